From an optimization exercise on the open Yosys and OpenROAD flow, aimed at small area; shortcuts taken in it are not production practice. RTL that was checked went through simulation tests only; none was proved equivalent to the original. Runs are listed by start time; runs that overlapped did not see each other's results, and the first one shown may already differ from the original design. The series may have gaps, and a smaller design here may also do less where the tests do not look. Function not checked in runs 1 to 4, 13, 17, 21 and 29: the RTL went through the layout flow alone. The clock cells of runs 8 to 34 come from the design's own scripts or RTL, not from TritonCTS. The flow treats the clock pin as an ideal source. Dropping or thinning the clock tree relies on that and would not hold on a real chip.

$ cat design.v
`default_nettype none
module MagComp
  #(parameter WIDTH = 30)
  (output logic AltB, AeqB, AgtB,
   input logic [WIDTH-1:0] A,
   input logic [WIDTH-1:0] B);
  assign AltB= (A<B);
  assign AgtB= (A>B);
  assign AeqB= (A==B);
endmodule
module Adder
  #(parameter WIDTH = 30)
  (output logic [WIDTH:0] S,
   input logic add,
   input logic [WIDTH-1:0] A,
   input logic [WIDTH-1:0] B);
  assign S = add ? A+B : A-B;
endmodule
module Multiplier
  #(parameter WIDTH = 30)
  (output logic [(WIDTH*2)-1:0] S,
   input logic [WIDTH-1:0] A,
   input logic [WIDTH-1:0] B);
  assign S = A*B;
endmodule
module Mux2to1
  #(parameter WIDTH = 30)
  (output logic [WIDTH-1:0]Y,
   input logic S,
   input logic [WIDTH-1:0]I0,
   input logic [WIDTH-1:0]I1);
  assign Y=S?I1:I0;
endmodule
module Register
  #(parameter WIDTH = 3)
  (input logic [WIDTH-1:0] D,
   input logic en, clear,
   input logic clock,
   output logic [WIDTH-1:0] Q);
  always_ff @(posedge clock)
    if (clear)
      Q <= 0;
    else if (en)
      Q <= D;
    else
      Q <= Q;
endmodule
module Counter
  #(parameter WIDTH = 4)
  (input logic clock,
   input logic clear,
   input logic en,
   output logic [WIDTH-1:0] Q);
  always_ff @(posedge clock) begin
    if (clear) begin
      Q <= 0;
    end
    else if (en) begin
      Q <= Q + 1'b1;
    end
    else begin
      Q <= Q;
    end
  end
endmodule
module Synchronizer
  (input logic async,
   input logic clock,
   output logic sync);
  logic tmp1, tmp2;
  assign tmp2 = tmp1;
  always_ff @(posedge clock)
    tmp1 <= async;
  always_ff @(posedge clock)
    sync <= tmp2;
endmodule
module ShiftRegister_8_128 
  (input logic [7:0] data_in,
   input logic en,
   input logic clock, rst,
   output logic [127:0] Q);
  always_ff @(posedge clock) begin
    if (rst) begin
      Q <= 128'b0;
    end
    else if (en) begin
      Q <= {Q[119:0],data_in};
    end
    else begin
      Q <= Q;
    end
  end
endmodule
module ShiftRegister_6_96
  (input logic [5:0] data_in,
   input logic en,
   input logic clock, rst,
   output logic [95:0] Q);
  always_ff @(posedge clock) begin
    if (rst) begin
      Q <= 96'b0;
    end
    else if (en) begin
      Q <= {Q[89:0],data_in};
    end
    else begin
      Q <= Q;
    end
  end
endmodule
module ShiftRegister_48_96
  (input logic [47:0] data_in,
   input logic en,
   input logic clock, rst,
   output logic [95:0] Q);
  always_ff @(posedge clock) begin
    if (rst) begin
      Q <= 96'b0;
    end
    else if (en) begin
      Q <= {Q[47:0],data_in};
    end
    else begin
      Q <= Q;
    end
  end
endmodule
module edge_detector (
    input logic signal,
    input logic clk,
    output logic pulse
);
    logic tmp1;
    always_ff @(posedge clk) begin
        tmp1<=signal;
    end
    assign pulse = (~tmp1)& signal;
endmodule
module ShiftRegister_12_96
  (input logic [11:0] data_in,
   input logic en,
   input logic clock, rst,
   output logic [95:0] Q);
  always_ff @(posedge clock) begin
    if (rst) begin
      Q <= 96'b0;
    end
    else if (en) begin
      Q <= {Q[83:0],data_in};
    end
    else begin
      Q <= Q;
    end
  end
endmodule
module ShiftRegister_20_160
  (input logic [19:0] data_in,
   input logic en,
   input logic clock, rst,
   output logic [159:0] Q);
  always_ff @(posedge clock) begin
    if (rst) begin
      Q <= 160'b0;
    end
    else if (en) begin
      Q <= {Q[149:0],data_in};
    end
    else begin
      Q <= Q;
    end
  end
endmodule
module ShiftRegister_96_96
  (input logic [95:0] data_in,
   input logic en,
   input logic clock, rst,
   output logic [95:0] Q);
  always_ff @(posedge clock) begin
    if (rst) begin
      Q <= 96'b0;
    end
    else if (en) begin
      Q <= data_in;
    end
    else begin
      Q <= Q;
    end
  end
endmodule
module ShiftRegister_160_160
  (input logic [159:0] data_in,
   input logic en,
   input logic clock, rst,
   output logic [159:0] Q);
  always_ff @(posedge clock) begin
    if (rst) begin
      Q <= 160'b0;
    end
    else if (en) begin
      Q <= data_in;
    end
    else begin
      Q <= Q;
    end
  end
endmodule
module ShiftRegister_80_160
  (input logic [79:0] data_in,
   input logic en,
   input logic clock, rst,
   output logic [159:0] Q);
  always_ff @(posedge clock) begin
    if (rst) begin
      Q <= 160'b0;
    end
    else if (en) begin
      Q <= {Q[79:0],data_in};
    end
    else begin
      Q <= Q;
    end
  end
endmodule
module ShiftRegister_40_160
  (input logic [39:0] data_in,
   input logic en,
   input logic clock, rst,
   output logic [159:0] Q);
  always_ff @(posedge clock) begin
    if (rst) begin
      Q <= 160'b0;
    end
    else if (en) begin
      Q <= {Q[119:0],data_in};
    end
    else begin
      Q <= Q;
    end
  end
endmodule
`default_nettype none
module Add_Path(input logic [63:0] mat_A, mat_B,
                input logic clk, rst, add_en,
                input logic sign,
                output logic [159:0] mat_out,
                output logic finish);
    logic shift_en;
    logic [39:0] shift_in;
    logic [4:0] add1_out, add2_out, add3_out, add4_out;
    logic [3:0] add1_in1, add1_in2, add2_in1, add2_in2;
    logic [3:0] add3_in1, add3_in2, add4_in1, add4_in2;
    Adder #(4) add1 (.S(add1_out), .add(~sign), .A(add1_in1), .B(add1_in2));
    Adder #(4) add2 (.S(add2_out), .add(~sign), .A(add2_in1), .B(add2_in2));
    Adder #(4) add3 (.S(add3_out), .add(~sign), .A(add3_in1), .B(add3_in2));
    Adder #(4) add4 (.S(add4_out), .add(~sign), .A(add4_in1), .B(add4_in2));
    assign shift_in[39:30] = {5'b0, add1_out};
    assign shift_in[29:20] = {5'b0, add2_out};
    assign shift_in[19:10] = {5'b0, add3_out};
    assign shift_in[9:0] = {5'b0, add4_out};
    ShiftRegister_40_160 shift1 (.data_in(shift_in), .en(shift_en), .clock(clk), .rst(rst), .Q(mat_out));
    add_fsm fsm (.mat_A(mat_A), .mat_B(mat_B), .clk(clk), .rst(rst), .add_en(add_en),
                 .add1_in1(add1_in1), .add1_in2(add1_in2), .add2_in1(add2_in1), .add2_in2(add2_in2),
                 .add3_in1(add3_in1), .add3_in2(add3_in2), .add4_in1(add4_in1), .add4_in2(add4_in2),
                 .shift_en(shift_en), .finish(finish));
endmodule
module add_fsm (input logic [63:0] mat_A, mat_B,
                input logic clk, rst, add_en,
                output logic [3:0] add1_in1, add1_in2, add2_in1, add2_in2,
                output logic [3:0] add3_in1, add3_in2, add4_in1, add4_in2,
                output logic shift_en, finish);
    logic [3:0] mat_A_1, mat_A_2, mat_A_3, mat_A_4;
    logic [3:0] mat_A_5, mat_A_6, mat_A_7, mat_A_8;
    logic [3:0] mat_A_9, mat_A_10, mat_A_11, mat_A_12;
    logic [3:0] mat_A_13, mat_A_14, mat_A_15, mat_A_16;
    logic [3:0] mat_B_1, mat_B_2, mat_B_3, mat_B_4;
    logic [3:0] mat_B_5, mat_B_6, mat_B_7, mat_B_8;
    logic [3:0] mat_B_9, mat_B_10, mat_B_11, mat_B_12;
    logic [3:0] mat_B_13, mat_B_14, mat_B_15, mat_B_16;
    assign mat_A_1 = mat_A[63:60];
    assign mat_A_2 = mat_A[59:56];
    assign mat_A_3 = mat_A[55:52];
    assign mat_A_4 = mat_A[51:48];
    assign mat_A_5 = mat_A[47:44];
    assign mat_A_6 = mat_A[43:40];
    assign mat_A_7 = mat_A[39:36];
    assign mat_A_8 = mat_A[35:32];
    assign mat_A_9 = mat_A[31:28];
    assign mat_A_10 = mat_A[27:24];
    assign mat_A_11 = mat_A[23:20];
    assign mat_A_12 = mat_A[19:16];
    assign mat_A_13 = mat_A[15:12];
    assign mat_A_14 = mat_A[11:8];
    assign mat_A_15 = mat_A[7:4];
    assign mat_A_16 = mat_A[3:0];
    assign mat_B_1 = mat_B[63:60];
    assign mat_B_2 = mat_B[59:56];
    assign mat_B_3 = mat_B[55:52];
    assign mat_B_4 = mat_B[51:48];
    assign mat_B_5 = mat_B[47:44];
    assign mat_B_6 = mat_B[43:40];
    assign mat_B_7 = mat_B[39:36];
    assign mat_B_8 = mat_B[35:32];
    assign mat_B_9 = mat_B[31:28];
    assign mat_B_10 = mat_B[27:24];
    assign mat_B_11 = mat_B[23:20];
    assign mat_B_12 = mat_B[19:16];
    assign mat_B_13 = mat_B[15:12];
    assign mat_B_14 = mat_B[11:8];
    assign mat_B_15 = mat_B[7:4];
    assign mat_B_16 = mat_B[3:0];
    enum logic [3:0] {S,A1,A2,A3,A4,E} cur_state, n_state;
    always_comb begin
        case(cur_state)
            S: begin
                add1_in1 = 4'b0;
                add1_in2 = 4'b0;
                add2_in1 = 4'b0;
                add2_in2 = 4'b0;
                add3_in1 = 4'b0;
                add3_in2 = 4'b0;
                add4_in1 = 4'b0;
                add4_in2 = 4'b0;
                shift_en = 1'b0;
                finish = 1'b0;
                if(add_en) begin
                    n_state = A1;
                end
                else begin
                    n_state = S;
                end
            end
            A1: begin
                add1_in1 = mat_A_1;
                add1_in2 = mat_B_1;
                add2_in1 = mat_A_2;
                add2_in2 = mat_B_2;
                add3_in1 = mat_A_3;
                add3_in2 = mat_B_3;
                add4_in1 = mat_A_4;
                add4_in2 = mat_B_4;
                shift_en = 1'b1;
                finish = 1'b0;
                n_state = A2;
            end
            A2: begin
                add1_in1 = mat_A_5;
                add1_in2 = mat_B_5;
                add2_in1 = mat_A_6;
                add2_in2 = mat_B_6;
                add3_in1 = mat_A_7;
                add3_in2 = mat_B_7;
                add4_in1 = mat_A_8;
                add4_in2 = mat_B_8;
                shift_en = 1'b1;
                finish = 1'b0;
                n_state = A3;
            end
            A3: begin
                add1_in1 = mat_A_9;
                add1_in2 = mat_B_9;
                add2_in1 = mat_A_10;
                add2_in2 = mat_B_10;
                add3_in1 = mat_A_11;
                add3_in2 = mat_B_11;
                add4_in1 = mat_A_12;
                add4_in2 = mat_B_12;
                shift_en = 1'b1;
                finish = 1'b0;
                n_state = A4;
            end
            A4: begin
                add1_in1 = mat_A_13;
                add1_in2 = mat_B_13;
                add2_in1 = mat_A_14;
                add2_in2 = mat_B_14;
                add3_in1 = mat_A_15;
                add3_in2 = mat_B_15;
                add4_in1 = mat_A_16;
                add4_in2 = mat_B_16;
                shift_en = 1'b1;
                finish = 1'b0;
                n_state = E;
            end
            E: begin
                add1_in1 = 4'b0;
                add1_in2 = 4'b0;
                add2_in1 = 4'b0;
                add2_in2 = 4'b0;
                add3_in1 = 4'b0;
                add3_in2 = 4'b0;
                add4_in1 = 4'b0;
                add4_in2 = 4'b0;
                shift_en = 1'b0;
                finish = 1'b1;
                n_state = E;
            end
            default: begin
                add1_in1 = 4'b0;
                add1_in2 = 4'b0;
                add2_in1 = 4'b0;
                add2_in2 = 4'b0;
                add3_in1 = 4'b0;
                add3_in2 = 4'b0;
                add4_in1 = 4'b0;
                add4_in2 = 4'b0;
                shift_en = 1'b0;
                finish = 1'b0;
                n_state = S;
            end
        endcase
    end
    always_ff @(posedge clk) begin
        if(rst)
            cur_state <= S;
        else
            cur_state <= n_state;
    end
endmodule
`default_nettype none
module Multiply_Path(input logic [63:0] mat_A, mat_B,
                     input logic clk, rst, mult_en,
                     output logic [159:0] mat_out,
                     output logic finish);
    logic [3:0] mult1_in1, mult1_in2;
    logic [7:0] mult1_out;
    logic [3:0] mult2_in1, mult2_in2;
    logic [7:0] mult2_out;
    logic [3:0] mult3_in1, mult3_in2;
    logic [7:0] mult3_out;
    logic [3:0] mult4_in1, mult4_in2;
    logic [7:0] mult4_out;
    logic [3:0] mult5_in1, mult5_in2;
    logic [7:0] mult5_out;
    logic [3:0] mult6_in1, mult6_in2;
    logic [7:0] mult6_out;
    logic [3:0] mult7_in1, mult7_in2;
    logic [7:0] mult7_out;
    logic [3:0] mult8_in1, mult8_in2;
    logic [7:0] mult8_out;
    logic [7:0] add_in1, add_in2, add_in3, add_in4;
    logic [9:0] add_out;
    logic [7:0] add_in5, add_in6, add_in7, add_in8;
    logic [9:0] add_out2;
    logic layer_1_en, layer_2_en;
    Multiplier #(4) mult1(.S(mult1_out),
                          .A(mult1_in1),
                          .B(mult1_in2));
    Multiplier #(4) mult2(.S(mult2_out),
                          .A(mult2_in1),
                          .B(mult2_in2));
    Multiplier #(4) mult3(.S(mult3_out),
                          .A(mult3_in1),
                          .B(mult3_in2));
    Multiplier #(4) mult4(.S(mult4_out),
                          .A(mult4_in1),
                          .B(mult4_in2));
    Multiplier #(4) mult5(.S(mult5_out),
                          .A(mult5_in1),
                          .B(mult5_in2));
    Multiplier #(4) mult6(.S(mult6_out),
                          .A(mult6_in1),
                          .B(mult6_in2));
    Multiplier #(4) mult7(.S(mult7_out),
                          .A(mult7_in1),
                          .B(mult7_in2));
    Multiplier #(4) mult8(.S(mult8_out),
                          .A(mult8_in1),
                          .B(mult8_in2));
    Register #(32) layer_1_reg(.D({mult1_out, mult2_out, mult3_out, mult4_out}),
                               .en(layer_1_en),
                               .clock(clk),
                               .clear(rst),
                               .Q({add_in1, add_in2, add_in3, add_in4}));
    Register #(32) layer_1_2_reg(.D({mult5_out, mult6_out, mult7_out, mult8_out}),
                                 .en(layer_1_en),
                                 .clock(clk),
                                 .clear(rst),
                                 .Q({add_in5, add_in6, add_in7, add_in8}));
    assign add_out = add_in1 + add_in2 + add_in3 + add_in4;
    assign add_out2 = add_in5 + add_in6 + add_in7 + add_in8;
    ShiftRegister_20_160 shift_register(.data_in({add_out, add_out2}),
                                      .en(layer_2_en),
                                      .clock(clk),
                                      .rst(rst),
                                      .Q(mat_out));
    mult_fsm fsm(.mat_A(mat_A),
                 .mat_B(mat_B),
                 .clk(clk),
                 .rst(rst),
                 .mult_en(mult_en),
                 .mult1_in1(mult1_in1),
                 .mult1_in2(mult1_in2),
                 .mult2_in1(mult2_in1),
                 .mult2_in2(mult2_in2),
                 .mult3_in1(mult3_in1),
                 .mult3_in2(mult3_in2),
                 .mult4_in1(mult4_in1),
                 .mult4_in2(mult4_in2),
                 .mult5_in1(mult5_in1),
                 .mult5_in2(mult5_in2),
                 .mult6_in1(mult6_in1),
                 .mult6_in2(mult6_in2),
                 .mult7_in1(mult7_in1),
                 .mult7_in2(mult7_in2),
                 .mult8_in1(mult8_in1),
                 .mult8_in2(mult8_in2),
                 .layer_1_en(layer_1_en),
                 .layer_2_en(layer_2_en),
                 .finish(finish));
endmodule
module mult_fsm(input logic [63:0] mat_A, mat_B,
                input logic clk, rst, mult_en,
                output logic [3:0] mult1_in1, mult1_in2,
                output logic [3:0] mult2_in1, mult2_in2,
                output logic [3:0] mult3_in1, mult3_in2,
                output logic [3:0] mult4_in1, mult4_in2,
                output logic [3:0] mult5_in1, mult5_in2,
                output logic [3:0] mult6_in1, mult6_in2,
                output logic [3:0] mult7_in1, mult7_in2,
                output logic [3:0] mult8_in1, mult8_in2,
                output logic layer_1_en, layer_2_en, finish);
    logic [3:0] mat_A_1, mat_A_2, mat_A_3, mat_A_4;
    logic [3:0] mat_A_5, mat_A_6, mat_A_7, mat_A_8;
    logic [3:0] mat_A_9, mat_A_10, mat_A_11, mat_A_12;
    logic [3:0] mat_A_13, mat_A_14, mat_A_15, mat_A_16;
    logic [3:0] mat_B_1, mat_B_2, mat_B_3, mat_B_4;
    logic [3:0] mat_B_5, mat_B_6, mat_B_7, mat_B_8;
    logic [3:0] mat_B_9, mat_B_10, mat_B_11, mat_B_12;
    logic [3:0] mat_B_13, mat_B_14, mat_B_15, mat_B_16;
    assign mat_A_1 = mat_A[63:60];
    assign mat_A_2 = mat_A[59:56];
    assign mat_A_3 = mat_A[55:52];
    assign mat_A_4 = mat_A[51:48];
    assign mat_A_5 = mat_A[47:44];
    assign mat_A_6 = mat_A[43:40];
    assign mat_A_7 = mat_A[39:36];
    assign mat_A_8 = mat_A[35:32];
    assign mat_A_9 = mat_A[31:28];
    assign mat_A_10 = mat_A[27:24];
    assign mat_A_11 = mat_A[23:20];
    assign mat_A_12 = mat_A[19:16];
    assign mat_A_13 = mat_A[15:12];
    assign mat_A_14 = mat_A[11:8];
    assign mat_A_15 = mat_A[7:4];
    assign mat_A_16 = mat_A[3:0];
    assign mat_B_1 = mat_B[63:60];
    assign mat_B_2 = mat_B[59:56];
    assign mat_B_3 = mat_B[55:52];
    assign mat_B_4 = mat_B[51:48];
    assign mat_B_5 = mat_B[47:44];
    assign mat_B_6 = mat_B[43:40];
    assign mat_B_7 = mat_B[39:36];
    assign mat_B_8 = mat_B[35:32];
    assign mat_B_9 = mat_B[31:28];
    assign mat_B_10 = mat_B[27:24];
    assign mat_B_11 = mat_B[23:20];
    assign mat_B_12 = mat_B[19:16];
    assign mat_B_13 = mat_B[15:12];
    assign mat_B_14 = mat_B[11:8];
    assign mat_B_15 = mat_B[7:4];
    assign mat_B_16 = mat_B[3:0];
    enum logic [4:0] {S,M1,M2A1,M3A2,M4A3,M5A4,M6A5,M7A6,M8A7,A8,E} cur_state, n_state;
    always_comb begin
        case(cur_state)
            S: begin
                mult1_in1 = 4'b0;
                mult1_in2 = 4'b0;
                mult2_in1 = 4'b0;
                mult2_in2 = 4'b0;
                mult3_in1 = 4'b0;
                mult3_in2 = 4'b0;
                mult4_in1 = 4'b0;
                mult4_in2 = 4'b0;
                mult5_in1 = 4'b0;
                mult5_in2 = 4'b0;
                mult6_in1 = 4'b0;
                mult6_in2 = 4'b0;
                mult7_in1 = 4'b0;
                mult7_in2 = 4'b0;
                mult8_in1 = 4'b0;
                mult8_in2 = 4'b0;
                layer_1_en = 1'b0;
                layer_2_en = 1'b0;
                finish = 1'b0;
                if(mult_en)
                    n_state = M1;
                else
                    n_state = S;
            end
            M1: begin
                mult1_in1 = mat_A_1;
                mult1_in2 = mat_B_1;
                mult2_in1 = mat_A_2;
                mult2_in2 = mat_B_5;
                mult3_in1 = mat_A_3;
                mult3_in2 = mat_B_9;
                mult4_in1 = mat_A_4;
                mult4_in2 = mat_B_13;
                mult5_in1 = mat_A_1;
                mult5_in2 = mat_B_2;
                mult6_in1 = mat_A_2;
                mult6_in2 = mat_B_6;
                mult7_in1 = mat_A_3;
                mult7_in2 = mat_B_10;
                mult8_in1 = mat_A_4;
                mult8_in2 = mat_B_14;
                layer_1_en = 1'b1;
                layer_2_en = 1'b0;
                finish = 1'b0;
                n_state = M2A1;
            end
            M2A1: begin
                mult1_in1 = mat_A_1;
                mult1_in2 = mat_B_3;
                mult2_in1 = mat_A_2;
                mult2_in2 = mat_B_7;
                mult3_in1 = mat_A_3;
                mult3_in2 = mat_B_11;
                mult4_in1 = mat_A_4;
                mult4_in2 = mat_B_15;
                mult5_in1 = mat_A_1;
                mult5_in2 = mat_B_4;
                mult6_in1 = mat_A_2;
                mult6_in2 = mat_B_8;
                mult7_in1 = mat_A_3;
                mult7_in2 = mat_B_12;
                mult8_in1 = mat_A_4;
                mult8_in2 = mat_B_16;
                layer_1_en = 1'b1;
                layer_2_en = 1'b1;
                finish = 1'b0;
                n_state = M3A2;
            end
            M3A2: begin
                mult1_in1 = mat_A_5;
                mult1_in2 = mat_B_1;
                mult2_in1 = mat_A_6;
                mult2_in2 = mat_B_5;
                mult3_in1 = mat_A_7;
                mult3_in2 = mat_B_9;
                mult4_in1 = mat_A_8;
                mult4_in2 = mat_B_13;
                mult5_in1 = mat_A_5;
                mult5_in2 = mat_B_2;
                mult6_in1 = mat_A_6;
                mult6_in2 = mat_B_6;
                mult7_in1 = mat_A_7;
                mult7_in2 = mat_B_10;
                mult8_in1 = mat_A_8;
                mult8_in2 = mat_B_14;
                layer_1_en = 1'b1;
                layer_2_en = 1'b1;
                finish = 1'b0;
                n_state = M4A3;
            end
            M4A3: begin
                mult1_in1 = mat_A_5;
                mult1_in2 = mat_B_3;
                mult2_in1 = mat_A_6;
                mult2_in2 = mat_B_7;
                mult3_in1 = mat_A_7;
                mult3_in2 = mat_B_11;
                mult4_in1 = mat_A_8;
                mult4_in2 = mat_B_15;
                mult5_in1 = mat_A_5;
                mult5_in2 = mat_B_4;
                mult6_in1 = mat_A_6;
                mult6_in2 = mat_B_8;
                mult7_in1 = mat_A_7;
                mult7_in2 = mat_B_12;
                mult8_in1 = mat_A_8;
                mult8_in2 = mat_B_16;
                layer_1_en = 1'b1;
                layer_2_en = 1'b1;
                finish = 1'b0;
                n_state = M5A4;
            end
            M5A4: begin
                mult1_in1 = mat_A_9;
                mult1_in2 = mat_B_1;
                mult2_in1 = mat_A_10;
                mult2_in2 = mat_B_5;
                mult3_in1 = mat_A_11;
                mult3_in2 = mat_B_9;
                mult4_in1 = mat_A_12;
                mult4_in2 = mat_B_13;
                mult5_in1 = mat_A_9;
                mult5_in2 = mat_B_2;
                mult6_in1 = mat_A_10;
                mult6_in2 = mat_B_6;
                mult7_in1 = mat_A_11;
                mult7_in2 = mat_B_10;
                mult8_in1 = mat_A_12;
                mult8_in2 = mat_B_14;
                layer_1_en = 1'b1;
                layer_2_en = 1'b1;
                finish = 1'b0;
                n_state = M6A5;
            end
            M6A5: begin
                mult1_in1 = mat_A_9;
                mult1_in2 = mat_B_3;
                mult2_in1 = mat_A_10;
                mult2_in2 = mat_B_7;
                mult3_in1 = mat_A_11;
                mult3_in2 = mat_B_11;
                mult4_in1 = mat_A_12;
                mult4_in2 = mat_B_15;
                mult5_in1 = mat_A_9;
                mult5_in2 = mat_B_4;
                mult6_in1 = mat_A_10;
                mult6_in2 = mat_B_8;
                mult7_in1 = mat_A_11;
                mult7_in2 = mat_B_12;
                mult8_in1 = mat_A_12;
                mult8_in2 = mat_B_16;
                layer_1_en = 1'b1;
                layer_2_en = 1'b1;
                finish = 1'b0;
                n_state = M7A6;
            end
            M7A6: begin
                mult1_in1 = mat_A_13;
                mult1_in2 = mat_B_1;
                mult2_in1 = mat_A_14;
                mult2_in2 = mat_B_5;
                mult3_in1 = mat_A_15;
                mult3_in2 = mat_B_9;
                mult4_in1 = mat_A_16;
                mult4_in2 = mat_B_13;
                mult5_in1 = mat_A_13;
                mult5_in2 = mat_B_2;
                mult6_in1 = mat_A_14;
                mult6_in2 = mat_B_6;
                mult7_in1 = mat_A_15;
                mult7_in2 = mat_B_10;
                mult8_in1 = mat_A_16;
                mult8_in2 = mat_B_14;
                layer_1_en = 1'b1;
                layer_2_en = 1'b1;
                finish = 1'b0;
                n_state = M8A7;
            end
            M8A7: begin
                mult1_in1 = mat_A_13;
                mult1_in2 = mat_B_3;
                mult2_in1 = mat_A_14;
                mult2_in2 = mat_B_7;
                mult3_in1 = mat_A_15;
                mult3_in2 = mat_B_11;
                mult4_in1 = mat_A_16;
                mult4_in2 = mat_B_15;
                mult5_in1 = mat_A_13;
                mult5_in2 = mat_B_4;
                mult6_in1 = mat_A_14;
                mult6_in2 = mat_B_8;
                mult7_in1 = mat_A_15;
                mult7_in2 = mat_B_12;
                mult8_in1 = mat_A_16;
                mult8_in2 = mat_B_16;
                layer_1_en = 1'b1;
                layer_2_en = 1'b1;
                finish = 1'b0;
                n_state = A8;
            end
            A8: begin
                mult1_in1 = 4'b0;
                mult1_in2 = 4'b0;
                mult2_in1 = 4'b0;
                mult2_in2 = 4'b0;
                mult3_in1 = 4'b0;
                mult3_in2 = 4'b0;
                mult4_in1 = 4'b0;
                mult4_in2 = 4'b0;
                mult5_in1 = 4'b0;
                mult5_in2 = 4'b0;
                mult6_in1 = 4'b0;
                mult6_in2 = 4'b0;
                mult7_in1 = 4'b0;
                mult7_in2 = 4'b0;
                mult8_in1 = 4'b0;
                mult8_in2 = 4'b0;
                layer_1_en = 1'b0;
                layer_2_en = 1'b1;
                finish = 1'b0;
                n_state = E;
            end
            E: begin
                mult1_in1 = 4'b0;
                mult1_in2 = 4'b0;
                mult2_in1 = 4'b0;
                mult2_in2 = 4'b0;
                mult3_in1 = 4'b0;
                mult3_in2 = 4'b0;
                mult4_in1 = 4'b0;
                mult4_in2 = 4'b0;
                mult5_in1 = 4'b0;
                mult5_in2 = 4'b0;
                mult6_in1 = 4'b0;
                mult6_in2 = 4'b0;
                mult7_in1 = 4'b0;
                mult7_in2 = 4'b0;
                mult8_in1 = 4'b0;
                mult8_in2 = 4'b0;
                layer_1_en = 1'b0;
                layer_2_en = 1'b0;
                finish = 1'b1;
                n_state = E;
            end
            default: begin
                mult1_in1 = 4'b0;
                mult1_in2 = 4'b0;
                mult2_in1 = 4'b0;
                mult2_in2 = 4'b0;
                mult3_in1 = 4'b0;
                mult3_in2 = 4'b0;
                mult4_in1 = 4'b0;
                mult4_in2 = 4'b0;
                mult5_in1 = 4'b0;
                mult5_in2 = 4'b0;
                mult6_in1 = 4'b0;
                mult6_in2 = 4'b0;
                mult7_in1 = 4'b0;
                mult7_in2 = 4'b0;
                mult8_in1 = 4'b0;
                mult8_in2 = 4'b0;
                layer_1_en = 1'b0;
                layer_2_en = 1'b0;
                finish = 1'b0;
                n_state = S;
            end
        endcase
    end
    always_ff @(posedge clk) begin
        if(rst)
            cur_state <= S;
        else
            cur_state <= n_state;
    end
endmodule
`default_nettype none
module Matrix_Calculator 
    (input logic [7:0] data_in,
     input logic enter, sw,
     input logic [1:0] operation,
     input logic clk, rst,
     output logic [4:0] data_out,
     output logic finish, error,
     output logic [3:0] index);
    logic input_en;
    logic[127:0] input_matrix;
    logic[1:0] input_op;
    logic[159:0] add_output, mul_output;
    logic[159:0] selected_output;
    logic[63:0] input_matrix_A, input_matrix_B;
    logic add_en, mul_en;
    logic add_finish, mul_finish;
    logic switch_pulse, enter_pulse;
    assign input_matrix_A = input_matrix[127:64];
    assign input_matrix_B = input_matrix[63:0];
    ShiftRegister_8_128 shift_register(.data_in(data_in),
                                      .en(enter_pulse && input_en),
                                      .clock(clk),
                                      .rst(rst),
                                      .Q(input_matrix));
    Register #(2) op_reg(.D(operation),
                         .en(enter_pulse && input_en),
                         .clock(clk),
                         .clear(rst),
                         .Q(input_op));
    Mux2to1 #(160) output_mux(.Y(selected_output),
                             .I1(add_output),
                             .I0(mul_output),
                             .S(input_op[1]));
    matrix_calc_fsm fsm(.clk(clk),
                        .rst(rst),
                        .enter(enter_pulse),
                        .add_finish(add_finish),
                        .mul_finish(mul_finish),
                        .finish(finish),
                        .input_op(input_op),
                        .input_en(input_en),
                        .error(error),
                        .mul_en(mul_en),
                        .add_en(add_en));
    Add_Path add_logic(.mat_A(input_matrix_A),
                       .mat_B(input_matrix_B),
                       .clk(clk),
                       .rst(rst),
                       .add_en(add_en),
                       .sign(input_op[0]),
                       .mat_out(add_output),
                       .finish(add_finish));
    Multiply_Path mul_logic(.mat_A(input_matrix_A),
                            .mat_B(input_matrix_B),
                            .clk(clk),
                            .rst(rst),
                            .mult_en(mul_en),
                            .mat_out(mul_output),
                            .finish(mul_finish));
    edge_detector sw_de(.clk(clk),
                        .signal(sw),
                        .pulse(switch_pulse));
    edge_detector ed_de(.clk(clk),
                        .signal(enter),
                        .pulse(enter_pulse));
    logic [4:0] index_count;
    Counter #(5) index_counter(.clock(clk),
                               .clear(rst),
                               .en(finish && switch_pulse),
                               .Q(index_count));
    assign index = index_count[4:1];
    always_comb begin
        case(index_count)
            5'b0000_0: data_out = selected_output[159:155];
            5'b0000_1: data_out = selected_output[154:150];
            5'b0001_0: data_out = selected_output[149:145];
            5'b0001_1: data_out = selected_output[144:140];
            5'b0010_0: data_out = selected_output[139:135];
            5'b0010_1: data_out = selected_output[134:130];
            5'b0011_0: data_out = selected_output[129:125];
            5'b0011_1: data_out = selected_output[124:120];
            5'b0100_0: data_out = selected_output[119:115];
            5'b0100_1: data_out = selected_output[114:110];
            5'b0101_0: data_out = selected_output[109:105];
            5'b0101_1: data_out = selected_output[104:100];
            5'b0110_0: data_out = selected_output[99:95];
            5'b0110_1: data_out = selected_output[94:90];
            5'b0111_0: data_out = selected_output[89:85];
            5'b0111_1: data_out = selected_output[84:80];
            5'b1000_0: data_out = selected_output[79:75];
            5'b1000_1: data_out = selected_output[74:70];
            5'b1001_0: data_out = selected_output[69:65];
            5'b1001_1: data_out = selected_output[64:60];
            5'b1010_0: data_out = selected_output[59:55];
            5'b1010_1: data_out = selected_output[54:50];
            5'b1011_0: data_out = selected_output[49:45];
            5'b1011_1: data_out = selected_output[44:40];
            5'b1100_0: data_out = selected_output[39:35];
            5'b1100_1: data_out = selected_output[34:30];
            5'b1101_0: data_out = selected_output[29:25];
            5'b1101_1: data_out = selected_output[24:20];
            5'b1110_0: data_out = selected_output[19:15];
            5'b1110_1: data_out = selected_output[14:10];
            5'b1111_0: data_out = selected_output[9:5];
            5'b1111_1: data_out = selected_output[4:0];
            default: data_out = 5'b0;
        endcase
    end
endmodule
module matrix_calc_fsm (input logic clk, rst,
                        input logic enter,
                        input logic [1:0] input_op,
                        input logic add_finish, mul_finish,
                        output logic finish,
                        output logic input_en, error,
                        output logic mul_en, add_en);
    enum logic [4:0] {S,S1,S2,S3,S4,S5,S6,S7,S8,
                      S9,S10,S11,S12,S13,S14,S15,S16,
                      M,A,E,F} cur_state, n_state;
    always_comb begin
        case(cur_state)
            S: begin
                input_en = 1'b1;
                error = 1'b0;
                mul_en = 1'b0;
                add_en = 1'b0;
                finish = 1'b0;
                if(enter) begin
                    n_state = S1;
                end
                else begin
                    n_state = S;
                end
            end
            S1: begin
                input_en = 1'b1;
                error = 1'b0;
                mul_en = 1'b0;
                add_en = 1'b0;
                finish = 1'b0;
                if(enter) begin
                    n_state = S2;
                end
                else begin
                    n_state = S1;
                end
            end
            S2: begin
                input_en = 1'b1;
                error = 1'b0;
                mul_en = 1'b0;
                add_en = 1'b0;
                finish = 1'b0;
                if(enter) begin
                    n_state = S3;
                end
                else begin
                    n_state = S2;
                end
            end
            S3: begin
                input_en = 1'b1;
                error = 1'b0;
                mul_en = 1'b0;
                add_en = 1'b0;
                finish = 1'b0;
                if(enter) begin
                    n_state = S4;
                end
                else begin
                    n_state = S3;
                end
            end
            S4: begin
                input_en = 1'b1;
                error = 1'b0;
                mul_en = 1'b0;
                add_en = 1'b0;
                finish = 1'b0;
                if(enter) begin
                    n_state = S5;
                end
                else begin
                    n_state = S4;
                end
            end
            S5: begin
                input_en = 1'b1;
                error = 1'b0;
                mul_en = 1'b0;
                add_en = 1'b0;
                finish = 1'b0;
                if(enter) begin
                    n_state = S6;
                end
                else begin
                    n_state = S5;
                end
            end
            S6: begin
                input_en = 1'b1;
                error = 1'b0;
                mul_en = 1'b0;
                add_en = 1'b0;
                finish = 1'b0;
                if(enter) begin
                    n_state = S7;
                end
                else begin
                    n_state = S6;
                end
            end
            S7: begin
                input_en = 1'b1;
                error = 1'b0;
                mul_en = 1'b0;
                add_en = 1'b0;
                finish = 1'b0;
                if(enter) begin
                    n_state = S8;
                end
                else begin
                    n_state = S7;
                end
            end
            S8: begin
                input_en = 1'b1;
                error = 1'b0;
                mul_en = 1'b0;
                add_en = 1'b0;
                finish = 1'b0;
                if(enter) begin
                    n_state = S9;
                end
                else begin
                    n_state = S8;
                end
            end
            S9: begin
                input_en = 1'b1;
                error = 1'b0;
                mul_en = 1'b0;
                add_en = 1'b0;
                finish = 1'b0;
                if(enter) begin
                    n_state = S10;
                end
                else begin
                    n_state = S9;
                end
            end
            S10: begin
                input_en = 1'b1;
                error = 1'b0;
                mul_en = 1'b0;
                add_en = 1'b0;
                finish = 1'b0;
                if(enter) begin
                    n_state = S11;
                end
                else begin
                    n_state = S10;
                end
            end
            S11: begin
                input_en = 1'b1;
                error = 1'b0;
                mul_en = 1'b0;
                add_en = 1'b0;
                finish = 1'b0;
                if(enter) begin
                    n_state = S12;
                end
                else begin
                    n_state = S11;
                end
            end
            S12: begin
                input_en = 1'b1;
                error = 1'b0;
                mul_en = 1'b0;
                add_en = 1'b0;
                finish = 1'b0;
                if(enter) begin
                    n_state = S13;
                end
                else begin
                    n_state = S12;
                end
            end
            S13: begin
                input_en = 1'b1;
                error = 1'b0;
                mul_en = 1'b0;
                add_en = 1'b0;
                finish = 1'b0;
                if(enter) begin
                    n_state = S14;
                end
                else begin
                    n_state = S13;
                end
            end
            S14: begin
                input_en = 1'b1;
                error = 1'b0;
                mul_en = 1'b0;
                add_en = 1'b0;
                finish = 1'b0;
                if(enter) begin
                    n_state = S15;
                end
                else begin
                    n_state = S14;
                end
            end
            S15: begin
                input_en = 1'b1;
                error = 1'b0;
                mul_en = 1'b0;
                add_en = 1'b0;
                finish = 1'b0;
                if(enter) begin
                    n_state = S16;
                end
                else begin
                    n_state = S15;
                end
            end
            S16: begin
                input_en = 1'b0;
                mul_en = 1'b0;
                add_en = 1'b0;
                finish = 1'b0;
                if (input_op == 2'b00) begin
                    n_state = M;
                    error = 1'b0;
                    mul_en = 1'b1;
                end
                else if (input_op[1] == 1'b1) begin
                    n_state = A;
                    error = 1'b0;
                    add_en = 1'b1;
                end
                else begin
                    n_state = F;
                    error = 1'b1;
                end
            end
            F: begin
                input_en = 1'b0;
                error = 1'b1;
                mul_en = 1'b0;
                add_en = 1'b0;
                finish = 1'b0;
                n_state = F;
            end
            M: begin
                input_en = 1'b0;
                mul_en = 1'b0;
                add_en = 1'b0;
                error = 1'b0;
                if (mul_finish) begin
                    n_state = E;
                    finish = 1'b1;
                end
                else begin
                    n_state = M;
                    finish = 1'b0;
                end
            end
            A: begin
                input_en = 1'b0;
                mul_en = 1'b0;
                add_en = 1'b0;
                error = 1'b0;
                if (add_finish) begin
                    n_state = E;
                    finish = 1'b1;
                end
                else begin
                    n_state = A;
                    finish = 1'b0;
                end
            end
            E: begin
                input_en = 1'b0;
                mul_en = 1'b0;
                add_en = 1'b0;
                error = 1'b0;
                finish = 1'b1;
                n_state = E;
            end
            default: begin
                input_en = 1'b0;
                mul_en = 1'b0;
                add_en = 1'b0;
                error = 1'b0;
                finish = 1'b0;
                n_state = S;
            end
        endcase
    end
    always_ff @(posedge clk) begin
        if(rst)
            cur_state <= S;
        else
            cur_state <= n_state;
    end
endmodule
$ cat run.sh
#!/bin/bash
# synth_recipe.tcl (not shown) runs the flow's synth.tcl, then flattens the netlist and writes it again
# the make line also repeats each setting of config.mk as NAME=value (left out here)
make -C /OpenROAD-flow-scripts/flow DESIGN_CONFIG=/design/flow/config.mk WORK_HOME=/design/flow/orfs CLKGATE_MAP_FILE= SYNTH_SCRIPT=/design/flow/synth_recipe.tcl finish
$ cat config.mk
export PLATFORM = sky130hd
export DESIGN_NAME = Matrix_Calculator
export DESIGN_NICKNAME = Matrix_Calculator
export VERILOG_FILES = /design/flow/design.v
export SDC_FILE = /design/flow/constraint.sdc
export NUM_CORES = 4
export LEC_CHECK = 0
export CAP_MARGIN = 20
export CORE_MARGIN = 2
export CORE_UTILIZATION = 45
export PLACE_DENSITY = 0.6
export SLEW_MARGIN = 20
$ cat constraint.sdc
create_clock -name core_clock -period 10.0 [get_ports {clk}]
set_input_delay 2.0000 -clock core_clock [delete_from_list [all_inputs] [get_ports {clk}]]
set_output_delay 2.0000 -clock core_clock [all_outputs]
set_load 0.01 [all_outputs]
==> results of run 1 <==
critical path, delay by kind of cell, from the launching register on:
| family | cells | cell delay (ns) |
|---|---|---|
| adder cells (fa/ha/maj) | 2 | 1.30 |
| AND/OR/NAND/NOR | 3 | 0.47 |
| buffers and inverters | 1 | 0.53 |
| AO/OA/AOI/OAI | 3 | 0.81 |
| flip-flops | 1 | 0.42 |
cell usage after synthesis, types with 5 or more instances:
master and number:
nor2b_1 16, a21oi_1 476, nand2b_1 11, a22oi_1 73, a211oi_1 28, a2bb2oi_1 17
a31oi_1 9, o22ai_1 11, mux2i_1 50, or2_2 32, o221ai_1 8, nand3b_1 5
mux2_2 14, nor3_1 21, inv_1 123, a22o_1 36, dfxtp_1 453, a221o_1 5
a221oi_1 33, fa_1 56, nand3_1 14, o21ai_0 44, nor2_1 171, nand2_1 867
a222oi_1 7, buf_1 7, buf_2 27, o21a_1 6, ha_1 154, buf_4 5
xor2_1 36, xnor2_1 42, clkbuf_1 176, a221oi_2 13, a21o_1 27
how the worst max path moves through the flow:
stage / slack [ns] / endpoint
detailed placement: 4.49 / data_out[2]
global placement: 4.54 / data_out[1]
global route: 3.63 / data_out[1]
CTS: 3.87 / data_out[2]
finish: 3.88 / data_out[1]
floorplan: 5.44 / data_out[2]
cell families (layout without fill, tap and decap cells):
group / count (synthesis) / count (layout) / share of synthesized area [%]
compound gates: 829 / 829 / 20.97
buf+inv: 339 / 275 / 5.385
simple gates: 1174 / 1174 / 19.20
flops: 453 / 453 / 36.64
xor+xnor: 79 / 79 / 2.826
fa+ha+maj: 210 / 210 / 12.32
mux: 64 / 64 / 2.659
per-layer routing:
| metal | vias to the layer above | GRT usage (%) |
|---|---|---|
| li1 | 10509 | - |
| met1 | 10061 | 31.71 |
| met2 | 559 | 40.49 |
| met4 | 0 | 9.110 |
| met5 | - | 0 |
| met3 | 126 | 2.575 |
sequential cells by signal (all words and copies together) (netlist names):
name	cells
shift_register.Q	128
sw_de.tmp1	1
mul_logic.layer_1_reg.Q	32
index_counter.Q	5
add_logic.fsm.cur_state	3
mul_logic.layer_1_2_reg.Q	32
op_reg.Q	2
ed_de.tmp1	1
add_logic.shift1.Q	80
mul_logic.shift_register.Q	160
fsm.cur_state	5
mul_logic.fsm.cur_state	4
stage by stage:
step,area (um2),setup slack (ns),hold slack [ns],instances
2_1_floorplan,24750,5.438,0.4319,3148
3_3_place_gp,25360,4.536,0.4419,3687
3_5_place_dp,25360,4.487,0.4465,3687
4_1_cts,27160,3.866,0.4548,3780
5_1_grt,27160,3.634,0.4670,3780
6_report,27160,3.876,0.4513,3780
area by class of cell:
| type | instances | share of cell area (%) |
|---|---|---|
| timing repair buffer | 59 | 1.930 |
| sequential | 453 | 33.40 |
| inverter | 123 | 1.700 |
| tap | 696 | 3.206 |
| clock buffer | 69 | 5.353 |
| multi-input combinational | 2356 | 53.14 |
| clock inverter | 24 | 1.262 |
==> out/results.txt, run 1 <==
RSZ-0062 raised after global routing: false
CP Class: reg2out
sequential cell area: 9072 um2
Period minus WS final: 6.124 ns
Clock transition at path regs: 0.06 ns
Most common cell on crit path: ha_1
Period Utilization, post-route: 61.24%
Post-synth EDFFs: 0
Hold Buf Count CTS: 0
Clock Sinks: 453
area of the multi-input gates: 14430 um2
Area growth syn-to-layout: 9.748%
DR top layer: met4
Syn Nets: 3372
crit path max fanout: 19
detailed-route wire length: 69170 um
post-CTS setup buffer count: 0
slew margin rel.: 27.16%
root buffer cell: clkbuf_16
Ant. Diodes: 0
First DRT Iteration DRCs: 1740
register bit total from synthesis: 453
drt via density: 5.623
Starting Density: 45.72%
reg2reg start: mul_logic.fsm.cur_state[3]
Die Y-Extent: 238.5 um
Clock Tree Buf Depth: 3
sequence of cells on the critical path: ha_1 -> and3_1 -> ha_1 -> nor3_1 -> nand3_1 -> a211oi_1 -> a222oi_1 -> o221ai_1 -> clkdlybuf4s50_1
Final Util: 50.17%
I/O pins: 25
R2R cell count: 16
Crit path arrival time: 4.12 ns
share of cells above drive strength 1: 6.485%
setup slack, reg-to-reg: 4.87 ns
worst hold path type: reg2reg
via count: 21255
Hold Crit Endpoint: mul_logic.layer_1_reg.Q[6]
total negative setup slack: 0 ns
final-layout fill cell count: 5213
largest net degree at the start of global routing: 230
M1 wire length: 30610 um
slowest stage delay, CP: 0.84 ns
commonest cells after routing, fill and taps aside: 865 x nand2_1, 476 x a21oi_1, 452 x dfxtp_1
fin nets: 3268
status: finished clean
first-pass GRT wire length: 109200 um
cell count after synthesis: 3148
routed wl met2: 32820 um
max_cap viols: 0
routed len/inst: 18.30 um
Synth Cell Area: 24750 um2
Die Width: 238.5 um
CTS tree: built
FP Rows: 85
initial antenna violation count: 0
slowest CP cell: ha_1
CP required: 8.00 ns
Async S/R FF share, synth: 0%
Clock Latency Late Sink: 0.59 ns
gr ovfl total: 0
WL met3: 3193 um
Layout Skew: 0.02147 ns
Yosys Warn Count: 11
DRC: 0
worst hold stages: 2
PostCTS Resize Cnt: 0
Slew Limit Fails: 0
GPL Wtd Cong: 0.8971
Worst-Margin Slew: 1.093 ns
Final ANT Viol Nets: 0
Synth Flop Type: dfxtp_1
H-tree Lvls: 2
Final Setup Violations: 0
Total GRT Usage: 24.01%
Worst setup SP type: register
Synth area leaders: dfxtp_1 37%, nand2_1 13%, a21oi_1 9.6%
fmax: 0.1633 GHz
CP Capture Type: output port
Die ar.: 56890 um2
Final Hold Fails: 0
post-synth top area share: 36.64%
core area: 54130 um2
Port Buf Inserts: 24
Worst Setup SP: index_counter.Q[1]
hold path start: mul_logic.layer_1_reg.Q[6]
TritonCTS Buffers: 51
worst r2r dst: mul_logic.layer_1_reg.Q[23]
sequential-to-total area share from yosys stat: 36.64%
Pre-Repair DR Iteration Count: 5
vias in the first global route: 19924
Yosys top cell by area: dfxtp_1
Netlist cell types: 70
commonest non-fill, non-tap cell in the layout: nand2_1
mean post-synth cell area: 7.861 um2
DPL Wire Length: 48240 um
Power of run 1 is not shown: the default activity estimate is doubtful for this run.
==> inputs of run 2 (changes only) <==
==> design.v (replaced) <==
`default_nettype none
`default_nettype none
`default_nettype none
`default_nettype none
module Matrix_Calculator
    (input logic [7:0] data_in,
     input logic enter, sw,
     input logic [1:0] operation,
     input logic clk, rst,
     output logic [4:0] data_out,
     output logic finish, error,
     output logic [3:0] index);
    logic enter_d, sw_d;
    logic enter_pulse, switch_pulse;
    logic [4:0] count;        
    logic [1:0] op;
    logic [127:0] mat;
    logic [4:0] n;            
    logic accept;
    always_ff @(posedge clk) begin
        enter_d <= enter;
        sw_d <= sw;
    end
    assign enter_pulse = enter & ~enter_d;
    assign switch_pulse = sw & ~sw_d;
    assign accept = enter_pulse & ~count[4];
    always_ff @(posedge clk) begin
        if (rst)
            count <= 5'd0;
        else if (accept)
            count <= count + 5'd1;
    end
    always_ff @(posedge clk) begin
        if (accept) begin
            op <= operation;
            mat <= {mat[119:0], data_in};
        end
    end
    assign error = count[4] & ~op[1] & op[0];
    assign finish = count[4] & ~(~op[1] & op[0]);
    always_ff @(posedge clk) begin
        if (rst)
            n <= 5'd0;
        else if (finish & switch_pulse)
            n <= n + 5'd1;
    end
    assign index = n[4:1];
    logic [3:0] a [0:3][0:3];
    logic [3:0] b [0:3][0:3];
    always_comb begin
        for (int r = 0; r < 4; r++)
            for (int c = 0; c < 4; c++) begin
                a[r][c] = mat[127 - 4*(4*r+c) -: 4];
                b[r][c] = mat[63 - 4*(4*r+c) -: 4];
            end
    end
    logic [1:0] ri, cj;
    assign ri = n[4:3];
    assign cj = n[2:1];
    logic [3:0] arow [0:3];
    logic [3:0] bcol [0:3];
    always_comb begin
        for (int k = 0; k < 4; k++) begin
            arow[k] = a[ri][k];
            bcol[k] = b[k][cj];
        end
    end
    logic [9:0] prod;
    assign prod = arow[0]*bcol[0] + arow[1]*bcol[1] + arow[2]*bcol[2] + arow[3]*bcol[3];
    logic [4:0] sum;
    assign sum = op[0] ? {1'b0, arow[cj]} - {1'b0, bcol[ri]}
                       : {1'b0, arow[cj]} + {1'b0, bcol[ri]};
    always_comb begin
        if (op[1])
            data_out = n[0] ? sum : 5'd0;
        else
            data_out = n[0] ? prod[4:0] : prod[9:5];
    end
endmodule
==> run 2 against run 1 <==
  * Critical path type unchanged
  * Non-clock buffer count shrank 27
  * Global-route usage is 6.0 points lower
  * Hold slack got worse by 0.014 ns
==> out/results.txt, run 2 <==
status: finished clean (unchanged)
drt via density: 5.267 (was 5.623)
routed len/inst: 18.90 um (was 18.30 um)
Period minus WS final: 9.295 ns (was 6.124 ns)
CP Capture Type: output port (unchanged)
reg2reg start: count[4] (was mul_logic.fsm.cur_state[3])
Starting Density: 45.86% (was 45.72%)
Layout Skew: 0.01191 ns (was 0.02147 ns)
Yosys top cell by area: edfxtp_1 (was dfxtp_1)
Final Hold Fails: 0 (unchanged)
via count: 4177 (was 21255)
slew margin rel.: 36.09% (was 27.16%)
Worst Setup SP: n[1] (was index_counter.Q[1])
total negative setup slack: 0 ns (unchanged)
vias in the first global route: 4384 (was 19924)
Crit path arrival time: 7.29 ns (was 4.12 ns)
Reg with most FFs: mat (was mul_logic.shift_register.Q)
DRC: 0 (unchanged)
Clock Tree Buf Depth: 2 (was 3)
Commonest cells post-synth: 130 x edfxtp_1, 74 x inv_1, 49 x fa_1 (was 867 x nand2_1, 476 x a21oi_1, 453 x dfxtp_1)
Worst setup endpoint: data_out[3] (was data_out[1])
R2R cell count: 3 (was 16)
Area growth syn-to-layout: 13.58% (was 9.748%)
setup slack, reg-to-reg: 7.59 ns (was 4.87 ns)
post-CTS setup buffer count: 0 (unchanged)
Worst-Margin Slew: 0.9587 ns (was 1.093 ns)
Die Y-Extent: 136.3 um (was 238.5 um)
CP Class: reg2out (unchanged)
Pre-Repair DR Iteration Count: 5 (unchanged)
Post-synth EDFFs: 130 (was 0)
commonest non-fill, non-tap cell in the layout: edfxtp_1 (was nand2_1)
largest net degree at the start of global routing: 78 (was 230)
Syn Nets: 629 (was 3372)
pre-CTS setup slack: 1.103 ns (was 4.487 ns)
Synth area leaders: edfxtp_1 50%, fa_1 12%, mux4_2 9.7% (was dfxtp_1 37%, nand2_1 13%, a21oi_1 9.6%)
first-pass GRT wire length: 24390 um (was 109200 um)
fin nets: 662 (was 3268)
cell count after synthesis: 523 (was 3148)
post-synth top area share: 49.56% (was 36.64%)
max_cap viols: 0 (unchanged)
detailed-route wire length: 14990 um (was 69170 um)
Synth Flop Type: edfxtp_1 (was dfxtp_1)
leading registers by flop count: mat (128), count (5), n (5) (was mul_logic.shift_register.Q (160), shift_register.Q (128), add_logic.shift1.Q (80))
RSZ-0062 raised after global routing: false (unchanged)
Slew Limit Fails: 0 (unchanged)
TritonCTS Buffers: 17 (was 51)
register bit total from synthesis: 142 (was 453)
crit path max fanout: 11 (was 19)
commonest cells after routing, fill and taps aside: 130 x edfxtp_1, 74 x inv_1, 49 x fa_1 (was 865 x nand2_1, 476 x a21oi_1, 452 x dfxtp_1)
FP Rows: 48 (was 85)
Die Width: 136.3 um (was 238.5 um)
core area: 17180 um2 (was 54130 um2)
Period Utilization, post-route: 92.95% (was 61.24%)
H-tree Lvls: 4 (was 2)
top-count cell post-synth: edfxtp_1 (was nand2_1)
hold_ws: 0.4372 ns (was 0.4513 ns)
Total GRT Usage: 18.06% (was 24.01%)
DPL Wire Length: 11180 um (was 48240 um)
Die ar.: 18580 um2 (was 56890 um2)
number of flip-flops in the largest register: 128 (was 160)
Final Setup Violations: 0 (unchanged)
CTS tree: built (unchanged)
First DRT Iteration DRCs: 258 (was 1740)
CP required: 8.00 ns (about the same)
Worst setup SP type: register (unchanged)
final setup margin: 0.7053 ns (was 3.876 ns)
Port Buf Inserts: 24 (unchanged)
share of cells above drive strength 1: 13.91% (was 6.485%)
I/O pins: 25 (unchanged)
Clock Sinks: 142 (was 453)
Hold Buf Count CTS: 0 (unchanged)
root buffer cell: clkbuf_16 (unchanged)
Final ANT Viol Nets: 0 (unchanged)
gr ovfl total: 0 (unchanged)
fmax: 0.1076 GHz (was 0.1633 GHz)
Synth Cell Area: 7876 um2 (was 24750 um2)
worst r2r dst: mat[60] (was mul_logic.layer_1_reg.Q[23])
PostCTS Resize Cnt: 0 (unchanged)
Clock transition at path regs: 0.07 ns (was 0.06 ns)
worst hold path type: reg2reg (unchanged)
Async S/R FF share, synth: 0% (unchanged)
initial antenna violation count: 0 (unchanged)
Clock Latency Late Sink: 0.43 ns (was 0.59 ns)
Netlist cell types: 40 (was 70)
Ant. Diodes: 0 (unchanged)
Yosys Warn Count: 5 (was 11)
GPL Wtd Cong: 0.8016 (was 0.8971)
mean post-synth cell area: 15.06 um2 (was 7.861 um2)
sequential-to-total area share from yosys stat: 52.61% (was 36.64%)
## run 2: cell types whose count changed in the layout (fill, tap and decap cells not counted), sizes merged, moves of 37 or more
cell / before / now
ha: 154 / 43
a22oi: 73 / 0
a221oi: 46 / 0
and2: 3 / 44
edfxtp: 0 / 130
nand2: 867 / 30
mux4: 0 / 37
a21oi: 476 / 10
nor2: 171 / 15
inv: 125 / 83
mux2i: 50 / 9
clkbuf: 69 / 17
o21ai: 45 / 3
dfxtp: 453 / 12
## run 2: per-layer routing
metal / global-route usage (%) / vias up / part of all wire [%]
met4: 5.035 / 0 / 1.2
met2: 29.03 / 133 / 49
met3: 3.840 / 17 / 6.0
li1: - / 1911 / -
met5: 0 / - / 0
met1: 25.09 / 2116 / 43
## run 2: kinds of logic (layout without fill, tap and decap cells)
family | count (synthesis) | in the layout | share of synthesized area (%)
flops | 142 | 142 | 52.61
simple gates | 103 | 103 | 6.799
buf+inv | 94 | 139 | 4.972
fa+ha+maj | 92 | 92 | 19.29
mux | 49 | 49 | 12.30
compound gates | 27 | 27 | 2.256
xor+xnor | 16 | 16 | 1.779
## run 2: worst min path at each step
stage                         from       end  slack [ns]  cells after the start
after CTS                   mat[4]   mat[12]        0.44                      0
after floorplan            mat[10]   mat[18]        0.42                      0
after global placement     mat[20]   mat[28]        0.42                      0
after detailed placement    mat[4]   mat[12]        0.43                      0
after global routing       mat[50]   mat[58]        0.45                      0
final                     mat[115]  mat[123]        0.44                      0
## run 2: stage by stage
step	std cells	util, %	instance area, um2
detailed placement	762	48.69	8363
finish	793	52.08	8946
CTS	793	52.08	8946
global placement	762	48.69	8363
floorplan	523	-	7881
global route	793	52.08	8946
## run 2: final cells by class
class,instances,area [um2]
Tap cell,225,281.5
Inverter,76,285.3
Fill cell,1469,8230
Multi-Input combinational cell,287,3352
Sequential cell,142,4144
Clock buffer,17,425.4
Timing Repair Buffer,32,300.3
Clock inverter,14,157.7
## run 2: worst max-delay path, stage by stage, from the launching register on
cell,delay (ns)
dfxtp_1,0.72
buf_4,0.34
mux4_2,0.59
and2_1,0.20
fa_1,0.50
inv_1,0.05
fa_1,0.50
fa_1,0.51
inv_1,0.05
fa_1,0.47
inv_1,0.05
fa_1,0.52
inv_1,0.04
ha_1,0.32
fa_1,0.46
a21o_1,0.17
a21oi_1,0.23
o21bai_1,0.10
a21oi_1,0.20
mux2i_1,0.24
mux2i_1,0.10
clkdlybuf4s50_1,0.50
Power of run 2 is not shown: the default activity estimate is doubtful for this run.
==> inputs of run 3 (changes only) <==
==> design.v (replaced) <==
`default_nettype none
`default_nettype none
`default_nettype none
`default_nettype none
module Matrix_Calculator
    (input logic [7:0] data_in,
     input logic enter, sw,
     input logic [1:0] operation,
     input logic clk, rst,
     output logic [4:0] data_out,
     output logic finish, error,
     output logic [3:0] index);
    logic enter_d, sw_d;
    logic enter_pulse, switch_pulse;
    logic [4:0] count;        
    logic accept, second;     
    logic [3:0] low_nib;
    logic [1:0] op;
    logic [4:0] n;            
    logic rot_a, rot_b;
    always_ff @(posedge clk) begin
        enter_d <= enter;
        sw_d <= sw;
        low_nib <= data_in[3:0];
    end
    assign enter_pulse = enter & ~enter_d;
    assign switch_pulse = sw & ~sw_d;
    assign accept = enter_pulse & ~count[4] & ~rst;
    always_ff @(posedge clk) begin
        second <= accept;
        if (accept)
            op <= operation;
    end
    always_ff @(posedge clk) begin
        if (rst)
            count <= 5'd0;
        else if (second)
            count <= count + 5'd1;
    end
    assign error = ~op[1] & op[0] & (count[4] | (second & (&count[3:0])));
    assign finish = count[4] & ~(~op[1] & op[0]);
    always_ff @(posedge clk) begin
        if (rst)
            n <= 5'd0;
        else if (finish & switch_pulse)
            n <= n + 5'd1;
    end
    assign index = n[4:1];
    assign rot_b = finish & switch_pulse & n[0];
    assign rot_a = rot_b & n[1] & n[2];
    logic [7:0] pa [0:3];     
    logic [7:0] qa [0:3];     
    logic en_pa, en_qa;
    assign en_pa = (accept & ~count[3] & ~count[0]) | rot_a;
    assign en_qa = (accept & ~count[3] & count[0]) | rot_a;
    always_ff @(posedge clk) begin
        if (en_pa) begin
            pa[0] <= count[4] ? pa[3] : data_in;
            pa[1] <= pa[0];
            pa[2] <= pa[1];
            pa[3] <= pa[2];
        end
        if (en_qa) begin
            qa[0] <= count[4] ? qa[3] : data_in;
            qa[1] <= qa[0];
            qa[2] <= qa[1];
            qa[3] <= qa[2];
        end
    end
    logic [3:0] rb [0:3][0:3];
    logic [3:0] nib_in;
    assign nib_in = second ? low_nib : data_in[7:4];
    genvar gk;
    generate
        for (gk = 0; gk < 4; gk++) begin : brow
            logic en;
            assign en = ((accept | second) & count[3] & (count[2:1] == gk)) | rot_b;
            always_ff @(posedge clk) begin
                if (en) begin
                    rb[gk][0] <= count[4] ? rb[gk][3] : nib_in;
                    rb[gk][1] <= rb[gk][0];
                    rb[gk][2] <= rb[gk][1];
                    rb[gk][3] <= rb[gk][2];
                end
            end
        end
    endgenerate
    logic [3:0] ak [0:3];
    logic [3:0] bk [0:3];
    assign ak[0] = pa[3][7:4];
    assign ak[1] = pa[3][3:0];
    assign ak[2] = qa[3][7:4];
    assign ak[3] = qa[3][3:0];
    assign bk[0] = rb[0][3];
    assign bk[1] = rb[1][3];
    assign bk[2] = rb[2][3];
    assign bk[3] = rb[3][3];
    logic [9:0] prod;
    logic pp1;
    logic pp2;
    logic pp3;
    logic pp4;
    logic pp5;
    logic pp6;
    logic pp7;
    logic pp8;
    logic pp9;
    logic pp10;
    logic pp11;
    logic pp12;
    logic pp13;
    logic pp14;
    logic pp15;
    logic pp16;
    logic pp17;
    logic pp18;
    logic pp19;
    logic pp20;
    logic pp21;
    logic pp22;
    logic pp23;
    logic pp24;
    logic pp25;
    logic pp26;
    logic pp27;
    logic pp28;
    logic pp29;
    logic pp30;
    logic pp31;
    logic pp32;
    logic pp33;
    logic pp34;
    logic pp35;
    logic pp36;
    logic pp37;
    logic pp38;
    logic pp39;
    logic pp40;
    logic pp41;
    logic pp42;
    logic pp43;
    logic pp44;
    logic pp45;
    logic pp46;
    logic pp47;
    logic pp48;
    logic pp49;
    logic pp50;
    logic pp51;
    logic pp52;
    logic pp53;
    logic pp54;
    logic pp55;
    logic pp56;
    logic pp57;
    logic pp58;
    logic pp59;
    logic pp60;
    logic pp61;
    logic pp62;
    logic pp63;
    logic pp64;
    logic s65;
    logic c66;
    logic s67;
    logic c68;
    logic s69;
    logic c70;
    logic s71;
    logic c72;
    logic s73;
    logic c74;
    logic s75;
    logic c76;
    logic s77;
    logic c78;
    logic s79;
    logic c80;
    logic s81;
    logic c82;
    logic s83;
    logic c84;
    logic s85;
    logic c86;
    logic s87;
    logic c88;
    logic s89;
    logic c90;
    logic s91;
    logic c92;
    logic s93;
    logic c94;
    logic s95;
    logic c96;
    logic s97;
    logic c98;
    logic s99;
    logic c100;
    logic s101;
    logic c102;
    logic s103;
    logic c104;
    logic s105;
    logic c106;
    logic s107;
    logic c108;
    logic s109;
    logic c110;
    logic s111;
    logic c112;
    logic s113;
    logic c114;
    logic s115;
    logic c116;
    logic s117;
    logic c118;
    logic s119;
    logic c120;
    logic s121;
    logic c122;
    logic s123;
    logic c124;
    logic s125;
    logic c126;
    logic s127;
    logic c128;
    logic s129;
    logic c130;
    logic s131;
    logic c132;
    logic s133;
    logic c134;
    logic s135;
    logic c136;
    logic s137;
    logic c138;
    logic s139;
    logic c140;
    logic s141;
    logic c142;
    logic s143;
    logic c144;
    logic s145;
    logic c146;
    logic s147;
    logic c148;
    logic s149;
    logic c150;
    logic s151;
    logic c152;
    logic s153;
    logic c154;
    logic s155;
    logic c156;
    logic s157;
    logic c158;
    logic s159;
    logic c160;
    logic s161;
    logic c162;
    logic s163;
    logic c164;
    logic s165;
    logic c166;
    logic s167;
    logic c168;
    logic s169;
    logic c170;
    logic s171;
    logic c172;
    logic s173;
    logic c174;
    logic s175;
    logic c176;
    logic s177;
    logic c178;
    logic s179;
    logic c180;
    logic s181;
    logic c182;
    logic s183;
    logic c184;
    assign pp1 = ~(ak[0][0] & bk[0][0]);
    assign pp2 = ~(ak[0][0] & bk[0][1]);
    assign pp3 = ~(ak[0][0] & bk[0][2]);
    assign pp4 = ~(ak[0][0] & bk[0][3]);
    assign pp5 = ~(ak[0][1] & bk[0][0]);
    assign pp6 = ~(ak[0][1] & bk[0][1]);
    assign pp7 = ~(ak[0][1] & bk[0][2]);
    assign pp8 = ~(ak[0][1] & bk[0][3]);
    assign pp9 = ~(ak[0][2] & bk[0][0]);
    assign pp10 = ~(ak[0][2] & bk[0][1]);
    assign pp11 = ~(ak[0][2] & bk[0][2]);
    assign pp12 = ~(ak[0][2] & bk[0][3]);
    assign pp13 = ~(ak[0][3] & bk[0][0]);
    assign pp14 = ~(ak[0][3] & bk[0][1]);
    assign pp15 = ~(ak[0][3] & bk[0][2]);
    assign pp16 = ~(ak[0][3] & bk[0][3]);
    assign pp17 = ~(ak[1][0] & bk[1][0]);
    assign pp18 = ~(ak[1][0] & bk[1][1]);
    assign pp19 = ~(ak[1][0] & bk[1][2]);
    assign pp20 = ~(ak[1][0] & bk[1][3]);
    assign pp21 = ~(ak[1][1] & bk[1][0]);
    assign pp22 = ~(ak[1][1] & bk[1][1]);
    assign pp23 = ~(ak[1][1] & bk[1][2]);
    assign pp24 = ~(ak[1][1] & bk[1][3]);
    assign pp25 = ~(ak[1][2] & bk[1][0]);
    assign pp26 = ~(ak[1][2] & bk[1][1]);
    assign pp27 = ~(ak[1][2] & bk[1][2]);
    assign pp28 = ~(ak[1][2] & bk[1][3]);
    assign pp29 = ~(ak[1][3] & bk[1][0]);
    assign pp30 = ~(ak[1][3] & bk[1][1]);
    assign pp31 = ~(ak[1][3] & bk[1][2]);
    assign pp32 = ~(ak[1][3] & bk[1][3]);
    assign pp33 = ~(ak[2][0] & bk[2][0]);
    assign pp34 = ~(ak[2][0] & bk[2][1]);
    assign pp35 = ~(ak[2][0] & bk[2][2]);
    assign pp36 = ~(ak[2][0] & bk[2][3]);
    assign pp37 = ~(ak[2][1] & bk[2][0]);
    assign pp38 = ~(ak[2][1] & bk[2][1]);
    assign pp39 = ~(ak[2][1] & bk[2][2]);
    assign pp40 = ~(ak[2][1] & bk[2][3]);
    assign pp41 = ~(ak[2][2] & bk[2][0]);
    assign pp42 = ~(ak[2][2] & bk[2][1]);
    assign pp43 = ~(ak[2][2] & bk[2][2]);
    assign pp44 = ~(ak[2][2] & bk[2][3]);
    assign pp45 = ~(ak[2][3] & bk[2][0]);
    assign pp46 = ~(ak[2][3] & bk[2][1]);
    assign pp47 = ~(ak[2][3] & bk[2][2]);
    assign pp48 = ~(ak[2][3] & bk[2][3]);
    assign pp49 = ~(ak[3][0] & bk[3][0]);
    assign pp50 = ~(ak[3][0] & bk[3][1]);
    assign pp51 = ~(ak[3][0] & bk[3][2]);
    assign pp52 = ~(ak[3][0] & bk[3][3]);
    assign pp53 = ~(ak[3][1] & bk[3][0]);
    assign pp54 = ~(ak[3][1] & bk[3][1]);
    assign pp55 = ~(ak[3][1] & bk[3][2]);
    assign pp56 = ~(ak[3][1] & bk[3][3]);
    assign pp57 = ~(ak[3][2] & bk[3][0]);
    assign pp58 = ~(ak[3][2] & bk[3][1]);
    assign pp59 = ~(ak[3][2] & bk[3][2]);
    assign pp60 = ~(ak[3][2] & bk[3][3]);
    assign pp61 = ~(ak[3][3] & bk[3][0]);
    assign pp62 = ~(ak[3][3] & bk[3][1]);
    assign pp63 = ~(ak[3][3] & bk[3][2]);
    assign pp64 = ~(ak[3][3] & bk[3][3]);
    FullAdder fa66 (.a(pp1), .b(pp17), .c(pp33), .s(s65), .co(c66));
    InvHalfAdder ha68 (.a(pp49), .b(s65), .s(s67), .co(c68));
    FullAdder fa70 (.a(pp2), .b(pp5), .c(pp18), .s(s69), .co(c70));
    FullAdder fa72 (.a(pp21), .b(pp34), .c(pp37), .s(s71), .co(c72));
    FullAdder fa74 (.a(pp50), .b(pp53), .c(c66), .s(s73), .co(c74));
    FullAdder fa76 (.a(s69), .b(s71), .c(c68), .s(s75), .co(c76));
    InvHalfAdder ha78 (.a(s73), .b(s75), .s(s77), .co(c78));
    FullAdder fa80 (.a(pp3), .b(pp6), .c(pp9), .s(s79), .co(c80));
    FullAdder fa82 (.a(pp19), .b(pp22), .c(pp25), .s(s81), .co(c82));
    FullAdder fa84 (.a(pp35), .b(pp38), .c(pp41), .s(s83), .co(c84));
    FullAdder fa86 (.a(pp51), .b(pp54), .c(pp57), .s(s85), .co(c86));
    FullAdder fa88 (.a(c70), .b(c72), .c(s79), .s(s87), .co(c88));
    FullAdder fa90 (.a(s81), .b(s83), .c(s85), .s(s89), .co(c90));
    FullAdder fa92 (.a(c74), .b(s87), .c(s89), .s(s91), .co(c92));
    FullAdder fa94 (.a(c76), .b(c78), .c(s91), .s(s93), .co(c94));
    FullAdder fa96 (.a(pp4), .b(pp7), .c(pp10), .s(s95), .co(c96));
    FullAdder fa98 (.a(pp13), .b(pp20), .c(pp23), .s(s97), .co(c98));
    FullAdder fa100 (.a(pp26), .b(pp29), .c(pp36), .s(s99), .co(c100));
    FullAdder fa102 (.a(pp39), .b(pp42), .c(pp45), .s(s101), .co(c102));
    FullAdder fa104 (.a(pp52), .b(pp55), .c(pp58), .s(s103), .co(c104));
    FullAdder fa106 (.a(pp61), .b(c80), .c(c82), .s(s105), .co(c106));
    FullAdder fa108 (.a(c84), .b(c86), .c(s95), .s(s107), .co(c108));
    FullAdder fa110 (.a(s97), .b(s99), .c(s101), .s(s109), .co(c110));
    FullAdder fa112 (.a(s103), .b(c88), .c(c90), .s(s111), .co(c112));
    FullAdder fa114 (.a(s105), .b(s107), .c(s109), .s(s113), .co(c114));
    FullAdder fa116 (.a(c92), .b(s111), .c(s113), .s(s115), .co(c116));
    InvHalfAdder ha118 (.a(c94), .b(s115), .s(s117), .co(c118));
    FullAdder fa120 (.a(pp8), .b(pp11), .c(pp14), .s(s119), .co(c120));
    FullAdder fa122 (.a(pp24), .b(pp27), .c(pp30), .s(s121), .co(c122));
    FullAdder fa124 (.a(pp40), .b(pp43), .c(pp46), .s(s123), .co(c124));
    FullAdder fa126 (.a(pp56), .b(pp59), .c(pp62), .s(s125), .co(c126));
    FullAdder fa128 (.a(c96), .b(c98), .c(c100), .s(s127), .co(c128));
    FullAdder fa130 (.a(c102), .b(c104), .c(s119), .s(s129), .co(c130));
    FullAdder fa132 (.a(s121), .b(s123), .c(s125), .s(s131), .co(c132));
    FullAdder fa134 (.a(c106), .b(c108), .c(c110), .s(s133), .co(c134));
    FullAdder fa136 (.a(s127), .b(s129), .c(s131), .s(s135), .co(c136));
    FullAdder fa138 (.a(c112), .b(c114), .c(s133), .s(s137), .co(c138));
    FullAdder fa140 (.a(s135), .b(c116), .c(s137), .s(s139), .co(c140));
    InvHalfAdder ha142 (.a(c118), .b(s139), .s(s141), .co(c142));
    FullAdder fa144 (.a(pp12), .b(pp15), .c(pp28), .s(s143), .co(c144));
    FullAdder fa146 (.a(pp31), .b(pp44), .c(pp47), .s(s145), .co(c146));
    FullAdder fa148 (.a(pp60), .b(pp63), .c(c120), .s(s147), .co(c148));
    FullAdder fa150 (.a(c122), .b(c124), .c(c126), .s(s149), .co(c150));
    FullAdder fa152 (.a(s143), .b(s145), .c(c128), .s(s151), .co(c152));
    FullAdder fa154 (.a(c130), .b(c132), .c(s147), .s(s153), .co(c154));
    FullAdder fa156 (.a(s149), .b(c134), .c(c136), .s(s155), .co(c156));
    FullAdder fa158 (.a(s151), .b(s153), .c(c138), .s(s157), .co(c158));
    FullAdder fa160 (.a(s155), .b(c140), .c(s157), .s(s159), .co(c160));
    InvHalfAdder ha162 (.a(c142), .b(s159), .s(s161), .co(c162));
    FullAdder fa164 (.a(pp16), .b(pp32), .c(pp48), .s(s163), .co(c164));
    FullAdder fa166 (.a(pp64), .b(c144), .c(c146), .s(s165), .co(c166));
    FullAdder fa168 (.a(s163), .b(c148), .c(c150), .s(s167), .co(c168));
    FullAdder fa170 (.a(s165), .b(c152), .c(c154), .s(s169), .co(c170));
    FullAdder fa172 (.a(s167), .b(c156), .c(s169), .s(s171), .co(c172));
    FullAdder fa174 (.a(c158), .b(s171), .c(c160), .s(s173), .co(c174));
    InvHalfAdder ha176 (.a(c162), .b(s173), .s(s175), .co(c176));
    FullAdder fa178 (.a(c164), .b(c166), .c(c168), .s(s177), .co(c178));
    FullAdder fa180 (.a(c170), .b(s177), .c(c172), .s(s179), .co(c180));
    FullAdder fa182 (.a(s179), .b(c174), .c(c176), .s(s181), .co(c182));
    FullAdder fa184 (.a(c178), .b(c180), .c(c182), .s(s183), .co(c184));
    assign prod = {~c184, ~s183, ~s181, ~s175, ~s161, ~s141, ~s117, ~s93, ~s77, ~s67};
    logic [3:0] aij, bij;
    assign aij = ak[n[2:1]];
    assign bij = bk[n[4:3]];
    logic [4:0] sum;
    assign sum = op[0] ? {1'b0, aij} - {1'b0, bij} : {1'b0, aij} + {1'b0, bij};
    always_comb begin
        if (op[1])
            data_out = n[0] ? sum : 5'd0;
        else
            data_out = n[0] ? prod[4:0] : prod[9:5];
    end
endmodule
module FullAdder (input logic a, b, c, output logic s, co);
    assign s = a ^ b ^ c;
    assign co = (a & b) | (a & c) | (b & c);
endmodule
module InvHalfAdder (input logic a, b, output logic s, co);
    Xnor2 x (.a(a), .b(b), .y(s));
    assign co = a | b;
endmodule
module Xnor2 (input logic a, b, output logic y);
    assign y = ~(a ^ b);
endmodule
--- a/config.mk
+++ b/config.mk
@@ -9,4 +9,7 @@
 export CORE_MARGIN = 2
 export CORE_UTILIZATION = 45
+export CTS_BUF_LIST = sky130_fd_sc_hd__clkbuf_4 sky130_fd_sc_hd__clkbuf_8
 export PLACE_DENSITY = 0.6
 export SLEW_MARGIN = 20
+export SYNTH_HIERARCHICAL = 1
+export SYNTH_MINIMUM_KEEP_SIZE = 0
==> run 3 against run 2 <==
  * Via count down 12%
  * Utilization down 0.82 points
  * First-iteration DRC count up 18%
  * Non-clock buffer count down 2
  * Area after synthesis down 13%
  * Sequential share of layout area up 8.8 points
  * Count of clock-buffer cells in the layout up 2
  * Highest routed layer unchanged
  * Critical path depth down 6
  * Worst setup slack better by 0.88 ns
  * Fmax up 11%
==> out/results.txt, run 3 <==
Reg with most FFs: rb (was mat)
Crit path arrival time: 6.41 ns (was 7.29 ns)
fin nets: 575 (was 662)
slew margin rel.: 40.31% (was 36.09%)
Final Cell Area: 7706 um2 (was 8946 um2)
Final Hold Fails: 0 (unchanged)
status: finished clean (unchanged)
Die Width: 127.5 um (was 136.3 um)
post-synth top area share: 56.89% (was 49.56%)
Synth Cell Area: 6862 um2 (was 7876 um2)
Worst-Margin Slew: 0.8829 ns (was 0.9587 ns)
fmax: 0.1189 GHz (was 0.1076 GHz)
CP Class: reg2out (unchanged)
cell count after synthesis: 468 (was 523)
Period Utilization, post-route: 84.11% (was 92.95%)
CTS tree: built (unchanged)
Final ANT Viol Nets: 0 (unchanged)
detailed-route wire length: 14020 um (was 14990 um)
DPL Wire Length: 10110 um (was 11180 um)
share of cells above drive strength 1: 9.728% (was 13.91%)
FP Rows: 45 (was 48)
Clock Latency Late Sink: 0.45 ns (was 0.43 ns)
sequence of cells on the critical path: nand2_1 -> fa_1 -> fa_1 -> fa_1 -> fa_1 -> fa_1 -> fa_1 -> fa_1 -> or2_1 -> fa_1 -> fa_1 -> nor3_1 -> nor2_1 -> o21ai_1 -> clkdlybuf4s50_1 (was buf_4 -> mux4_2 -> and2_1 -> fa_1 -> inv_1 -> fa_1 -> fa_1 -> inv_1 -> fa_1 -> inv_1 -> fa_1 -> inv_1 -> ha_1 -> fa_1 -> a21o_1 -> a21oi_1 -> o21bai_1 -> a21oi_1 -> mux2i_1 -> mux2i_1 -> clkdlybuf4s50_1)
Post-synth EDFFs: 130 (unchanged)
sequential-to-total area share from yosys stat: 61.85% (was 52.61%)
gr ovfl total: 0 (unchanged)
Synth Flop Type: edfxtp_1 (unchanged)
Slew Limit Fails: 0 (unchanged)
Async S/R FF share, synth: 0% (unchanged)
Clock Tree Buf Depth: 2 (unchanged)
commonest cells after routing, fill and taps aside: 130 x edfxtp_1, 115 x nand2_1, 55 x fa_1 (was 130 x edfxtp_1, 74 x inv_1, 49 x fa_1)
Netlist cell types: 40 (unchanged)
leading registers by flop count: rb (64), pa (32), qa (32) (was mat (128), count (5), n (5))
CP required: 8.00 ns (about the same)
PostCTS Resize Cnt: 0 (unchanged)
GPL Wtd Cong: 0.9050 (was 0.8016)
Most common cell on crit path: fa_1 (unchanged)
slowest stage delay, CP: 0.59 ns (was 0.72 ns)
via count: 3668 (was 4177)
mean post-synth cell area: 14.66 um2 (was 15.06 um2)
drt via density: 5.225 (was 5.267)
Yosys Warn Count: 12 (was 5)
Clock transition at path regs: 0.09 ns (was 0.07 ns)
R2R cell count: 5 (was 3)
Placed Cells: 670 (was 762)
total negative setup slack: 0 ns (unchanged)
hold_ws: 0.4181 ns (was 0.4372 ns)
root buffer cell: clkbuf_8 (was clkbuf_16)
final-layout fill cell count: 1269 (was 1469)
Commonest cells post-synth: 130 x edfxtp_1, 115 x nand2_1, 55 x fa_1 (was 130 x edfxtp_1, 74 x inv_1, 49 x fa_1)
first-pass GRT wire length: 22110 um (was 24390 um)
CP Capture Type: output port (unchanged)
Period minus WS final: 8.411 ns (was 9.295 ns)
initial antenna violation count: 0 (unchanged)
Hold Buf Count CTS: 0 (unchanged)
register bit total from synthesis: 147 (was 142)
worst hold stages: 0 (unchanged)
First DRT Iteration DRCs: 304 (was 258)
TritonCTS Buffers: 17 (unchanged)
core area: 15030 um2 (was 17180 um2)
Area growth syn-to-layout: 12.31% (was 13.58%)
placed inst area: 7306 um2 (was 8363 um2)
vias in the first global route: 3776 (was 4384)
Syn Nets: 542 (was 629)
RSZ-0062 raised after global routing: false (unchanged)
slowest CP cell: edfxtp_1 (was dfxtp_1)
routed len/inst: 19.97 um (was 18.90 um)
largest net degree at the start of global routing: 40 (was 78)
Non-Filler Instances: 702 (was 793)
Starting Density: 45.64% (was 45.86%)
crit path max fanout: 6 (was 11)
post-CTS setup buffer count: 0 (unchanged)
Yosys top cell by area: edfxtp_1 (unchanged)
Ant. Diodes: 0 (unchanged)
worst hold path type: reg2reg (unchanged)
Final Setup Violations: 0 (unchanged)
H-tree Lvls: 4 (unchanged)
Total GRT Usage: 18.97% (was 18.06%)
commonest non-fill, non-tap cell in the layout: edfxtp_1 (unchanged)
number of flip-flops in the largest register: 64 (was 128)
Worst setup SP type: register (unchanged)
max_cap viols: 0 (unchanged)
DRC: 0 (unchanged)
Synth area leaders: edfxtp_1 57%, fa_1 16%, nand2_1 6.3% (was edfxtp_1 50%, fa_1 12%, mux4_2 9.7%)
Die Y-Extent: 127.5 um (was 136.3 um)
top-count cell post-synth: edfxtp_1 (unchanged)
Layout Skew: 0.01200 ns (was 0.01191 ns)
Die ar.: 16250 um2 (was 18580 um2)
Clock Sinks: 147 (was 142)
Pre-Repair DR Iteration Count: 5 (unchanged)
Port Buf Inserts: 24 (unchanged)
I/O pins: 25 (unchanged)
[run 3: cell count changes in the layout (fill, tap and decap cells not counted), moves of 5 or more]
cell,delta
a21oi_1,+8
and2_1,-43
clkbuf_16,-17
clkbuf_8,+19
dfxtp_1,+5
fa_1,+6
ha_1,-38
inv_1,-55
mux4_2,-27
nand2_1,+85
or2_1,+6
[run 3: cell type report]
cell class / count / area (um2) / area share [%]
clock buffers: 19 / 261.5 / 3.393
multi-input cells: 285 / 2466 / 32.00
repair buffers: 30 / 285.3 / 3.702
inverters: 20 / 75.07 / 0.9742
clock inverters: 13 / 138.9 / 1.802
flip-flops and latches: 147 / 4244 / 55.07
well taps: 188 / 235.2 / 3.052
[run 3: critical path: cells and delay by family (launching register included)]
kind / cells / cell delay (ns)
simple gates: 4 / 0.66
fa+ha+maj: 9 / 4.07
flops: 1 / 0.59
compound gates: 1 / 0.08
buf+inv: 1 / 0.54
[run 3: stage by stage]
stage          utilization, %  worst slack (ns)
2_1_floorplan               -             2.970
3_3_place_gp            48.60             2.139
3_5_place_dp            48.60             2.049
4_1_cts                 51.26             1.536
5_1_grt                 51.26             1.351
6_report                51.26             1.589
[run 3: cell families after synthesis]
| group | Yosys count | share of synthesized area (%) |
|---|---|---|
| AOI/OAI and AO/OA | 39 | 3.392 |
| xor gates and xnor gates | 21 | 2.680 |
| adders and majority gates | 60 | 16.96 |
| buffers and inverters | 36 | 2.316 |
| DFF | 147 | 61.85 |
| muxes | 14 | 3.556 |
| and+or+nand+nor | 151 | 9.245 |
[run 3: worst paths after layout]
path / startpoint / to / slack (ns)
hold / removal: rb[12][1] / rb[13][1] / 0.42
setup / recovery: rb[7][3] / data_out[3] / 1.59
hold reg to reg: rb[12][1] / rb[13][1] / 0.42
setup reg to reg: count[4] / rb[12][1] / 7.32
[run 3: per-layer routing]
| metal | wire, um | GRT usage, % |
|---|---|---|
| met2 | 6522 | 27.71 |
| met3 | 677 | 4.271 |
| met1 | 6650 | 28.40 |
| met4 | 170 | 6.464 |
| met5 | 0 | 0 |
[run 3: modules after synthesis, one instance, submodules excluded]
module | flops+latches | area, um2 | cells | copies in the design
FullAdder | 0 | 20.02 | 1 | 54
Matrix_Calculator | 147 | 5690 | 402 | 1
InvHalfAdder | 0 | 6.256 | 1 | 6
Xnor2 | 0 | 8.758 | 1 | 6
Power of run 3 is not shown: the default activity estimate is doubtful for this run.
==> inputs of run 4 (changes only) <==
--- a/config.mk
+++ b/config.mk
@@ -9,5 +9,4 @@
 export CORE_MARGIN = 2
 export CORE_UTILIZATION = 45
-export CTS_BUF_LIST = sky130_fd_sc_hd__clkbuf_4 sky130_fd_sc_hd__clkbuf_8
 export PLACE_DENSITY = 0.6
 export SLEW_MARGIN = 20
==> run 4 against run 3 <==
  * Register-to-register slack about the same
  * Largest cell class unchanged
  * Count of clock-buffer cells in the layout unchanged
  * Cell area up 2.5%
  * Non-clock buffer count unchanged
  * Critical path depth unchanged
==> out/results.txt, run 4 <==
slew margin rel.: 41.35% (was 40.31%)
drt via density: 5.303 (was 5.225)
Synth area leaders: edfxtp_1 57%, fa_1 16%, nand2_1 6.3% (unchanged)
DRC: 0 (unchanged)
commonest cells after routing, fill and taps aside: 130 x edfxtp_1, 115 x nand2_1, 55 x fa_1 (unchanged)
mean post-synth cell area: 14.66 um2 (unchanged)
Total GRT Usage: 18.89% (was 18.97%)
H-tree Lvls: 4 (unchanged)
Netlist cell types: 40 (unchanged)
crit path max fanout: 6 (unchanged)
first-pass GRT wire length: 22150 um (was 22110 um)
I/O pins: 25 (unchanged)
vias in the first global route: 3784 (was 3776)
placed inst area: 7306 um2 (unchanged)
detailed-route wire length: 14090 um (was 14020 um)
Layout Skew: 0.01012 ns (was 0.01200 ns)
total negative setup slack: 0 ns (unchanged)
Final Cell Area: 7898 um2 (was 7706 um2)
max_cap viols: 0 (unchanged)
Clock Tree Buf Depth: 2 (unchanged)
Pre-Repair DR Iteration Count: 5 (unchanged)
TritonCTS Buffers: 17 (unchanged)
gr ovfl total: 0 (unchanged)
Post-synth EDFFs: 130 (unchanged)
Final Setup Violations: 0 (unchanged)
status: finished clean (unchanged)
Reg with most FFs: rb (unchanged)
worst hold path type: reg2reg (unchanged)
root buffer cell: clkbuf_16 (was clkbuf_8)
Final ANT Viol Nets: 0 (unchanged)
core area: 15030 um2 (unchanged)
FP Rows: 45 (unchanged)
Die Y-Extent: 127.5 um (unchanged)
GPL Wtd Cong: 0.9050 (unchanged)
PostCTS Resize Cnt: 0 (unchanged)
Synth Flop Type: edfxtp_1 (unchanged)
largest net degree at the start of global routing: 40 (unchanged)
Hold Buf Count CTS: 0 (unchanged)
Syn Nets: 542 (unchanged)
fmax: 0.1197 GHz (was 0.1189 GHz)
share of cells above drive strength 1: 9.728% (unchanged)
Worst Setup SP: rb[3][3] (was rb[7][3])
number of flip-flops in the largest register: 64 (unchanged)
routed len/inst: 20.07 um (was 19.97 um)
CP Class: reg2out (unchanged)
fin nets: 575 (unchanged)
leading registers by flop count: rb (64), pa (32), qa (32) (unchanged)
initial antenna violation count: 0 (unchanged)
final-layout fill cell count: 1239 (was 1269)
Area growth syn-to-layout: 15.10% (was 12.31%)
First DRT Iteration DRCs: 345 (was 304)
Crit path arrival time: 6.36 ns (was 6.41 ns)
cell count after synthesis: 468 (unchanged)
Async S/R FF share, synth: 0% (unchanged)
CP Capture Type: output port (unchanged)
RSZ-0062 raised after global routing: false (unchanged)
Period minus WS final: 8.357 ns (was 8.411 ns)
post-synth top area share: 56.89% (unchanged)
Yosys top cell by area: edfxtp_1 (unchanged)
Period Utilization, post-route: 83.57% (was 84.11%)
Worst-Margin Slew: 0.8675 ns (was 0.8829 ns)
post-CTS setup buffer count: 0 (unchanged)
Starting Density: 45.64% (unchanged)
Die Width: 127.5 um (unchanged)
reg2reg start: count[4] (unchanged)
register bit total from synthesis: 147 (unchanged)
Commonest cells post-synth: 130 x edfxtp_1, 115 x nand2_1, 55 x fa_1 (unchanged)
Port Buf Inserts: 24 (unchanged)
Slew Limit Fails: 0 (unchanged)
Synth Cell Area: 6862 um2 (unchanged)
Worst setup SP type: register (unchanged)
Yosys Warn Count: 12 (unchanged)
sequential-to-total area share from yosys stat: 61.85% (unchanged)
Clock transition at path regs: 0.06 ns (was 0.09 ns)
hold path start: rb[5][1] (was rb[12][1])
Clock Latency Late Sink: 0.43 ns (was 0.45 ns)
Final Hold Fails: 0 (unchanged)
Ant. Diodes: 0 (unchanged)
via count: 3723 (was 3668)
commonest non-fill, non-tap cell in the layout: edfxtp_1 (unchanged)
DPL Wire Length: 10110 um (unchanged)
CTS tree: built (unchanged)
Die ar.: 16250 um2 (unchanged)
Clock Sinks: 147 (unchanged)
top-count cell post-synth: edfxtp_1 (unchanged)
CP required: 8.00 ns (about the same)
run 4: cell types whose count changed in the layout (fill, tap and decap cells not counted):
| cell | before | now |
|---|---|---|
| clkbuf_16 | 0 | 17 |
| clkbuf_8 | 19 | 2 |
run 4: cells by family (layout without fill, tap and decap cells):
group	after synthesis	in the layout	share of synthesized area, %
adders and majority gates	60	60	16.96
AOI/OAI and AO/OA	39	39	3.392
muxes	14	14	3.556
DFF	147	147	61.85
buffers and inverters	36	82	2.316
and+or+nand+nor	151	151	9.245
xor gates and xnor gates	21	21	2.680
run 4: stage by stage:
step           std cells  worst slack (ns)  hold slack, ns  utilization (%)
2_1_floorplan        468             2.970          0.4003                -
3_3_place_gp         670             2.139          0.4010            48.60
3_5_place_dp         670             2.049          0.4045            48.60
4_1_cts              702             1.587          0.4190            52.53
5_1_grt              702             1.412          0.4191            52.53
6_report             702             1.643          0.4198            52.53
run 4: worst paths after layout:
check / endpoint / slack [ns] / depth (start not counted)
setup / recovery: data_out[3] / 1.64 / 15
hold / removal: rb[6][1] / 0.42 / 0
setup reg to reg: rb[15][1] / 7.32 / 5
hold reg to reg: rb[6][1] / 0.42 / 0
run 4: final cells by class:
type,count,area (um2),area share (%)
flip-flops and latches,147,4244,53.74
multi-input cells,285,2466,31.23
clock buffers,19,452.9,5.735
repair buffers,30,285.3,3.612
well taps,188,235.2,2.978
clock inverters,13,138.9,1.759
inverters,20,75.07,0.9506
run 4: layer usage:
metal	GRT usage, %	part of all wire (%)	up-vias
met2	27.56	47	110
met3	3.894	4.8	18
met1	28.55	47	1908
met5	0	0	-
met4	6.464	1.3	0
li1	-	-	1687
run 4: worst max-delay path, cell delays in order, from the launching register on:
cell             delay (ns)
edfxtp_1               0.54
nand2_1                0.14
fa_1                   0.61
fa_1                   0.45
fa_1                   0.44
fa_1                   0.48
fa_1                   0.40
fa_1                   0.41
fa_1                   0.47
or2_1                  0.26
fa_1                   0.38
fa_1                   0.44
nor3_1                 0.19
nor2_1                 0.08
o21ai_1                0.08
clkdlybuf4s50_1        0.54
run 4: Yosys stat by module, one instance, submodules excluded:
module	flip-flops and latches	cells inside	area, um2
FullAdder	0	1	20.02
InvHalfAdder	0	1	6.256
Matrix_Calculator	147	402	5690
Xnor2	0	1	8.758
Power of run 4 is not shown: the default activity estimate is doubtful for this run.
==> inputs of run 5 (changes only) <==
--- a/design.v
+++ b/design.v
@@ -13,10 +13,10 @@
     logic enter_d, sw_d;
     logic enter_pulse, switch_pulse;
-    logic [4:0] count;        
+    logic [4:0] c;
+    logic done;
     logic accept, second;     
     logic [3:0] low_nib;
     logic [1:0] op;
-    logic [4:0] n;            
-    logic rot_a, rot_b;
+    logic invalid, step, rot_a, rot_b;
     always_ff @(posedge clk) begin
         enter_d <= enter;
@@ -26,5 +26,5 @@
     assign enter_pulse = enter & ~enter_d;
     assign switch_pulse = sw & ~sw_d;
-    assign accept = enter_pulse & ~count[4] & ~rst;
+    assign accept = enter_pulse & ~done & ~rst;
     always_ff @(posedge clk) begin
         second <= accept;
@@ -32,29 +32,32 @@
             op <= operation;
     end
+    assign invalid = ~op[1] & op[0];
+    assign finish = done & ~invalid;
+    assign error = invalid & (done | (second & (&c[3:0])));
+    assign step = finish & switch_pulse;
     always_ff @(posedge clk) begin
-        if (rst)
-            count <= 5'd0;
-        else if (second)
-            count <= count + 5'd1;
-    end
-    assign error = ~op[1] & op[0] & (count[4] | (second & (&count[3:0])));
-    assign finish = count[4] & ~(~op[1] & op[0]);
-    always_ff @(posedge clk) begin
-        if (rst)
-            n <= 5'd0;
-        else if (finish & switch_pulse)
-            n <= n + 5'd1;
+        if (rst) begin
+            c <= 5'd0;
+            done <= 1'b0;
+        end else begin
+            if ((second & ~done) | step)
+                c[3:0] <= c[3:0] + 4'd1;
+            if (step & (&c[3:0]))
+                c[4] <= ~c[4];
+            if (second & (&c[3:0]))
+                done <= 1'b1;
+        end
     end
-    assign index = n[4:1];
-    assign rot_b = finish & switch_pulse & n[0];
-    assign rot_a = rot_b & n[1] & n[2];
+    assign index = done ? c[4:1] : 4'd0;
+    assign rot_b = step & c[0];
+    assign rot_a = rot_b & c[1] & c[2];
     logic [7:0] pa [0:3];     
     logic [7:0] qa [0:3];     
     logic en_pa, en_qa;
-    assign en_pa = (accept & ~count[3] & ~count[0]) | rot_a;
-    assign en_qa = (accept & ~count[3] & count[0]) | rot_a;
+    assign en_pa = (accept & ~c[3] & ~c[0]) | rot_a;
+    assign en_qa = (accept & ~c[3] & c[0]) | rot_a;
     always_ff @(posedge clk) begin
         if (en_pa) begin
-            pa[0] <= count[4] ? pa[3] : data_in;
+            pa[0] <= done ? pa[3] : data_in;
             pa[1] <= pa[0];
             pa[2] <= pa[1];
@@ -62,5 +65,5 @@
         end
         if (en_qa) begin
-            qa[0] <= count[4] ? qa[3] : data_in;
+            qa[0] <= done ? qa[3] : data_in;
             qa[1] <= qa[0];
             qa[2] <= qa[1];
@@ -75,8 +78,8 @@
         for (gk = 0; gk < 4; gk++) begin : brow
             logic en;
-            assign en = ((accept | second) & count[3] & (count[2:1] == gk)) | rot_b;
+            assign en = ((accept | second) & c[3] & (c[2:1] == gk)) | rot_b;
             always_ff @(posedge clk) begin
                 if (en) begin
-                    rb[gk][0] <= count[4] ? rb[gk][3] : nib_in;
+                    rb[gk][0] <= done ? rb[gk][3] : nib_in;
                     rb[gk][1] <= rb[gk][0];
                     rb[gk][2] <= rb[gk][1];
@@ -407,13 +410,13 @@
     assign prod = {~c184, ~s183, ~s181, ~s175, ~s161, ~s141, ~s117, ~s93, ~s77, ~s67};
     logic [3:0] aij, bij;
-    assign aij = ak[n[2:1]];
-    assign bij = bk[n[4:3]];
+    assign aij = ak[c[2:1]];
+    assign bij = bk[c[4:3]];
     logic [4:0] sum;
     assign sum = op[0] ? {1'b0, aij} - {1'b0, bij} : {1'b0, aij} + {1'b0, bij};
     always_comb begin
         if (op[1])
-            data_out = n[0] ? sum : 5'd0;
+            data_out = c[0] ? sum : 5'd0;
         else
-            data_out = n[0] ? prod[4:0] : prod[9:5];
+            data_out = c[0] ? prod[4:0] : prod[9:5];
     end
 endmodule
==> run 5 against run 4 <==
  * Still clean
  * Via count decreased by 0.86%
  * Count of clock-buffer cells in the layout increased by 3
  * First-iteration DRC count decreased by 9.0%
  * Worst setup slack improved by 0.052 ns
  * Global-route usage increased by 0.15 points
  * Routed wire length decreased by 0.89%
  * Hold slack got worse by 0.0074 ns
  * Critical path depth unchanged
  * Critical path type unchanged
  * Critical endpoint unchanged
==> out/results.txt, run 5 <==
cell count after synthesis: 458 (was 468)
Reg with most FFs: rb (unchanged)
max_cap viols: 0 (unchanged)
M1 wire length: 6034 um (was 6611 um)
Clock Sinks: 143 (was 147)
Period Utilization, post-route: 83.05% (was 83.57%)
Final Setup Violations: 0 (unchanged)
Synth area leaders: edfxtp_1 58%, fa_1 16%, nand2_1 6.0% (was edfxtp_1 57%, fa_1 16%, nand2_1 6.3%)
core area: 14590 um2 (was 15030 um2)
drt via density: 5.357 (was 5.303)
post-CTS setup buffer count: 0 (unchanged)
hold path start: pa[0][7] (was rb[5][1])
TritonCTS Buffers: 17 (unchanged)
DR top layer: met4 (unchanged)
Yosys top cell by area: edfxtp_1 (unchanged)
Final Hold Fails: 0 (unchanged)
RSZ-0062 raised after global routing: false (unchanged)
final-layout fill cell count: 1169 (was 1239)
Total GRT Usage: 19.04% (was 18.89%)
gr ovfl total: 0 (unchanged)
detailed-route wire length: 13970 um (was 14090 um)
CP required: 8.00 ns (about the same)
R2R cell count: 7 (was 5)
Clock transition at path regs: 0.06 ns (about the same)
number of flip-flops in the largest register: 64 (unchanged)
slew margin rel.: 35.55% (was 41.35%)
Slew Limit Fails: 0 (unchanged)
Netlist cell types: 38 (was 40)
worst r2r dst: rb[8][1] (was rb[15][1])
Worst setup SP type: register (unchanged)
CTS tree: built (unchanged)
Commonest cells post-synth: 130 x edfxtp_1, 108 x nand2_1, 55 x fa_1 (was 130 x edfxtp_1, 115 x nand2_1, 55 x fa_1)
register bit total from synthesis: 143 (was 147)
fin nets: 567 (was 575)
Period minus WS final: 8.305 ns (was 8.357 ns)
routed wl met2: 6539 um (was 6622 um)
initial antenna violation count: 0 (unchanged)
largest net degree at the start of global routing: 55 (was 40)
commonest cells after routing, fill and taps aside: 130 x edfxtp_1, 108 x nand2_1, 55 x fa_1 (was 130 x edfxtp_1, 115 x nand2_1, 55 x fa_1)
WL met3: 937 um (was 670 um)
share of cells above drive strength 1: 8.119% (was 9.728%)
fmax: 0.1204 GHz (was 0.1197 GHz)
CP Class: reg2out (unchanged)
Clock Tree Buf Depth: 2 (unchanged)
Hold Buf Count CTS: 0 (unchanged)
Layout Skew: 0.01543 ns (was 0.01012 ns)
commonest non-fill, non-tap cell in the layout: edfxtp_1 (unchanged)
Worst-Margin Slew: 0.9609 ns (was 0.8675 ns)
Post-synth EDFFs: 130 (unchanged)
CP Capture Type: output port (unchanged)
sequential-to-total area share from yosys stat: 61.69% (was 61.85%)
Die Y-Extent: 126.5 um (was 127.5 um)
Crit path arrival time: 6.30 ns (was 6.36 ns)
Clock Latency Late Sink: 0.43 ns (about the same)
Die Width: 126.5 um (was 127.5 um)
leading registers by flop count: rb (64), pa (32), qa (32) (unchanged)
routed len/inst: 20.27 um (was 20.07 um)
crit path max fanout: 6 (unchanged)
setup slack, reg-to-reg: 7.42 ns (was 7.32 ns)
First DRT Iteration DRCs: 314 (was 345)
Synth Flop Type: edfxtp_1 (unchanged)
final setup margin: 1.695 ns (was 1.643 ns)
PostCTS Resize Cnt: 0 (unchanged)
Starting Density: 46.27% (was 45.64%)
first-pass GRT wire length: 22090 um (was 22150 um)
Yosys Warn Count: 12 (unchanged)
worst hold stages: 0 (unchanged)
via count: 3691 (was 3723)
Pre-Repair DR Iteration Count: 4 (was 5)
status: finished clean (unchanged)
Area growth syn-to-layout: 14.90% (was 15.10%)
Async S/R FF share, synth: 0% (unchanged)
root buffer cell: clkbuf_16 (unchanged)
total negative setup slack: 0 ns (unchanged)
vias in the first global route: 3931 (was 3784)
Hold Crit Endpoint: pa[1][7] (was rb[6][1])
reg2reg start: done (was count[4])
DRC: 0 (unchanged)
mean post-synth cell area: 14.74 um2 (was 14.66 um2)
GPL Wtd Cong: 0.8653 (was 0.9050)
pre-CTS setup slack: 2.144 ns (was 2.049 ns)
FP Rows: 44 (was 45)
DPL Wire Length: 9610 um (was 10110 um)
I/O pins: 25 (unchanged)
H-tree Lvls: 4 (unchanged)
Syn Nets: 531 (was 542)
worst hold path type: reg2reg (unchanged)
post-synth top area share: 57.83% (was 56.89%)
Final ANT Viol Nets: 0 (unchanged)
Die ar.: 16000 um2 (was 16250 um2)
top-count cell post-synth: edfxtp_1 (unchanged)
Ant. Diodes: 0 (unchanged)
Synth Cell Area: 6750 um2 (was 6862 um2)
Port Buf Inserts: 24 (unchanged)
==> run 5: layout make-up <==
cell class              count  area, um2  area share, %
well taps                 184      230.2          2.968
multi-input cells         282       2465          31.78
clock buffers              22      444.2          5.727
repair buffers             30      285.3          3.678
inverters                  20      75.07         0.9679
flip-flops and latches    143       4164          53.69
clock inverters             8      92.59          1.194
==> run 5: cell families after synthesis <==
family | share of synthesized area, %
AO/OA/AOI/OAI | 3.596
AND/OR/NAND/NOR | 10.03
multiplexers | 3.466
buffers and inverters | 1.965
XOR/XNOR | 2.206
flip-flops | 61.69
adder cells (fa/ha/maj) | 17.05
==> run 5: through the flow <==
step	hold slack [ns]	cell area, um2	util, %	instances
floorplan	0.4003	6750	-	458
global placement	0.4004	7219	49.49	659
global route	0.4192	7756	53.16	689
detailed placement	0.4045	7219	49.49	659
finish	0.4124	7756	53.16	689
CTS	0.4143	7756	53.16	689
==> run 5: critical path, cell delays in order, from the launching register on <==
cell and delay (ns):
edfxtp_1 0.50, nand2_1 0.15, fa_1 0.53, fa_1 0.57
fa_1 0.43, fa_1 0.40, fa_1 0.44, fa_1 0.42
fa_1 0.48, or2_1 0.26, fa_1 0.38, fa_1 0.46
nor3_1 0.18, nor2_1 0.07, o21ai_0 0.06, clkdlybuf4s50_1 0.55
==> run 5: worst max path at each step <==
stage / startpoint / to / slack, ns
2_1_floorplan: rb[3][0] / data_out[3] / 2.97
3_3_place_gp: pa[3][4] / data_out[3] / 2.15
3_5_place_dp: pa[3][5] / data_out[3] / 2.14
4_1_cts: pa[3][7] / data_out[3] / 1.68
5_1_grt: pa[3][0] / data_out[3] / 1.49
6_report: pa[3][7] / data_out[3] / 1.70
==> run 5: per-layer routing <==
metal	vias to the layer above	global-route usage [%]
li1	1657	-
met1	1863	24.98
met2	138	29.16
met3	33	5.694
met4	0	9.438
met5	-	0
==> run 5: modules after synthesis (local to each module, per instance) <==
module             cell area, um2  cells  flops+latches  copies in the design
Matrix_Calculator            5579    392            143                     1
FullAdder                   20.02      1              0                    54
InvHalfAdder                6.256      1              0                     6
Xnor2                       8.758      1              0                     6
Power of run 5 is not shown: the default activity estimate is doubtful for this run.
==> inputs of run 6 (changes only) <==
==> flow/run.sh (new file) <==
#!/bin/bash
# The standard layout, with smaller port buffers and a clock tree without
# dummy loads. Each tool's full output goes to the ORFS logs under orfs/logs;
# make's own output goes to make.log here.
set -euo pipefail
cd "$(dirname "$0")/.."
bash standard.sh \
  "BUFFER_PORTS_ARGS=-buffer_cell sky130_fd_sc_hd__buf_1" \
  "CTS_ARGS=-sink_clustering_enable -repair_clock_nets -dont_use_dummy_load -buf_list sky130_fd_sc_hd__clkbuf_8 -sink_clustering_size 20 -sink_clustering_max_diameter 80" \
  finish > make.log 2>&1
==> standard.sh (new file) <==
#!/bin/bash
# synth_recipe.tcl (not shown) runs the flow's synth.tcl, then flattens the netlist and writes it again
# the make line also repeats each setting of config.mk as NAME=value (left out here)
make -C /OpenROAD-flow-scripts/flow DESIGN_CONFIG=/design/flow/config.mk WORK_HOME=/design/flow/orfs CLKGATE_MAP_FILE= SYNTH_SCRIPT=/design/flow/synth_recipe.tcl "${@:-finish}"
--- a/config.mk
+++ b/config.mk
@@ -8,6 +8,6 @@
 export CAP_MARGIN = 20
 export CORE_MARGIN = 2
-export CORE_UTILIZATION = 45
-export PLACE_DENSITY = 0.6
+export CORE_UTILIZATION = 70
+export PLACE_DENSITY = 0.8
 export SLEW_MARGIN = 20
 export SYNTH_HIERARCHICAL = 1
removed: run.sh
==> run 6 against run 5 <==
  * Die area decreased by 35%
  * Sequential share of layout area increased by 3.9 points
  * Still clean
  * Flip-flop and latch count unchanged
  * Utilization increased by 25 points
  * Fmax increased by 4.2%
  * Routed wire length decreased by 4.6%
  * Global-route usage increased by 10 points
  * Critical path depth unchanged
  * Clock skew increased by 0.0069 ns
  * Worst setup slack improved by 0.34 ns
==> out/results.txt, run 6 <==
slew margin rel.: 40.39% (was 35.55%)
CP Class: reg2out (unchanged)
Reg with most FFs: rb (unchanged)
GR peak layer: met2 (unchanged)
Synth Flop Type: edfxtp_1 (unchanged)
Crit path arrival time: 5.97 ns (was 6.30 ns)
post-CTS setup buffer count: 0 (unchanged)
gr ovfl total: 0 (unchanged)
Worst-Margin Slew: 0.8889 ns (was 0.9609 ns)
Pre-Repair DR Iteration Count: 14 (was 4)
GPL Wtd Cong: 0.9191 (was 0.8653)
cell count after synthesis: 458 (unchanged)
CP required: 8.00 ns (about the same)
Starting Density: 72.71% (was 46.27%)
vias in the first global route: 3965 (was 3931)
Hold Buf Count CTS: 0 (unchanged)
CTS tree: built (unchanged)
register bit total from synthesis: 143 (unchanged)
mean post-synth cell area: 14.74 um2 (unchanged)
Ant. Diodes: 0 (unchanged)
Die ar.: 10440 um2 (was 16000 um2)
crit path max fanout: 6 (unchanged)
post-synth top area share: 57.83% (unchanged)
worst r2r dst: rb[10][2] (was rb[8][1])
status: finished clean (unchanged)
Slew Limit Fails: 0 (unchanged)
I/O pins: 25 (unchanged)
Clock transition at path regs: 0.09 ns (was 0.06 ns)
sequential-to-total area share from yosys stat: 61.69% (unchanged)
met3 GRT Util: 8.960% (was 5.694%)
Die Y-Extent: 102.2 um (was 126.5 um)
initial antenna violation count: 0 (unchanged)
max_cap viols: 0 (unchanged)
routed len/inst: 21.45 um (was 20.27 um)
commonest cells after routing, fill and taps aside: 130 x edfxtp_1, 108 x nand2_1, 55 x fa_1 (unchanged)
RSZ-0062 raised after global routing: false (unchanged)
PostCTS Resize Cnt: 0 (unchanged)
total negative setup slack: 0 ns (unchanged)
Final ANT Viol Nets: 0 (unchanged)
Layout Skew: 0.02229 ns (was 0.01543 ns)
Die Width: 102.2 um (was 126.5 um)
fin nets: 567 (unchanged)
Worst Setup SP: qa[3][2] (was pa[3][7])
Yosys Warn Count: 12 (unchanged)
Clock Sinks: 143 (unchanged)
number of flip-flops in the largest register: 64 (unchanged)
Post-synth EDFFs: 130 (unchanged)
Clock Latency Late Sink: 0.44 ns (was 0.43 ns)
DPL Wire Length: 9301 um (was 9610 um)
H-tree Lvls: 4 (unchanged)
first-pass GRT wire length: 21090 um (was 22090 um)
root buffer cell: clkbuf_8 (was clkbuf_16)
share of cells above drive strength 1: 7.317% (was 8.119%)
TritonCTS Buffers: 17 (unchanged)
FP Rows: 35 (was 44)
met2 global-route usage: 44.99% (was 29.16%)
Synth area leaders: edfxtp_1 58%, fa_1 16%, nand2_1 6.0% (unchanged)
Netlist cell types: 38 (unchanged)
Commonest cells post-synth: 130 x edfxtp_1, 108 x nand2_1, 55 x fa_1 (unchanged)
fmax: 0.1255 GHz (was 0.1204 GHz)
detailed-route wire length: 13320 um (was 13970 um)
leading registers by flop count: rb (64), pa (32), qa (32) (unchanged)
First DRT Iteration DRCs: 426 (was 314)
Worst setup endpoint: data_out[3] (unchanged)
Total GRT Usage: 29.00% (was 19.04%)
met1 usage: 39.27% (was 24.98%)
Final Hold Fails: 0 (unchanged)
Area growth syn-to-layout: 7.173% (was 14.90%)
reg2reg start: done (unchanged)
Period minus WS final: 7.967 ns (was 8.305 ns)
Period Utilization, post-route: 79.67% (was 83.05%)
commonest non-fill, non-tap cell in the layout: edfxtp_1 (unchanged)
Synth Cell Area: 6750 um2 (unchanged)
core area: 9284 um2 (was 14590 um2)
Port Buf Inserts: 24 (unchanged)
largest net degree at the start of global routing: 55 (unchanged)
worst hold path type: reg2reg (unchanged)
top-count cell post-synth: edfxtp_1 (unchanged)
DRC: 0 (unchanged)
drt via density: 6.118 (was 5.357)
R2R cell count: 7 (unchanged)
Final Setup Violations: 0 (unchanged)
Yosys top cell by area: edfxtp_1 (unchanged)
Syn Nets: 531 (unchanged)
via count: 3799 (was 3691)
CP Capture Type: output port (unchanged)
Worst setup SP type: register (unchanged)
setup slack, reg-to-reg: 7.43 ns (was 7.42 ns)
Async S/R FF share, synth: 0% (unchanged)
Clock Tree Buf Depth: 2 (unchanged)
run 6: cell counts after synthesis:
Identical to the previous run, type by type.
run 6: per-layer routing:
layer / vias to the layer above / share of wire (%)
li1: 1649 / -
met3: 52 / 9.3
met1: 1869 / 39
met4: 0 / 3.5
met2: 229 / 48
met5: - / 0
run 6: logic make-up (layout without fill, tap and decap cells):
group	after synthesis	after routing	share of synthesized area, %
AO/OA/AOI/OAI	39	39	3.596
adder cells (fa/ha/maj)	59	59	17.05
buffers and inverters	33	67	1.965
multiplexers	13	13	3.466
XOR/XNOR	17	17	2.206
flip-flops	143	143	61.69
AND/OR/NAND/NOR	154	154	10.03
run 6: through the flow:
| step | instances | area, um2 | util (%) | hold slack (ns) | setup WS [ns] |
|---|---|---|---|---|---|
| 2_1_floorplan | 458 | 6750 | - | 0.4003 | 2.967 |
| 3_3_place_gp | 604 | 7000 | 75.40 | 0.4005 | 2.631 |
| 3_5_place_dp | 604 | 7000 | 75.40 | 0.4045 | 2.509 |
| 4_1_cts | 621 | 7234 | 77.92 | 0.4139 | 2.037 |
| 5_1_grt | 621 | 7234 | 77.92 | 0.4217 | 1.785 |
| 6_report | 621 | 7234 | 77.92 | 0.4155 | 2.033 |
run 6: how the worst min path moves through the flow:
stage / start / endpoint / slack [ns] / cells past startpoint
2_1_floorplan: pa[0][0] / pa[1][0] / 0.40 / 0
3_3_place_gp: pa[1][6] / pa[2][6] / 0.40 / 0
3_5_place_dp: pa[0][0] / pa[1][0] / 0.40 / 0
4_1_cts: pa[1][4] / pa[2][4] / 0.41 / 0
5_1_grt: pa[2][3] / pa[3][3] / 0.42 / 0
6_report: pa[1][2] / pa[2][2] / 0.42 / 0
run 6: cell type report:
| cell class | instances | area (um2) |
|---|---|---|
| clock buffer | 17 | 234.0 |
| timing repair buffer | 30 | 135.1 |
| inverter | 20 | 75.07 |
| sequential | 143 | 4164 |
| multi-input combinational | 282 | 2465 |
| fill | 547 | 2049 |
| tap | 129 | 161.4 |
run 6: critical path: stages (launching register included):
cell	delay, ns
edfxtp_1	0.58
nand2_1	0.15
fa_1	0.54
fa_1	0.43
fa_1	0.42
fa_1	0.46
fa_1	0.42
fa_1	0.43
fa_1	0.47
or2_1	0.25
fa_1	0.40
fa_1	0.45
nor3_1	0.21
nor2_1	0.07
o21ai_0	0.07
buf_1	0.16
run 6: modules after synthesis (local to each module, per instance):
module | flops+latches | area [um2] | times used
Matrix_Calculator | 143 | 5579 | 1
FullAdder | 0 | 20.02 | 54
Xnor2 | 0 | 8.758 | 6
InvHalfAdder | 0 | 6.256 | 6
Power of run 6 is not shown: the default activity estimate is doubtful for this run.
==> inputs of run 7 (changes only) <==
--- a/config.mk
+++ b/config.mk
@@ -8,6 +8,6 @@
 export CAP_MARGIN = 20
 export CORE_MARGIN = 2
-export CORE_UTILIZATION = 70
-export PLACE_DENSITY = 0.8
+export CORE_UTILIZATION = 45
+export PLACE_DENSITY = 0.6
 export SLEW_MARGIN = 20
 export SYNTH_HIERARCHICAL = 1
==> run 7 against run 6 <==
  * Die area is 53% higher
  * Sequential share of layout area is 0.54 points lower
  * Register-to-register slack worse by 0.03 ns
  * Area after synthesis stayed put
  * Fmax is 0.12% lower
  * Synthesized cell count stayed put
  * Non-clock buffer count stayed put
  * Critical path depth stayed put
  * Critical endpoint unchanged
==> out/results.txt, run 7 <==
commonest cells after routing, fill and taps aside: 130 x edfxtp_1, 108 x nand2_1, 55 x fa_1 (unchanged)
Period minus WS final: 7.976 ns (was 7.967 ns)
number of flip-flops in the largest register: 64 (unchanged)
DRC: 0 (unchanged)
final setup margin: 2.024 ns (was 2.033 ns)
sequential-to-total area share from yosys stat: 61.69% (unchanged)
I/O pins: 25 (unchanged)
CP Class: reg2out (unchanged)
Slew Limit Fails: 0 (unchanged)
Die ar.: 16000 um2 (was 10440 um2)
Synth Cell Area: 6750 um2 (unchanged)
Period Utilization, post-route: 79.76% (was 79.67%)
Adder-Cell Fraction of Synth Area: 17.05% (unchanged)
post-synth top area share: 57.83% (unchanged)
Synth Area in Compound Gates: 3.596% (unchanged)
via count: 3616 (was 3799)
Layout Skew: 0.04586 ns (was 0.02229 ns)
initial antenna violation count: 0 (unchanged)
worst hold path type: reg2reg (unchanged)
post-CTS setup buffer count: 0 (unchanged)
Final Hold Fails: 0 (unchanged)
Post-synth EDFFs: 130 (unchanged)
top-count cell post-synth: edfxtp_1 (unchanged)
H-tree Lvls: 4 (unchanged)
commonest non-fill, non-tap cell in the layout: edfxtp_1 (unchanged)
Reg with most FFs: rb (unchanged)
pre-CTS setup slack: 2.496 ns (was 2.509 ns)
placed inst area: 7069 um2 (was 7000 um2)
Die Y-Extent: 126.5 um (was 102.2 um)
drt via density: 5.349 (was 6.118)
share of cells above drive strength 1: 7.317% (unchanged)
RSZ-0062 raised after global routing: false (unchanged)
root buffer cell: clkbuf_8 (unchanged)
Clock Tree Buf Depth: 2 (unchanged)
Final ANT Viol Nets: 0 (unchanged)
Synth Flop Type: edfxtp_1 (unchanged)
Worst-Margin Slew: 0.8831 ns (was 0.8889 ns)
core area: 14590 um2 (was 9284 um2)
FP Rows: 44 (was 35)
Starting Density: 46.27% (was 72.71%)
Ant. Diodes: 0 (unchanged)
Clock Sinks: 143 (unchanged)
Commonest cells post-synth: 130 x edfxtp_1, 108 x nand2_1, 55 x fa_1 (unchanged)
fmax: 0.1254 GHz (was 0.1255 GHz)
DPL Wire Length: 9449 um (was 9301 um)
Synth area leaders: edfxtp_1 58%, fa_1 16%, nand2_1 6.0% (unchanged)
Yosys top cell by area: edfxtp_1 (unchanged)
Placed Cells: 659 (was 604)
leading registers by flop count: rb (64), pa (32), qa (32) (unchanged)
TritonCTS Buffers: 17 (unchanged)
Clock transition at path regs: 0.08 ns (was 0.09 ns)
post-synthesis simple-gate area fraction: 10.03% (unchanged)
status: finished clean (unchanged)
Worst setup SP type: register (unchanged)
detailed-route wire length: 13540 um (was 13320 um)
register bit total from synthesis: 143 (unchanged)
Die Width: 126.5 um (was 102.2 um)
Port Buf Inserts: 24 (unchanged)
Crit path arrival time: 5.98 ns (was 5.97 ns)
Yosys Warn Count: 12 (unchanged)
Final Setup Violations: 0 (unchanged)
Clock Latency Late Sink: 0.46 ns (was 0.44 ns)
CP required: 8.00 ns (about the same)
First DRT Iteration DRCs: 311 (was 426)
gr ovfl total: 0 (unchanged)
CP Capture Type: output port (unchanged)
largest family of logic cells by synthesized area: adder cells (unchanged)
Final Cell Area: 7303 um2 (was 7234 um2)
Async S/R FF share, synth: 0% (unchanged)
Syn Nets: 531 (unchanged)
max_cap viols: 0 (unchanged)
fin nets: 567 (unchanged)
mean post-synth cell area: 14.74 um2 (unchanged)
routed len/inst: 20.02 um (was 21.45 um)
mux cell area share after synthesis: 3.466% (unchanged)
crit path max fanout: 6 (unchanged)
GPL Wtd Cong: 0.8619 (was 0.9191)
vias in the first global route: 3840 (was 3965)
XOR/XNOR share of the synthesized area: 2.206% (unchanged)
Netlist cell types: 38 (unchanged)
first-pass GRT wire length: 21380 um (was 21090 um)
PostCTS Resize Cnt: 0 (unchanged)
largest net degree at the start of global routing: 55 (unchanged)
Hold Buf Count CTS: 0 (unchanged)
total negative setup slack: 0 ns (unchanged)
Total GRT Usage: 18.28% (was 29.00%)
cell count after synthesis: 458 (unchanged)
slew margin rel.: 40.77% (was 40.39%)
Non-Filler Instances: 676 (was 621)
Area growth syn-to-layout: 8.193% (was 7.173%)
CTS tree: built (unchanged)
Pre-Repair DR Iteration Count: 7 (was 14)
-- run 7: cell counts after synthesis --
No cell type changed its count.
-- run 7: Yosys stat by module, one instance, submodules excluded --
module,cells,area [um2]
Matrix_Calculator,392,5579
InvHalfAdder,1,6.256
FullAdder,1,20.02
Xnor2,1,8.758
-- run 7: worst max-delay path, stage by stage (launching register included) --
cell,delay (ns)
edfxtp_1,0.50
nand2_1,0.12
fa_1,0.62
fa_1,0.46
fa_1,0.43
fa_1,0.48
fa_1,0.41
fa_1,0.42
fa_1,0.48
or2_1,0.26
fa_1,0.38
fa_1,0.45
nor3_1,0.18
nor2_1,0.07
o21ai_0,0.08
buf_1,0.17
-- run 7: final timing paths --
path,from,end,slack (ns),depth (start not counted)
worst max-delay path,pa[3][4],data_out[3],2.02,15
worst min-delay path,rb[14][2],rb[15][2],0.40,0
worst max register to register,done,rb[8][0],7.40,7
worst min register to register,rb[14][2],rb[15][2],0.40,0
-- run 7: area by class of cell --
type                       count  area (um2)
timing repair buffer          30       135.1
inverter                      20       75.07
tap                          184       230.2
fill                        1228        7286
clock buffer                  17       234.0
sequential                   143        4164
multi-input combinational    282        2465
-- run 7: metrics by stage --
stage / utilization (%) / hold slack, ns
2_1_floorplan: - / 0.4003
3_3_place_gp: 48.46 / 0.4002
3_5_place_dp: 48.46 / 0.4045
4_1_cts: 50.06 / 0.3984
5_1_grt: 50.06 / 0.4082
6_report: 50.06 / 0.3976
-- run 7: cells by family after synthesis --
| logic type | after synthesis |
|---|---|
| XOR/XNOR | 17 |
| buffers and inverters | 33 |
| AND/OR/NAND/NOR | 154 |
| flip-flops | 143 |
| multiplexers | 13 |
| adder cells (fa/ha/maj) | 59 |
| AO/OA/AOI/OAI | 39 |
-- run 7: routing by layer --
| metal | track usage, % | up-vias | routed length, um |
|---|---|---|---|
| li1 | - | 1643 | - |
| met2 | 27.02 | 86 | 6452 |
| met4 | 9.114 | 0 | 317 |
| met1 | 25.55 | 1868 | 6203 |
| met5 | 0 | - | 0 |
| met3 | 4.429 | 19 | 562 |
Power of run 7 is not shown: the default activity estimate is doubtful for this run.
==> inputs of run 8 (changes only) <==
==> flow/run.sh (replaced) <==
#!/bin/bash
# The standard layout with two changes: port buffers are buf_1, and the clock
# tree is built by manual_cts.tcl (a balanced two-level tree of clkbuf
# cells) instead of TritonCTS. Each tool's full output goes to the ORFS logs
# under orfs/logs; make's own output goes to make.log here.
set -euo pipefail
cd "$(dirname "$0")/.."

bash standard.sh \
  "BUFFER_PORTS_ARGS=-buffer_cell sky130_fd_sc_hd__buf_1" \
  "PRE_CTS_TCL=$PWD/flow/manual_cts.tcl" \
  finish > make.log 2>&1
==> flow/manual_cts.tcl (new file) <==
# Used as PRE_CTS_TCL in place of TritonCTS: a two-level clock tree. The
# clock port drives NTOP buffers; each drives an equal share of NLEAF leaf
# buffers; each leaf buffer drives an equal share of the flip-flops. Groups
# come from recursive bisection of the placed locations, cutting the longer
# side of each group's bounding box.
set NTOP 2
set NLEAF 10
set TOPBUF sky130_fd_sc_hd__clkbuf_4
set LEAFBUF sky130_fd_sc_hd__clkbuf_8

proc mcts_split {items n} {
  if {$n <= 1} { return [list $items] }
  set xs {}; set ys {}
  foreach s $items { lappend xs [lindex $s 1]; lappend ys [lindex $s 2] }
  set xs [lsort -real $xs]; set ys [lsort -real $ys]
  set w [expr {[lindex $xs end] - [lindex $xs 0]}]
  set h [expr {[lindex $ys end] - [lindex $ys 0]}]
  set sorted [lsort -real -index [expr {$w >= $h ? 1 : 2}] $items]
  set n1 [expr {$n / 2}]
  set cut [expr {int(round([llength $sorted] * double($n1) / $n))}]
  return [concat [mcts_split [lrange $sorted 0 [expr {$cut - 1}]] $n1] \
                 [mcts_split [lrange $sorted $cut end] [expr {$n - $n1}]]]
}

proc mcts_buffer {block master name innet items} {
  set sx 0; set sy 0
  foreach s $items { set sx [expr {$sx + [lindex $s 1]}]; set sy [expr {$sy + [lindex $s 2]}] }
  set m [llength $items]
  set cx [expr {$sx / $m}]; set cy [expr {$sy / $m}]
  set net [odb::dbNet_create $block "${name}_net"]
  $net setSigType CLOCK
  set inst [odb::dbInst_create $block $master $name]
  $inst setLocation [expr {int($cx)}] [expr {int($cy)}]
  $inst setPlacementStatus PLACED
  [$inst findITerm A] connect $innet
  [$inst findITerm X] connect $net
  foreach s $items {
    set it [lindex $s 0]
    $it disconnect
    $it connect $net
  }
  puts "manual_cts: $name ([$master getName]) drives $m pins"
  return [list [$inst findITerm A] $cx $cy]
}

proc manual_cts {ntop nleaf topbuf leafbuf} {
  set block [ord::get_db_block]
  set clk [$block findNet clk]
  set tm [[ord::get_db] findMaster $topbuf]
  set lm [[ord::get_db] findMaster $leafbuf]
  set sinks {}
  foreach it [$clk getITerms] {
    set b [[$it getInst] getBBox]
    lappend sinks [list $it [expr {([$b xMin] + [$b xMax]) / 2.0}] [expr {([$b yMin] + [$b yMax]) / 2.0}]]
  }
  set leaves {}
  set k 0
  foreach group [mcts_split $sinks $nleaf] {
    lappend leaves [mcts_buffer $block $lm "clkbuf_leaf$k" $clk $group]
    incr k
  }
  set t 0
  foreach group [mcts_split $leaves $ntop] {
    mcts_buffer $block $tm "clkbuf_top$t" $clk $group
    incr t
  }
}

manual_cts $NTOP $NLEAF $TOPBUF $LEAFBUF
rename clock_tree_synthesis __tritoncts_unused
proc clock_tree_synthesis {args} {
  set_propagated_clock [all_clocks]
}
==> run 8 against run 7 <==
  * Via count decreased by 0.39%
  * Synthesized cell count is the same
  * Utilization decreased by 0.56 points
  * Fmax increased by 0.73%
  * Cell area down 1.1%
  * Hold slack got worse by 0.025 ns
  * Critical path depth unchanged
  * Global-route usage decreased by 1.2 points
  * Clock skew rose by 0.0042 ns
  * First-iteration DRC count is 24% lower
  * Routed wire length shrank 1.5%
  * Flip-flop and latch count unchanged
  * Critical path type unchanged
  * Critical endpoint unchanged
==> out/results.txt, run 8 <==
status: finished clean (unchanged)
via count: 3602 (was 3616)
Ant. Diodes: 0 (unchanged)
Die Y-Extent: 126.5 um (unchanged)
top-count cell post-synth: edfxtp_1 (unchanged)
First DRT Iteration DRCs: 235 (was 311)
slew margin rel.: 39.84% (was 40.77%)
leading registers by flop count: rb (64), pa (32), qa (32) (unchanged)
Final Cell Area: 7222 um2 (was 7303 um2)
fmax: 0.1263 GHz (was 0.1254 GHz)
Worst setup SP type: register (unchanged)
Period minus WS final: 7.919 ns (was 7.976 ns)
PostCTS Resize Cnt: 0 (unchanged)
first-pass GRT wire length: 21380 um (about the same)
Netlist cell types: 38 (unchanged)
Yosys top cell by area: edfxtp_1 (unchanged)
DPL Wire Length: 9449 um (unchanged)
Reg with most FFs: rb (unchanged)
Pre-Repair DR Iteration Count: 4 (was 7)
Area growth syn-to-layout: 6.988% (was 8.193%)
Worst-Margin Slew: 0.8970 ns (was 0.8831 ns)
Post-synth EDFFs: 130 (unchanged)
detailed-route wire length: 13340 um (was 13540 um)
Layout Skew: 0.05008 ns (was 0.04586 ns)
Synth area leaders: edfxtp_1 58%, fa_1 16%, nand2_1 6.0% (unchanged)
gr ovfl total: 0 (unchanged)
fin nets: 562 (was 567)
register bit total from synthesis: 143 (unchanged)
commonest cells after routing, fill and taps aside: 130 x edfxtp_1, 108 x nand2_1, 55 x fa_1 (unchanged)
Final Setup Violations: 0 (unchanged)
vias in the first global route: 3823 (was 3840)
crit path max fanout: 6 (unchanged)
Final ANT Viol Nets: 0 (unchanged)
CP Capture Type: output port (unchanged)
number of flip-flops in the largest register: 64 (unchanged)
mean post-synth cell area: 14.74 um2 (unchanged)
Crit path arrival time: 5.92 ns (was 5.98 ns)
cell count after synthesis: 458 (unchanged)
Period Utilization, post-route: 79.19% (was 79.76%)
RSZ-0062 raised after global routing: false (unchanged)
share of cells above drive strength 1: 6.366% (was 7.317%)
Hold Buf Count CTS: 0 (unchanged)
drt via density: 5.368 (was 5.349)
Total GRT Usage: 17.10% (was 18.28%)
Final Util: 49.50% (was 50.06%)
final-layout fill cell count: 1243 (was 1228)
GPL Wtd Cong: 0.8619 (unchanged)
Synth Cell Area: 6750 um2 (unchanged)
placed inst area: 7069 um2 (unchanged)
sequential cell area: 4164 um2 (unchanged)
FP Rows: 44 (unchanged)
Yosys Warn Count: 12 (unchanged)
Final Hold Fails: 0 (unchanged)
sequential-to-total area share from yosys stat: 61.69% (unchanged)
Clock transition at path regs: 0.12 ns (was 0.08 ns)
Synth Flop Type: edfxtp_1 (unchanged)
CP required: 8.00 ns (about the same)
setup slack, reg-to-reg: 7.47 ns (was 7.40 ns)
max_cap viols: 0 (unchanged)
Die ar.: 16000 um2 (unchanged)
I/O pins: 25 (unchanged)
Commonest cells post-synth: 130 x edfxtp_1, 108 x nand2_1, 55 x fa_1 (unchanged)
Slew Limit Fails: 0 (unchanged)
post-CTS setup buffer count: 0 (unchanged)
Clock Latency Late Sink: 0.41 ns (was 0.46 ns)
post-synth top area share: 57.83% (unchanged)
Syn Nets: 531 (unchanged)
largest net degree at the start of global routing: 55 (unchanged)
Port Buf Inserts: 24 (unchanged)
core area: 14590 um2 (unchanged)
Async S/R FF share, synth: 0% (unchanged)
area of the multi-input gates: 2465 um2 (unchanged)
Starting Density: 46.27% (unchanged)
DRC: 0 (unchanged)
routed len/inst: 19.88 um (was 20.02 um)
total negative setup slack: 0 ns (unchanged)
worst hold path type: reg2reg (unchanged)
CP Class: reg2out (unchanged)
Die Width: 126.5 um (unchanged)
commonest non-fill, non-tap cell in the layout: edfxtp_1 (unchanged)
initial antenna violation count: 0 (unchanged)
run 8: final timing paths:
check,startpoint,endpoint,depth (start not counted)
worst max-delay path,rb[3][2],data_out[3],15
worst min-delay path,pa[2][2],pa[3][2],0
worst max register to register,done,rb[9][1],7
worst min register to register,pa[2][2],pa[3][2],0
run 8: cell type report:
type	instances	share of cell area (%)
plain buffers	12	2.114
well taps	184	3.188
repair buffers	30	1.871
flip-flops and latches	143	57.66
inverters	20	1.040
multi-input cells	282	34.13
run 8: routing by layer:
layer	up-vias	wire (um)	share of wire (%)	global-route usage [%]
met5	-	0	0	0
met4	0	478	3.6	5.559
met3	25	719	5.4	1.982
met2	97	6154	46	26.52
met1	1843	5984	45	25.56
li1	1637	-	-	-
run 8: worst max-delay path, cell delays in order, from the launching register on:
cell and delay, ns:
edfxtp_1 0.52, nand2_1 0.12, fa_1 0.60, fa_1 0.46
fa_1 0.43, fa_1 0.48, fa_1 0.41, fa_1 0.42
fa_1 0.48, or2_1 0.26, fa_1 0.39, fa_1 0.45
nor3_1 0.18, nor2_1 0.07, o21ai_0 0.08, buf_1 0.17
run 8: cell families (layout without fill, tap and decap cells):
| family | after synthesis | after routing | synth area share [%] |
|---|---|---|---|
| adders and majority gates | 59 | 59 | 17.05 |
| and+or+nand+nor | 154 | 154 | 10.03 |
| muxes | 13 | 13 | 3.466 |
| DFF | 143 | 143 | 61.69 |
| buffers and inverters | 33 | 62 | 1.965 |
| AOI/OAI and AO/OA | 39 | 39 | 3.596 |
| xor gates and xnor gates | 17 | 17 | 2.206 |
run 8: modules after synthesis (local to each module, per instance):
| module | copies in the design | cells inside | cell area [um2] |
|---|---|---|---|
| InvHalfAdder | 6 | 1 | 6.256 |
| FullAdder | 54 | 1 | 20.02 |
| Xnor2 | 6 | 1 | 8.758 |
| Matrix_Calculator | 1 | 392 | 5579 |
run 8: per-stage QoR:
| stage | setup slack, ns | hold WS, ns | instances |
|---|---|---|---|
| 2_1_floorplan | 2.967 | 0.4003 | 458 |
| 3_3_place_gp | 2.559 | 0.4002 | 659 |
| 3_5_place_dp | 2.496 | 0.4045 | 659 |
| 4_1_cts | 2.071 | 0.3822 | 671 |
| 5_1_grt | 1.870 | 0.4034 | 671 |
| 6_report | 2.081 | 0.3729 | 671 |
Power of run 8 is not shown: the default activity estimate is doubtful for this run.
==> inputs of run 9 (changes only) <==
--- a/flow/manual_cts.tcl
+++ b/flow/manual_cts.tcl
@@ -5,5 +5,5 @@
 # side of each group's bounding box.
 set NTOP 2
-set NLEAF 10
+set NLEAF 11
 set TOPBUF sky130_fd_sc_hd__clkbuf_4
 set LEAFBUF sky130_fd_sc_hd__clkbuf_8
==> run 9 against run 8 <==
  * Hold slack improved by 0.045 ns
  * Critical endpoint unchanged
  * Via count down 0.53%
  * Sequential share of layout area shrank 0.13 points
  * Flip-flop and latch count is the same
  * Cell area grew 0.23%
  * Utilization increased by 0.11 points
  * Worst setup slack better by 0.0023 ns
  * Critical path type unchanged
  * Global-route usage barely moved
  * Still clean
  * Final cell count increased by 0.30%
  * Fmax barely moved
  * Clock skew decreased by 0.029 ns
  * Area after synthesis stayed put
  * Highest routed layer unchanged
==> out/results.txt, run 9 <==
status: finished clean (unchanged)
Worst-Margin Slew: 0.8858 ns (was 0.8970 ns)
Hold Buf Count CTS: 0 (unchanged)
area of the multi-input gates: 2465 um2 (unchanged)
Worst setup SP type: register (unchanged)
WL met3: 666 um (was 719 um)
leading registers by flop count: rb (64), pa (32), qa (32) (unchanged)
post-synth top area share: 57.83% (unchanged)
Final Hold Fails: 0 (unchanged)
post-CTS setup buffer count: 0 (unchanged)
sequential-to-total area share from yosys stat: 61.69% (unchanged)
Starting Density: 46.27% (unchanged)
I/O pins: 25 (unchanged)
vias in the first global route: 3822 (was 3823)
PostCTS Resize Cnt: 0 (unchanged)
drt via density: 5.324 (was 5.368)
Slew Limit Fails: 0 (unchanged)
Total GRT Usage: 17.11% (was 17.10%)
worst hold path type: reg2reg (unchanged)
final-layout fill cell count: 1242 (was 1243)
CP Class: reg2out (unchanged)
commonest cells after routing, fill and taps aside: 130 x edfxtp_1, 108 x nand2_1, 55 x fa_1 (unchanged)
DR top layer: met4 (unchanged)
via count: 3583 (was 3602)
Synth Cell Area: 6750 um2 (unchanged)
Area growth syn-to-layout: 7.229% (was 6.988%)
Yosys top cell by area: edfxtp_1 (unchanged)
total negative setup slack: 0 ns (unchanged)
initial antenna violation count: 1 (was 0)
Period Utilization, post-route: 79.16% (was 79.19%)
detailed-route wire length: 13410 um (was 13340 um)
CP Capture Type: output port (unchanged)
FP Rows: 44 (unchanged)
routed wl met2: 6176 um (was 6154 um)
Syn Nets: 531 (unchanged)
sequential cell area: 4164 um2 (unchanged)
Async S/R FF share, synth: 0% (unchanged)
Die ar.: 16000 um2 (unchanged)
largest net degree at the start of global routing: 55 (unchanged)
max_cap viols: 0 (unchanged)
Commonest cells post-synth: 130 x edfxtp_1, 108 x nand2_1, 55 x fa_1 (unchanged)
hold path start: rb[12][1] (was pa[2][2])
Final ANT Viol Nets: 0 (unchanged)
Clock transition at path regs: 0.10 ns (was 0.12 ns)
fmax: 0.1263 GHz (about the same)
slew margin rel.: 40.59% (was 39.84%)
CP required: 8.00 ns (about the same)
core area: 14590 um2 (unchanged)
Netlist cell types: 38 (unchanged)
Worst Setup SP: pa[3][5] (was rb[3][2])
routed len/inst: 19.93 um (was 19.88 um)
GPL Wtd Cong: 0.8619 (unchanged)
Period minus WS final: 7.916 ns (was 7.919 ns)
commonest non-fill, non-tap cell in the layout: edfxtp_1 (unchanged)
Synth Flop Type: edfxtp_1 (unchanged)
DPL Wire Length: 9449 um (unchanged)
Layout Skew: 0.02085 ns (was 0.05008 ns)
top-count cell post-synth: edfxtp_1 (unchanged)
register bit total from synthesis: 143 (unchanged)
reg2reg start: done (unchanged)
Yosys Warn Count: 12 (unchanged)
Die Y-Extent: 126.5 um (unchanged)
First DRT Iteration DRCs: 257 (was 235)
M1 wire length: 6088 um (was 5984 um)
Pre-Repair DR Iteration Count: 5 (was 4)
Post-synth EDFFs: 130 (unchanged)
cell count after synthesis: 458 (unchanged)
share of cells above drive strength 1: 6.557% (was 6.366%)
Synth area leaders: edfxtp_1 58%, fa_1 16%, nand2_1 6.0% (unchanged)
Crit path arrival time: 5.92 ns (about the same)
RSZ-0062 raised after global routing: false (unchanged)
fin nets: 563 (was 562)
Final Setup Violations: 0 (unchanged)
first-pass GRT wire length: 21320 um (was 21380 um)
gr ovfl total: 0 (unchanged)
Clock Latency Late Sink: 0.40 ns (was 0.41 ns)
Die Width: 126.5 um (unchanged)
DRC: 0 (unchanged)
Port Buf Inserts: 24 (unchanged)
mean post-synth cell area: 14.74 um2 (unchanged)
crit path max fanout: 6 (unchanged)
number of flip-flops in the largest register: 64 (unchanged)
Reg with most FFs: rb (unchanged)
run 9: cell counts after synthesis:
No cell type changed its count.
run 9: cells by family (layout without fill, tap and decap cells):
kind of cell	count (synthesis)	count (layout)	synth area share, %
flops	143	143	61.69
other cells	0	1	0
mux	13	13	3.466
simple gates	154	154	10.03
buf+inv	33	63	1.965
fa+ha+maj	59	59	17.05
xor+xnor	17	17	2.206
compound gates	39	39	3.596
run 9: worst paths after layout:
check,endpoint,slack [ns],depth (start not counted)
worst max register to register,rb[9][3],7.44,7
worst max-delay path,data_out[3],2.08,15
worst min register to register,rb[13][1],0.42,0
worst min-delay path,rb[13][1],0.42,0
run 9: cell type report:
cell class,instances,share of cell area [%]
inverters,20,1.037
repair buffers,30,1.867
multi-input cells,282,34.05
flip-flops and latches,143,57.53
plain buffers,13,2.299
well taps,184,3.181
diodes,1,0.03457
run 9: metal layers:
| metal | track usage [%] | vias to the layer above |
|---|---|---|
| li1 | - | 1639 |
| met4 | 5.882 | 0 |
| met1 | 25.61 | 1813 |
| met2 | 26.61 | 101 |
| met3 | 1.645 | 30 |
| met5 | 0 | - |
run 9: Yosys stat by module (local to each module, per instance):
module	flops+latches	cell area [um2]	cells
Matrix_Calculator	143	5579	392
InvHalfAdder	0	6.256	1
Xnor2	0	8.758	1
FullAdder	0	20.02	1
run 9: metrics by stage:
step	area, um2	hold WS [ns]	setup WS, ns	utilization, %	std cells
finish	7238	0.4176	2.084	49.61	673
global route	7238	0.4277	1.901	49.61	673
CTS	7236	0.4207	2.069	49.60	672
detailed placement	7069	0.4045	2.496	48.46	659
global placement	7069	0.4002	2.559	48.46	659
floorplan	6750	0.4003	2.967	-	458
run 9: worst max-delay path: stages, from the launching register on:
cell      delay [ns]
edfxtp_1        0.54
nand2_1         0.13
fa_1            0.60
fa_1            0.46
fa_1            0.43
fa_1            0.48
fa_1            0.41
fa_1            0.42
fa_1            0.48
or2_1           0.26
fa_1            0.39
fa_1            0.45
nor3_1          0.18
nor2_1          0.07
o21ai_0         0.08
buf_1           0.17
Power of run 9 is not shown: the default activity estimate is doubtful for this run.
==> inputs of run 10 (changes only) <==
--- a/design.v
+++ b/design.v
@@ -413,5 +413,9 @@
     assign bij = bk[c[4:3]];
     logic [4:0] sum;
-    assign sum = op[0] ? {1'b0, aij} - {1'b0, bij} : {1'b0, aij} + {1'b0, bij};
+    logic [3:0] bx;
+    logic [4:0] s4;
+    assign bx = bij ^ {4{op[0]}};
+    assign s4 = {1'b0, aij} + {1'b0, bx} + {4'd0, op[0]};
+    assign sum = {s4[4] ^ op[0], s4[3:0]};
     always_comb begin
         if (op[1])
==> run 10 against run 9 <==
  * Via count fell by 1.6%
  * First-iteration DRC count rose by 31%
  * Flip-flop and latch count did not move
  * Critical path type unchanged
  * Sequential share of layout area rose by 0.15 points
  * Fmax fell by 0.36%
  * Cell area fell by 0.26%
  * Utilization fell by 0.13 points
  * Clock skew fell by 0.0043 ns
  * Routed wire length fell by 2.5%
  * Hold slack got worse by 0.0021 ns
  * Critical path depth fell by 1
==> out/results.txt, run 10 <==
Yosys Warn Count: 12 (unchanged)
total negative setup slack: 0 ns (unchanged)
share of cells above drive strength 1: 7.083% (was 6.557%)
routed wl met2: 6220 um (was 6176 um)
Total GRT Usage: 16.49% (was 17.11%)
Worst Setup SP: pa[3][0] (was pa[3][5])
status: finished clean (unchanged)
Die Width: 126.3 um (was 126.5 um)
Die ar.: 15960 um2 (was 16000 um2)
Clock transition at path regs: 0.09 ns (was 0.10 ns)
final-layout fill cell count: 1258 (was 1242)
first-pass GRT wire length: 20500 um (was 21320 um)
cell count after synthesis: 451 (was 458)
M1 wire length: 6016 um (was 6088 um)
Reg with most FFs: rb (unchanged)
Synth Flop Type: edfxtp_1 (unchanged)
Synth Cell Area: 6734 um2 (was 6750 um2)
Port Buf Inserts: 24 (unchanged)
sequential-to-total area share from yosys stat: 61.84% (was 61.69%)
DR top layer: met4 (unchanged)
Final Setup Violations: 0 (unchanged)
PostCTS Resize Cnt: 0 (unchanged)
slew margin rel.: 35.70% (was 40.59%)
DPL Wire Length: 9277 um (was 9449 um)
CP required: 8.00 ns (about the same)
post-synth top area share: 57.97% (was 57.83%)
Netlist cell types: 39 (was 38)
max_cap viols: 0 (unchanged)
post-CTS setup buffer count: 0 (unchanged)
Layout Skew: 0.01657 ns (was 0.02085 ns)
routed len/inst: 19.70 um (was 19.93 um)
Die Y-Extent: 126.3 um (was 126.5 um)
vias in the first global route: 3639 (was 3822)
Final Hold Fails: 0 (unchanged)
hold path start: rb[10][2] (was rb[12][1])
Post-synth EDFFs: 130 (unchanged)
reg2reg start: done (unchanged)
commonest non-fill, non-tap cell in the layout: edfxtp_1 (unchanged)
slowest CP cell: fa_1 (unchanged)
Period minus WS final: 7.945 ns (was 7.916 ns)
register bit total from synthesis: 143 (unchanged)
GPL Wtd Cong: 0.8275 (was 0.8619)
Pre-Repair DR Iteration Count: 5 (unchanged)
fin nets: 555 (was 563)
First DRT Iteration DRCs: 337 (was 257)
Synth area leaders: edfxtp_1 58%, fa_1 16%, nand2_1 5.6% (was edfxtp_1 58%, fa_1 16%, nand2_1 6.0%)
Worst-Margin Slew: 0.9588 ns (was 0.8858 ns)
post-synthesis simple-gate area fraction: 9.569% (was 10.03%)
Area growth syn-to-layout: 7.209% (was 7.229%)
mean post-synth cell area: 14.93 um2 (was 14.74 um2)
sequence of cells on the critical path: nand2_1 -> fa_1 -> fa_1 -> fa_1 -> fa_1 -> fa_1 -> fa_1 -> fa_1 -> or2_1 -> fa_1 -> fa_1 -> nor3_1 -> a311o_1 -> buf_1 (was nand2_1 -> fa_1 -> fa_1 -> fa_1 -> fa_1 -> fa_1 -> fa_1 -> fa_1 -> or2_1 -> fa_1 -> fa_1 -> nor3_1 -> nor2_1 -> o21ai_0 -> buf_1)
largest family of logic cells by synthesized area: adder cells (unchanged)
Starting Density: 46.16% (was 46.27%)
Adder-Cell Fraction of Synth Area: 17.09% (was 17.05%)
Most common cell on crit path: fa_1 (unchanged)
leading registers by flop count: rb (64), pa (32), qa (32) (unchanged)
via count: 3526 (was 3583)
FP Rows: 44 (unchanged)
Period Utilization, post-route: 79.45% (was 79.16%)
RSZ-0062 raised after global routing: false (unchanged)
drt via density: 5.310 (was 5.324)
worst hold path type: reg2reg (unchanged)
Commonest cells post-synth: 130 x edfxtp_1, 101 x nand2_1, 55 x fa_1 (was 130 x edfxtp_1, 108 x nand2_1, 55 x fa_1)
Ant. Diodes: 0 (was 1)
Yosys top cell by area: edfxtp_1 (unchanged)
number of flip-flops in the largest register: 64 (unchanged)
Synth Area in Compound Gates: 3.716% (was 3.596%)
Slew Limit Fails: 0 (unchanged)
I/O pins: 25 (unchanged)
Syn Nets: 524 (was 531)
CP Capture Type: output port (unchanged)
Hold Buf Count CTS: 0 (unchanged)
fmax: 0.1259 GHz (was 0.1263 GHz)
slowest stage delay, CP: 0.57 ns (was 0.60 ns)
largest net degree at the start of global routing: 55 (unchanged)
Final ANT Viol Nets: 0 (unchanged)
Worst setup SP type: register (unchanged)
DRC: 0 (unchanged)
WL met3: 627 um (was 666 um)
gr ovfl total: 0 (unchanged)
core area: 14590 um2 (unchanged)
commonest cells after routing, fill and taps aside: 130 x edfxtp_1, 101 x nand2_1, 55 x fa_1 (was 130 x edfxtp_1, 108 x nand2_1, 55 x fa_1)
Async S/R FF share, synth: 0% (unchanged)
Crit path arrival time: 5.94 ns (was 5.92 ns)
initial antenna violation count: 0 (was 1)
mux cell area share after synthesis: 3.549% (was 3.466%)
crit path max fanout: 6 (unchanged)
Clock Latency Late Sink: 0.38 ns (was 0.40 ns)
XOR/XNOR share of the synthesized area: 2.211% (was 2.206%)
detailed-route wire length: 13080 um (was 13410 um)
CP Class: reg2out (unchanged)
top-count cell post-synth: edfxtp_1 (unchanged)
-- run 10: metrics by stage --
| step | utilization [%] | worst slack, ns | instance area (um2) | hold slack, ns | cells |
|---|---|---|---|---|---|
| 4_1_cts | 49.49 | 2.040 | 7219 | 0.4208 | 664 |
| 5_1_grt | 49.49 | 1.845 | 7219 | 0.4273 | 664 |
| 3_5_place_dp | 48.34 | 2.472 | 7053 | 0.4045 | 651 |
| 3_3_place_gp | 48.34 | 2.513 | 7053 | 0.4005 | 651 |
| 2_1_floorplan | - | 2.860 | 6734 | 0.4003 | 451 |
| 6_report | 49.49 | 2.055 | 7219 | 0.4156 | 664 |
-- run 10: cells by family (layout without fill, tap and decap cells) --
logic type / count (synthesis) / count (layout)
simple gates: 147 / 147
flops: 143 / 143
fa+ha+maj: 59 / 59
compound gates: 39 / 39
buf+inv: 34 / 63
xor+xnor: 17 / 17
mux: 12 / 12
-- run 10: per-layer routing --
metal	up-vias	track usage, %
met4	0	2.392
met2	92	27.20
met1	1798	24.51
met5	-	0
met3	18	2.024
li1	1618	-
-- run 10: final cells by class --
cell class,count,area (um2),share of cell area (%)
Sequential cell,143,4164,57.68
Buffer,13,166.4,2.305
Timing Repair Buffer,31,142.6,1.976
Inverter,19,71.32,0.9879
Tap cell,184,230.2,3.189
Multi-Input combinational cell,274,2445,33.86
-- run 10: final timing paths --
path	slack [ns]	end	cells past startpoint
worst max-delay path	2.06	data_out[3]	14
worst min-delay path	0.42	rb[11][2]	0
worst max register to register	7.40	rb[7][2]	7
worst min register to register	0.42	rb[11][2]	0
-- run 10: Yosys stat by module (local to each module, per instance) --
module	cells inside	times used	cell area, um2
FullAdder	1	54	20.02
InvHalfAdder	1	6	6.256
Matrix_Calculator	385	1	5563
Xnor2	1	6	8.758
-- run 10: worst max-delay path, delay by kind of cell (launching register included) --
kind | cells | cell delay, ns
fa+ha+maj | 9 | 4.11
simple gates | 3 | 0.45
buf+inv | 1 | 0.13
flops | 1 | 0.56
compound gates | 1 | 0.33
Power of run 10 is not shown: the default activity estimate is doubtful for this run.
==> inputs of run 11 (changes only) <==
--- a/config.mk
+++ b/config.mk
@@ -6,9 +6,9 @@
 export NUM_CORES = 4
 export LEC_CHECK = 0
-export CAP_MARGIN = 20
+export CAP_MARGIN = 0
 export CORE_MARGIN = 2
 export CORE_UTILIZATION = 45
 export PLACE_DENSITY = 0.6
-export SLEW_MARGIN = 20
+export SLEW_MARGIN = 0
 export SYNTH_HIERARCHICAL = 1
 export SYNTH_MINIMUM_KEEP_SIZE = 0
==> run 11 against run 10 <==
  * Area after synthesis unchanged
  * Flip-flop and latch count stayed put
  * Die area did not move
  * Critical endpoint unchanged
  * Largest cell class unchanged
  * Still clean on timing, DRC and antenna
  * Register-to-register slack about the same
  * Global-route usage did not move
==> out/results.txt, run 11 <==
status: finished clean (unchanged)
first-pass GRT wire length: 20500 um (unchanged)
vias in the first global route: 3639 (unchanged)
Period minus WS final: 7.945 ns (unchanged)
largest net degree at the start of global routing: 55 (unchanged)
drt via density: 5.310 (unchanged)
post-CTS setup buffer count: 0 (unchanged)
fmax: 0.1259 GHz (unchanged)
Yosys top cell by area: edfxtp_1 (unchanged)
Syn Nets: 524 (unchanged)
sequential-to-total area share from yosys stat: 61.84% (unchanged)
number of flip-flops in the largest register: 64 (unchanged)
delay-heaviest family, CP: adder cells (unchanged)
Layout Skew: 0.01657 ns (unchanged)
gr ovfl total: 0 (unchanged)
Port Buf Inserts: 24 (unchanged)
max_cap viols: 0 (unchanged)
fin nets: 555 (unchanged)
Final ANT Viol Nets: 0 (unchanged)
RSZ-0062 raised after global routing: false (unchanged)
via count: 3526 (unchanged)
detailed-route wire length: 13080 um (unchanged)
Crit path arrival time: 5.94 ns (about the same)
register bit total from synthesis: 143 (unchanged)
I/O pins: 25 (unchanged)
slew margin rel.: 35.70% (unchanged)
slowest stage delay, CP: 0.57 ns (about the same)
CP Buf/Inv Count: 1 (unchanged)
DPL Wire Length: 9277 um (unchanged)
total negative setup slack: 0 ns (unchanged)
initial antenna violation count: 0 (unchanged)
CP Class: reg2out (unchanged)
core area: 14590 um2 (unchanged)
Synth Flop Type: edfxtp_1 (unchanged)
Ant. Diodes: 0 (unchanged)
Clock transition at path regs: 0.09 ns (about the same)
Commonest cells post-synth: 130 x edfxtp_1, 101 x nand2_1, 55 x fa_1 (unchanged)
GPL Wtd Cong: 0.8275 (unchanged)
Die Width: 126.3 um (unchanged)
cell count after synthesis: 451 (unchanged)
placed inst area: 7053 um2 (unchanged)
First DRT Iteration DRCs: 337 (unchanged)
mean post-synth cell area: 14.93 um2 (unchanged)
Post-synth EDFFs: 130 (unchanged)
Most common cell on crit path: fa_1 (unchanged)
Synth area leaders: edfxtp_1 58%, fa_1 16%, nand2_1 5.6% (unchanged)
Worst setup SP type: register (unchanged)
Period Utilization, post-route: 79.45% (unchanged)
crit path max fanout: 6 (unchanged)
DRC: 0 (unchanged)
Worst-Margin Slew: 0.9588 ns (unchanged)
Final Hold Fails: 0 (unchanged)
Slew Limit Fails: 0 (unchanged)
hold_ws: 0.4156 ns (unchanged)
CP required: 8.00 ns (about the same)
Final Setup Violations: 0 (unchanged)
Final Cell Area: 7219 um2 (unchanged)
slowest CP cell: fa_1 (unchanged)
FP Rows: 44 (unchanged)
leading registers by flop count: rb (64), pa (32), qa (32) (unchanged)
routed len/inst: 19.70 um (unchanged)
Clock Latency Late Sink: 0.38 ns (about the same)
Reg with most FFs: rb (unchanged)
Pre-Repair DR Iteration Count: 5 (unchanged)
CP Capture Type: output port (unchanged)
PostCTS Resize Cnt: 0 (unchanged)
share of cells above drive strength 1: 7.083% (unchanged)
Total GRT Usage: 16.49% (unchanged)
commonest non-fill, non-tap cell in the layout: edfxtp_1 (unchanged)
Starting Density: 46.16% (unchanged)
Die ar.: 15960 um2 (unchanged)
Yosys Warn Count: 12 (unchanged)
Die Y-Extent: 126.3 um (unchanged)
Hold Buf Count CTS: 0 (unchanged)
top-count cell post-synth: edfxtp_1 (unchanged)
Async S/R FF share, synth: 0% (unchanged)
post-synth top area share: 57.97% (unchanged)
worst hold path type: reg2reg (unchanged)
sequence of cells on the critical path: nand2_1 -> fa_1 -> fa_1 -> fa_1 -> fa_1 -> fa_1 -> fa_1 -> fa_1 -> or2_1 -> fa_1 -> fa_1 -> nor3_1 -> a311o_1 -> buf_1 (unchanged)
final-layout fill cell count: 1258 (unchanged)
Area growth syn-to-layout: 7.209% (unchanged)
Synth Cell Area: 6734 um2 (unchanged)
Final Util: 49.49% (unchanged)
Netlist cell types: 39 (unchanged)
commonest cells after routing, fill and taps aside: 130 x edfxtp_1, 101 x nand2_1, 55 x fa_1 (unchanged)
## run 11: cell counts after synthesis
Identical to the previous run, type by type.
## run 11: routing by layer
metal  up-vias  global-route usage, %  wire length (um)
li1       1618                      -                 -
met1      1798                  24.51              6016
met2        92                  27.20              6220
met3        18                  2.024               627
met4         0                  2.392               220
met5         -                      0                 0
## run 11: worst paths after layout
path                  start     endpoint  slack [ns]  cells past startpoint
setup reg to reg       done     rb[7][2]        7.40                      7
hold / removal    rb[10][2]    rb[11][2]        0.42                      0
hold reg to reg   rb[10][2]    rb[11][2]        0.42                      0
setup / recovery   pa[3][0]  data_out[3]        2.06                     14
## run 11: logic make-up after synthesis
family	count (synthesis)	synth area share (%)
buffers and inverters	34	2.025
AO/OA/AOI/OAI	39	3.716
AND/OR/NAND/NOR	147	9.569
multiplexers	12	3.549
XOR/XNOR	17	2.211
adder cells (fa/ha/maj)	59	17.09
flip-flops	143	61.84
## run 11: final cells by class
class,instances,area (um2),share of cell area [%]
Inverter,19,71.32,0.9879
Multi-Input combinational cell,274,2445,33.86
Buffer,13,166.4,2.305
Timing Repair Buffer,31,142.6,1.976
Sequential cell,143,4164,57.68
Tap cell,184,230.2,3.189
## run 11: metrics by stage
step,setup slack [ns],std cells
2_1_floorplan,2.860,451
3_3_place_gp,2.513,651
3_5_place_dp,2.472,651
4_1_cts,2.040,664
5_1_grt,1.845,664
6_report,2.055,664
## run 11: modules after synthesis, one instance, submodules excluded
module,cells,flops+latches,cell area (um2),times used
Xnor2,1,0,8.758,6
Matrix_Calculator,385,143,5563,1
FullAdder,1,0,20.02,54
InvHalfAdder,1,0,6.256,6
Power of run 11 is not shown: the default activity estimate is doubtful for this run.
==> inputs of run 12 (changes only) <==
--- a/flow/manual_cts.tcl
+++ b/flow/manual_cts.tcl
@@ -5,5 +5,5 @@
 # side of each group's bounding box.
 set NTOP 2
-set NLEAF 11
+set NLEAF 8
 set TOPBUF sky130_fd_sc_hd__clkbuf_4
 set LEAFBUF sky130_fd_sc_hd__clkbuf_8
--- a/config.mk
+++ b/config.mk
@@ -6,9 +6,9 @@
 export NUM_CORES = 4
 export LEC_CHECK = 0
-export CAP_MARGIN = 0
+export CAP_MARGIN = 20
 export CORE_MARGIN = 2
 export CORE_UTILIZATION = 45
-export PLACE_DENSITY = 0.6
-export SLEW_MARGIN = 0
+export PLACE_DENSITY = 0.85
+export SLEW_MARGIN = 20
 export SYNTH_HIERARCHICAL = 1
 export SYNTH_MINIMUM_KEEP_SIZE = 0
==> run 12 against run 11 <==
  * Routed wire length grew 3.2%
  * Area after synthesis is the same
  * Die area is the same
  * Worst setup slack lost 0.090 ns
  * Via count grew 4.0%
  * Cell area shrank 0.57%
  * First-iteration DRC count grew 26%
  * Fmax shrank 1.1%
  * Sequential share of layout area grew 0.33 points
  * Flip-flop and latch count is the same
  * Utilization shrank 0.28 points
  * Critical path depth is the same
  * Still clean on timing, DRC and antenna
  * Largest cell class unchanged
  * Critical endpoint unchanged
==> out/results.txt, run 12 <==
commonest non-fill, non-tap cell in the layout: edfxtp_1 (unchanged)
Yosys top cell by area: edfxtp_1 (unchanged)
Die Width: 126.3 um (unchanged)
sequential cell area: 4164 um2 (unchanged)
core area: 14590 um2 (unchanged)
mean post-synth cell area: 14.93 um2 (unchanged)
CP Capture Type: output port (unchanged)
DRC: 0 (unchanged)
commonest cells after routing, fill and taps aside: 130 x edfxtp_1, 101 x nand2_1, 55 x fa_1 (unchanged)
PostCTS Resize Cnt: 0 (unchanged)
first-pass GRT wire length: 20660 um (was 20500 um)
mux cell area share after synthesis: 3.549% (unchanged)
final setup margin: 1.966 ns (was 2.055 ns)
GPL Wtd Cong: 0.9532 (was 0.8275)
leading registers by flop count: rb (64), pa (32), qa (32) (unchanged)
sequential-to-total area share from yosys stat: 61.84% (unchanged)
Synth area leaders: edfxtp_1 58%, fa_1 16%, nand2_1 5.6% (unchanged)
Die ar.: 15960 um2 (unchanged)
I/O pins: 25 (unchanged)
Final ANT Viol Nets: 0 (unchanged)
FP Rows: 44 (unchanged)
slew margin rel.: 44.89% (was 35.70%)
Clock Latency Late Sink: 0.39 ns (was 0.38 ns)
Synth Cell Area: 6734 um2 (unchanged)
largest family of logic cells by synthesized area: adder cells (unchanged)
share of cells above drive strength 1: 6.499% (was 7.083%)
total negative setup slack: 0 ns (unchanged)
DPL Wire Length: 9938 um (was 9277 um)
Area growth syn-to-layout: 6.596% (was 7.209%)
Crit path arrival time: 6.03 ns (was 5.94 ns)
CP required: 8.00 ns (about the same)
Reg with most FFs: rb (unchanged)
Synth Area in Compound Gates: 3.716% (unchanged)
via count: 3667 (was 3526)
Port Buf Inserts: 24 (unchanged)
Slew Limit Fails: 0 (unchanged)
Netlist cell types: 39 (unchanged)
Starting Density: 46.16% (unchanged)
Worst setup SP type: register (unchanged)
max_cap viols: 0 (unchanged)
vias in the first global route: 3746 (was 3639)
Ant. Diodes: 0 (unchanged)
fin nets: 552 (was 555)
Layout Skew: 0.03175 ns (was 0.01657 ns)
gr ovfl total: 0 (unchanged)
final-layout fill cell count: 1222 (was 1258)
area of the multi-input gates: 2445 um2 (unchanged)
pre-CTS setup slack: 2.384 ns (was 2.472 ns)
fmax: 0.1245 GHz (was 0.1259 GHz)
XOR/XNOR share of the synthesized area: 2.211% (unchanged)
top-count cell post-synth: edfxtp_1 (unchanged)
Total GRT Usage: 16.55% (was 16.49%)
Post-synth EDFFs: 130 (unchanged)
post-synth top area share: 57.97% (unchanged)
Period Utilization, post-route: 80.34% (was 79.45%)
RSZ-0062 raised after global routing: false (unchanged)
CP Class: reg2out (unchanged)
Final Hold Fails: 0 (unchanged)
crit path max fanout: 6 (unchanged)
Yosys Warn Count: 12 (unchanged)
number of flip-flops in the largest register: 64 (unchanged)
Final Util: 49.20% (was 49.49%)
drt via density: 5.548 (was 5.310)
post-synthesis simple-gate area fraction: 9.569% (unchanged)
Worst-Margin Slew: 0.8217 ns (was 0.9588 ns)
initial antenna violation count: 0 (unchanged)
cell count after synthesis: 451 (unchanged)
Pre-Repair DR Iteration Count: 5 (unchanged)
Clock transition at path regs: 0.10 ns (was 0.09 ns)
detailed-route wire length: 13500 um (was 13080 um)
Period minus WS final: 8.034 ns (was 7.945 ns)
Final Setup Violations: 0 (unchanged)
status: finished clean (unchanged)
register bit total from synthesis: 143 (unchanged)
Adder-Cell Fraction of Synth Area: 17.09% (unchanged)
post-CTS setup buffer count: 0 (unchanged)
routed len/inst: 20.43 um (was 19.70 um)
Syn Nets: 524 (unchanged)
worst hold path type: reg2reg (unchanged)
First DRT Iteration DRCs: 426 (was 337)
Hold Buf Count CTS: 0 (unchanged)
Synth Flop Type: edfxtp_1 (unchanged)
Commonest cells post-synth: 130 x edfxtp_1, 101 x nand2_1, 55 x fa_1 (unchanged)
Die Y-Extent: 126.3 um (unchanged)
largest net degree at the start of global routing: 55 (unchanged)
Async S/R FF share, synth: 0% (unchanged)
-- run 12: cell type report --
type,count,share of cell area (%)
flip-flops and latches,143,58.01
repair buffers,31,1.987
inverters,19,0.9936
plain buffers,10,1.743
well taps,184,3.207
multi-input cells,274,34.06
-- run 12: layer usage --
layer | track usage [%] | up-vias | share of wire [%]
met4 | 2.909 | 0 | 2.0
li1 | - | 1610 | -
met3 | 2.446 | 30 | 8.9
met5 | 0 | - | 0
met2 | 26.50 | 177 | 46
met1 | 24.82 | 1850 | 43
-- run 12: path summary, 6_finish.rpt --
check,start,to,slack (ns),cells past startpoint
hold / removal,rb[1][2],rb[2][2],0.41,0
setup / recovery,rb[7][2],data_out[3],1.97,14
hold reg to reg,rb[1][2],rb[2][2],0.41,0
setup reg to reg,done,rb[4][3],7.43,7
-- run 12: metrics by stage --
stage | hold slack (ns) | cell area, um2 | instances
floorplan | 0.4003 | 6734 | 451
global placement | 0.4006 | 7053 | 651
detailed placement | 0.4045 | 7053 | 651
CTS | 0.4210 | 7178 | 661
global route | 0.4328 | 7178 | 661
finish | 0.4095 | 7178 | 661
-- run 12: logic make-up (layout without fill, tap and decap cells) --
group / count (synthesis) / after routing
buffers and inverters: 34 / 60
and+or+nand+nor: 147 / 147
muxes: 12 / 12
adders and majority gates: 59 / 59
AOI/OAI and AO/OA: 39 / 39
DFF: 143 / 143
xor gates and xnor gates: 17 / 17
-- run 12: per-module statistics from Yosys, one instance, submodules excluded --
module / copies in the design / cell area, um2 / flops+latches / cells inside
FullAdder: 54 / 20.02 / 0 / 1
InvHalfAdder: 6 / 6.256 / 0 / 1
Matrix_Calculator: 1 / 5563 / 143 / 385
Xnor2: 6 / 8.758 / 0 / 1
-- run 12: critical path, cell delays in order, from the launching register on --
cell and delay, ns:
edfxtp_1 0.57, nand2_1 0.14, fa_1 0.56, fa_1 0.51
fa_1 0.42, fa_1 0.46, fa_1 0.43, fa_1 0.42
fa_1 0.49, or2_1 0.26, fa_1 0.38, fa_1 0.49
nor3_1 0.05, a311o_1 0.33, buf_1 0.13
Power of run 12 is not shown: the default activity estimate is doubtful for this run.
==> inputs of run 13 (changes only) <==
==> design.v (replaced) <==
`default_nettype none
`default_nettype none
`default_nettype none
`default_nettype none
module Matrix_Calculator
    (input logic [7:0] data_in,
     input logic enter, sw,
     input logic [1:0] operation,
     input logic clk, rst,
     output logic [4:0] data_out,
     output logic finish, error,
     output logic [3:0] index);
    logic enter_d, sw_d;
    logic enter_pulse, switch_pulse;
    logic [4:0] c;
    logic done;
    logic accept, second;     
    logic [3:0] low_nib;
    logic [1:0] op;
    logic invalid, mult, step, elem, last;
    logic busy, first, ready;
    logic [1:0] k;
    logic start, rot_a, rot_b;
    always_ff @(posedge clk) begin
        enter_d <= enter;
        sw_d <= sw;
        low_nib <= data_in[3:0];
    end
    assign enter_pulse = enter & ~enter_d;
    assign switch_pulse = sw & ~sw_d;
    assign accept = enter_pulse & ~done & ~rst;
    always_ff @(posedge clk) begin
        second <= accept;
        if (accept)
            op <= operation;
    end
    assign invalid = ~op[1] & op[0];
    assign mult = ~op[1] & ~op[0];
    assign finish = done & ~invalid & (op[1] | ready);
    assign error = invalid & (done | (second & (&c[3:0])));
    assign last = second & (&c[3:0]);
    assign step = finish & switch_pulse;
    assign elem = step & c[0];
    always_ff @(posedge clk) begin
        if (rst) begin
            c <= 5'd0;
            done <= 1'b0;
        end else begin
            if ((second & ~done) | step)
                c[3:0] <= c[3:0] + 4'd1;
            if (step & (&c[3:0]))
                c[4] <= ~c[4];
            if (last)
                done <= 1'b1;
        end
    end
    assign index = done ? c[4:1] : 4'd0;
    logic first_step;
    assign first_step = done & mult & ~first & ~busy;
    assign start = last | first_step | elem;
    always_ff @(posedge clk) begin
        if (rst) begin
            busy <= 1'b0;
            k <= 2'd0;
            first <= 1'b0;
            ready <= 1'b0;
        end else begin
            if (start) begin
                busy <= 1'b1;
                k <= 2'd0;
            end else if (busy) begin
                k <= k + 2'd1;
                if (k == 2'd3)
                    busy <= 1'b0;
            end
            if (first_step)
                first <= 1'b1;
            ready <= first;
        end
    end
    assign rot_b = elem | first_step;
    assign rot_a = elem & c[2] & (c[1] ^ mult);
    logic [7:0] pa [0:3];     
    logic [7:0] qa [0:3];     
    logic en_pa, en_qa;
    assign en_pa = (accept & ~c[3] & ~c[0]) | rot_a;
    assign en_qa = (accept & ~c[3] & c[0]) | rot_a;
    always_ff @(posedge clk) begin
        if (en_pa) begin
            pa[0] <= done ? pa[3] : data_in;
            pa[1] <= pa[0];
            pa[2] <= pa[1];
            pa[3] <= pa[2];
        end
        if (en_qa) begin
            qa[0] <= done ? qa[3] : data_in;
            qa[1] <= qa[0];
            qa[2] <= qa[1];
            qa[3] <= qa[2];
        end
    end
    logic [3:0] rb [0:3][0:3];
    logic [3:0] nib_in;
    assign nib_in = second ? low_nib : data_in[7:4];
    genvar gk;
    generate
        for (gk = 0; gk < 4; gk++) begin : brow
            logic en;
            assign en = ((accept | second) & c[3] & (c[2:1] == gk)) | rot_b;
            always_ff @(posedge clk) begin
                if (en) begin
                    rb[gk][0] <= done ? rb[gk][3] : nib_in;
                    rb[gk][1] <= rb[gk][0];
                    rb[gk][2] <= rb[gk][1];
                    rb[gk][3] <= rb[gk][2];
                end
            end
        end
    endgenerate
    logic [3:0] ak [0:3];
    logic [3:0] bk [0:3];
    assign ak[0] = pa[3][7:4];
    assign ak[1] = pa[3][3:0];
    assign ak[2] = qa[3][7:4];
    assign ak[3] = qa[3][3:0];
    assign bk[0] = rb[0][3];
    assign bk[1] = rb[1][3];
    assign bk[2] = rb[2][3];
    assign bk[3] = rb[3][3];
    logic [1:0] sel_a, sel_b;
    logic [3:0] xa, yb;
    assign sel_a = mult ? k : c[2:1];
    assign sel_b = mult ? k : c[4:3];
    assign xa = ak[sel_a];
    assign yb = bk[sel_b];
    logic [3:0] mx, my;
    assign mx = xa & {4{busy}};
    assign my = yb;
    logic [9:0] acc_n, res_n, mac_n;
    logic pp1;
    logic pp2;
    logic pp3;
    logic pp4;
    logic pp5;
    logic pp6;
    logic pp7;
    logic pp8;
    logic pp9;
    logic pp10;
    logic pp11;
    logic pp12;
    logic pp13;
    logic pp14;
    logic pp15;
    logic pp16;
    logic s17;
    logic c18;
    logic s19;
    logic c20;
    logic s21;
    logic c22;
    logic s23;
    logic c24;
    logic s25;
    logic c26;
    logic s27;
    logic c28;
    logic s29;
    logic c30;
    logic s31;
    logic c32;
    logic s33;
    logic c34;
    logic s35;
    logic c36;
    logic s37;
    logic c38;
    logic s39;
    logic c40;
    logic s41;
    logic c42;
    logic s43;
    logic c44;
    logic s45;
    logic c46;
    logic s47;
    logic c48;
    logic s49;
    logic c50;
    logic s51;
    logic c52;
    logic s53;
    logic c54;
    logic s55;
    logic c56;
    logic s57;
    logic c58;
    logic s59;
    assign pp1 = ~(mx[0] & my[0]);
    assign pp2 = ~(mx[0] & my[1]);
    assign pp3 = ~(mx[0] & my[2]);
    assign pp4 = ~(mx[0] & my[3]);
    assign pp5 = ~(mx[1] & my[0]);
    assign pp6 = ~(mx[1] & my[1]);
    assign pp7 = ~(mx[1] & my[2]);
    assign pp8 = ~(mx[1] & my[3]);
    assign pp9 = ~(mx[2] & my[0]);
    assign pp10 = ~(mx[2] & my[1]);
    assign pp11 = ~(mx[2] & my[2]);
    assign pp12 = ~(mx[2] & my[3]);
    assign pp13 = ~(mx[3] & my[0]);
    assign pp14 = ~(mx[3] & my[1]);
    assign pp15 = ~(mx[3] & my[2]);
    assign pp16 = ~(mx[3] & my[3]);
    InvHalfAdder ha18 (.a(acc_n[0]), .b(pp1), .s(s17), .co(c18));
    FullAdder fa20 (.a(acc_n[1]), .b(pp2), .c(pp5), .s(s19), .co(c20));
    InvHalfAdder ha22 (.a(c18), .b(s19), .s(s21), .co(c22));
    FullAdder fa24 (.a(acc_n[2]), .b(pp3), .c(pp6), .s(s23), .co(c24));
    FullAdder fa26 (.a(pp9), .b(c20), .c(s23), .s(s25), .co(c26));
    InvHalfAdder ha28 (.a(c22), .b(s25), .s(s27), .co(c28));
    FullAdder fa30 (.a(acc_n[3]), .b(pp4), .c(pp7), .s(s29), .co(c30));
    FullAdder fa32 (.a(pp10), .b(pp13), .c(c24), .s(s31), .co(c32));
    FullAdder fa34 (.a(s29), .b(c26), .c(s31), .s(s33), .co(c34));
    InvHalfAdder ha36 (.a(c28), .b(s33), .s(s35), .co(c36));
    FullAdder fa38 (.a(acc_n[4]), .b(pp8), .c(pp11), .s(s37), .co(c38));
    FullAdder fa40 (.a(pp14), .b(c30), .c(s37), .s(s39), .co(c40));
    FullAdder fa42 (.a(c32), .b(s39), .c(c34), .s(s41), .co(c42));
    InvHalfAdder ha44 (.a(c36), .b(s41), .s(s43), .co(c44));
    FullAdder fa46 (.a(acc_n[5]), .b(pp12), .c(pp15), .s(s45), .co(c46));
    FullAdder fa48 (.a(c38), .b(s45), .c(c40), .s(s47), .co(c48));
    FullAdder fa50 (.a(s47), .b(c42), .c(c44), .s(s49), .co(c50));
    FullAdder fa52 (.a(acc_n[6]), .b(pp16), .c(c46), .s(s51), .co(c52));
    FullAdder fa54 (.a(s51), .b(c48), .c(c50), .s(s53), .co(c54));
    FullAdder fa56 (.a(acc_n[7]), .b(c52), .c(c54), .s(s55), .co(c56));
    InvHalfAdder ha58 (.a(acc_n[8]), .b(c56), .s(s57), .co(c58));
    assign s59 = ~(acc_n[9] ^ c58);
    assign mac_n = {s59, s57, s55, s53, s49, s43, s35, s27, s21, s17};
    always_ff @(posedge clk) begin
        acc_n <= start ? 10'h3ff : mac_n;
        if (elem | first_step)
            res_n <= mac_n;
    end
    logic [4:0] sum;
    logic [3:0] bx;
    logic [4:0] s4;
    assign bx = yb ^ {4{op[0]}};
    assign s4 = {1'b0, xa} + {1'b0, bx} + {4'd0, op[0]};
    assign sum = {s4[4] ^ op[0], s4[3:0]};
    always_comb begin
        if (op[1])
            data_out = c[0] ? sum : 5'd0;
        else
            data_out = c[0] ? ~res_n[4:0] : ~res_n[9:5];
    end
endmodule
module FullAdder (input logic a, b, c, output logic s, co);
    assign s = a ^ b ^ c;
    assign co = (a & b) | (a & c) | (b & c);
endmodule
module InvHalfAdder (input logic a, b, output logic s, co);
    Xnor2 x (.a(a), .b(b), .y(s));
    assign co = a | b;
endmodule
module Xnor2 (input logic a, b, output logic y);
    assign y = ~(a ^ b);
endmodule
--- a/flow/manual_cts.tcl
+++ b/flow/manual_cts.tcl
@@ -5,5 +5,5 @@
 # side of each group's bounding box.
 set NTOP 2
-set NLEAF 8
+set NLEAF 12
 set TOPBUF sky130_fd_sc_hd__clkbuf_4
 set LEAFBUF sky130_fd_sc_hd__clkbuf_8
--- a/config.mk
+++ b/config.mk
@@ -9,5 +9,5 @@
 export CORE_MARGIN = 2
 export CORE_UTILIZATION = 45
-export PLACE_DENSITY = 0.85
+export PLACE_DENSITY = 0.6
 export SLEW_MARGIN = 20
 export SYNTH_HIERARCHICAL = 1
==> run 13 against run 12 <==
  * Worst setup slack improved by 1.8 ns
  * Register-to-register slack lost 3.7 ns
  * Largest cell class unchanged
  * Utilization hardly changed
==> out/results.txt, run 13 <==
Port Buf Inserts: 24 (unchanged)
Netlist cell types: 44 (was 39)
Area growth syn-to-layout: 6.924% (was 6.596%)
FP Rows: 44 (unchanged)
slowest stage delay, CP: 0.82 ns (was 0.57 ns)
core area: 14530 um2 (was 14590 um2)
Commonest cells post-synth: 140 x edfxtp_1, 67 x nand2_1, 28 x dfxtp_1 (was 130 x edfxtp_1, 101 x nand2_1, 55 x fa_1)
CP Class: reg2reg (was reg2out)
leading registers by flop count: rb (64), pa (32), qa (32) (unchanged)
Pre-Repair DR Iteration Count: 4 (was 5)
Synth Flop Type: edfxtp_1 (unchanged)
Ant. Diodes: 0 (unchanged)
Hold Crit Endpoint: qa[1][1] (was rb[2][2])
final-layout fill cell count: 1303 (was 1222)
post-CTS setup buffer count: 0 (unchanged)
total negative setup slack: 0 ns (unchanged)
max_cap viols: 0 (unchanged)
Final Util: 49.19% (was 49.20%)
largest net degree at the start of global routing: 44 (was 55)
Final ANT Viol Nets: 0 (unchanged)
Placed Cells: 644 (was 651)
CP required: 10.31 ns (was 8.00 ns)
sequential-to-total area share from yosys stat: 71.26% (was 61.84%)
share of cells above drive strength 1: 9.494% (was 6.499%)
Reg with most FFs: rb (unchanged)
Period Utilization, post-route: 62.47% (was 80.34%)
Period minus WS final: 6.247 ns (was 8.034 ns)
initial antenna violation count: 0 (unchanged)
post-synth top area share: 62.87% (was 57.97%)
Most common cell on crit path: fa_1 (unchanged)
Layout Skew: 0.02418 ns (was 0.03175 ns)
hold path start: qa[0][1] (was rb[1][2])
commonest cells after routing, fill and taps aside: 140 x edfxtp_1, 67 x nand2_1, 28 x dfxtp_1 (was 130 x edfxtp_1, 101 x nand2_1, 55 x fa_1)
Non-Filler Instances: 658 (was 661)
hold_ws: 0.4109 ns (was 0.4095 ns)
register bit total from synthesis: 168 (was 143)
Worst Setup SP: op[1] (was rb[7][2])
worst hold stages: 0 (unchanged)
Die ar.: 15850 um2 (was 15960 um2)
Syn Nets: 483 (was 524)
Yosys top cell by area: edfxtp_1 (unchanged)
Final Setup Violations: 0 (unchanged)
top-count cell post-synth: edfxtp_1 (unchanged)
slowest CP cell: edfxtp_1 (unchanged)
Post-synth EDFFs: 140 (was 130)
Crit path arrival time: 6.56 ns (was 6.03 ns)
Total GRT Usage: 15.04% (was 16.55%)
fmax: 0.1601 GHz (was 0.1245 GHz)
Worst-Margin Slew: 0.9402 ns (was 0.8217 ns)
DPL Wire Length: 8366 um (was 9938 um)
first-pass GRT wire length: 19060 um (was 20660 um)
slew margin rel.: 36.44% (was 44.89%)
Slew Limit Fails: 0 (unchanged)
R2R cell count: 16 (was 7)
Yosys Warn Count: 12 (unchanged)
reg2reg start: op[1] (was done)
crit path max fanout: 21 (was 6)
Async S/R FF share, synth: 0% (unchanged)
number of flip-flops in the largest register: 64 (unchanged)
Worst setup SP type: register (unchanged)
Die Width: 125.9 um (was 126.3 um)
Clock Latency Late Sink: 0.41 ns (was 0.39 ns)
mean post-synth cell area: 14.93 um2 (about the same)
via count: 3345 (was 3667)
Clock transition at path regs: 0.10 ns (about the same)
drt via density: 5.084 (was 5.548)
I/O pins: 25 (unchanged)
Synth area leaders: edfxtp_1 63%, dfxtp_1 8.4%, fa_1 4.8% (was edfxtp_1 58%, fa_1 16%, nand2_1 5.6%)
DRC: 0 (unchanged)
First DRT Iteration DRCs: 210 (was 426)
Hold Buf Count CTS: 0 (unchanged)
worst r2r dst: acc_n[9] (was rb[4][3])
sequence of cells on the critical path: or3b_4 -> and2_1 -> mux4_2 -> and2_1 -> nand2_1 -> fa_1 -> fa_1 -> fa_1 -> fa_1 -> or2_1 -> fa_1 -> fa_1 -> fa_1 -> or2_1 -> xnor2_1 -> or2_2 (was nand2_1 -> fa_1 -> fa_1 -> fa_1 -> fa_1 -> fa_1 -> fa_1 -> fa_1 -> or2_1 -> fa_1 -> fa_1 -> nor3_1 -> a311o_1 -> buf_1)
GPL Wtd Cong: 0.7794 (was 0.9532)
worst hold path type: reg2reg (unchanged)
CP Capture Type: register (was output port)
RSZ-0062 raised after global routing: false (unchanged)
cell count after synthesis: 448 (was 451)
gr ovfl total: 0 (unchanged)
status: finished clean (unchanged)
Die Y-Extent: 125.9 um (was 126.3 um)
detailed-route wire length: 12010 um (was 13500 um)
Starting Density: 46.01% (was 46.16%)
routed len/inst: 18.25 um (was 20.43 um)
setup slack, reg-to-reg: 3.75 ns (was 7.43 ns)
PostCTS Resize Cnt: 0 (unchanged)
commonest non-fill, non-tap cell in the layout: edfxtp_1 (unchanged)
fin nets: 511 (was 552)
vias in the first global route: 3526 (was 3746)
Synth Cell Area: 6686 um2 (was 6734 um2)
Final Hold Fails: 0 (unchanged)
[run 13: layer usage]
metal / GRT usage, % / vias up / share of wire, %
li1: - / 1625 / -
met1: 23.75 / 1653 / 51
met2: 23.37 / 51 / 44
met3: 1.402 / 16 / 2.8
met4: 2.392 / 0 / 1.9
met5: 0 / - / 0
[run 13: final cells by class]
type                            count  area (um2)  area share (%)
Multi-Input combinational cell    241        1764           24.68
Sequential cell                   168        4765           66.64
Timing Repair Buffer               29       127.6           1.785
Inverter                           22       82.58           1.155
Buffer                             14       180.2           2.520
Tap cell                          184       230.2           3.220
[run 13: worst max path at each step]
| stage | to | slack [ns] | cells past startpoint |
|---|---|---|---|
| finish | acc_n[9] | 3.75 | 16 |
| global route | acc_n[9] | 3.45 | 16 |
| CTS | acc_n[9] | 3.74 | 16 |
| detailed placement | acc_n[9] | 3.75 | 16 |
| global placement | acc_n[9] | 3.88 | 16 |
| floorplan | acc_n[9] | 4.22 | 17 |
[run 13: cell families after synthesis]
| logic type | Yosys count | share of synthesized area, % |
|---|---|---|
| xor+xnor | 20 | 2.620 |
| compound gates | 54 | 5.090 |
| mux | 13 | 3.162 |
| simple gates | 133 | 9.712 |
| fa+ha+maj | 21 | 5.726 |
| flops | 168 | 71.26 |
| buf+inv | 39 | 2.433 |
[run 13: critical path, delay by kind of cell, from the launching register on]
family	cells	cell delay [ns]
flops	1	0.82
mux	1	0.60
simple gates	7	1.67
xor+xnor	1	0.15
fa+ha+maj	7	2.92
[run 13: Yosys stat by module, one instance, submodules excluded]
module | flip-flops and latches | area, um2 | copies in the design
Xnor2 | 0 | 8.758 | 6
InvHalfAdder | 0 | 6.256 | 6
Matrix_Calculator | 168 | 6296 | 1
FullAdder | 0 | 20.02 | 15
[run 13: metrics by stage]
stage | setup slack [ns] | area [um2]
floorplan | 4.221 | 6686
global placement | 3.882 | 6969
detailed placement | 3.752 | 6969
CTS | 3.738 | 7149
global route | 3.446 | 7149
finish | 3.753 | 7149
Power of run 13 is not shown: the default activity estimate is doubtful for this run.
==> inputs of run 14 (changes only) <==
--- a/design.v
+++ b/design.v
@@ -15,21 +15,18 @@
     logic [4:0] c;
     logic done;
-    logic accept, second;     
-    logic [3:0] low_nib;
+    logic accept, last;
     logic [1:0] op;
-    logic invalid, mult, step, elem, last;
-    logic busy, first, ready;
+    logic invalid, mult, sub, step, elem;
+    logic busy, first, ready, first_step, start;
     logic [1:0] k;
-    logic start, rot_a, rot_b;
     always_ff @(posedge clk) begin
         enter_d <= enter;
         sw_d <= sw;
-        low_nib <= data_in[3:0];
     end
     assign enter_pulse = enter & ~enter_d;
     assign switch_pulse = sw & ~sw_d;
     assign accept = enter_pulse & ~done & ~rst;
-    always_ff @(posedge clk) begin
-        second <= accept;
+    assign last = accept & (&c[3:0]);
+    always_ff @(posedge clk) begin
         if (accept)
             op <= operation;
@@ -37,7 +34,7 @@
     assign invalid = ~op[1] & op[0];
     assign mult = ~op[1] & ~op[0];
-    assign finish = done & ~invalid & (op[1] | ready);
-    assign error = invalid & (done | (second & (&c[3:0])));
-    assign last = second & (&c[3:0]);
+    assign sub = op[1] & op[0];
+    assign finish = done & ~invalid & ready;
+    assign error = done & invalid;
     assign step = finish & switch_pulse;
     assign elem = step & c[0];
@@ -47,5 +44,5 @@
             done <= 1'b0;
         end else begin
-            if ((second & ~done) | step)
+            if (accept | step)
                 c[3:0] <= c[3:0] + 4'd1;
             if (step & (&c[3:0]))
@@ -56,6 +53,5 @@
     end
     assign index = done ? c[4:1] : 4'd0;
-    logic first_step;
-    assign first_step = done & mult & ~first & ~busy;
+    assign first_step = done & ~invalid & ~first & ~busy;
     assign start = last | first_step | elem;
     always_ff @(posedge clk) begin
@@ -79,6 +75,8 @@
         end
     end
-    assign rot_b = elem | first_step;
-    assign rot_a = elem & c[2] & (c[1] ^ mult);
+    logic [3:0] ce;
+    assign ce = c[4:1] + {3'd0, first};
+    logic rot_a;
+    assign rot_a = elem & c[2] & ~c[1];
     logic [7:0] pa [0:3];     
     logic [7:0] qa [0:3];     
@@ -100,18 +98,20 @@
         end
     end
-    logic [3:0] rb [0:3][0:3];
-    logic [3:0] nib_in;
-    assign nib_in = second ? low_nib : data_in[7:4];
-    genvar gk;
+    logic [3:0] lb [0:3][0:3];
+    logic [3:0] tap;
+    assign tap = lb[0][3];
+    genvar gj;
     generate
-        for (gk = 0; gk < 4; gk++) begin : brow
+        for (gj = 0; gj < 4; gj++) begin : blane
             logic en;
-            assign en = ((accept | second) & c[3] & (c[2:1] == gk)) | rot_b;
+            logic [3:0] nib;
+            assign nib = gj[0] ? data_in[3:0] : data_in[7:4];
+            assign en = (accept & c[3] & (c[0] == gj[1])) | (done & busy);
             always_ff @(posedge clk) begin
                 if (en) begin
-                    rb[gk][0] <= done ? rb[gk][3] : nib_in;
-                    rb[gk][1] <= rb[gk][0];
-                    rb[gk][2] <= rb[gk][1];
-                    rb[gk][3] <= rb[gk][2];
+                    lb[gj][0] <= done ? lb[(gj + 1) % 4][3] : nib;
+                    lb[gj][1] <= lb[gj][0];
+                    lb[gj][2] <= lb[gj][1];
+                    lb[gj][3] <= lb[gj][2];
                 end
             end
@@ -119,22 +119,17 @@
     endgenerate
     logic [3:0] ak [0:3];
-    logic [3:0] bk [0:3];
     assign ak[0] = pa[3][7:4];
     assign ak[1] = pa[3][3:0];
     assign ak[2] = qa[3][7:4];
     assign ak[3] = qa[3][3:0];
-    assign bk[0] = rb[0][3];
-    assign bk[1] = rb[1][3];
-    assign bk[2] = rb[2][3];
-    assign bk[3] = rb[3][3];
-    logic [1:0] sel_a, sel_b;
-    logic [3:0] xa, yb;
-    assign sel_a = mult ? k : c[2:1];
-    assign sel_b = mult ? k : c[4:3];
-    assign xa = ak[sel_a];
-    assign yb = bk[sel_b];
-    logic [3:0] mx, my;
-    assign mx = xa & {4{busy}};
-    assign my = yb;
+    logic [3:0] xa, mx, my;
+    logic [1:0] d;
+    logic add_b, add_a;
+    assign xa = ak[mult ? k : ce[1:0]];
+    assign d = k - ce[3:2];
+    assign add_b = ~mult & (d == 2'd0);
+    assign add_a = ~mult & (d == 2'd1);
+    assign mx = {4{busy}} & (mult ? xa : add_a ? (xa ^ {4{sub}}) : {3'd0, add_b});
+    assign my = (mult | add_b) ? tap : {3'd0, add_a};
     logic [9:0] acc_n, res_n, mac_n;
     logic pp1;
@@ -237,19 +232,13 @@
     assign mac_n = {s59, s57, s55, s53, s49, s43, s35, s27, s21, s17};
     always_ff @(posedge clk) begin
-        acc_n <= start ? 10'h3ff : mac_n;
+        acc_n <= start ? {5'h1f, ~(last ? &operation : sub), 4'hf} : mac_n;
         if (elem | first_step)
             res_n <= mac_n;
     end
-    logic [4:0] sum;
-    logic [3:0] bx;
-    logic [4:0] s4;
-    assign bx = yb ^ {4{op[0]}};
-    assign s4 = {1'b0, xa} + {1'b0, bx} + {4'd0, op[0]};
-    assign sum = {s4[4] ^ op[0], s4[3:0]};
     always_comb begin
-        if (op[1])
-            data_out = c[0] ? sum : 5'd0;
+        if (c[0])
+            data_out = res_n[4:0] ^ {5{~sub}};
         else
-            data_out = c[0] ? ~res_n[4:0] : ~res_n[9:5];
+            data_out = mult ? ~res_n[9:5] : 5'd0;
     end
 endmodule
==> run 14 against run 13 <==
  * Fmax is 1.0% lower
  * Clock skew grew 0.013 ns
  * First-iteration DRC count grew 12%
  * Critical path depth unchanged
  * Utilization is 0.70 points higher
  * Routed wire length fell by 7.2%
  * Area after synthesis shrank 3.1%
  * Die area is 3.0% lower
  * Via count decreased by 0.63%
  * Global-route usage barely moved
  * Hold slack worse by 0.019 ns
  * Highest routed layer unchanged
  * Cell area shrank 2.4%
==> out/results.txt, run 14 <==
status: finished clean (unchanged)
routed len/inst: 17.28 um (was 18.25 um)
R2R cell count: 16 (unchanged)
Die ar.: 15380 um2 (was 15850 um2)
CP Capture Type: register (unchanged)
pre-CTS setup slack: 3.729 ns (was 3.752 ns)
Synth Area in Compound Gates: 4.632% (was 5.090%)
Most common cell on crit path: fa_1 (unchanged)
Synth area leaders: edfxtp_1 65%, dfxtp_1 7.1%, fa_1 4.6% (was edfxtp_1 63%, dfxtp_1 8.4%, fa_1 4.8%)
Layout Skew: 0.03758 ns (was 0.02418 ns)
number of flip-flops in the largest register: 64 (unchanged)
fmax: 0.1584 GHz (was 0.1601 GHz)
Worst setup SP type: register (unchanged)
Synth Cell Area: 6482 um2 (was 6686 um2)
largest family of logic cells by synthesized area: simple AND/OR/NAND/NOR gates (unchanged)
Clock transition at path regs: 0.09 ns (was 0.10 ns)
post-synth top area share: 64.85% (was 62.87%)
CP Class: reg2reg (unchanged)
Final Hold Fails: 0 (unchanged)
total negative setup slack: 0 ns (unchanged)
delay-heaviest family, CP: adder cells (unchanged)
Period minus WS final: 6.312 ns (was 6.247 ns)
Area growth syn-to-layout: 7.663% (was 6.924%)
Ant. Diodes: 0 (unchanged)
First DRT Iteration DRCs: 236 (was 210)
post-CTS setup buffer count: 0 (unchanged)
setup slack, reg-to-reg: 3.69 ns (was 3.75 ns)
via count: 3324 (was 3345)
slew margin rel.: 32.12% (was 36.44%)
Commonest cells post-synth: 140 x edfxtp_1, 72 x nand2_1, 23 x dfxtp_1 (was 140 x edfxtp_1, 67 x nand2_1, 28 x dfxtp_1)
sequential-to-total area share from yosys stat: 71.96% (was 71.26%)
Total GRT Usage: 15.06% (was 15.04%)
reg2reg start: op[0] (was op[1])
PostCTS Resize Cnt: 0 (unchanged)
first-pass GRT wire length: 18080 um (was 19060 um)
DPL Wire Length: 7462 um (was 8366 um)
cell count after synthesis: 439 (was 448)
commonest cells after routing, fill and taps aside: 140 x edfxtp_1, 72 x nand2_1, 24 x buf_1 (was 140 x edfxtp_1, 67 x nand2_1, 28 x dfxtp_1)
Die Width: 124.0 um (was 125.9 um)
detailed-route wire length: 11150 um (was 12010 um)
Hold Buf Count CTS: 0 (unchanged)
post-synthesis simple-gate area fraction: 12.20% (was 9.712%)
worst hold stages: 0 (unchanged)
final setup margin: 3.688 ns (was 3.753 ns)
worst hold path type: reg2reg (unchanged)
worst r2r dst: acc_n[9] (unchanged)
CP required: 10.31 ns (about the same)
Period Utilization, post-route: 63.12% (was 62.47%)
max_cap viols: 0 (unchanged)
Worst-Margin Slew: 1.016 ns (was 0.9402 ns)
CP Buf/Inv Count: 0 (unchanged)
Adder-Cell Fraction of Synth Area: 5.771% (was 5.726%)
sequence of cells on the critical path: nor2_2 -> mux2i_2 -> mux4_2 -> o21a_2 -> nand3_1 -> fa_1 -> fa_1 -> fa_1 -> fa_1 -> or2_1 -> fa_1 -> fa_1 -> fa_1 -> or2_1 -> xnor2_1 -> or2_2 (was or3b_4 -> and2_1 -> mux4_2 -> and2_1 -> nand2_1 -> fa_1 -> fa_1 -> fa_1 -> fa_1 -> or2_1 -> fa_1 -> fa_1 -> fa_1 -> or2_1 -> xnor2_1 -> or2_2)
DRC: 0 (unchanged)
vias in the first global route: 3353 (was 3526)
Slew Limit Fails: 0 (unchanged)
register bit total from synthesis: 163 (was 168)
drt via density: 5.153 (was 5.084)
gr ovfl total: 0 (unchanged)
core area: 13990 um2 (was 14530 um2)
initial antenna violation count: 0 (unchanged)
top-count cell post-synth: edfxtp_1 (unchanged)
Hold Crit Endpoint: qa[2][0] (was qa[1][1])
Crit path arrival time: 6.62 ns (was 6.56 ns)
mux cell area share after synthesis: 1.177% (was 3.162%)
Port Buf Inserts: 24 (unchanged)
I/O pins: 25 (unchanged)
hold path start: qa[1][0] (was qa[0][1])
Reg with most FFs: lb (was rb)
GPL Wtd Cong: 0.8372 (was 0.7794)
Die Y-Extent: 124.0 um (was 125.9 um)
Starting Density: 46.34% (was 46.01%)
leading registers by flop count: lb (64), pa (32), qa (32) (was rb (64), pa (32), qa (32))
Final Util: 49.89% (was 49.19%)
Final Setup Violations: 0 (unchanged)
share of cells above drive strength 1: 9.677% (was 9.494%)
commonest non-fill, non-tap cell in the layout: edfxtp_1 (unchanged)
Synth Flop Type: edfxtp_1 (unchanged)
Syn Nets: 473 (was 483)
Async S/R FF share, synth: 0% (unchanged)
largest net degree at the start of global routing: 51 (was 44)
Pre-Repair DR Iteration Count: 4 (unchanged)
mean post-synth cell area: 14.77 um2 (was 14.93 um2)
Netlist cell types: 50 (was 44)
FP Rows: 43 (was 44)
XOR/XNOR share of the synthesized area: 2.683% (was 2.620%)
Clock Latency Late Sink: 0.42 ns (was 0.41 ns)
slowest CP cell: edfxtp_1 (unchanged)
slowest stage delay, CP: 0.59 ns (was 0.82 ns)
Yosys Warn Count: 11 (was 12)
Post-synth EDFFs: 140 (unchanged)
fin nets: 501 (was 511)
Yosys top cell by area: edfxtp_1 (unchanged)
Final ANT Viol Nets: 0 (unchanged)
crit path max fanout: 11 (was 21)
RSZ-0062 raised after global routing: false (unchanged)
==> run 14: cell types whose count changed after synthesis, moves of 5 or more <==
cell / before / now
and3_1: 1 / 8
nand2_1: 67 / 72
a21oi_1: 20 / 9
nand3_1: 2 / 11
nand2b_1: 1 / 10
mux4_2: 6 / 1
o22ai_1: 0 / 5
inv_1: 21 / 5
nor2b_1: 6 / 1
dfxtp_1: 28 / 23
==> run 14: final cells by class <==
class	count	area (um2)
repair buffers	28	140.1
fillers	1208	7009
plain buffers	14	180.2
inverters	6	22.52
well taps	180	225.2
multi-input cells	254	1747
flip-flops and latches	163	4664
==> run 14: metal layers <==
layer	part of all wire, %	up-vias	global-route usage, %
li1	-	1606	-
met1	48	1637	22.85
met2	45	67	24.18
met3	4.8	14	1.557
met4	1.8	0	2.388
met5	0	-	0
==> run 14: cells by family after synthesis <==
family	Yosys count
AO/OA/AOI/OAI	47
XOR/XNOR	18
multiplexers	6
buffers and inverters	22
flip-flops	163
AND/OR/NAND/NOR	162
adder cells (fa/ha/maj)	21
==> run 14: metrics by stage <==
stage               cells  instance area (um2)  hold WS, ns
floorplan             439                 6482       0.4003
global placement      630                 6771       0.4002
detailed placement    630                 6771       0.4045
CTS                   644                 6952       0.3902
global route          645                 6979       0.4067
finish                645                 6979       0.3920
==> run 14: worst max path at each step <==
stage,startpoint,to,slack (ns),depth (start not counted)
6_report,op[0],acc_n[9],3.69,16
5_1_grt,op[0],acc_n[9],3.36,16
4_1_cts,c[1],acc_n[9],3.70,20
3_5_place_dp,c[1],acc_n[9],3.73,20
3_3_place_gp,c[1],acc_n[9],3.84,20
2_1_floorplan,c[1],acc_n[9],4.00,20
==> run 14: Yosys stat by module, one instance, submodules excluded <==
module / flip-flops and latches / times used / cell area, um2 / cells
Xnor2: 0 / 6 / 8.758 / 1
Matrix_Calculator: 163 / 1 / 6092 / 412
FullAdder: 0 / 15 / 20.02 / 1
InvHalfAdder: 0 / 6 / 6.256 / 1
==> run 14: worst register-to-register path, stage by stage, from the launching register on <==
cell	delay, ns
edfxtp_1	0.59
nor2_2	0.47
mux2i_2	0.50
mux4_2	0.41
o21a_2	0.26
nand3_1	0.11
fa_1	0.44
fa_1	0.40
fa_1	0.41
fa_1	0.47
or2_1	0.25
fa_1	0.38
fa_1	0.42
fa_1	0.41
or2_1	0.25
xnor2_1	0.14
or2_2	0.29
Power of run 14 is not shown: the default activity estimate is doubtful for this run.
==> inputs of run 15 (changes only) <==
--- a/flow/manual_cts.tcl
+++ b/flow/manual_cts.tcl
@@ -5,5 +5,5 @@
 # side of each group's bounding box.
 set NTOP 2
-set NLEAF 12
+set NLEAF 10
 set TOPBUF sky130_fd_sc_hd__clkbuf_4
 set LEAFBUF sky130_fd_sc_hd__clkbuf_8
--- a/config.mk
+++ b/config.mk
@@ -9,5 +9,5 @@
 export CORE_MARGIN = 2
 export CORE_UTILIZATION = 45
-export PLACE_DENSITY = 0.6
+export PLACE_DENSITY = 0.85
 export SLEW_MARGIN = 20
 export SYNTH_HIERARCHICAL = 1
==> run 15 against run 14 <==
  * Cell area is 0.36% lower
  * Critical path depth rose by 4
  * Routed wire length rose by 0.46%
  * Largest cell class unchanged
  * Worst setup slack improved by 0.032 ns
  * Still clean
  * Area after synthesis did not move
  * Critical path type unchanged
  * Clock skew rose by 0.0086 ns
  * Utilization is 0.18 points lower
==> out/results.txt, run 15 <==
Final Setup Violations: 0 (unchanged)
Final ANT Viol Nets: 0 (unchanged)
final-layout fill cell count: 1176 (was 1208)
gr ovfl total: 0 (unchanged)
commonest non-fill, non-tap cell in the layout: edfxtp_1 (unchanged)
Starting Density: 46.34% (unchanged)
Yosys Warn Count: 11 (unchanged)
pre-CTS setup slack: 3.771 ns (was 3.729 ns)
Die ar.: 15380 um2 (unchanged)
Total GRT Usage: 14.98% (was 15.06%)
crit path max fanout: 6 (was 11)
final setup margin: 3.721 ns (was 3.688 ns)
total negative setup slack: 0 ns (unchanged)
Layout Skew: 0.04623 ns (was 0.03758 ns)
fin nets: 499 (was 501)
post-synth top area share: 64.85% (unchanged)
sequential-to-total area share from yosys stat: 71.96% (unchanged)
Worst setup SP type: register (unchanged)
worst r2r dst: acc_n[9] (unchanged)
slowest stage delay, CP: 0.48 ns (was 0.59 ns)
Area growth syn-to-layout: 7.277% (was 7.663%)
Post-synth EDFFs: 140 (unchanged)
Synth area leaders: edfxtp_1 65%, dfxtp_1 7.1%, fa_1 4.6% (unchanged)
reg2reg start: c[1] (was op[0])
area of the multi-input gates: 1747 um2 (unchanged)
cell count after synthesis: 439 (unchanged)
post-CTS setup buffer count: 0 (unchanged)
Crit path arrival time: 6.58 ns (was 6.62 ns)
CP Class: reg2reg (unchanged)
CP required: 10.30 ns (was 10.31 ns)
Pre-Repair DR Iteration Count: 5 (was 4)
Synth Cell Area: 6482 um2 (unchanged)
Async S/R FF share, synth: 0% (unchanged)
drt via density: 5.261 (was 5.153)
CP Buf/Inv Count: 0 (unchanged)
leading registers by flop count: lb (64), pa (32), qa (32) (unchanged)
Non-Filler Instances: 644 (was 645)
delay-heaviest family, CP: adder cells (unchanged)
PostCTS Resize Cnt: 0 (unchanged)
number of flip-flops in the largest register: 64 (unchanged)
Port Buf Inserts: 24 (unchanged)
Hold Buf Count CTS: 0 (unchanged)
Die Y-Extent: 124.0 um (unchanged)
Reg with most FFs: lb (unchanged)
Clock transition at path regs: 0.10 ns (was 0.09 ns)
slowest CP cell: fa_1 (was edfxtp_1)
Placed Cells: 630 (unchanged)
max_cap viols: 0 (unchanged)
mean post-synth cell area: 14.77 um2 (unchanged)
sequential cell area: 4664 um2 (unchanged)
routed len/inst: 17.39 um (was 17.28 um)
Period minus WS final: 6.279 ns (was 6.312 ns)
largest net degree at the start of global routing: 51 (unchanged)
Slew Limit Fails: 0 (unchanged)
DPL Wire Length: 7734 um (was 7462 um)
vias in the first global route: 3393 (was 3353)
Netlist cell types: 50 (unchanged)
First DRT Iteration DRCs: 411 (was 236)
share of cells above drive strength 1: 9.287% (was 9.677%)
detailed-route wire length: 11200 um (was 11150 um)
worst hold stages: 0 (unchanged)
hold path start: lb[2][1] (was qa[1][0])
Most common cell on crit path: fa_1 (unchanged)
Clock Latency Late Sink: 0.41 ns (was 0.42 ns)
core area: 13990 um2 (unchanged)
CP Capture Type: register (unchanged)
initial antenna violation count: 1 (was 0)
DRC: 0 (unchanged)
RSZ-0062 raised after global routing: false (unchanged)
R2R cell count: 20 (was 16)
commonest cells after routing, fill and taps aside: 140 x edfxtp_1, 72 x nand2_1, 24 x buf_1 (unchanged)
I/O pins: 25 (unchanged)
via count: 3388 (was 3324)
Syn Nets: 473 (unchanged)
Die Width: 124.0 um (unchanged)
first-pass GRT wire length: 18010 um (was 18080 um)
worst hold path type: reg2reg (unchanged)
top-count cell post-synth: edfxtp_1 (unchanged)
Worst-Margin Slew: 1.030 ns (was 1.016 ns)
Synth Flop Type: edfxtp_1 (unchanged)
Period Utilization, post-route: 62.79% (was 63.12%)
Hold Crit Endpoint: lb[3][1] (was qa[2][0])
FP Rows: 43 (unchanged)
Commonest cells post-synth: 140 x edfxtp_1, 72 x nand2_1, 23 x dfxtp_1 (unchanged)
Final Hold Fails: 0 (unchanged)
setup slack, reg-to-reg: 3.72 ns (was 3.69 ns)
register bit total from synthesis: 163 (unchanged)
GPL Wtd Cong: 0.8489 (was 0.8372)
sequence of cells on the critical path: ha_1 -> ha_1 -> xor2_1 -> ha_1 -> and4b_1 -> mux2i_1 -> maj3_2 -> o21a_2 -> nand3_1 -> fa_1 -> fa_1 -> fa_1 -> fa_1 -> or2_1 -> fa_1 -> fa_1 -> fa_1 -> or2_1 -> xnor2_1 -> or2_2 (was nor2_2 -> mux2i_2 -> mux4_2 -> o21a_2 -> nand3_1 -> fa_1 -> fa_1 -> fa_1 -> fa_1 -> or2_1 -> fa_1 -> fa_1 -> fa_1 -> or2_1 -> xnor2_1 -> or2_2)
status: finished clean (unchanged)
Yosys top cell by area: edfxtp_1 (unchanged)
fmax: 0.1593 GHz (was 0.1584 GHz)
slew margin rel.: 31.18% (was 32.12%)
hold_ws: 0.3791 ns (was 0.3920 ns)
run 15: per-layer routing:
| layer | share of wire [%] | track usage [%] | up-vias |
|---|---|---|---|
| met5 | 0 | 0 | - |
| met4 | 1.9 | 2.669 | 0 |
| li1 | - | - | 1605 |
| met2 | 46 | 24.28 | 86 |
| met3 | 5.2 | 1.648 | 16 |
| met1 | 47 | 22.39 | 1681 |
run 15: Yosys stat by module (local to each module, per instance):
module             copies in the design  cells inside
Xnor2                                 6             1
InvHalfAdder                          6             1
FullAdder                            15             1
Matrix_Calculator                     1           412
run 15: per-stage QoR:
| stage | utilization, % | instance area (um2) |
|---|---|---|
| floorplan | - | 6482 |
| global placement | 48.41 | 6771 |
| detailed placement | 48.41 | 6771 |
| CTS | 49.50 | 6924 |
| global route | 49.71 | 6954 |
| finish | 49.71 | 6954 |
run 15: layout make-up:
cell class	count	area share, %
tap	180	3.239
timing repair buffer	28	2.015
antenna	1	0.03598
multi-input combinational	254	25.12
buffer	12	2.195
inverter	6	0.3239
sequential	163	67.07
run 15: how the worst max path moves through the flow:
stage	start	end	slack (ns)	depth (start not counted)
global route	c[1]	acc_n[9]	3.44	20
CTS	c[1]	acc_n[9]	3.73	20
finish	c[1]	acc_n[9]	3.72	20
global placement	c[1]	acc_n[9]	3.86	20
floorplan	c[1]	acc_n[9]	4.00	20
detailed placement	c[1]	acc_n[9]	3.77	20
run 15: logic make-up after synthesis:
kind of cell / count (synthesis) / synth area share [%]
compound gates: 47 / 4.632
xor+xnor: 18 / 2.683
fa+ha+maj: 21 / 5.771
buf+inv: 22 / 1.583
flops: 163 / 71.96
mux: 6 / 1.177
simple gates: 162 / 12.20
run 15: worst reg2reg max path, cell delays in order, from the launching register on:
cell	delay, ns
dfxtp_1	0.36
ha_1	0.25
ha_1	0.20
xor2_1	0.14
ha_1	0.34
and4b_1	0.20
mux2i_1	0.24
maj3_2	0.26
o21a_2	0.15
nand3_1	0.10
fa_1	0.48
fa_1	0.40
fa_1	0.42
fa_1	0.48
or2_1	0.26
fa_1	0.38
fa_1	0.40
fa_1	0.41
or2_1	0.26
xnor2_1	0.14
or2_2	0.29
Power of run 15 is not shown: the default activity estimate is doubtful for this run.
==> inputs of run 16 (changes only) <==
--- a/design.v
+++ b/design.v
@@ -130,7 +130,9 @@
     assign add_b = ~mult & (d == 2'd0);
     assign add_a = ~mult & (d == 2'd1);
-    assign mx = {4{busy}} & (mult ? xa : add_a ? (xa ^ {4{sub}}) : {3'd0, add_b});
-    assign my = (mult | add_b) ? tap : {3'd0, add_a};
+    assign mx = {4{busy}} & ((mult | add_a) ? xa : {3'd0, add_b});
+    assign my = (mult | add_b) ? (tap ^ {4{sub}}) : {3'd0, add_a};
     logic [9:0] acc_n, res_n, mac_n;
+    logic sub_init;
+    assign sub_init = last ? &operation : sub;
     logic pp1;
     logic pp2;
@@ -232,5 +234,5 @@
     assign mac_n = {s59, s57, s55, s53, s49, s43, s35, s27, s21, s17};
     always_ff @(posedge clk) begin
-        acc_n <= start ? {5'h1f, ~(last ? &operation : sub), 4'hf} : mac_n;
+        acc_n <= start ? {5'h1f, ~sub_init, 3'h7, ~sub_init} : mac_n;
         if (elem | first_step)
             res_n <= mac_n;
@@ -238,5 +240,5 @@
     always_comb begin
         if (c[0])
-            data_out = res_n[4:0] ^ {5{~sub}};
+            data_out = ~res_n[4:0];
         else
             data_out = mult ? ~res_n[9:5] : 5'd0;
--- a/flow/manual_cts.tcl
+++ b/flow/manual_cts.tcl
@@ -5,5 +5,5 @@
 # side of each group's bounding box.
 set NTOP 2
-set NLEAF 10
+set NLEAF 8
 set TOPBUF sky130_fd_sc_hd__clkbuf_4
 set LEAFBUF sky130_fd_sc_hd__clkbuf_8
==> run 16 against run 15 <==
  * Synthesized cell count is 2.7% lower
  * Cell area is 1.2% lower
  * Hold slack better by 0.0085 ns
  * Area after synthesis is 0.87% lower
  * Worst setup slack worse by 0.20 ns
  * Via count is 3.2% lower
  * Clock skew is 0.0014 ns lower
  * Critical path type unchanged
  * Critical endpoint unchanged
  * Largest cell class unchanged
==> out/results.txt, run 16 <==
leading registers by flop count: lb (64), pa (32), qa (32) (unchanged)
Netlist cell types: 49 (was 50)
fin nets: 487 (was 499)
Die Y-Extent: 123.5 um (was 124.0 um)
Ant. Diodes: 0 (was 1)
largest net degree at the start of global routing: 51 (unchanged)
Hold Buf Count CTS: 0 (unchanged)
DPL Wire Length: 7416 um (was 7734 um)
CP required: 10.29 ns (was 10.30 ns)
CP Capture Type: register (unchanged)
vias in the first global route: 3256 (was 3393)
Reg with most FFs: lb (unchanged)
Period Utilization, post-route: 64.75% (was 62.79%)
core area: 13930 um2 (was 13990 um2)
Starting Density: 46.12% (was 46.34%)
FP Rows: 43 (unchanged)
Period minus WS final: 6.475 ns (was 6.279 ns)
Async S/R FF share, synth: 0% (unchanged)
Synth area leaders: edfxtp_1 65%, dfxtp_1 7.2%, fa_1 4.7% (was edfxtp_1 65%, dfxtp_1 7.1%, fa_1 4.6%)
drt via density: 5.195 (was 5.261)
Die Width: 123.5 um (was 124.0 um)
Commonest cells post-synth: 140 x edfxtp_1, 73 x nand2_1, 23 x dfxtp_1 (was 140 x edfxtp_1, 72 x nand2_1, 23 x dfxtp_1)
status: finished clean (unchanged)
Syn Nets: 461 (was 473)
Worst-Margin Slew: 0.6341 ns (was 1.030 ns)
initial antenna violation count: 0 (was 1)
worst hold path type: reg2reg (unchanged)
Crit path arrival time: 6.77 ns (was 6.58 ns)
GPL Wtd Cong: 0.8657 (was 0.8489)
total negative setup slack: 0 ns (unchanged)
PostCTS Resize Cnt: 0 (unchanged)
Final Setup Violations: 0 (unchanged)
gr ovfl total: 0 (unchanged)
I/O pins: 25 (unchanged)
fmax: 0.1544 GHz (was 0.1593 GHz)
Final Util: 49.32% (was 49.71%)
hold_ws: 0.3877 ns (was 0.3791 ns)
first-pass GRT wire length: 16970 um (was 18010 um)
Die ar.: 15250 um2 (was 15380 um2)
Port Buf Inserts: 24 (unchanged)
Worst setup SP type: register (unchanged)
Yosys top cell by area: edfxtp_1 (unchanged)
Pre-Repair DR Iteration Count: 4 (was 5)
post-synth top area share: 65.42% (was 64.85%)
via count: 3278 (was 3388)
Yosys Warn Count: 11 (unchanged)
Clock transition at path regs: 0.12 ns (was 0.10 ns)
max_cap viols: 0 (unchanged)
mean post-synth cell area: 15.05 um2 (was 14.77 um2)
Synth Cell Area: 6426 um2 (was 6482 um2)
register bit total from synthesis: 163 (unchanged)
CP Class: reg2reg (unchanged)
top-count cell post-synth: edfxtp_1 (unchanged)
slew margin rel.: 57.37% (was 31.18%)
detailed-route wire length: 10750 um (was 11200 um)
post-CTS setup buffer count: 0 (unchanged)
Area growth syn-to-layout: 6.951% (was 7.277%)
Synth Flop Type: edfxtp_1 (unchanged)
Post-synth EDFFs: 140 (unchanged)
commonest non-fill, non-tap cell in the layout: edfxtp_1 (unchanged)
Final Hold Fails: 0 (unchanged)
commonest cells after routing, fill and taps aside: 140 x edfxtp_1, 73 x nand2_1, 24 x buf_1 (was 140 x edfxtp_1, 72 x nand2_1, 24 x buf_1)
Final ANT Viol Nets: 0 (unchanged)
DRC: 0 (unchanged)
routed len/inst: 17.04 um (was 17.39 um)
Slew Limit Fails: 0 (unchanged)
First DRT Iteration DRCs: 334 (was 411)
RSZ-0062 raised after global routing: false (unchanged)
crit path max fanout: 9 (was 6)
Total GRT Usage: 14.25% (was 14.98%)
share of cells above drive strength 1: 7.761% (was 9.287%)
number of flip-flops in the largest register: 64 (unchanged)
Clock Latency Late Sink: 0.40 ns (was 0.41 ns)
Layout Skew: 0.04481 ns (was 0.04623 ns)
sequential-to-total area share from yosys stat: 72.59% (was 71.96%)
cell count after synthesis: 427 (was 439)
-- run 16: cell count changes after synthesis, sizes merged, moves of 5 or more --
cell | before | now
nand3 | 11 | 18
mux2i | 5 | 13
o21ai | 21 | 10
and3 | 8 | 1
or3 | 0 | 5
-- run 16: kinds of logic after synthesis --
| group | after synthesis | share of synthesized area (%) |
|---|---|---|
| AOI/OAI and AO/OA | 31 | 3.213 |
| xor gates and xnor gates | 15 | 2.375 |
| adders and majority gates | 20 | 5.646 |
| buffers and inverters | 23 | 1.635 |
| DFF | 163 | 72.59 |
| muxes | 15 | 2.745 |
| and+or+nand+nor | 160 | 11.80 |
-- run 16: critical path, cell delays in order (launching register included) --
cell     delay [ns]
dfxtp_1        0.43
ha_1           0.20
ha_1           0.17
xor2_1         0.16
ha_1           0.17
xnor3_1        0.25
xnor2_2        0.34
a21oi_1        0.12
nor2b_1        0.44
nand3_1        0.17
fa_1           0.42
fa_1           0.48
fa_1           0.40
fa_1           0.49
or2_1          0.26
fa_1           0.38
fa_1           0.40
fa_1           0.41
or2_1          0.25
xnor2_1        0.14
or2_2          0.27
-- run 16: final timing paths --
kind         startpoint       end  slack [ns]  cells past startpoint
max                c[1]  acc_n[9]        3.52                     20
min            pa[0][7]  pa[1][7]        0.39                      0
max reg2reg        c[1]  acc_n[9]        3.52                     20
min reg2reg    pa[0][7]  pa[1][7]        0.39                      0
-- run 16: cell type report --
type | count | area (um2)
Tap cell | 180 | 225.2
Buffer | 10 | 125.1
Inverter | 8 | 30.03
Timing Repair Buffer | 29 | 147.6
Sequential cell | 163 | 4664
Multi-Input combinational cell | 241 | 1680
Fill cell | 1148 | 7062
-- run 16: Yosys stat by module (local to each module, per instance) --
module / area [um2] / copies in the design / cells
Matrix_Calculator: 6036 / 1 / 400
FullAdder: 20.02 / 15 / 1
Xnor2: 8.758 / 6 / 1
InvHalfAdder: 6.256 / 6 / 1
-- run 16: metal layers --
layer	vias up	track usage [%]	share of wire (%)
met5	-	0	0
met2	101	22.08	45
li1	1560	-	-
met3	20	1.476	5.0
met1	1597	21.77	47
met4	0	3.551	2.5
-- run 16: metrics by stage --
step / setup slack (ns) / std cells / area, um2
after floorplan: 4.137 / 427 / 6426
after global placement: 3.800 / 620 / 6720
after detailed placement: 3.527 / 621 / 6748
after CTS: 3.524 / 631 / 6873
after global routing: 3.018 / 631 / 6873
final: 3.525 / 631 / 6873
Power of run 16 is not shown: the default activity estimate is doubtful for this run.
==> inputs of run 17 (changes only) <==
--- a/design.v
+++ b/design.v
@@ -77,23 +77,15 @@
     logic [3:0] ce;
     assign ce = c[4:1] + {3'd0, first};
-    logic rot_a;
-    assign rot_a = elem & c[2] & ~c[1];
-    logic [7:0] pa [0:3];     
-    logic [7:0] qa [0:3];     
-    logic en_pa, en_qa;
-    assign en_pa = (accept & ~c[3] & ~c[0]) | rot_a;
-    assign en_qa = (accept & ~c[3] & c[0]) | rot_a;
-    always_ff @(posedge clk) begin
-        if (en_pa) begin
-            pa[0] <= done ? pa[3] : data_in;
-            pa[1] <= pa[0];
-            pa[2] <= pa[1];
-            pa[3] <= pa[2];
-        end
-        if (en_qa) begin
-            qa[0] <= done ? qa[3] : data_in;
-            qa[1] <= qa[0];
-            qa[2] <= qa[1];
-            qa[3] <= qa[2];
+    logic row_end, rot_a;
+    assign row_end = busy & (&ce[1:0]) & k[1];
+    assign rot_a = row_end;
+    logic [7:0] sa [0:7];
+    logic en_a;
+    assign en_a = (accept & ~c[3]) | rot_a;
+    always_ff @(posedge clk) begin
+        if (en_a) begin
+            sa[0] <= done ? sa[7] : data_in;
+            for (int s = 1; s < 8; s++)
+                sa[s] <= sa[s - 1];
         end
     end
@@ -119,12 +111,14 @@
     endgenerate
     logic [3:0] ak [0:3];
-    assign ak[0] = pa[3][7:4];
-    assign ak[1] = pa[3][3:0];
-    assign ak[2] = qa[3][7:4];
-    assign ak[3] = qa[3][3:0];
+    assign ak[0] = sa[7][7:4];
+    assign ak[1] = sa[7][3:0];
+    assign ak[2] = sa[6][7:4];
+    assign ak[3] = sa[6][3:0];
     logic [3:0] xa, mx, my;
     logic [1:0] d;
     logic add_b, add_a;
-    assign xa = ak[mult ? k : ce[1:0]];
+    logic [1:0] sel_a;
+    assign sel_a = mult ? k : ce[1:0];
+    assign xa = ak[{sel_a[1] & ~(row_end & k[0]), sel_a[0]}];
     assign d = k - ce[3:2];
     assign add_b = ~mult & (d == 2'd0);
--- a/flow/manual_cts.tcl
+++ b/flow/manual_cts.tcl
@@ -5,5 +5,5 @@
 # side of each group's bounding box.
 set NTOP 2
-set NLEAF 8
+set NLEAF 10
 set TOPBUF sky130_fd_sc_hd__clkbuf_4
 set LEAFBUF sky130_fd_sc_hd__clkbuf_8
==> run 17 against run 16 <==
  * Sequential share of layout area fell by 0.64 points
  * Critical path depth stayed put
  * Cell area increased by 0.95%
  * Via count up 1.2%
  * Area after synthesis is 1.5% higher
  * Final cell count unchanged
  * Worst setup slack better by 0.11 ns
  * Register-to-register slack better by 0.11 ns
  * First-iteration DRC count fell by 14%
  * Die area up 1.4%
  * Highest routed layer unchanged
==> out/results.txt, run 17 <==
CP Buf/Inv Count: 0 (unchanged)
crit path max fanout: 6 (was 9)
Die Width: 124.4 um (was 123.5 um)
detailed-route wire length: 10470 um (was 10750 um)
Layout Skew: 0.04035 ns (was 0.04481 ns)
Port Buf Inserts: 24 (unchanged)
slowest CP cell: fa_1 (unchanged)
CP Class: reg2reg (unchanged)
Synth Cell Area: 6521 um2 (was 6426 um2)
Post-synth EDFFs: 140 (unchanged)
FP Rows: 43 (unchanged)
Final Hold Fails: 0 (unchanged)
Most common cell on crit path: fa_1 (unchanged)
DPL Wire Length: 7109 um (was 7416 um)
GPL Wtd Cong: 0.9071 (was 0.8657)
Total GRT Usage: 13.41% (was 14.25%)
Final Setup Violations: 0 (unchanged)
Non-Filler Instances: 631 (unchanged)
Hold Crit Endpoint: sa[6][2] (was pa[1][7])
commonest non-fill, non-tap cell in the layout: edfxtp_1 (unchanged)
first-pass GRT wire length: 17280 um (was 16970 um)
fmax: 0.1571 GHz (was 0.1544 GHz)
Commonest cells post-synth: 140 x edfxtp_1, 77 x nand2_1, 23 x dfxtp_1 (was 140 x edfxtp_1, 73 x nand2_1, 23 x dfxtp_1)
cell count after synthesis: 427 (unchanged)
core area: 14040 um2 (was 13930 um2)
met2 global-route usage: 22.21% (was 22.08%)
top-count cell post-synth: edfxtp_1 (unchanged)
Period minus WS final: 6.367 ns (was 6.475 ns)
Die Y-Extent: 124.4 um (was 123.5 um)
Hold Buf Count CTS: 0 (unchanged)
worst hold stages: 0 (unchanged)
R2R cell count: 20 (unchanged)
post-CTS setup buffer count: 0 (unchanged)
reg2reg start: c[1] (unchanged)
leading registers by flop count: lb (64), sa (64) (was lb (64), pa (32), qa (32))
Yosys Warn Count: 10 (was 11)
Period Utilization, post-route: 63.67% (was 64.75%)
Synth Flop Type: edfxtp_1 (unchanged)
slowest stage delay, CP: 0.47 ns (was 0.49 ns)
Async S/R FF share, synth: 0% (unchanged)
cell count along the critical path: 20 (unchanged)
via count: 3317 (was 3278)
sequence of cells on the critical path: ha_1 -> ha_1 -> xor2_1 -> ha_1 -> xnor3_2 -> xor2_2 -> and3_1 -> o21ai_2 -> a311o_1 -> fa_1 -> fa_1 -> fa_1 -> fa_1 -> or2_1 -> fa_1 -> fa_1 -> fa_1 -> or2_1 -> xnor2_1 -> or3_1 (was ha_1 -> ha_1 -> xor2_1 -> ha_1 -> xnor3_1 -> xnor2_2 -> a21oi_1 -> nor2b_1 -> nand3_1 -> fa_1 -> fa_1 -> fa_1 -> fa_1 -> or2_1 -> fa_1 -> fa_1 -> fa_1 -> or2_1 -> xnor2_1 -> or2_2)
Die ar.: 15470 um2 (was 15250 um2)
I/O pins: 25 (unchanged)
met3 GRT Util: 1.761% (was 1.476%)
Syn Nets: 461 (unchanged)
Synth area leaders: edfxtp_1 64%, dfxtp_1 7.1%, fa_1 4.6% (was edfxtp_1 65%, dfxtp_1 7.2%, fa_1 4.7%)
Final Util: 49.41% (was 49.32%)
Area growth syn-to-layout: 6.389% (was 6.951%)
Clock Latency Late Sink: 0.40 ns (about the same)
PostCTS Resize Cnt: 0 (unchanged)
register bit total from synthesis: 163 (unchanged)
Netlist cell types: 63 (was 49)
gr ovfl total: 0 (unchanged)
Crit path arrival time: 6.65 ns (was 6.77 ns)
GR peak layer: met2 (unchanged)
First DRT Iteration DRCs: 287 (was 334)
vias in the first global route: 3427 (was 3256)
delay-heaviest family, CP: adder cells (unchanged)
met1 usage: 19.34% (was 21.77%)
worst hold path type: reg2reg (unchanged)
initial antenna violation count: 1 (was 0)
Final ANT Viol Nets: 0 (unchanged)
routed len/inst: 16.60 um (was 17.04 um)
status: finished clean (unchanged)
Slew Limit Fails: 0 (unchanged)
CP Capture Type: register (unchanged)
worst r2r dst: acc_n[9] (unchanged)
share of cells above drive strength 1: 8.667% (was 7.761%)
commonest cells after routing, fill and taps aside: 140 x edfxtp_1, 77 x nand2_1, 24 x buf_1 (was 140 x edfxtp_1, 73 x nand2_1, 24 x buf_1)
Placed Cells: 618 (was 621)
total negative setup slack: 0 ns (unchanged)
largest net degree at the start of global routing: 65 (was 51)
Worst Setup SP: c[1] (unchanged)
sequential-to-total area share from yosys stat: 71.53% (was 72.59%)
Pre-Repair DR Iteration Count: 4 (unchanged)
RSZ-0062 raised after global routing: false (unchanged)
DRC: 0 (unchanged)
CP required: 10.29 ns (about the same)
Clock transition at path regs: 0.10 ns (was 0.12 ns)
post-synth top area share: 64.47% (was 65.42%)
hold path start: sa[5][2] (was pa[0][7])
Yosys top cell by area: edfxtp_1 (unchanged)
Worst-Margin Slew: 0.7876 ns (was 0.6341 ns)
slew margin rel.: 47.50% (was 57.37%)
fin nets: 486 (was 487)
max_cap viols: 0 (unchanged)
setup slack, reg-to-reg: 3.63 ns (was 3.52 ns)
mean post-synth cell area: 15.27 um2 (was 15.05 um2)
Starting Density: 46.44% (was 46.12%)
drt via density: 5.257 (was 5.195)
Worst setup SP type: register (unchanged)
==> run 17: per-layer routing <==
layer	up-vias	part of all wire (%)
li1	1579	-
met1	1622	46
met2	99	46
met3	17	5.4
met4	0	2.0
met5	-	0
==> run 17: kinds of logic (layout without fill, tap and decap cells) <==
| kind of cell | after synthesis | count (layout) | synth area share, % |
|---|---|---|---|
| other cells | 0 | 1 | 0 |
| flops | 163 | 163 | 71.53 |
| mux | 4 | 4 | 0.6523 |
| xor+xnor | 15 | 15 | 2.360 |
| simple gates | 161 | 161 | 12.30 |
| fa+ha+maj | 21 | 21 | 5.718 |
| buf+inv | 22 | 45 | 1.803 |
| compound gates | 41 | 41 | 5.641 |
==> run 17: worst max-delay path by stage <==
stage                           to  slack (ns)
after detailed placement  acc_n[9]        3.68
after global placement    acc_n[9]        3.87
after floorplan           sa[0][0]        2.39
after global routing      acc_n[9]        3.31
after CTS                 acc_n[9]        3.65
final                     acc_n[9]        3.63
==> run 17: final cells by class <==
type / instances / area [um2]
fillers: 1157 / 7104
flip-flops and latches: 163 / 4664
diodes: 1 / 2.502
plain buffers: 12 / 152.6
well taps: 180 / 225.2
multi-input cells: 242 / 1754
repair buffers: 28 / 120.1
inverters: 5 / 18.77
==> run 17: stage by stage <==
step / setup WS, ns / area, um2 / hold WS [ns]
final: 3.633 / 6938 / 0.3824
after global routing: 3.311 / 6938 / 0.3996
after CTS: 3.653 / 6935 / 0.3782
after detailed placement: 3.681 / 6783 / 0.4045
after global placement: 3.868 / 6783 / 0.4023
after floorplan: 2.393 / 6521 / 0.4003
==> run 17: per-module statistics from Yosys, one instance, submodules excluded <==
module,flops+latches,area (um2),cells
InvHalfAdder,0,6.256,1
FullAdder,0,20.02,1
Xnor2,0,8.758,1
Matrix_Calculator,163,6131,400
Power of run 17 is not shown: the default activity estimate is doubtful for this run.
==> inputs of run 18 (changes only) <==
--- a/design.v
+++ b/design.v
@@ -77,15 +77,23 @@
     logic [3:0] ce;
     assign ce = c[4:1] + {3'd0, first};
-    logic row_end, rot_a;
-    assign row_end = busy & (&ce[1:0]) & k[1];
-    assign rot_a = row_end;
-    logic [7:0] sa [0:7];
-    logic en_a;
-    assign en_a = (accept & ~c[3]) | rot_a;
-    always_ff @(posedge clk) begin
-        if (en_a) begin
-            sa[0] <= done ? sa[7] : data_in;
-            for (int s = 1; s < 8; s++)
-                sa[s] <= sa[s - 1];
+    logic rot_a;
+    assign rot_a = elem & c[2] & ~c[1];
+    logic [7:0] pa [0:3];     
+    logic [7:0] qa [0:3];     
+    logic en_pa, en_qa;
+    assign en_pa = (accept & ~c[3] & ~c[0]) | rot_a;
+    assign en_qa = (accept & ~c[3] & c[0]) | rot_a;
+    always_ff @(posedge clk) begin
+        if (en_pa) begin
+            pa[0] <= done ? pa[3] : data_in;
+            pa[1] <= pa[0];
+            pa[2] <= pa[1];
+            pa[3] <= pa[2];
+        end
+        if (en_qa) begin
+            qa[0] <= done ? qa[3] : data_in;
+            qa[1] <= qa[0];
+            qa[2] <= qa[1];
+            qa[3] <= qa[2];
         end
     end
@@ -111,14 +119,12 @@
     endgenerate
     logic [3:0] ak [0:3];
-    assign ak[0] = sa[7][7:4];
-    assign ak[1] = sa[7][3:0];
-    assign ak[2] = sa[6][7:4];
-    assign ak[3] = sa[6][3:0];
+    assign ak[0] = pa[3][7:4];
+    assign ak[1] = pa[3][3:0];
+    assign ak[2] = qa[3][7:4];
+    assign ak[3] = qa[3][3:0];
     logic [3:0] xa, mx, my;
     logic [1:0] d;
     logic add_b, add_a;
-    logic [1:0] sel_a;
-    assign sel_a = mult ? k : ce[1:0];
-    assign xa = ak[{sel_a[1] & ~(row_end & k[0]), sel_a[0]}];
+    assign xa = ak[mult ? k : ce[1:0]];
     assign d = k - ce[3:2];
     assign add_b = ~mult & (d == 2'd0);
==> run 18 against run 17 <==
  * First-iteration DRC count grew 7.3%
  * Critical path depth is the same
  * Die area decreased by 1.4%
  * Sequential share of layout area rose by 0.37 points
  * Highest routed layer unchanged
  * Routed wire length up 3.9%
  * Synthesized cell count stayed put
  * Largest cell class unchanged
  * Cell area is 0.54% lower
  * Clock skew fell by 0.016 ns
  * Area after synthesis shrank 1.5%
==> out/results.txt, run 18 <==
routed len/inst: 17.18 um (was 16.60 um)
Hold Buf Count CTS: 0 (unchanged)
core area: 13930 um2 (was 14040 um2)
slew margin rel.: 57.48% (was 47.50%)
post-synth top area share: 65.42% (was 64.47%)
area of the multi-input gates: 1680 um2 (was 1754 um2)
cell count along the critical path: 20 (unchanged)
Starting Density: 46.12% (was 46.44%)
Period Utilization, post-route: 64.95% (was 63.67%)
Final Hold Fails: 0 (unchanged)
Placed Cells: 621 (was 618)
first-pass GRT wire length: 17180 um (was 17280 um)
DRC: 0 (unchanged)
PostCTS Resize Cnt: 0 (unchanged)
Area growth syn-to-layout: 7.379% (was 6.389%)
delay-heaviest family, CP: adder cells (unchanged)
leading registers by flop count: lb (64), pa (32), qa (32) (was lb (64), sa (64))
Die ar.: 15250 um2 (was 15470 um2)
slowest CP cell: fa_1 (unchanged)
sequence of cells on the critical path: ha_1 -> ha_1 -> xor2_1 -> ha_1 -> xnor3_1 -> xnor2_2 -> a21oi_1 -> nor2b_1 -> nand3_1 -> fa_1 -> fa_1 -> fa_1 -> fa_1 -> or2_1 -> fa_1 -> fa_1 -> fa_1 -> or2_1 -> xnor2_1 -> or2_2 (was ha_1 -> ha_1 -> xor2_1 -> ha_1 -> xnor3_2 -> xor2_2 -> and3_1 -> o21ai_2 -> a311o_1 -> fa_1 -> fa_1 -> fa_1 -> fa_1 -> or2_1 -> fa_1 -> fa_1 -> fa_1 -> or2_1 -> xnor2_1 -> or3_1)
Port Buf Inserts: 24 (unchanged)
final setup margin: 3.505 ns (was 3.633 ns)
vias in the first global route: 3268 (was 3427)
cell count after synthesis: 427 (unchanged)
GPL Wtd Cong: 0.8657 (was 0.9071)
worst r2r dst: acc_n[9] (unchanged)
FP Rows: 43 (unchanged)
sequential cell area: 4664 um2 (unchanged)
CP Class: reg2reg (unchanged)
Async S/R FF share, synth: 0% (unchanged)
largest net degree at the start of global routing: 51 (was 65)
hold_ws: 0.3980 ns (was 0.3824 ns)
Worst-Margin Slew: 0.6324 ns (was 0.7876 ns)
top-count cell post-synth: edfxtp_1 (unchanged)
Synth area leaders: edfxtp_1 65%, dfxtp_1 7.2%, fa_1 4.7% (was edfxtp_1 64%, dfxtp_1 7.1%, fa_1 4.6%)
setup slack, reg-to-reg: 3.50 ns (was 3.63 ns)
Clock Latency Late Sink: 0.41 ns (was 0.40 ns)
Yosys top cell by area: edfxtp_1 (unchanged)
slowest stage delay, CP: 0.48 ns (was 0.47 ns)
Crit path arrival time: 6.79 ns (was 6.65 ns)
Die Width: 123.5 um (was 124.4 um)
commonest cells after routing, fill and taps aside: 140 x edfxtp_1, 73 x nand2_1, 24 x buf_1 (was 140 x edfxtp_1, 77 x nand2_1, 24 x buf_1)
post-CTS setup buffer count: 0 (unchanged)
mean post-synth cell area: 15.05 um2 (was 15.27 um2)
status: finished clean (unchanged)
Final Setup Violations: 0 (unchanged)
Worst setup SP type: register (unchanged)
commonest non-fill, non-tap cell in the layout: edfxtp_1 (unchanged)
final-layout fill cell count: 1144 (was 1157)
Synth Cell Area: 6426 um2 (was 6521 um2)
Post-synth EDFFs: 140 (unchanged)
reg2reg start: c[1] (unchanged)
Total GRT Usage: 14.48% (was 13.41%)
Ant. Diodes: 0 (was 1)
CP Capture Type: register (unchanged)
max_cap viols: 0 (unchanged)
Clock transition at path regs: 0.10 ns (about the same)
sequential-to-total area share from yosys stat: 72.59% (was 71.53%)
Netlist cell types: 49 (was 63)
First DRT Iteration DRCs: 308 (was 287)
fmax: 0.1540 GHz (was 0.1571 GHz)
share of cells above drive strength 1: 8.168% (was 8.667%)
detailed-route wire length: 10880 um (was 10470 um)
I/O pins: 25 (unchanged)
Slew Limit Fails: 0 (unchanged)
Die Y-Extent: 123.5 um (was 124.4 um)
crit path max fanout: 9 (was 6)
initial antenna violation count: 0 (was 1)
worst hold path type: reg2reg (unchanged)
Reg with most FFs: lb
pre-CTS setup slack: 3.527 ns (was 3.681 ns)
Synth Flop Type: edfxtp_1 (unchanged)
Yosys Warn Count: 11 (was 10)
Pre-Repair DR Iteration Count: 5 (was 4)
register bit total from synthesis: 163 (unchanged)
Commonest cells post-synth: 140 x edfxtp_1, 73 x nand2_1, 23 x dfxtp_1 (was 140 x edfxtp_1, 77 x nand2_1, 23 x dfxtp_1)
Most common cell on crit path: fa_1 (unchanged)
CP Buf/Inv Count: 0 (unchanged)
drt via density: 5.243 (was 5.257)
via count: 3319 (was 3317)
CP required: 10.29 ns (about the same)
Worst setup endpoint: acc_n[9] (unchanged)
total negative setup slack: 0 ns (unchanged)
Final ANT Viol Nets: 0 (unchanged)
RSZ-0062 raised after global routing: false (unchanged)
R2R cell count: 20 (unchanged)
Layout Skew: 0.02429 ns (was 0.04035 ns)
Non-Filler Instances: 633 (was 631)
Worst Setup SP: c[1] (unchanged)
Period minus WS final: 6.495 ns (was 6.367 ns)
fin nets: 489 (was 486)
DPL Wire Length: 7416 um (was 7109 um)
gr ovfl total: 0 (unchanged)
number of flip-flops in the largest register: 64
Syn Nets: 461 (unchanged)
==> run 18: cell count changes after synthesis, moves of 4 or more <==
cell       previous run  this run
nand3_1               2        18
mux2i_1               2         9
or2_2                 1         8
nand2_1              77        73
o2111ai_1             0         4
o21ai_0               5         9
o31ai_1               5         1
or3_1                 9         5
==> run 18: kinds of logic (layout without fill, tap and decap cells) <==
family	after synthesis	after routing	synth area share [%]
flip-flops	163	163	72.59
AND/OR/NAND/NOR	160	160	11.80
AO/OA/AOI/OAI	31	31	3.213
buffers and inverters	23	49	1.635
adder cells (fa/ha/maj)	20	20	5.646
XOR/XNOR	15	15	2.375
multiplexers	15	15	2.745
==> run 18: worst min-delay path by stage <==
stage          startpoint   endpoint  cells past startpoint
6_report         lb[1][2]   lb[2][2]                      0
5_1_grt          pa[1][6]   pa[2][6]                      0
4_1_cts          lb[1][2]   lb[2][2]                      0
3_5_place_dp     lb[1][2]   lb[2][2]                      0
3_3_place_gp     pa[2][2]   pa[3][2]                      0
2_1_floorplan    lb[9][0]  lb[10][0]                      0
==> run 18: per-stage QoR <==
step	cell area, um2	utilization (%)
floorplan	6426	-
global placement	6720	48.23
detailed placement	6748	48.42
CTS	6900	49.52
global route	6900	49.52
finish	6900	49.52
==> run 18: worst reg2reg max path: cells and delay by family, from the launching register on <==
| kind | cells | cell delay, ns |
|---|---|---|
| DFF | 1 | 0.43 |
| AOI/OAI and AO/OA | 1 | 0.13 |
| xor gates and xnor gates | 4 | 0.90 |
| and+or+nand+nor | 5 | 1.39 |
| adders and majority gates | 10 | 3.53 |
==> run 18: area by class of cell <==
class,count,area share (%)
tap,180,3.264
multi-input combinational,241,24.35
timing repair buffer,29,2.140
inverter,8,0.4352
sequential,163,67.60
buffer,12,2.212
==> run 18: metal layers <==
metal  track usage [%]  share of wire [%]  wire (um)  vias up
li1                  -                  -          -     1566
met5                 0                  0          0        -
met3             1.568                6.0        656       27
met1             22.05                 46       4979     1615
met4             3.906                2.9        316        0
met2             22.32                 45       4925      111
==> run 18: modules after synthesis (local to each module, per instance) <==
module	flops+latches	cells	times used	cell area (um2)
Matrix_Calculator	163	400	1	6036
FullAdder	0	1	15	20.02
Xnor2	0	1	6	8.758
InvHalfAdder	0	1	6	6.256
Power of run 18 is not shown: the default activity estimate is doubtful for this run.
==> inputs of run 19 (changes only) <==
--- a/flow/manual_cts.tcl
+++ b/flow/manual_cts.tcl
@@ -1,3 +1,4 @@
-# Used as PRE_CTS_TCL in place of TritonCTS: a two-level clock tree. The
+# Used as PRE_CTS_TCL. Sizes cells down where setup slack allows, then
+# builds a two-level clock tree in place of TritonCTS. The
 # clock port drives NTOP buffers; each drives an equal share of NLEAF leaf
 # buffers; each leaf buffer drives an equal share of the flip-flops. Groups
@@ -67,4 +68,7 @@
 }
 
+# the design has ample setup slack: first size cells down where it allows
+estimate_parasitics -placement
+repair_timing -recover_power 100
 manual_cts $NTOP $NLEAF $TOPBUF $LEAFBUF
 rename clock_tree_synthesis __tritoncts_unused
==> run 19 against run 18 <==
  * Still clean
  * Register-to-register slack worse by 0.20 ns
  * Synthesized cell count did not move
  * Hold slack improved by 0.0021 ns
  * Highest routed layer unchanged
==> out/results.txt, run 19 <==
top-count cell post-synth: edfxtp_1 (unchanged)
Clock Latency Late Sink: 0.41 ns (about the same)
routed len/inst: 17.22 um (was 17.18 um)
Die Width: 123.5 um (unchanged)
Port Buf Inserts: 24 (unchanged)
Synth area leaders: edfxtp_1 65%, dfxtp_1 7.2%, fa_1 4.7% (unchanged)
Hold Buf Count CTS: 0 (unchanged)
Async S/R FF share, synth: 0% (unchanged)
CP Capture Type: register (unchanged)
largest net degree at the start of global routing: 51 (unchanged)
cell count after synthesis: 427 (unchanged)
RSZ-0062 raised after global routing: false (unchanged)
Total GRT Usage: 14.51% (was 14.48%)
Clock transition at path regs: 0.10 ns (about the same)
Period minus WS final: 6.700 ns (was 6.495 ns)
Synth Flop Type: edfxtp_1 (unchanged)
Worst setup SP type: register (unchanged)
post-synth top area share: 65.42% (unchanged)
total negative setup slack: 0 ns (unchanged)
First DRT Iteration DRCs: 282 (was 308)
drt via density: 5.215 (was 5.243)
commonest cells after routing, fill and taps aside: 140 x edfxtp_1, 73 x nand2_1, 23 x dfxtp_1, 23 x buf_1, 18 x nand3_1 (was 140 x edfxtp_1, 73 x nand2_1, 24 x buf_1)
Reg with most FFs: lb (unchanged)
DRC: 0 (unchanged)
Post-synth EDFFs: 140 (unchanged)
Slew Limit Fails: 0 (unchanged)
sequential cell area: 4664 um2 (unchanged)
Ant. Diodes: 0 (unchanged)
Syn Nets: 461 (unchanged)
core area: 13930 um2 (unchanged)
initial antenna violation count: 0 (unchanged)
Layout Skew: 0.02560 ns (was 0.02429 ns)
FP Rows: 43 (unchanged)
CP required: 10.29 ns (about the same)
Synth Cell Area: 6426 um2 (unchanged)
final-layout fill cell count: 1147 (was 1144)
Crit path arrival time: 6.99 ns (was 6.79 ns)
Starting Density: 46.12% (unchanged)
Final Setup Violations: 0 (unchanged)
Yosys top cell by area: edfxtp_1 (unchanged)
sequential-to-total area share from yosys stat: 72.59% (unchanged)
max_cap viols: 0 (unchanged)
share of cells above drive strength 1: 8.315% (was 8.168%)
Period Utilization, post-route: 67.00% (was 64.95%)
GPL Wtd Cong: 0.8657 (unchanged)
slew margin rel.: 41.77% (was 57.48%)
leading registers by flop count: lb (64), pa (32), qa (32) (unchanged)
via count: 3322 (was 3319)
Worst-Margin Slew: 0.8565 ns (was 0.6324 ns)
Netlist cell types: 49 (unchanged)
I/O pins: 25 (unchanged)
Yosys Warn Count: 11 (unchanged)
Final Hold Fails: 0 (unchanged)
detailed-route wire length: 10970 um (was 10880 um)
Commonest cells post-synth: 140 x edfxtp_1, 73 x nand2_1, 23 x dfxtp_1 (unchanged)
gr ovfl total: 0 (unchanged)
register bit total from synthesis: 163 (unchanged)
fmax: 0.1493 GHz (was 0.1540 GHz)
post-CTS setup buffer count: 0 (unchanged)
Pre-Repair DR Iteration Count: 5 (unchanged)
PostCTS Resize Cnt: 0 (unchanged)
area of the multi-input gates: 1657 um2 (was 1680 um2)
vias in the first global route: 3269 (was 3268)
fin nets: 493 (was 489)
Final ANT Viol Nets: 0 (unchanged)
first-pass GRT wire length: 17220 um (was 17180 um)
DPL Wire Length: 7416 um (unchanged)
number of flip-flops in the largest register: 64 (unchanged)
Die ar.: 15250 um2 (unchanged)
Die Y-Extent: 123.5 um (unchanged)
CP Class: reg2reg (unchanged)
commonest non-fill, non-tap cell in the layout: edfxtp_1 (unchanged)
status: finished clean (unchanged)
Area growth syn-to-layout: 7.866% (was 7.379%)
mean post-synth cell area: 15.05 um2 (unchanged)
crit path max fanout: 9 (unchanged)
worst hold path type: reg2reg (unchanged)
==> run 19: cell count changes in the layout (fill, tap and decap cells not counted), sizes merged <==
cell / previous run / this run
clkbuf: 12 / 18
buf: 29 / 27
==> run 19: path summary, 6_finish.rpt <==
check / from / endpoint / slack [ns] / cells past startpoint
worst min register to register: lb[1][2] / lb[2][2] / 0.40 / 0
worst max-delay path: c[1] / acc_n[9] / 3.30 / 20
worst max register to register: c[1] / acc_n[9] / 3.30 / 20
worst min-delay path: lb[1][2] / lb[2][2] / 0.40 / 0
==> run 19: critical path: stages, from the launching register on <==
cell and delay [ns]:
dfxtp_1 0.43, ha_1 0.20, ha_1 0.17, xor2_1 0.16
ha_1 0.18, xnor3_1 0.23, xnor2_1 0.53, a21oi_1 0.15
nor2b_1 0.44, nand3_1 0.18, fa_1 0.42, fa_1 0.48
fa_1 0.40, fa_1 0.48, or2_0 0.26, fa_1 0.39
fa_1 0.40, fa_1 0.41, or2_1 0.25, xnor2_1 0.14
or2_2 0.27
==> run 19: Yosys stat by module (local to each module, per instance) <==
module	cell area (um2)	flops+latches	times used
Matrix_Calculator	6036	163	1
FullAdder	20.02	0	15
Xnor2	8.758	0	6
InvHalfAdder	6.256	0	6
==> run 19: final cells by class <==
class | count | share of cell area, %
Timing Repair Buffer | 33 | 2.924
Sequential cell | 163 | 67.29
Tap cell | 180 | 3.249
Inverter | 8 | 0.4332
Buffer | 12 | 2.202
Multi-Input combinational cell | 241 | 23.90
==> run 19: cells by family after synthesis <==
family	share of synthesized area (%)
compound gates	3.213
buf+inv	1.635
simple gates	11.80
mux	2.745
flops	72.59
xor+xnor	2.375
fa+ha+maj	5.646
==> run 19: per-layer routing <==
layer / global-route usage [%] / vias up / wire length (um)
met5: 0 / - / 0
met4: 3.906 / 0 / 278
met3: 1.568 / 26 / 752
met2: 22.32 / 108 / 4989
met1: 22.13 / 1611 / 4946
li1: - / 1577 / -
==> run 19: through the flow <==
| stage | instance area, um2 | utilization [%] | worst slack (ns) | std cells | hold WS [ns] |
|---|---|---|---|---|---|
| after CTS | 6834 | 49.04 | 3.336 | 633 | 0.4095 |
| after global routing | 6932 | 49.74 | 2.748 | 637 | 0.4019 |
| after floorplan | 6426 | - | 4.137 | 427 | 0.4003 |
| after global placement | 6720 | 48.23 | 3.800 | 620 | 0.4001 |
| final | 6932 | 49.74 | 3.300 | 637 | 0.4001 |
| after detailed placement | 6748 | 48.42 | 3.527 | 621 | 0.4045 |
Power of run 19 is not shown: the default activity estimate is doubtful for this run.
==> inputs of run 20 (changes only) <==
--- a/flow/manual_cts.tcl
+++ b/flow/manual_cts.tcl
@@ -1,4 +1,3 @@
-# Used as PRE_CTS_TCL. Sizes cells down where setup slack allows, then
-# builds a two-level clock tree in place of TritonCTS. The
+# Used as PRE_CTS_TCL in place of TritonCTS: a two-level clock tree. The
 # clock port drives NTOP buffers; each drives an equal share of NLEAF leaf
 # buffers; each leaf buffer drives an equal share of the flip-flops. Groups
@@ -6,5 +5,5 @@
 # side of each group's bounding box.
 set NTOP 2
-set NLEAF 10
+set NLEAF 9
 set TOPBUF sky130_fd_sc_hd__clkbuf_4
 set LEAFBUF sky130_fd_sc_hd__clkbuf_8
@@ -68,7 +67,4 @@
 }
 
-# the design has ample setup slack: first size cells down where it allows
-estimate_parasitics -placement
-repair_timing -recover_power 100
 manual_cts $NTOP $NLEAF $TOPBUF $LEAFBUF
 rename clock_tree_synthesis __tritoncts_unused
==> run 20 against run 19 <==
  * Flip-flop and latch count unchanged
  * Global-route usage down 0.18 points
  * Synthesized cell count unchanged
  * Die area unchanged
  * Area after synthesis stayed put
  * Worst setup slack better by 0.20 ns
  * Routed wire length down 1.5%
  * Hold slack improved by 0.021 ns
  * Utilization is 0.32 points lower
  * Sequential share of layout area grew 0.44 points
  * Clock skew shrank 0.0083 ns
  * Fmax increased by 3.0%
  * Critical endpoint unchanged
  * Largest cell class unchanged
==> out/results.txt, run 20 <==
Hold Buf Count CTS: 0 (unchanged)
initial antenna violation count: 0 (unchanged)
leading registers by flop count: lb (64), pa (32), qa (32) (unchanged)
CP required: 10.27 ns (was 10.29 ns)
Synth area leaders: edfxtp_1 65%, dfxtp_1 7.2%, fa_1 4.7% (unchanged)
Port Buf Inserts: 24 (unchanged)
max_cap viols: 0 (unchanged)
detailed-route wire length: 10810 um (was 10970 um)
CP Capture Type: register (unchanged)
cell count after synthesis: 427 (unchanged)
fin nets: 488 (was 493)
gr ovfl total: 0 (unchanged)
DRC: 0 (unchanged)
Hold Crit Endpoint: lb[6][0] (was lb[2][2])
GPL Wtd Cong: 0.8657 (unchanged)
Worst-Margin Slew: 0.6278 ns (was 0.8565 ns)
Netlist cell types: 49 (unchanged)
slew margin rel.: 57.79% (was 41.77%)
number of flip-flops in the largest register: 64 (unchanged)
Total GRT Usage: 14.33% (was 14.51%)
post-synth top area share: 65.42% (unchanged)
Die Width: 123.5 um (unchanged)
Layout Skew: 0.01728 ns (was 0.02560 ns)
FP Rows: 43 (unchanged)
sequence of cells on the critical path: ha_1 -> ha_1 -> xor2_1 -> ha_1 -> xnor3_1 -> xnor2_2 -> a21oi_1 -> nor2b_1 -> nand3_1 -> fa_1 -> fa_1 -> fa_1 -> fa_1 -> or2_1 -> fa_1 -> fa_1 -> fa_1 -> or2_1 -> xnor2_1 -> or2_2 (was ha_1 -> ha_1 -> xor2_1 -> ha_1 -> xnor3_1 -> xnor2_1 -> a21oi_1 -> nor2b_1 -> nand3_1 -> fa_1 -> fa_1 -> fa_1 -> fa_1 -> or2_0 -> fa_1 -> fa_1 -> fa_1 -> or2_1 -> xnor2_1 -> or2_2)
Syn Nets: 461 (unchanged)
Synth Cell Area: 6426 um2 (unchanged)
slowest CP cell: fa_1 (was xnor2_1)
First DRT Iteration DRCs: 335 (was 282)
commonest cells after routing, fill and taps aside: 140 x edfxtp_1, 73 x nand2_1, 24 x buf_1 (was 140 x edfxtp_1, 73 x nand2_1, 23 x dfxtp_1, 23 x buf_1, 18 x nand3_1)
worst hold stages: 0 (unchanged)
Async S/R FF share, synth: 0% (unchanged)
reg2reg start: c[1] (unchanged)
slowest stage delay, CP: 0.48 ns (was 0.53 ns)
Worst setup SP type: register (unchanged)
delay-heaviest family, CP: adder cells (unchanged)
top-count cell post-synth: edfxtp_1 (unchanged)
Post-synth EDFFs: 140 (unchanged)
share of cells above drive strength 1: 7.965% (was 8.315%)
CP Buf/Inv Count: 0 (unchanged)
CP Class: reg2reg (unchanged)
first-pass GRT wire length: 17050 um (was 17220 um)
via count: 3340 (was 3322)
Pre-Repair DR Iteration Count: 5 (unchanged)
worst hold path type: reg2reg (unchanged)
Die ar.: 15250 um2 (unchanged)
Period minus WS final: 6.503 ns (was 6.700 ns)
sequential-to-total area share from yosys stat: 72.59% (unchanged)
total negative setup slack: 0 ns (unchanged)
cell count along the critical path: 20 (unchanged)
RSZ-0062 raised after global routing: false (unchanged)
Clock Latency Late Sink: 0.38 ns (was 0.41 ns)
I/O pins: 25 (unchanged)
Ant. Diodes: 0 (unchanged)
Area growth syn-to-layout: 7.165% (was 7.866%)
Final Setup Violations: 0 (unchanged)
Synth Flop Type: edfxtp_1 (unchanged)
Crit path arrival time: 6.77 ns (was 6.99 ns)
vias in the first global route: 3270 (was 3269)
R2R cell count: 20 (unchanged)
Clock transition at path regs: 0.12 ns (was 0.10 ns)
register bit total from synthesis: 163 (unchanged)
Final Hold Fails: 0 (unchanged)
drt via density: 5.285 (was 5.215)
crit path max fanout: 9 (unchanged)
Yosys Warn Count: 11 (unchanged)
Commonest cells post-synth: 140 x edfxtp_1, 73 x nand2_1, 23 x dfxtp_1 (unchanged)
Final ANT Viol Nets: 0 (unchanged)
Slew Limit Fails: 0 (unchanged)
core area: 13930 um2 (unchanged)
commonest non-fill, non-tap cell in the layout: edfxtp_1 (unchanged)
DPL Wire Length: 7416 um (unchanged)
Die Y-Extent: 123.5 um (unchanged)
Most common cell on crit path: fa_1 (unchanged)
Period Utilization, post-route: 65.03% (was 67.00%)
mean post-synth cell area: 15.05 um2 (unchanged)
worst r2r dst: acc_n[9] (unchanged)
Starting Density: 46.12% (unchanged)
post-CTS setup buffer count: 0 (unchanged)
hold path start: lb[5][0] (was lb[1][2])
Reg with most FFs: lb (unchanged)
setup slack, reg-to-reg: 3.50 ns (was 3.30 ns)
fmax: 0.1538 GHz (was 0.1493 GHz)
status: finished clean (unchanged)
largest net degree at the start of global routing: 51 (unchanged)
routed len/inst: 17.10 um (was 17.22 um)
PostCTS Resize Cnt: 0 (unchanged)
Yosys top cell by area: edfxtp_1 (unchanged)
==> run 20: cell counts after synthesis <==
Identical to the previous run, type by type.
==> run 20: cell families after synthesis <==
| kind of cell | Yosys count | share of synthesized area [%] |
|---|---|---|
| compound gates | 31 | 3.213 |
| buf+inv | 23 | 1.635 |
| simple gates | 160 | 11.80 |
| fa+ha+maj | 20 | 5.646 |
| mux | 15 | 2.745 |
| flops | 163 | 72.59 |
| xor+xnor | 15 | 2.375 |
==> run 20: layout make-up <==
| cell class | count | area (um2) |
|---|---|---|
| timing repair buffer | 29 | 147.6 |
| multi-input combinational | 241 | 1680 |
| fill | 1142 | 7048 |
| tap | 180 | 225.2 |
| buffer | 11 | 138.9 |
| inverter | 8 | 30.03 |
| sequential | 163 | 4664 |
==> run 20: modules after synthesis (local to each module, per instance) <==
| module | copies in the design | flops+latches | cell area (um2) | cells |
|---|---|---|---|---|
| Matrix_Calculator | 1 | 163 | 6036 | 400 |
| FullAdder | 15 | 0 | 20.02 | 1 |
| Xnor2 | 6 | 0 | 8.758 | 1 |
| InvHalfAdder | 6 | 0 | 6.256 | 1 |
==> run 20: per-layer routing <==
| metal | vias to the layer above | part of all wire (%) | track usage (%) |
|---|---|---|---|
| met1 | 1619 | 47 | 21.83 |
| met4 | 0 | 2.7 | 3.764 |
| met2 | 131 | 45 | 22.32 |
| met5 | - | 0 | 0 |
| met3 | 25 | 5.8 | 1.292 |
| li1 | 1565 | - | - |
==> run 20: worst register-to-register path, cell delays in order (launching register included) <==
cell,delay (ns)
dfxtp_1,0.44
ha_1,0.20
ha_1,0.17
xor2_1,0.16
ha_1,0.18
xnor3_1,0.25
xnor2_2,0.35
a21oi_1,0.13
nor2b_1,0.44
nand3_1,0.17
fa_1,0.42
fa_1,0.48
fa_1,0.41
fa_1,0.49
or2_1,0.26
fa_1,0.38
fa_1,0.40
fa_1,0.41
or2_1,0.25
xnor2_1,0.14
or2_2,0.27
==> run 20: worst max-delay path by stage <==
stage                           to  from
final                     acc_n[9]  c[1]
after global routing      acc_n[9]  c[1]
after CTS                 acc_n[9]  c[1]
after detailed placement  acc_n[9]  c[1]
after global placement    acc_n[9]  c[1]
after floorplan           acc_n[9]  c[1]
==> run 20: through the flow <==
| step | util (%) | setup slack [ns] | instance area, um2 | hold slack (ns) | instances |
|---|---|---|---|---|---|
| 3_3_place_gp | 48.23 | 3.800 | 6720 | 0.4001 | 620 |
| 3_5_place_dp | 48.42 | 3.527 | 6748 | 0.4045 | 621 |
| 2_1_floorplan | - | 4.137 | 6426 | 0.4003 | 427 |
| 5_1_grt | 49.42 | 3.000 | 6887 | 0.4334 | 632 |
| 6_report | 49.42 | 3.497 | 6887 | 0.4210 | 632 |
| 4_1_cts | 49.42 | 3.504 | 6887 | 0.4202 | 632 |
Power of run 20 is not shown: the default activity estimate is doubtful for this run.
==> inputs of run 21 (changes only) <==
--- a/design.v
+++ b/design.v
@@ -77,23 +77,15 @@
     logic [3:0] ce;
     assign ce = c[4:1] + {3'd0, first};
-    logic rot_a;
-    assign rot_a = elem & c[2] & ~c[1];
-    logic [7:0] pa [0:3];     
-    logic [7:0] qa [0:3];     
-    logic en_pa, en_qa;
-    assign en_pa = (accept & ~c[3] & ~c[0]) | rot_a;
-    assign en_qa = (accept & ~c[3] & c[0]) | rot_a;
-    always_ff @(posedge clk) begin
-        if (en_pa) begin
-            pa[0] <= done ? pa[3] : data_in;
-            pa[1] <= pa[0];
-            pa[2] <= pa[1];
-            pa[3] <= pa[2];
-        end
-        if (en_qa) begin
-            qa[0] <= done ? qa[3] : data_in;
-            qa[1] <= qa[0];
-            qa[2] <= qa[1];
-            qa[3] <= qa[2];
+    logic row_end, rot_a;
+    assign row_end = busy & (&ce[1:0]) & k[1];
+    assign rot_a = row_end;
+    logic [7:0] sa [0:7];
+    logic en_a;
+    assign en_a = (accept & ~c[3]) | rot_a;
+    always_ff @(posedge clk) begin
+        if (en_a) begin
+            sa[0] <= done ? sa[7] : data_in;
+            for (int s = 1; s < 8; s++)
+                sa[s] <= sa[s - 1];
         end
     end
@@ -119,12 +111,14 @@
     endgenerate
     logic [3:0] ak [0:3];
-    assign ak[0] = pa[3][7:4];
-    assign ak[1] = pa[3][3:0];
-    assign ak[2] = qa[3][7:4];
-    assign ak[3] = qa[3][3:0];
+    assign ak[0] = sa[7][7:4];
+    assign ak[1] = sa[7][3:0];
+    assign ak[2] = sa[6][7:4];
+    assign ak[3] = sa[6][3:0];
     logic [3:0] xa, mx, my;
     logic [1:0] d;
     logic add_b, add_a;
-    assign xa = ak[mult ? k : ce[1:0]];
+    logic [1:0] sel_a;
+    assign sel_a = mult ? k : ce[1:0];
+    assign xa = ak[{sel_a[1] & ~(row_end & k[0]), sel_a[0]}];
     assign d = k - ce[3:2];
     assign add_b = ~mult & (d == 2'd0);
--- a/flow/manual_cts.tcl
+++ b/flow/manual_cts.tcl
@@ -5,5 +5,5 @@
 # side of each group's bounding box.
 set NTOP 2
-set NLEAF 9
+set NLEAF 10
 set TOPBUF sky130_fd_sc_hd__clkbuf_4
 set LEAFBUF sky130_fd_sc_hd__clkbuf_8
--- a/config.mk
+++ b/config.mk
@@ -6,4 +6,5 @@
 export NUM_CORES = 4
 export LEC_CHECK = 0
+export ABC_AREA = 1
 export CAP_MARGIN = 20
 export CORE_MARGIN = 2
==> run 21 against run 20 <==
  * Routed wire length down 0.70%
  * Utilization is 0.12 points higher
  * Critical path depth up 7
  * Synthesized cell count increased by 16%
  * Global-route usage fell by 0.29 points
  * Die area grew 0.15%
  * Fmax grew 11%
  * Via count up 9.1%
  * Final cell count increased by 12%
  * Clock skew is 0.022 ns higher
  * Critical path type unchanged
  * Critical endpoint unchanged
==> out/results.txt, run 21 <==
Port Buf Inserts: 24 (unchanged)
Period Utilization, post-route: 58.58% (was 65.03%)
first-pass GRT wire length: 17030 um (was 17050 um)
fmax: 0.1707 GHz (was 0.1538 GHz)
Yosys top cell by area: edfxtp_1 (unchanged)
DPL Wire Length: 7462 um (was 7416 um)
I/O pins: 25 (unchanged)
largest net degree at the start of global routing: 65 (was 51)
Die ar.: 15280 um2 (was 15250 um2)
sequential-to-total area share from yosys stat: 72.47% (was 72.59%)
Syn Nets: 530 (was 461)
Die Y-Extent: 123.6 um (was 123.5 um)
DRC: 0 (unchanged)
commonest non-fill, non-tap cell in the layout: edfxtp_1 (unchanged)
gr ovfl total: 0 (unchanged)
CP required: 10.31 ns (was 10.27 ns)
R2R cell count: 27 (was 20)
Crit path arrival time: 6.17 ns (was 6.77 ns)
PostCTS Resize Cnt: 0 (unchanged)
commonest cells after routing, fill and taps aside: 140 x edfxtp_1, 126 x nand2_1, 55 x inv_1 (was 140 x edfxtp_1, 73 x nand2_1, 24 x buf_1)
First DRT Iteration DRCs: 273 (was 335)
total negative setup slack: 0 ns (unchanged)
Synth Cell Area: 6436 um2 (was 6426 um2)
share of cells above drive strength 1: 7.034% (was 7.965%)
Synth Flop Type: edfxtp_1 (unchanged)
CP Class: reg2reg (unchanged)
Clock Latency Late Sink: 0.41 ns (was 0.38 ns)
worst hold stages: 0 (unchanged)
Die Width: 123.6 um (was 123.5 um)
Total GRT Usage: 14.04% (was 14.33%)
Clock transition at path regs: 0.11 ns (was 0.12 ns)
register bit total from synthesis: 163 (unchanged)
CP Capture Type: register (unchanged)
Worst setup SP type: register (unchanged)
post-CTS setup buffer count: 0 (unchanged)
Commonest cells post-synth: 140 x edfxtp_1, 126 x nand2_1, 55 x inv_1 (was 140 x edfxtp_1, 73 x nand2_1, 23 x dfxtp_1)
leading registers by flop count: lb (64), sa (64) (was lb (64), pa (32), qa (32))
Async S/R FF share, synth: 0% (unchanged)
fin nets: 562 (was 488)
Area growth syn-to-layout: 7.251% (was 7.165%)
drt via density: 5.163 (was 5.285)
worst hold path type: reg2reg (unchanged)
Ant. Diodes: 0 (unchanged)
Pre-Repair DR Iteration Count: 5 (unchanged)
cell count after synthesis: 496 (was 427)
slew margin rel.: 47.92% (was 57.79%)
core area: 13930 um2 (unchanged)
Final Hold Fails: 0 (unchanged)
routed len/inst: 15.20 um (was 17.10 um)
Hold Buf Count CTS: 0 (unchanged)
Final ANT Viol Nets: 0 (unchanged)
status: finished clean (unchanged)
Final Setup Violations: 0 (unchanged)
Post-synth EDFFs: 140 (unchanged)
crit path max fanout: 12 (was 9)
Worst-Margin Slew: 0.7812 ns (was 0.6278 ns)
final-layout fill cell count: 1122 (was 1142)
initial antenna violation count: 0 (unchanged)
GPL Wtd Cong: 0.9304 (was 0.8657)
detailed-route wire length: 10730 um (was 10810 um)
FP Rows: 43 (unchanged)
post-synth top area share: 65.32% (was 65.42%)
mean post-synth cell area: 12.98 um2 (was 15.05 um2)
vias in the first global route: 3589 (was 3270)
Period minus WS final: 5.858 ns (was 6.503 ns)
Slew Limit Fails: 0 (unchanged)
top-count cell post-synth: edfxtp_1 (unchanged)
Netlist cell types: 31 (was 49)
max_cap viols: 0 (unchanged)
RSZ-0062 raised after global routing: false (unchanged)
Starting Density: 46.19% (was 46.12%)
Layout Skew: 0.03951 ns (was 0.01728 ns)
Yosys Warn Count: 10 (was 11)
via count: 3645 (was 3340)
Synth area leaders: edfxtp_1 65%, nand2_1 7.3%, dfxtp_1 7.2% (was edfxtp_1 65%, dfxtp_1 7.2%, fa_1 4.7%)
[run 21: cell count changes after synthesis, moves of 7 or more]
cell	delta
nor2_1	+7
inv_1	+47
nand2b_1	-13
nand3_1	+18
xnor2_1	-8
mux2i_1	-9
nand2_1	+53
[run 21: final timing paths]
kind / slack (ns) / to / start
worst max-delay path: 4.14 / acc_n[9] / c[1]
worst min-delay path: 0.39 / sa[6][0] / sa[5][0]
worst max register to register: 4.14 / acc_n[9] / c[1]
worst min register to register: 0.39 / sa[6][0] / sa[5][0]
[run 21: through the flow]
| stage | setup slack, ns | utilization [%] | hold WS (ns) | instances | instance area, um2 |
|---|---|---|---|---|---|
| finish | 4.142 | 49.54 | 0.3936 | 706 | 6903 |
| global route | 3.805 | 49.54 | 0.4139 | 706 | 6903 |
| CTS | 4.169 | 49.53 | 0.3830 | 706 | 6902 |
| detailed placement | 4.127 | 48.43 | 0.4045 | 694 | 6749 |
| global placement | 4.349 | 48.43 | 0.4011 | 694 | 6749 |
| floorplan | 4.157 | - | 0.4003 | 496 | 6436 |
[run 21: cells by family (layout without fill, tap and decap cells)]
kind of cell,count (synthesis),in the layout,synth area share (%)
simple gates,211,211,14.40
compound gates,27,27,2.216
flops,163,163,72.47
fa+ha+maj,20,20,5.638
xor+xnor,8,8,1.089
buf+inv,67,97,4.180
[run 21: worst max-delay path: stages (launching register included)]
cell	delay, ns
dfxtp_1	0.36
ha_1	0.24
ha_1	0.19
xor2_1	0.14
ha_1	0.23
inv_1	0.08
nand2_1	0.07
nand2_1	0.07
nand2_1	0.04
nand3_1	0.08
nand2_1	0.06
nand2_1	0.07
nand2_1	0.09
nor2_2	0.33
nand3_1	0.17
fa_1	0.42
fa_1	0.42
fa_1	0.42
fa_1	0.48
inv_1	0.07
nand2_1	0.05
fa_1	0.38
fa_1	0.39
fa_1	0.42
inv_1	0.08
nand2_1	0.06
xnor2_1	0.13
or2_1	0.23
[run 21: metal layers]
| layer | global-route usage (%) | wire length (um) |
|---|---|---|
| met2 | 23.21 | 5156 |
| met4 | 4.190 | 355 |
| met1 | 19.76 | 4742 |
| met3 | 1.648 | 476 |
| met5 | 0 | 0 |
[run 21: final cells by class]
type	instances	area, um2	area share (%)
plain buffers	12	152.6	2.211
inverters	58	217.7	3.154
multi-input cells	266	1529	22.15
flip-flops and latches	163	4666	67.59
well taps	180	225.2	3.263
repair buffers	27	112.6	1.631
[run 21: Yosys stat by module (local to each module, per instance)]
| module | flops+latches | area (um2) |
|---|---|---|
| InvHalfAdder | 0 | 11.26 |
| Xnor2 | 0 | 18.77 |
| Matrix_Calculator | 163 | 5956 |
| FullAdder | 0 | 20.02 |
Power of run 21 is not shown: the default activity estimate is doubtful for this run.
==> inputs of run 22 (changes only) <==
--- a/design.v
+++ b/design.v
@@ -77,15 +77,23 @@
     logic [3:0] ce;
     assign ce = c[4:1] + {3'd0, first};
-    logic row_end, rot_a;
-    assign row_end = busy & (&ce[1:0]) & k[1];
-    assign rot_a = row_end;
-    logic [7:0] sa [0:7];
-    logic en_a;
-    assign en_a = (accept & ~c[3]) | rot_a;
-    always_ff @(posedge clk) begin
-        if (en_a) begin
-            sa[0] <= done ? sa[7] : data_in;
-            for (int s = 1; s < 8; s++)
-                sa[s] <= sa[s - 1];
+    logic rot_a;
+    assign rot_a = elem & c[2] & ~c[1];
+    logic [7:0] pa [0:3];     
+    logic [7:0] qa [0:3];     
+    logic en_pa, en_qa;
+    assign en_pa = (accept & ~c[3] & ~c[0]) | rot_a;
+    assign en_qa = (accept & ~c[3] & c[0]) | rot_a;
+    always_ff @(posedge clk) begin
+        if (en_pa) begin
+            pa[0] <= done ? pa[3] : data_in;
+            pa[1] <= pa[0];
+            pa[2] <= pa[1];
+            pa[3] <= pa[2];
+        end
+        if (en_qa) begin
+            qa[0] <= done ? qa[3] : data_in;
+            qa[1] <= qa[0];
+            qa[2] <= qa[1];
+            qa[3] <= qa[2];
         end
     end
@@ -111,14 +119,12 @@
     endgenerate
     logic [3:0] ak [0:3];
-    assign ak[0] = sa[7][7:4];
-    assign ak[1] = sa[7][3:0];
-    assign ak[2] = sa[6][7:4];
-    assign ak[3] = sa[6][3:0];
+    assign ak[0] = pa[3][7:4];
+    assign ak[1] = pa[3][3:0];
+    assign ak[2] = qa[3][7:4];
+    assign ak[3] = qa[3][3:0];
     logic [3:0] xa, mx, my;
     logic [1:0] d;
     logic add_b, add_a;
-    logic [1:0] sel_a;
-    assign sel_a = mult ? k : ce[1:0];
-    assign xa = ak[{sel_a[1] & ~(row_end & k[0]), sel_a[0]}];
+    assign xa = ak[mult ? k : ce[1:0]];
     assign d = k - ce[3:2];
     assign add_b = ~mult & (d == 2'd0);
--- a/config.mk
+++ b/config.mk
@@ -6,8 +6,7 @@
 export NUM_CORES = 4
 export LEC_CHECK = 0
-export ABC_AREA = 1
 export CAP_MARGIN = 20
 export CORE_MARGIN = 2
-export CORE_UTILIZATION = 45
+export CORE_UTILIZATION = 60
 export PLACE_DENSITY = 0.85
 export SLEW_MARGIN = 20
==> run 22 against run 21 <==
  * Still clean on timing, DRC and antenna
  * Fmax down 11%
  * Utilization grew 17 points
  * First-iteration DRC count rose by 7.0%
  * Synthesized cell count fell by 14%
  * Flip-flop and latch count unchanged
  * Global-route usage rose by 5.5 points
  * Critical path depth decreased by 7
  * Critical path type unchanged
  * Largest cell class unchanged
==> out/results.txt, run 22 <==
gr ovfl total: 0 (unchanged)
Worst Setup SP: c[1] (unchanged)
sequential-to-total area share from yosys stat: 72.59% (was 72.47%)
fin nets: 489 (was 562)
FP Rows: 37 (was 43)
commonest non-fill, non-tap cell in the layout: edfxtp_1 (unchanged)
drt via density: 5.660 (was 5.163)
pre-CTS setup slack: 3.448 ns (was 4.127 ns)
fmax: 0.1511 GHz (was 0.1707 GHz)
cell count after synthesis: 427 (was 496)
Post-synth EDFFs: 140 (unchanged)
CP required: 10.31 ns (about the same)
placed inst area: 6673 um2 (was 6749 um2)
Worst-Margin Slew: 0.7844 ns (was 0.7812 ns)
Layout Skew: 0.04242 ns (was 0.03951 ns)
Synth Flop Type: edfxtp_1 (unchanged)
Ant. Diodes: 0 (unchanged)
Netlist cell types: 49 (was 31)
initial antenna violation count: 0 (unchanged)
Clock Latency Late Sink: 0.41 ns (about the same)
crit path max fanout: 9 (was 12)
status: finished clean (unchanged)
via count: 3334 (was 3645)
total negative setup slack: 0 ns (unchanged)
Async S/R FF share, synth: 0% (unchanged)
R2R cell count: 20 (was 27)
Worst setup endpoint: acc_n[9] (unchanged)
Slew Limit Fails: 0 (unchanged)
Worst setup SP type: register (unchanged)
Die Width: 107.5 um (was 123.6 um)
Starting Density: 61.97% (was 46.19%)
DPL Wire Length: 7382 um (was 7462 um)
Final ANT Viol Nets: 0 (unchanged)
DRC: 0 (unchanged)
Die ar.: 11550 um2 (was 15280 um2)
largest net degree at the start of global routing: 33 (was 65)
Syn Nets: 461 (was 530)
slowest stage delay, CP: 0.50 ns (was 0.48 ns)
I/O pins: 25 (unchanged)
max_cap viols: 0 (unchanged)
Clock transition at path regs: 0.10 ns (was 0.11 ns)
post-CTS setup buffer count: 0 (unchanged)
vias in the first global route: 3421 (was 3589)
post-synth top area share: 65.42% (was 65.32%)
Final Util: 66.08% (was 49.54%)
Total GRT Usage: 19.56% (was 14.04%)
Die Y-Extent: 107.5 um (was 123.6 um)
Hold Buf Count CTS: 0 (unchanged)
XOR/XNOR share of the synthesized area: 2.375% (was 1.089%)
largest family of logic cells by synthesized area: simple AND/OR/NAND/NOR gates (unchanged)
number of flip-flops in the largest register: 64
RSZ-0062 raised after global routing: false (unchanged)
Crit path arrival time: 6.93 ns (was 6.17 ns)
sequence of cells on the critical path: ha_1 -> ha_1 -> xor2_1 -> ha_1 -> xnor3_1 -> xnor2_2 -> a21oi_1 -> nor2b_1 -> nand3_1 -> fa_1 -> fa_1 -> fa_1 -> fa_1 -> or2_1 -> fa_1 -> fa_1 -> fa_1 -> or2_1 -> xnor2_1 -> or2_2
Pre-Repair DR Iteration Count: 4 (was 5)
reg2reg start: c[1] (unchanged)
leading registers by flop count: lb (64), pa (32), qa (32) (was lb (64), sa (64))
Yosys top cell by area: edfxtp_1 (unchanged)
mux cell area share after synthesis: 2.745% (was 0%)
Synth Cell Area: 6426 um2 (was 6436 um2)
slew margin rel.: 47.63% (was 47.92%)
Synth Area in Compound Gates: 3.213% (was 2.216%)
final setup margin: 3.382 ns (was 4.142 ns)
Final Setup Violations: 0 (unchanged)
worst r2r dst: acc_n[9] (unchanged)
core area: 10370 um2 (was 13930 um2)
first-pass GRT wire length: 17530 um (was 17030 um)
Final Hold Fails: 0 (unchanged)
Period minus WS final: 6.618 ns (was 5.858 ns)
Area growth syn-to-layout: 6.639% (was 7.251%)
routed len/inst: 18.67 um (was 15.20 um)
slowest CP cell: fa_1 (unchanged)
top-count cell post-synth: edfxtp_1 (unchanged)
Adder-Cell Fraction of Synth Area: 5.646% (was 5.638%)
First DRT Iteration DRCs: 292 (was 273)
setup slack, reg-to-reg: 3.38 ns (was 4.14 ns)
worst hold path type: reg2reg (unchanged)
detailed-route wire length: 10990 um (was 10730 um)
mean post-synth cell area: 15.05 um2 (was 12.98 um2)
commonest cells after routing, fill and taps aside: 140 x edfxtp_1, 73 x nand2_1, 24 x buf_1 (was 140 x edfxtp_1, 126 x nand2_1, 55 x inv_1)
Yosys Warn Count: 11 (was 10)
register bit total from synthesis: 163 (unchanged)
post-synthesis simple-gate area fraction: 11.80% (was 14.41%)
GPL Wtd Cong: 0.8529 (was 0.9304)
CP Class: reg2reg (unchanged)
CP Capture Type: register (unchanged)
Most common cell on crit path: fa_1 (was nand2_1)
Final Cell Area: 6853 um2 (was 6903 um2)
Port Buf Inserts: 24 (unchanged)
PostCTS Resize Cnt: 0 (unchanged)
Reg with most FFs: lb
final-layout fill cell count: 744 (was 1122)
Commonest cells post-synth: 140 x edfxtp_1, 73 x nand2_1, 23 x dfxtp_1 (was 140 x edfxtp_1, 126 x nand2_1, 55 x inv_1)
Period Utilization, post-route: 66.18% (was 58.58%)
Synth area leaders: edfxtp_1 65%, dfxtp_1 7.2%, fa_1 4.7% (was edfxtp_1 65%, nand2_1 7.3%, dfxtp_1 7.2%)
share of cells above drive strength 1: 8.168% (was 7.034%)
-- run 22: kinds of logic after synthesis --
kind of cell    Yosys count
simple gates            160
fa+ha+maj                20
flops                   163
compound gates           31
buf+inv                  23
mux                      15
xor+xnor                 15
-- run 22: worst min-delay path by stage --
stage | start | endpoint | slack, ns | depth (start not counted)
finish | lb[0][1] | lb[1][1] | 0.38 | 0
global route | lb[1][2] | lb[2][2] | 0.41 | 0
CTS | lb[0][1] | lb[1][1] | 0.37 | 0
detailed placement | lb[0][1] | lb[1][1] | 0.40 | 0
global placement | qa[2][3] | qa[3][3] | 0.40 | 0
floorplan | lb[9][0] | lb[10][0] | 0.40 | 0
-- run 22: final cells by class --
type / count / area [um2] / share of cell area (%)
Buffer: 12 / 152.6 / 2.227
Sequential cell: 163 / 4664 / 68.07
Inverter: 8 / 30.03 / 0.4382
Multi-Input combinational cell: 241 / 1688 / 24.63
Tap cell: 136 / 170.2 / 2.483
Timing Repair Buffer: 29 / 147.6 / 2.154
-- run 22: worst max-delay path: cells and delay by family, from the launching register on --
family                   cells  cell delay [ns]
AO/OA/AOI/OAI                1             0.14
AND/OR/NAND/NOR              5             1.45
flip-flops                   1             0.43
XOR/XNOR                     4             0.91
adder cells (fa/ha/maj)     10             3.58
-- run 22: routing by layer --
layer	GRT usage (%)	wire, um	vias to the layer above
met2	32.35	5285	112
met5	0	0	-
met1	28.34	4804	1633
li1	-	-	1569
met4	5.220	255	0
met3	1.877	648	20
-- run 22: per-stage QoR --
| stage | hold slack (ns) | instances |
|---|---|---|
| floorplan | 0.4003 | 427 |
| global placement | 0.4014 | 576 |
| detailed placement | 0.4045 | 576 |
| CTS | 0.3730 | 588 |
| global route | 0.4072 | 589 |
| finish | 0.3847 | 589 |
-- run 22: per-module statistics from Yosys (local to each module, per instance) --
module             flops+latches  cell area (um2)  times used
Matrix_Calculator            163             6036           1
Xnor2                          0            8.758           6
InvHalfAdder                   0            6.256           6
FullAdder                      0            20.02          15
Power of run 22 is not shown: the default activity estimate is doubtful for this run.
==> inputs of run 23 (changes only) <==
--- a/config.mk
+++ b/config.mk
@@ -8,5 +8,6 @@
 export CAP_MARGIN = 20
 export CORE_MARGIN = 2
-export CORE_UTILIZATION = 60
+export CORE_UTILIZATION = 45
+export GPL_TIMING_DRIVEN = 0
 export PLACE_DENSITY = 0.85
 export SLEW_MARGIN = 20
==> run 23 against run 22 <==
  * Synthesized cell count stayed put
  * Global-route usage decreased by 4.3 points
  * Die area increased by 32%
  * Still clean
  * Cell area increased by 2.9%
  * Flip-flop and latch count unchanged
  * Register-to-register slack improved by 0.16 ns
  * Sequential share of layout area shrank 1.9 points
  * Area after synthesis unchanged
  * Hold slack improved by 0.0062 ns
  * Critical path depth increased by 1
==> out/results.txt, run 23 <==
status: finished clean (unchanged)
Clock transition at path regs: 0.11 ns (was 0.10 ns)
Worst-Margin Slew: 0.7640 ns (was 0.7844 ns)
vias in the first global route: 3451 (was 3421)
Starting Density: 46.12% (was 61.97%)
Synth Flop Type: edfxtp_1 (unchanged)
commonest non-fill, non-tap cell in the layout: edfxtp_1 (unchanged)
drt via density: 5.343 (was 5.660)
core area: 13930 um2 (was 10370 um2)
hold_ws: 0.3908 ns (was 0.3847 ns)
fmax: 0.1548 GHz (was 0.1511 GHz)
routed len/inst: 17.69 um (was 18.67 um)
worst r2r dst: acc_n[9] (unchanged)
cell count after synthesis: 427 (unchanged)
largest net degree at the start of global routing: 29 (was 33)
Post-synth EDFFs: 140 (unchanged)
Yosys top cell by area: edfxtp_1 (unchanged)
Period Utilization, post-route: 64.60% (was 66.18%)
Area growth syn-to-layout: 9.716% (was 6.639%)
final-layout fill cell count: 1157 (was 744)
Die Y-Extent: 123.5 um (was 107.5 um)
worst hold path type: reg2reg (unchanged)
Synth area leaders: edfxtp_1 65%, dfxtp_1 7.2%, fa_1 4.7% (unchanged)
setup slack, reg-to-reg: 3.54 ns (was 3.38 ns)
Hold Crit Endpoint: qa[1][4] (was lb[1][1])
hold path start: qa[0][4] (was lb[0][1])
crit path max fanout: 9 (unchanged)
Clock Latency Late Sink: 0.43 ns (was 0.41 ns)
Final ANT Viol Nets: 0 (unchanged)
Slew Limit Fails: 0 (unchanged)
Crit path arrival time: 6.77 ns (was 6.93 ns)
DRC: 0 (unchanged)
via count: 3457 (was 3334)
Layout Skew: 0.04121 ns (was 0.04242 ns)
PostCTS Resize Cnt: 0 (unchanged)
mean post-synth cell area: 15.05 um2 (unchanged)
Synth Cell Area: 6426 um2 (unchanged)
DPL Wire Length: 8061 um (was 7382 um)
CP Class: reg2reg (unchanged)
RSZ-0062 raised after global routing: false (unchanged)
gr ovfl total: 0 (unchanged)
slew margin rel.: 47.98% (was 47.63%)
Final Hold Fails: 0 (unchanged)
Pre-Repair DR Iteration Count: 4 (unchanged)
register bit total from synthesis: 163 (unchanged)
CP required: 10.31 ns (about the same)
reg2reg start: c[1] (unchanged)
sequential-to-total area share from yosys stat: 72.59% (unchanged)
first-pass GRT wire length: 17930 um (was 17530 um)
CP Capture Type: register (unchanged)
First DRT Iteration DRCs: 253 (was 292)
I/O pins: 25 (unchanged)
number of flip-flops in the largest register: 64 (unchanged)
Die ar.: 15250 um2 (was 11550 um2)
Worst setup SP type: register (unchanged)
Reg with most FFs: lb (unchanged)
Yosys Warn Count: 11 (unchanged)
post-CTS setup buffer count: 0 (unchanged)
R2R cell count: 21 (was 20)
max_cap viols: 0 (unchanged)
total negative setup slack: 0 ns (unchanged)
Final Setup Violations: 0 (unchanged)
Netlist cell types: 49 (unchanged)
detailed-route wire length: 11450 um (was 10990 um)
Commonest cells post-synth: 140 x edfxtp_1, 73 x nand2_1, 23 x dfxtp_1 (unchanged)
Syn Nets: 461 (unchanged)
initial antenna violation count: 0 (unchanged)
commonest cells after routing, fill and taps aside: 140 x edfxtp_1, 73 x nand2_1, 25 x buf_1 (was 140 x edfxtp_1, 73 x nand2_1, 24 x buf_1)
Total GRT Usage: 15.21% (was 19.56%)
Die Width: 123.5 um (was 107.5 um)
Async S/R FF share, synth: 0% (unchanged)
fin nets: 503 (was 489)
GPL Wtd Cong: 0.8232 (was 0.8529)
share of cells above drive strength 1: 8.779% (was 8.168%)
Hold Buf Count CTS: 0 (unchanged)
leading registers by flop count: lb (64), pa (32), qa (32) (unchanged)
top-count cell post-synth: edfxtp_1 (unchanged)
Ant. Diodes: 0 (unchanged)
post-synth top area share: 65.42% (unchanged)
worst hold stages: 0 (unchanged)
Port Buf Inserts: 24 (unchanged)
Period minus WS final: 6.460 ns (was 6.618 ns)
FP Rows: 43 (was 37)
==> run 23: cell counts after synthesis <==
No cell type changed its count.
==> run 23: kinds of logic (layout without fill, tap and decap cells) <==
family	count (synthesis)	count (layout)	synth area share [%]
muxes	15	15	2.745
xor gates and xnor gates	15	15	2.375
adders and majority gates	20	20	5.646
and+or+nand+nor	160	160	11.80
DFF	163	163	72.59
AOI/OAI and AO/OA	31	31	3.213
buffers and inverters	23	63	1.635
==> run 23: per-layer routing <==
layer	global-route usage (%)	wire length [um]
met1	21.95	5251
met2	25.21	5204
met3	1.522	681
met4	3.409	309
met5	0	0
==> run 23: worst max path at each step <==
stage / from / end / slack, ns / cells past startpoint
after floorplan: c[1] / acc_n[9] / 4.14 / 21
after global placement: rst / lb[4][2] / 3.48 / 5
after detailed placement: c[1] / acc_n[9] / 3.67 / 21
after CTS: c[1] / acc_n[9] / 3.59 / 21
after global routing: c[1] / acc_n[9] / 3.30 / 21
final: c[1] / acc_n[9] / 3.54 / 21
==> run 23: stage by stage <==
stage	setup WS, ns	cells	utilization, %	area, um2
global placement	3.484	631	48.38	6741
detailed placement	3.671	635	49.50	6898
finish	3.540	647	50.60	7051
global route	3.302	647	50.60	7051
CTS	3.595	647	50.60	7051
floorplan	4.137	427	-	6426
==> run 23: modules after synthesis (local to each module, per instance) <==
module	flip-flops and latches	cells inside	copies in the design
FullAdder	0	1	15
InvHalfAdder	0	1	6
Matrix_Calculator	163	400	1
Xnor2	0	1	6
==> run 23: worst max-delay path, stage by stage (launching register included) <==
cell and delay (ns):
dfxtp_1 0.45, ha_1 0.21, ha_1 0.16, xor2_1 0.20, ha_1 0.20, xnor3_1 0.26, xnor2_2 0.36, a21oi_1 0.13
nor2b_1 0.18, buf_2 0.21, nand3_1 0.11, fa_1 0.41, fa_1 0.46, fa_1 0.39, fa_1 0.47, or2_1 0.26
fa_1 0.38, fa_1 0.41, fa_1 0.41, or2_1 0.26, xnor2_1 0.14, or2_2 0.27
==> run 23: final cells by class <==
| class | count | area [um2] | area share, % |
|---|---|---|---|
| Tap cell | 180 | 225.2 | 3.194 |
| Inverter | 8 | 30.03 | 0.4259 |
| Multi-Input combinational cell | 241 | 1703 | 24.15 |
| Sequential cell | 163 | 4664 | 66.16 |
| Buffer | 27 | 227.7 | 3.230 |
| Timing Repair Buffer | 28 | 200.2 | 2.839 |
Power of run 23 is not shown: the default activity estimate is doubtful for this run.
==> inputs of run 24 (changes only) <==
--- a/config.mk
+++ b/config.mk
@@ -9,6 +9,5 @@
 export CORE_MARGIN = 2
 export CORE_UTILIZATION = 45
-export GPL_TIMING_DRIVEN = 0
-export PLACE_DENSITY = 0.85
+export PLACE_DENSITY = 0.75
 export SLEW_MARGIN = 20
 export SYNTH_HIERARCHICAL = 1
==> run 24 against run 23 <==
  * Cell area decreased by 1.7%
  * Register-to-register slack worse by 0.03 ns
  * Sequential share of layout area grew 1.2 points
  * Synthesized cell count unchanged
  * Highest routed layer unchanged
  * Largest cell class unchanged
  * Routed wire length is 5.9% lower
  * Clock skew shrank 0.0054 ns
  * First-iteration DRC count is 5.1% higher
  * Fmax is 0.41% lower
  * Still clean
  * Utilization shrank 0.88 points
  * Global-route usage down 0.30 points
  * Critical path depth shrank 1
==> out/results.txt, run 24 <==
Final Setup Violations: 0 (unchanged)
crit path max fanout: 9 (unchanged)
PostCTS Resize Cnt: 0 (unchanged)
cell count after synthesis: 427 (unchanged)
register bit total from synthesis: 163 (unchanged)
worst hold path type: reg2reg (unchanged)
Worst setup SP type: register (unchanged)
commonest non-fill, non-tap cell in the layout: edfxtp_1 (unchanged)
fin nets: 489 (was 503)
DRC: 0 (unchanged)
Die Y-Extent: 123.5 um (unchanged)
GR peak layer: met2 (unchanged)
Die Width: 123.5 um (unchanged)
Async S/R FF share, synth: 0% (unchanged)
Period minus WS final: 6.486 ns (was 6.460 ns)
Final Hold Fails: 0 (unchanged)
routed len/inst: 17.03 um (was 17.69 um)
commonest cells after routing, fill and taps aside: 140 x edfxtp_1, 73 x nand2_1, 24 x buf_1 (was 140 x edfxtp_1, 73 x nand2_1, 25 x buf_1)
detailed-route wire length: 10780 um (was 11450 um)
core area: 13930 um2 (unchanged)
met1 usage: 22.64% (was 21.95%)
Worst-Margin Slew: 0.6882 ns (was 0.7640 ns)
status: finished clean (unchanged)
Port Buf Inserts: 24 (unchanged)
FP Rows: 43 (unchanged)
Final ANT Viol Nets: 0 (unchanged)
max_cap viols: 0 (unchanged)
Total GRT Usage: 14.91% (was 15.21%)
Post-synth EDFFs: 140 (unchanged)
met2 global-route usage: 22.87% (was 25.21%)
I/O pins: 25 (unchanged)
drt via density: 5.310 (was 5.343)
Yosys Warn Count: 11 (unchanged)
leading registers by flop count: lb (64), pa (32), qa (32) (unchanged)
sequential-to-total area share from yosys stat: 72.59% (unchanged)
Starting Density: 46.12% (unchanged)
Layout Skew: 0.03579 ns (was 0.04121 ns)
gr ovfl total: 0 (unchanged)
CP required: 10.30 ns (was 10.31 ns)
Synth Flop Type: edfxtp_1 (unchanged)
Die ar.: 15250 um2 (unchanged)
Synth Cell Area: 6426 um2 (unchanged)
largest net degree at the start of global routing: 51 (was 29)
Slew Limit Fails: 0 (unchanged)
initial antenna violation count: 0 (unchanged)
number of flip-flops in the largest register: 64 (unchanged)
First DRT Iteration DRCs: 266 (was 253)
CP Capture Type: register (unchanged)
Yosys top cell by area: edfxtp_1 (unchanged)
met3 GRT Util: 1.430% (was 1.522%)
fmax: 0.1542 GHz (was 0.1548 GHz)
CP Class: reg2reg (unchanged)
via count: 3361 (was 3457)
RSZ-0062 raised after global routing: false (unchanged)
Period Utilization, post-route: 64.86% (was 64.60%)
mean post-synth cell area: 15.05 um2 (unchanged)
DPL Wire Length: 7352 um (was 8061 um)
Pre-Repair DR Iteration Count: 4 (unchanged)
first-pass GRT wire length: 17920 um (was 17930 um)
Syn Nets: 461 (unchanged)
Hold Buf Count CTS: 0 (unchanged)
top-count cell post-synth: edfxtp_1 (unchanged)
Netlist cell types: 49 (unchanged)
vias in the first global route: 3454 (was 3451)
GPL Wtd Cong: 0.8160 (was 0.8232)
post-CTS setup buffer count: 0 (unchanged)
share of cells above drive strength 1: 8.168% (was 8.779%)
total negative setup slack: 0 ns (unchanged)
Synth area leaders: edfxtp_1 65%, dfxtp_1 7.2%, fa_1 4.7% (unchanged)
Crit path arrival time: 6.79 ns (was 6.77 ns)
post-synth top area share: 65.42% (unchanged)
Reg with most FFs: lb (unchanged)
Ant. Diodes: 0 (unchanged)
Area growth syn-to-layout: 7.808% (was 9.716%)
Commonest cells post-synth: 140 x edfxtp_1, 73 x nand2_1, 23 x dfxtp_1 (unchanged)
Clock transition at path regs: 0.10 ns (was 0.11 ns)
Clock Latency Late Sink: 0.41 ns (was 0.43 ns)
slew margin rel.: 53.14% (was 47.98%)
## run 24: cell counts after synthesis
Identical to the previous run, type by type.
## run 24: metal layers
metal | part of all wire, % | routed length [um] | vias up
met5 | 0 | 0 | -
met1 | 47 | 5022 | 1643
met3 | 6.0 | 650 | 27
li1 | - | - | 1569
met4 | 3.8 | 414 | 0
met2 | 44 | 4689 | 122
## run 24: stage by stage
stage / instances / hold WS [ns] / setup slack (ns) / utilization [%] / area [um2]
after floorplan: 427 / 0.4003 / 4.137 / - / 6426
after global placement: 619 / 0.4000 / 3.789 / 48.23 / 6720
after detailed placement: 620 / 0.4045 / 3.578 / 48.42 / 6748
after CTS: 632 / 0.3850 / 3.555 / 49.52 / 6900
after global routing: 633 / 0.4045 / 3.176 / 49.72 / 6928
final: 633 / 0.3910 / 3.514 / 49.72 / 6928
## run 24: kinds of logic (layout without fill, tap and decap cells)
family,Yosys count,in the layout,synth area share [%]
AO/OA/AOI/OAI,31,31,3.213
XOR/XNOR,15,15,2.375
adder cells (fa/ha/maj),20,20,5.646
buffers and inverters,23,49,1.635
flip-flops,163,163,72.59
multiplexers,15,15,2.745
AND/OR/NAND/NOR,160,160,11.80
## run 24: final cells by class
type                       count  area [um2]
sequential                   163        4664
multi-input combinational    241        1688
buffer                        12       152.6
fill                        1148        7007
inverter                       8       30.03
tap                          180       225.2
timing repair buffer          29       167.7
## run 24: critical path, stage by stage (launching register included)
cell and delay (ns):
dfxtp_1 0.43, ha_1 0.20, ha_1 0.16, xor2_1 0.16, ha_1 0.17, xnor3_1 0.24, xnor2_2 0.36, a21oi_1 0.14
nor2b_1 0.46, nand3_1 0.20, fa_1 0.47, fa_1 0.40, fa_1 0.42, fa_1 0.48, or2_1 0.25, fa_1 0.38
fa_1 0.40, fa_1 0.41, or2_1 0.25, xnor2_1 0.14, or2_2 0.27
## run 24: per-module statistics from Yosys (local to each module, per instance)
module / flops+latches / area, um2 / times used / cells inside
FullAdder: 0 / 20.02 / 15 / 1
InvHalfAdder: 0 / 6.256 / 6 / 1
Matrix_Calculator: 163 / 6036 / 1 / 400
Xnor2: 0 / 8.758 / 6 / 1
## run 24: final timing paths
check	start	to	slack, ns	cells past startpoint
worst max-delay path	c[1]	acc_n[9]	3.51	20
worst max register to register	c[1]	acc_n[9]	3.51	20
worst min-delay path	qa[0][0]	qa[1][0]	0.39	0
worst min register to register	qa[0][0]	qa[1][0]	0.39	0
Power of run 24 is not shown: the default activity estimate is doubtful for this run.
==> inputs of run 25 (changes only) <==
--- a/config.mk
+++ b/config.mk
@@ -9,5 +9,5 @@
 export CORE_MARGIN = 2
 export CORE_UTILIZATION = 45
-export PLACE_DENSITY = 0.75
+export PLACE_DENSITY = 0.95
 export SLEW_MARGIN = 20
 export SYNTH_HIERARCHICAL = 1
==> run 25 against run 24 <==
  * Utilization decreased by 0.18 points
  * Global-route usage decreased by 0.43 points
  * First-iteration DRC count increased by 23%
  * Final cell count increased by 0.16%
  * Area after synthesis unchanged
  * Cell area decreased by 0.36%
  * Critical endpoint unchanged
  * Highest routed layer unchanged
==> out/results.txt, run 25 <==
Clock transition at path regs: 0.10 ns (about the same)
vias in the first global route: 3372 (was 3454)
CP Capture Type: register (unchanged)
max_cap viols: 0 (unchanged)
Hold Crit Endpoint: pa[3][6] (was qa[1][0])
sequence of cells on the critical path: ha_1 -> ha_1 -> xor2_1 -> ha_1 -> xnor3_1 -> xnor2_2 -> a21oi_1 -> nor2b_1 -> nand3_1 -> fa_1 -> fa_1 -> fa_1 -> fa_1 -> or2_1 -> fa_1 -> fa_1 -> fa_1 -> or2_1 -> xnor2_1 -> or2_2 (unchanged)
fin nets: 489 (unchanged)
core area: 13930 um2 (unchanged)
Yosys Warn Count: 11 (unchanged)
commonest cells after routing, fill and taps aside: 140 x edfxtp_1, 73 x nand2_1, 24 x buf_1 (unchanged)
hold path start: pa[2][6] (was qa[0][0])
Syn Nets: 461 (unchanged)
leading registers by flop count: lb (64), pa (32), qa (32) (unchanged)
R2R cell count: 20 (unchanged)
final-layout fill cell count: 1133 (was 1148)
Period Utilization, post-route: 65.59% (was 64.86%)
Yosys top cell by area: edfxtp_1 (unchanged)
Period minus WS final: 6.559 ns (was 6.486 ns)
GPL Wtd Cong: 0.8469 (was 0.8160)
post-synth top area share: 65.42% (unchanged)
status: finished clean (unchanged)
Synth Flop Type: edfxtp_1 (unchanged)
Pre-Repair DR Iteration Count: 5 (was 4)
Synth area leaders: edfxtp_1 65%, dfxtp_1 7.2%, fa_1 4.7% (unchanged)
Total GRT Usage: 14.48% (was 14.91%)
CP Class: reg2reg (unchanged)
via count: 3364 (was 3361)
Port Buf Inserts: 24 (unchanged)
Most common cell on crit path: fa_1 (unchanged)
Final Setup Violations: 0 (unchanged)
Area growth syn-to-layout: 7.418% (was 7.808%)
slew margin rel.: 47.64% (was 53.14%)
Post-synth EDFFs: 140 (unchanged)
worst hold stages: 0 (unchanged)
Slew Limit Fails: 0 (unchanged)
drt via density: 5.306 (was 5.310)
post-CTS setup buffer count: 0 (unchanged)
worst r2r dst: acc_n[9] (unchanged)
CP required: 10.30 ns (about the same)
Worst setup SP type: register (unchanged)
initial antenna violation count: 1 (was 0)
Layout Skew: 0.02830 ns (was 0.03579 ns)
detailed-route wire length: 10930 um (was 10780 um)
gr ovfl total: 0 (unchanged)
FP Rows: 43 (unchanged)
Async S/R FF share, synth: 0% (unchanged)
number of flip-flops in the largest register: 64 (unchanged)
largest net degree at the start of global routing: 51 (unchanged)
Starting Density: 46.12% (unchanged)
register bit total from synthesis: 163 (unchanged)
commonest non-fill, non-tap cell in the layout: edfxtp_1 (unchanged)
Final Util: 49.54% (was 49.72%)
top-count cell post-synth: edfxtp_1 (unchanged)
Netlist cell types: 49 (unchanged)
DPL Wire Length: 7386 um (was 7352 um)
Die Y-Extent: 123.5 um (unchanged)
Crit path arrival time: 6.86 ns (was 6.79 ns)
fmax: 0.1525 GHz (was 0.1542 GHz)
worst hold path type: reg2reg (unchanged)
Die ar.: 15250 um2 (unchanged)
Commonest cells post-synth: 140 x edfxtp_1, 73 x nand2_1, 23 x dfxtp_1 (unchanged)
hold_ws: 0.4063 ns (was 0.3910 ns)
slowest stage delay, CP: 0.48 ns (about the same)
Final ANT Viol Nets: 0 (unchanged)
crit path max fanout: 9 (unchanged)
First DRT Iteration DRCs: 328 (was 266)
Hold Buf Count CTS: 0 (unchanged)
Synth Cell Area: 6426 um2 (unchanged)
reg2reg start: c[1] (unchanged)
Worst-Margin Slew: 0.7690 ns (was 0.6882 ns)
total negative setup slack: 0 ns (unchanged)
PostCTS Resize Cnt: 0 (unchanged)
RSZ-0062 raised after global routing: false (unchanged)
DRC: 0 (unchanged)
sequential-to-total area share from yosys stat: 72.59% (unchanged)
share of cells above drive strength 1: 8.168% (unchanged)
first-pass GRT wire length: 17350 um (was 17920 um)
slowest CP cell: nor2b_1 (was fa_1)
Final Hold Fails: 0 (unchanged)
setup slack, reg-to-reg: 3.44 ns (was 3.51 ns)
mean post-synth cell area: 15.05 um2 (unchanged)
Die Width: 123.5 um (unchanged)
cell count after synthesis: 427 (unchanged)
routed len/inst: 17.23 um (was 17.03 um)
Reg with most FFs: lb (unchanged)
Clock Latency Late Sink: 0.40 ns (was 0.41 ns)
I/O pins: 25 (unchanged)
==> run 25: cell counts after synthesis <==
Identical to the previous run, type by type.
==> run 25: per-module statistics from Yosys (local to each module, per instance) <==
module	cells	cell area, um2	flops+latches	copies in the design
FullAdder	1	20.02	0	15
InvHalfAdder	1	6.256	0	6
Matrix_Calculator	400	6036	163	1
Xnor2	1	8.758	0	6
==> run 25: cells by family (layout without fill, tap and decap cells) <==
logic type      count (synthesis)  after routing  synth area share, %
other cells                     0              1                    0
simple gates                  160            160                11.80
compound gates                 31             31                3.213
xor+xnor                       15             15                2.375
fa+ha+maj                      20             20                5.646
flops                         163            163                72.59
buf+inv                        23             49                1.635
mux                            15             15                2.745
==> run 25: worst max-delay path by stage <==
| stage | start | endpoint |
|---|---|---|
| CTS | c[1] | acc_n[9] |
| global placement | c[1] | acc_n[9] |
| finish | c[1] | acc_n[9] |
| floorplan | c[1] | acc_n[9] |
| global route | c[1] | acc_n[9] |
| detailed placement | c[1] | acc_n[9] |
==> run 25: area by class of cell <==
cell class | instances | area (um2) | share of cell area (%)
inverter | 8 | 30.03 | 0.4350
multi-input combinational | 241 | 1680 | 24.34
antenna | 1 | 2.502 | 0.03625
timing repair buffer | 29 | 147.6 | 2.139
tap | 180 | 225.2 | 3.263
buffer | 12 | 152.6 | 2.211
sequential | 163 | 4664 | 67.57
==> run 25: routing by layer <==
| metal | wire length [um] | share of wire, % | vias to the layer above | track usage, % |
|---|---|---|---|---|
| met5 | 0 | 0 | - | 0 |
| met4 | 275 | 2.5 | 0 | 3.977 |
| met3 | 648 | 5.9 | 22 | 1.430 |
| met2 | 5112 | 47 | 99 | 23.70 |
| met1 | 4889 | 45 | 1672 | 20.86 |
| li1 | - | - | 1571 | - |
==> run 25: per-stage QoR <==
| step | setup WS (ns) | instances | instance area, um2 |
|---|---|---|---|
| 3_5_place_dp | 3.505 | 621 | 6748 |
| 4_1_cts | 3.493 | 633 | 6900 |
| 6_report | 3.441 | 634 | 6903 |
| 2_1_floorplan | 4.137 | 427 | 6426 |
| 5_1_grt | 3.065 | 634 | 6903 |
| 3_3_place_gp | 3.797 | 620 | 6720 |
==> run 25: worst max-delay path: cells and delay by family (launching register included) <==
| family | cells | cell delay (ns) |
|---|---|---|
| compound gates | 1 | 0.14 |
| simple gates | 5 | 1.44 |
| xor+xnor | 4 | 0.92 |
| fa+ha+maj | 10 | 3.52 |
| flops | 1 | 0.43 |
Power of run 25 is not shown: the default activity estimate is doubtful for this run.
==> inputs of run 26 (changes only) <==
--- a/flow/manual_cts.tcl
+++ b/flow/manual_cts.tcl
@@ -67,4 +67,7 @@
 }
 
+estimate_parasitics -placement
+repair_timing -recover_power 100
+repair_design -slew_margin 20 -cap_margin 20
 manual_cts $NTOP $NLEAF $TOPBUF $LEAFBUF
 rename clock_tree_synthesis __tritoncts_unused
==> run 26 against run 25 <==
  * Worst setup slack worse by 0.25 ns
  * First-iteration DRC count down 7.3%
  * Fmax down 3.6%
  * Cell area up 0.67%
  * Sequential share of layout area down 0.45 points
==> out/results.txt, run 26 <==
status: finished clean (unchanged)
RSZ-0062 raised after global routing: false (unchanged)
Final Setup Violations: 0 (unchanged)
Synth area leaders: edfxtp_1 65%, dfxtp_1 7.2%, fa_1 4.7% (unchanged)
total negative setup slack: 0 ns (unchanged)
First DRT Iteration DRCs: 304 (was 328)
Yosys top cell by area: edfxtp_1 (unchanged)
GPL Wtd Cong: 0.8469 (unchanged)
R2R cell count: 20 (unchanged)
Hold Crit Endpoint: pa[3][6] (unchanged)
Synth Cell Area: 6426 um2 (unchanged)
core area: 13930 um2 (unchanged)
final setup margin: 3.196 ns (was 3.441 ns)
reg2reg start: c[1] (unchanged)
number of flip-flops in the largest register: 64 (unchanged)
Layout Skew: 0.01773 ns (was 0.02830 ns)
hold path start: pa[2][6] (unchanged)
Worst setup SP type: register (unchanged)
Die ar.: 15250 um2 (unchanged)
Area growth syn-to-layout: 8.139% (was 7.418%)
Async S/R FF share, synth: 0% (unchanged)
drt via density: 5.353 (was 5.306)
Syn Nets: 461 (unchanged)
commonest cells after routing, fill and taps aside: 140 x edfxtp_1, 73 x nand2_1, 23 x dfxtp_1, 23 x buf_1, 18 x nand3_1 (was 140 x edfxtp_1, 73 x nand2_1, 24 x buf_1)
CP required: 10.28 ns (was 10.30 ns)
fmax: 0.1470 GHz (was 0.1525 GHz)
via count: 3415 (was 3364)
share of cells above drive strength 1: 8.096% (was 8.168%)
Crit path arrival time: 7.09 ns (was 6.86 ns)
Die Y-Extent: 123.5 um (unchanged)
Starting Density: 46.12% (unchanged)
commonest non-fill, non-tap cell in the layout: edfxtp_1 (unchanged)
FP Rows: 43 (unchanged)
Period minus WS final: 6.805 ns (was 6.559 ns)
Final Hold Fails: 0 (unchanged)
top-count cell post-synth: edfxtp_1 (unchanged)
slowest CP cell: xnor2_1 (was nor2b_1)
Total GRT Usage: 14.64% (was 14.48%)
worst r2r dst: acc_n[9] (unchanged)
pre-CTS setup slack: 3.505 ns (unchanged)
fin nets: 493 (was 489)
initial antenna violation count: 1 (unchanged)
cell count after synthesis: 427 (unchanged)
Period Utilization, post-route: 68.05% (was 65.59%)
sequential-to-total area share from yosys stat: 72.59% (unchanged)
CP Capture Type: register (unchanged)
Clock Latency Late Sink: 0.39 ns (was 0.40 ns)
worst hold stages: 0 (unchanged)
slew margin rel.: 35.50% (was 47.64%)
post-synth top area share: 65.42% (unchanged)
DRC: 0 (unchanged)
leading registers by flop count: lb (64), pa (32), qa (32) (unchanged)
Netlist cell types: 49 (unchanged)
gr ovfl total: 0 (unchanged)
DPL Wire Length: 7386 um (unchanged)
max_cap viols: 0 (unchanged)
Slew Limit Fails: 0 (unchanged)
vias in the first global route: 3418 (was 3372)
crit path max fanout: 9 (unchanged)
register bit total from synthesis: 163 (unchanged)
PostCTS Resize Cnt: 0 (unchanged)
slowest stage delay, CP: 0.55 ns (was 0.48 ns)
mean post-synth cell area: 15.05 um2 (unchanged)
Port Buf Inserts: 24 (unchanged)
CP Class: reg2reg (unchanged)
Worst-Margin Slew: 0.9675 ns (was 0.7690 ns)
Hold Buf Count CTS: 0 (unchanged)
Clock transition at path regs: 0.10 ns (about the same)
Commonest cells post-synth: 140 x edfxtp_1, 73 x nand2_1, 23 x dfxtp_1 (unchanged)
routed len/inst: 17.32 um (was 17.23 um)
worst hold path type: reg2reg (unchanged)
Final ANT Viol Nets: 0 (unchanged)
Reg with most FFs: lb (unchanged)
detailed-route wire length: 11050 um (was 10930 um)
Most common cell on crit path: fa_1 (unchanged)
first-pass GRT wire length: 17550 um (was 17350 um)
setup slack, reg-to-reg: 3.20 ns (was 3.44 ns)
Synth Flop Type: edfxtp_1 (unchanged)
I/O pins: 25 (unchanged)
post-CTS setup buffer count: 0 (unchanged)
Yosys Warn Count: 11 (unchanged)
sequence of cells on the critical path: ha_1 -> ha_1 -> xor2_1 -> ha_1 -> xnor3_1 -> xnor2_1 -> a21oi_1 -> nor2b_1 -> nand3_1 -> fa_1 -> fa_1 -> fa_1 -> fa_1 -> or2_0 -> fa_1 -> fa_1 -> fa_1 -> or2_1 -> xnor2_1 -> or2_2 (was ha_1 -> ha_1 -> xor2_1 -> ha_1 -> xnor3_1 -> xnor2_2 -> a21oi_1 -> nor2b_1 -> nand3_1 -> fa_1 -> fa_1 -> fa_1 -> fa_1 -> or2_1 -> fa_1 -> fa_1 -> fa_1 -> or2_1 -> xnor2_1 -> or2_2)
Die Width: 123.5 um (unchanged)
Post-synth EDFFs: 140 (unchanged)
Pre-Repair DR Iteration Count: 6 (was 5)
largest net degree at the start of global routing: 41 (was 51)
run 26: cell count changes in the layout (fill, tap and decap cells not counted), moves of 2 or more:
cell and change:
or2_1 -2, o21ai_2 -2, or2_0 +2, buf_12 +2, clkbuf_1 +2, buf_4 -4, clkbuf_2 +4, o21ai_0 +2
run 26: kinds of logic (layout without fill, tap and decap cells):
family	after synthesis	count (layout)	share of synthesized area [%]
flops	163	163	72.59
xor+xnor	15	15	2.375
other cells	0	1	0
fa+ha+maj	20	20	5.646
compound gates	31	31	3.213
buf+inv	23	53	1.635
mux	15	15	2.745
simple gates	160	160	11.80
run 26: how the worst max path moves through the flow:
stage	start	to	slack (ns)	cells after the start
floorplan	c[1]	acc_n[9]	4.14	21
global placement	c[1]	acc_n[9]	3.80	20
detailed placement	c[1]	acc_n[9]	3.51	20
CTS	c[1]	acc_n[9]	3.28	20
global route	c[1]	acc_n[9]	2.82	20
finish	c[1]	acc_n[9]	3.20	20
run 26: layer usage:
layer / up-vias / track usage [%] / part of all wire, %
li1: 1579 / - / -
met1: 1681 / 20.93 / 44
met2: 128 / 24.18 / 46
met3: 27 / 1.476 / 6.6
met4: 0 / 3.906 / 3.1
met5: - / 0 / 0
run 26: layout make-up:
cell class / count / area (um2)
plain buffers: 12 / 152.6
repair buffers: 33 / 209.0
diodes: 1 / 2.502
well taps: 180 / 225.2
fillers: 1133 / 6985
flip-flops and latches: 163 / 4664
multi-input cells: 241 / 1665
inverters: 8 / 30.03
run 26: worst max-delay path, delay by kind of cell, from the launching register on:
family                     cells  cell delay (ns)
xor gates and xnor gates       4             1.09
and+or+nand+nor                5             1.44
DFF                            1             0.44
adders and majority gates     10             3.53
AOI/OAI and AO/OA              1             0.17
run 26: per-stage QoR:
step	std cells	util [%]	instance area, um2	hold slack [ns]
6_report	638	49.87	6949	0.4194
5_1_grt	638	49.87	6949	0.4143
4_1_cts	637	49.85	6947	0.4044
3_5_place_dp	621	48.42	6748	0.4045
3_3_place_gp	620	48.23	6720	0.4008
2_1_floorplan	427	-	6426	0.4003
run 26: modules after synthesis (local to each module, per instance):
module             flip-flops and latches  area [um2]
Xnor2                                   0       8.758
Matrix_Calculator                     163        6036
InvHalfAdder                            0       6.256
FullAdder                               0       20.02
Power of run 26 is not shown: the default activity estimate is doubtful for this run.
==> inputs of run 27 (changes only) <==
--- a/flow/run.sh
+++ b/flow/run.sh
@@ -1,5 +1,5 @@
 #!/bin/bash
 # The standard layout with two changes: port buffers are buf_1, and the clock
-# tree is built by manual_cts.tcl (a balanced two-level tree of clkbuf
+# tree is built by manual_cts.tcl (a balanced two-level tree of inverter
 # cells) instead of TritonCTS. Each tool's full output goes to the ORFS logs
 # under orfs/logs; make's own output goes to make.log here.
--- a/flow/manual_cts.tcl
+++ b/flow/manual_cts.tcl
@@ -1,11 +1,12 @@
-# Used as PRE_CTS_TCL in place of TritonCTS: a two-level clock tree. The
-# clock port drives NTOP buffers; each drives an equal share of NLEAF leaf
-# buffers; each leaf buffer drives an equal share of the flip-flops. Groups
+# Used as PRE_CTS_TCL in place of TritonCTS: a two-level clock tree of
+# inverters (two inversions, so every flip-flop sees the clock's polarity).
+# The clock port drives NTOP inverters; each drives an equal share of NLEAF
+# leaf inverters; each leaf drives an equal share of the flip-flops. Groups
 # come from recursive bisection of the placed locations, cutting the longer
 # side of each group's bounding box.
 set NTOP 2
-set NLEAF 10
-set TOPBUF sky130_fd_sc_hd__clkbuf_4
-set LEAFBUF sky130_fd_sc_hd__clkbuf_8
+set NLEAF 9
+set TOPBUF sky130_fd_sc_hd__inv_6
+set LEAFBUF sky130_fd_sc_hd__inv_8
 
 proc mcts_split {items n} {
@@ -34,5 +35,7 @@
   $inst setPlacementStatus PLACED
   [$inst findITerm A] connect $innet
-  [$inst findITerm X] connect $net
+  set out [$inst findITerm X]
+  if {$out == "NULL"} { set out [$inst findITerm Y] }
+  $out connect $net
   foreach s $items {
     set it [lindex $s 0]
@@ -67,7 +70,4 @@
 }
 
-estimate_parasitics -placement
-repair_timing -recover_power 100
-repair_design -slew_margin 20 -cap_margin 20
 manual_cts $NTOP $NLEAF $TOPBUF $LEAFBUF
 rename clock_tree_synthesis __tritoncts_unused
@@ -75,2 +75,5 @@
   set_propagated_clock [all_clocks]
 }
+# the tree's inverters already sit next to their flip-flops
+rename repair_clock_inverters __repair_clock_inverters_unused
+proc repair_clock_inverters {args} {}
==> run 27 against run 26 <==
  * Still clean
  * Via count shrank 1.9%
  * Area after synthesis is the same
  * Clock skew grew 0.0036 ns
  * Global-route usage shrank 0.11 points
  * Routed wire length shrank 1.9%
  * Fmax grew 3.9%
  * Synthesized cell count is the same
  * Sequential share of layout area grew 0.81 points
  * Cell area shrank 1.2%
  * Flip-flop and latch count is the same
  * Worst setup slack gained 0.25 ns
  * Largest cell class unchanged
==> out/results.txt, run 27 <==
slew margin rel.: 48.02% (was 35.50%)
post-CTS setup buffer count: 0 (unchanged)
initial antenna violation count: 0 (was 1)
post-synthesis simple-gate area fraction: 11.80% (unchanged)
Reg with most FFs: lb (unchanged)
Worst setup SP type: register (unchanged)
crit path max fanout: 9 (unchanged)
reg2reg start: c[1] (unchanged)
Hold Buf Count CTS: 0 (unchanged)
detailed-route wire length: 10840 um (was 11050 um)
commonest non-fill, non-tap cell in the layout: edfxtp_1 (unchanged)
Die Y-Extent: 123.5 um (unchanged)
final setup margin: 3.450 ns (was 3.196 ns)
Adder-Cell Fraction of Synth Area: 5.646% (unchanged)
mean post-synth cell area: 15.05 um2 (unchanged)
Final Hold Fails: 0 (unchanged)
Area growth syn-to-layout: 6.854% (was 8.139%)
register bit total from synthesis: 163 (unchanged)
Yosys top cell by area: edfxtp_1 (unchanged)
routed len/inst: 17.16 um (was 17.32 um)
max_cap viols: 0 (unchanged)
Starting Density: 46.12% (unchanged)
Period Utilization, post-route: 65.50% (was 68.05%)
Clock Latency Late Sink: 0.18 ns (was 0.39 ns)
Die Width: 123.5 um (unchanged)
First DRT Iteration DRCs: 267 (was 304)
XOR/XNOR share of the synthesized area: 2.375% (unchanged)
sequential-to-total area share from yosys stat: 72.59% (unchanged)
sequence of cells on the critical path: ha_1 -> ha_1 -> xor2_1 -> ha_1 -> xnor3_1 -> xnor2_2 -> a21oi_1 -> nor2b_1 -> nand3_1 -> fa_1 -> fa_1 -> fa_1 -> fa_1 -> or2_1 -> fa_1 -> fa_1 -> fa_1 -> or2_1 -> xnor2_1 -> or2_2 (was ha_1 -> ha_1 -> xor2_1 -> ha_1 -> xnor3_1 -> xnor2_1 -> a21oi_1 -> nor2b_1 -> nand3_1 -> fa_1 -> fa_1 -> fa_1 -> fa_1 -> or2_0 -> fa_1 -> fa_1 -> fa_1 -> or2_1 -> xnor2_1 -> or2_2)
number of flip-flops in the largest register: 64 (unchanged)
Clock transition at path regs: 0.09 ns (was 0.10 ns)
Port Buf Inserts: 24 (unchanged)
Slew Limit Fails: 0 (unchanged)
cell count after synthesis: 427 (unchanged)
commonest cells after routing, fill and taps aside: 140 x edfxtp_1, 73 x nand2_1, 24 x buf_1 (was 140 x edfxtp_1, 73 x nand2_1, 23 x dfxtp_1, 23 x buf_1, 18 x nand3_1)
fin nets: 488 (was 493)
Pre-Repair DR Iteration Count: 5 (was 6)
Most common cell on crit path: fa_1 (unchanged)
Layout Skew: 0.02136 ns (was 0.01773 ns)
Period minus WS final: 6.550 ns (was 6.805 ns)
Syn Nets: 461 (unchanged)
worst hold stages: 0 (unchanged)
via count: 3350 (was 3415)
Final Setup Violations: 0 (unchanged)
slowest stage delay, CP: 0.47 ns (was 0.55 ns)
Total GRT Usage: 14.53% (was 14.64%)
Yosys Warn Count: 11 (unchanged)
Worst-Margin Slew: 0.7634 ns (was 0.9675 ns)
RSZ-0062 raised after global routing: false (unchanged)
CP Class: reg2reg (unchanged)
Non-Filler Instances: 632 (was 638)
Final Util: 49.28% (was 49.87%)
worst r2r dst: acc_n[9] (unchanged)
top-count cell post-synth: edfxtp_1 (unchanged)
core area: 13930 um2 (unchanged)
Post-synth EDFFs: 140 (unchanged)
Placed Cells: 621 (unchanged)
first-pass GRT wire length: 17430 um (was 17550 um)
gr ovfl total: 0 (unchanged)
GPL Wtd Cong: 0.8469 (unchanged)
leading registers by flop count: lb (64), pa (32), qa (32) (unchanged)
vias in the first global route: 3380 (was 3418)
Final ANT Viol Nets: 0 (unchanged)
FP Rows: 43 (unchanged)
largest family of logic cells by synthesized area: simple AND/OR/NAND/NOR gates (unchanged)
Async S/R FF share, synth: 0% (unchanged)
setup slack, reg-to-reg: 3.45 ns (was 3.20 ns)
Crit path arrival time: 6.61 ns (was 7.09 ns)
Ant. Diodes: 0 (was 1)
DRC: 0 (unchanged)
share of cells above drive strength 1: 7.965% (was 8.096%)
DPL Wire Length: 7386 um (unchanged)
PostCTS Resize Cnt: 0 (unchanged)
status: finished clean (unchanged)
Synth Cell Area: 6426 um2 (unchanged)
post-synth top area share: 65.42% (unchanged)
Synth Flop Type: edfxtp_1 (unchanged)
mux cell area share after synthesis: 2.745% (unchanged)
largest net degree at the start of global routing: 51 (was 41)
drt via density: 5.301 (was 5.353)
Die ar.: 15250 um2 (unchanged)
CP Capture Type: register (unchanged)
worst hold path type: reg2reg (unchanged)
Synth Area in Compound Gates: 3.213% (unchanged)
pre-CTS setup slack: 3.505 ns (unchanged)
Commonest cells post-synth: 140 x edfxtp_1, 73 x nand2_1, 23 x dfxtp_1 (unchanged)
total negative setup slack: 0 ns (unchanged)
slowest CP cell: nor2b_1 (was xnor2_1)
fmax: 0.1527 GHz (was 0.1470 GHz)
R2R cell count: 20 (unchanged)
Synth area leaders: edfxtp_1 65%, dfxtp_1 7.2%, fa_1 4.7% (unchanged)
CP required: 10.06 ns (was 10.28 ns)
I/O pins: 25 (unchanged)
hold path start: lb[14][3] (was pa[2][6])
Hold Crit Endpoint: lb[15][3] (was pa[3][6])
Netlist cell types: 49 (unchanged)
-- run 27: area by class of cell --
cell class                 instances  area, um2
sequential                       163       4664
inverter                          19      148.9
fill                            1146       7068
multi-input combinational        241       1680
tap                              180      225.2
timing repair buffer              29      147.6
-- run 27: logic make-up after synthesis --
group | Yosys count
XOR/XNOR | 15
buffers and inverters | 23
AND/OR/NAND/NOR | 160
multiplexers | 15
AO/OA/AOI/OAI | 31
flip-flops | 163
adder cells (fa/ha/maj) | 20
-- run 27: worst max path at each step --
| stage | startpoint | endpoint | slack [ns] | depth (start not counted) |
|---|---|---|---|---|
| 2_1_floorplan | c[1] | acc_n[9] | 4.14 | 21 |
| 6_report | c[1] | acc_n[9] | 3.45 | 20 |
| 3_3_place_gp | c[1] | acc_n[9] | 3.80 | 20 |
| 4_1_cts | c[1] | acc_n[9] | 3.49 | 20 |
| 3_5_place_dp | c[1] | acc_n[9] | 3.51 | 20 |
| 5_1_grt | c[1] | acc_n[9] | 3.03 | 20 |
-- run 27: per-layer routing --
layer  GRT usage (%)  routed length [um]  vias up
met4           3.977                 243        0
met2           23.73                5118       86
met5               0                   0        -
met3           1.476                 481       22
li1                -                   -     1575
met1           20.95                4998     1667
-- run 27: Yosys stat by module, one instance, submodules excluded --
module	cell area, um2	cells	flops+latches	copies in the design
Matrix_Calculator	6036	400	163	1
FullAdder	20.02	1	0	15
InvHalfAdder	6.256	1	0	6
Xnor2	8.758	1	0	6
-- run 27: metrics by stage --
| stage | hold slack, ns | cell area [um2] |
|---|---|---|
| finish | 0.4172 | 6867 |
| global route | 0.4284 | 6867 |
| CTS | 0.4227 | 6867 |
| detailed placement | 0.4045 | 6748 |
| global placement | 0.4008 | 6720 |
| floorplan | 0.4003 | 6426 |
-- run 27: critical path: cells and delay by family, from the launching register on --
family          cells  cell delay (ns)
xor+xnor            4             0.91
fa+ha+maj          10             3.53
compound gates      1             0.14
flops               1             0.43
simple gates        5             1.42
Power of run 27 is not shown: the default activity estimate is doubtful for this run.
==> inputs of run 28 (changes only) <==
==> flow/run.sh (replaced) <==
#!/bin/bash
# The standard layout with three changes: port buffers are buf_1, repairs
# use buffers of at most drive 4 (small_buffers.tcl), and the clock
# tree is built by manual_cts.tcl (a balanced two-level tree of inverter
# cells) instead of TritonCTS. Each tool's full output goes to the ORFS logs
# under orfs/logs; make's own output goes to make.log here.
set -euo pipefail
cd "$(dirname "$0")/.."

bash standard.sh \
  "BUFFER_PORTS_ARGS=-buffer_cell sky130_fd_sc_hd__buf_1" \
  "PRE_CTS_TCL=$PWD/flow/manual_cts.tcl" \
  "PRE_GLOBAL_PLACE_TCL=$PWD/flow/small_buffers.tcl" \
  "PRE_RESIZE_TCL=$PWD/flow/small_buffers.tcl" \
  "PRE_GLOBAL_ROUTE_TCL=$PWD/flow/small_buffers.tcl" \
  finish > make.log 2>&1
==> flow/small_buffers.tcl (new file) <==
# Used as PRE_*_TCL for the steps that repair slew and capacitance: the
# design has ample timing slack, so its repairs use buffers of at most
# drive 4.
set_dont_use {sky130_fd_sc_hd__buf_6 sky130_fd_sc_hd__buf_8 sky130_fd_sc_hd__buf_12 sky130_fd_sc_hd__buf_16 sky130_fd_sc_hd__bufbuf_8 sky130_fd_sc_hd__bufbuf_16 sky130_fd_sc_hd__clkbuf_8 sky130_fd_sc_hd__clkbuf_16}
==> run 28 against run 27 <==
  * Still clean on timing, DRC and antenna
  * Register-to-register slack worse by 0.06 ns
  * Flip-flop and latch count unchanged
  * Hold slack worse by 0.00065 ns
  * Utilization down 0.26 points
  * Global-route usage up 0.065 points
  * Synthesized cell count unchanged
==> out/results.txt, run 28 <==
area of the multi-input gates: 1680 um2 (unchanged)
leading registers by flop count: lb (64), pa (32), qa (32) (unchanged)
Final ANT Viol Nets: 0 (unchanged)
Ant. Diodes: 0 (unchanged)
slew margin rel.: 28.36% (was 48.02%)
Pre-Repair DR Iteration Count: 5 (unchanged)
Die Width: 123.5 um (unchanged)
Non-Filler Instances: 632 (unchanged)
routed len/inst: 17.25 um (was 17.16 um)
final-layout fill cell count: 1152 (was 1146)
sequential-to-total area share from yosys stat: 72.59% (unchanged)
Period minus WS final: 6.613 ns (was 6.550 ns)
share of cells above drive strength 1: 7.301% (was 7.965%)
commonest cells after routing, fill and taps aside: 140 x edfxtp_1, 73 x nand2_1, 27 x buf_1 (was 140 x edfxtp_1, 73 x nand2_1, 24 x buf_1)
gr ovfl total: 0 (unchanged)
CP required: 10.06 ns (about the same)
number of flip-flops in the largest register: 64 (unchanged)
DPL Wire Length: 7634 um (was 7386 um)
register bit total from synthesis: 163 (unchanged)
Crit path arrival time: 6.67 ns (was 6.61 ns)
Total GRT Usage: 14.60% (was 14.53%)
pre-CTS setup slack: 3.477 ns (was 3.505 ns)
post-synth top area share: 65.42% (unchanged)
first-pass GRT wire length: 17440 um (was 17430 um)
Worst-Margin Slew: 1.075 ns (was 0.7634 ns)
Reg with most FFs: lb (unchanged)
Post-synth EDFFs: 140 (unchanged)
Clock Latency Late Sink: 0.19 ns (was 0.18 ns)
Clock transition at path regs: 0.10 ns (was 0.09 ns)
Hold Buf Count CTS: 0 (unchanged)
via count: 3397 (was 3350)
core area: 13930 um2 (unchanged)
DRC: 0 (unchanged)
Async S/R FF share, synth: 0% (unchanged)
CP Capture Type: register (unchanged)
slowest stage delay, CP: 0.49 ns (was 0.47 ns)
FP Rows: 43 (unchanged)
sequence of cells on the critical path: ha_1 -> ha_1 -> xor2_1 -> ha_1 -> xnor3_1 -> xnor2_2 -> a21oi_1 -> nor2b_1 -> nand3_1 -> fa_1 -> fa_1 -> fa_1 -> fa_1 -> or2_1 -> fa_1 -> fa_1 -> fa_1 -> or2_1 -> xnor2_1 -> or2_2 (unchanged)
top-count cell post-synth: edfxtp_1 (unchanged)
final setup margin: 3.387 ns (was 3.450 ns)
initial antenna violation count: 0 (unchanged)
status: finished clean (unchanged)
Slew Limit Fails: 0 (unchanged)
Most common cell on crit path: fa_1 (unchanged)
First DRT Iteration DRCs: 280 (was 267)
I/O pins: 25 (unchanged)
Area growth syn-to-layout: 6.289% (was 6.854%)
Commonest cells post-synth: 140 x edfxtp_1, 73 x nand2_1, 23 x dfxtp_1 (unchanged)
vias in the first global route: 3393 (was 3380)
Starting Density: 46.12% (unchanged)
Netlist cell types: 49 (unchanged)
hold_ws: 0.4166 ns (was 0.4172 ns)
fin nets: 488 (unchanged)
CP Class: reg2reg (unchanged)
Synth Cell Area: 6426 um2 (unchanged)
commonest non-fill, non-tap cell in the layout: edfxtp_1 (unchanged)
largest net degree at the start of global routing: 29 (was 51)
Synth Flop Type: edfxtp_1 (unchanged)
detailed-route wire length: 10900 um (was 10840 um)
RSZ-0062 raised after global routing: false (unchanged)
Period Utilization, post-route: 66.13% (was 65.50%)
Layout Skew: 0.02197 ns (was 0.02136 ns)
Synth area leaders: edfxtp_1 65%, dfxtp_1 7.2%, fa_1 4.7% (unchanged)
Die ar.: 15250 um2 (unchanged)
slowest CP cell: nor2b_1 (unchanged)
Port Buf Inserts: 24 (unchanged)
mean post-synth cell area: 15.05 um2 (unchanged)
Yosys Warn Count: 11 (unchanged)
fmax: 0.1512 GHz (was 0.1527 GHz)
GPL Wtd Cong: 0.8676 (was 0.8469)
PostCTS Resize Cnt: 0 (unchanged)
total negative setup slack: 0 ns (unchanged)
Die Y-Extent: 123.5 um (unchanged)
Final Setup Violations: 0 (unchanged)
Yosys top cell by area: edfxtp_1 (unchanged)
Final Hold Fails: 0 (unchanged)
max_cap viols: 0 (unchanged)
worst hold path type: reg2reg (unchanged)
drt via density: 5.375 (was 5.301)
sequential cell area: 4664 um2 (unchanged)
Worst setup SP type: register (unchanged)
crit path max fanout: 9 (unchanged)
Syn Nets: 461 (unchanged)
post-CTS setup buffer count: 0 (unchanged)
cell count after synthesis: 427 (unchanged)
Placed Cells: 621 (unchanged)
[run 28: cell counts after synthesis]
No cell type changed its count.
[run 28: path summary, 6_finish.rpt]
kind              startpoint  cells past startpoint         to  slack (ns)
setup reg to reg        c[1]                     20   acc_n[9]        3.39
setup / recovery        c[1]                     20   acc_n[9]        3.39
hold / removal     lb[10][3]                      0  lb[11][3]        0.42
hold reg to reg    lb[10][3]                      0  lb[11][3]        0.42
[run 28: critical path: cells and delay by family (launching register included)]
kind / cells / cell delay (ns)
simple gates: 5 / 1.45
xor+xnor: 4 / 0.94
compound gates: 1 / 0.13
flops: 1 / 0.44
fa+ha+maj: 10 / 3.53
[run 28: cells by family after synthesis]
| family | count (synthesis) | synth area share [%] |
|---|---|---|
| adders and majority gates | 20 | 5.646 |
| muxes | 15 | 2.745 |
| and+or+nand+nor | 160 | 11.80 |
| DFF | 163 | 72.59 |
| buffers and inverters | 23 | 1.635 |
| AOI/OAI and AO/OA | 31 | 3.213 |
| xor gates and xnor gates | 15 | 2.375 |
[run 28: layout make-up]
type                    instances  share of cell area [%]
repair buffers                 29                   1.630
flip-flops and latches        163                   68.29
well taps                     180                   3.297
multi-input cells             241                   24.60
inverters                      19                   2.180
[run 28: metrics by stage]
| stage | util, % | area (um2) |
|---|---|---|
| 2_1_floorplan | - | 6426 |
| 3_3_place_gp | 48.15 | 6709 |
| 3_5_place_dp | 48.15 | 6709 |
| 4_1_cts | 49.00 | 6828 |
| 5_1_grt | 49.02 | 6830 |
| 6_report | 49.02 | 6830 |
[run 28: routing by layer]
layer / up-vias / routed length [um] / track usage (%)
met1: 1700 / 4912 / 21.52
met4: 0 / 261 / 3.338
li1: 1567 / - / -
met2: 108 / 5200 / 23.66
met5: - / 0 / 0
met3: 22 / 526 / 1.476
[run 28: per-module statistics from Yosys (local to each module, per instance)]
module	flops+latches	cells inside	times used	cell area [um2]
FullAdder	0	1	15	20.02
InvHalfAdder	0	1	6	6.256
Matrix_Calculator	163	400	1	6036
Xnor2	0	1	6	8.758
Power of run 28 is not shown: the default activity estimate is doubtful for this run.
==> inputs of run 29 (changes only) <==
--- a/design.v
+++ b/design.v
@@ -77,23 +77,15 @@
     logic [3:0] ce;
     assign ce = c[4:1] + {3'd0, first};
-    logic rot_a;
-    assign rot_a = elem & c[2] & ~c[1];
-    logic [7:0] pa [0:3];     
-    logic [7:0] qa [0:3];     
-    logic en_pa, en_qa;
-    assign en_pa = (accept & ~c[3] & ~c[0]) | rot_a;
-    assign en_qa = (accept & ~c[3] & c[0]) | rot_a;
-    always_ff @(posedge clk) begin
-        if (en_pa) begin
-            pa[0] <= done ? pa[3] : data_in;
-            pa[1] <= pa[0];
-            pa[2] <= pa[1];
-            pa[3] <= pa[2];
-        end
-        if (en_qa) begin
-            qa[0] <= done ? qa[3] : data_in;
-            qa[1] <= qa[0];
-            qa[2] <= qa[1];
-            qa[3] <= qa[2];
+    logic row_end, rot_a;
+    assign row_end = busy & (&ce[1:0]) & k[1];
+    assign rot_a = row_end;
+    logic [7:0] sa [0:7];
+    logic en_a;
+    assign en_a = (accept & ~c[3]) | rot_a;
+    always_ff @(posedge clk) begin
+        if (en_a) begin
+            sa[0] <= done ? sa[7] : data_in;
+            for (int s = 1; s < 8; s++)
+                sa[s] <= sa[s - 1];
         end
     end
@@ -119,12 +111,14 @@
     endgenerate
     logic [3:0] ak [0:3];
-    assign ak[0] = pa[3][7:4];
-    assign ak[1] = pa[3][3:0];
-    assign ak[2] = qa[3][7:4];
-    assign ak[3] = qa[3][3:0];
+    assign ak[0] = sa[7][7:4];
+    assign ak[1] = sa[7][3:0];
+    assign ak[2] = sa[6][7:4];
+    assign ak[3] = sa[6][3:0];
     logic [3:0] xa, mx, my;
     logic [1:0] d;
     logic add_b, add_a;
-    assign xa = ak[mult ? k : ce[1:0]];
+    logic [1:0] sel_a;
+    assign sel_a = mult ? k : ce[1:0];
+    assign xa = ak[{sel_a[1] & ~(row_end & k[0]), sel_a[0]}];
     assign d = k - ce[3:2];
     assign add_b = ~mult & (d == 2'd0);
==> run 29 against run 28 <==
  * Area after synthesis rose by 1.5%
  * Routed wire length fell by 3.2%
  * Clock skew fell by 0.0038 ns
  * Hold slack got worse by 0.0037 ns
  * Synthesized cell count did not move
  * Cell area rose by 0.84%
  * First-iteration DRC count fell by 14%
  * Flip-flop and latch count did not move
  * Via count fell by 2.6%
  * Sequential share of layout area fell by 0.57 points
  * Fmax rose by 3.7%
  * Highest routed layer unchanged
==> out/results.txt, run 29 <==
Ant. Diodes: 0 (unchanged)
Total GRT Usage: 13.41% (was 14.60%)
slowest CP cell: fa_1 (was nor2b_1)
Port Buf Inserts: 24 (unchanged)
CP Class: reg2reg (unchanged)
commonest cells after routing, fill and taps aside: 140 x edfxtp_1, 77 x nand2_1, 27 x buf_1 (was 140 x edfxtp_1, 73 x nand2_1, 27 x buf_1)
CP Capture Type: register (unchanged)
mean post-synth cell area: 15.27 um2 (was 15.05 um2)
first-pass GRT wire length: 17280 um (was 17440 um)
commonest non-fill, non-tap cell in the layout: edfxtp_1 (unchanged)
detailed-route wire length: 10550 um (was 10900 um)
Pre-Repair DR Iteration Count: 4 (was 5)
status: finished clean (unchanged)
Clock transition at path regs: 0.10 ns (about the same)
Crit path arrival time: 6.43 ns (was 6.67 ns)
DR top layer: met4 (unchanged)
Period minus WS final: 6.376 ns (was 6.613 ns)
worst hold path type: reg2reg (unchanged)
Synth Cell Area: 6521 um2 (was 6426 um2)
Final Hold Fails: 0 (unchanged)
Final Util: 49.05% (was 49.02%)
fin nets: 485 (was 488)
max_cap viols: 0 (unchanged)
delay-heaviest family, CP: adder cells (unchanged)
Die Y-Extent: 124.4 um (was 123.5 um)
Layout Skew: 0.01815 ns (was 0.02197 ns)
CP required: 10.05 ns (was 10.06 ns)
routed wl met2: 5041 um (was 5200 um)
PostCTS Resize Cnt: 0 (unchanged)
WL met3: 466 um (was 526 um)
Die ar.: 15470 um2 (was 15250 um2)
via count: 3307 (was 3397)
First DRT Iteration DRCs: 242 (was 280)
Synth Flop Type: edfxtp_1 (unchanged)
share of cells above drive strength 1: 7.795% (was 7.301%)
fmax: 0.1569 GHz (was 0.1512 GHz)
gr ovfl total: 0 (unchanged)
Period Utilization, post-route: 63.76% (was 66.13%)
drt via density: 5.258 (was 5.375)
GPL Wtd Cong: 0.8710 (was 0.8676)
Starting Density: 46.44% (was 46.12%)
Final ANT Viol Nets: 0 (unchanged)
Async S/R FF share, synth: 0% (unchanged)
RSZ-0062 raised after global routing: false (unchanged)
sequence of cells on the critical path: ha_1 -> ha_1 -> xor2_1 -> ha_1 -> xnor3_2 -> xor2_2 -> and3_1 -> o21ai_2 -> a311o_1 -> fa_1 -> fa_1 -> fa_1 -> fa_1 -> or2_1 -> fa_1 -> fa_1 -> fa_1 -> or2_1 -> xnor2_1 -> or3_1 (was ha_1 -> ha_1 -> xor2_1 -> ha_1 -> xnor3_1 -> xnor2_2 -> a21oi_1 -> nor2b_1 -> nand3_1 -> fa_1 -> fa_1 -> fa_1 -> fa_1 -> or2_1 -> fa_1 -> fa_1 -> fa_1 -> or2_1 -> xnor2_1 -> or2_2)
Area growth syn-to-layout: 5.622% (was 6.289%)
post-synth top area share: 64.47% (was 65.42%)
largest net degree at the start of global routing: 49 (was 29)
sequential-to-total area share from yosys stat: 71.53% (was 72.59%)
Hold Buf Count CTS: 0 (unchanged)
Post-synth EDFFs: 140 (unchanged)
routed len/inst: 16.77 um (was 17.25 um)
Synth area leaders: edfxtp_1 64%, dfxtp_1 7.1%, fa_1 4.6% (was edfxtp_1 65%, dfxtp_1 7.2%, fa_1 4.7%)
post-CTS setup buffer count: 0 (unchanged)
register bit total from synthesis: 163 (unchanged)
Die Width: 124.4 um (was 123.5 um)
crit path max fanout: 6 (was 9)
Yosys top cell by area: edfxtp_1 (unchanged)
cell count after synthesis: 427 (unchanged)
Clock Latency Late Sink: 0.18 ns (was 0.19 ns)
Slew Limit Fails: 0 (unchanged)
Final Setup Violations: 0 (unchanged)
initial antenna violation count: 0 (unchanged)
Commonest cells post-synth: 140 x edfxtp_1, 77 x nand2_1, 23 x dfxtp_1 (was 140 x edfxtp_1, 73 x nand2_1, 23 x dfxtp_1)
DRC: 0 (unchanged)
slowest stage delay, CP: 0.47 ns (was 0.49 ns)
Yosys Warn Count: 10 (was 11)
Syn Nets: 461 (unchanged)
M1 wire length: 4867 um (was 4912 um)
vias in the first global route: 3363 (was 3393)
I/O pins: 25 (unchanged)
Worst setup SP type: register (unchanged)
DPL Wire Length: 7431 um (was 7634 um)
Netlist cell types: 63 (was 49)
core area: 14040 um2 (was 13930 um2)
FP Rows: 43 (unchanged)
CP Buf/Inv Count: 0 (unchanged)
total negative setup slack: 0 ns (unchanged)
Worst-Margin Slew: 1.026 ns (was 1.075 ns)
Most common cell on crit path: fa_1 (unchanged)
leading registers by flop count: lb (64), sa (64) (was lb (64), pa (32), qa (32))
top-count cell post-synth: edfxtp_1 (unchanged)
slew margin rel.: 31.59% (was 28.36%)
-- run 29: changes by cell type after synthesis, sizes merged, moves of 4 or more --
cell	delta
nand3	-16
mux2i	-11
or2	-6
nand2	+4
o2111ai	-4
o21ai	-4
o31ai	+4
or3	+4
-- run 29: kinds of logic after synthesis --
group                      Yosys count  synth area share [%]
AOI/OAI and AO/OA                   41                 5.641
xor gates and xnor gates            15                 2.360
adders and majority gates           21                 5.718
buffers and inverters               22                 1.803
DFF                                163                 71.53
muxes                                4                0.6523
and+or+nand+nor                    161                 12.30
-- run 29: Yosys stat by module (local to each module, per instance) --
module,cells inside,flip-flops and latches
Matrix_Calculator,400,163
FullAdder,1,0
Xnor2,1,0
InvHalfAdder,1,0
-- run 29: final cells by class --
type / instances / area (um2)
Tap cell: 180 / 225.2
Multi-Input combinational cell: 242 / 1754
Timing Repair Buffer: 28 / 106.4
Sequential cell: 163 / 4664
Fill cell: 1181 / 7154
Inverter: 16 / 137.6
-- run 29: final timing paths --
path         startpoint         to  slack, ns  depth (start not counted)
max                c[1]   acc_n[9]       3.62                         20
min           lb[14][3]  lb[15][3]       0.41                          0
max reg2reg        c[1]   acc_n[9]       3.62                         20
min reg2reg   lb[14][3]  lb[15][3]       0.41                          0
-- run 29: per-stage QoR --
step	instance area (um2)	hold slack, ns	worst slack (ns)	instances
2_1_floorplan	6521	0.4003	2.393	427
3_3_place_gp	6769	0.4016	3.851	618
3_5_place_dp	6769	0.4045	3.695	618
4_1_cts	6888	0.4174	3.633	629
5_1_grt	6888	0.4186	3.278	629
6_report	6888	0.4128	3.625	629
-- run 29: routing by layer --
layer  vias up  GRT usage, %
met5         -             0
met1      1640         19.22
met2        76         22.60
li1       1577             -
met3        14         1.589
met4         0         2.181
Power of run 29 is not shown: the default activity estimate is doubtful for this run.
==> inputs of run 30 (changes only) <==
--- a/design.v
+++ b/design.v
@@ -77,15 +77,23 @@
     logic [3:0] ce;
     assign ce = c[4:1] + {3'd0, first};
-    logic row_end, rot_a;
-    assign row_end = busy & (&ce[1:0]) & k[1];
-    assign rot_a = row_end;
-    logic [7:0] sa [0:7];
-    logic en_a;
-    assign en_a = (accept & ~c[3]) | rot_a;
-    always_ff @(posedge clk) begin
-        if (en_a) begin
-            sa[0] <= done ? sa[7] : data_in;
-            for (int s = 1; s < 8; s++)
-                sa[s] <= sa[s - 1];
+    logic rot_a;
+    assign rot_a = elem & c[2] & ~c[1];
+    logic [7:0] pa [0:3];     
+    logic [7:0] qa [0:3];     
+    logic en_pa, en_qa;
+    assign en_pa = (accept & ~c[3] & ~c[0]) | rot_a;
+    assign en_qa = (accept & ~c[3] & c[0]) | rot_a;
+    always_ff @(posedge clk) begin
+        if (en_pa) begin
+            pa[0] <= done ? pa[3] : data_in;
+            pa[1] <= pa[0];
+            pa[2] <= pa[1];
+            pa[3] <= pa[2];
+        end
+        if (en_qa) begin
+            qa[0] <= done ? qa[3] : data_in;
+            qa[1] <= qa[0];
+            qa[2] <= qa[1];
+            qa[3] <= qa[2];
         end
     end
@@ -111,14 +119,12 @@
     endgenerate
     logic [3:0] ak [0:3];
-    assign ak[0] = sa[7][7:4];
-    assign ak[1] = sa[7][3:0];
-    assign ak[2] = sa[6][7:4];
-    assign ak[3] = sa[6][3:0];
+    assign ak[0] = pa[3][7:4];
+    assign ak[1] = pa[3][3:0];
+    assign ak[2] = qa[3][7:4];
+    assign ak[3] = qa[3][3:0];
     logic [3:0] xa, mx, my;
     logic [1:0] d;
     logic add_b, add_a;
-    logic [1:0] sel_a;
-    assign sel_a = mult ? k : ce[1:0];
-    assign xa = ak[{sel_a[1] & ~(row_end & k[0]), sel_a[0]}];
+    assign xa = ak[mult ? k : ce[1:0]];
     assign d = k - ce[3:2];
     assign add_b = ~mult & (d == 2'd0);
--- a/flow/manual_cts.tcl
+++ b/flow/manual_cts.tcl
@@ -6,5 +6,5 @@
 # side of each group's bounding box.
 set NTOP 2
-set NLEAF 9
+set NLEAF 8
 set TOPBUF sky130_fd_sc_hd__inv_6
 set LEAFBUF sky130_fd_sc_hd__inv_8
--- a/config.mk
+++ b/config.mk
@@ -6,4 +6,5 @@
 export NUM_CORES = 4
 export LEC_CHECK = 0
+export ABC_AREA = 1
 export CAP_MARGIN = 20
 export CORE_MARGIN = 2
==> run 30 against run 29 <==
  * Synthesized cell count grew 23%
  * Fmax grew 9.6%
  * Die area grew 0.22%
  * Utilization shrank 0.68 points
  * Final cell count grew 17%
  * Routed wire length grew 10%
  * Sequential share of layout area shrank 0.61 points
  * Hold slack gained 0.0048 ns
  * Cell area grew 0.91%
  * Critical path type unchanged
==> out/results.txt, run 30 <==
GPL Wtd Cong: 0.8480 (was 0.8710)
routed len/inst: 15.79 um (was 16.77 um)
top-count cell post-synth: nand2_1 (was edfxtp_1)
fmax: 0.1718 GHz (was 0.1569 GHz)
final-layout fill cell count: 1201 (was 1181)
area of the multi-input gates: 1605 um2 (was 1754 um2)
Worst setup SP type: register (unchanged)
slew margin rel.: 29.54% (was 31.59%)
Crit path arrival time: 5.90 ns (was 6.43 ns)
CP required: 10.08 ns (was 10.05 ns)
commonest non-fill, non-tap cell in the layout: nand2_1 (was edfxtp_1)
RSZ-0062 raised after global routing: false (unchanged)
Async S/R FF share, synth: 0% (unchanged)
drt via density: 5.119 (was 5.258)
largest family of logic cells by synthesized area: simple AND/OR/NAND/NOR gates (unchanged)
FP Rows: 44 (was 43)
Clock Latency Late Sink: 0.18 ns (about the same)
sequential-to-total area share from yosys stat: 71.36% (was 71.53%)
register bit total from synthesis: 163 (unchanged)
CP Capture Type: register (unchanged)
number of flip-flops in the largest register: 64
sequential cell area: 4664 um2 (unchanged)
leading registers by flop count: lb (64), pa (32), qa (32) (was lb (64), sa (64))
CP Class: reg2reg (unchanged)
Area growth syn-to-layout: 6.336% (was 5.622%)
Ant. Diodes: 0 (unchanged)
Synth Flop Type: edfxtp_1 (unchanged)
first-pass GRT wire length: 18930 um (was 17280 um)
reg2reg start: c[1] (unchanged)
mean post-synth cell area: 12.47 um2 (was 15.27 um2)
placed inst area: 6842 um2 (was 6769 um2)
Period minus WS final: 5.819 ns (was 6.376 ns)
setup slack, reg-to-reg: 4.18 ns (was 3.62 ns)
core area: 14370 um2 (was 14040 um2)
worst hold stages: 0 (unchanged)
Adder-Cell Fraction of Synth Area: 5.551% (was 5.718%)
Port Buf Inserts: 24 (unchanged)
fin nets: 589 (was 485)
Die Y-Extent: 124.5 um (was 124.4 um)
DRC: 0 (unchanged)
total negative setup slack: 0 ns (unchanged)
Reg with most FFs: lb
Final Cell Area: 6950 um2 (was 6888 um2)
Clock transition at path regs: 0.11 ns (was 0.10 ns)
Hold Crit Endpoint: lb[3][1] (was lb[15][3])
via count: 3773 (was 3307)
Yosys top cell by area: edfxtp_1 (unchanged)
initial antenna violation count: 0 (unchanged)
max_cap viols: 0 (unchanged)
share of cells above drive strength 1: 7.233% (was 7.795%)
post-synthesis simple-gate area fraction: 14.74% (was 12.30%)
cell count after synthesis: 524 (was 427)
detailed-route wire length: 11640 um (was 10550 um)
Starting Density: 45.49% (was 46.44%)
Synth Area in Compound Gates: 3.025% (was 5.641%)
PostCTS Resize Cnt: 0 (unchanged)
largest net degree at the start of global routing: 28 (was 49)
Period Utilization, post-route: 58.19% (was 63.76%)
post-CTS setup buffer count: 0 (unchanged)
R2R cell count: 25 (was 20)
Final Hold Fails: 0 (unchanged)
Total GRT Usage: 14.93% (was 13.41%)
Final Setup Violations: 0 (unchanged)
mux cell area share after synthesis: 0% (was 0.6523%)
XOR/XNOR share of the synthesized area: 0.9380% (was 2.360%)
post-synth top area share: 64.32% (was 64.47%)
hold_ws: 0.4176 ns (was 0.4128 ns)
gr ovfl total: 0 (unchanged)
Synth Cell Area: 6536 um2 (was 6521 um2)
crit path max fanout: 5 (was 6)
commonest cells after routing, fill and taps aside: 153 x nand2_1, 140 x edfxtp_1, 55 x inv_1 (was 140 x edfxtp_1, 77 x nand2_1, 27 x buf_1)
Syn Nets: 558 (was 461)
Worst-Margin Slew: 1.057 ns (was 1.026 ns)
Pre-Repair DR Iteration Count: 7 (was 4)
Post-synth EDFFs: 140 (unchanged)
Slew Limit Fails: 0 (unchanged)
Worst Setup SP: c[1] (unchanged)
Final ANT Viol Nets: 0 (unchanged)
Die ar.: 15510 um2 (was 15470 um2)
hold path start: lb[2][1] (was lb[14][3])
Layout Skew: 0.02106 ns (was 0.01815 ns)
worst hold path type: reg2reg (unchanged)
Netlist cell types: 30 (was 63)
Commonest cells post-synth: 153 x nand2_1, 140 x edfxtp_1, 55 x inv_1 (was 140 x edfxtp_1, 77 x nand2_1, 23 x dfxtp_1)
First DRT Iteration DRCs: 346 (was 242)
Yosys Warn Count: 11 (was 10)
DPL Wire Length: 8455 um (was 7431 um)
I/O pins: 25 (unchanged)
Die Width: 124.5 um (was 124.4 um)
Synth area leaders: edfxtp_1 64%, nand2_1 8.8%, dfxtp_1 7.0% (was edfxtp_1 64%, dfxtp_1 7.1%, fa_1 4.6%)
Hold Buf Count CTS: 0 (unchanged)
worst r2r dst: acc_n[9] (unchanged)
vias in the first global route: 3694 (was 3363)
status: finished clean (unchanged)
-- run 30: logic make-up after synthesis --
group / after synthesis
AOI/OAI and AO/OA: 36
adders and majority gates: 20
DFF: 163
buffers and inverters: 71
and+or+nand+nor: 227
xor gates and xnor gates: 7
-- run 30: worst max path at each step --
stage               endpoint  slack, ns  depth (start not counted)
finish              acc_n[9]       4.18                         25
detailed placement  acc_n[9]       4.19                         21
global route        acc_n[9]       3.87                         21
CTS                 acc_n[9]       4.18                         21
floorplan           acc_n[9]       4.56                         25
global placement    acc_n[9]       4.41                         25
-- run 30: metrics by stage --
step                setup slack, ns  util [%]  std cells
CTS                           4.180     48.36        737
detailed placement            4.192     47.61        727
global route                  3.872     48.37        737
global placement              4.413     47.56        726
finish                        4.181     48.37        737
floorplan                     4.563         -        524
-- run 30: per-module statistics from Yosys (local to each module, per instance) --
module / flip-flops and latches / cell area, um2 / times used
InvHalfAdder: 0 / 11.26 / 6
Xnor2: 0 / 18.77 / 6
FullAdder: 0 / 20.02 / 15
Matrix_Calculator: 163 / 6056 / 1
-- run 30: critical path, cell delays in order, from the launching register on --
cell,delay (ns)
dfxtp_1,0.37
ha_1,0.23
ha_1,0.19
xor2_1,0.15
ha_1,0.23
inv_1,0.08
nand2_1,0.06
nand2_1,0.07
nand2_1,0.04
nand3_1,0.10
nand3_1,0.13
a21oi_1,0.29
nand2_1,0.13
fa_1,0.49
fa_1,0.40
fa_1,0.42
fa_1,0.49
inv_1,0.07
nand2_1,0.06
fa_1,0.38
fa_1,0.39
fa_1,0.41
inv_1,0.07
nand2_1,0.05
xnor2_1,0.13
or2_2,0.29
-- run 30: cell type report --
cell class / count / share of cell area [%]
multi-input cells: 290 / 23.10
flip-flops and latches: 163 / 67.11
inverters: 70 / 4.788
repair buffers: 30 / 1.692
well taps: 184 / 3.312
-- run 30: per-layer routing --
layer | vias up | wire length [um] | GRT usage [%]
li1 | 1792 | - | -
met1 | 1833 | 5252 | 21.43
met2 | 130 | 5501 | 24.91
met3 | 18 | 646 | 1.933
met4 | 0 | 236 | 2.710
met5 | - | 0 | 0
Power of run 30 is not shown: the default activity estimate is doubtful for this run.
==> inputs of run 31 (changes only) <==
--- a/config.mk
+++ b/config.mk
@@ -6,5 +6,4 @@
 export NUM_CORES = 4
 export LEC_CHECK = 0
-export ABC_AREA = 1
 export CAP_MARGIN = 20
 export CORE_MARGIN = 2
==> run 31 against run 30 <==
  * Sequential share of layout area increased by 1.3 points
  * Die area decreased by 1.6%
  * Utilization increased by 0.56 points
  * Critical endpoint unchanged
  * Worst setup slack got worse by 0.84 ns
  * Clock skew decreased by 0.0046 ns
==> out/results.txt, run 31 <==
Worst-Margin Slew: 1.071 ns (was 1.057 ns)
Final Hold Fails: 0 (unchanged)
CP Capture Type: register (unchanged)
Hold Buf Count CTS: 0 (unchanged)
slew margin rel.: 28.60% (was 29.54%)
DRC: 0 (unchanged)
Period Utilization, post-route: 66.56% (was 58.19%)
PostCTS Resize Cnt: 0 (unchanged)
GPL Wtd Cong: 0.8676 (was 0.8480)
cell count after synthesis: 427 (was 524)
Final ANT Viol Nets: 0 (unchanged)
Synth area leaders: edfxtp_1 65%, dfxtp_1 7.2%, fa_1 4.7% (was edfxtp_1 64%, nand2_1 8.8%, dfxtp_1 7.0%)
max_cap viols: 0 (unchanged)
Die ar.: 15250 um2 (was 15510 um2)
First DRT Iteration DRCs: 317 (was 346)
leading registers by flop count: lb (64), pa (32), qa (32) (unchanged)
crit path max fanout: 9 (was 5)
Starting Density: 46.12% (was 45.49%)
routed len/inst: 17.14 um (was 15.79 um)
delay-heaviest family, CP: adder cells (unchanged)
Ant. Diodes: 0 (unchanged)
detailed-route wire length: 10810 um (was 11640 um)
post-CTS setup buffer count: 0 (unchanged)
vias in the first global route: 3381 (was 3694)
Port Buf Inserts: 24 (unchanged)
Commonest cells post-synth: 140 x edfxtp_1, 73 x nand2_1, 23 x dfxtp_1 (was 153 x nand2_1, 140 x edfxtp_1, 55 x inv_1)
commonest non-fill, non-tap cell in the layout: edfxtp_1 (was nand2_1)
setup slack, reg-to-reg: 3.34 ns (was 4.18 ns)
mean post-synth cell area: 15.05 um2 (was 12.47 um2)
Slew Limit Fails: 0 (unchanged)
CP required: 10.07 ns (was 10.08 ns)
first-pass GRT wire length: 17280 um (was 18930 um)
Die Y-Extent: 123.5 um (was 124.5 um)
Final Setup Violations: 0 (unchanged)
Crit path arrival time: 6.72 ns (was 5.90 ns)
Netlist cell types: 49 (was 30)
post-synth top area share: 65.42% (was 64.32%)
status: finished clean (unchanged)
Async S/R FF share, synth: 0% (unchanged)
commonest cells after routing, fill and taps aside: 140 x edfxtp_1, 73 x nand2_1, 27 x buf_1 (was 153 x nand2_1, 140 x edfxtp_1, 55 x inv_1)
worst hold path type: reg2reg (unchanged)
slowest stage delay, CP: 0.50 ns (was 0.49 ns)
Synth Flop Type: edfxtp_1 (unchanged)
fin nets: 487 (was 589)
Clock Latency Late Sink: 0.18 ns (about the same)
via count: 3385 (was 3773)
Die Width: 123.5 um (was 124.5 um)
Final Util: 48.94% (was 48.37%)
number of flip-flops in the largest register: 64 (unchanged)
sequential-to-total area share from yosys stat: 72.59% (was 71.36%)
Yosys Warn Count: 11 (unchanged)
gr ovfl total: 0 (unchanged)
CP Buf/Inv Count: 0 (was 3)
FP Rows: 43 (was 44)
RSZ-0062 raised after global routing: false (unchanged)
Synth Cell Area: 6426 um2 (was 6536 um2)
top-count cell post-synth: edfxtp_1 (was nand2_1)
register bit total from synthesis: 163 (unchanged)
drt via density: 5.365 (was 5.119)
Most common cell on crit path: fa_1 (unchanged)
Clock transition at path regs: 0.11 ns (about the same)
I/O pins: 25 (unchanged)
DPL Wire Length: 7634 um (was 8455 um)
initial antenna violation count: 0 (unchanged)
Yosys top cell by area: edfxtp_1 (unchanged)
Syn Nets: 461 (was 558)
total negative setup slack: 0 ns (unchanged)
slowest CP cell: nor2b_1 (was fa_1)
largest net degree at the start of global routing: 29 (was 28)
CP Class: reg2reg (unchanged)
Area growth syn-to-layout: 6.114% (was 6.336%)
Period minus WS final: 6.656 ns (was 5.819 ns)
Post-synth EDFFs: 140 (unchanged)
Worst setup SP type: register (unchanged)
Layout Skew: 0.01649 ns (was 0.02106 ns)
fmax: 0.1503 GHz (was 0.1718 GHz)
Total GRT Usage: 14.43% (was 14.93%)
sequence of cells on the critical path: ha_1 -> ha_1 -> xor2_1 -> ha_1 -> xnor3_1 -> xnor2_2 -> a21oi_1 -> nor2b_1 -> nand3_1 -> fa_1 -> fa_1 -> fa_1 -> fa_1 -> or2_1 -> fa_1 -> fa_1 -> fa_1 -> or2_1 -> xnor2_1 -> or2_2
core area: 13930 um2 (was 14370 um2)
Pre-Repair DR Iteration Count: 4 (was 7)
share of cells above drive strength 1: 7.095% (was 7.233%)
hold_ws: 0.4120 ns (was 0.4176 ns)
Reg with most FFs: lb (unchanged)
-- run 31: per-module statistics from Yosys, one instance, submodules excluded --
module,cells inside,area [um2],flops+latches
Matrix_Calculator,400,6036,163
FullAdder,1,20.02,0
Xnor2,1,8.758,0
InvHalfAdder,1,6.256,0
-- run 31: path summary, 6_finish.rpt --
| kind | from | endpoint | depth (start not counted) |
|---|---|---|---|
| setup / recovery | c[1] | acc_n[9] | 20 |
| hold / removal | qa[2][6] | qa[3][6] | 0 |
| setup reg to reg | c[1] | acc_n[9] | 20 |
| hold reg to reg | qa[2][6] | qa[3][6] | 0 |
-- run 31: per-stage QoR --
step / setup WS (ns) / instance area (um2) / cells
2_1_floorplan: 4.137 / 6426 / 427
3_3_place_gp: 3.805 / 6709 / 621
3_5_place_dp: 3.477 / 6709 / 621
4_1_cts: 3.402 / 6817 / 631
5_1_grt: 2.999 / 6819 / 631
6_report: 3.344 / 6819 / 631
-- run 31: cell type report --
class,instances,area (um2)
Fill cell,1151,7116
Sequential cell,163,4664
Multi-Input combinational cell,241,1680
Tap cell,180,225.2
Inverter,18,137.6
Timing Repair Buffer,29,111.4
-- run 31: routing by layer --
layer	vias to the layer above	part of all wire [%]	track usage, %
li1	1568	-	-
met1	1689	46	21.14
met2	109	47	23.80
met3	19	4.8	1.199
met4	0	2.1	3.196
met5	-	0	0
-- run 31: kinds of logic (layout without fill, tap and decap cells) --
| kind of cell | count (synthesis) | count (layout) | share of synthesized area, % |
|---|---|---|---|
| fa+ha+maj | 20 | 20 | 5.646 |
| mux | 15 | 15 | 2.745 |
| xor+xnor | 15 | 15 | 2.375 |
| compound gates | 31 | 31 | 3.213 |
| simple gates | 160 | 160 | 11.80 |
| buf+inv | 23 | 47 | 1.635 |
| flops | 163 | 163 | 72.59 |
Power of run 31 is not shown: the default activity estimate is doubtful for this run.
==> inputs of run 32 (changes only) <==
==> flow/small_buffers.tcl (replaced) <==
set big {}
foreach pat {*_4 *_6 *_8 *_12 *_16} {
  foreach c [get_lib_cells */sky130_fd_sc_hd__$pat] {
    set n [get_name $c]
    if {$n ne "sky130_fd_sc_hd__buf_4" && $n ne "sky130_fd_sc_hd__clkbuf_4"} {
      lappend big $c
    }
  }
}
set_dont_use $big
==> run 32 against run 31 <==
  * Critical path depth stayed put
  * Synthesized cell count stayed put
  * Worst setup slack better by 0.17 ns
  * Largest cell class unchanged
==> out/results.txt, run 32 <==
Clock Latency Late Sink: 0.18 ns (about the same)
largest net degree at the start of global routing: 30 (was 29)
worst hold path type: reg2reg (unchanged)
via count: 3382 (was 3385)
post-CTS setup buffer count: 0 (unchanged)
PostCTS Resize Cnt: 0 (unchanged)
reg2reg start: c[1] (unchanged)
post-synth top area share: 65.42% (unchanged)
fin nets: 487 (unchanged)
slowest stage delay, CP: 0.47 ns (was 0.50 ns)
worst hold stages: 0 (unchanged)
DRC: 0 (unchanged)
Pre-Repair DR Iteration Count: 5 (was 4)
CP Class: reg2reg (unchanged)
area of the multi-input gates: 1672 um2 (was 1680 um2)
Die ar.: 15250 um2 (unchanged)
sequential cell area: 4664 um2 (unchanged)
Synth Flop Type: edfxtp_1 (unchanged)
Netlist cell types: 49 (unchanged)
DPL Wire Length: 7676 um (was 7634 um)
status: finished clean (unchanged)
Worst Setup SP: c[1] (unchanged)
final-layout fill cell count: 1146 (was 1151)
core area: 13930 um2 (unchanged)
crit path max fanout: 9 (unchanged)
first-pass GRT wire length: 17520 um (was 17280 um)
Hold Buf Count CTS: 0 (unchanged)
FP Rows: 43 (unchanged)
Crit path arrival time: 6.56 ns (was 6.72 ns)
slowest CP cell: fa_1 (was nor2b_1)
total negative setup slack: 0 ns (unchanged)
First DRT Iteration DRCs: 324 (was 317)
Die Width: 123.5 um (unchanged)
setup slack, reg-to-reg: 3.52 ns (was 3.34 ns)
commonest cells after routing, fill and taps aside: 140 x edfxtp_1, 73 x nand2_1, 28 x buf_1 (was 140 x edfxtp_1, 73 x nand2_1, 27 x buf_1)
CP Buf/Inv Count: 0 (unchanged)
Yosys top cell by area: edfxtp_1 (unchanged)
Clock transition at path regs: 0.10 ns (was 0.11 ns)
delay-heaviest family, CP: adder cells (unchanged)
Area growth syn-to-layout: 5.958% (was 6.114%)
Final ANT Viol Nets: 0 (unchanged)
I/O pins: 25 (unchanged)
Most common cell on crit path: fa_1 (unchanged)
Starting Density: 46.12% (unchanged)
routed len/inst: 17.33 um (was 17.14 um)
slew margin rel.: 30.57% (was 28.60%)
share of cells above drive strength 1: 6.874% (was 7.095%)
Slew Limit Fails: 0 (unchanged)
Ant. Diodes: 0 (unchanged)
RSZ-0062 raised after global routing: false (unchanged)
Final Hold Fails: 0 (unchanged)
Syn Nets: 461 (unchanged)
number of flip-flops in the largest register: 64 (unchanged)
detailed-route wire length: 10940 um (was 10810 um)
Worst-Margin Slew: 1.041 ns (was 1.071 ns)
Commonest cells post-synth: 140 x edfxtp_1, 73 x nand2_1, 23 x dfxtp_1 (unchanged)
Reg with most FFs: lb (unchanged)
Post-synth EDFFs: 140 (unchanged)
R2R cell count: 20 (unchanged)
Period minus WS final: 6.481 ns (was 6.656 ns)
commonest non-fill, non-tap cell in the layout: edfxtp_1 (unchanged)
drt via density: 5.360 (was 5.365)
Yosys Warn Count: 11 (unchanged)
sequential-to-total area share from yosys stat: 72.59% (unchanged)
Die Y-Extent: 123.5 um (unchanged)
Synth Cell Area: 6426 um2 (unchanged)
sequence of cells on the critical path: ha_1 -> ha_1 -> xor2_1 -> ha_1 -> xnor3_1 -> xnor2_2 -> a21oi_1 -> nor2b_1 -> nand3_1 -> fa_1 -> fa_1 -> fa_1 -> fa_1 -> or2_1 -> fa_1 -> fa_1 -> fa_1 -> or2_1 -> xnor2_1 -> or2_2 (unchanged)
GPL Wtd Cong: 0.8678 (was 0.8676)
CP Capture Type: register (unchanged)
initial antenna violation count: 0 (unchanged)
worst r2r dst: acc_n[9] (unchanged)
max_cap viols: 0 (unchanged)
cell count after synthesis: 427 (unchanged)
fmax: 0.1543 GHz (was 0.1503 GHz)
Total GRT Usage: 14.66% (was 14.43%)
mean post-synth cell area: 15.05 um2 (unchanged)
Period Utilization, post-route: 64.81% (was 66.56%)
Layout Skew: 0.01843 ns (was 0.01649 ns)
CP required: 10.08 ns (was 10.07 ns)
cell count along the critical path: 20 (unchanged)
vias in the first global route: 3362 (was 3381)
gr ovfl total: 0 (unchanged)
leading registers by flop count: lb (64), pa (32), qa (32) (unchanged)
Synth area leaders: edfxtp_1 65%, dfxtp_1 7.2%, fa_1 4.7% (unchanged)
Async S/R FF share, synth: 0% (unchanged)
register bit total from synthesis: 163 (unchanged)
Port Buf Inserts: 24 (unchanged)
Final Setup Violations: 0 (unchanged)
Worst setup endpoint: acc_n[9] (unchanged)
Worst setup SP type: register (unchanged)
top-count cell post-synth: edfxtp_1 (unchanged)
run 32: cells by family after synthesis:
kind of cell	share of synthesized area, %
AND/OR/NAND/NOR	11.80
multiplexers	2.745
adder cells (fa/ha/maj)	5.646
XOR/XNOR	2.375
flip-flops	72.59
buffers and inverters	1.635
AO/OA/AOI/OAI	3.213
run 32: metal layers:
layer  vias up  routed length, um  GRT usage (%)
met5         -                  0              0
met4         0                257          3.196
met3        27                727          1.568
met2       135               5131          24.52
met1      1650               4820          20.93
li1       1570                  -              -
run 32: final cells by class:
cell class                 count  area share (%)
inverter                      18           2.021
sequential                   163           68.50
multi-input combinational    241           24.55
timing repair buffer          29           1.617
tap                          180           3.308
run 32: how the worst min path moves through the flow:
stage | from | end | slack, ns
after floorplan | lb[9][0] | lb[10][0] | 0.40
after global placement | qa[1][5] | qa[2][5] | 0.40
after detailed placement | lb[9][2] | lb[10][2] | 0.40
after CTS | pa[2][3] | pa[3][3] | 0.41
after global routing | qa[2][6] | qa[3][6] | 0.43
final | qa[2][7] | qa[3][7] | 0.41
run 32: modules after synthesis (local to each module, per instance):
module             cell area [um2]  cells inside  times used
Xnor2                        8.758             1           6
FullAdder                    20.02             1          15
InvHalfAdder                 6.256             1           6
Matrix_Calculator             6036           400           1
run 32: per-stage QoR:
step | setup slack, ns | area, um2 | util [%] | instances | hold slack, ns
2_1_floorplan | 4.137 | 6426 | - | 427 | 0.4003
3_3_place_gp | 3.800 | 6700 | 48.08 | 621 | 0.4009
3_5_place_dp | 3.571 | 6700 | 48.08 | 621 | 0.4045
4_1_cts | 3.557 | 6808 | 48.86 | 631 | 0.4083
5_1_grt | 3.073 | 6809 | 48.86 | 631 | 0.4273
6_report | 3.519 | 6809 | 48.86 | 631 | 0.4098
Power of run 32 is not shown: the default activity estimate is doubtful for this run.
==> inputs of run 33 (changes only) <==
==> flow/run.sh (replaced) <==
#!/bin/bash
set -euo pipefail
cd "$(dirname "$0")/.."

bash standard.sh \
  "BUFFER_PORTS_ARGS=-buffer_cell sky130_fd_sc_hd__buf_1" \
  "PRE_CTS_TCL=$PWD/flow/manual_cts.tcl" \
  "PRE_GLOBAL_PLACE_TCL=$PWD/flow/downsize.tcl" \
  "PRE_RESIZE_TCL=$PWD/flow/small_buffers.tcl" \
  "PRE_GLOBAL_ROUTE_TCL=$PWD/flow/small_buffers.tcl" \
  finish > make.log 2>&1
==> flow/downsize.tcl (new file) <==
# Used as PRE_GLOBAL_PLACE_TCL: the design has ample timing slack, so logic
# cells that synthesis sized up go back to drive 1; the placement's own
# repair then fixes any slew or capacitance this leaves, with the small
# cells small_buffers.tcl allows.
source [file join [file dirname [info script]] small_buffers.tcl]
set n 0
foreach inst [[ord::get_db_block] getInsts] {
  set m [[$inst getMaster] getName]
  if {![regexp {^(sky130_fd_sc_hd__[a-z0-9]+)_([0-9]+)$} $m -> base size]} { continue }
  if {$size <= 1 || [regexp {df|buf|inv|tap|fill|conb|decap} $base]} { continue }
  set small [[ord::get_db] findMaster ${base}_1]
  if {$small eq "NULL"} { continue }
  $inst swapMaster $small
  incr n
}
puts "downsize: $n cells set to drive 1"
==> run 33 against run 32 <==
  * First-iteration DRC count is 20% higher
  * Via count is 1.1% lower
  * Synthesized cell count stayed put
  * Routed wire length is 0.87% lower
  * Critical path depth stayed put
  * Register-to-register slack worse by 0.20 ns
  * Final cell count is 0.16% higher
  * Flip-flop and latch count stayed put
  * Cell area is 0.44% lower
  * Die area stayed put
  * Critical endpoint unchanged
==> out/results.txt, run 33 <==
status: finished clean (unchanged)
top-count cell post-synth: edfxtp_1 (unchanged)
sequence of cells on the critical path: ha_1 -> ha_1 -> xor2_1 -> ha_1 -> xnor3_1 -> xnor2_1 -> a21oi_1 -> nor2b_1 -> nand3_1 -> fa_1 -> fa_1 -> fa_1 -> fa_1 -> or2_1 -> fa_1 -> fa_1 -> fa_1 -> or2_1 -> xnor2_1 -> or2_1 (was ha_1 -> ha_1 -> xor2_1 -> ha_1 -> xnor3_1 -> xnor2_2 -> a21oi_1 -> nor2b_1 -> nand3_1 -> fa_1 -> fa_1 -> fa_1 -> fa_1 -> or2_1 -> fa_1 -> fa_1 -> fa_1 -> or2_1 -> xnor2_1 -> or2_2)
register bit total from synthesis: 163 (unchanged)
share of cells above drive strength 1: 3.540% (was 6.874%)
DRC: 0 (unchanged)
crit path max fanout: 9 (unchanged)
Most common cell on crit path: fa_1 (unchanged)
gr ovfl total: 0 (unchanged)
worst hold path type: reg2reg (unchanged)
Hold Buf Count CTS: 0 (unchanged)
Ant. Diodes: 0 (unchanged)
sequential cell area: 4664 um2 (unchanged)
Crit path arrival time: 6.76 ns (was 6.56 ns)
DPL Wire Length: 7580 um (was 7676 um)
final-layout fill cell count: 1149 (was 1146)
cell count after synthesis: 427 (unchanged)
I/O pins: 25 (unchanged)
post-synth top area share: 65.42% (unchanged)
sequential-to-total area share from yosys stat: 72.59% (unchanged)
Starting Density: 46.12% (unchanged)
vias in the first global route: 3409 (was 3362)
Layout Skew: 0.01546 ns (was 0.01843 ns)
FP Rows: 43 (unchanged)
Async S/R FF share, synth: 0% (unchanged)
Commonest cells post-synth: 140 x edfxtp_1, 73 x nand2_1, 23 x dfxtp_1 (unchanged)
RSZ-0062 raised after global routing: false (unchanged)
Post-synth EDFFs: 140 (unchanged)
Slew Limit Fails: 0 (unchanged)
Area growth syn-to-layout: 5.491% (was 5.958%)
leading registers by flop count: lb (64), pa (32), qa (32) (unchanged)
core area: 13930 um2 (unchanged)
commonest cells after routing, fill and taps aside: 140 x edfxtp_1, 73 x nand2_1, 28 x buf_1 (unchanged)
slew margin rel.: 36.97% (was 30.57%)
total negative setup slack: 0 ns (unchanged)
First DRT Iteration DRCs: 388 (was 324)
number of flip-flops in the largest register: 64 (unchanged)
via count: 3344 (was 3382)
post-CTS setup buffer count: 0 (unchanged)
Die ar.: 15250 um2 (unchanged)
CP Capture Type: register (unchanged)
commonest non-fill, non-tap cell in the layout: edfxtp_1 (unchanged)
Yosys top cell by area: edfxtp_1 (unchanged)
Port Buf Inserts: 24 (unchanged)
Final Setup Violations: 0 (unchanged)
mean post-synth cell area: 15.05 um2 (unchanged)
slowest stage delay, CP: 0.55 ns (was 0.47 ns)
Synth Cell Area: 6426 um2 (unchanged)
Reg with most FFs: lb (unchanged)
Worst-Margin Slew: 0.9442 ns (was 1.041 ns)
Die Y-Extent: 123.5 um (unchanged)
largest net degree at the start of global routing: 33 (was 30)
initial antenna violation count: 0 (unchanged)
Clock transition at path regs: 0.10 ns (about the same)
Clock Latency Late Sink: 0.18 ns (about the same)
CP required: 10.07 ns (was 10.08 ns)
Syn Nets: 461 (unchanged)
detailed-route wire length: 10840 um (was 10940 um)
Final ANT Viol Nets: 0 (unchanged)
Total GRT Usage: 14.64% (was 14.66%)
fmax: 0.1496 GHz (was 0.1543 GHz)
CP Class: reg2reg (unchanged)
PostCTS Resize Cnt: 0 (unchanged)
Die Width: 123.5 um (unchanged)
Worst setup SP type: register (unchanged)
slowest CP cell: xnor2_1 (was fa_1)
Netlist cell types: 49 (unchanged)
Pre-Repair DR Iteration Count: 5 (unchanged)
Synth Flop Type: edfxtp_1 (unchanged)
Final Hold Fails: 0 (unchanged)
routed len/inst: 17.15 um (was 17.33 um)
Yosys Warn Count: 11 (unchanged)
fin nets: 488 (was 487)
Synth area leaders: edfxtp_1 65%, dfxtp_1 7.2%, fa_1 4.7% (unchanged)
Period Utilization, post-route: 66.84% (was 64.81%)
first-pass GRT wire length: 17660 um (was 17520 um)
Period minus WS final: 6.684 ns (was 6.481 ns)
max_cap viols: 0 (unchanged)
drt via density: 5.291 (was 5.360)
GPL Wtd Cong: 0.9364 (was 0.8678)
area of the multi-input gates: 1637 um2 (was 1672 um2)
## run 33: cell type report
| class | count | area share, % |
|---|---|---|
| Sequential cell | 163 | 68.81 |
| Multi-Input combinational cell | 241 | 24.14 |
| Tap cell | 180 | 3.322 |
| Inverter | 18 | 2.030 |
| Timing Repair Buffer | 30 | 1.698 |
## run 33: cell families (layout without fill, tap and decap cells)
family                   count (synthesis)  after routing  share of synthesized area, %
flip-flops                             163            163                         72.59
AND/OR/NAND/NOR                        160            160                         11.80
AO/OA/AOI/OAI                           31             31                         3.213
buffers and inverters                   23             48                         1.635
adder cells (fa/ha/maj)                 20             20                         5.646
XOR/XNOR                                15             15                         2.375
multiplexers                            15             15                         2.745
## run 33: through the flow
stage / setup WS [ns] / std cells / hold WS [ns] / instance area, um2 / util [%]
finish: 3.316 / 632 / 0.4160 / 6779 / 48.65
global route: 2.898 / 632 / 0.4137 / 6779 / 48.65
CTS: 3.383 / 632 / 0.4138 / 6778 / 48.64
detailed placement: 3.408 / 622 / 0.4045 / 6670 / 47.87
global placement: 3.740 / 622 / 0.4005 / 6670 / 47.87
floorplan: 4.137 / 427 / 0.4003 / 6426 / -
## run 33: final timing paths
| path | start | end | slack [ns] | cells past startpoint |
|---|---|---|---|---|
| min reg2reg | pa[0][5] | pa[1][5] | 0.42 | 0 |
| min | pa[0][5] | pa[1][5] | 0.42 | 0 |
| max | c[1] | acc_n[9] | 3.32 | 20 |
| max reg2reg | c[1] | acc_n[9] | 3.32 | 20 |
## run 33: critical path: cells and delay by family, from the launching register on
family / cells / cell delay, ns
fa+ha+maj: 10 / 3.52
xor+xnor: 4 / 1.10
simple gates: 5 / 1.36
flops: 1 / 0.43
compound gates: 1 / 0.16
## run 33: modules after synthesis, one instance, submodules excluded
module	flops+latches	cell area [um2]	copies in the design	cells inside
FullAdder	0	20.02	15	1
InvHalfAdder	0	6.256	6	1
Matrix_Calculator	163	6036	1	400
Xnor2	0	8.758	6	1
## run 33: per-layer routing
layer / wire length, um / track usage [%] / vias up
met5: 0 / 0 / -
met4: 191 / 3.267 / 0
met3: 548 / 1.384 / 19
met2: 5082 / 24.07 / 106
met1: 5018 / 21.36 / 1654
li1: - / - / 1565
Power of run 33 is not shown: the default activity estimate is doubtful for this run.
==> inputs of run 34 (changes only) <==
--- a/flow/manual_cts.tcl
+++ b/flow/manual_cts.tcl
@@ -6,5 +6,5 @@
 # side of each group's bounding box.
 set NTOP 2
-set NLEAF 8
+set NLEAF 7
 set TOPBUF sky130_fd_sc_hd__inv_6
 set LEAFBUF sky130_fd_sc_hd__inv_8
--- a/config.mk
+++ b/config.mk
@@ -8,5 +8,5 @@
 export CAP_MARGIN = 20
 export CORE_MARGIN = 2
-export CORE_UTILIZATION = 45
+export CORE_UTILIZATION = 70
 export PLACE_DENSITY = 0.95
 export SLEW_MARGIN = 20
==> run 34 against run 33 <==
  * Still clean on timing, DRC and antenna
  * Final cell count fell by 12%
  * Register-to-register slack is essentially flat
  * Cell area decreased by 1.5%
  * Critical endpoint unchanged
  * Highest routed layer unchanged
==> out/results.txt, run 34 <==
status: finished clean (unchanged)
I/O pins: 25 (unchanged)
Async S/R FF share, synth: 0% (unchanged)
mean post-synth cell area: 15.05 um2 (unchanged)
Layout Skew: 0.01701 ns (was 0.01546 ns)
Port Buf Inserts: 24 (unchanged)
vias in the first global route: 3416 (was 3409)
worst r2r dst: acc_n[9] (unchanged)
First DRT Iteration DRCs: 235 (was 388)
Yosys top cell by area: edfxtp_1 (unchanged)
commonest cells after routing, fill and taps aside: 140 x edfxtp_1, 73 x nand2_1, 26 x buf_1 (was 140 x edfxtp_1, 73 x nand2_1, 28 x buf_1)
largest net degree at the start of global routing: 51 (was 33)
R2R cell count: 20 (unchanged)
Starting Density: 72.98% (was 46.12%)
gr ovfl total: 0 (unchanged)
Clock Latency Late Sink: 0.18 ns (about the same)
core area: 8806 um2 (was 13930 um2)
Worst setup SP type: register (unchanged)
Crit path arrival time: 6.77 ns (was 6.76 ns)
Synth Cell Area: 6426 um2 (unchanged)
Hold Buf Count CTS: 0 (unchanged)
CP Class: reg2reg (unchanged)
detailed-route wire length: 10640 um (was 10840 um)
worst hold stages: 0 (unchanged)
Hold Crit Endpoint: pa[2][7] (was pa[1][5])
share of cells above drive strength 1: 3.556% (was 3.540%)
first-pass GRT wire length: 16960 um (was 17660 um)
Netlist cell types: 49 (unchanged)
Yosys Warn Count: 11 (unchanged)
XOR/XNOR share of the synthesized area: 2.375% (unchanged)
Die Width: 99.82 um (was 123.5 um)
DRC: 0 (unchanged)
fin nets: 486 (was 488)
PostCTS Resize Cnt: 0 (unchanged)
CP Capture Type: register (unchanged)
Final Setup Violations: 0 (unchanged)
Reg with most FFs: lb (unchanged)
initial antenna violation count: 0 (unchanged)
FP Rows: 34 (was 43)
reg2reg start: c[1] (unchanged)
largest family of logic cells by synthesized area: simple AND/OR/NAND/NOR gates (unchanged)
CP required: 10.08 ns (was 10.07 ns)
register bit total from synthesis: 163 (unchanged)
Synth Flop Type: edfxtp_1 (unchanged)
fmax: 0.1493 GHz (was 0.1496 GHz)
Die ar.: 9963 um2 (was 15250 um2)
Pre-Repair DR Iteration Count: 5 (unchanged)
Final ANT Viol Nets: 0 (unchanged)
Period minus WS final: 6.696 ns (was 6.684 ns)
GPL Wtd Cong: 0.9091 (was 0.9364)
Die Y-Extent: 99.82 um (was 123.5 um)
Clock transition at path regs: 0.11 ns (was 0.10 ns)
cell count after synthesis: 427 (unchanged)
sequential cell area: 4664 um2 (unchanged)
hold path start: pa[1][7] (was pa[0][5])
Syn Nets: 461 (unchanged)
RSZ-0062 raised after global routing: false (unchanged)
crit path max fanout: 9 (unchanged)
Total GRT Usage: 21.83% (was 14.64%)
Synth Area in Compound Gates: 3.213% (unchanged)
DPL Wire Length: 7307 um (was 7580 um)
commonest non-fill, non-tap cell in the layout: edfxtp_1 (unchanged)
Post-synth EDFFs: 140 (unchanged)
via count: 3401 (was 3344)
number of flip-flops in the largest register: 64 (unchanged)
Period Utilization, post-route: 66.96% (was 66.84%)
Commonest cells post-synth: 140 x edfxtp_1, 73 x nand2_1, 23 x dfxtp_1 (unchanged)
post-synth top area share: 65.42% (unchanged)
area of the multi-input gates: 1637 um2 (unchanged)
final-layout fill cell count: 509 (was 1149)
worst hold path type: reg2reg (unchanged)
Synth area leaders: edfxtp_1 65%, dfxtp_1 7.2%, fa_1 4.7% (unchanged)
routed len/inst: 19.06 um (was 17.15 um)
post-synthesis simple-gate area fraction: 11.80% (unchanged)
Slew Limit Fails: 0 (unchanged)
setup slack, reg-to-reg: 3.30 ns (was 3.32 ns)
Adder-Cell Fraction of Synth Area: 5.646% (unchanged)
Ant. Diodes: 0 (unchanged)
drt via density: 6.095 (was 5.291)
sequential-to-total area share from yosys stat: 72.59% (unchanged)
post-CTS setup buffer count: 0 (unchanged)
slew margin rel.: 28.90% (was 36.97%)
Worst-Margin Slew: 1.067 ns (was 0.9442 ns)
top-count cell post-synth: edfxtp_1 (unchanged)
max_cap viols: 0 (unchanged)
leading registers by flop count: lb (64), pa (32), qa (32) (unchanged)
mux cell area share after synthesis: 2.745% (unchanged)
Final Hold Fails: 0 (unchanged)
Area growth syn-to-layout: 3.875% (was 5.491%)
total negative setup slack: 0 ns (unchanged)
==> run 34: worst max-delay path by stage <==
stage          start       end  slack, ns  cells after the start
3_3_place_gp    c[1]  acc_n[9]       3.75                     20
6_report        c[1]  acc_n[9]       3.30                     20
5_1_grt         c[1]  acc_n[9]       2.93                     20
4_1_cts         c[1]  acc_n[9]       3.39                     20
3_5_place_dp    c[1]  acc_n[9]       3.42                     20
2_1_floorplan   c[1]  acc_n[9]       4.14                     21
==> run 34: layout make-up <==
type / instances / share of cell area, %
flip-flops and latches: 163 / 69.88
multi-input cells: 241 / 24.52
inverters: 17 / 1.893
well taps: 108 / 2.024
repair buffers: 29 / 1.687
==> run 34: worst max-delay path, stage by stage, from the launching register on <==
cell and delay (ns):
dfxtp_1 0.42, ha_1 0.19, ha_1 0.17, xor2_1 0.17, ha_1 0.17, xnor3_1 0.22, xnor2_1 0.55, a21oi_1 0.15
nor2b_1 0.47, nand3_1 0.20, fa_1 0.48, fa_1 0.40, fa_1 0.45, fa_1 0.49, or2_1 0.26, fa_1 0.38
fa_1 0.40, fa_1 0.42, or2_1 0.27, xnor2_1 0.14, or2_1 0.20
==> run 34: per-module statistics from Yosys, one instance, submodules excluded <==
| module | flip-flops and latches | cell area (um2) | cells inside | times used |
|---|---|---|---|---|
| InvHalfAdder | 0 | 6.256 | 1 | 6 |
| Matrix_Calculator | 163 | 6036 | 400 | 1 |
| Xnor2 | 0 | 8.758 | 1 | 6 |
| FullAdder | 0 | 20.02 | 1 | 15 |
==> run 34: per-stage QoR <==
stage | std cells | worst slack, ns | util (%) | instance area, um2 | hold WS, ns
after floorplan | 427 | 4.137 | - | 6426 | 0.4003
after global placement | 549 | 3.748 | 74.68 | 6576 | 0.4007
after detailed placement | 549 | 3.420 | 74.68 | 6576 | 0.4045
after CTS | 558 | 3.386 | 75.77 | 6673 | 0.4247
after global routing | 558 | 2.928 | 75.80 | 6675 | 0.4359
final | 558 | 3.304 | 75.80 | 6675 | 0.4247
==> run 34: metal layers <==
metal	GRT usage [%]	up-vias	part of all wire, %
met5	0	-	0
met4	6.217	0	3.0
met3	2.019	30	7.1
met2	37.47	159	49
met1	30.69	1647	40
li1	-	1565	-
==> run 34: cells by family after synthesis <==
family                   count (synthesis)
AO/OA/AOI/OAI                           31
XOR/XNOR                                15
adder cells (fa/ha/maj)                 20
buffers and inverters                   23
flip-flops                             163
multiplexers                            15
AND/OR/NAND/NOR                        160
Power of run 34 is not shown: the default activity estimate is doubtful for this run.

what the ideal ports hide:
Ports are ideal in the flow. The routed layouts listed here were re-timed in OpenROAD. Step 1: set_driving_cell puts a clkbuf_16 on clk and a buf_2 on each other input, an assumption about the parent block. Step 2 times the ports against the registers' clock, not the clock port: input delays grow and output delays shrink by t, the midpoint of the rising clock arrivals with the driver on. Three values: ideal, step 1, step 2; two values: the first two.
| run | shift t [ns] | setup slack, ns | cell pins on the clock port's net |
|---|---|---|---|
| run 1 | 0.641 | 3.876 / 3.818 / 4.459 | 1 |
| run 2 | 0.460 | 0.705 / 0.665 / 1.125 | 1 |
| run 3 | 0.482 | 1.589 / 1.553 / 2.036 | 1 |
| run 4 | 0.465 | 1.643 / 1.601 / 2.066 | 1 |
| run 5 | 0.460 | 1.695 / 1.653 / 2.113 | 1 |
| run 6 | 0.455 | 2.033 / 2.001 / 2.456 | 1 |
| run 7 | 0.473 | 2.024 / 1.988 / 2.461 | 1 |
| run 8 | 0.434 | 2.081 / 2.036 / 2.470 | 2 |
| run 9 | 0.433 | 2.084 / 2.040 / 2.473 | 2 |
| run 10 | 0.421 | 2.055 / 2.010 / 2.431 | 2 |
| run 11 | 0.421 | 2.055 / 2.010 / 2.431 | 2 |
| run 12 | 0.417 | 1.966 / 1.923 / 2.340 | 2 |
| run 13 | 0.442 | 3.753 / 3.753 / 3.753 | 2 |
| run 14 | 0.444 | 3.688 / 3.688 / 3.688 | 2 |
| run 15 | 0.434 | 3.721 / 3.721 / 3.721 | 2 |
| run 16 | 0.421 | 3.525 / 3.525 / 3.525 | 2 |
| run 17 | 0.425 | 3.633 / 3.633 / 3.633 | 2 |
| run 18 | 0.434 | 3.505 / 3.505 / 3.505 | 2 |
| run 19 | 0.436 | 3.300 / 3.300 / 3.300 | 2 |
| run 20 | 0.418 | 3.497 / 3.497 / 3.497 | 2 |
| run 21 | 0.429 | 4.142 / 4.141 / 4.141 | 2 |
| run 22 | 0.428 | 3.382 / 3.382 / 3.382 | 2 |
| run 23 | 0.446 | 3.540 / 3.540 / 3.540 | 2 |
| run 24 | 0.432 | 3.514 / 3.514 / 3.514 | 2 |
| run 25 | 0.433 | 3.441 / 3.441 / 3.441 | 2 |
| run 26 | 0.427 | 3.195 / 3.195 / 3.195 | 2 |
| run 27 | 0.239 | 3.450 / 3.450 / 3.450 | 2 |
| run 28 | 0.244 | 3.387 / 3.387 / 3.387 | 2 |
| run 29 | 0.240 | 3.625 / 3.625 / 3.625 | 2 |
| run 30 | 0.233 | 4.181 / 4.181 / 4.181 | 2 |
| run 31 | 0.234 | 3.344 / 3.344 / 3.344 | 2 |
| run 32 | 0.240 | 3.519 / 3.519 / 3.519 | 2 |
| run 33 | 0.238 | 3.316 / 3.316 / 3.316 | 2 |
| run 34 | 0.236 | 3.304 / 3.304 / 3.304 | 2 |
After both steps every run listed still meets setup and hold. For run 21, which loses most, drivers alone change the setup slack by -0.001 ns; drivers and shift together by -0.001 ns.
